Source: an optimization exercise on an open RTL-to-GDS flow (aim: a short achievable clock period). Production flows keep margins and buffers that such runs may drop. At most, simulation tests tie the RTL to the original design; equivalence was not proved. Order is by start time. A run may have started before the one above it ended, and the first run may already hold edits. Some runs may be left out. An edit can pass the tests and still lose a function that they never use. Only the layout flow was run in runs 1 to 12, 17, 18, 33 and 35 to 38; the RTL was not checked for function there. In runs 7 and 9 to 38 the design's own scripts or RTL, not TritonCTS, make the clock network. No driver is modelled on the clock port, so clock power and skew are understated where the tree is cut down; a real chip needs a root buffer or a tree.

--- design/flow/run.sh ---
#!/bin/bash
# synth_recipe.tcl (not shown) runs the flow's synth.tcl, then flattens the netlist and writes it again
# the make line also repeats each setting of config.mk as NAME=value (left out here)
make -C /OpenROAD-flow-scripts/flow DESIGN_CONFIG=/design/flow/config.mk WORK_HOME=/design/flow/orfs CLKGATE_MAP_FILE= SYNTH_SCRIPT=/design/flow/synth_recipe.tcl finish
--- design/flow/config.mk ---
export PLATFORM = sky130hd
export DESIGN_NAME = Fifo
export DESIGN_NICKNAME = Fifo
export VERILOG_FILES = /design/flow/design.v
export SDC_FILE = /design/flow/constraint.sdc
export NUM_CORES = 4
export LEC_CHECK = 0
export CAP_MARGIN = 20
export CORE_MARGIN = 2
export CORE_UTILIZATION = 40
export SLEW_MARGIN = 20
--- design/flow/constraint.sdc ---
create_clock -name core_clock -period 4.0 [get_ports {clk}]
set_input_delay 0.8000 -clock core_clock [delete_from_list [all_inputs] [get_ports {clk}]]
set_output_delay 0.8000 -clock core_clock [all_outputs]
set_load 0.01 [all_outputs]
--- design/flow/design.v ---
module Fifo   
(
input clk,rst, wr_en, rd_en,
input           [7:0] buf_in,
output reg      [7:0] buf_out,
output reg      [7:0] fifo_counter,
output reg      buf_empty,buf_full  
);
reg [5:0] tail, head;
reg [7:0] buf_mem[63:0];
always @(fifo_counter)
begin
     buf_empty = (fifo_counter==0);      
     buf_full = (fifo_counter==64);     
end
always @(posedge clk or posedge rst)
begin
if(rst)                                                   
     fifo_counter <= 0;                                  
else if((!buf_full && wr_en) && (!buf_empty && rd_en))  
     fifo_counter <= fifo_counter;                     
else if(!buf_full && wr_en)                           
     fifo_counter <= fifo_counter + 1;               
else if(!buf_empty && rd_en)                        
     fifo_counter <= fifo_counter - 1;             
else                                              
     fifo_counter <= fifo_counter;               
end
always @(posedge clk or posedge rst)
begin
if(rst)
     buf_out <= 0;
else
begin
if(!buf_empty && rd_en)
         buf_out <= buf_mem [tail];   
else       
         buf_out <= buf_out;
end
end
always @(posedge clk)
begin
if(!buf_full && wr_en)
         buf_mem[head] <= buf_in ;   
else
         buf_mem[head] <= buf_mem[head];
end
always @(posedge clk or posedge rst)
begin
if(rst)
begin
         head<=0;
         tail<=0;
end
else
begin
         if(!buf_full && wr_en)
               head <= head+1;
         else
               head <= head; 
         if(!buf_empty && rd_en)
               tail <= tail+1;
         else
               tail <= tail;
end
end
endmodule
==> results.py, run 1 <==
metrics = {
    "yosys": {
        "ys_warn_count": 1,
        "synth_area_um2": 21700,
        "yosysSeqAreaShare_pct": 74.2,
        "ys_seq_elements": 540,
        "netlist-cell-type-count": 51,
        "synth_fp_nets": 1152,
        "avgSynthCellArea_um2": 19.1,
        "synth_cells": 1131,
    },
    "worst_setup_path": {
        "cp_max_fo": 4,
        "start_kind": "flip-flop",
        "criticalPathCategory": "reg -> out",
        "worst_setup_path_end_kind": "primary output",
        "critPathBufInv": 1,
        "cpMaxStageDelayCell": "clkdlybuf4s50_1",
        "worst_ep_required_time_ns": 3.20,
        "arrival_ns": 2.28,
        "cpPeakStageDelay_ns": 0.55,
        "critical-path-top-delay-family": "simple AND/OR/NAND/NOR gates",
        "crit_chain": "nor4_2, nand2_1, nor2_1, clkdlybuf4s50_1",
    },
    "global_route": {
        "antenna_found_initial": 0,
        "track_usage_pct": 16.7,
        "grt_max_degree": 51,
        "grt_overflow_total": 0,
        "grt_pass1_vias": 11000,
        "grt_pass1_wl_um": 69300,
    },
    "finish": {
        "drive_gt1_share_pct": 19.5,
        "area_delta_synth_final_pct": 12.8,
        "diodes": 0,
        "nets": 1223,
    },
    "timing": {
        "hold_viol_final": 0,
        "period_share_pct": 76.9,
        "finalCriticalPeriod_ns": 3.08,
        "rsz0062_at_grt": "no",
        "tightest_slew_ns": 1.06,
        "setup_slack_ns": 0.924,
        "setup-tns-final_ns": 0,
        "setup_viol": 0,
        "maxSlewViolCount": 0,
        "fmax_mhz": 325,
        "relSlewSlack_pct": 29.2,
        "skew_ns": 0.0174,
    },
    "placement": {
        "pre_cts_ws_ns": 0.515,
        "dp_hpwl_um": 29100,
        "port_buffers": 29,
        "place.gp.congestion": 0.832,
    },
    "floorplanning": {
        "die-height_um": 237,
        "num_rows": 85,
        "ioPinCount": 30,
        "die-area_um2": 56000,
        "fp.dieW_um": 237,
        "start_util_pct": 40.3,
        "core_area_um2": 53700,
    },
    "clocking": {
        "root_buffer": "clkbuf_16",
        "post_cts_buffers": 0,
        "numClockSinks": 540,
        "clk_latency_ns": 0.62,
        "cts_tree": "yes",
        "hold_buffers": 0,
        "path_clk_slew_ns": 0.06,
        "cts-buffers-inserted": 52,
        "cts_buffer_depth": 3,
        "h-tree-depth": 2,
        "cts_resized": 0,
    },
    "drt": {
        "ant_nets": 0,
        "routed_via_density": 5.45,
        "drc": 0,
        "drt_iter0_drc": 815,
        "firstDrtPassIters": 5,
        "wl_per_cell_um": 23.8,
        "routed_wl_um": 46100,
        "num_vias": 10600,
    },
    "min_path": {
        "worstHoldPathType": "reg -> reg",
    },
    "flow_run": {
        "maxCapViolCount": 0,
    },
    "run_status": {
        "outcome": "complete, no violations",
    },
}
-- final cells by class --
| type | count | area [um2] |
|---|---|---|
| fillers | 4418 | 29300 |
| flip-flops and latches | 540 | 16100 |
| multi-input cells | 517 | 5070 |
| clock buffers | 62 | 1340 |
| well taps | 696 | 871 |
| repair buffers | 81 | 678 |
| clock inverters | 34 | 348 |
| inverters | 10 | 37.5 |
-- state kept, by name, summed over array words and instances, names as in the netlist --
signal        flops
buf_mem         512
buf_out           8
fifo_counter      8
head              6
tail              6
-- stage by stage --
step | hold slack, ns | utilization, % | std cells | instance area, um2
after floorplan | 0.528 | - | 1131 | 21700
after global placement | 0.479 | 42.3 | 1844 | 22700
after detailed placement | 0.481 | 42.3 | 1844 | 22700
after CTS | 0.495 | 45.5 | 1940 | 24400
after global routing | 0.512 | 45.5 | 1940 | 24400
final | 0.493 | 45.5 | 1940 | 24400
-- cells by family after synthesis --
logic type	synth area share, %
AOI/OAI and AO/OA	4.02
muxes	14.4
DFF	74.2
and+or+nand+nor	3.84
buffers and inverters	2.33
xor gates and xnor gates	0.607
adders and majority gates	0.555
-- cell usage after synthesis (all sizes together) --
library cell  number  share of area [%]
inv               10               0.17
a21o               1              0.035
nand3b             3               0.10
xnor2             10               0.40
and2               1              0.029
nand2b             6               0.17
o21ai             12               0.28
edfxtp           512                 71
nor2             100                1.7
o22ai              9               0.26
nor3              11               0.25
o221ai             8               0.32
clkbuf            14               0.27
nand2             32               0.55
a31oi              2              0.058
dfrtp             28                3.2
or3                1              0.029
ha                 8               0.46
o41ai              9               0.36
mux2               1              0.052
nor2b             14               0.44
buf               50                1.9
a211oi             8               0.37
or3b               2              0.081
mux4              96                 10
o31ai              8               0.46
mux2i             89                4.1
nor4               1              0.058
and4b              1              0.046
xor2               5               0.20
nand3              8               0.18
or2                1              0.029
nand4              3              0.087
and3               1              0.029
a22oi             24               0.83
a21oi             40               0.99
fa                 1              0.092
a31o               1              0.040
-- worst reg2reg max path, cell delays in order (launching register included) --
cell     delay, ns
dfrtp_1       0.42
nor4_2        0.45
a31oi_1       0.18
inv_1         0.30
ha_1          0.30
a21o_1        0.18
a21oi_1       0.22
o22ai_1       0.14
o41ai_1       0.32
mux2i_1       0.26
xnor2_1       0.13
-- routing by layer --
layer | global-route usage, % | wire length [um]
met2 | 26.5 | 21800
met5 | 0 | 0
met4 | 6.52 | 1530
met3 | 2.63 | 2320
met1 | 23.2 | 20500
-- layout by cell type (no fill, tap or decap), drive strengths merged, types with 28 or more instances in the layout --
master,synthesis,final
a21oi,40,40
buf,50,60
clkbuf,14,62
clkinv,0,28
dfrtp,28,28
edfxtp,512,512
mux2i,89,89
mux4,96,96
nand2,32,32
nor2,100,100
-- worst paths after layout --
kind,start,to,slack (ns),cells after the start
max,fifo_counter[2],buf_full,0.92,4
min,buf_out[7],buf_out[7],0.49,2
max reg2reg,fifo_counter[2],fifo_counter[7],1.02,10
min reg2reg,buf_out[7],buf_out[7],0.49,2
max in group asynchronous,rst,head[4],2.76,3
min in group asynchronous,rst,fifo_counter[2],0.60,2
Power of run 1 is not shown: the default activity estimate is doubtful for this run.
==> inputs of run 2 (changes only) <==
==> design/flow/design.v (replaced) <==
module Fifo
(
input clk,rst, wr_en, rd_en,
input           [7:0] buf_in,
output reg      [7:0] buf_out,
output          [7:0] fifo_counter,
output reg      buf_empty,buf_full
);
reg  [6:0]  cnt;
reg  [63:0] head;    
reg  [63:0] tail;    
reg         wr_q;    
reg  [7:0]  din_q;   
reg  [7:0]  buf_mem [63:0];
assign fifo_counter = {1'b0, cnt};
wire we = wr_en & ~buf_full;
wire re = rd_en & ~buf_empty;
reg  [7:0] mem_rd;
integer i;
always @* begin
     mem_rd = 8'd0;
     for (i = 0; i < 64; i = i + 1)
          mem_rd = mem_rd | (buf_mem[i] & {8{tail[i]}});
end
wire [7:0] rd_data = (wr_q && cnt == 7'd1) ? din_q : mem_rd;
wire [6:0] cnt_up = cnt + 7'd1;
wire [6:0] cnt_dn = cnt - 7'd1;
always @(posedge clk or posedge rst)
begin
if (rst) begin
     cnt       <= 7'd0;
     buf_empty <= 1'b1;
     buf_full  <= 1'b0;
end else if (we && !re) begin
     cnt       <= cnt_up;
     buf_empty <= 1'b0;
     buf_full  <= (cnt == 7'd63);
end else if (re && !we) begin
     cnt       <= cnt_dn;
     buf_empty <= (cnt == 7'd1);
     buf_full  <= 1'b0;
end
end
always @(posedge clk or posedge rst)
begin
if (rst)
     buf_out <= 8'd0;
else if (re)
     buf_out <= rd_data;
end
always @(posedge clk or posedge rst)
begin
if (rst) begin
     head <= 64'd1;
     tail <= 64'd1;
     wr_q <= 1'b0;
end else begin
     if (we)
          head <= {head[62:0], head[63]};
     if (re)
          tail <= {tail[62:0], tail[63]};
     wr_q <= we;
end
end
always @(posedge clk)
begin
if (we)
     din_q <= buf_in;
end
always @(posedge clk)
begin
     for (i = 0; i < 64; i = i + 1)
          if (wr_q && head[(i + 1) % 64])
               buf_mem[i] <= din_q;
end
endmodule
==> run 2 against run 1 <==
  * Still clean
  * Clock skew up 0.0046 ns
  * Synthesized cell count is 29% higher
  * Hold slack improved by 0.014 ns
  * Global-route usage up 7.3 points
  * Critical endpoint is now buf_out[1]
  * Die area grew 13%
  * First-iteration DRC count increased by 140%
==> results.py, run 2 <==
metrics = {
    "run_status": {
        "outcome": "complete, no violations",
    },
    "yosys": {
        "synth_common_cells": "edfxtp_1, nand2_1, dfrtp_1",
        "ys.flop_type": "edfxtp_1",
        "netlist-cell-type-count": 41,
        "yosysSeqAreaShare_pct": 78.8,
        "synth_cells": 1463,
        "synth_fp_nets": 1479,
        "synth_area_leader_cell": "edfxtp_1",
        "yosys-top-cells-area": "edfxtp_1, dfrtp_1, a22oi_1",
        "synth-edff-count": 520,
        "avgSynthCellArea_um2": 16.7,
        "ys_warn_count": 2,
        "ys_seq_elements": 666,
        "async_flop_share_pct": 21.9,
        "synth_area_um2": 24400,
        "synth_top_area_share_pct": 63.9,
        "yosysMostFrequentCell": "edfxtp_1",
    },
    "worst_setup_path": {
        "worst_setup_path_end_kind": "flip-flop",
        "worst_ep_required_time_ns": 4.45,
        "reg2reg_to": "buf_out[1]",
        "r2r_start": "tail[31]",
        "worst-r2r-cell-count": 5,
        "arrival_ns": 3.13,
        "criticalPathCategory": "in -> reg",
        "start_kind": "input pin",
        "r2r_slack_ns": 1.40,
        "cp_max_fo": 73,
    },
    "timing": {
        "finalCriticalPeriod_ns": 2.68,
        "setup-tns-final_ns": 0,
        "fmax_mhz": 373,
        "period_share_pct": 67.1,
        "skew_ns": 0.0220,
        "hold_viol_final": 0,
        "setup_viol": 0,
        "rsz0062_at_grt": "no",
        "maxSlewViolCount": 0,
        "relSlewSlack_pct": 23.6,
        "hold_ws_ns": 0.507,
        "tightest_slew_ns": 1.15,
    },
    "min_path": {
        "min_from": "head[21]",
        "hold_path_depth": 1,
        "worstHoldPathType": "reg -> reg",
        "worstHoldEndpoint": "head[22]",
    },
    "global_route": {
        "met3_usage_pct": 4.91,
        "track_usage_pct": 24.0,
        "antenna_found_initial": 2,
        "use_met2_pct": 37.1,
        "use_met1_pct": 33.5,
        "grt_pass1_vias": 13700,
        "grt_overflow_total": 0,
        "grt_max_degree": 74,
        "grt_busiest_layer": "met2",
        "grt_pass1_wl_um": 105000,
    },
    "drt": {
        "routed_wl_um": 74500,
        "firstDrtPassIters": 5,
        "wl_per_cell_um": 32.1,
        "ant_nets": 0,
        "num_vias": 14200,
        "drc": 0,
        "routed_via_density": 6.10,
        "drt_iter0_drc": 1929,
    },
    "floorplanning": {
        "start_util_pct": 40.5,
        "ioPinCount": 30,
        "die-height_um": 251,
        "core_area_um2": 60400,
        "fp.dieW_um": 251,
        "die-area_um2": 63100,
        "num_rows": 90,
    },
    "finish": {
        "fill_cells": 5211,
        "area_delta_synth_final_pct": 13.3,
        "diodes": 0,
        "post-route-cell-area_um2": 27700,
        "layout_commonest_cell": "edfxtp_1",
        "drive_gt1_share_pct": 12.9,
        "nets": 1505,
        "seqCellArea_um2": 19300,
        "largest_reg_flops": 512,
        "layout_common_cells": "edfxtp_1, nand2_1, dfrtp_1, a22oi_1",
        "fin_cells": 2323,
        "multi_input_area_um2": 4740,
        "top_register": "buf_mem",
    },
    "flow_run": {
        "maxCapViolCount": 0,
    },
    "placement": {
        "place_area_um2": 25500,
        "place.gp.congestion": 0.883,
        "dp_cells": 2201,
        "port_buffers": 28,
        "dp_hpwl_um": 47900,
    },
    "clocking": {
        "path_clk_slew_ns": 0.06,
        "root_buffer": "clkbuf_16",
        "post_cts_buffers": 0,
        "cts_tree": "yes",
        "h-tree-depth": 3,
        "cts_buffer_depth": 3,
        "cts_resized": 0,
        "cts-buffers-inserted": 67,
        "numClockSinks": 666,
        "hold_buffers": 0,
        "clk_latency_ns": 0.60,
    },
}
==> run 2: cell types whose count changed after synthesis, sizes merged, moves of 39 or more <==
cell,delta
a221oi,+72
a22o,+72
a22oi,+88
and2,+63
dfrtp,+115
mux2,+63
mux2i,-88
mux4,-96
nand2,+163
nand4,+39
nor2,-97
==> run 2: metrics by stage <==
| stage | setup slack, ns | util (%) |
|---|---|---|
| final | 1.32 | 45.9 |
| after global routing | 1.14 | 45.9 |
| after CTS | 1.33 | 45.9 |
| after detailed placement | 0.707 | 42.2 |
| after global placement | 0.798 | 42.2 |
| after floorplan | 1.37 | - |
==> run 2: worst max-delay path by stage <==
| stage | from | to | slack [ns] | depth (start not counted) |
|---|---|---|---|---|
| finish | rd_en | buf_out[1] | 1.32 | 6 |
| global route | rd_en | buf_out[1] | 1.14 | 6 |
| CTS | rd_en | buf_out[1] | 1.33 | 6 |
| detailed placement | rd_en | buf_out[1] | 0.71 | 6 |
| global placement | rd_en | buf_out[1] | 0.80 | 6 |
| floorplan | rst | buf_full | 1.37 | 1 |
==> run 2: logic make-up after synthesis <==
kind of cell | Yosys count | synth area share, %
flip-flops | 666 | 78.8
AND/OR/NAND/NOR | 338 | 6.60
AO/OA/AOI/OAI | 280 | 9.27
buffers and inverters | 102 | 1.84
multiplexers | 65 | 2.99
XOR/XNOR | 7 | 0.251
adder cells (fa/ha/maj) | 4 | 0.205
other | 1 | 0.0153
==> run 2: final cells by class <==
type	count	share of cell area (%)
clock buffers	99	7.01
flip-flops and latches	666	69.6
inverters	6	0.0949
repair buffers	53	1.81
well taps	782	3.53
multi-input cells	695	17.1
clock inverters	22	0.867
==> run 2: worst max-delay path, stage by stage <==
cell and delay, ns:
clkdlybuf4s50_1 0.47, nor2b_4 0.16, buf_4 0.74, nand4_1 0.57, o22ai_1 0.29, a21oi_1 0.07
==> run 2: routing by layer <==
| metal | routed length, um | share of wire, % |
|---|---|---|
| met1 | 29300 | 39 |
| met2 | 34400 | 46 |
| met3 | 8060 | 11 |
| met4 | 2750 | 3.7 |
| met5 | 0 | 0 |
Power of run 2 is not shown: the default activity estimate is doubtful for this run.
==> inputs of run 3 (changes only) <==
--- a/design/flow/config.mk
+++ b/design/flow/config.mk
@@ -5,7 +5,11 @@
 export SDC_FILE = /design/flow/constraint.sdc
 export NUM_CORES = 4
 export LEC_CHECK = 0
+export ABC_CLOCK_PERIOD_IN_PS = 1000
 export CAP_MARGIN = 20
 export CORE_MARGIN = 2
-export CORE_UTILIZATION = 40
+export CORE_UTILIZATION = 60
+export CTS_CLUSTER_DIAMETER = 100
+export CTS_CLUSTER_SIZE = 30
+export SETUP_SLACK_MARGIN = 2.5
 export SLEW_MARGIN = 20
==> run 3 against run 2 <==
  * Still clean on timing, DRC and antenna
  * Count of clock-buffer cells in the layout shrank 52
  * Utilization rose by 26 points
  * Die area fell by 33%
  * Largest cell class unchanged
  * Highest routed layer unchanged
==> results.py, run 3 <==
metrics = {
    "placement": {
        "port_buffers": 28,
        "dp_hpwl_um": 47000,
        "place.gp.congestion": 0.911,
    },
    "worst_setup_path": {
        "crit_chain": "a22o_1, a221oi_4, nand4_1, nor4_4, a21oi_1",
        "reg2reg_to": "buf_out[4]",
        "criticalPathCategory": "reg -> reg",
        "worst_setup_path_end_kind": "flip-flop",
        "cpMaxStageDelayCell": "dfrtp_4",
        "worst_ep_required_time_ns": 4.48,
        "r2r_slack_ns": 1.86,
        "worst-r2r-cell-count": 5,
        "arrival_ns": 2.61,
        "cpPeakStageDelay_ns": 0.52,
        "r2r_start": "tail[20]",
        "start_kind": "flip-flop",
        "cp_max_fo": 4,
    },
    "finish": {
        "nets": 1587,
        "layout_commonest_cell": "edfxtp_1",
        "layout_common_cells": "edfxtp_1, nand2_1, a22oi_1, buf_4, dfrtp_1",
        "area_delta_synth_final_pct": 17.0,
        "drive_gt1_share_pct": 29.5,
        "largest_reg_flops": 512,
        "top_register": "buf_mem",
    },
    "global_route": {
        "use_met2_pct": 58.4,
        "grt_pass1_vias": 14000,
        "grt_max_degree": 92,
        "track_usage_pct": 38.1,
        "use_met1_pct": 54.8,
        "antenna_found_initial": 0,
        "grt_busiest_layer": "met2",
        "grt_pass1_wl_um": 109000,
        "grt_overflow_total": 0,
        "met3_usage_pct": 8.12,
    },
    "clocking": {
        "cts_buffer_depth": 3,
        "cts-buffers-inserted": 26,
        "clk_latency_ns": 0.61,
        "root_buffer": "clkbuf_16",
        "h-tree-depth": 1,
        "cts_tree": "yes",
        "hold_buffers": 0,
        "path_clk_slew_ns": 0.11,
        "numClockSinks": 666,
    },
    "yosys": {
        "synth_fp_nets": 1479,
        "netlist-cell-type-count": 41,
        "ys.flop_type": "edfxtp_1",
        "async_flop_share_pct": 21.9,
        "ys_seq_elements": 666,
        "avgSynthCellArea_um2": 16.7,
        "synth_top_area_share_pct": 63.9,
        "synth_common_cells": "edfxtp_1, nand2_1, dfrtp_1",
        "yosys-top-cells-area": "edfxtp_1, dfrtp_1, a22oi_1",
        "yosysSeqAreaShare_pct": 78.8,
        "yosysMostFrequentCell": "edfxtp_1",
        "synth-edff-count": 520,
        "synth_area_leader_cell": "edfxtp_1",
        "synth_cells": 1463,
        "synth_area_um2": 24400,
        "ys_warn_count": 2,
    },
    "timing": {
        "fmax_mhz": 468,
        "setup_viol": 0,
        "period_share_pct": 53.4,
        "setup-tns-final_ns": 0,
        "skew_ns": 0.0362,
        "finalCriticalPeriod_ns": 2.14,
        "tightest_slew_ns": 0.846,
        "maxSlewViolCount": 0,
        "rsz0062_at_grt": "yes",
        "hold_viol_final": 0,
        "relSlewSlack_pct": 43.6,
    },
    "flow_run": {
        "maxCapViolCount": 0,
    },
    "drt": {
        "firstDrtPassIters": 6,
        "routed_via_density": 7.05,
        "drc": 0,
        "wl_per_cell_um": 37.3,
        "routed_wl_um": 79000,
        "ant_nets": 0,
        "num_vias": 14900,
        "drt_iter0_drc": 2137,
    },
    "floorplanning": {
        "die-area_um2": 42400,
        "start_util_pct": 61.1,
        "core_area_um2": 40000,
        "ioPinCount": 30,
        "die-height_um": 206,
        "num_rows": 73,
        "fp.dieW_um": 206,
    },
    "min_path": {
        "min_from": "head[3]",
        "worstHoldPathType": "reg -> reg",
        "worstHoldEndpoint": "head[4]",
        "hold_path_depth": 1,
    },
    "run_status": {
        "outcome": "complete, no violations",
    },
}
-- run 3: cell counts after synthesis --
No cell type changed its count.
-- run 3: repair_timing --
action                                  in CTS  in global routing
resized for setup                          355                 52
gates cloned                                 9                  1
endpoints found under the setup margin     887                234
pin swaps                                   46                 24
endpoints found under the hold margin        0                  0
buffers inserted                            96                 19
-- run 3: kinds of logic after synthesis --
family / synth area share [%]
AND/OR/NAND/NOR: 6.60
XOR/XNOR: 0.251
other: 0.0153
AO/OA/AOI/OAI: 9.27
buffers and inverters: 1.84
flip-flops: 78.8
multiplexers: 2.99
adder cells (fa/ha/maj): 0.205
-- run 3: metal layers --
layer  share of wire, %  up-vias
met4                4.5        0
met3                 12      194
met1                 38     7772
li1                   -     5912
met5                  0        -
met2                 46     1046
-- run 3: how the worst max path moves through the flow --
stage	start	slack [ns]	depth (start not counted)	endpoint
2_1_floorplan	rst	1.37	1	buf_full
3_3_place_gp	wr_en	1.18	8	cnt[5]
3_5_place_dp	wr_en	1.18	8	cnt[5]
4_1_cts	buf_empty	1.96	1	buf_empty
5_1_grt	tail[49]	1.86	4	buf_out[4]
6_report	tail[20]	1.86	5	buf_out[4]
-- run 3: worst max-delay path, delay by kind of cell, from the launching register on --
family | cells | cell delay [ns]
AND/OR/NAND/NOR | 2 | 0.79
AO/OA/AOI/OAI | 3 | 0.70
flip-flops | 1 | 0.52
-- run 3: per-stage QoR --
step | cell area, um2 | std cells | hold slack [ns] | worst slack, ns | util (%)
floorplan | 24900 | 1463 | 0.489 | 1.37 | -
global placement | 25400 | 1941 | 0.500 | 1.18 | 63.5
detailed placement | 25400 | 1943 | 0.507 | 1.18 | 63.6
CTS | 28200 | 2096 | 0.514 | 1.96 | 70.4
global route | 28600 | 2116 | 0.530 | 1.86 | 71.5
finish | 28600 | 2117 | 0.517 | 1.86 | 71.5
-- run 3: cell type report --
cell class,instances,area [um2]
Inverter,6,38.8
Sequential cell,666,19400
Clock inverter,1,30.0
Tap cell,525,657
Fill cell,2548,11400
Timing Repair Buffer,176,1950
Multi-Input combinational cell,695,5800
Clock buffer,47,751
Antenna cell,1,2.50
Power of run 3 is not shown: the default activity estimate is doubtful for this run.
==> inputs of run 4 (changes only) <==
==> design/flow/config.mk (replaced) <==
export PLATFORM = sky130hd
export DESIGN_NAME = Fifo
export DESIGN_NICKNAME = Fifo
export VERILOG_FILES = /design/flow/design.v
export SDC_FILE = /design/flow/constraint.sdc
export NUM_CORES = 4
export LEC_CHECK = 0
export CAP_MARGIN = 20
export CORE_MARGIN = 2
export CORE_UTILIZATION = 40
export SETUP_SLACK_MARGIN = 2.5
export SLEW_MARGIN = 20
==> run 4 against run 3 <==
  * Still clean on timing, DRC and antenna
  * Cell count is 15% higher
  * Highest routed layer unchanged
  * Clock skew is 0.011 ns lower
  * Routed wire length is 1.4% higher
  * Utilization is 22 points lower
  * Setup slack worse by 0.014 ns
  * Maximum frequency is 0.67% lower
  * First-iteration DRC count is 2.5% higher
  * Hold slack better by 0.0088 ns
  * Critical endpoint is now buf_out[2]
  * Sequential share of layout area is 3.2 points lower
  * Design area is 4.8% higher
  * Die area is 49% higher
  * Register-to-register slack hardly changed
==> results.py, run 4 <==
metrics = {
    "global_route": {
        "track_usage_pct": 24.4,
        "grt_pass1_vias": 14400,
        "grt_pass1_wl_um": 107000,
        "grt_overflow_total": 0,
        "antenna_found_initial": 0,
        "grt_max_degree": 73,
    },
    "worst_setup_path": {
        "reg2reg_to": "buf_out[2]",
        "worst-r2r-cell-count": 5,
        "start_kind": "flip-flop",
        "crit_end": "buf_out[2]",
        "r2r_slack_ns": 1.85,
        "worst_ep_required_time_ns": 4.46,
        "r2r_start": "tail[46]",
        "worst_setup_path_end_kind": "flip-flop",
        "criticalPathCategory": "reg -> reg",
        "cp_max_fo": 8,
        "crit_start": "tail[46]",
        "arrival_ns": 2.61,
    },
    "placement": {
        "port_buffers": 28,
        "dp_hpwl_um": 46400,
        "pre_cts_ws_ns": 1.24,
        "place.gp.congestion": 0.882,
    },
    "yosys": {
        "avgSynthCellArea_um2": 16.7,
        "synth_area_leader_cell": "edfxtp_1",
        "synth_top_area_share_pct": 63.9,
        "yosysMostFrequentCell": "edfxtp_1",
        "ys_warn_count": 2,
        "ys_seq_elements": 666,
        "yosysSeqAreaShare_pct": 78.8,
        "synth-edff-count": 520,
        "synth_common_cells": "edfxtp_1, nand2_1, dfrtp_1",
        "async_flop_share_pct": 21.9,
        "synth_fp_nets": 1479,
        "netlist-cell-type-count": 41,
        "yosys-top-cells-area": "edfxtp_1, dfrtp_1, a22oi_1",
        "synth_cells": 1463,
        "ys.flop_type": "edfxtp_1",
        "synth_area_um2": 24400,
    },
    "finish": {
        "fill_cells": 4884,
        "largest_reg_flops": 512,
        "multi_input_area_um2": 5630,
        "nets": 1608,
        "drive_gt1_share_pct": 31.2,
        "area_delta_synth_final_pct": 22.6,
        "top_register": "buf_mem",
        "seqCellArea_um2": 19400,
        "diodes": 0,
        "layout_commonest_cell": "edfxtp_1",
        "layout_common_cells": "edfxtp_1, nand2_1, a22oi_1, dfrtp_1, clkbuf_16",
    },
    "floorplanning": {
        "num_rows": 90,
        "fp.dieW_um": 251,
        "ioPinCount": 30,
        "die-height_um": 251,
        "start_util_pct": 40.5,
        "die-area_um2": 63100,
        "core_area_um2": 60400,
    },
    "timing": {
        "tightest_slew_ns": 0.843,
        "relSlewSlack_pct": 43.8,
        "setup_viol": 0,
        "setup-tns-final_ns": 0,
        "finalCriticalPeriod_ns": 2.15,
        "setup_slack_ns": 1.85,
        "maxSlewViolCount": 0,
        "skew_ns": 0.0253,
        "hold_viol_final": 0,
        "period_share_pct": 53.7,
        "rsz0062_at_grt": "yes",
        "fmax_mhz": 465,
    },
    "drt": {
        "wl_per_cell_um": 33.0,
        "num_vias": 14800,
        "ant_nets": 0,
        "routed_via_density": 6.09,
        "routed_wl_um": 80200,
        "drt_iter0_drc": 2191,
        "drc": 0,
        "firstDrtPassIters": 5,
    },
    "min_path": {
        "worstHoldPathType": "in -> async",
    },
    "clocking": {
        "clk_latency_ns": 0.61,
        "h-tree-depth": 3,
        "path_clk_slew_ns": 0.06,
        "cts_tree": "yes",
        "cts-buffers-inserted": 68,
        "cts_buffer_depth": 3,
        "root_buffer": "clkbuf_16",
        "hold_buffers": 0,
        "numClockSinks": 666,
    },
    "flow_run": {
        "maxCapViolCount": 0,
    },
    "run_status": {
        "outcome": "complete, no violations",
    },
}
[run 4: cell counts after synthesis]
No cell type changed its count.
[run 4: what timing repair did]
item | in CTS | in global routing
endpoints found under the setup margin | 710 | 251
endpoints found under the hold margin | 0 | 0
gates resized for setup | 304 | 39
cloned | 4 | 14
pin swaps | 41 | 33
setup buffers | 73 | 18
[run 4: logic make-up (layout without fill, tap and decap cells)]
family,after synthesis,count (layout),share of synthesized area [%]
flip-flops,666,666,78.8
AND/OR/NAND/NOR,338,338,6.60
AO/OA/AOI/OAI,280,280,9.27
buffers and inverters,102,285,1.84
multiplexers,65,65,2.99
XOR/XNOR,7,7,0.251
adder cells (fa/ha/maj),4,4,0.205
other,1,1,0.0153
[run 4: worst min-delay path by stage]
| stage | end | slack (ns) |
|---|---|---|
| 6_report | head[28] | 0.53 |
| 5_1_grt | head[61] | 0.55 |
| 4_1_cts | buf_full | 0.50 |
| 3_5_place_dp | buf_full | 0.49 |
| 3_3_place_gp | buf_empty | 0.50 |
| 2_1_floorplan | head[62] | 0.49 |
[run 4: area by class of cell]
type	count	share of cell area [%]
Clock buffer	93	6.64
Timing Repair Buffer	155	5.83
Tap cell	782	3.26
Multi-Input combinational cell	695	18.8
Clock inverter	31	0.739
Inverter	6	0.129
Sequential cell	666	64.6
[run 4: worst max-delay path: stages (launching register included)]
cell and delay [ns]:
dfrtp_4 0.59, a22o_1 0.25, a221oi_2 0.26, nand4_1 0.26
nor4_4 0.54, a21oi_1 0.11
[run 4: metal layers]
layer	vias to the layer above	track usage (%)	share of wire, %
li1	6004	-	-
met1	7547	31.8	37
met2	1047	37.4	46
met3	190	6.66	12
met4	0	13.0	5.1
met5	-	0	0
[run 4: stage by stage]
stage	util, %	cell area [um2]	hold WS [ns]	std cells
after global routing	49.7	30000	0.549	2428
after detailed placement	42.6	25700	0.494	2195
after CTS	48.7	29400	0.503	2396
after global placement	42.6	25700	0.496	2195
after floorplan	-	24900	0.489	1463
final	49.7	30000	0.526	2428
Power of run 4 is not shown: the default activity estimate is doubtful for this run.
==> inputs of run 5 (changes only) <==
==> design/flow/design.v (replaced) <==
module Fifo
(
input clk,rst, wr_en, rd_en,
input           [7:0] buf_in,
output reg      [7:0] buf_out,
output          [7:0] fifo_counter,
output reg      buf_empty,buf_full
);
reg  [6:0]  cnt;
reg  [7:0]  ent [63:0];
assign fifo_counter = {1'b0, cnt};
wire we = wr_en & ~buf_full;
wire re = rd_en & ~buf_empty;
wire [64:0] at;
genvar g;
generate
for (g = 0; g <= 64; g = g + 1) begin : dec
     assign at[g] = (cnt == g);
end
endgenerate
wire [6:0] cnt_up = cnt + 7'd1;
wire [6:0] cnt_dn = cnt - 7'd1;
always @(posedge clk or posedge rst)
begin
if (rst) begin
     cnt       <= 7'd0;
     buf_empty <= 1'b1;
     buf_full  <= 1'b0;
end else if (we && !re) begin
     cnt       <= cnt_up;
     buf_empty <= 1'b0;
     buf_full  <= at[63];
end else if (re && !we) begin
     cnt       <= cnt_dn;
     buf_empty <= at[1];
     buf_full  <= 1'b0;
end
end
always @(posedge clk or posedge rst)
begin
if (rst)
     buf_out <= 8'd0;
else if (re)
     buf_out <= ent[0];
end
integer i;
always @(posedge clk)
begin
     for (i = 0; i < 63; i = i + 1)
          if (re)
               ent[i] <= (wr_en && at[i + 1]) ? buf_in : ent[i + 1];
          else if (wr_en && at[i])
               ent[i] <= buf_in;
     if (!re && wr_en && at[63])
          ent[63] <= buf_in;
end
endmodule
--- a/design/flow/config.mk
+++ b/design/flow/config.mk
@@ -8,5 +8,5 @@
 export CAP_MARGIN = 20
 export CORE_MARGIN = 2
 export CORE_UTILIZATION = 40
-export SETUP_SLACK_MARGIN = 2.5
+export SETUP_SLACK_MARGIN = 2.7
 export SLEW_MARGIN = 20
==> run 5 against run 4 <==
  * First-iteration DRC count increased by 40%
  * Utilization increased by 11 points
  * Clock skew fell by 0.0021 ns
  * Critical path depth up 2
  * Count of clock-buffer cells in the layout down 9
  * Synthesized area down 14%
  * Sequential share of layout area decreased by 31 points
  * Maximum frequency decreased by 6.5%
  * Critical path type unchanged
  * Die area down 13%
  * Design area rose by 6.4%
  * Synthesized cell count grew 38%
  * Register-to-register slack worse by 0.15 ns
  * Still clean
==> results.py, run 5 <==
metrics = {
    "finish": {
        "layout_common_cells": "dfxtp_1, o221a_2, nand2_1, nand2_2, nand2_4",
        "top_register": "ent",
        "area_delta_synth_final_pct": 51.0,
        "multi_input_area_um2": 13500,
        "drive_gt1_share_pct": 61.0,
        "largest_reg_flops": 512,
        "layout_commonest_cell": "dfxtp_1",
        "fill_cells": 3741,
        "nets": 2331,
        "seqCellArea_um2": 10900,
        "post-route-cell-area_um2": 31900,
        "fin_cells": 3050,
    },
    "worst_setup_path": {
        "worst_setup_path_end_kind": "flip-flop",
        "criticalPathCategory": "reg -> reg",
        "cp_max_fo": 8,
        "worst_ep_required_time_ns": 4.48,
        "cpPeakStageDelay_ns": 0.51,
        "arrival_ns": 2.78,
        "start_kind": "flip-flop",
        "crit_chain": "buf_8, buf_12, nor4bb_4, buf_6, nand3_4, o21ai_4, a222oi_1",
        "cpMaxStageDelayCell": "dfrtp_4",
    },
    "placement": {
        "port_buffers": 28,
        "dp_hpwl_um": 42800,
        "place.gp.congestion": 0.871,
        "place_area_um2": 22000,
        "dp_cells": 2655,
    },
    "drt": {
        "wl_met2_um": 40100,
        "routed_via_density": 6.75,
        "drc": 0,
        "wl_per_cell_um": 32.3,
        "firstDrtPassIters": 15,
        "routed.top_layer": "met5",
        "met1_length_um": 35400,
        "met3_length_um": 13700,
        "drt_iter0_drc": 3073,
        "num_vias": 20600,
        "routed_wl_um": 98500,
        "ant_nets": 0,
    },
    "yosys": {
        "async_flop_share_pct": 3.21,
        "synthAdderAreaFrac_pct": 0.355,
        "yosys-top-cells-area": "dfxtp_1, o221a_2, nand2_1",
        "synth_top_area_share_pct": 47.0,
        "synth_cells": 2021,
        "synth-compound-area-share_pct": 27.0,
        "ys_warn_count": 2,
        "muxShareOfSynthArea_pct": 0.948,
        "synth-simple-area-share_pct": 15.4,
        "ys.flop_type": "dfxtp_1",
        "synth_area_um2": 21100,
        "yosysMostFrequentCell": "nand2_1",
        "synth_top_family_by_area": "compound AO/OA/AOI/OAI gates",
        "synth_area_leader_cell": "dfxtp_1",
        "yosysSeqAreaShare_pct": 51.3,
        "synth-edff-count": 16,
        "avgSynthCellArea_um2": 10.5,
        "synth-xor-area-share_pct": 0.290,
        "ys_seq_elements": 529,
        "synth_common_cells": "nand2_1, dfxtp_1, o221a_2",
        "netlist-cell-type-count": 51,
        "synth_fp_nets": 2039,
    },
    "floorplanning": {
        "fp.dieW_um": 234,
        "num_rows": 84,
        "ioPinCount": 30,
        "die-area_um2": 54700,
        "die-height_um": 234,
        "core_area_um2": 52300,
        "start_util_pct": 40.4,
    },
    "global_route": {
        "track_usage_pct": 30.9,
        "antenna_found_initial": 5,
        "grt_pass1_vias": 19000,
        "grt_pass1_wl_um": 126000,
        "grt_max_degree": 25,
        "grt_overflow_total": 0,
    },
    "clocking": {
        "cts-buffers-inserted": 55,
        "hold_buffers": 0,
        "cts_buffer_depth": 3,
        "h-tree-depth": 2,
        "cts_tree": "yes",
        "path_clk_slew_ns": 0.07,
        "numClockSinks": 529,
        "clk_latency_ns": 0.64,
        "root_buffer": "clkbuf_16",
    },
    "timing": {
        "maxSlewViolCount": 0,
        "finalCriticalPeriod_ns": 2.30,
        "skew_ns": 0.0231,
        "hold_viol_final": 0,
        "tightest_slew_ns": 0.918,
        "rsz0062_at_grt": "yes",
        "period_share_pct": 57.5,
        "setup-tns-final_ns": 0,
        "fmax_mhz": 435,
        "relSlewSlack_pct": 38.8,
        "setup_viol": 0,
    },
    "flow_run": {
        "maxCapViolCount": 0,
    },
    "run_status": {
        "outcome": "complete, no violations",
    },
    "min_path": {
        "worstHoldPathType": "reg -> reg",
    },
}
==> run 5: cell count changes in the layout (fill, tap and decap cells not counted), moves of 69 or more <==
cell,delta
o221a_2,+324
o221a_4,+134
edfxtp_1,-504
a22oi_1,-108
dfxtp_1,+496
nand2_4,+181
dfrtp_1,-75
a22o_1,-69
nand2_2,+247
==> run 5: through the flow <==
| stage | util, % | hold WS (ns) | setup WS, ns |
|---|---|---|---|
| final | 60.9 | 0.442 | 1.70 |
| after global routing | 60.9 | 0.461 | 1.77 |
| after CTS | 54.3 | 0.445 | 1.92 |
| after detailed placement | 42.0 | 0.432 | 0.509 |
| after global placement | 42.0 | 0.427 | 0.534 |
| after floorplan | - | 0.422 | 1.51 |
==> run 5: path summary, 6_finish.rpt <==
path | cells past startpoint | start | endpoint | slack, ns
max in group asynchronous | 2 | rst | buf_empty | 3.16
worst max register to register | 7 | cnt[3] | ent[47][4] | 1.70
worst min-delay path | 2 | ent[0][1] | buf_out[1] | 0.44
worst max-delay path | 7 | cnt[3] | ent[47][4] | 1.70
min in group asynchronous | 2 | rst | buf_out[7] | 0.51
worst min register to register | 2 | ent[0][1] | buf_out[1] | 0.44
==> run 5: layout make-up <==
class,count,share of cell area [%]
clock buffers,84,5.03
repair inverters,1,0.0275
multi-input cells,1340,42.2
clock inverters,19,0.510
repair buffers,326,14.7
well taps,688,2.70
flip-flops and latches,529,34.0
inverters,60,0.777
diodes,3,0.0235
==> run 5: metal layers <==
metal | GRT usage [%] | vias to the layer above
met4 | 21.6 | 6
li1 | - | 8386
met5 | 0.536 | -
met3 | 10.9 | 614
met2 | 44.9 | 1579
met1 | 38.2 | 10000
==> run 5: repair_timing <==
action                                  4_1_cts  5_1_grt
cloned                                       57       14
gates resized for setup                     547      587
endpoints found under the setup margin      555      555
pin swaps                                   124      102
setup buffers                               175       43
hold endpoints to repair                      0        0
==> run 5: cells by family (layout without fill, tap and decap cells) <==
kind of cell,after synthesis,in the layout
AND/OR/NAND/NOR,764,769
flip-flops,529,529
AO/OA/AOI/OAI,520,521
buffers and inverters,177,490
multiplexers,17,36
XOR/XNOR,7,7
adder cells (fa/ha/maj),6,6
other,1,4
==> run 5: worst max-delay path: cells and delay by family (launching register included) <==
family	cells	cell delay, ns
AND/OR/NAND/NOR	2	0.65
buffers and inverters	3	0.55
flip-flops	1	0.51
AO/OA/AOI/OAI	2	0.41
Power of run 5 is not shown: the default activity estimate is doubtful for this run.
==> inputs of run 6 (changes only) <==
==> design/flow/design.v (replaced) <==
module Fifo
(
input clk,rst, wr_en, rd_en,
input           [7:0] buf_in,
output reg      [7:0] buf_out,
output          [7:0] fifo_counter,
output          buf_empty,
output reg      buf_full
);
reg  [6:0]  cnt;      
reg  [6:0]  cnt_p;    
reg  [6:0]  cnt_m;    
reg  [64:0] lvl;      
reg         nempty;   
reg  [7:0]  ent [63:0];
assign fifo_counter = {1'b0, cnt};
assign buf_empty    = ~nempty;
wire we  = wr_en & ~buf_full;
wire re  = rd_en & nempty;
wire inc = we & ~re;
wire dec = re & ~we;
always @(posedge clk or posedge rst)
begin
if (rst) begin
     cnt    <= 7'd0;
     cnt_p  <= 7'd1;
     cnt_m  <= 7'h7f;
     lvl    <= 65'd1;
     nempty <= 1'b0;
     buf_full <= 1'b0;
end else if (inc) begin
     cnt    <= cnt_p;
     cnt_p  <= cnt_p + 7'd1;
     cnt_m  <= cnt;
     lvl    <= {lvl[63:0], 1'b0};
     nempty <= 1'b1;
     buf_full <= lvl[63];
end else if (dec) begin
     cnt    <= cnt_m;
     cnt_p  <= cnt;
     cnt_m  <= cnt_m - 7'd1;
     lvl    <= {1'b0, lvl[64:1]};
     nempty <= ~lvl[1];
     buf_full <= 1'b0;
end
end
always @(posedge clk or posedge rst)
begin
if (rst)
     buf_out <= 8'd0;
else if (re)
     buf_out <= ent[0];
end
integer i;
always @(posedge clk)
begin
     for (i = 0; i < 63; i = i + 1)
          if (re)
               ent[i] <= (wr_en && lvl[i + 1]) ? buf_in : ent[i + 1];
          else if (wr_en && lvl[i])
               ent[i] <= buf_in;
     if (!re && wr_en && lvl[63])
          ent[63] <= buf_in;
end
endmodule
--- a/design/flow/config.mk
+++ b/design/flow/config.mk
@@ -5,8 +5,10 @@
 export SDC_FILE = /design/flow/constraint.sdc
 export NUM_CORES = 4
 export LEC_CHECK = 0
+export ABC_CLOCK_PERIOD_IN_PS = 1000
 export CAP_MARGIN = 20
 export CORE_MARGIN = 2
-export CORE_UTILIZATION = 40
+export CORE_UTILIZATION = 50
 export SETUP_SLACK_MARGIN = 2.7
 export SLEW_MARGIN = 20
+export TNS_END_PERCENT = 5
==> run 6 against run 5 <==
  * Setup slack better by 0.23 ns
  * Highest routed layer is now met4
  * Die area is 7.3% higher
  * Still clean on timing, DRC and antenna
  * Critical endpoint is now buf_empty
  * Synthesized area is 34% higher
==> results.py, run 6 <==
metrics = {
    "run_status": {
        "outcome": "complete, no violations",
    },
    "clocking": {
        "cts_buffer_depth": 3,
        "path_clk_slew_ns": 0.06,
        "root_buffer": "clkbuf_16",
        "cts-buffers-inserted": 68,
        "cts_tree": "yes",
        "numClockSinks": 607,
        "h-tree-depth": 3,
        "clk_latency_ns": 0.60,
    },
    "timing": {
        "fmax_mhz": 484,
        "tightest_slew_ns": 1.08,
        "setup-tns-final_ns": 0,
        "maxSlewViolCount": 0,
        "setup_viol": 0,
        "hold_ws_ns": 0.444,
        "rsz0062_at_grt": "yes",
        "relSlewSlack_pct": 28.3,
        "skew_ns": 0.0209,
        "period_share_pct": 51.7,
        "hold_viol_final": 0,
        "finalCriticalPeriod_ns": 2.07,
    },
    "global_route": {
        "grt_pass1_vias": 20000,
        "track_usage_pct": 24.8,
        "grt_max_degree": 107,
        "grt_overflow_total": 0,
        "antenna_found_initial": 0,
        "grt_pass1_wl_um": 118000,
    },
    "placement": {
        "place.gp.congestion": 0.811,
        "port_buffers": 28,
        "dp_hpwl_um": 42300,
    },
    "yosys": {
        "avgSynthCellArea_um2": 11.5,
        "ys.flop_type": "dfxtp_1",
        "synth_area_leader_cell": "dfxtp_1",
        "synth_common_cells": "dfxtp_1, nand2b_1, o221a_1",
        "synth_top_area_share_pct": 35.0,
        "synth-edff-count": 16,
        "async_flop_share_pct": 15.7,
        "ys_seq_elements": 607,
        "ys_warn_count": 2,
        "synth_cells": 2465,
        "netlist-cell-type-count": 62,
        "yosysSeqAreaShare_pct": 45.1,
        "yosys-top-cells-area": "dfxtp_1, o221a_1, o221a_2",
        "yosysMostFrequentCell": "dfxtp_1",
        "synth_fp_nets": 2480,
        "synth_area_um2": 28400,
    },
    "finish": {
        "largest_reg_flops": 512,
        "area_delta_synth_final_pct": 14.5,
        "fill_cells": 4706,
        "top_register": "ent",
        "layout_commonest_cell": "dfxtp_1",
        "layout_common_cells": "dfxtp_1, nand2b_1, o221a_1, o221a_2, nand2_1",
        "drive_gt1_share_pct": 27.5,
        "fin_util_pct": 57.7,
        "diodes": 0,
        "nets": 2499,
    },
    "drt": {
        "drc": 0,
        "routed_wl_um": 74700,
        "routed_via_density": 6.07,
        "wl_per_cell_um": 22.7,
        "drt_iter0_drc": 1443,
        "num_vias": 20000,
        "ant_nets": 0,
        "firstDrtPassIters": 5,
    },
    "floorplanning": {
        "die-area_um2": 58600,
        "fp.dieW_um": 242,
        "num_rows": 87,
        "die-height_um": 242,
        "start_util_pct": 50.4,
        "ioPinCount": 30,
        "core_area_um2": 56300,
    },
    "worst_setup_path": {
        "crit_chain": "inv_4, buf_6",
        "cpPeakStageDelay_ns": 0.50,
        "worst-r2r-cell-count": 8,
        "worst_setup_path_end_kind": "primary output",
        "criticalPathCategory": "reg -> out",
        "arrival_ns": 1.27,
        "path_depth": 2,
        "critical-path-top-delay-family": "flip-flops",
        "critPathBufInv": 2,
        "cp_max_fo": 2,
        "start_kind": "flip-flop",
        "worst_ep_required_time_ns": 3.20,
        "cpMaxStageDelayCell": "dfrtp_4",
    },
    "flow_run": {
        "maxCapViolCount": 0,
    },
    "min_path": {
        "worstHoldPathType": "reg -> reg",
        "hold_path_depth": 2,
    },
}
run 6: path summary, 6_finish.rpt:
check                           from    endpoint  slack, ns
min                        ent[0][2]  buf_out[2]       0.44
min in group asynchronous        rst      lvl[2]       0.65
min reg2reg                ent[0][2]  buf_out[2]       0.44
max in group asynchronous        rst    cnt_m[1]       2.89
max reg2reg                   nempty    cnt_p[5]       1.93
max                           nempty   buf_empty       1.93
run 6: final cells by class:
cell class | count | area, um2 | area share (%)
clock buffer | 106 | 2100 | 6.47
clock inverter | 15 | 229 | 0.705
inverter | 7 | 40.0 | 0.123
multi-input combinational | 1691 | 14700 | 45.3
sequential | 607 | 12800 | 39.4
tap | 756 | 946 | 2.91
timing repair buffer | 109 | 1650 | 5.08
run 6: repair_timing:
| item | in CTS | in global routing |
|---|---|---|
| hold buffers | 0 | 0 |
| buffers inserted | 31 | 6 |
| gates resized for setup | 106 | 26 |
| pin swaps | 10 | 3 |
| cloned | 14 | 6 |
| setup endpoints to repair | 637 | 637 |
run 6: kinds of logic after synthesis:
logic type | Yosys count | synth area share (%)
AND/OR/NAND/NOR | 818 | 17.5
AO/OA/AOI/OAI | 791 | 30.8
flip-flops | 607 | 45.1
buffers and inverters | 167 | 3.59
multiplexers | 78 | 2.79
adder cells (fa/ha/maj) | 3 | 0.132
other | 1 | 0.0132
run 6: per-layer routing:
| metal | vias to the layer above | global-route usage [%] | part of all wire, % |
|---|---|---|---|
| li1 | 9499 | - | - |
| met1 | 9945 | 35.2 | 49 |
| met2 | 424 | 39.6 | 45 |
| met3 | 116 | 3.00 | 3.9 |
| met4 | 0 | 7.39 | 2.4 |
| met5 | - | 0 | 0 |
run 6: stage by stage:
step | worst slack [ns] | area (um2) | instances
6_report | 1.93 | 32500 | 3291
5_1_grt | 1.90 | 32500 | 3291
4_1_cts | 1.91 | 32200 | 3279
3_5_place_dp | 0.861 | 28900 | 3113
3_3_place_gp | 0.877 | 28900 | 3113
2_1_floorplan | 1.52 | 28400 | 2465
run 6: tightest hold or removal path: stages, from the launching register on:
cell      delay, ns
edfxtp_1       0.32
nand2_1        0.05
nand2_1        0.05
Power of run 6 is not shown: the default activity estimate is doubtful for this run.
==> inputs of run 7 (changes only) <==
==> design/flow/design.v (replaced) <==
module Fifo
(
input clk,rst, wr_en, rd_en,
input           [7:0] buf_in,
output reg      [7:0] buf_out,
output          [7:0] fifo_counter,
output          buf_empty,
output reg      buf_full
);
reg  [6:0]  cnt;      
reg         nempty;   
reg         sh;       
reg  [7:0]  ent [63:0];
assign fifo_counter = {1'b0, cnt};
assign buf_empty    = ~nempty;
wire [6:0] cnt_inc = cnt + 7'd1;
wire [6:0] cnt_dec = cnt - 7'd1;
wire       at1     = (cnt == 7'd1);
wire       at63    = (cnt == 7'd63);
wire [6:0] cnt_w  = buf_full ? cnt : cnt_inc;
wire       full_w = buf_full | at63;
wire [6:0] cnt_r  = nempty ? cnt_dec : cnt;
wire       ne_r   = nempty & ~at1;
wire [6:0] cnt_b  = buf_full ? cnt_dec : (nempty ? cnt : cnt_inc);
always @(posedge clk or posedge rst)
begin
if (rst) begin
     cnt      <= 7'd0;
     nempty   <= 1'b0;
     buf_full <= 1'b0;
end else begin
     case ({wr_en, rd_en})
     2'b10: begin cnt <= cnt_w; nempty <= 1'b1;   buf_full <= full_w; end
     2'b01: begin cnt <= cnt_r; nempty <= ne_r;   buf_full <= 1'b0;   end
     2'b11: begin cnt <= cnt_b; nempty <= 1'b1;   buf_full <= 1'b0;   end
     default: ;
     endcase
end
end
wire [7:0] head = sh ? ent[1] : ent[0];
always @(posedge clk or posedge rst)
begin
if (rst) begin
     buf_out <= 8'd0;
     sh      <= 1'b0;
end else begin
     if (rd_en && nempty)
          buf_out <= head;
     sh <= rd_en & nempty;
end
end
integer i;
always @(posedge clk)
begin
     for (i = 0; i < 64; i = i + 1)
          if (wr_en && cnt == i)
               ent[i] <= buf_in;
          else if (sh && i < 63)
               ent[i] <= ent[i + 1];
end
endmodule
==> design/flow/flow/run.sh (new file) <==
#!/bin/bash
# The standard layout (standard.sh), except that the clock tree is built
# by flow/mycts.tcl (hooked in through ORFS's PRE_CTS_TCL): the clock port
# drives MY_CTS_COLS clkbuf_16 roots, each driving MY_CTS_ROWS clkbuf_16
# leaves, each driving an equal group of nearby flip-flops.
set -euo pipefail
export PRE_CTS_TCL=$PWD/flow/pre_cts.tcl
export MY_CTS_COLS=4
export MY_CTS_ROWS=5
bash standard.sh > standard.log 2>&1
==> design/flow/flow/mycts.tcl (new file) <==
proc my_clock_tree {ncol nrow} {
  set block [ord::get_db_block]
  set db [ord::get_db]
  set master [$db findMaster sky130_fd_sc_hd__clkbuf_16]
  set clk [$block findNet clk]
  set sinks {}
  foreach it [$clk getITerms] {
    set inst [$it getInst]
    set bb [$inst getBBox]
    set x [expr {([$bb xMin] + [$bb xMax]) / 2}]
    set y [expr {([$bb yMin] + [$bb yMax]) / 2}]
    lappend sinks [list $x $y $it]
  }
  set n [llength $sinks]
  # columns by x, equal counts
  set sx [lsort -integer -index 0 $sinks]
  set per_col [expr {($n + $ncol - 1) / $ncol}]
  set root_i 0
  set leaf_i 0
  for {set c 0} {$c < $ncol} {incr c} {
    set col [lrange $sx [expr {$c * $per_col}] [expr {($c + 1) * $per_col - 1}]]
    if {[llength $col] == 0} continue
    set rnet [odb::dbNet_create $block "clknet_root_$c"]
    $rnet setSigType CLOCK
    set rinst [odb::dbInst_create $block $master "clkbuf_root_$c"]
    [$rinst findITerm A] connect $clk
    [$rinst findITerm X] connect $rnet
    set sy [lsort -integer -index 1 $col]
    set m [llength $sy]
    set per_row [expr {($m + $nrow - 1) / $nrow}]
    set lx 0; set ly 0; set nl 0
    for {set r 0} {$r < $nrow} {incr r} {
      set grp [lrange $sy [expr {$r * $per_row}] [expr {($r + 1) * $per_row - 1}]]
      if {[llength $grp] == 0} continue
      set lnet [odb::dbNet_create $block "clknet_leaf_${c}_$r"]
      $lnet setSigType CLOCK
      set linst [odb::dbInst_create $block $master "clkbuf_leaf_${c}_$r"]
      [$linst findITerm A] connect $rnet
      [$linst findITerm X] connect $lnet
      set gx 0; set gy 0
      foreach s $grp {
        lassign $s x y it
        $it disconnect
        $it connect $lnet
        set gx [expr {$gx + $x}]; set gy [expr {$gy + $y}]
      }
      set gx [expr {$gx / [llength $grp]}]
      set gy [expr {$gy / [llength $grp]}]
      $linst setLocation $gx $gy
      $linst setPlacementStatus PLACED
      set lx [expr {$lx + $gx}]; set ly [expr {$ly + $gy}]; incr nl
    }
    $rinst setLocation [expr {$lx / $nl}] [expr {$ly / $nl}]
    $rinst setPlacementStatus PLACED
  }
  $clk setSigType CLOCK
  puts "my_clock_tree: $n sinks, $ncol roots, $ncol x $nrow leaves"
}
==> design/flow/flow/pre_cts.tcl (new file) <==
# Sourced by ORFS's cts.tcl (PRE_CTS_TCL) just before it builds the clock
# tree: replace TritonCTS with the two-level tree of mycts.tcl. The rest of
# cts.tcl (legalisation, timing repair) runs as usual.
source [file join [file dirname [info script]] mycts.tcl]
rename clock_tree_synthesis _tritoncts
proc clock_tree_synthesis {args} {
  my_clock_tree $::env(MY_CTS_COLS) $::env(MY_CTS_ROWS)
}
==> design/flow/standard.sh (new file) <==
#!/bin/bash
# synth_recipe.tcl (not shown) runs the flow's synth.tcl, then flattens the netlist and writes it again
# the make line also repeats each setting of config.mk as NAME=value (left out here)
make -C /OpenROAD-flow-scripts/flow DESIGN_CONFIG=/design/flow/config.mk WORK_HOME=/design/flow/orfs CLKGATE_MAP_FILE= SYNTH_SCRIPT=/design/flow/synth_recipe.tcl "${@:-finish}"
removed: design/flow/run.sh
==> run 7 against run 6 <==
  * Still clean
  * Flip-flop and latch count down 77
  * Cell count down 38%
  * Routed wire length down 35%
  * Hold slack better by 0.084 ns
  * Die area down 16%
  * Utilization down 0.23 points
  * Clock skew up 0.0026 ns
  * Setup slack worse by 0.047 ns
  * Critical path type unchanged
  * Critical endpoint is now buf_full
==> results.py, run 7 <==
metrics = {
    "worst_setup_path": {
        "criticalPathCategory": "reg -> out",
        "cp_max_fo": 3,
        "cpPeakStageDelay_ns": 0.54,
        "cpMaxStageDelayCell": "clkdlybuf4s50_1",
        "critPathBufInv": 1,
        "critical-path-top-delay-family": "buffers and inverters",
        "worst_ep_required_time_ns": 3.20,
        "arrival_ns": 1.31,
        "reg2reg_to": "ent[14][0]",
        "r2r_start": "cnt[0]",
        "r2r_slack_ns": 1.89,
        "start_kind": "flip-flop",
        "crit_chain": "clkdlybuf4s50_1",
        "worst-r2r-cell-count": 6,
        "path_depth": 1,
        "worst_setup_path_end_kind": "primary output",
    },
    "placement": {
        "dp_hpwl_um": 27400,
        "place_area_um2": 24500,
        "place.gp.congestion": 0.773,
        "port_buffers": 28,
    },
    "finish": {
        "top_register": "ent",
        "fill_cells": 3529,
        "layout_commonest_cell": "edfxtp_1",
        "post-route-cell-area_um2": 26800,
        "layout_common_cells": "edfxtp_1, mux2_2, buf_4, mux2_1, mux2_4",
        "drive_gt1_share_pct": 52.9,
        "largest_reg_flops": 512,
        "diodes": 0,
        "nets": 1451,
        "area_delta_synth_final_pct": 13.2,
    },
    "timing": {
        "hold_viol_final": 0,
        "fmax_mhz": 473,
        "setup-tns-final_ns": 0,
        "finalCriticalPeriod_ns": 2.11,
        "tightest_slew_ns": 0.726,
        "skew_ns": 0.0236,
        "period_share_pct": 52.8,
        "maxSlewViolCount": 0,
        "relSlewSlack_pct": 51.6,
        "setup_viol": 0,
        "rsz0062_at_grt": "yes",
    },
    "drt": {
        "firstDrtPassIters": 16,
        "num_vias": 11600,
        "ant_nets": 0,
        "routed_wl_um": 48800,
        "drt_iter0_drc": 918,
        "routed_via_density": 5.70,
        "drc": 0,
        "wl_per_cell_um": 23.9,
    },
    "global_route": {
        "antenna_found_initial": 0,
        "track_usage_pct": 19.3,
        "grt_max_degree": 46,
        "grt_overflow_total": 0,
        "grt_pass1_vias": 11800,
        "grt_pass1_wl_um": 73700,
    },
    "yosys": {
        "synth_common_cells": "edfxtp_1, mux2_2, clkbuf_1",
        "ys_warn_count": 2,
        "yosysMostFrequentCell": "edfxtp_1",
        "synth_area_um2": 23700,
        "netlist-cell-type-count": 47,
        "synth-edff-count": 504,
        "yosysSeqAreaShare_pct": 66.5,
        "ys_seq_elements": 530,
        "synth_top_area_share_pct": 63.9,
        "synth_area_leader_cell": "edfxtp_1",
        "yosys-top-cells-area": "edfxtp_1, mux2_2, mux2_1",
        "synth_fp_nets": 1373,
        "ys.flop_type": "edfxtp_1",
        "synth_cells": 1356,
        "async_flop_share_pct": 3.40,
        "avgSynthCellArea_um2": 17.5,
    },
    "floorplanning": {
        "die-height_um": 222,
        "num_rows": 79,
        "fp.dieW_um": 222,
        "core_area_um2": 46700,
        "die-area_um2": 49100,
        "ioPinCount": 30,
        "start_util_pct": 50.8,
    },
    "min_path": {
        "worstHoldEndpoint": "ent[55][1]",
        "worstHoldPathType": "reg -> reg",
        "min_from": "ent[56][1]",
        "hold_path_depth": 1,
    },
    "clocking": {
        "clk_latency_ns": 0.36,
        "path_clk_slew_ns": 0.11,
    },
    "flow_run": {
        "maxCapViolCount": 0,
    },
    "run_status": {
        "outcome": "complete, no violations",
    },
}
## run 7: logic make-up (layout without fill, tap and decap cells)
logic type | count (synthesis) | count (layout) | share of synthesized area, %
AO/OA/AOI/OAI | 30 | 30 | 0.718
multiplexers | 504 | 504 | 23.9
adder cells (fa/ha/maj) | 5 | 5 | 0.264
other | 1 | 1 | 0.0158
XOR/XNOR | 7 | 7 | 0.259
buffers and inverters | 89 | 138 | 1.59
flip-flops | 530 | 530 | 66.5
AND/OR/NAND/NOR | 190 | 217 | 6.75
## run 7: final cells by class
type / instances / area (um2) / area share [%]
sequential: 530 / 15800 / 58.8
multi-input combinational: 764 / 8440 / 31.5
timing repair buffer: 109 / 1220 / 4.54
tap: 607 / 759 / 2.83
buffer: 24 / 601 / 2.24
inverter: 5 / 18.8 / 0.0700
## run 7: how the worst max path moves through the flow
stage	start	end	slack [ns]
after floorplan	wr_en	ent[44][0]	1.93
after detailed placement	wr_en	ent[14][5]	0.77
after global routing	cnt[0]	ent[14][0]	1.85
final	buf_full	buf_full	1.89
after CTS	wr_en	ent[27][0]	1.62
after global placement	wr_en	ent[28][4]	0.81
## run 7: per-layer routing
metal	up-vias	track usage, %	part of all wire [%]
met5	-	0	0
met4	0	2.96	2.0
met3	42	1.26	3.4
met2	235	30.7	47
met1	6031	29.8	48
li1	5306	-	-
## run 7: timing repair
action                     4_1_cts  5_1_grt
pin swaps                       29       11
setup buffers                   22       43
gates cloned                    25        4
hold buffers                     0        0
resized for setup              117       97
setup endpoints to repair     1069     1062
## run 7: metrics by stage
step                      utilization [%]  hold slack (ns)  instances  worst slack (ns)
after floorplan                         -            0.486       1356              1.93
after global placement               52.5            0.506       1921             0.806
after detailed placement             52.5            0.510       1921             0.765
after CTS                            55.8            0.512       1992              1.62
after global routing                 57.4            0.551       2039              1.85
final                                57.4            0.529       2039              1.89
Power of run 7 is not shown: the default activity estimate is doubtful for this run.
==> inputs of run 8 (changes only) <==
==> design/flow/run.sh (new file) <==
#!/bin/bash
# synth_recipe.tcl (not shown) runs the flow's synth.tcl, then flattens the netlist and writes it again
# the make line also repeats each setting of config.mk as NAME=value (left out here)
make -C /OpenROAD-flow-scripts/flow DESIGN_CONFIG=/design/flow/config.mk WORK_HOME=/design/flow/orfs CLKGATE_MAP_FILE= SYNTH_SCRIPT=/design/flow/synth_recipe.tcl finish
removed: design/flow/flow/run.sh
removed: design/flow/flow/mycts.tcl
removed: design/flow/flow/pre_cts.tcl
removed: design/flow/standard.sh
==> run 8 against run 7 <==
  * Synthesized cell count is the same
  * First-iteration DRC count is 14% lower
  * Flip-flop and latch count did not move
  * Maximum frequency grew 0.42%
  * Sequential share of layout area fell by 2.4 points
  * Critical endpoint is now ent[27][0]
==> results.py, run 8 <==
metrics = {
    "run_status": {
        "outcome": "complete, no violations",
    },
    "worst_setup_path": {
        "worst-r2r-cell-count": 7,
        "reg2reg_to": "ent[27][0]",
        "critPathBufInv": 3,
        "criticalPathCategory": "reg -> reg",
        "r2r_start": "cnt[6]",
        "cpMaxStageDelayCell": "dfrtp_2",
        "r2r_slack_ns": 1.90,
        "arrival_ns": 2.47,
        "crit_chain": "buf_6, and2b_4, nand3b_4, buf_12, nor2_4, clkbuf_16, mux2_4",
        "path_depth": 7,
        "start_kind": "flip-flop",
        "worst_ep_required_time_ns": 4.37,
        "worst_setup_path_end_kind": "flip-flop",
        "critical-path-top-delay-family": "simple AND/OR/NAND/NOR gates",
        "cp_max_fo": 7,
        "cpPeakStageDelay_ns": 0.41,
    },
    "yosys": {
        "yosysMostFrequentCell": "edfxtp_1",
        "synth_area_um2": 23700,
        "ys_warn_count": 2,
        "ys.flop_type": "edfxtp_1",
        "async_flop_share_pct": 3.40,
        "netlist-cell-type-count": 47,
        "synth_cells": 1356,
        "ys_seq_elements": 530,
        "synth_area_leader_cell": "edfxtp_1",
        "yosys-top-cells-area": "edfxtp_1, mux2_2, mux2_1",
        "synth_top_area_share_pct": 63.9,
        "synth_fp_nets": 1373,
        "yosysSeqAreaShare_pct": 66.5,
        "synth-edff-count": 504,
        "synth_common_cells": "edfxtp_1, mux2_2, clkbuf_1",
        "avgSynthCellArea_um2": 17.5,
    },
    "global_route": {
        "grt_pass1_vias": 12300,
        "grt_overflow_total": 0,
        "grt_pass1_wl_um": 76700,
        "grt_max_degree": 46,
        "antenna_found_initial": 0,
        "track_usage_pct": 20.5,
    },
    "clocking": {
        "cts-buffers-inserted": 56,
        "numClockSinks": 530,
        "cts_buffer_depth": 3,
        "hold_buffers": 0,
        "root_buffer": "clkbuf_16",
        "path_clk_slew_ns": 0.06,
        "cts_tree": "yes",
        "h-tree-depth": 2,
        "clk_latency_ns": 0.62,
    },
    "min_path": {
        "min_from": "wr_en",
        "worstHoldEndpoint": "nempty",
        "hold_path_depth": 2,
        "worstHoldPathType": "in -> reg",
    },
    "floorplanning": {
        "ioPinCount": 30,
        "num_rows": 79,
        "die-height_um": 222,
        "fp.dieW_um": 222,
        "die-area_um2": 49100,
        "core_area_um2": 46700,
        "start_util_pct": 50.8,
    },
    "finish": {
        "layout_common_cells": "edfxtp_1, mux2_2, clkbuf_16, mux2_1, nor2_4",
        "diodes": 0,
        "layout_commonest_cell": "edfxtp_1",
        "area_delta_synth_final_pct": 17.9,
        "fill_cells": 3438,
        "largest_reg_flops": 512,
        "drive_gt1_share_pct": 54.1,
        "fin_util_pct": 59.9,
        "top_register": "ent",
        "nets": 1474,
    },
    "flow_run": {
        "maxCapViolCount": 0,
    },
    "drt": {
        "routed_via_density": 5.65,
        "routed_wl_um": 50200,
        "wl_per_cell_um": 23.8,
        "drc": 0,
        "num_vias": 11900,
        "firstDrtPassIters": 15,
        "ant_nets": 0,
        "drt_iter0_drc": 786,
    },
    "timing": {
        "skew_ns": 0.0244,
        "finalCriticalPeriod_ns": 2.10,
        "maxSlewViolCount": 0,
        "rsz0062_at_grt": "yes",
        "hold_ws_ns": 0.524,
        "fmax_mhz": 475,
        "period_share_pct": 52.6,
        "setup_viol": 0,
        "hold_viol_final": 0,
        "relSlewSlack_pct": 34.3,
        "setup-tns-final_ns": 0,
        "tightest_slew_ns": 0.986,
    },
    "placement": {
        "place.gp.congestion": 0.773,
        "port_buffers": 28,
        "dp_hpwl_um": 27400,
    },
}
-- run 8: cell counts after synthesis --
No cell type changed its count.
-- run 8: cells by family after synthesis --
group,after synthesis,share of synthesized area [%]
flip-flops,530,66.5
multiplexers,504,23.9
AND/OR/NAND/NOR,190,6.75
buffers and inverters,89,1.59
AO/OA/AOI/OAI,30,0.718
XOR/XNOR,7,0.259
adder cells (fa/ha/maj),5,0.264
other,1,0.0158
-- run 8: metrics by stage --
step / cell area (um2) / setup WS [ns] / instances
finish: 27900 / 1.90 / 2109
global route: 27900 / 1.87 / 2109
CTS: 27500 / 1.95 / 2089
detailed placement: 24500 / 0.765 / 1921
global placement: 24500 / 0.806 / 1921
floorplan: 23700 / 1.93 / 1356
-- run 8: what timing repair did --
item                                     CTS  global route
endpoints found under the setup margin  1046          1044
pin swaps                                 48            11
gates resized for setup                  185            42
cloned                                    33             8
setup buffers                             32            12
-- run 8: worst max path at each step --
stage / startpoint / end
3_3_place_gp: wr_en / ent[28][4]
6_report: cnt[6] / ent[27][0]
4_1_cts: cnt[1] / fifo_counter[1]
2_1_floorplan: wr_en / ent[44][0]
3_5_place_dp: wr_en / ent[14][5]
5_1_grt: cnt[6] / ent[22][5]
-- run 8: area by class of cell --
type                    instances  area [um2]  share of cell area, %
repair buffers                 91        1100                   3.96
inverters                       5        18.8                 0.0672
multi-input cells             773        8440                   30.2
well taps                     607         759                   2.72
flip-flops and latches        530       15800                   56.4
clock inverters                27         264                  0.945
clock buffers                  76        1580                   5.66
-- run 8: worst register-to-register path, cell delays in order, from the launching register on --
cell       delay, ns
dfrtp_2         0.41
buf_6           0.12
and2b_4         0.33
nand3b_4        0.14
buf_12          0.18
nor2_4          0.20
clkbuf_16       0.19
mux2_4          0.30
-- run 8: per-layer routing --
| layer | wire [um] | global-route usage, % |
|---|---|---|
| met1 | 23500 | 29.7 |
| met2 | 23300 | 32.2 |
| met3 | 2270 | 3.34 |
| met4 | 1160 | 5.75 |
| met5 | 0 | 0 |
Power of run 8 is not shown: the default activity estimate is doubtful for this run.
==> inputs of run 9 (changes only) <==
==> design/flow/design.v (replaced) <==
module Fifo
(
input clk,rst, wr_en, rd_en,
input           [7:0] buf_in,
output reg      [7:0] buf_out,
output          [7:0] fifo_counter,
output          buf_empty,
output reg      buf_full
);
reg  [6:0]  cnt_o;    
reg  [6:0]  cnt_n;    
reg  [7:0]  lo;       
reg  [8:0]  hi;       
reg         empty;    
reg         nfull;    
reg         ne_o;     
reg         sh;       
reg  [7:0]  ent [63:0];
assign fifo_counter = {1'b0, cnt_o};
assign buf_empty    = ~ne_o;
wire [6:0] cnt     = ~cnt_n;
wire       nempty  = ~empty;
wire       full    = ~nfull;
wire [6:0] cnt_inc = cnt + 7'd1;
wire [6:0] cnt_dec = cnt - 7'd1;
wire [7:0] lo_inc  = {lo[6:0], lo[7]};
wire [7:0] lo_dec  = {lo[0], lo[7:1]};
wire [8:0] hi_inc  = lo[7] ? {hi[7:0], 1'b0} : hi;
wire [8:0] hi_dec  = lo[0] ? {1'b0, hi[8:1]} : hi;
wire       ne_dec  = ~(lo[1] & hi[0]);    
wire       full_inc = lo[7] & hi[7];      
wire inc_w = nfull;
wire dec_r = nempty;
wire inc_b = empty;
wire dec_b = full;
reg  [6:0] cnt_nx;
reg  [7:0] lo_nx;
reg  [8:0] hi_nx;
reg        ne_nx, full_nx;
always @*
begin
     cnt_nx = cnt; lo_nx = lo; hi_nx = hi; ne_nx = nempty; full_nx = full;
     case ({wr_en, rd_en})
     2'b10: if (inc_w) begin
               cnt_nx = cnt_inc; lo_nx = lo_inc; hi_nx = hi_inc;
               ne_nx = 1'b1; full_nx = full_inc;
            end
     2'b01: if (dec_r) begin
               cnt_nx = cnt_dec; lo_nx = lo_dec; hi_nx = hi_dec;
               ne_nx = ne_dec; full_nx = 1'b0;
            end
     2'b11: if (inc_b) begin
               cnt_nx = cnt_inc; lo_nx = lo_inc; hi_nx = hi_inc;
               ne_nx = 1'b1; full_nx = 1'b0;
            end else if (dec_b) begin
               cnt_nx = cnt_dec; lo_nx = lo_dec; hi_nx = hi_dec;
               ne_nx = 1'b1; full_nx = 1'b0;
            end
     default: ;
     endcase
end
always @(posedge clk or posedge rst)
begin
if (rst) begin
     cnt_o     <= 7'd0;
     cnt_n     <= 7'h7f;
     lo        <= 8'd1;
     hi        <= 9'd1;
     empty     <= 1'b1;
     nfull     <= 1'b1;
     ne_o      <= 1'b0;
     buf_full  <= 1'b0;
end else begin
     cnt_o     <= cnt_nx;
     cnt_n     <= ~cnt_nx;
     lo        <= lo_nx;
     hi        <= hi_nx;
     empty     <= ~ne_nx;
     nfull     <= ~full_nx;
     ne_o      <= ne_nx;
     buf_full  <= full_nx;
end
end
wire [7:0] head = sh ? ent[1] : ent[0];
wire       re   = rd_en & nempty;
always @(posedge clk or posedge rst)
begin
if (rst) begin
     buf_out <= 8'd0;
     sh      <= 1'b0;
end else begin
     if (re)
          buf_out <= head;
     sh <= re;
end
end
integer i;
always @(posedge clk)
begin
     for (i = 0; i < 64; i = i + 1)
          if (wr_en && lo[i % 8] && hi[i / 8])
               ent[i] <= buf_in;
          else if (sh && i < 63)
               ent[i] <= ent[i + 1];
end
endmodule
==> design/flow/flow/run.sh (new file) <==
#!/bin/bash
# The standard layout (standard.sh), except that the clock tree is built
# by flow/mycts.tcl (hooked in through ORFS's PRE_CTS_TCL): the clock port
# drives MY_CTS_COLS clkbuf_16 roots, each driving MY_CTS_ROWS clkbuf_16
# leaves, each driving an equal group of nearby flip-flops.
set -euo pipefail
export PRE_CTS_TCL=$PWD/flow/pre_cts.tcl
export MY_CTS_COLS=4
export MY_CTS_ROWS=6
bash standard.sh > standard.log 2>&1
==> design/flow/flow/mycts.tcl (new file) <==
proc my_clock_tree {ncol nrow} {
  set block [ord::get_db_block]
  set db [ord::get_db]
  set master [$db findMaster sky130_fd_sc_hd__clkbuf_16]
  set clk [$block findNet clk]
  set sinks {}
  foreach it [$clk getITerms] {
    set inst [$it getInst]
    set bb [$inst getBBox]
    set x [expr {([$bb xMin] + [$bb xMax]) / 2}]
    set y [expr {([$bb yMin] + [$bb yMax]) / 2}]
    lappend sinks [list $x $y $it]
  }
  set n [llength $sinks]
  # columns by x, equal counts
  set sx [lsort -integer -index 0 $sinks]
  set per_col [expr {($n + $ncol - 1) / $ncol}]
  set root_i 0
  set leaf_i 0
  for {set c 0} {$c < $ncol} {incr c} {
    set col [lrange $sx [expr {$c * $per_col}] [expr {($c + 1) * $per_col - 1}]]
    if {[llength $col] == 0} continue
    set rnet [odb::dbNet_create $block "clknet_root_$c"]
    $rnet setSigType CLOCK
    set rinst [odb::dbInst_create $block $master "clkbuf_root_$c"]
    [$rinst findITerm A] connect $clk
    [$rinst findITerm X] connect $rnet
    set sy [lsort -integer -index 1 $col]
    set m [llength $sy]
    set per_row [expr {($m + $nrow - 1) / $nrow}]
    set lx 0; set ly 0; set nl 0
    for {set r 0} {$r < $nrow} {incr r} {
      set grp [lrange $sy [expr {$r * $per_row}] [expr {($r + 1) * $per_row - 1}]]
      if {[llength $grp] == 0} continue
      set lnet [odb::dbNet_create $block "clknet_leaf_${c}_$r"]
      $lnet setSigType CLOCK
      set linst [odb::dbInst_create $block $master "clkbuf_leaf_${c}_$r"]
      [$linst findITerm A] connect $rnet
      [$linst findITerm X] connect $lnet
      set gx 0; set gy 0
      foreach s $grp {
        lassign $s x y it
        $it disconnect
        $it connect $lnet
        set gx [expr {$gx + $x}]; set gy [expr {$gy + $y}]
      }
      set gx [expr {$gx / [llength $grp]}]
      set gy [expr {$gy / [llength $grp]}]
      $linst setLocation $gx $gy
      $linst setPlacementStatus PLACED
      set lx [expr {$lx + $gx}]; set ly [expr {$ly + $gy}]; incr nl
    }
    $rinst setLocation [expr {$lx / $nl}] [expr {$ly / $nl}]
    $rinst setPlacementStatus PLACED
  }
  $clk setSigType CLOCK
  puts "my_clock_tree: $n sinks, $ncol roots, $ncol x $nrow leaves"
}
==> design/flow/flow/pre_cts.tcl (new file) <==
# Sourced by ORFS's cts.tcl (PRE_CTS_TCL) just before it builds the clock
# tree: replace TritonCTS with the two-level tree of mycts.tcl. The rest of
# cts.tcl (legalisation, timing repair) runs as usual.
source [file join [file dirname [info script]] mycts.tcl]
rename clock_tree_synthesis _tritoncts
proc clock_tree_synthesis {args} {
  my_clock_tree $::env(MY_CTS_COLS) $::env(MY_CTS_ROWS)
}
==> design/flow/standard.sh (new file) <==
#!/bin/bash
# synth_recipe.tcl (not shown) runs the flow's synth.tcl, then flattens the netlist and writes it again
# the make line also repeats each setting of config.mk as NAME=value (left out here)
make -C /OpenROAD-flow-scripts/flow DESIGN_CONFIG=/design/flow/config.mk WORK_HOME=/design/flow/orfs CLKGATE_MAP_FILE= SYNTH_SCRIPT=/design/flow/synth_recipe.tcl "${@:-finish}"
removed: design/flow/run.sh
==> run 9 against run 8 <==
  * Global-route usage is 0.43 points lower
  * Routed wire length is 1.7% higher
  * Design area is 0.27% higher
  * Clock skew is 0.0033 ns lower
  * Via count is 4.1% higher
  * Synthesized cell count is 8.4% higher
  * Critical path type unchanged
  * Largest cell class unchanged
==> results.py, run 9 <==
metrics = {
    "finish": {
        "top_register": "ent",
        "layout_commonest_cell": "edfxtp_1",
        "diodes": 0,
        "fill_cells": 3620,
        "nets": 1537,
        "layout_common_cells": "edfxtp_1, mux2_2, mux2_4, nand2b_2, buf_4",
        "area_delta_synth_final_pct": 15.1,
        "fin_util_pct": 58.5,
        "drive_gt1_share_pct": 53.9,
        "largest_reg_flops": 512,
    },
    "global_route": {
        "grt_pass1_wl_um": 78400,
        "grt_max_degree": 65,
        "met3_usage_pct": 0.810,
        "track_usage_pct": 20.1,
        "use_met1_pct": 29.3,
        "grt_busiest_layer": "met2",
        "grt_pass1_vias": 12900,
        "antenna_found_initial": 0,
        "use_met2_pct": 34.5,
        "grt_overflow_total": 0,
    },
    "drt": {
        "routed_wl_um": 51100,
        "wl_per_cell_um": 23.9,
        "drc": 0,
        "num_vias": 12400,
        "ant_nets": 0,
        "firstDrtPassIters": 5,
        "drt_iter0_drc": 904,
        "routed_via_density": 5.80,
    },
    "yosys": {
        "yosys-top-cells-area": "edfxtp_1, mux2_2, dfrtp_1",
        "avgSynthCellArea_um2": 16.5,
        "ys_warn_count": 2,
        "synth_area_um2": 24300,
        "synth_fp_nets": 1484,
        "synth_area_leader_cell": "edfxtp_1",
        "ys.flop_type": "edfxtp_1",
        "netlist-cell-type-count": 55,
        "synth-edff-count": 504,
        "ys_seq_elements": 556,
        "yosysSeqAreaShare_pct": 67.5,
        "synth_cells": 1470,
        "synth_top_area_share_pct": 62.2,
        "yosysMostFrequentCell": "edfxtp_1",
        "async_flop_share_pct": 7.91,
        "synth_common_cells": "edfxtp_1, mux2_2, clkbuf_1",
    },
    "placement": {
        "dp_hpwl_um": 29000,
        "pre_cts_ws_ns": 0.906,
        "place.gp.congestion": 0.780,
        "port_buffers": 28,
    },
    "min_path": {
        "min_from": "buf_out[6]",
        "worstHoldEndpoint": "buf_out[6]",
        "worstHoldPathType": "reg -> reg",
        "hold_path_depth": 2,
    },
    "timing": {
        "fmax_mhz": 534,
        "period_share_pct": 46.8,
        "setup_viol": 0,
        "relSlewSlack_pct": 46.2,
        "setup_slack_ns": 2.13,
        "skew_ns": 0.0211,
        "hold_ws_ns": 0.493,
        "maxSlewViolCount": 0,
        "tightest_slew_ns": 0.808,
        "hold_viol_final": 0,
        "setup-tns-final_ns": 0,
        "finalCriticalPeriod_ns": 1.87,
        "rsz0062_at_grt": "yes",
    },
    "worst_setup_path": {
        "crit_chain": "ha_2, nand4_1, or3_1, o32a_1, o211a_1",
        "cpPeakStageDelay_ns": 0.62,
        "worst_setup_path_end_kind": "flip-flop",
        "r2r_start": "cnt_n[1]",
        "worst-r2r-cell-count": 5,
        "criticalPathCategory": "reg -> reg",
        "arrival_ns": 2.17,
        "start_kind": "flip-flop",
        "r2r_slack_ns": 2.13,
        "cpMaxStageDelayCell": "dfstp_2",
        "worst_ep_required_time_ns": 4.30,
        "cp_max_fo": 6,
    },
    "floorplanning": {
        "core_area_um2": 47800,
        "start_util_pct": 50.8,
        "die-area_um2": 50400,
        "die-height_um": 225,
        "ioPinCount": 30,
        "fp.dieW_um": 225,
        "num_rows": 80,
    },
    "clocking": {
        "clk_latency_ns": 0.36,
        "path_clk_slew_ns": 0.10,
        "hold_buffers": 0,
    },
    "flow_run": {
        "maxCapViolCount": 0,
    },
    "run_status": {
        "outcome": "complete, no violations",
    },
}
==> run 9: cell count changes in the layout (fill, tap and decap cells not counted), sizes merged, moves of 8 or more <==
cell,delta
o21ai,+23
nand2b,+48
dfrtp,+15
clkbuf,-36
a22oi,+8
nor2,-85
o2bb2ai,+8
clkinv,-19
dfstp,+11
or2,-47
nand2,+77
==> run 9: cell type report <==
cell class / count / area, um2 / share of cell area (%)
well taps: 615 / 769 / 2.75
flip-flops and latches: 556 / 16400 / 58.7
plain buffers: 28 / 701 / 2.50
multi-input cells: 824 / 8940 / 31.9
repair buffers: 99 / 1080 / 3.87
inverters: 14 / 72.6 / 0.259
==> run 9: worst max path at each step <==
stage | start | endpoint | slack [ns]
6_report | cnt_n[1] | flip-flop | 2.13
5_1_grt | cnt_n[1] | flip-flop | 2.06
4_1_cts | wr_en | ent[39][7] | 1.92
3_5_place_dp | wr_en | ent[55][4] | 0.91
3_3_place_gp | wr_en | ent[55][2] | 0.93
2_1_floorplan | rd_en | flip-flop | 2.00
==> run 9: kinds of logic (layout without fill, tap and decap cells) <==
family | Yosys count | after routing | share of synthesized area (%)
buffers and inverters | 111 | 141 | 1.89
other | 1 | 1 | 0.0154
DFF | 556 | 556 | 67.5
adders and majority gates | 2 | 2 | 0.103
xor gates and xnor gates | 6 | 6 | 0.216
muxes | 511 | 511 | 23.6
AOI/OAI and AO/OA | 80 | 83 | 2.21
and+or+nand+nor | 203 | 221 | 4.51
==> run 9: critical path: cells and delay by family, from the launching register on <==
family / cells / cell delay, ns
AO/OA/AOI/OAI: 2 / 0.44
adder cells (fa/ha/maj): 1 / 0.23
flip-flops: 1 / 0.62
AND/OR/NAND/NOR: 2 / 0.52
==> run 9: timing repair <==
| action | CTS | global route |
|---|---|---|
| setup buffers | 23 | 18 |
| endpoints found under the setup margin | 1121 | 1117 |
| cloned | 22 | 4 |
| pin swaps | 4 | 6 |
| resized for setup | 217 | 69 |
==> run 9: metal layers <==
layer / routed length, um / vias up
met5: 0 / -
met4: 901 / 0
met3: 1220 / 44
met2: 25100 / 210
met1: 23800 / 6406
li1: - / 5735
==> run 9: metrics by stage <==
stage          cell area, um2  std cells
2_1_floorplan           24800       1470
3_3_place_gp            25600       2041
3_5_place_dp            25600       2041
4_1_cts                 27700       2114
5_1_grt                 28000       2136
6_report                28000       2136
Power of run 9 is not shown: the default activity estimate is doubtful for this run.
==> inputs of run 10 (changes only) <==
--- a/design/flow/config.mk
+++ b/design/flow/config.mk
@@ -8,7 +8,7 @@
 export ABC_CLOCK_PERIOD_IN_PS = 1000
 export CAP_MARGIN = 20
 export CORE_MARGIN = 2
-export CORE_UTILIZATION = 50
+export CORE_UTILIZATION = 65
 export SETUP_SLACK_MARGIN = 2.7
 export SLEW_MARGIN = 20
 export TNS_END_PERCENT = 5
==> run 10 against run 9 <==
  * Via count rose by 1.3%
  * Global-route usage increased by 4.3 points
  * Setup slack gained 0.054 ns
  * Synthesized area did not move
==> results.py, run 10 <==
metrics = {
    "finish": {
        "nets": 1544,
        "top_register": "ent",
        "area_delta_synth_final_pct": 14.9,
        "largest_reg_flops": 512,
        "fin_util_pct": 76.2,
        "layout_commonest_cell": "edfxtp_1",
        "fin_cells": 1996,
        "layout_common_cells": "edfxtp_1, mux2_2, buf_4, mux2_4, nand2b_2",
        "diodes": 0,
        "drive_gt1_share_pct": 55.2,
    },
    "worst_setup_path": {
        "worst-r2r-cell-count": 6,
        "cp_max_fo": 8,
        "r2r_slack_ns": 2.18,
        "critPathBufInv": 1,
        "crit_chain": "nand2b_4, inv_8, a21oi_4, o21ai_4, o21bai_4, o2bb2ai_2",
        "worst_ep_required_time_ns": 4.24,
        "criticalPathCategory": "reg -> reg",
        "cpMaxStageDelayCell": "dfstp_4",
        "reg2reg_to": "hi[4]",
        "r2r_start": "empty",
        "start_kind": "flip-flop",
        "cpPeakStageDelay_ns": 0.66,
        "worst_setup_path_end_kind": "flip-flop",
        "arrival_ns": 2.06,
        "critical-path-top-delay-family": "compound AO/OA/AOI/OAI gates",
    },
    "floorplanning": {
        "die-area_um2": 39000,
        "core_area_um2": 36700,
        "start_util_pct": 66.3,
        "num_rows": 70,
        "ioPinCount": 30,
        "die-height_um": 197,
        "fp.dieW_um": 197,
    },
    "yosys": {
        "synthAdderAreaFrac_pct": 0.103,
        "avgSynthCellArea_um2": 16.5,
        "synth_fp_nets": 1484,
        "ys_warn_count": 2,
        "synth_area_leader_cell": "edfxtp_1",
        "synth-simple-area-share_pct": 4.51,
        "netlist-cell-type-count": 55,
        "synth_common_cells": "edfxtp_1, mux2_2, clkbuf_1",
        "synth-compound-area-share_pct": 2.21,
        "synth_area_um2": 24300,
        "synth_top_family_by_area": "multiplexers",
        "synth-xor-area-share_pct": 0.216,
        "yosys-top-cells-area": "edfxtp_1, mux2_2, dfrtp_1",
        "ys.flop_type": "edfxtp_1",
        "ys_seq_elements": 556,
        "synth-edff-count": 504,
        "synth_top_area_share_pct": 62.2,
        "synth_cells": 1470,
        "muxShareOfSynthArea_pct": 23.6,
        "async_flop_share_pct": 7.91,
        "yosysMostFrequentCell": "edfxtp_1",
        "yosysSeqAreaShare_pct": 67.5,
    },
    "drt": {
        "routed_wl_um": 48900,
        "firstDrtPassIters": 5,
        "wl_per_cell_um": 24.5,
        "num_vias": 12600,
        "drc": 0,
        "ant_nets": 0,
        "drt_iter0_drc": 851,
        "routed_via_density": 6.29,
    },
    "global_route": {
        "grt_overflow_total": 0,
        "grt_pass1_vias": 12700,
        "track_usage_pct": 24.3,
        "antenna_found_initial": 0,
        "grt_pass1_wl_um": 73300,
        "grt_max_degree": 49,
    },
    "timing": {
        "setup-tns-final_ns": 0,
        "finalCriticalPeriod_ns": 1.82,
        "maxSlewViolCount": 0,
        "fmax_mhz": 550,
        "hold_viol_final": 0,
        "hold_ws_ns": 0.490,
        "period_share_pct": 45.5,
        "setup_viol": 0,
        "skew_ns": 0.0321,
        "relSlewSlack_pct": 43.8,
        "tightest_slew_ns": 0.843,
        "rsz0062_at_grt": "yes",
    },
    "min_path": {
        "worstHoldPathType": "reg -> reg",
        "min_from": "buf_out[0]",
        "worstHoldEndpoint": "buf_out[0]",
        "hold_path_depth": 2,
    },
    "clocking": {
        "hold_buffers": 0,
        "path_clk_slew_ns": 0.10,
        "clk_latency_ns": 0.36,
    },
    "flow_run": {
        "maxCapViolCount": 0,
    },
    "placement": {
        "port_buffers": 28,
        "place.gp.congestion": 0.779,
        "dp_hpwl_um": 28000,
        "dp_cells": 1889,
    },
    "run_status": {
        "outcome": "complete, no violations",
    },
}
[run 10: cell counts after synthesis]
No cell type changed its count.
[run 10: worst max path at each step]
stage	start	to	slack, ns	cells past startpoint
floorplan	rd_en	flip-flop	2.00	6
global placement	wr_en	ent[14][4]	0.72	4
detailed placement	wr_en	ent[32][4]	0.65	5
CTS	rd_en	hi[3]	1.96	8
global route	hi[6]	ent[48][4]	2.15	2
finish	empty	hi[4]	2.18	6
[run 10: area by class of cell]
type / instances / area, um2
Fill cell: 2099 / 8750
Multi-Input combinational cell: 811 / 8900
Sequential cell: 556 / 16400
Inverter: 14 / 75.1
Timing Repair Buffer: 119 / 1250
Tap cell: 468 / 586
Buffer: 28 / 701
[run 10: repair_timing]
item,in CTS,in global routing
gates cloned,10,2
setup endpoints to repair,1121,1117
buffers inserted,32,35
gates resized for setup,220,98
pin swaps,5,10
[run 10: through the flow]
step                cell area, um2  setup WS (ns)
global placement             25300          0.718
global route                 27900           2.15
CTS                          27400           1.96
floorplan                    24800           2.00
detailed placement           25300          0.651
finish                       27900           2.18
[run 10: metal layers]
metal	up-vias	track usage, %	wire length [um]	part of all wire (%)
li1	5701	-	-	-
met1	6479	33.6	20900	43
met2	301	43.7	24900	51
met3	72	1.25	1950	4.0
met4	0	4.40	1170	2.4
met5	-	0	0	0
[run 10: cell families after synthesis]
family                     after synthesis
xor gates and xnor gates                 6
other                                    1
and+or+nand+nor                        203
AOI/OAI and AO/OA                       80
buffers and inverters                  111
muxes                                  511
adders and majority gates                2
DFF                                    556
[run 10: worst reg2reg max path, stage by stage, from the launching register on]
cell and delay, ns:
dfstp_4 0.66, nand2b_4 0.20, inv_8 0.06, a21oi_4 0.18, o21ai_4 0.15, o21bai_4 0.28, o2bb2ai_2 0.18
Power of run 10 is not shown: the default activity estimate is doubtful for this run.
==> inputs of run 11 (changes only) <==
==> design/flow/design.v (replaced) <==
module Fifo
(
input clk,rst, wr_en, rd_en,
input           [7:0] buf_in,
output reg      [7:0] buf_out,
output          [7:0] fifo_counter,
output          buf_empty,
output reg      buf_full
);
reg  [6:0]  cnt_o;    
reg         ne_o;     
reg  [7:0]  lo_r;     
reg  [8:0]  hi_r;     
reg         sh;       
reg         wq;       
reg  [7:0]  din_q;    
reg  [7:0]  ent [63:0];
assign fifo_counter = {1'b0, cnt_o};
assign buf_empty    = ~ne_o;
wire [7:0] lo = {lo_r[7:1], ~lo_r[0]};
wire [8:0] hi = {hi_r[8:1], ~hi_r[0]};
wire empty = lo[0] & hi[0];      
wire full  = hi[8];              
wire at1   = lo[1] & hi[0];      
wire at63  = lo[7] & hi[7];      
wire [7:0] lo_inc = {lo[6:0], lo[7]};
wire [7:0] lo_dec = {lo[0], lo[7:1]};
wire [8:0] hi_inc = lo[7] ? {hi[7:0], 1'b0} : hi;
wire [8:0] hi_dec = lo[0] ? {1'b0, hi[8:1]} : hi;
function [6:0] enc;
     input [7:0] l;
     input [8:0] h;
     begin
          enc[0] = l[1] | l[3] | l[5] | l[7];
          enc[1] = l[2] | l[3] | l[6] | l[7];
          enc[2] = l[4] | l[5] | l[6] | l[7];
          enc[3] = h[1] | h[3] | h[5] | h[7];
          enc[4] = h[2] | h[3] | h[6] | h[7];
          enc[5] = h[4] | h[5] | h[6] | h[7];
          enc[6] = h[8];
     end
endfunction
wire [6:0] b_hold = enc(lo, hi);
wire [6:0] b_inc  = enc(lo_inc, hi_inc);
wire [6:0] b_dec  = enc(lo_dec, hi_dec);
wire [7:0] lo_10 = full  ? lo : lo_inc;
wire [8:0] hi_10 = full  ? hi : hi_inc;
wire [6:0] b_10  = full  ? b_hold : b_inc;
wire       f_10  = full | at63;
wire [7:0] lo_01 = empty ? lo : lo_dec;
wire [8:0] hi_01 = empty ? hi : hi_dec;
wire [6:0] b_01  = empty ? b_hold : b_dec;
wire       ne_01 = ~(empty | at1);
wire [7:0] lo_11 = full ? lo_dec : (empty ? lo_inc : lo);
wire [8:0] hi_11 = full ? hi_dec : (empty ? hi_inc : hi);
wire [6:0] b_11  = full ? b_dec  : (empty ? b_inc  : b_hold);
reg  [7:0] lo_nx;
reg  [8:0] hi_nx;
reg  [6:0] b_nx;
reg        ne_nx, f_nx;
always @*
begin
     case ({wr_en, rd_en})
     2'b10:   begin lo_nx = lo_10; hi_nx = hi_10; b_nx = b_10;   ne_nx = 1'b1;   f_nx = f_10; end
     2'b01:   begin lo_nx = lo_01; hi_nx = hi_01; b_nx = b_01;   ne_nx = ne_01;  f_nx = 1'b0; end
     2'b11:   begin lo_nx = lo_11; hi_nx = hi_11; b_nx = b_11;   ne_nx = 1'b1;   f_nx = 1'b0; end
     default: begin lo_nx = lo;    hi_nx = hi;    b_nx = b_hold; ne_nx = ~empty; f_nx = full; end
     endcase
end
always @(posedge clk or posedge rst)
begin
if (rst) begin
     cnt_o    <= 7'd0;
     ne_o     <= 1'b0;
     buf_full <= 1'b0;
     lo_r     <= 8'd0;
     hi_r     <= 9'd0;
end else begin
     cnt_o    <= b_nx;
     ne_o     <= ne_nx;
     buf_full <= f_nx;
     lo_r     <= {lo_nx[7:1], ~lo_nx[0]};
     hi_r     <= {hi_nx[8:1], ~hi_nx[0]};
end
end
wire [7:0] head = (wq && at1) ? din_q : (sh ? ent[1] : ent[0]);
wire       re   = rd_en & ~empty;
wire       we   = wr_en & ~full;
always @(posedge clk or posedge rst)
begin
if (rst) begin
     buf_out <= 8'd0;
     sh      <= 1'b0;
     wq      <= 1'b0;
end else begin
     if (re)
          buf_out <= head;
     sh <= re;
     wq <= we;
end
end
always @(posedge clk)
     din_q <= buf_in;
integer i;
always @(posedge clk)
begin
     for (i = 0; i < 64; i = i + 1)
          if (wq && lo_dec[i % 8] && hi_dec[i / 8])
               ent[i] <= din_q;
          else if (sh && i < 63)
               ent[i] <= ent[i + 1];
end
endmodule
==> run 11 against run 10 <==
  * First-iteration DRC count up 11%
  * Critical endpoint is now ent[2][7]
  * Die area up 0.32%
  * Maximum frequency down 8.5%
==> results.py, run 11 <==
metrics = {
    "yosys": {
        "synth-edff-count": 504,
        "netlist-cell-type-count": 55,
        "synth_common_cells": "edfxtp_1, mux2_2, clkbuf_1, nand2_1, o21ai_0",
        "yosysSeqAreaShare_pct": 67.0,
        "synth_area_um2": 24400,
        "synth_cells": 1522,
        "async_flop_share_pct": 6.47,
        "ys.flop_type": "edfxtp_1",
        "synth_fp_nets": 1534,
        "yosysMostFrequentCell": "edfxtp_1",
        "ys_warn_count": 2,
        "ys_seq_elements": 556,
        "avgSynthCellArea_um2": 16.0,
        "yosys-top-cells-area": "edfxtp_1, mux2_2, dfrtp_1",
        "synth_area_leader_cell": "edfxtp_1",
        "synth_top_area_share_pct": 62.0,
    },
    "finish": {
        "top_register": "ent",
        "largest_reg_flops": 512,
        "nets": 1591,
        "area_delta_synth_final_pct": 11.9,
        "drive_gt1_share_pct": 50.9,
        "fill_cells": 2238,
        "layout_common_cells": "edfxtp_1, mux2_2, nand2_1, nor2_4, o21ai_0",
        "layout_commonest_cell": "edfxtp_1",
    },
    "clocking": {
        "hold_buffers": 0,
        "path_clk_slew_ns": 0.10,
        "clk_latency_ns": 0.35,
    },
    "min_path": {
        "worstHoldPathType": "reg -> reg",
        "min_from": "ent[40][4]",
        "hold_path_depth": 2,
    },
    "timing": {
        "tightest_slew_ns": 0.892,
        "finalCriticalPeriod_ns": 1.99,
        "skew_ns": 0.0251,
        "setup_viol": 0,
        "setup-tns-final_ns": 0,
        "relSlewSlack_pct": 40.5,
        "maxSlewViolCount": 0,
        "period_share_pct": 49.7,
        "fmax_mhz": 503,
        "rsz0062_at_grt": "yes",
        "hold_viol_final": 0,
    },
    "drt": {
        "num_vias": 13000,
        "routed_via_density": 6.36,
        "ant_nets": 0,
        "drc": 0,
        "routed_wl_um": 50900,
        "drt_iter0_drc": 941,
        "firstDrtPassIters": 5,
        "wl_per_cell_um": 24.9,
    },
    "global_route": {
        "grt_pass1_vias": 13200,
        "grt_pass1_wl_um": 77200,
        "track_usage_pct": 26.0,
        "grt_overflow_total": 0,
        "antenna_found_initial": 3,
        "grt_max_degree": 58,
    },
    "worst_setup_path": {
        "arrival_ns": 2.09,
        "critPathBufInv": 2,
        "cp_max_fo": 7,
        "worst_ep_required_time_ns": 4.11,
        "cpMaxStageDelayCell": "dfrtp_4",
        "critical-path-top-delay-family": "flip-flops",
        "path_depth": 6,
        "criticalPathCategory": "reg -> reg",
        "crit_chain": "buf_12, nor2b_4, a21oi_4, buf_12, nor2_2, mux2_2",
        "cpPeakStageDelay_ns": 0.54,
        "worst_setup_path_end_kind": "flip-flop",
        "worst-r2r-cell-count": 6,
        "start_kind": "flip-flop",
        "crit_top_cell": "buf_12",
    },
    "run_status": {
        "outcome": "complete, no violations",
    },
    "floorplanning": {
        "start_util_pct": 66.3,
        "core_area_um2": 36800,
        "die-area_um2": 39100,
        "fp.dieW_um": 198,
        "ioPinCount": 30,
        "num_rows": 70,
        "die-height_um": 198,
    },
    "flow_run": {
        "maxCapViolCount": 0,
    },
    "placement": {
        "dp_hpwl_um": 30100,
        "port_buffers": 28,
        "place.gp.congestion": 0.823,
    },
}
==> run 11: cell count changes after synthesis, sizes merged, moves of 7 or more <==
cell / delta
or2: +55
nand2b: -51
nor2: +48
o21ai: +34
mux2: -21
dfstp: -11
and2: -8
dfxtp: +8
mux2i: +8
o221ai: +8
o2bb2ai: -8
clkbuf: +7
nand2: -7
==> run 11: repair_timing <==
| action | CTS | global route |
|---|---|---|
| resized for setup | 166 | 56 |
| gates cloned | 17 | 7 |
| hold endpoints to repair | 0 | 0 |
| pin swaps | 27 | 12 |
| buffers inserted | 36 | 16 |
| endpoints found under the setup margin | 1108 | 1099 |
==> run 11: path summary, 6_finish.rpt <==
check	to	slack, ns
max	ent[2][7]	2.01
min	ent[39][4]	0.52
max reg2reg	ent[2][7]	2.01
min reg2reg	ent[39][4]	0.52
max in group asynchronous	wq	2.50
min in group asynchronous	cnt_o[1]	0.85
==> run 11: layout make-up <==
cell class,instances,area (um2),share of cell area [%]
sequential,556,16400,60.0
multi-input combinational,872,8460,31.0
timing repair buffer,105,1110,4.07
buffer,28,701,2.57
tap,468,586,2.14
inverter,16,66.3,0.243
antenna,1,2.50,0.00916
==> run 11: layer usage <==
metal  GRT usage (%)  share of wire, %
met4            7.44               3.1
met5               0                 0
met1            36.7                43
met3            2.20               5.0
met2            43.9                49
==> run 11: worst register-to-register path, stage by stage (launching register included) <==
cell and delay (ns):
dfrtp_4 0.54, buf_12 0.17, nor2b_4 0.25, a21oi_4 0.06
buf_12 0.16, nor2_2 0.20, mux2_2 0.36
==> run 11: stage by stage <==
| stage | std cells | worst slack (ns) | util, % | area [um2] | hold WS [ns] |
|---|---|---|---|---|---|
| floorplan | 1522 | 2.09 | - | 24500 | 0.406 |
| global placement | 1939 | 1.21 | 68.2 | 25100 | 0.481 |
| detailed placement | 1941 | 1.12 | 68.3 | 25100 | 0.503 |
| CTS | 2022 | 2.03 | 73.6 | 27100 | 0.508 |
| global route | 2046 | 1.97 | 74.2 | 27300 | 0.551 |
| finish | 2046 | 2.01 | 74.2 | 27300 | 0.521 |
==> run 11: logic make-up after synthesis <==
kind of cell           share of synthesized area (%)
AO/OA/AOI/OAI                                   2.60
AND/OR/NAND/NOR                                 5.43
other                                         0.0154
flip-flops                                      67.0
buffers and inverters                           1.88
multiplexers                                    23.0
Power of run 11 is not shown: the default activity estimate is doubtful for this run.
==> inputs of run 12 (changes only) <==
--- a/design/flow/flow/run.sh
+++ b/design/flow/flow/run.sh
@@ -6,5 +6,5 @@
 set -euo pipefail
 export PRE_CTS_TCL=$PWD/flow/pre_cts.tcl
 export MY_CTS_COLS=4
-export MY_CTS_ROWS=6
+export MY_CTS_ROWS=8
 bash standard.sh > standard.log 2>&1
==> run 12 against run 11 <==
  * Sequential share of layout area down 0.27 points
  * Flip-flop and latch count unchanged
  * Still clean
  * Highest routed layer unchanged
  * First-iteration DRC count down 0.21%
  * Critical path depth unchanged
  * Via count up 0.76%
  * Register-to-register slack worse by 0.02 ns
  * Cell count unchanged
  * Synthesized cell count unchanged
  * Routed wire length up 0.54%
  * Clock skew up 0.0063 ns
  * Hold slack worse by 0.0033 ns
==> results.py, run 12 <==
metrics = {
    "finish": {
        "fill_cells": 2229,
        "fin_cells": 2046,
        "seqCellArea_um2": 16400,
        "top_register": "ent",
        "multi_input_area_um2": 8430,
        "drive_gt1_share_pct": 50.8,
        "diodes": 0,
        "layout_common_cells": "edfxtp_1, mux2_2, nand2_1, nor2_4, o21ai_0",
        "largest_reg_flops": 512,
        "nets": 1592,
        "area_delta_synth_final_pct": 12.4,
        "layout_commonest_cell": "edfxtp_1",
    },
    "worst_setup_path": {
        "worst_setup_path_end_kind": "flip-flop",
        "arrival_ns": 2.10,
        "start_kind": "flip-flop",
        "criticalPathCategory": "reg -> reg",
        "worst_ep_required_time_ns": 4.09,
        "cp_max_fo": 9,
    },
    "drt": {
        "wl_met2_um": 25200,
        "wl_per_cell_um": 25.0,
        "drt_iter0_drc": 939,
        "num_vias": 13100,
        "routed_wl_um": 51100,
        "met3_length_um": 2710,
        "routed_via_density": 6.41,
        "drc": 0,
        "met1_length_um": 21500,
        "ant_nets": 0,
        "firstDrtPassIters": 5,
        "routed.top_layer": "met4",
    },
    "clocking": {
        "clk_latency_ns": 0.36,
        "path_clk_slew_ns": 0.08,
    },
    "floorplanning": {
        "start_util_pct": 66.3,
        "fp.dieW_um": 198,
        "num_rows": 70,
        "ioPinCount": 30,
        "die-height_um": 198,
        "die-area_um2": 39100,
        "core_area_um2": 36800,
    },
    "flow_run": {
        "maxCapViolCount": 0,
    },
    "yosys": {
        "ys_warn_count": 2,
        "ys.flop_type": "edfxtp_1",
        "async_flop_share_pct": 6.47,
        "synth_area_leader_cell": "edfxtp_1",
        "avgSynthCellArea_um2": 16.0,
        "synth_area_um2": 24400,
        "synth_cells": 1522,
        "netlist-cell-type-count": 55,
        "synth-edff-count": 504,
        "yosysSeqAreaShare_pct": 67.0,
        "yosysMostFrequentCell": "edfxtp_1",
        "synth_top_area_share_pct": 62.0,
        "ys_seq_elements": 556,
        "yosys-top-cells-area": "edfxtp_1, mux2_2, dfrtp_1",
        "synth_fp_nets": 1534,
        "synth_common_cells": "edfxtp_1, mux2_2, clkbuf_1, nand2_1, o21ai_0",
    },
    "timing": {
        "maxSlewViolCount": 0,
        "rsz0062_at_grt": "yes",
        "hold_viol_final": 0,
        "period_share_pct": 50.2,
        "fmax_mhz": 498,
        "relSlewSlack_pct": 39.5,
        "skew_ns": 0.0314,
        "finalCriticalPeriod_ns": 2.01,
        "setup-tns-final_ns": 0,
        "tightest_slew_ns": 0.908,
        "setup_viol": 0,
    },
    "global_route": {
        "grt_pass1_wl_um": 77700,
        "grt_max_degree": 58,
        "antenna_found_initial": 0,
        "grt_pass1_vias": 13400,
        "track_usage_pct": 26.2,
        "grt_overflow_total": 0,
    },
    "placement": {
        "port_buffers": 28,
        "dp_hpwl_um": 30100,
        "dp_cells": 1941,
        "place.gp.congestion": 0.823,
    },
    "run_status": {
        "outcome": "complete, no violations",
    },
    "min_path": {
        "worstHoldPathType": "reg -> reg",
    },
}
[run 12: cell counts after synthesis]
No cell type changed its count.
[run 12: kinds of logic (layout without fill, tap and decap cells)]
kind of cell / count (synthesis) / count (layout) / synth area share (%)
mux: 498 / 498 / 23.0
flops: 556 / 556 / 67.0
simple gates: 248 / 267 / 5.43
buf+inv: 114 / 150 / 1.88
compound gates: 105 / 106 / 2.60
other cells: 1 / 1 / 0.0154
[run 12: stage by stage]
stage	hold slack, ns	setup slack [ns]	area, um2	utilization (%)
2_1_floorplan	0.406	2.09	24500	-
3_3_place_gp	0.481	1.21	25100	68.2
3_5_place_dp	0.503	1.12	25100	68.3
4_1_cts	0.508	2.03	27300	74.2
5_1_grt	0.546	1.95	27400	74.6
6_report	0.518	1.99	27400	74.6
[run 12: layout make-up]
cell class                      instances  area share, %
Inverter                               16          0.228
Sequential cell                       556           59.7
Tap cell                              468           2.14
Multi-Input combinational cell        872           30.8
Buffer                                 36           3.28
Timing Repair Buffer                   98           3.87
[run 12: worst max-delay path, stage by stage (launching register included)]
cell and delay (ns):
dfrtp_4 0.55, buf_12 0.18, mux2i_4 0.21, buf_12 0.19, nor2_4 0.13, buf_12 0.14
mux2_2 0.33
[run 12: final timing paths]
| kind | start | end | slack, ns | depth (start not counted) |
|---|---|---|---|---|
| worst min register to register | buf_out[1] | buf_out[1] | 0.52 | 2 |
| worst min-delay path | buf_out[1] | buf_out[1] | 0.52 | 2 |
| max in group asynchronous | rst | wq | 2.50 | 3 |
| min in group asynchronous | rst | buf_out[2] | 0.85 | 2 |
| worst max register to register | flip-flop | ent[12][1] | 1.99 | 6 |
| worst max-delay path | flip-flop | ent[12][1] | 1.99 | 6 |
[run 12: what timing repair did]
action | 4_1_cts | 5_1_grt
resized for setup | 167 | 48
setup buffers | 35 | 10
endpoints found under the setup margin | 1108 | 1099
hold buffers | 0 | 0
cloned | 18 | 6
pin swaps | 30 | 9
[run 12: per-layer routing]
| metal | global-route usage (%) | vias to the layer above |
|---|---|---|
| met4 | 7.57 | 0 |
| li1 | - | 5857 |
| met2 | 43.9 | 433 |
| met3 | 2.42 | 98 |
| met5 | 0 | - |
| met1 | 37.0 | 6717 |
Power of run 12 is not shown: the default activity estimate is doubtful for this run.
==> inputs of run 13 (changes only) <==
--- a/design/flow/design.v
+++ b/design/flow/design.v
@@ -12,8 +12,6 @@
 reg  [7:0]  lo_r;     
 reg  [8:0]  hi_r;     
 reg         sh;       
-reg         wq;       
-reg  [7:0]  din_q;    
 reg  [7:0]  ent [63:0];
 assign fifo_counter = {1'b0, cnt_o};
 assign buf_empty    = ~ne_o;
@@ -83,30 +81,25 @@
      hi_r     <= {hi_nx[8:1], ~hi_nx[0]};
 end
 end
-wire [7:0] head = (wq && at1) ? din_q : (sh ? ent[1] : ent[0]);
+wire [7:0] head = sh ? ent[1] : ent[0];
 wire       re   = rd_en & ~empty;
-wire       we   = wr_en & ~full;
 always @(posedge clk or posedge rst)
 begin
 if (rst) begin
      buf_out <= 8'd0;
      sh      <= 1'b0;
-     wq      <= 1'b0;
 end else begin
      if (re)
           buf_out <= head;
      sh <= re;
-     wq <= we;
 end
 end
-always @(posedge clk)
-     din_q <= buf_in;
 integer i;
 always @(posedge clk)
 begin
      for (i = 0; i < 64; i = i + 1)
-          if (wq && lo_dec[i % 8] && hi_dec[i / 8])
-               ent[i] <= din_q;
+          if (wr_en && lo[i % 8] && hi[i / 8])
+               ent[i] <= buf_in;
           else if (sh && i < 63)
                ent[i] <= ent[i + 1];
 end
--- a/design/flow/flow/run.sh
+++ b/design/flow/flow/run.sh
@@ -6,5 +6,5 @@
 set -euo pipefail
 export PRE_CTS_TCL=$PWD/flow/pre_cts.tcl
 export MY_CTS_COLS=4
-export MY_CTS_ROWS=8
+export MY_CTS_ROWS=6
 bash standard.sh > standard.log 2>&1
==> run 13 against run 12 <==
  * Utilization decreased by 1.2 points
  * Critical path type unchanged
  * Via count decreased by 3.7%
  * Die area increased by 1.0%
  * Flip-flop and latch count decreased by 9
==> results.py, run 13 <==
metrics = {
    "yosys": {
        "yosysMostFrequentCell": "edfxtp_1",
        "ys.flop_type": "edfxtp_1",
        "synth_fp_nets": 1485,
        "yosysSeqAreaShare_pct": 65.6,
        "ys_seq_elements": 547,
        "synth_area_um2": 24700,
        "synth_common_cells": "edfxtp_1, mux2_2, mux2_4, nand2b_1, clkbuf_1",
        "synth_top_area_share_pct": 61.4,
        "avgSynthCellArea_um2": 16.7,
        "async_flop_share_pct": 6.40,
        "netlist-cell-type-count": 68,
        "ys_warn_count": 2,
        "synth_area_leader_cell": "edfxtp_1",
        "yosys-top-cells-area": "edfxtp_1, mux2_2, mux2_4",
        "synth-edff-count": 504,
        "synth_cells": 1473,
    },
    "global_route": {
        "grt_pass1_wl_um": 72400,
        "grt_overflow_total": 0,
        "antenna_found_initial": 0,
        "grt_pass1_vias": 12200,
        "track_usage_pct": 24.0,
        "grt_max_degree": 50,
    },
    "run_status": {
        "outcome": "complete, no violations",
    },
    "finish": {
        "fin_cells": 2020,
        "fill_cells": 2281,
        "drive_gt1_share_pct": 53.3,
        "largest_reg_flops": 512,
        "diodes": 0,
        "top_register": "ent",
        "layout_common_cells": "edfxtp_1, mux2_2, mux2_4, buf_4, nand2b_2",
        "area_delta_synth_final_pct": 11.5,
        "layout_commonest_cell": "edfxtp_1",
        "nets": 1523,
    },
    "drt": {
        "drc": 0,
        "wl_per_cell_um": 24.6,
        "routed_via_density": 6.24,
        "routed_wl_um": 49600,
        "ant_nets": 0,
        "drt_iter0_drc": 1112,
        "firstDrtPassIters": 6,
        "num_vias": 12600,
    },
    "clocking": {
        "path_clk_slew_ns": 0.10,
        "hold_buffers": 0,
        "clk_latency_ns": 0.35,
    },
    "placement": {
        "dp_cells": 1936,
        "pre_cts_ws_ns": 0.678,
        "place.gp.congestion": 0.813,
        "port_buffers": 28,
        "dp_hpwl_um": 28900,
    },
    "floorplanning": {
        "die-area_um2": 39500,
        "ioPinCount": 30,
        "core_area_um2": 37500,
        "fp.dieW_um": 199,
        "num_rows": 71,
        "die-height_um": 199,
        "start_util_pct": 65.8,
    },
    "timing": {
        "rsz0062_at_grt": "yes",
        "finalCriticalPeriod_ns": 1.81,
        "hold_viol_final": 0,
        "period_share_pct": 45.2,
        "relSlewSlack_pct": 54.5,
        "setup-tns-final_ns": 0,
        "setup_slack_ns": 2.19,
        "skew_ns": 0.0186,
        "maxSlewViolCount": 0,
        "fmax_mhz": 553,
        "setup_viol": 0,
        "tightest_slew_ns": 0.682,
    },
    "flow_run": {
        "maxCapViolCount": 0,
    },
    "worst_setup_path": {
        "criticalPathCategory": "reg -> reg",
        "worst_setup_path_end_kind": "flip-flop",
        "cp_max_fo": 15,
        "start_kind": "flip-flop",
        "worst_ep_required_time_ns": 4.22,
        "arrival_ns": 2.02,
    },
    "min_path": {
        "worstHoldPathType": "reg -> reg",
    },
}
-- run 13: layout make-up --
class                      instances  area [um2]  share of cell area [%]
timing repair buffer             113        1090                    3.95
buffer                            28         701                    2.55
sequential                       547       16200                    58.9
multi-input combinational        811        8810                    32.1
tap                              511         639                    2.33
inverter                          10        55.1                   0.200
-- run 13: critical path: stages (launching register included) --
cell and delay, ns:
dfrtp_4 0.67, or4_1 0.63, o211ai_1 0.23, o211ai_1 0.16
-- run 13: final timing paths --
| check | to | depth (start not counted) | slack, ns | from |
|---|---|---|---|---|
| min in group asynchronous | hi_r[8] | 2 | 0.83 | rst |
| max reg2reg | cnt_o[3] | 3 | 2.19 | hi_r[1] |
| max | cnt_o[3] | 3 | 2.19 | hi_r[1] |
| max in group asynchronous | hi_r[5] | 3 | 2.67 | rst |
| min reg2reg | buf_out[1] | 2 | 0.51 | buf_out[1] |
| min | buf_out[1] | 2 | 0.51 | buf_out[1] |
-- run 13: kinds of logic after synthesis --
family	after synthesis	synth area share, %
compound gates	77	2.27
mux	507	24.1
flops	547	65.6
simple gates	224	5.78
buf+inv	117	2.27
other cells	1	0.0152
-- run 13: timing repair --
action	CTS	global route
endpoints found under the hold margin	0	0
cloned	1	4
pin swaps	3	11
buffers inserted	11	40
setup endpoints to repair	1103	1099
resized for setup	124	110
-- run 13: through the flow --
stage | instance area (um2) | hold WS (ns) | util (%)
6_report | 27500 | 0.507 | 73.4
5_1_grt | 27500 | 0.559 | 73.4
4_1_cts | 26900 | 0.471 | 71.6
3_5_place_dp | 25600 | 0.471 | 68.4
3_3_place_gp | 25600 | 0.466 | 68.3
2_1_floorplan | 25000 | 0.504 | -
-- run 13: per-layer routing --
| metal | vias to the layer above | track usage [%] | wire, um |
|---|---|---|---|
| li1 | 5690 | - | - |
| met1 | 6494 | 37.0 | 22700 |
| met2 | 350 | 39.0 | 23500 |
| met3 | 80 | 0.882 | 2030 |
| met4 | 0 | 4.51 | 1340 |
| met5 | - | 0 | 0 |
Power of run 13 is not shown: the default activity estimate is doubtful for this run.
==> inputs of run 14 (changes only) <==
--- a/design/flow/design.v
+++ b/design/flow/design.v
@@ -12,6 +12,10 @@
 reg  [7:0]  lo_r;     
 reg  [8:0]  hi_r;     
 reg         sh;       
+reg         wq;       
+reg  [7:0]  din_q;    
+reg  [7:0]  wlo;      
+reg  [7:0]  whi;      
 reg  [7:0]  ent [63:0];
 assign fifo_counter = {1'b0, cnt_o};
 assign buf_empty    = ~ne_o;
@@ -81,25 +85,34 @@
      hi_r     <= {hi_nx[8:1], ~hi_nx[0]};
 end
 end
-wire [7:0] head = sh ? ent[1] : ent[0];
+wire [7:0] head = (wq && at1) ? din_q : (sh ? ent[1] : ent[0]);
 wire       re   = rd_en & ~empty;
+wire       we   = wr_en & ~full;
 always @(posedge clk or posedge rst)
 begin
 if (rst) begin
      buf_out <= 8'd0;
      sh      <= 1'b0;
+     wq      <= 1'b0;
+     wlo     <= 8'd0;
+     whi     <= 8'd0;
 end else begin
      if (re)
           buf_out <= head;
-     sh <= re;
+     sh  <= re;
+     wq  <= we;
+     wlo <= re ? lo_dec : lo;
+     whi <= we ? (re ? hi_dec[7:0] : hi[7:0]) : 8'd0;
 end
 end
+always @(posedge clk)
+     din_q <= buf_in;
 integer i;
 always @(posedge clk)
 begin
      for (i = 0; i < 64; i = i + 1)
-          if (wr_en && lo[i % 8] && hi[i / 8])
-               ent[i] <= buf_in;
+          if (wlo[i % 8] && whi[i / 8])
+               ent[i] <= din_q;
           else if (sh && i < 63)
                ent[i] <= ent[i + 1];
 end
--- a/design/flow/flow/run.sh
+++ b/design/flow/flow/run.sh
@@ -6,5 +6,5 @@
 set -euo pipefail
 export PRE_CTS_TCL=$PWD/flow/pre_cts.tcl
 export MY_CTS_COLS=4
-export MY_CTS_ROWS=6
+export MY_CTS_ROWS=8
 bash standard.sh > standard.log 2>&1
--- a/design/flow/config.mk
+++ b/design/flow/config.mk
@@ -11,4 +11,4 @@
 export CORE_UTILIZATION = 65
 export SETUP_SLACK_MARGIN = 2.7
 export SLEW_MARGIN = 20
-export TNS_END_PERCENT = 5
+export TNS_END_PERCENT = 30
==> run 14 against run 13 <==
  * Cell count rose by 13%
  * Synthesized cell count is 5.3% higher
  * Design area grew 14%
  * Clock skew rose by 0.0025 ns
  * First-iteration DRC count shrank 7.4%
  * Synthesized area grew 0.80%
  * Utilization is 10 points higher
  * Routed wire length rose by 26%
  * Largest cell class unchanged
==> results.py, run 14 <==
metrics = {
    "run_status": {
        "outcome": "complete, no violations",
    },
    "worst_setup_path": {
        "worst_setup_path_end_kind": "primary output",
        "critical-path-top-delay-family": "flip-flops",
        "crit_chain": "clkbuf_2",
        "start_kind": "flip-flop",
        "worst-r2r-cell-count": 5,
        "reg2reg_to": "cnt_o[5]",
        "r2r_start": "lo_r[7]",
        "r2r_slack_ns": 2.25,
        "worst_ep_required_time_ns": 3.20,
        "cp_max_fo": 2,
        "cpPeakStageDelay_ns": 0.44,
        "arrival_ns": 0.97,
        "critPathBufInv": 1,
        "cpMaxStageDelayCell": "dfrtp_1",
        "criticalPathCategory": "reg -> out",
    },
    "finish": {
        "largest_reg_flops": 512,
        "layout_common_cells": "edfxtp_1, mux2_2, mux2_4, buf_4, nand2b_4",
        "seqCellArea_um2": 16900,
        "area_delta_synth_final_pct": 26.5,
        "nets": 1787,
        "layout_commonest_cell": "edfxtp_1",
        "drive_gt1_share_pct": 58.2,
        "top_register": "ent",
        "multi_input_area_um2": 10000,
        "fill_cells": 1799,
    },
    "yosys": {
        "ys_warn_count": 2,
        "synth_area_leader_cell": "edfxtp_1",
        "netlist-cell-type-count": 52,
        "yosysSeqAreaShare_pct": 67.4,
        "yosys-top-cells-area": "edfxtp_1, mux2_2, dfrtp_1",
        "synth_fp_nets": 1563,
        "synth_cells": 1551,
        "synth_area_um2": 24900,
        "ys_seq_elements": 572,
        "yosysMostFrequentCell": "edfxtp_1",
        "ys.flop_type": "edfxtp_1",
        "synth_common_cells": "edfxtp_1, mux2_2, nand2_1",
        "avgSynthCellArea_um2": 16.0,
        "async_flop_share_pct": 9.09,
        "synth_top_area_share_pct": 60.9,
        "synth-edff-count": 504,
    },
    "timing": {
        "setup-tns-final_ns": 0,
        "relSlewSlack_pct": 42.5,
        "fmax_mhz": 564,
        "period_share_pct": 44.3,
        "hold_ws_ns": 0.430,
        "hold_viol_final": 0,
        "skew_ns": 0.0211,
        "finalCriticalPeriod_ns": 1.77,
        "maxSlewViolCount": 0,
        "tightest_slew_ns": 0.858,
        "setup_viol": 0,
        "rsz0062_at_grt": "yes",
    },
    "global_route": {
        "grt_pass1_vias": 13700,
        "grt_max_degree": 38,
        "grt_pass1_wl_um": 81700,
        "antenna_found_initial": 0,
        "track_usage_pct": 27.4,
        "grt_overflow_total": 0,
    },
    "drt": {
        "num_vias": 14600,
        "firstDrtPassIters": 5,
        "routed_via_density": 6.39,
        "drt_iter0_drc": 1030,
        "ant_nets": 0,
        "drc": 0,
        "wl_per_cell_um": 27.4,
        "routed_wl_um": 62700,
    },
    "floorplanning": {
        "fp.dieW_um": 200,
        "die-height_um": 200,
        "core_area_um2": 37700,
        "start_util_pct": 66.0,
        "ioPinCount": 30,
        "num_rows": 71,
        "die-area_um2": 39800,
    },
    "flow_run": {
        "maxCapViolCount": 0,
    },
    "clocking": {
        "path_clk_slew_ns": 0.08,
        "clk_latency_ns": 0.37,
        "hold_buffers": 0,
    },
    "placement": {
        "place.gp.congestion": 0.861,
        "port_buffers": 28,
        "dp_hpwl_um": 29400,
    },
    "min_path": {
        "worstHoldPathType": "in -> async",
    },
}
-- run 14: cell types whose count changed in the layout (fill, tap and decap cells not counted), sizes merged, moves of 7 or more --
cell	previous run	this run
buf	94	255
clkdlybuf4s50	1	8
dfrtp	35	52
dfxtp	8	16
mux2i	11	20
nand2	86	131
nor2	24	37
o21ai	15	23
-- run 14: how the worst max path moves through the flow --
stage                from    endpoint  slack, ns  cells past startpoint
2_1_floorplan       wr_en     lo_r[7]       2.07                      8
3_3_place_gp        wr_en     lo_r[4]       1.17                      6
3_5_place_dp        rd_en     hi_r[1]       1.14                      6
4_1_cts             wr_en    cnt_o[5]       2.02                      6
5_1_grt           lo_r[7]    cnt_o[5]       2.21                      5
6_report       buf_out[7]  buf_out[7]       2.23                      1
-- run 14: layout make-up --
type	instances	share of cell area (%)
buffer	36	2.87
timing repair inverter	1	0.0159
multi-input combinational	878	31.8
tap	511	2.03
antenna	1	0.00796
timing repair buffer	277	9.49
sequential	572	53.6
inverter	9	0.159
-- run 14: layer usage --
layer	share of wire, %	track usage, %	up-vias
li1	-	-	6340
met4	2.9	5.84	0
met2	49	46.4	526
met3	5.7	2.14	127
met1	42	39.4	7607
met5	0	0	-
-- run 14: kinds of logic after synthesis --
kind of cell           count (synthesis)  share of synthesized area (%)
buffers and inverters                124                           2.01
other                                  1                         0.0151
multiplexers                         516                           23.3
AND/OR/NAND/NOR                      246                           4.70
AO/OA/AOI/OAI                         92                           2.56
flip-flops                           572                           67.4
-- run 14: what timing repair did --
action                                  4_1_cts  5_1_grt
cloned                                       12       19
pin swaps                                    19       33
resized for setup                           290      375
buffers inserted                             73      154
endpoints found under the setup margin     1142     1049
-- run 14: stage by stage --
stage	area (um2)	util (%)	setup WS, ns	instances
final	31400	83.5	2.23	2285
after global routing	31400	83.5	2.21	2284
after CTS	28500	75.8	2.02	2111
after detailed placement	25700	68.3	1.14	1990
after global placement	25700	68.3	1.17	1990
after floorplan	25200	-	2.07	1551
Power of run 14 is not shown: the default activity estimate is doubtful for this run.
==> inputs of run 15 (changes only) <==
==> design/flow/flow/run.sh (replaced) <==
#!/bin/bash
# The standard layout (standard.sh), except that:
# - the clock tree is built by flow/mycts.tcl (hooked in through ORFS's
#   PRE_CTS_TCL): the clock port drives MY_CTS_COLS roots, each driving
#   MY_CTS_ROWS leaves, each driving an equal group of nearby flip-flops;
# - the port buffers that ORFS adds to every input and output are
#   BUFFER_CELL instead of the smallest buffer.
# Everything standard.sh runs logs to standard.log and ORFS's own logs.
set -euo pipefail
export PRE_CTS_TCL=$PWD/flow/pre_cts.tcl
export MY_CTS_COLS=4
export MY_CTS_ROWS=10
export MY_CTS_ROOT_CELL=sky130_fd_sc_hd__buf_16
export MY_CTS_LEAF_CELL=sky130_fd_sc_hd__clkbuf_8
export BUFFER_PORTS_ARGS="-buffer_cell sky130_fd_sc_hd__buf_6"
bash standard.sh > standard.log 2>&1
--- a/design/flow/flow/mycts.tcl
+++ b/design/flow/flow/mycts.tcl
@@ -1,7 +1,12 @@
 proc my_clock_tree {ncol nrow} {
   set block [ord::get_db_block]
   set db [ord::get_db]
-  set master [$db findMaster sky130_fd_sc_hd__clkbuf_16]
+  set rcell sky130_fd_sc_hd__clkbuf_16
+  set lcell sky130_fd_sc_hd__clkbuf_16
+  if {[info exists ::env(MY_CTS_ROOT_CELL)]} { set rcell $::env(MY_CTS_ROOT_CELL) }
+  if {[info exists ::env(MY_CTS_LEAF_CELL)]} { set lcell $::env(MY_CTS_LEAF_CELL) }
+  set rmaster [$db findMaster $rcell]
+  set lmaster [$db findMaster $lcell]
   set clk [$block findNet clk]
   set sinks {}
   foreach it [$clk getITerms] {
@@ -22,7 +27,7 @@
     if {[llength $col] == 0} continue
     set rnet [odb::dbNet_create $block "clknet_root_$c"]
     $rnet setSigType CLOCK
-    set rinst [odb::dbInst_create $block $master "clkbuf_root_$c"]
+    set rinst [odb::dbInst_create $block $rmaster "clkbuf_root_$c"]
     [$rinst findITerm A] connect $clk
     [$rinst findITerm X] connect $rnet
     set sy [lsort -integer -index 1 $col]
@@ -34,7 +39,7 @@
       if {[llength $grp] == 0} continue
       set lnet [odb::dbNet_create $block "clknet_leaf_${c}_$r"]
       $lnet setSigType CLOCK
-      set linst [odb::dbInst_create $block $master "clkbuf_leaf_${c}_$r"]
+      set linst [odb::dbInst_create $block $lmaster "clkbuf_leaf_${c}_$r"]
       [$linst findITerm A] connect $rnet
       [$linst findITerm X] connect $lnet
       set gx 0; set gy 0
--- a/design/flow/config.mk
+++ b/design/flow/config.mk
@@ -11,4 +11,4 @@
 export CORE_UTILIZATION = 65
 export SETUP_SLACK_MARGIN = 2.7
 export SLEW_MARGIN = 20
-export TNS_END_PERCENT = 30
+export TNS_END_PERCENT = 5
==> run 15 against run 14 <==
  * Flip-flop and latch count unchanged
  * Die area did not move
  * Synthesized area unchanged
  * Global-route usage is 2.8 points lower
  * Critical path depth is 4 higher
  * Setup slack lost 0.058 ns
  * Highest routed layer unchanged
  * Synthesized cell count did not move
  * Still clean
  * Register-to-register slack got worse by 0.08 ns
==> results.py, run 15 <==
metrics = {
    "yosys": {
        "ys.flop_type": "edfxtp_1",
        "synth_area_um2": 24900,
        "ys_seq_elements": 572,
        "synth_fp_nets": 1563,
        "avgSynthCellArea_um2": 16.0,
        "async_flop_share_pct": 9.09,
        "yosysSeqAreaShare_pct": 67.4,
        "ys_warn_count": 2,
        "synth_top_area_share_pct": 60.9,
        "synth_common_cells": "edfxtp_1, mux2_2, nand2_1",
        "synth_area_leader_cell": "edfxtp_1",
        "yosysMostFrequentCell": "edfxtp_1",
        "netlist-cell-type-count": 52,
        "synth_cells": 1551,
        "synth-edff-count": 504,
        "yosys-top-cells-area": "edfxtp_1, mux2_2, dfrtp_1",
    },
    "finish": {
        "fin_util_pct": 73.4,
        "drive_gt1_share_pct": 48.8,
        "fin_cells": 2104,
        "layout_commonest_cell": "edfxtp_1",
        "diodes": 0,
        "nets": 1607,
        "area_delta_synth_final_pct": 11.3,
        "top_register": "ent",
        "post-route-cell-area_um2": 27700,
        "largest_reg_flops": 512,
        "layout_common_cells": "edfxtp_1, mux2_2, nand2_1, buf_4, clkbuf_8",
    },
    "global_route": {
        "grt_pass1_wl_um": 74800,
        "grt_pass1_vias": 13100,
        "grt_max_degree": 53,
        "antenna_found_initial": 0,
        "track_usage_pct": 24.6,
        "grt_overflow_total": 0,
    },
    "floorplanning": {
        "core_area_um2": 37700,
        "die-area_um2": 39800,
        "start_util_pct": 66.0,
        "fp.dieW_um": 200,
        "die-height_um": 200,
        "num_rows": 71,
        "ioPinCount": 30,
    },
    "worst_setup_path": {
        "arrival_ns": 2.04,
        "cp_max_fo": 10,
        "worst_ep_required_time_ns": 4.21,
        "start_kind": "flip-flop",
        "worst_setup_path_end_kind": "flip-flop",
        "criticalPathCategory": "reg -> reg",
    },
    "drt": {
        "firstDrtPassIters": 6,
        "num_vias": 13300,
        "drc": 0,
        "routed_wl_um": 51400,
        "wl_per_cell_um": 24.4,
        "routed_via_density": 6.34,
        "drt_iter0_drc": 1034,
        "ant_nets": 0,
    },
    "timing": {
        "rsz0062_at_grt": "yes",
        "period_share_pct": 45.7,
        "skew_ns": 0.0333,
        "fmax_mhz": 547,
        "finalCriticalPeriod_ns": 1.83,
        "hold_viol_final": 0,
        "relSlewSlack_pct": 52.1,
        "setup-tns-final_ns": 0,
        "tightest_slew_ns": 0.718,
        "setup_viol": 0,
        "maxSlewViolCount": 0,
    },
    "placement": {
        "dp_hpwl_um": 28400,
        "port_buffers": 28,
        "place_area_um2": 25500,
        "place.gp.congestion": 0.859,
        "dp_cells": 1986,
    },
    "clocking": {
        "clk_latency_ns": 0.32,
        "path_clk_slew_ns": 0.10,
    },
    "flow_run": {
        "maxCapViolCount": 0,
    },
    "min_path": {
        "worstHoldPathType": "reg -> reg",
    },
    "run_status": {
        "outcome": "complete, no violations",
    },
}
-- run 15: cell counts after synthesis --
Identical to the previous run, type by type.
-- run 15: per-stage QoR --
stage | hold WS [ns] | worst slack (ns)
2_1_floorplan | 0.406 | 2.07
3_3_place_gp | 0.492 | 1.46
3_5_place_dp | 0.497 | 1.42
6_report | 0.516 | 2.17
4_1_cts | 0.497 | 2.09
5_1_grt | 0.536 | 2.15
-- run 15: cell type report --
class	count	area, um2
flip-flops and latches	572	16800
inverters	9	47.5
repair buffers	107	1200
well taps	511	639
plain buffers	44	661
fillers	2381	10000
multi-input cells	861	8250
-- run 15: what timing repair did --
action,in CTS,in global routing
setup endpoints to repair,1127,1087
gates resized for setup,77,131
buffers inserted,25,41
pin swaps,15,18
hold buffers,0,0
cloned,3,5
-- run 15: path summary, 6_finish.rpt --
path	end	depth (start not counted)	startpoint	slack, ns
max reg2reg	flip-flop	5	flip-flop	2.17
min reg2reg	buf_out[2]	2	buf_out[2]	0.52
max in group asynchronous	lo_r[7]	3	rst	2.77
min in group asynchronous	cnt_o[5]	3	rst	0.68
min	buf_out[2]	2	buf_out[2]	0.52
max	flip-flop	5	flip-flop	2.17
-- run 15: logic make-up after synthesis --
group                  count (synthesis)  share of synthesized area, %
DFF                                  572                          67.4
muxes                                516                          23.3
and+or+nand+nor                      246                          4.70
buffers and inverters                124                          2.01
AOI/OAI and AO/OA                     92                          2.56
other                                  1                        0.0151
-- run 15: worst max-delay path, stage by stage (launching register included) --
cell	delay [ns]
dfrtp_4	0.49
buf_2	0.20
clkbuf_4	0.24
a21boi_0	0.42
o32ai_1	0.19
a31oi_1	0.21
-- run 15: metal layers --
metal / wire (um) / part of all wire [%] / up-vias / global-route usage (%)
li1: - / - / 5942 / -
met1: 22700 / 44 / 6846 / 36.1
met2: 24600 / 48 / 431 / 40.7
met3: 2550 / 5.0 / 117 / 1.97
met4: 1460 / 2.8 / 0 / 5.35
met5: 0 / 0 / - / 0
Power of run 15 is not shown: the default activity estimate is doubtful for this run.
==> inputs of run 16 (changes only) <==
==> design/flow/flow/run.sh (replaced) <==
#!/bin/bash
# The standard layout (standard.sh), except that the clock tree is built
# by flow/mycts.tcl (hooked in through ORFS's PRE_CTS_TCL): the clock port
# drives MY_CTS_COLS clkbuf_16 roots, each driving MY_CTS_ROWS clkbuf_16
# leaves, each driving an equal group of nearby flip-flops.
set -euo pipefail
export PRE_CTS_TCL=$PWD/flow/pre_cts.tcl
export MY_CTS_COLS=4
export MY_CTS_ROWS=8
bash standard.sh > standard.log 2>&1
--- a/design/flow/flow/mycts.tcl
+++ b/design/flow/flow/mycts.tcl
@@ -1,12 +1,7 @@
 proc my_clock_tree {ncol nrow} {
   set block [ord::get_db_block]
   set db [ord::get_db]
-  set rcell sky130_fd_sc_hd__clkbuf_16
-  set lcell sky130_fd_sc_hd__clkbuf_16
-  if {[info exists ::env(MY_CTS_ROOT_CELL)]} { set rcell $::env(MY_CTS_ROOT_CELL) }
-  if {[info exists ::env(MY_CTS_LEAF_CELL)]} { set lcell $::env(MY_CTS_LEAF_CELL) }
-  set rmaster [$db findMaster $rcell]
-  set lmaster [$db findMaster $lcell]
+  set master [$db findMaster sky130_fd_sc_hd__clkbuf_16]
   set clk [$block findNet clk]
   set sinks {}
   foreach it [$clk getITerms] {
@@ -27,7 +22,7 @@
     if {[llength $col] == 0} continue
     set rnet [odb::dbNet_create $block "clknet_root_$c"]
     $rnet setSigType CLOCK
-    set rinst [odb::dbInst_create $block $rmaster "clkbuf_root_$c"]
+    set rinst [odb::dbInst_create $block $master "clkbuf_root_$c"]
     [$rinst findITerm A] connect $clk
     [$rinst findITerm X] connect $rnet
     set sy [lsort -integer -index 1 $col]
@@ -39,7 +34,7 @@
       if {[llength $grp] == 0} continue
       set lnet [odb::dbNet_create $block "clknet_leaf_${c}_$r"]
       $lnet setSigType CLOCK
-      set linst [odb::dbInst_create $block $lmaster "clkbuf_leaf_${c}_$r"]
+      set linst [odb::dbInst_create $block $master "clkbuf_leaf_${c}_$r"]
       [$linst findITerm A] connect $rnet
       [$linst findITerm X] connect $lnet
       set gx 0; set gy 0
==> run 16 against run 15 <==
  * Still clean on timing, DRC and antenna
  * Sequential share of layout area increased by 0.40 points
  * Synthesized cell count unchanged
  * Critical path depth decreased by 4
  * Utilization fell by 0.57 points
  * Critical path type is now reg -> out
  * Largest cell class unchanged
==> results.py, run 16 <==
metrics = {
    "run_status": {
        "outcome": "complete, no violations",
    },
    "finish": {
        "diodes": 0,
        "largest_reg_flops": 512,
        "top_register": "ent",
        "layout_common_cells": "edfxtp_1, mux2_2, nand2_1, nand2b_2, buf_4",
        "drive_gt1_share_pct": 47.6,
        "area_delta_synth_final_pct": 10.4,
        "nets": 1582,
        "layout_commonest_cell": "edfxtp_1",
        "fin_util_pct": 72.8,
    },
    "yosys": {
        "netlist-cell-type-count": 52,
        "synth-xor-area-share_pct": 0,
        "ys_warn_count": 2,
        "ys_seq_elements": 572,
        "synth_cells": 1551,
        "ys.flop_type": "edfxtp_1",
        "yosysMostFrequentCell": "edfxtp_1",
        "yosys-top-cells-area": "edfxtp_1, mux2_2, dfrtp_1",
        "muxShareOfSynthArea_pct": 23.3,
        "synthAdderAreaFrac_pct": 0,
        "synth_top_family_by_area": "multiplexers",
        "yosysSeqAreaShare_pct": 67.4,
        "synth_area_um2": 24900,
        "synth_fp_nets": 1563,
        "synth-edff-count": 504,
        "async_flop_share_pct": 9.09,
        "synth-simple-area-share_pct": 4.70,
        "synth_common_cells": "edfxtp_1, mux2_2, nand2_1",
        "synth_area_leader_cell": "edfxtp_1",
        "synth-compound-area-share_pct": 2.56,
        "synth_top_area_share_pct": 60.9,
        "avgSynthCellArea_um2": 16.0,
    },
    "worst_setup_path": {
        "worst_setup_path_end_kind": "primary output",
        "start_kind": "flip-flop",
        "cpMaxStageDelayCell": "dfrtp_1",
        "cpPeakStageDelay_ns": 0.39,
        "reg2reg_to": "lo_r[6]",
        "critPathBufInv": 1,
        "arrival_ns": 0.93,
        "worst-r2r-cell-count": 4,
        "crit_chain": "dlymetal6s2s_1",
        "crit_start": "cnt_o[1]",
        "cp_max_fo": 1,
        "worst_ep_required_time_ns": 3.20,
        "critical-path-top-delay-family": "flip-flops",
        "r2r_slack_ns": 2.28,
        "criticalPathCategory": "reg -> out",
    },
    "drt": {
        "ant_nets": 0,
        "routed_via_density": 6.25,
        "routed_wl_um": 49500,
        "drt_iter0_drc": 695,
        "firstDrtPassIters": 5,
        "wl_per_cell_um": 23.8,
        "drc": 0,
        "num_vias": 13000,
    },
    "timing": {
        "hold_ws_ns": 0.536,
        "relSlewSlack_pct": 40.1,
        "setup_slack_ns": 2.27,
        "skew_ns": 0.0167,
        "tightest_slew_ns": 0.894,
        "fmax_mhz": 577,
        "maxSlewViolCount": 0,
        "setup_viol": 0,
        "rsz0062_at_grt": "yes",
        "hold_viol_final": 0,
        "finalCriticalPeriod_ns": 1.73,
        "period_share_pct": 43.3,
        "setup-tns-final_ns": 0,
    },
    "global_route": {
        "grt_overflow_total": 0,
        "antenna_found_initial": 1,
        "grt_pass1_vias": 13500,
        "grt_max_degree": 50,
        "track_usage_pct": 24.7,
        "grt_pass1_wl_um": 75700,
    },
    "clocking": {
        "path_clk_slew_ns": 0.08,
        "clk_latency_ns": 0.36,
        "hold_buffers": 0,
    },
    "min_path": {
        "worstHoldEndpoint": "buf_out[6]",
        "hold_path_depth": 2,
        "min_from": "buf_out[6]",
        "worstHoldPathType": "reg -> reg",
    },
    "placement": {
        "port_buffers": 28,
        "dp_hpwl_um": 28600,
        "pre_cts_ws_ns": 0.955,
        "place.gp.congestion": 0.871,
    },
    "floorplanning": {
        "die-height_um": 200,
        "core_area_um2": 37700,
        "fp.dieW_um": 200,
        "num_rows": 71,
        "start_util_pct": 66.0,
        "ioPinCount": 30,
        "die-area_um2": 39800,
    },
    "flow_run": {
        "maxCapViolCount": 0,
    },
}
run 16: tightest hold or removal path: stages (launching register included):
cell     delay [ns]
dfrtp_1        0.37
nand2_1        0.06
o21ai_0        0.07
run 16: cell type report:
| cell class | count | area (um2) |
|---|---|---|
| buffer | 36 | 901 |
| fill | 2390 | 10200 |
| inverter | 9 | 55.1 |
| multi-input combinational | 856 | 8060 |
| sequential | 572 | 16800 |
| tap | 511 | 639 |
| timing repair buffer | 94 | 951 |
| timing repair inverter | 1 | 5.00 |
run 16: how the worst max path moves through the flow:
| stage | to | slack, ns | cells after the start |
|---|---|---|---|
| after floorplan | lo_r[7] | 2.07 | 8 |
| after global placement | lo_r[2] | 0.99 | 7 |
| after detailed placement | lo_r[6] | 0.95 | 7 |
| after CTS | ent[16][5] | 2.00 | 2 |
| after global routing | whi[5] | 2.23 | 6 |
| final | fifo_counter[1] | 2.27 | 1 |
run 16: metal layers:
metal | GRT usage (%) | part of all wire [%]
met1 | 35.0 | 44
met3 | 1.70 | 4.4
met5 | 0 | 0
met4 | 4.94 | 2.6
met2 | 42.6 | 49
run 16: timing repair:
item	4_1_cts	5_1_grt
endpoints found under the hold margin	0	0
pin swaps	22	2
endpoints found under the setup margin	1144	1130
setup buffers	26	24
cloned	4	2
resized for setup	83	153
run 16: kinds of logic after synthesis:
group,after synthesis
flops,572
mux,516
simple gates,246
buf+inv,124
compound gates,92
other cells,1
run 16: per-stage QoR:
step / instance area, um2 / std cells
floorplan: 24900 / 1551
detailed placement: 25400 / 1987
global placement: 25400 / 1987
CTS: 26800 / 2053
global route: 27400 / 2079
finish: 27400 / 2079
Power of run 16 is not shown: the default activity estimate is doubtful for this run.
==> inputs of run 17 (changes only) <==
--- a/design/flow/design.v
+++ b/design/flow/design.v
@@ -14,8 +14,7 @@
 reg         sh;       
 reg         wq;       
 reg  [7:0]  din_q;    
-reg  [7:0]  wlo;      
-reg  [7:0]  whi;      
+reg  [63:0] wsel;     
 reg  [7:0]  ent [63:0];
 assign fifo_counter = {1'b0, cnt_o};
 assign buf_empty    = ~ne_o;
@@ -85,6 +84,14 @@
      hi_r     <= {hi_nx[8:1], ~hi_nx[0]};
 end
 end
+wire [63:0] at, at_dec;
+genvar g;
+generate
+for (g = 0; g < 64; g = g + 1) begin : dec
+     assign at[g]     = lo[g % 8] & hi[g / 8];
+     assign at_dec[g] = lo[(g + 1) % 8] & hi[(g + 1) / 8];
+end
+endgenerate
 wire [7:0] head = (wq && at1) ? din_q : (sh ? ent[1] : ent[0]);
 wire       re   = rd_en & ~empty;
 wire       we   = wr_en & ~full;
@@ -94,15 +101,13 @@
      buf_out <= 8'd0;
      sh      <= 1'b0;
      wq      <= 1'b0;
-     wlo     <= 8'd0;
-     whi     <= 8'd0;
+     wsel    <= 64'd0;
 end else begin
      if (re)
           buf_out <= head;
      sh  <= re;
      wq  <= we;
-     wlo <= re ? lo_dec : lo;
-     whi <= we ? (re ? hi_dec[7:0] : hi[7:0]) : 8'd0;
+     wsel <= we ? (re ? at_dec : at) : 64'd0;
 end
 end
 always @(posedge clk)
@@ -111,7 +116,7 @@
 always @(posedge clk)
 begin
      for (i = 0; i < 64; i = i + 1)
-          if (wlo[i % 8] && whi[i / 8])
+          if (wsel[i])
                ent[i] <= din_q;
           else if (sh && i < 63)
                ent[i] <= ent[i + 1];
==> design/flow/flow/run.sh (replaced) <==
#!/bin/bash
# The standard layout (standard.sh), except that:
# - the clock tree is built by flow/mycts.tcl (hooked in through ORFS's
#   PRE_CTS_TCL): the clock port drives MY_CTS_COLS roots, each driving
#   MY_CTS_ROWS leaves, each driving an equal group of nearby flip-flops;
# - the port buffers that ORFS adds to every input and output are
#   BUFFER_CELL instead of the smallest buffer.
# Everything standard.sh runs logs to standard.log and ORFS's own logs.
set -euo pipefail
export PRE_CTS_TCL=$PWD/flow/pre_cts.tcl
export MY_CTS_COLS=4
export MY_CTS_ROWS=10
export MY_CTS_ROOT_CELL=sky130_fd_sc_hd__buf_16
export MY_CTS_LEAF_CELL=sky130_fd_sc_hd__clkbuf_8
export BUFFER_PORTS_ARGS="-buffer_cell sky130_fd_sc_hd__buf_6"
bash standard.sh > standard.log 2>&1
--- a/design/flow/flow/mycts.tcl
+++ b/design/flow/flow/mycts.tcl
@@ -1,7 +1,12 @@
 proc my_clock_tree {ncol nrow} {
   set block [ord::get_db_block]
   set db [ord::get_db]
-  set master [$db findMaster sky130_fd_sc_hd__clkbuf_16]
+  set rcell sky130_fd_sc_hd__clkbuf_16
+  set lcell sky130_fd_sc_hd__clkbuf_16
+  if {[info exists ::env(MY_CTS_ROOT_CELL)]} { set rcell $::env(MY_CTS_ROOT_CELL) }
+  if {[info exists ::env(MY_CTS_LEAF_CELL)]} { set lcell $::env(MY_CTS_LEAF_CELL) }
+  set rmaster [$db findMaster $rcell]
+  set lmaster [$db findMaster $lcell]
   set clk [$block findNet clk]
   set sinks {}
   foreach it [$clk getITerms] {
@@ -22,7 +27,7 @@
     if {[llength $col] == 0} continue
     set rnet [odb::dbNet_create $block "clknet_root_$c"]
     $rnet setSigType CLOCK
-    set rinst [odb::dbInst_create $block $master "clkbuf_root_$c"]
+    set rinst [odb::dbInst_create $block $rmaster "clkbuf_root_$c"]
     [$rinst findITerm A] connect $clk
     [$rinst findITerm X] connect $rnet
     set sy [lsort -integer -index 1 $col]
@@ -34,7 +39,7 @@
       if {[llength $grp] == 0} continue
       set lnet [odb::dbNet_create $block "clknet_leaf_${c}_$r"]
       $lnet setSigType CLOCK
-      set linst [odb::dbInst_create $block $master "clkbuf_leaf_${c}_$r"]
+      set linst [odb::dbInst_create $block $lmaster "clkbuf_leaf_${c}_$r"]
       [$linst findITerm A] connect $rnet
       [$linst findITerm X] connect $lnet
       set gx 0; set gy 0
==> run 17 against run 16 <==
  * Still clean on timing, DRC and antenna
  * Cell count grew 3.1%
  * Flip-flop and latch count increased by 48
  * First-iteration DRC count increased by 57%
  * Largest cell class unchanged
  * Highest routed layer unchanged
==> results.py, run 17 <==
metrics = {
    "timing": {
        "hold_viol_final": 0,
        "maxSlewViolCount": 0,
        "period_share_pct": 43.5,
        "setup-tns-final_ns": 0,
        "setup_viol": 0,
        "skew_ns": 0.0349,
        "relSlewSlack_pct": 51.9,
        "rsz0062_at_grt": "yes",
        "fmax_mhz": 574,
        "finalCriticalPeriod_ns": 1.74,
        "tightest_slew_ns": 0.721,
    },
    "yosys": {
        "async_flop_share_pct": 16.1,
        "ys_seq_elements": 620,
        "synth_common_cells": "mux2_2, edfxtp_1, dfrtp_1",
        "netlist-cell-type-count": 58,
        "ys_warn_count": 2,
        "synth_fp_nets": 1633,
        "synth_top_area_share_pct": 57.4,
        "yosysMostFrequentCell": "mux2_2",
        "yosysSeqAreaShare_pct": 68.1,
        "ys.flop_type": "edfxtp_1",
        "synth_area_um2": 26400,
        "avgSynthCellArea_um2": 16.3,
        "synth-edff-count": 504,
        "yosys-top-cells-area": "edfxtp_1, mux2_2, dfrtp_1",
        "synth_cells": 1621,
        "synth_area_leader_cell": "edfxtp_1",
    },
    "drt": {
        "firstDrtPassIters": 8,
        "ant_nets": 0,
        "drc": 0,
        "drt_iter0_drc": 1091,
        "routed_via_density": 6.28,
        "routed_wl_um": 53500,
        "num_vias": 13500,
        "wl_per_cell_um": 24.9,
    },
    "finish": {
        "fin_cells": 2143,
        "largest_reg_flops": 512,
        "seqCellArea_um2": 18000,
        "post-route-cell-area_um2": 28700,
        "drive_gt1_share_pct": 49.6,
        "top_register": "ent",
        "multi_input_area_um2": 8030,
        "area_delta_synth_final_pct": 8.86,
        "layout_commonest_cell": "mux2_2",
        "nets": 1630,
        "layout_common_cells": "mux2_2, edfxtp_1, dfrtp_1, or2_2, buf_4",
        "fill_cells": 2448,
    },
    "clocking": {
        "clk_latency_ns": 0.32,
        "path_clk_slew_ns": 0.10,
    },
    "worst_setup_path": {
        "worst_ep_required_time_ns": 4.22,
        "arrival_ns": 1.96,
        "cp_max_fo": 6,
        "r2r_slack_ns": 2.26,
        "worst-r2r-cell-count": 5,
        "start_kind": "flip-flop",
        "worst_setup_path_end_kind": "flip-flop",
        "reg2reg_to": "cnt_o[4]",
        "criticalPathCategory": "reg -> reg",
    },
    "placement": {
        "place.gp.congestion": 0.865,
        "dp_hpwl_um": 30300,
        "dp_cells": 2018,
        "place_area_um2": 26800,
        "port_buffers": 28,
    },
    "floorplanning": {
        "die-height_um": 205,
        "core_area_um2": 39900,
        "fp.dieW_um": 205,
        "start_util_pct": 66.1,
        "num_rows": 73,
        "ioPinCount": 30,
        "die-area_um2": 42200,
    },
    "global_route": {
        "grt_max_degree": 83,
        "antenna_found_initial": 1,
        "grt_overflow_total": 0,
        "grt_pass1_vias": 13400,
        "track_usage_pct": 24.1,
        "grt_pass1_wl_um": 78300,
    },
    "run_status": {
        "outcome": "complete, no violations",
    },
    "flow_run": {
        "maxCapViolCount": 0,
    },
    "min_path": {
        "worstHoldPathType": "in -> async",
    },
}
[run 17: changes by cell type after synthesis, moves of 5 or more]
| cell | delta |
|---|---|
| nand2_1 | -80 |
| nand2b_1 | -65 |
| or2_2 | +62 |
| buf_1 | +55 |
| and2_1 | +52 |
| dfrtp_1 | +48 |
| nor2_1 | -22 |
| mux2_2 | +14 |
| nand3_1 | +14 |
| o21ai_0 | -7 |
| a21o_1 | +5 |
| a22o_1 | +5 |
[run 17: what timing repair did]
item / 4_1_cts / 5_1_grt
gates cloned: 4 / 1
pin swaps: 17 / 16
setup buffers: 35 / 39
gates resized for setup: 50 / 74
hold buffers: 0 / 0
setup endpoints to repair: 1150 / 1174
[run 17: cells by family (layout without fill, tap and decap cells)]
| group | count (synthesis) | in the layout | share of synthesized area [%] |
|---|---|---|---|
| compound gates | 81 | 81 | 2.13 |
| flops | 620 | 620 | 68.1 |
| simple gates | 217 | 219 | 4.75 |
| mux | 527 | 527 | 22.4 |
| other cells | 1 | 3 | 0.0142 |
| buf+inv | 175 | 168 | 2.60 |
[run 17: metrics by stage]
step / hold WS, ns / worst slack (ns) / util [%]
after floorplan: 0.406 / 2.01 / -
after global placement: 0.489 / 1.58 / 67.2
after CTS: 0.497 / 2.01 / 70.2
after detailed placement: 0.500 / 1.51 / 67.2
after global routing: 0.483 / 2.23 / 71.9
final: 0.464 / 2.26 / 71.9
[run 17: critical path, stage by stage, from the launching register on]
cell and delay [ns]:
dfrtp_4 0.56, o21ai_4 0.21, buf_12 0.17, nor2_4 0.04
a211o_4 0.33, a221o_1 0.32
[run 17: worst max-delay path by stage]
stage,endpoint,from,slack (ns)
3_5_place_dp,hi_r[6],wr_en,1.51
2_1_floorplan,async pin,rst,2.01
3_3_place_gp,hi_r[3],wr_en,1.58
4_1_cts,cnt_o[4],wr_en,2.01
5_1_grt,cnt_o[4],flip-flop,2.23
6_report,cnt_o[4],flip-flop,2.26
[run 17: final cells by class]
class / instances / share of cell area [%]
Sequential cell: 620 / 62.8
Multi-Input combinational cell: 828 / 28.0
Timing Repair Buffer: 115 / 4.49
Buffer: 44 / 2.30
Tap cell: 525 / 2.29
Inverter: 8 / 0.166
Timing Repair inverter: 1 / 0.0218
Antenna cell: 2 / 0.0174
[run 17: per-layer routing]
layer  track usage, %  wire (um)
met4             4.11       1500
met5                0          0
met2             41.1      26300
met1             35.2      23200
met3             1.41       2440
Power of run 17 is not shown: the default activity estimate is doubtful for this run.
==> inputs of run 18 (changes only) <==
==> design/flow/design.v (replaced) <==
module Fifo
(
input clk,rst, wr_en, rd_en,
input           [7:0] buf_in,
output reg      [7:0] buf_out,
output          [7:0] fifo_counter,
output          buf_empty,
output reg      buf_full
);
reg  [6:0]  cnt_o;    
reg         ne_o;     
reg  [64:0] lvl;      
reg  [7:0]  lo_r;     
reg  [8:0]  hi_r;     
reg         lvl64_n;  
reg         sh;       
reg  [63:0] wsel;     
reg  [7:0]  din_q;    
reg  [7:0]  ent [63:0];
assign fifo_counter = {1'b0, cnt_o};
assign buf_empty    = ~ne_o;
wire [7:0]  lo = {lo_r[7:1], ~lo_r[0]};
wire [8:0]  hi = {hi_r[8:1], ~hi_r[0]};
wire [64:0] lv = {~lvl64_n, lvl[63:0]};
wire empty = lv[0];
wire full  = lv[64];
function [6:0] enc;
     input [7:0] l;
     input [8:0] h;
     begin
          enc[0] = l[1] | l[3] | l[5] | l[7];
          enc[1] = l[2] | l[3] | l[6] | l[7];
          enc[2] = l[4] | l[5] | l[6] | l[7];
          enc[3] = h[1] | h[3] | h[5] | h[7];
          enc[4] = h[2] | h[3] | h[6] | h[7];
          enc[5] = h[4] | h[5] | h[6] | h[7];
          enc[6] = h[8];
     end
endfunction
wire [64:0] lv_10 = {lv[64] | lv[63], lv[62:0], 1'b0};
wire [64:0] lv_01 = {1'b0, lv[64:2], lv[1] | lv[0]};
wire [64:0] lv_11 = {1'b0, lv[63] | lv[64], lv[62:2], lv[1] | lv[0], 1'b0};
wire [7:0]  lo_10 = {lo[6:1], lo[0] & ~full, lo[7] | full};
wire [7:0]  lo_01 = {lo[0] & ~empty, lo[7:2], lo[1] | empty};
wire [7:0]  lo_11 = {lo[7] | full, lo[6:2], lo[1] | empty, lo[0] & ~full & ~empty};
wire [8:0]  hi_10 = lo[7] ? {hi[7:0], 1'b0} : hi;
wire [8:0]  hi_01 = lo[0] ? {1'b0, hi[8:2], hi[1] | hi[0]} : hi;
wire [8:0]  hi_11 = {1'b0, hi[7] | hi[8], hi[6:0]};
reg  [64:0] lv_nx;
reg  [7:0]  lo_nx;
reg  [8:0]  hi_nx;
reg  [6:0]  b_nx;
reg         ne_nx, f_nx;
always @*
begin
     case ({wr_en, rd_en})
     2'b10:   begin lv_nx = lv_10; lo_nx = lo_10; hi_nx = hi_10; b_nx = enc(lo_10, hi_10); end
     2'b01:   begin lv_nx = lv_01; lo_nx = lo_01; hi_nx = hi_01; b_nx = enc(lo_01, hi_01); end
     2'b11:   begin lv_nx = lv_11; lo_nx = lo_11; hi_nx = hi_11; b_nx = enc(lo_11, hi_11); end
     default: begin lv_nx = lv;    lo_nx = lo;    hi_nx = hi;    b_nx = enc(lo, hi);       end
     endcase
     case ({wr_en, rd_en})
     2'b10:   begin ne_nx = 1'b1;               f_nx = lv[64] | lv[63]; end
     2'b01:   begin ne_nx = ~(lv[0] | lv[1]);   f_nx = 1'b0; end
     2'b11:   begin ne_nx = 1'b1;               f_nx = 1'b0; end
     default: begin ne_nx = ~lv[0];             f_nx = lv[64]; end
     endcase
end
always @(posedge clk or posedge rst)
begin
if (rst) begin
     cnt_o    <= 7'd0;
     ne_o     <= 1'b0;
     buf_full <= 1'b0;
     lvl      <= 64'd1;
     lvl64_n  <= 1'b1;
     lo_r     <= 8'd0;
     hi_r     <= 9'd0;
end else begin
     cnt_o    <= b_nx;
     ne_o     <= ne_nx;
     buf_full <= f_nx;
     lvl      <= lv_nx[63:0];
     lvl64_n  <= ~lv_nx[64];
     lo_r     <= {lo_nx[7:1], ~lo_nx[0]};
     hi_r     <= {hi_nx[8:1], ~hi_nx[0]};
end
end
wire [7:0] head = wsel[0] ? din_q : (sh ? ent[1] : ent[0]);
wire [63:0] wsel_nx;
assign wsel_nx[0] = wr_en & (rd_en ? (lv[1] | lv[0]) : lv[0]);
genvar g;
generate
for (g = 1; g < 63; g = g + 1) begin : ws
     assign wsel_nx[g] = wr_en & (rd_en ? lv[g + 1] : lv[g]);
end
endgenerate
assign wsel_nx[63] = wr_en & ~rd_en & lv[63];
always @(posedge clk or posedge rst)
begin
if (rst) begin
     buf_out <= 8'd0;
     sh      <= 1'b0;
     wsel    <= 64'd0;
end else begin
     if (rd_en && !empty)
          buf_out <= head;
     sh   <= rd_en & ~empty;
     wsel <= wsel_nx;
end
end
always @(posedge clk)
     din_q <= buf_in;
integer i;
always @(posedge clk)
begin
     for (i = 0; i < 64; i = i + 1)
          if (wsel[i])
               ent[i] <= din_q;
          else if (sh && i < 63)
               ent[i] <= ent[i + 1];
end
endmodule
==> design/flow/flow/run.sh (replaced) <==
#!/bin/bash
# The standard layout (standard.sh), except that the clock tree is built
# by flow/mycts.tcl (hooked in through ORFS's PRE_CTS_TCL): the clock port
# drives MY_CTS_COLS clkbuf_16 roots, each driving MY_CTS_ROWS clkbuf_16
# leaves, each driving an equal group of nearby flip-flops.
set -euo pipefail
export PRE_CTS_TCL=$PWD/flow/pre_cts.tcl
export MY_CTS_COLS=4
export MY_CTS_ROWS=8
bash standard.sh > standard.log 2>&1
==> run 18 against run 17 <==
  * Synthesized area grew 12%
  * Via count rose by 18%
  * Critical path type is now in -> reg
  * Routed wire length rose by 12%
  * Global-route usage increased by 0.42 points
  * Clock skew decreased by 0.0091 ns
  * Maximum frequency fell by 4.7%
  * Utilization grew 0.59 points
  * Setup slack got worse by 0.086 ns
  * Design area rose by 14%
  * Critical path depth grew 3
  * Largest cell class unchanged
==> results.py, run 18 <==
metrics = {
    "run_status": {
        "outcome": "complete, no violations",
    },
    "global_route": {
        "track_usage_pct": 24.5,
        "antenna_found_initial": 2,
        "use_met1_pct": 35.6,
        "grt_busiest_layer": "met2",
        "met3_usage_pct": 1.80,
        "grt_overflow_total": 0,
        "grt_max_degree": 93,
        "use_met2_pct": 40.6,
        "grt_pass1_vias": 16300,
        "grt_pass1_wl_um": 92000,
    },
    "worst_setup_path": {
        "crit_top_cell": "buf_16",
        "cpMaxStageDelayCell": "ha_4",
        "path_depth": 8,
        "cpPeakStageDelay_ns": 0.23,
        "critPathBufInv": 5,
        "worst_setup_path_end_kind": "flip-flop",
        "worst-r2r-cell-count": 2,
        "crit_chain": "buf_16, clkinvlp_4, ha_4, buf_12, buf_8, buf_16, a22oi_1, o22ai_1",
        "start_kind": "input pin",
        "arrival_ns": 2.07,
        "crit_start": "rd_en",
        "r2r_start": "din_q[2]",
        "criticalPathCategory": "in -> reg",
        "cp_max_fo": 5,
        "critical-path-top-delay-family": "buffers and inverters",
        "worst_ep_required_time_ns": 4.24,
    },
    "floorplanning": {
        "die-area_um2": 47100,
        "start_util_pct": 65.4,
        "ioPinCount": 30,
        "fp.dieW_um": 217,
        "num_rows": 78,
        "die-height_um": 217,
        "core_area_um2": 45100,
    },
    "timing": {
        "tightest_slew_ns": 0.784,
        "period_share_pct": 45.7,
        "hold_viol_final": 0,
        "rsz0062_at_grt": "yes",
        "fmax_mhz": 547,
        "skew_ns": 0.0258,
        "setup_viol": 0,
        "setup-tns-final_ns": 0,
        "maxSlewViolCount": 0,
        "relSlewSlack_pct": 47.7,
        "finalCriticalPeriod_ns": 1.83,
        "hold_ws_ns": 0.514,
    },
    "clocking": {
        "hold_buffers": 0,
        "clk_latency_ns": 0.37,
        "path_clk_slew_ns": 0.10,
    },
    "drt": {
        "num_vias": 15900,
        "wl_per_cell_um": 23.9,
        "routed_via_density": 6.30,
        "ant_nets": 0,
        "drc": 0,
        "drt_iter0_drc": 1354,
        "firstDrtPassIters": 5,
        "routed_wl_um": 60100,
    },
    "yosys": {
        "synth-edff-count": 504,
        "synth_area_um2": 29500,
        "ys_seq_elements": 684,
        "netlist-cell-type-count": 49,
        "synth_common_cells": "edfxtp_1, mux2_2, dfrtp_1",
        "ys_warn_count": 2,
        "synth_cells": 1946,
        "synth_area_leader_cell": "edfxtp_1",
        "avgSynthCellArea_um2": 15.2,
        "yosysSeqAreaShare_pct": 66.3,
        "synth_top_area_share_pct": 51.3,
        "async_flop_share_pct": 24.0,
        "ys.flop_type": "edfxtp_1",
        "synth_fp_nets": 1962,
        "yosys-top-cells-area": "edfxtp_1, mux2_2, dfrtp_1",
    },
    "finish": {
        "nets": 1935,
        "layout_common_cells": "mux2_2, edfxtp_1, dfrtp_1, inv_1, nor2_1",
        "fin_util_pct": 72.5,
        "drive_gt1_share_pct": 42.1,
        "area_delta_synth_final_pct": 10.9,
        "largest_reg_flops": 512,
        "top_register": "ent",
    },
    "placement": {
        "dp_hpwl_um": 32600,
        "place.gp.congestion": 0.879,
        "port_buffers": 28,
    },
    "flow_run": {
        "maxCapViolCount": 0,
    },
    "min_path": {
        "min_from": "buf_out[5]",
        "worstHoldPathType": "reg -> reg",
        "hold_path_depth": 1,
    },
}
run 18: what timing repair did:
action | 4_1_cts | 5_1_grt
gates cloned | 23 | 3
gates resized for setup | 128 | 99
endpoints found under the setup margin | 1138 | 1221
pin swaps | 38 | 8
setup buffers | 31 | 16
run 18: worst paths after layout:
kind | slack (ns) | endpoint
worst min register to register | 0.51 | buf_out[5]
worst min-delay path | 0.51 | buf_out[5]
worst max-delay path | 2.17 | lv[24]
min in group asynchronous | 0.84 | buf_out[6]
worst max register to register | 2.36 | ent[36][2]
max in group asynchronous | 2.39 | wsel[47]
run 18: layer usage:
metal / part of all wire (%) / vias to the layer above
met1: 44 / 8197
met3: 4.1 / 131
li1: - / 7095
met5: 0 / -
met2: 49 / 451
met4: 3.4 / 0
run 18: cell families (layout without fill, tap and decap cells):
logic type                 count (synthesis)  in the layout  synth area share [%]
muxes                                    576            576                  21.7
DFF                                      684            684                  66.3
other                                      1              2                0.0127
AOI/OAI and AO/OA                        215            215                  4.83
buffers and inverters                    272            242                  3.76
and+or+nand+nor                          194            195                  3.20
adders and majority gates                  4              4                 0.170
run 18: stage by stage:
step / worst slack [ns] / area (um2) / instances
final: 2.17 / 32700 / 2518
after global routing: 2.15 / 32700 / 2518
after CTS: 1.95 / 32300 / 2498
after detailed placement: 1.02 / 29900 / 2408
after global placement: 1.11 / 29900 / 2408
after floorplan: 1.12 / 29500 / 1946
run 18: final cells by class:
cell class	instances	area, um2
Buffer	36	901
Sequential cell	684	19600
Timing Repair Buffer	119	1800
Antenna cell	1	2.50
Timing Repair inverter	1	5.00
Multi-Input combinational cell	991	9320
Fill cell	2817	12400
Inverter	86	335
Tap cell	600	751
Power of run 18 is not shown: the default activity estimate is doubtful for this run.
==> inputs of run 19 (changes only) <==
==> design/flow/design.v: back to that of run 14 <==
==> design/flow/flow/run.sh (replaced) <==
#!/bin/bash
# The standard layout (standard.sh), except that:
# - the clock tree is built by flow/mycts.tcl (hooked in through ORFS's
#   PRE_CTS_TCL): the clock port drives MY_CTS_COLS roots, each driving
#   MY_CTS_ROWS leaves, each driving an equal group of nearby flip-flops;
# - the port buffers that ORFS adds to every input and output are
#   buf_6 instead of the smallest buffer;
# - timing repair may resize a cell to one of another footprint
#   (MATCH_CELL_FOOTPRINT=0; the platform sets 1).
# Everything standard.sh runs logs to standard.log and ORFS's own logs.
set -euo pipefail
export PRE_CTS_TCL=$PWD/flow/pre_cts.tcl
export MY_CTS_COLS=4
export MY_CTS_ROWS=8
export MY_CTS_ROOT_CELL=sky130_fd_sc_hd__clkbuf_16
export MY_CTS_LEAF_CELL=sky130_fd_sc_hd__clkbuf_16
export BUFFER_PORTS_ARGS="-buffer_cell sky130_fd_sc_hd__buf_6"
bash standard.sh MATCH_CELL_FOOTPRINT=0 finish > standard.log 2>&1
==> run 19 against run 18 <==
  * Synthesized area shrank 16%
  * Synthesized cell count decreased by 20%
  * Critical path depth shrank 3
  * Sequential share of layout area is 0.50 points higher
  * Critical endpoint is now lo_r[1]
  * Flip-flop and latch count down 112
  * Clock skew down 0.013 ns
  * Cell count down 17%
  * First-iteration DRC count down 42%
  * Still clean
  * Hold slack got worse by 0.0016 ns
  * Global-route usage grew 0.091 points
  * Register-to-register slack got worse by 0.15 ns
  * Maximum frequency up 2.1%
==> results.py, run 19 <==
metrics = {
    "drt": {
        "wl_per_cell_um": 24.4,
        "routed_wl_um": 51200,
        "drt_iter0_drc": 782,
        "num_vias": 13200,
        "ant_nets": 0,
        "drc": 0,
        "firstDrtPassIters": 5,
        "routed_via_density": 6.28,
    },
    "finish": {
        "area_delta_synth_final_pct": 12.2,
        "fin_cells": 2094,
        "drive_gt1_share_pct": 48.1,
        "layout_commonest_cell": "edfxtp_1",
        "largest_reg_flops": 512,
        "diodes": 0,
        "layout_common_cells": "edfxtp_1, mux2_2, nand2_1, buf_4, clkbuf_16",
        "top_register": "ent",
        "nets": 1597,
    },
    "timing": {
        "skew_ns": 0.0128,
        "maxSlewViolCount": 0,
        "relSlewSlack_pct": 45.2,
        "finalCriticalPeriod_ns": 1.79,
        "setup_slack_ns": 2.21,
        "tightest_slew_ns": 0.822,
        "hold_viol_final": 0,
        "setup_viol": 0,
        "rsz0062_at_grt": "yes",
        "period_share_pct": 44.7,
        "setup-tns-final_ns": 0,
        "hold_ws_ns": 0.513,
        "fmax_mhz": 559,
    },
    "yosys": {
        "synth_area_um2": 24900,
        "ys_warn_count": 2,
        "synth_area_leader_cell": "edfxtp_1",
        "netlist-cell-type-count": 52,
        "yosysMostFrequentCell": "edfxtp_1",
        "synth_common_cells": "edfxtp_1, mux2_2, nand2_1",
        "synth_fp_nets": 1563,
        "synth_top_area_share_pct": 60.9,
        "synth_cells": 1551,
        "yosysSeqAreaShare_pct": 67.4,
        "ys_seq_elements": 572,
        "synth-edff-count": 504,
        "ys.flop_type": "edfxtp_1",
        "yosys-top-cells-area": "edfxtp_1, mux2_2, dfrtp_1",
        "async_flop_share_pct": 9.09,
        "avgSynthCellArea_um2": 16.0,
    },
    "floorplanning": {
        "die-height_um": 200,
        "ioPinCount": 30,
        "die-area_um2": 39800,
        "start_util_pct": 66.0,
        "num_rows": 71,
        "core_area_um2": 37700,
        "fp.dieW_um": 200,
    },
    "placement": {
        "pre_cts_ws_ns": 1.42,
        "port_buffers": 28,
        "place.gp.congestion": 0.859,
        "dp_cells": 1986,
        "dp_hpwl_um": 28400,
    },
    "global_route": {
        "grt_max_degree": 53,
        "grt_pass1_vias": 13000,
        "grt_pass1_wl_um": 74900,
        "track_usage_pct": 24.6,
        "grt_overflow_total": 0,
        "antenna_found_initial": 1,
    },
    "clocking": {
        "hold_buffers": 0,
        "path_clk_slew_ns": 0.08,
        "clk_latency_ns": 0.36,
    },
    "worst_setup_path": {
        "cp_max_fo": 7,
        "start_kind": "flip-flop",
        "worst_ep_required_time_ns": 4.29,
        "worst_setup_path_end_kind": "flip-flop",
        "criticalPathCategory": "reg -> reg",
        "arrival_ns": 2.07,
    },
    "flow_run": {
        "maxCapViolCount": 0,
    },
    "run_status": {
        "outcome": "complete, no violations",
    },
    "min_path": {
        "worstHoldPathType": "reg -> reg",
    },
}
## run 19: changes by cell type after synthesis, sizes merged, moves of 40 or more
| cell | delta |
|---|---|
| dfrtp | -110 |
| nand2b | +60 |
| a22oi | -71 |
| nand2 | +81 |
| or2 | -61 |
| o22ai | -72 |
| nor2 | -41 |
| inv | -77 |
| clkbuf | -40 |
| mux2i | -50 |
## run 19: metal layers
| layer | global-route usage, % | routed length (um) |
|---|---|---|
| met4 | 4.75 | 1280 |
| met3 | 2.11 | 2540 |
| met1 | 35.9 | 22200 |
| met5 | 0 | 13 |
| met2 | 41.2 | 25100 |
## run 19: worst paths after layout
path | from | to | slack (ns) | cells after the start
hold / removal | buf_out[2] | buf_out[2] | 0.51 | 2
hold reg to reg | buf_out[2] | buf_out[2] | 0.51 | 2
setup reg to reg | flip-flop | lo_r[1] | 2.21 | 5
max in group asynchronous | rst | wlo[4] | 2.80 | 3
min in group asynchronous | rst | hi_r[5] | 0.63 | 3
setup / recovery | flip-flop | lo_r[1] | 2.21 | 5
## run 19: critical path, cell delays in order (launching register included)
cell and delay (ns):
dfrtp_4 0.54, o21ai_4 0.27, clkinv_4 0.12, a211oi_4 0.35
or2_4 0.26, a221o_1 0.17
## run 19: through the flow
step,utilization (%),area (um2)
floorplan,-,24900
global placement,67.5,25400
detailed placement,67.6,25500
CTS,71.3,26900
global route,74.0,27900
finish,74.0,27900
## run 19: layout make-up
class | count | area (um2)
Inverter | 9 | 50.0
Multi-Input combinational cell | 863 | 8290
Tap cell | 511 | 639
Sequential cell | 572 | 16800
Buffer | 36 | 901
Fill cell | 2314 | 9780
Timing Repair Buffer | 103 | 1160
## run 19: cell families (layout without fill, tap and decap cells)
| logic type | Yosys count | after routing | share of synthesized area [%] |
|---|---|---|---|
| DFF | 572 | 572 | 67.4 |
| muxes | 516 | 516 | 23.3 |
| and+or+nand+nor | 246 | 253 | 4.70 |
| buffers and inverters | 124 | 148 | 2.01 |
| AOI/OAI and AO/OA | 92 | 93 | 2.56 |
| other | 1 | 1 | 0.0151 |
## run 19: timing repair
item	CTS	global route
pin swaps	16	25
resized for setup	68	152
setup endpoints to repair	1127	1083
setup buffers	24	38
cloned	3	7
Power of run 19 is not shown: the default activity estimate is doubtful for this run.
==> inputs of run 20 (changes only) <==
--- a/design/flow/flow/run.sh
+++ b/design/flow/flow/run.sh
@@ -12,7 +12,7 @@
 export PRE_CTS_TCL=$PWD/flow/pre_cts.tcl
 export MY_CTS_COLS=4
 export MY_CTS_ROWS=8
-export MY_CTS_ROOT_CELL=sky130_fd_sc_hd__clkbuf_16
+export MY_CTS_ROOT_CELL=sky130_fd_sc_hd__buf_16
 export MY_CTS_LEAF_CELL=sky130_fd_sc_hd__clkbuf_16
 export BUFFER_PORTS_ARGS="-buffer_cell sky130_fd_sc_hd__buf_6"
 bash standard.sh MATCH_CELL_FOOTPRINT=0 finish > standard.log 2>&1
==> run 20 against run 19 <==
  * Critical endpoint is now hi_r[1]
  * Still clean on timing, DRC and antenna
  * Synthesized area did not move
  * Register-to-register slack got worse by 0.07 ns
  * Sequential share of layout area fell by 0.082 points
  * Maximum frequency fell by 3.7%
  * Largest cell class unchanged
  * Design area rose by 0.12%
  * Die area did not move
  * Highest routed layer is now met4
==> results.py, run 20 <==
metrics = {
    "yosys": {
        "ys_seq_elements": 572,
        "synth-edff-count": 504,
        "synth_area_um2": 24900,
        "muxShareOfSynthArea_pct": 23.3,
        "synth_top_area_share_pct": 60.9,
        "synth-simple-area-share_pct": 4.70,
        "synth_fp_nets": 1563,
        "avgSynthCellArea_um2": 16.0,
        "async_flop_share_pct": 9.09,
        "ys.flop_type": "edfxtp_1",
        "synth_common_cells": "edfxtp_1, mux2_2, nand2_1",
        "netlist-cell-type-count": 52,
        "synth-xor-area-share_pct": 0,
        "yosysMostFrequentCell": "edfxtp_1",
        "synthAdderAreaFrac_pct": 0,
        "synth_cells": 1551,
        "yosysSeqAreaShare_pct": 67.4,
        "synth_area_leader_cell": "edfxtp_1",
        "ys_warn_count": 2,
        "yosys-top-cells-area": "edfxtp_1, mux2_2, dfrtp_1",
        "synth_top_family_by_area": "multiplexers",
        "synth-compound-area-share_pct": 2.56,
    },
    "finish": {
        "top_register": "ent",
        "area_delta_synth_final_pct": 12.4,
        "diodes": 0,
        "nets": 1603,
        "drive_gt1_share_pct": 48.9,
        "fin_util_pct": 74.1,
        "layout_commonest_cell": "edfxtp_1",
        "layout_common_cells": "edfxtp_1, mux2_2, nand2_1, buf_4",
        "largest_reg_flops": 512,
    },
    "timing": {
        "tightest_slew_ns": 0.730,
        "skew_ns": 0.0122,
        "hold_ws_ns": 0.512,
        "period_share_pct": 46.4,
        "setup-tns-final_ns": 0,
        "rsz0062_at_grt": "yes",
        "finalCriticalPeriod_ns": 1.86,
        "fmax_mhz": 538,
        "relSlewSlack_pct": 51.3,
        "setup_viol": 0,
        "hold_viol_final": 0,
        "maxSlewViolCount": 0,
    },
    "drt": {
        "wl_per_cell_um": 24.4,
        "drt_iter0_drc": 901,
        "routed_wl_um": 51200,
        "routed_via_density": 6.32,
        "ant_nets": 0,
        "firstDrtPassIters": 6,
        "num_vias": 13300,
        "drc": 0,
    },
    "worst_setup_path": {
        "cpPeakStageDelay_ns": 0.54,
        "criticalPathCategory": "reg -> reg",
        "cp_max_fo": 7,
        "start_kind": "flip-flop",
        "arrival_ns": 2.03,
        "reg2reg_to": "hi_r[1]",
        "critical-path-top-delay-family": "compound AO/OA/AOI/OAI gates",
        "worst_setup_path_end_kind": "flip-flop",
        "critPathBufInv": 2,
        "crit_chain": "o21ai_4, buf_6, nor2_4, buf_4, o31ai_2, o221ai_1",
        "worst_ep_required_time_ns": 4.18,
        "r2r_slack_ns": 2.14,
        "crit_end": "hi_r[1]",
        "path_depth": 6,
        "worst-r2r-cell-count": 6,
        "cpMaxStageDelayCell": "dfrtp_4",
    },
    "global_route": {
        "grt_overflow_total": 0,
        "grt_max_degree": 53,
        "grt_pass1_wl_um": 74900,
        "antenna_found_initial": 1,
        "grt_pass1_vias": 13000,
        "track_usage_pct": 24.6,
    },
    "placement": {
        "place.gp.congestion": 0.859,
        "dp_hpwl_um": 28400,
        "port_buffers": 28,
    },
    "floorplanning": {
        "die-area_um2": 39800,
        "num_rows": 71,
        "die-height_um": 200,
        "fp.dieW_um": 200,
        "ioPinCount": 30,
        "start_util_pct": 66.0,
        "core_area_um2": 37700,
    },
    "run_status": {
        "outcome": "complete, no violations",
    },
    "flow_run": {
        "maxCapViolCount": 0,
    },
    "clocking": {
        "path_clk_slew_ns": 0.08,
        "clk_latency_ns": 0.33,
        "hold_buffers": 0,
    },
    "min_path": {
        "worstHoldPathType": "reg -> reg",
    },
}
-- run 20: repair_timing --
| action | in CTS | in global routing |
|---|---|---|
| setup endpoints to repair | 1127 | 1090 |
| buffers inserted | 24 | 46 |
| hold endpoints to repair | 0 | 0 |
| resized for setup | 68 | 153 |
| cloned | 3 | 5 |
| pin swaps | 16 | 24 |
-- run 20: cell families after synthesis --
group	Yosys count
buf+inv	124
flops	572
other cells	1
mux	516
simple gates	246
compound gates	92
-- run 20: how the worst min path moves through the flow --
| stage | from | to | slack, ns | cells past startpoint |
|---|---|---|---|---|
| 4_1_cts | buf_out[2] | buf_out[2] | 0.50 | 2 |
| 5_1_grt | buf_out[2] | buf_out[2] | 0.53 | 2 |
| 6_report | buf_out[2] | buf_out[2] | 0.51 | 2 |
| 2_1_floorplan | din_q[0] | ent[63][0] | 0.41 | 0 |
| 3_3_place_gp | buf_out[2] | buf_out[2] | 0.49 | 2 |
| 3_5_place_dp | buf_out[2] | buf_out[2] | 0.50 | 2 |
-- run 20: stage by stage --
step	setup WS (ns)	area (um2)	cells
after floorplan	2.07	24900	1551
after global routing	2.14	27900	2100
after CTS	2.04	26900	2049
after global placement	1.46	25400	1985
after detailed placement	1.42	25500	1986
final	2.14	27900	2100
-- run 20: layout make-up --
cell class / count / area [um2]
timing repair buffer: 111 / 1220
inverter: 9 / 50.0
tap: 511 / 639
buffer: 36 / 911
multi-input combinational: 861 / 8260
fill: 2293 / 9740
sequential: 572 / 16800
-- run 20: layer usage --
layer	global-route usage, %	share of wire, %	vias up	routed length, um
met2	41.1	49	364	25000
met4	4.86	2.7	0	1370
met1	36.0	44	6867	22300
met3	2.06	4.7	91	2410
met5	0	0	-	0
li1	-	-	5941	-
-- run 20: worst reg2reg max path, delay by kind of cell (launching register included) --
| family | cells | cell delay, ns |
|---|---|---|
| simple gates | 1 | 0.04 |
| buf+inv | 2 | 0.31 |
| flops | 1 | 0.54 |
| compound gates | 3 | 0.81 |
Power of run 20 is not shown: the default activity estimate is doubtful for this run.
==> inputs of run 21 (changes only) <==
--- a/design/flow/config.mk
+++ b/design/flow/config.mk
@@ -5,7 +5,7 @@
 export SDC_FILE = /design/flow/constraint.sdc
 export NUM_CORES = 4
 export LEC_CHECK = 0
-export ABC_CLOCK_PERIOD_IN_PS = 1000
+export ABC_CLOCK_PERIOD_IN_PS = 150
 export CAP_MARGIN = 20
 export CORE_MARGIN = 2
 export CORE_UTILIZATION = 65
==> run 21 against run 20 <==
  * Hold slack stayed put
  * Critical path depth unchanged
  * Synthesized area stayed put
  * Sequential share of layout area unchanged
  * Setup slack unchanged
  * Cell count stayed put
  * Flip-flop and latch count unchanged
==> results.py, run 21 <==
metrics = {
    "yosys": {
        "synth_fp_nets": 1563,
        "ys_seq_elements": 572,
        "async_flop_share_pct": 9.09,
        "ys_warn_count": 2,
        "yosys-top-cells-area": "edfxtp_1, mux2_2, dfrtp_1",
        "synth_area_um2": 24900,
        "synth_common_cells": "edfxtp_1, mux2_2, nand2_1",
        "yosysSeqAreaShare_pct": 67.4,
        "synth_top_area_share_pct": 60.9,
        "synth_cells": 1551,
        "synth-edff-count": 504,
        "netlist-cell-type-count": 52,
        "ys.flop_type": "edfxtp_1",
        "avgSynthCellArea_um2": 16.0,
        "synth_area_leader_cell": "edfxtp_1",
        "yosysMostFrequentCell": "edfxtp_1",
    },
    "timing": {
        "setup-tns-final_ns": 0,
        "setup_viol": 0,
        "finalCriticalPeriod_ns": 1.86,
        "fmax_mhz": 538,
        "skew_ns": 0.0122,
        "relSlewSlack_pct": 51.3,
        "hold_viol_final": 0,
        "rsz0062_at_grt": "yes",
        "maxSlewViolCount": 0,
        "tightest_slew_ns": 0.730,
        "period_share_pct": 46.4,
    },
    "worst_setup_path": {
        "cpPeakStageDelay_ns": 0.54,
        "worst-r2r-cell-count": 6,
        "worst_setup_path_end_kind": "flip-flop",
        "arrival_ns": 2.03,
        "crit_chain": "o21ai_4, buf_6, nor2_4, buf_4, o31ai_2, o221ai_1",
        "criticalPathCategory": "reg -> reg",
        "cpMaxStageDelayCell": "dfrtp_4",
        "reg2reg_to": "hi_r[1]",
        "start_kind": "flip-flop",
        "cp_max_fo": 7,
        "worst_ep_required_time_ns": 4.18,
        "r2r_slack_ns": 2.14,
    },
    "drt": {
        "wl_per_cell_um": 24.4,
        "routed_wl_um": 51200,
        "routed_via_density": 6.32,
        "firstDrtPassIters": 6,
        "drt_iter0_drc": 901,
        "ant_nets": 0,
        "drc": 0,
        "num_vias": 13300,
    },
    "min_path": {
        "hold_path_depth": 2,
        "worstHoldEndpoint": "buf_out[2]",
        "min_from": "buf_out[2]",
        "worstHoldPathType": "reg -> reg",
    },
    "floorplanning": {
        "start_util_pct": 66.0,
        "num_rows": 71,
        "fp.dieW_um": 200,
        "die-area_um2": 39800,
        "core_area_um2": 37700,
        "ioPinCount": 30,
        "die-height_um": 200,
    },
    "finish": {
        "layout_common_cells": "edfxtp_1, mux2_2, nand2_1, buf_4",
        "diodes": 0,
        "fin_cells": 2100,
        "layout_commonest_cell": "edfxtp_1",
        "drive_gt1_share_pct": 48.9,
        "largest_reg_flops": 512,
        "area_delta_synth_final_pct": 12.4,
        "nets": 1603,
        "top_register": "ent",
    },
    "global_route": {
        "track_usage_pct": 24.6,
        "antenna_found_initial": 1,
        "grt_max_degree": 53,
        "grt_pass1_wl_um": 74900,
        "grt_pass1_vias": 13000,
        "grt_overflow_total": 0,
    },
    "placement": {
        "port_buffers": 28,
        "dp_cells": 1986,
        "dp_hpwl_um": 28400,
        "place.gp.congestion": 0.859,
    },
    "clocking": {
        "clk_latency_ns": 0.33,
        "path_clk_slew_ns": 0.08,
        "hold_buffers": 0,
    },
    "run_status": {
        "outcome": "complete, no violations",
    },
    "flow_run": {
        "maxCapViolCount": 0,
    },
}
## run 21: cell counts in the layout (fill, tap and decap cells not counted)
No cell type changed its count.
## run 21: cell type report
| cell class | instances | area (um2) |
|---|---|---|
| fillers | 2293 | 9740 |
| multi-input cells | 861 | 8260 |
| plain buffers | 36 | 911 |
| inverters | 9 | 50.0 |
| repair buffers | 111 | 1220 |
| well taps | 511 | 639 |
| flip-flops and latches | 572 | 16800 |
## run 21: logic make-up after synthesis
logic type,count (synthesis),share of synthesized area (%)
mux,516,23.3
simple gates,246,4.70
flops,572,67.4
buf+inv,124,2.01
compound gates,92,2.56
other cells,1,0.0151
## run 21: per-stage QoR
stage | setup slack [ns] | hold WS [ns] | util, % | instance area, um2
floorplan | 2.07 | 0.406 | - | 24900
global placement | 1.46 | 0.492 | 67.5 | 25400
detailed placement | 1.42 | 0.497 | 67.6 | 25500
CTS | 2.04 | 0.497 | 71.4 | 26900
global route | 2.14 | 0.532 | 74.1 | 27900
finish | 2.14 | 0.512 | 74.1 | 27900
## run 21: how the worst max path moves through the flow
stage	from	endpoint	cells after the start
after global placement	flip-flop	lo_r[7]	5
after global routing	flip-flop	hi_r[1]	6
final	flip-flop	hi_r[1]	6
after detailed placement	flip-flop	lo_r[1]	5
after CTS	rd_en	lo_r[1]	6
after floorplan	wr_en	lo_r[7]	8
## run 21: layer usage
| metal | global-route usage, % | wire length, um | vias up |
|---|---|---|---|
| li1 | - | - | 5941 |
| met1 | 36.0 | 22300 | 6867 |
| met5 | 0 | 0 | - |
| met4 | 4.86 | 1370 | 0 |
| met2 | 41.1 | 25000 | 364 |
| met3 | 2.06 | 2410 | 91 |
## run 21: worst max-delay path: cells and delay by family, from the launching register on
kind / cells / cell delay, ns
buffers and inverters: 2 / 0.31
DFF: 1 / 0.54
and+or+nand+nor: 1 / 0.04
AOI/OAI and AO/OA: 3 / 0.81
## run 21: timing repair
item	4_1_cts	5_1_grt
resized for setup	68	153
pin swaps	16	24
setup buffers	24	46
endpoints found under the setup margin	1127	1090
cloned	3	5
Power of run 21 is not shown: the default activity estimate is doubtful for this run.
==> inputs of run 22 (changes only) <==
--- a/design/flow/config.mk
+++ b/design/flow/config.mk
@@ -5,7 +5,7 @@
 export SDC_FILE = /design/flow/constraint.sdc
 export NUM_CORES = 4
 export LEC_CHECK = 0
-export ABC_CLOCK_PERIOD_IN_PS = 150
+export ABC_CLOCK_PERIOD_IN_PS = 400
 export CAP_MARGIN = 20
 export CORE_MARGIN = 2
 export CORE_UTILIZATION = 65
==> run 22 against run 21 <==
  * Critical endpoint unchanged
  * Die area unchanged
  * Clock skew unchanged
  * Via count is the same
  * Cell count did not move
  * Largest cell class unchanged
  * First-iteration DRC count stayed put
  * Design area did not move
  * Critical path depth is the same
  * Global-route usage stayed put
  * Flip-flop and latch count stayed put
  * Still clean
==> results.py, run 22 <==
metrics = {
    "run_status": {
        "outcome": "complete, no violations",
    },
    "yosys": {
        "synth_common_cells": "edfxtp_1, mux2_2, nand2_1",
        "synth_cells": 1551,
        "yosys-top-cells-area": "edfxtp_1, mux2_2, dfrtp_1",
        "synth_fp_nets": 1563,
        "netlist-cell-type-count": 52,
        "synth-edff-count": 504,
        "ys_warn_count": 2,
        "yosysMostFrequentCell": "edfxtp_1",
        "synth_top_area_share_pct": 60.9,
        "ys_seq_elements": 572,
        "synth_area_leader_cell": "edfxtp_1",
        "yosysSeqAreaShare_pct": 67.4,
        "avgSynthCellArea_um2": 16.0,
        "synth_area_um2": 24900,
        "async_flop_share_pct": 9.09,
        "ys.flop_type": "edfxtp_1",
    },
    "timing": {
        "tightest_slew_ns": 0.730,
        "maxSlewViolCount": 0,
        "rsz0062_at_grt": "yes",
        "finalCriticalPeriod_ns": 1.86,
        "hold_viol_final": 0,
        "skew_ns": 0.0122,
        "fmax_mhz": 538,
        "setup_viol": 0,
        "period_share_pct": 46.4,
        "setup-tns-final_ns": 0,
        "relSlewSlack_pct": 51.3,
    },
    "clocking": {
        "path_clk_slew_ns": 0.08,
        "hold_buffers": 0,
        "clk_latency_ns": 0.33,
    },
    "global_route": {
        "use_met1_pct": 36.0,
        "antenna_found_initial": 1,
        "use_met2_pct": 41.1,
        "grt_pass1_wl_um": 74900,
        "track_usage_pct": 24.6,
        "grt_overflow_total": 0,
        "grt_pass1_vias": 13000,
        "met3_usage_pct": 2.06,
        "grt_busiest_layer": "met2",
        "grt_max_degree": 53,
    },
    "placement": {
        "port_buffers": 28,
        "dp_hpwl_um": 28400,
        "place.gp.congestion": 0.859,
        "dp_cells": 1986,
    },
    "worst_setup_path": {
        "criticalPathCategory": "reg -> reg",
        "cpPeakStageDelay_ns": 0.54,
        "worst_setup_path_end_kind": "flip-flop",
        "crit_chain": "o21ai_4, buf_6, nor2_4, buf_4, o31ai_2, o221ai_1",
        "cp_max_fo": 7,
        "cpMaxStageDelayCell": "dfrtp_4",
        "critical-path-top-delay-family": "compound AO/OA/AOI/OAI gates",
        "critPathBufInv": 2,
        "start_kind": "flip-flop",
        "arrival_ns": 2.03,
        "worst_ep_required_time_ns": 4.18,
    },
    "floorplanning": {
        "fp.dieW_um": 200,
        "core_area_um2": 37700,
        "num_rows": 71,
        "die-height_um": 200,
        "start_util_pct": 66.0,
        "die-area_um2": 39800,
        "ioPinCount": 30,
    },
    "finish": {
        "nets": 1603,
        "largest_reg_flops": 512,
        "diodes": 0,
        "layout_commonest_cell": "edfxtp_1",
        "drive_gt1_share_pct": 48.9,
        "area_delta_synth_final_pct": 12.4,
        "layout_common_cells": "edfxtp_1, mux2_2, nand2_1, buf_4",
        "fin_cells": 2100,
        "fill_cells": 2293,
        "top_register": "ent",
    },
    "drt": {
        "firstDrtPassIters": 6,
        "drt_iter0_drc": 901,
        "num_vias": 13300,
        "ant_nets": 0,
        "drc": 0,
        "wl_per_cell_um": 24.4,
        "routed_wl_um": 51200,
        "routed_via_density": 6.32,
    },
    "flow_run": {
        "maxCapViolCount": 0,
    },
    "min_path": {
        "worstHoldPathType": "reg -> reg",
    },
}
## run 22: kinds of logic after synthesis
kind of cell    Yosys count  synth area share, %
other cells               1               0.0151
compound gates           92                 2.56
buf+inv                 124                 2.01
flops                   572                 67.4
simple gates            246                 4.70
mux                     516                 23.3
## run 22: path summary, 6_finish.rpt
path | startpoint | end | slack (ns) | cells after the start
worst max-delay path | flip-flop | hi_r[1] | 2.14 | 6
worst min-delay path | buf_out[2] | buf_out[2] | 0.51 | 2
worst max register to register | flip-flop | hi_r[1] | 2.14 | 6
worst min register to register | buf_out[2] | buf_out[2] | 0.51 | 2
max in group asynchronous | rst | wlo[6] | 2.77 | 3
min in group asynchronous | rst | hi_r[5] | 0.66 | 3
## run 22: tightest hold or removal path, delay by kind of cell (launching register included)
kind | cells | cell delay [ns]
AOI/OAI and AO/OA | 1 | 0.06
and+or+nand+nor | 1 | 0.05
DFF | 1 | 0.37
## run 22: metal layers
metal	vias to the layer above	part of all wire, %	wire (um)
met4	0	2.7	1370
met2	364	49	25000
met3	91	4.7	2410
met5	-	0	0
met1	6867	44	22300
li1	5941	-	-
## run 22: repair_timing
| item | CTS | global route |
|---|---|---|
| pin swaps | 16 | 24 |
| gates cloned | 3 | 5 |
| gates resized for setup | 68 | 153 |
| endpoints found under the hold margin | 0 | 0 |
| endpoints found under the setup margin | 1127 | 1090 |
| setup buffers | 24 | 46 |
## run 22: area by class of cell
type | instances | area [um2] | area share [%]
Buffer | 36 | 911 | 3.26
Inverter | 9 | 50.0 | 0.179
Timing Repair Buffer | 111 | 1220 | 4.38
Sequential cell | 572 | 16800 | 60.3
Tap cell | 511 | 639 | 2.29
Multi-Input combinational cell | 861 | 8260 | 29.6
## run 22: stage by stage
step	hold slack (ns)	util [%]	worst slack, ns	instance area (um2)
3_3_place_gp	0.492	67.5	1.46	25400
6_report	0.512	74.1	2.14	27900
2_1_floorplan	0.406	-	2.07	24900
3_5_place_dp	0.497	67.6	1.42	25500
4_1_cts	0.497	71.4	2.04	26900
5_1_grt	0.532	74.1	2.14	27900
Power of run 22 is not shown: the default activity estimate is doubtful for this run.
==> inputs of run 23 (changes only) <==
==> design/flow/design.v (replaced) <==
module Fifo
(
input clk,rst, wr_en, rd_en,
input           [7:0] buf_in,
output reg      [7:0] buf_out,
output          [7:0] fifo_counter,
output          buf_empty,
output reg      buf_full
);
reg  [6:0]  cnt_o;    
reg         ne_o;     
reg  [7:0]  lo_r;     
reg  [8:0]  hi_r;     
reg         sh;       
reg         wq;       
reg  [7:0]  din_q;    
reg  [7:0]  wlo;      
reg  [7:0]  whi;      
reg  [7:0]  ent [63:0];
assign fifo_counter = {1'b0, cnt_o};
assign buf_empty    = ~ne_o;
wire [7:0] lo = {lo_r[7:1], ~lo_r[0]};
wire [8:0] hi = {hi_r[8:1], ~hi_r[0]};
wire empty = lo[0] & hi[0];      
wire full  = hi[8];              
function [6:0] enc;
     input [7:0] l;
     input [8:0] h;
     begin
          enc[0] = l[1] | l[3] | l[5] | l[7];
          enc[1] = l[2] | l[3] | l[6] | l[7];
          enc[2] = l[4] | l[5] | l[6] | l[7];
          enc[3] = h[1] | h[3] | h[5] | h[7];
          enc[4] = h[2] | h[3] | h[6] | h[7];
          enc[5] = h[4] | h[5] | h[6] | h[7];
          enc[6] = h[8];
     end
endfunction
wire [7:0] lo_10 = {lo[6:1], lo[0] & ~full, lo[7] | full};
wire [7:0] lo_01 = {lo[0] & ~empty, lo[7:2], lo[1] | empty};
wire [7:0] lo_11 = {lo[7] | full, lo[6:2], lo[1] | empty, lo[0] & ~full & ~empty};
wire [8:0] hi_10 = lo[7] ? {hi[7:0], 1'b0} : hi;
wire [8:0] hi_01 = lo[0] ? {1'b0, hi[8:2], hi[1] | hi[0]} : hi;
wire [8:0] hi_11 = {1'b0, hi[7] | hi[8], hi[6:0]};
wire [6:0] b_10 = enc(lo_10, hi_10);
wire [6:0] b_01 = enc(lo_01, hi_01);
wire [6:0] b_11 = enc(lo_11, hi_11);
wire [6:0] b_00 = enc(lo, hi);
wire       ne_01 = ~(hi[0] & (lo[0] | lo[1]));
wire       f_10  = hi[8] | (lo[7] & hi[7]);
wire [7:0] wlo_1 = {lo[0] & ~empty, lo[7:2], lo[1] | empty};    
wire [7:0] whi_1 = {hi[7] & ~lo[0], lo[0] ? hi[7:2] : hi[6:1], lo[0] ? (hi[1] | hi[0]) : hi[0]};
always @(posedge clk or posedge rst)
begin
if (rst) begin
     cnt_o    <= 7'd0;
     ne_o     <= 1'b0;
     buf_full <= 1'b0;
     lo_r     <= 8'd0;
     hi_r     <= 9'd0;
     wlo      <= 8'd0;
     whi      <= 8'd0;
end else begin
     cnt_o    <= wr_en ? (rd_en ? b_11 : b_10) : (rd_en ? b_01 : b_00);
     ne_o     <= wr_en | (rd_en ? ne_01 : ~empty);
     buf_full <= ~rd_en & (wr_en ? f_10 : full);
     lo_r     <= wr_en ? (rd_en ? {lo_11[7:1], ~lo_11[0]} : {lo_10[7:1], ~lo_10[0]})
                       : (rd_en ? {lo_01[7:1], ~lo_01[0]} : lo_r);
     hi_r     <= wr_en ? (rd_en ? {hi_11[8:1], ~hi_11[0]} : {hi_10[8:1], ~hi_10[0]})
                       : (rd_en ? {hi_01[8:1], ~hi_01[0]} : hi_r);
     wlo      <= rd_en ? wlo_1 : lo;
     whi      <= wr_en ? (rd_en ? whi_1 : hi[7:0]) : 8'd0;
end
end
wire [7:0] head = (wq && lo[1] && hi[0]) ? din_q : (sh ? ent[1] : ent[0]);
wire       re   = rd_en & ~empty;
always @(posedge clk or posedge rst)
begin
if (rst) begin
     buf_out <= 8'd0;
     sh      <= 1'b0;
     wq      <= 1'b0;
end else begin
     if (re)
          buf_out <= head;
     sh <= re;
     wq <= wr_en & ~full;
end
end
always @(posedge clk)
     din_q <= buf_in;
integer i;
always @(posedge clk)
begin
     for (i = 0; i < 64; i = i + 1)
          if (wlo[i % 8] && whi[i / 8])
               ent[i] <= din_q;
          else if (sh && i < 63)
               ent[i] <= ent[i + 1];
end
endmodule
==> design/flow/flow/run.sh (replaced) <==
#!/bin/bash
# The standard layout (standard.sh), except that the clock tree is built
# by flow/mycts.tcl (hooked in through ORFS's PRE_CTS_TCL): the clock port
# drives MY_CTS_COLS clkbuf_16 roots, each driving MY_CTS_ROWS clkbuf_16
# leaves, each driving an equal group of nearby flip-flops.
set -euo pipefail
export PRE_CTS_TCL=$PWD/flow/pre_cts.tcl
export MY_CTS_COLS=4
export MY_CTS_ROWS=8
bash standard.sh > standard.log 2>&1
--- a/design/flow/flow/mycts.tcl
+++ b/design/flow/flow/mycts.tcl
@@ -1,12 +1,7 @@
 proc my_clock_tree {ncol nrow} {
   set block [ord::get_db_block]
   set db [ord::get_db]
-  set rcell sky130_fd_sc_hd__clkbuf_16
-  set lcell sky130_fd_sc_hd__clkbuf_16
-  if {[info exists ::env(MY_CTS_ROOT_CELL)]} { set rcell $::env(MY_CTS_ROOT_CELL) }
-  if {[info exists ::env(MY_CTS_LEAF_CELL)]} { set lcell $::env(MY_CTS_LEAF_CELL) }
-  set rmaster [$db findMaster $rcell]
-  set lmaster [$db findMaster $lcell]
+  set master [$db findMaster sky130_fd_sc_hd__clkbuf_16]
   set clk [$block findNet clk]
   set sinks {}
   foreach it [$clk getITerms] {
@@ -27,7 +22,7 @@
     if {[llength $col] == 0} continue
     set rnet [odb::dbNet_create $block "clknet_root_$c"]
     $rnet setSigType CLOCK
-    set rinst [odb::dbInst_create $block $rmaster "clkbuf_root_$c"]
+    set rinst [odb::dbInst_create $block $master "clkbuf_root_$c"]
     [$rinst findITerm A] connect $clk
     [$rinst findITerm X] connect $rnet
     set sy [lsort -integer -index 1 $col]
@@ -39,7 +34,7 @@
       if {[llength $grp] == 0} continue
       set lnet [odb::dbNet_create $block "clknet_leaf_${c}_$r"]
       $lnet setSigType CLOCK
-      set linst [odb::dbInst_create $block $lmaster "clkbuf_leaf_${c}_$r"]
+      set linst [odb::dbInst_create $block $master "clkbuf_leaf_${c}_$r"]
       [$linst findITerm A] connect $rnet
       [$linst findITerm X] connect $lnet
       set gx 0; set gy 0
--- a/design/flow/config.mk
+++ b/design/flow/config.mk
@@ -5,7 +5,7 @@
 export SDC_FILE = /design/flow/constraint.sdc
 export NUM_CORES = 4
 export LEC_CHECK = 0
-export ABC_CLOCK_PERIOD_IN_PS = 400
+export ABC_CLOCK_PERIOD_IN_PS = 1000
 export CAP_MARGIN = 20
 export CORE_MARGIN = 2
 export CORE_UTILIZATION = 65
==> run 23 against run 22 <==
  * Still clean
  * Synthesized area is 0.28% lower
  * Utilization fell by 1.7 points
  * Clock skew shrank 0.00058 ns
  * Die area down 0.28%
  * Maximum frequency grew 5.5%
  * Hold slack worse by 0.033 ns
  * Cell count fell by 2.8%
  * Flip-flop and latch count unchanged
  * Sequential share of layout area up 1.5 points
  * First-iteration DRC count decreased by 33%
  * Setup slack better by 0.097 ns
  * Critical endpoint is now buf_out[4]
==> results.py, run 23 <==
metrics = {
    "run_status": {
        "outcome": "complete, no violations",
    },
    "yosys": {
        "yosysSeqAreaShare_pct": 67.6,
        "ys_warn_count": 2,
        "avgSynthCellArea_um2": 16.2,
        "async_flop_share_pct": 9.09,
        "synth_area_um2": 24800,
        "synth-edff-count": 504,
        "synth-compound-area-share_pct": 2.28,
        "synth-simple-area-share_pct": 4.88,
        "synth-xor-area-share_pct": 0,
        "ys.flop_type": "edfxtp_1",
        "yosys-top-cells-area": "edfxtp_1, mux2_2, dfrtp_1",
        "synth_top_area_share_pct": 61.1,
        "synthAdderAreaFrac_pct": 0.0505,
        "ys_seq_elements": 572,
        "muxShareOfSynthArea_pct": 23.3,
        "synth_top_family_by_area": "multiplexers",
        "synth_cells": 1526,
        "netlist-cell-type-count": 56,
        "synth_area_leader_cell": "edfxtp_1",
        "yosysMostFrequentCell": "edfxtp_1",
        "synth_fp_nets": 1539,
        "synth_common_cells": "edfxtp_1, mux2_2, nand2_1",
    },
    "drt": {
        "wl_per_cell_um": 23.0,
        "drc": 0,
        "ant_nets": 0,
        "num_vias": 12700,
        "routed_wl_um": 46900,
        "drt_iter0_drc": 608,
        "routed_via_density": 6.23,
        "firstDrtPassIters": 5,
    },
    "finish": {
        "layout_common_cells": "edfxtp_1, mux2_2, nand2_1, clkbuf_16, nand2b_2",
        "area_delta_synth_final_pct": 9.80,
        "nets": 1545,
        "layout_commonest_cell": "edfxtp_1",
        "diodes": 0,
        "largest_reg_flops": 512,
        "top_register": "ent",
        "drive_gt1_share_pct": 45.0,
    },
    "global_route": {
        "antenna_found_initial": 0,
        "grt_pass1_vias": 12800,
        "grt_max_degree": 53,
        "grt_overflow_total": 0,
        "grt_pass1_wl_um": 72800,
        "track_usage_pct": 23.7,
    },
    "worst_setup_path": {
        "start_kind": "flip-flop",
        "worst_setup_path_end_kind": "primary output",
        "critical-path-top-delay-family": "flip-flops",
        "crit_chain": "buf_6",
        "criticalPathCategory": "reg -> out",
        "worst-r2r-cell-count": 2,
        "cpPeakStageDelay_ns": 0.46,
        "cp_max_fo": 2,
        "reg2reg_to": "ent[43][5]",
        "worst_ep_required_time_ns": 3.20,
        "r2r_slack_ns": 2.28,
        "cpMaxStageDelayCell": "dfrtp_2",
        "r2r_start": "wlo[3]",
        "critPathBufInv": 1,
        "arrival_ns": 0.96,
    },
    "placement": {
        "dp_hpwl_um": 27600,
        "port_buffers": 28,
        "place.gp.congestion": 0.781,
    },
    "floorplanning": {
        "fp.dieW_um": 199,
        "num_rows": 71,
        "start_util_pct": 65.9,
        "core_area_um2": 37600,
        "die-area_um2": 39700,
        "ioPinCount": 30,
        "die-height_um": 199,
    },
    "min_path": {
        "worstHoldEndpoint": "buf_out[6]",
        "hold_path_depth": 2,
        "min_from": "buf_out[6]",
        "worstHoldPathType": "reg -> reg",
    },
    "clocking": {
        "path_clk_slew_ns": 0.07,
        "clk_latency_ns": 0.36,
        "hold_buffers": 0,
    },
    "timing": {
        "relSlewSlack_pct": 54.5,
        "hold_ws_ns": 0.479,
        "period_share_pct": 44.0,
        "setup_viol": 0,
        "hold_viol_final": 0,
        "skew_ns": 0.0117,
        "finalCriticalPeriod_ns": 1.76,
        "setup-tns-final_ns": 0,
        "rsz0062_at_grt": "yes",
        "fmax_mhz": 568,
        "maxSlewViolCount": 0,
        "tightest_slew_ns": 0.683,
    },
    "flow_run": {
        "maxCapViolCount": 0,
    },
}
[run 23: cells by family after synthesis]
logic type / Yosys count
and+or+nand+nor: 240
AOI/OAI and AO/OA: 81
other: 1
buffers and inverters: 117
DFF: 572
muxes: 514
adders and majority gates: 1
[run 23: worst max-delay path by stage]
stage / startpoint / end / slack, ns / cells past startpoint
2_1_floorplan: wr_en / hi_r[1] / 1.80 / 7
3_3_place_gp: rd_en / cnt_o[4] / 1.16 / 5
3_5_place_dp: rd_en / cnt_o[4] / 1.13 / 5
4_1_cts: wlo[5] / ent[37][1] / 1.92 / 2
5_1_grt: buf_out[4] / buf_out[4] / 2.21 / 1
6_report: buf_out[4] / buf_out[4] / 2.24 / 1
[run 23: metrics by stage]
step	instances	cell area, um2	util [%]	setup WS (ns)
final	2041	27200	72.4	2.24
after floorplan	1526	24900	-	1.80
after global routing	2041	27200	72.4	2.21
after CTS	2033	26800	71.4	1.92
after global placement	1969	25400	67.7	1.16
after detailed placement	1970	25500	67.7	1.13
[run 23: area by class of cell]
type / count / area [um2]
fillers: 2339 / 10400
repair inverters: 2 / 12.5
repair buffers: 74 / 848
multi-input cells: 838 / 7930
plain buffers: 36 / 901
well taps: 511 / 639
inverters: 8 / 53.8
flip-flops and latches: 572 / 16800
[run 23: routing by layer]
| layer | GRT usage [%] | up-vias | wire (um) |
|---|---|---|---|
| li1 | - | 5781 | - |
| met1 | 35.4 | 6557 | 21400 |
| met2 | 39.2 | 313 | 22600 |
| met3 | 1.38 | 58 | 1880 |
| met4 | 5.00 | 0 | 1050 |
| met5 | 0 | - | 0 |
[run 23: timing repair]
action | CTS | global route
gates cloned | 5 | 1
pin swaps | 15 | 0
buffers inserted | 22 | 7
endpoints found under the setup margin | 1144 | 1070
resized for setup | 81 | 115
Power of run 23 is not shown: the default activity estimate is doubtful for this run.
==> inputs of run 24 (changes only) <==
==> design/flow/flow/run.sh (replaced) <==
#!/bin/bash
# The standard layout (standard.sh), except that:
# - the clock tree is built by flow/mycts.tcl (hooked in through ORFS's
#   PRE_CTS_TCL): the clock port drives MY_CTS_COLS roots, each driving
#   MY_CTS_ROWS leaves, each driving an equal group of nearby flip-flops;
# - the port buffers that ORFS adds to every input and output are
#   buf_6 instead of the smallest buffer;
# - timing repair may resize a cell to one of another footprint
#   (MATCH_CELL_FOOTPRINT=0; the platform sets 1).
# Everything standard.sh runs logs to standard.log and ORFS's own logs.
set -euo pipefail
export PRE_CTS_TCL=$PWD/flow/pre_cts.tcl
export MY_CTS_COLS=4
export MY_CTS_ROWS=8
export MY_CTS_ROOT_CELL=sky130_fd_sc_hd__buf_16
export MY_CTS_LEAF_CELL=sky130_fd_sc_hd__clkbuf_16
export BUFFER_PORTS_ARGS="-buffer_cell sky130_fd_sc_hd__buf_6"
bash standard.sh MATCH_CELL_FOOTPRINT=0 finish > standard.log 2>&1
--- a/design/flow/flow/mycts.tcl
+++ b/design/flow/flow/mycts.tcl
@@ -1,7 +1,12 @@
 proc my_clock_tree {ncol nrow} {
   set block [ord::get_db_block]
   set db [ord::get_db]
-  set master [$db findMaster sky130_fd_sc_hd__clkbuf_16]
+  set rcell sky130_fd_sc_hd__clkbuf_16
+  set lcell sky130_fd_sc_hd__clkbuf_16
+  if {[info exists ::env(MY_CTS_ROOT_CELL)]} { set rcell $::env(MY_CTS_ROOT_CELL) }
+  if {[info exists ::env(MY_CTS_LEAF_CELL)]} { set lcell $::env(MY_CTS_LEAF_CELL) }
+  set rmaster [$db findMaster $rcell]
+  set lmaster [$db findMaster $lcell]
   set clk [$block findNet clk]
   set sinks {}
   foreach it [$clk getITerms] {
@@ -22,7 +27,7 @@
     if {[llength $col] == 0} continue
     set rnet [odb::dbNet_create $block "clknet_root_$c"]
     $rnet setSigType CLOCK
-    set rinst [odb::dbInst_create $block $master "clkbuf_root_$c"]
+    set rinst [odb::dbInst_create $block $rmaster "clkbuf_root_$c"]
     [$rinst findITerm A] connect $clk
     [$rinst findITerm X] connect $rnet
     set sy [lsort -integer -index 1 $col]
@@ -34,7 +39,7 @@
       if {[llength $grp] == 0} continue
       set lnet [odb::dbNet_create $block "clknet_leaf_${c}_$r"]
       $lnet setSigType CLOCK
-      set linst [odb::dbInst_create $block $master "clkbuf_leaf_${c}_$r"]
+      set linst [odb::dbInst_create $block $lmaster "clkbuf_leaf_${c}_$r"]
       [$linst findITerm A] connect $rnet
       [$linst findITerm X] connect $lnet
       set gx 0; set gy 0
==> run 24 against run 23 <==
  * Cell count is 0.20% lower
  * Utilization decreased by 0.29 points
  * Maximum frequency rose by 0.41%
  * Register-to-register slack about the same
  * Clock skew increased by 0.0012 ns
  * Global-route usage is 0.27 points lower
  * Synthesized cell count stayed put
  * Flip-flop and latch count stayed put
==> results.py, run 24 <==
metrics = {
    "run_status": {
        "outcome": "complete, no violations",
    },
    "yosys": {
        "async_flop_share_pct": 9.09,
        "synth_top_area_share_pct": 61.1,
        "ys.flop_type": "edfxtp_1",
        "yosysMostFrequentCell": "edfxtp_1",
        "synth_fp_nets": 1539,
        "synth_area_leader_cell": "edfxtp_1",
        "avgSynthCellArea_um2": 16.2,
        "netlist-cell-type-count": 56,
        "synth_area_um2": 24800,
        "ys_warn_count": 2,
        "ys_seq_elements": 572,
        "synth_cells": 1526,
        "synth_common_cells": "edfxtp_1, mux2_2, nand2_1",
        "yosys-top-cells-area": "edfxtp_1, mux2_2, dfrtp_1",
        "synth-edff-count": 504,
        "yosysSeqAreaShare_pct": 67.6,
    },
    "min_path": {
        "worstHoldEndpoint": "buf_out[7]",
        "hold_path_depth": 2,
        "min_from": "buf_out[7]",
        "worstHoldPathType": "reg -> reg",
    },
    "timing": {
        "relSlewSlack_pct": 52.1,
        "maxSlewViolCount": 0,
        "setup_viol": 0,
        "hold_viol_final": 0,
        "rsz0062_at_grt": "yes",
        "period_share_pct": 43.8,
        "setup-tns-final_ns": 0,
        "skew_ns": 0.0129,
        "fmax_mhz": 570,
        "finalCriticalPeriod_ns": 1.75,
        "tightest_slew_ns": 0.718,
    },
    "finish": {
        "area_delta_synth_final_pct": 9.36,
        "layout_commonest_cell": "edfxtp_1",
        "top_register": "ent",
        "nets": 1541,
        "layout_common_cells": "edfxtp_1, mux2_2, nand2_1, dfrtp_1, clkbuf_16",
        "fill_cells": 2413,
        "largest_reg_flops": 512,
        "diodes": 0,
        "drive_gt1_share_pct": 45.3,
    },
    "global_route": {
        "track_usage_pct": 23.5,
        "grt_pass1_vias": 12400,
        "grt_overflow_total": 0,
        "grt_max_degree": 53,
        "grt_busiest_layer": "met2",
        "met3_usage_pct": 0.827,
        "antenna_found_initial": 0,
        "use_met2_pct": 38.9,
        "grt_pass1_wl_um": 72000,
        "use_met1_pct": 35.8,
    },
    "worst_setup_path": {
        "start_kind": "input pin",
        "worst-r2r-cell-count": 2,
        "reg2reg_to": "ent[37][1]",
        "r2r_slack_ns": 2.29,
        "arrival_ns": 1.96,
        "cp_max_fo": 6,
        "criticalPathCategory": "in -> reg",
        "worst_ep_required_time_ns": 4.20,
        "r2r_start": "wlo[5]",
        "worst_setup_path_end_kind": "flip-flop",
    },
    "clocking": {
        "hold_buffers": 0,
        "clk_latency_ns": 0.33,
        "path_clk_slew_ns": 0.07,
    },
    "drt": {
        "routed_wl_um": 46200,
        "drt_iter0_drc": 723,
        "ant_nets": 0,
        "firstDrtPassIters": 5,
        "wl_per_cell_um": 22.7,
        "drc": 0,
        "num_vias": 12600,
        "routed_via_density": 6.17,
    },
    "flow_run": {
        "maxCapViolCount": 0,
    },
    "floorplanning": {
        "ioPinCount": 30,
        "start_util_pct": 65.9,
        "fp.dieW_um": 199,
        "core_area_um2": 37600,
        "die-height_um": 199,
        "num_rows": 71,
        "die-area_um2": 39700,
    },
    "placement": {
        "dp_hpwl_um": 27500,
        "port_buffers": 28,
        "place.gp.congestion": 0.812,
    },
}
## run 24: changes by cell type in the layout (fill, tap and decap cells not counted), sizes merged
cell	previous run	this run
buf	51	74
clkbuf	36	35
clkdlybuf4s15	1	0
clkdlybuf4s50	8	0
clkinvlp	3	1
dlymetal6s2s	14	0
nand2	94	93
## run 24: logic make-up (layout without fill, tap and decap cells)
logic type	Yosys count	in the layout	share of synthesized area [%]
other cells	1	1	0.0151
simple gates	240	240	4.88
fa+ha+maj	1	1	0.0505
mux	514	514	23.3
flops	572	572	67.6
buf+inv	117	117	1.86
compound gates	81	81	2.28
## run 24: worst max-delay path: stages
cell and delay (ns):
buf_16 0.11, inv_12 0.03, ha_4 0.28, or3b_4 0.42, a221o_1 0.31
## run 24: area by class of cell
type                       instances  area, um2  area share [%]
buffer                            36        911            3.36
inverter                           8       53.8           0.199
multi-input combinational        837       7860            29.0
sequential                       572      16800            62.1
tap                              511        639            2.36
timing repair buffer              73        813            3.00
## run 24: layer usage
layer  part of all wire [%]  wire (um)
met1                     46      21100
met5                      0          0
met4                    1.7        802
met2                     49      22500
met3                    4.1       1880
## run 24: timing repair
item / 4_1_cts / 5_1_grt
cloned: 3 / 0
pin swaps: 10 / 6
setup endpoints to repair: 1121 / 1080
resized for setup: 59 / 63
setup buffers: 18 / 12
hold endpoints to repair: 0 / 0
## run 24: worst max path at each step
stage	end	depth (start not counted)	slack, ns	startpoint
finish	hi_r[4]	5	2.25	wr_en
global route	hi_r[4]	5	2.23	wr_en
CTS	hi_r[4]	5	1.89	rd_en
detailed placement	hi_r[4]	5	1.52	rd_en
global placement	hi_r[3]	5	1.58	rd_en
floorplan	hi_r[1]	7	1.80	wr_en
## run 24: stage by stage
step	worst slack, ns	cell area [um2]	std cells	hold slack [ns]	utilization (%)
after floorplan	1.80	24900	1526	0.406	-
after global placement	1.58	25500	1968	0.484	67.7
after detailed placement	1.52	25500	1968	0.490	67.7
after CTS	1.89	26800	2025	0.490	71.3
after global routing	2.23	27100	2037	0.532	72.1
final	2.25	27100	2037	0.501	72.1
Power of run 24 is not shown: the default activity estimate is doubtful for this run.
==> inputs of run 25 (changes only) <==
==> design/flow/flow/run.sh (replaced) <==
#!/bin/bash
# The standard layout (standard.sh), except that the clock tree is built
# by flow/mycts.tcl (hooked in through ORFS's PRE_CTS_TCL): the clock port
# drives MY_CTS_COLS clkbuf_16 roots, each driving MY_CTS_ROWS clkbuf_16
# leaves, each driving an equal group of nearby flip-flops.
set -euo pipefail
export PRE_CTS_TCL=$PWD/flow/pre_cts.tcl
export MY_CTS_COLS=4
export MY_CTS_ROWS=8
bash standard.sh > standard.log 2>&1
--- a/design/flow/flow/mycts.tcl
+++ b/design/flow/flow/mycts.tcl
@@ -1,12 +1,7 @@
 proc my_clock_tree {ncol nrow} {
   set block [ord::get_db_block]
   set db [ord::get_db]
-  set rcell sky130_fd_sc_hd__clkbuf_16
-  set lcell sky130_fd_sc_hd__clkbuf_16
-  if {[info exists ::env(MY_CTS_ROOT_CELL)]} { set rcell $::env(MY_CTS_ROOT_CELL) }
-  if {[info exists ::env(MY_CTS_LEAF_CELL)]} { set lcell $::env(MY_CTS_LEAF_CELL) }
-  set rmaster [$db findMaster $rcell]
-  set lmaster [$db findMaster $lcell]
+  set master [$db findMaster sky130_fd_sc_hd__clkbuf_16]
   set clk [$block findNet clk]
   set sinks {}
   foreach it [$clk getITerms] {
@@ -27,7 +22,7 @@
     if {[llength $col] == 0} continue
     set rnet [odb::dbNet_create $block "clknet_root_$c"]
     $rnet setSigType CLOCK
-    set rinst [odb::dbInst_create $block $rmaster "clkbuf_root_$c"]
+    set rinst [odb::dbInst_create $block $master "clkbuf_root_$c"]
     [$rinst findITerm A] connect $clk
     [$rinst findITerm X] connect $rnet
     set sy [lsort -integer -index 1 $col]
@@ -39,7 +34,7 @@
       if {[llength $grp] == 0} continue
       set lnet [odb::dbNet_create $block "clknet_leaf_${c}_$r"]
       $lnet setSigType CLOCK
-      set linst [odb::dbInst_create $block $lmaster "clkbuf_leaf_${c}_$r"]
+      set linst [odb::dbInst_create $block $master "clkbuf_leaf_${c}_$r"]
       [$linst findITerm A] connect $rnet
       [$linst findITerm X] connect $lnet
       set gx 0; set gy 0
--- a/design/flow/config.mk
+++ b/design/flow/config.mk
@@ -9,6 +9,6 @@
 export CAP_MARGIN = 20
 export CORE_MARGIN = 2
 export CORE_UTILIZATION = 65
-export SETUP_SLACK_MARGIN = 2.7
+export SETUP_SLACK_MARGIN = 2.45
 export SLEW_MARGIN = 20
-export TNS_END_PERCENT = 5
+export TNS_END_PERCENT = 30
==> run 25 against run 24 <==
  * Die area unchanged
  * First-iteration DRC count up 0.28%
  * Global-route usage up 0.090 points
  * Critical path depth down 4
==> results.py, run 25 <==
metrics = {
    "drt": {
        "met3_length_um": 2370,
        "routed_via_density": 6.26,
        "met1_length_um": 21700,
        "ant_nets": 0,
        "routed.top_layer": "met4",
        "firstDrtPassIters": 5,
        "drt_iter0_drc": 725,
        "drc": 0,
        "wl_met2_um": 22700,
        "num_vias": 12800,
        "routed_wl_um": 48000,
        "wl_per_cell_um": 23.5,
    },
    "finish": {
        "fin_util_pct": 72.1,
        "post-route-cell-area_um2": 27100,
        "layout_common_cells": "edfxtp_1, mux2_2, nand2b_2, nand2_2, nand2_1",
        "largest_reg_flops": 512,
        "seqCellArea_um2": 16800,
        "top_register": "ent",
        "fin_cells": 2039,
        "fill_cells": 2366,
        "drive_gt1_share_pct": 49.1,
        "nets": 1543,
        "diodes": 0,
        "area_delta_synth_final_pct": 9.34,
        "multi_input_area_um2": 7930,
        "layout_commonest_cell": "edfxtp_1",
    },
    "timing": {
        "relSlewSlack_pct": 54.8,
        "fmax_mhz": 553,
        "setup_viol": 0,
        "finalCriticalPeriod_ns": 1.81,
        "rsz0062_at_grt": "yes",
        "hold_viol_final": 0,
        "setup-tns-final_ns": 0,
        "tightest_slew_ns": 0.677,
        "period_share_pct": 45.2,
        "maxSlewViolCount": 0,
        "skew_ns": 0.0115,
    },
    "min_path": {
        "worstHoldEndpoint": "buf_out[1]",
        "hold_path_depth": 2,
        "min_from": "buf_out[1]",
        "worstHoldPathType": "reg -> reg",
    },
    "floorplanning": {
        "core_area_um2": 37600,
        "die-height_um": 199,
        "die-area_um2": 39700,
        "ioPinCount": 30,
        "fp.dieW_um": 199,
        "num_rows": 71,
        "start_util_pct": 65.9,
    },
    "yosys": {
        "synth_area_leader_cell": "edfxtp_1",
        "synth-edff-count": 504,
        "synth_cells": 1526,
        "ys.flop_type": "edfxtp_1",
        "yosysSeqAreaShare_pct": 67.6,
        "async_flop_share_pct": 9.09,
        "synth_fp_nets": 1539,
        "ys_warn_count": 2,
        "ys_seq_elements": 572,
        "netlist-cell-type-count": 56,
        "yosys-top-cells-area": "edfxtp_1, mux2_2, dfrtp_1",
        "synth_area_um2": 24800,
        "synth_common_cells": "edfxtp_1, mux2_2, nand2_1",
        "synth_top_area_share_pct": 61.1,
        "avgSynthCellArea_um2": 16.2,
        "yosysMostFrequentCell": "edfxtp_1",
    },
    "global_route": {
        "grt_overflow_total": 0,
        "grt_max_degree": 53,
        "antenna_found_initial": 1,
        "grt_pass1_vias": 12900,
        "grt_pass1_wl_um": 72500,
        "track_usage_pct": 23.5,
    },
    "placement": {
        "dp_hpwl_um": 27600,
        "place.gp.congestion": 0.781,
        "dp_cells": 1970,
        "place_area_um2": 25500,
        "port_buffers": 28,
    },
    "worst_setup_path": {
        "critical-path-top-delay-family": "flip-flops",
        "criticalPathCategory": "reg -> out",
        "cpMaxStageDelayCell": "dfrtp_2",
        "arrival_ns": 1.01,
        "start_kind": "flip-flop",
        "reg2reg_to": "ent[33][0]",
        "worst-r2r-cell-count": 2,
        "critPathBufInv": 1,
        "crit_chain": "dlymetal6s2s_1",
        "worst_ep_required_time_ns": 3.20,
        "r2r_slack_ns": 2.26,
        "cp_max_fo": 2,
        "worst_setup_path_end_kind": "primary output",
        "r2r_start": "wlo[1]",
        "cpPeakStageDelay_ns": 0.46,
    },
    "clocking": {
        "path_clk_slew_ns": 0.08,
        "hold_buffers": 0,
        "clk_latency_ns": 0.36,
    },
    "run_status": {
        "outcome": "complete, no violations",
    },
    "flow_run": {
        "maxCapViolCount": 0,
    },
}
-- run 25: per-layer routing --
metal / GRT usage (%) / up-vias
met4: 5.06 / 0
met3: 1.42 / 70
met2: 38.9 / 355
met5: 0 / -
li1: - / 5772
met1: 35.1 / 6573
-- run 25: how the worst max path moves through the flow --
stage                     startpoint  slack (ns)  depth (start not counted)         end
after floorplan                wr_en        1.80                          7     hi_r[1]
after global placement         rd_en        1.16                          5    cnt_o[4]
after detailed placement       rd_en        1.13                          5    cnt_o[4]
after CTS                      wr_en        1.92                          5     hi_r[4]
after global routing      buf_out[4]        2.17                          1  buf_out[4]
final                     buf_out[4]        2.19                          1  buf_out[4]
-- run 25: area by class of cell --
| cell class | count | area share, % |
|---|---|---|
| Buffer | 36 | 3.32 |
| Inverter | 8 | 0.199 |
| Multi-Input combinational cell | 837 | 29.3 |
| Sequential cell | 572 | 62.1 |
| Tap cell | 511 | 2.36 |
| Timing Repair Buffer | 73 | 2.72 |
| Timing Repair inverter | 2 | 0.0462 |
-- run 25: per-stage QoR --
step | hold slack [ns] | setup slack (ns)
CTS | 0.468 | 1.92
detailed placement | 0.469 | 1.13
global route | 0.523 | 2.17
global placement | 0.463 | 1.16
floorplan | 0.406 | 1.80
finish | 0.480 | 2.19
-- run 25: what timing repair did --
action / in CTS / in global routing
buffers inserted: 19 / 10
gates resized for setup: 144 / 86
pin swaps: 15 / 5
endpoints found under the setup margin: 1129 / 816
gates cloned: 4 / 0
-- run 25: cell families (layout without fill, tap and decap cells) --
logic type	Yosys count	in the layout	share of synthesized area, %
buf+inv	117	119	1.86
compound gates	81	81	2.28
simple gates	240	240	4.88
fa+ha+maj	1	1	0.0505
other cells	1	1	0.0151
flops	572	572	67.6
mux	514	514	23.3
Power of run 25 is not shown: the default activity estimate is doubtful for this run.
==> inputs of run 26 (changes only) <==
--- a/design/flow/config.mk
+++ b/design/flow/config.mk
@@ -9,6 +9,6 @@
 export CAP_MARGIN = 20
 export CORE_MARGIN = 2
 export CORE_UTILIZATION = 65
-export SETUP_SLACK_MARGIN = 2.45
+export SETUP_SLACK_MARGIN = 2.35
 export SLEW_MARGIN = 20
-export TNS_END_PERCENT = 30
+export TNS_END_PERCENT = 100
==> run 26 against run 25 <==
  * Hold slack is essentially flat
  * Sequential share of layout area grew 0.59 points
  * Still clean on timing, DRC and antenna
  * Design area shrank 1.0%
  * Cell count shrank 0.88%
  * Global-route usage grew 0.11 points
  * Register-to-register slack gained 0.07 ns
  * Critical path type is now in -> reg
  * Die area is the same
==> results.py, run 26 <==
metrics = {
    "run_status": {
        "outcome": "complete, no violations",
    },
    "finish": {
        "layout_commonest_cell": "edfxtp_1",
        "drive_gt1_share_pct": 47.4,
        "multi_input_area_um2": 7870,
        "diodes": 0,
        "area_delta_synth_final_pct": 8.25,
        "largest_reg_flops": 512,
        "seqCellArea_um2": 16800,
        "nets": 1525,
        "top_register": "ent",
        "layout_common_cells": "edfxtp_1, mux2_2, nand2_1, nand2b_2, clkbuf_16",
        "fill_cells": 2453,
    },
    "timing": {
        "setup-tns-final_ns": 0,
        "relSlewSlack_pct": 60.3,
        "finalCriticalPeriod_ns": 1.71,
        "hold_viol_final": 0,
        "maxSlewViolCount": 0,
        "setup_viol": 0,
        "setup_slack_ns": 2.29,
        "period_share_pct": 42.8,
        "tightest_slew_ns": 0.596,
        "rsz0062_at_grt": "yes",
        "fmax_mhz": 585,
        "skew_ns": 0.0135,
    },
    "yosys": {
        "netlist-cell-type-count": 56,
        "synth_area_um2": 24800,
        "yosys-top-cells-area": "edfxtp_1, mux2_2, dfrtp_1",
        "ys_warn_count": 2,
        "synth_common_cells": "edfxtp_1, mux2_2, nand2_1",
        "synth_top_area_share_pct": 61.1,
        "avgSynthCellArea_um2": 16.2,
        "yosysMostFrequentCell": "edfxtp_1",
        "synth-edff-count": 504,
        "yosysSeqAreaShare_pct": 67.6,
        "ys.flop_type": "edfxtp_1",
        "synth_fp_nets": 1539,
        "async_flop_share_pct": 9.09,
        "ys_seq_elements": 572,
        "synth_area_leader_cell": "edfxtp_1",
        "synth_cells": 1526,
    },
    "min_path": {
        "min_from": "buf_out[2]",
        "worstHoldPathType": "reg -> reg",
    },
    "floorplanning": {
        "num_rows": 71,
        "core_area_um2": 37600,
        "ioPinCount": 30,
        "fp.dieW_um": 199,
        "start_util_pct": 65.9,
        "die-height_um": 199,
        "die-area_um2": 39700,
    },
    "global_route": {
        "grt_pass1_vias": 12600,
        "antenna_found_initial": 1,
        "grt_max_degree": 46,
        "grt_overflow_total": 0,
        "grt_pass1_wl_um": 72800,
        "track_usage_pct": 23.7,
    },
    "worst_setup_path": {
        "r2r_start": "wlo[6]",
        "cpMaxStageDelayCell": "or3b_4",
        "start_kind": "input pin",
        "crit_start": "wr_en",
        "arrival_ns": 1.95,
        "criticalPathCategory": "in -> reg",
        "crit_chain": "buf_12, inv_12, ha_4, or3b_4, a221o_1",
        "worst_setup_path_end_kind": "flip-flop",
        "worst_ep_required_time_ns": 4.24,
        "cpPeakStageDelay_ns": 0.42,
        "cp_max_fo": 6,
    },
    "clocking": {
        "hold_buffers": 0,
        "path_clk_slew_ns": 0.07,
        "clk_latency_ns": 0.36,
    },
    "drt": {
        "num_vias": 12500,
        "wl_per_cell_um": 23.0,
        "ant_nets": 0,
        "routed_via_density": 6.21,
        "firstDrtPassIters": 5,
        "drc": 0,
        "drt_iter0_drc": 722,
        "routed_wl_um": 46500,
    },
    "placement": {
        "dp_hpwl_um": 27500,
        "pre_cts_ws_ns": 0.978,
        "place.gp.congestion": 0.766,
        "port_buffers": 28,
    },
    "flow_run": {
        "maxCapViolCount": 0,
    },
}
[run 26: cell counts after synthesis]
No cell type changed its count.
[run 26: through the flow]
step	util (%)	std cells	instance area [um2]	hold WS, ns
after floorplan	-	1526	24900	0.406
after global placement	67.7	1970	25400	0.461
after detailed placement	67.7	1970	25400	0.471
after CTS	71.2	2018	26800	0.465
after global routing	71.4	2021	26800	0.517
final	71.4	2021	26800	0.480
[run 26: final timing paths]
check,endpoint,cells after the start,slack [ns]
worst min-delay path,buf_out[2],2,0.48
worst max register to register,ent[54][1],2,2.33
worst max-delay path,hi_r[1],5,2.29
min in group asynchronous,cnt_o[6],2,0.95
worst min register to register,buf_out[2],2,0.48
max in group asynchronous,sh,3,2.70
[run 26: final cells by class]
cell class	count	share of cell area, %
multi-input cells	837	29.3
flip-flops and latches	572	62.7
plain buffers	36	3.36
repair inverters	1	0.0280
well taps	511	2.38
inverters	8	0.191
repair buffers	56	2.01
[run 26: metal layers]
metal	share of wire [%]	GRT usage, %
met1	46	36.3
met2	48	38.3
met3	4.3	1.08
met4	2.2	4.92
met5	0	0
[run 26: cells by family (layout without fill, tap and decap cells)]
family	count (synthesis)	in the layout	share of synthesized area (%)
flops	572	572	67.6
simple gates	240	240	4.88
fa+ha+maj	1	1	0.0505
buf+inv	117	101	1.86
other cells	1	1	0.0151
mux	514	514	23.3
compound gates	81	81	2.28
[run 26: repair_timing]
| item | CTS | global route |
|---|---|---|
| buffers inserted | 10 | 3 |
| hold endpoints to repair | 0 | 0 |
| pin swaps | 12 | 6 |
| setup endpoints to repair | 1126 | 406 |
| cloned | 2 | 0 |
| gates resized for setup | 146 | 73 |
[run 26: worst max-delay path: cells and delay by family]
| family | cells | cell delay [ns] |
|---|---|---|
| adders and majority gates | 1 | 0.28 |
| and+or+nand+nor | 1 | 0.42 |
| buffers and inverters | 2 | 0.13 |
| AOI/OAI and AO/OA | 1 | 0.31 |
Power of run 26 is not shown: the default activity estimate is doubtful for this run.
==> inputs of run 27 (changes only) <==
--- a/design/flow/design.v
+++ b/design/flow/design.v
@@ -12,10 +12,11 @@
 reg  [7:0]  lo_r;     
 reg  [8:0]  hi_r;     
 reg         sh;       
-reg         wq;       
 reg  [7:0]  din_q;    
-reg  [7:0]  wlo;      
-reg  [7:0]  whi;      
+reg  [63:0] wsel;     
+reg  [7:0]  dlo_n;    
+reg  [8:0]  dhi_n;    
+reg  [7:0]  bo_n;     
 reg  [7:0]  ent [63:0];
 assign fifo_counter = {1'b0, cnt_o};
 assign buf_empty    = ~ne_o;
@@ -48,8 +49,25 @@
 wire [6:0] b_00 = enc(lo, hi);
 wire       ne_01 = ~(hi[0] & (lo[0] | lo[1]));
 wire       f_10  = hi[8] | (lo[7] & hi[7]);
-wire [7:0] wlo_1 = {lo[0] & ~empty, lo[7:2], lo[1] | empty};    
-wire [7:0] whi_1 = {hi[7] & ~lo[0], lo[0] ? hi[7:2] : hi[6:1], lo[0] ? (hi[1] | hi[0]) : hi[0]};
+wire [7:0] lo_nx = wr_en ? (rd_en ? lo_11 : lo_10) : (rd_en ? lo_01 : lo);
+wire [8:0] hi_nx = wr_en ? (rd_en ? hi_11 : hi_10) : (rd_en ? hi_01 : hi);
+wire [7:0]  dl = ~dlo_n;
+wire [8:0]  dh = ~dhi_n;
+wire [64:0] at;
+genvar g;
+generate
+for (g = 0; g <= 64; g = g + 1) begin : dec
+     assign at[g] = dl[g % 8] & dh[g / 8];
+end
+endgenerate
+wire [63:0] wsel_nx;
+assign wsel_nx[0] = wr_en & (rd_en ? (at[1] | at[0]) : at[0]);
+generate
+for (g = 1; g < 63; g = g + 1) begin : ws
+     assign wsel_nx[g] = wr_en & (rd_en ? at[g + 1] : at[g]);
+end
+endgenerate
+assign wsel_nx[63] = wr_en & ~rd_en & at[63];
 always @(posedge clk or posedge rst)
 begin
 if (rst) begin
@@ -58,33 +76,32 @@
      buf_full <= 1'b0;
      lo_r     <= 8'd0;
      hi_r     <= 9'd0;
-     wlo      <= 8'd0;
-     whi      <= 8'd0;
+     dlo_n    <= 8'hfe;
+     dhi_n    <= 9'h1fe;
+     wsel     <= 64'd0;
 end else begin
      cnt_o    <= wr_en ? (rd_en ? b_11 : b_10) : (rd_en ? b_01 : b_00);
      ne_o     <= wr_en | (rd_en ? ne_01 : ~empty);
      buf_full <= ~rd_en & (wr_en ? f_10 : full);
-     lo_r     <= wr_en ? (rd_en ? {lo_11[7:1], ~lo_11[0]} : {lo_10[7:1], ~lo_10[0]})
-                       : (rd_en ? {lo_01[7:1], ~lo_01[0]} : lo_r);
-     hi_r     <= wr_en ? (rd_en ? {hi_11[8:1], ~hi_11[0]} : {hi_10[8:1], ~hi_10[0]})
-                       : (rd_en ? {hi_01[8:1], ~hi_01[0]} : hi_r);
-     wlo      <= rd_en ? wlo_1 : lo;
-     whi      <= wr_en ? (rd_en ? whi_1 : hi[7:0]) : 8'd0;
+     lo_r     <= {lo_nx[7:1], ~lo_nx[0]};
+     hi_r     <= {hi_nx[8:1], ~hi_nx[0]};
+     dlo_n    <= wr_en ? (rd_en ? ~lo_11 : ~lo_10) : (rd_en ? ~lo_01 : dlo_n);
+     dhi_n    <= wr_en ? (rd_en ? ~hi_11 : ~hi_10) : (rd_en ? ~hi_01 : dhi_n);
+     wsel     <= wsel_nx;
 end
 end
-wire [7:0] head = (wq && lo[1] && hi[0]) ? din_q : (sh ? ent[1] : ent[0]);
+wire [7:0] head = wsel[0] ? din_q : (sh ? ent[1] : ent[0]);
 wire       re   = rd_en & ~empty;
 always @(posedge clk or posedge rst)
 begin
 if (rst) begin
      buf_out <= 8'd0;
+     bo_n    <= 8'hff;
      sh      <= 1'b0;
-     wq      <= 1'b0;
 end else begin
-     if (re)
-          buf_out <= head;
+     buf_out <= re ? head : ~bo_n;
+     bo_n    <= re ? ~head : bo_n;
      sh <= re;
-     wq <= wr_en & ~full;
 end
 end
 always @(posedge clk)
@@ -93,7 +110,7 @@
 always @(posedge clk)
 begin
      for (i = 0; i < 64; i = i + 1)
-          if (wlo[i % 8] && whi[i / 8])
+          if (wsel[i])
                ent[i] <= din_q;
           else if (sh && i < 63)
                ent[i] <= ent[i + 1];
==> run 27 against run 26 <==
  * Via count grew 14%
  * Synthesized cell count grew 14%
  * Critical path depth shrank 4
  * Setup slack lost 0.079 ns
  * Synthesized area grew 10%
  * Global-route usage grew 1.7 points
  * Flip-flop and latch count grew 71
  * Critical path type is now reg -> out
  * Largest cell class unchanged
==> results.py, run 27 <==
metrics = {
    "run_status": {
        "outcome": "complete, no violations",
    },
    "yosys": {
        "synth_area_leader_cell": "edfxtp_1",
        "synth_fp_nets": 1747,
        "netlist-cell-type-count": 67,
        "ys_seq_elements": 643,
        "avgSynthCellArea_um2": 15.8,
        "synth_area_um2": 27400,
        "async_flop_share_pct": 19.1,
        "synth_common_cells": "edfxtp_1, mux2_2, clkbuf_1",
        "synth-edff-count": 504,
        "yosysSeqAreaShare_pct": 67.8,
        "yosys-top-cells-area": "edfxtp_1, mux2_2, dfrtp_1",
        "yosysMostFrequentCell": "edfxtp_1",
        "ys.flop_type": "edfxtp_1",
        "ys_warn_count": 2,
        "synth_cells": 1733,
        "synth_top_area_share_pct": 55.3,
    },
    "floorplanning": {
        "die-height_um": 209,
        "core_area_um2": 41800,
        "die-area_um2": 43800,
        "fp.dieW_um": 209,
        "start_util_pct": 65.6,
        "ioPinCount": 30,
        "num_rows": 75,
    },
    "drt": {
        "num_vias": 14300,
        "drc": 0,
        "routed_via_density": 6.36,
        "firstDrtPassIters": 5,
        "routed_wl_um": 55900,
        "wl_per_cell_um": 24.9,
        "ant_nets": 0,
        "drt_iter0_drc": 1225,
    },
    "worst_setup_path": {
        "cpPeakStageDelay_ns": 0.47,
        "r2r_slack_ns": 2.41,
        "r2r_start": "lo_r[7]",
        "cp_max_fo": 1,
        "reg2reg_to": "cnt_o[0]",
        "critical-path-top-delay-family": "flip-flops",
        "critPathBufInv": 1,
        "path_depth": 1,
        "arrival_ns": 0.99,
        "crit_chain": "clkbuf_2",
        "worst_setup_path_end_kind": "primary output",
        "cpMaxStageDelayCell": "dfrtp_2",
        "criticalPathCategory": "reg -> out",
        "worst_ep_required_time_ns": 3.20,
        "worst-r2r-cell-count": 3,
        "start_kind": "flip-flop",
    },
    "finish": {
        "area_delta_synth_final_pct": 10.3,
        "fin_util_pct": 72.3,
        "fill_cells": 2525,
        "largest_reg_flops": 512,
        "diodes": 0,
        "drive_gt1_share_pct": 48.8,
        "nets": 1727,
        "top_register": "ent",
        "layout_commonest_cell": "edfxtp_1",
        "layout_common_cells": "edfxtp_1, mux2_2, dfrtp_1, nor2_1, or2_2",
    },
    "clocking": {
        "clk_latency_ns": 0.37,
        "path_clk_slew_ns": 0.08,
        "hold_buffers": 0,
    },
    "min_path": {
        "hold_path_depth": 2,
        "worstHoldEndpoint": "bo_n[7]",
        "min_from": "bo_n[7]",
        "worstHoldPathType": "reg -> reg",
    },
    "timing": {
        "setup_viol": 0,
        "rsz0062_at_grt": "yes",
        "relSlewSlack_pct": 47.5,
        "skew_ns": 0.0264,
        "tightest_slew_ns": 0.783,
        "setup-tns-final_ns": 0,
        "finalCriticalPeriod_ns": 1.79,
        "hold_viol_final": 0,
        "fmax_mhz": 559,
        "maxSlewViolCount": 0,
        "period_share_pct": 44.7,
    },
    "global_route": {
        "grt_overflow_total": 0,
        "antenna_found_initial": 2,
        "grt_max_degree": 46,
        "grt_pass1_wl_um": 86500,
        "grt_pass1_vias": 14900,
        "track_usage_pct": 25.4,
    },
    "placement": {
        "port_buffers": 28,
        "dp_hpwl_um": 32300,
        "place.gp.congestion": 0.840,
    },
    "flow_run": {
        "maxCapViolCount": 0,
    },
}
==> run 27: cell families (layout without fill, tap and decap cells) <==
| group | Yosys count | in the layout | synth area share, % |
|---|---|---|---|
| and+or+nand+nor | 226 | 226 | 4.03 |
| other | 1 | 1 | 0.0137 |
| AOI/OAI and AO/OA | 135 | 137 | 3.55 |
| adders and majority gates | 2 | 2 | 0.0914 |
| buffers and inverters | 204 | 180 | 3.17 |
| DFF | 643 | 643 | 67.8 |
| muxes | 522 | 522 | 21.4 |
==> run 27: layer usage <==
metal | up-vias | share of wire, % | GRT usage (%)
met3 | 93 | 4.2 | 1.37
met2 | 434 | 49 | 43.8
met4 | 0 | 2.8 | 5.27
met1 | 7477 | 44 | 36.6
met5 | - | 0 | 0
li1 | 6307 | - | -
==> run 27: repair_timing <==
item | 4_1_cts | 5_1_grt
gates cloned | 15 | 0
endpoints found under the hold margin | 0 | 0
gates resized for setup | 162 | 48
setup buffers | 51 | 8
pin swaps | 38 | 0
endpoints found under the setup margin | 864 | 201
==> run 27: layout make-up <==
class                   instances  area (um2)  share of cell area [%]
repair inverters                1        5.00                  0.0166
well taps                     539         674                    2.23
repair buffers                115        1440                    4.77
inverters                      28         133                   0.439
flip-flops and latches        643       18600                    61.6
plain buffers                  36         901                    2.98
multi-input cells             888        8440                    27.9
==> run 27: worst max path at each step <==
stage                           from         end  slack (ns)
final                     buf_out[2]  buf_out[2]        2.21
after global routing      buf_out[2]  buf_out[2]        2.19
after CTS                      wr_en     hi_r[7]        2.15
after detailed placement       rd_en     lo_r[1]        1.44
after global placement         wr_en     lo_r[1]        1.45
after floorplan                  rst   async pin        1.71
==> run 27: metrics by stage <==
step           instances  instance area [um2]  hold slack, ns  setup slack [ns]
6_report            2250                30200           0.477              2.21
5_1_grt             2250                30200           0.491              2.19
4_1_cts             2242                30100           0.466              2.15
3_5_place_dp        2140                27900           0.483              1.44
3_3_place_gp        2140                27900           0.463              1.45
2_1_floorplan       1733                27700           0.406              1.71
Power of run 27 is not shown: the default activity estimate is doubtful for this run.
==> inputs of run 28 (changes only) <==
==> design/flow/flow/run.sh (replaced) <==
#!/bin/bash
# The standard layout (standard.sh), except that:
# - the clock tree is built by flow/mycts.tcl (hooked in through ORFS's
#   PRE_CTS_TCL): the clock port drives MY_CTS_COLS roots, each driving
#   MY_CTS_ROWS leaves, each driving an equal group of nearby flip-flops;
# - the port buffers that ORFS adds to every input and output are
#   buf_6 instead of the smallest buffer;
# - timing repair may resize a cell to one of another footprint
#   (MATCH_CELL_FOOTPRINT=0; the platform sets 1).
# Everything standard.sh runs logs to standard.log and ORFS's own logs.
set -euo pipefail
export PRE_CTS_TCL=$PWD/flow/pre_cts.tcl
export MY_CTS_COLS=4
export MY_CTS_ROWS=8
export MY_CTS_ROOT_CELL=sky130_fd_sc_hd__buf_16
export MY_CTS_LEAF_CELL=sky130_fd_sc_hd__clkbuf_16
export BUFFER_PORTS_ARGS="-buffer_cell sky130_fd_sc_hd__buf_6"
bash standard.sh MATCH_CELL_FOOTPRINT=0 finish > standard.log 2>&1
--- a/design/flow/flow/mycts.tcl
+++ b/design/flow/flow/mycts.tcl
@@ -1,7 +1,12 @@
 proc my_clock_tree {ncol nrow} {
   set block [ord::get_db_block]
   set db [ord::get_db]
-  set master [$db findMaster sky130_fd_sc_hd__clkbuf_16]
+  set rcell sky130_fd_sc_hd__clkbuf_16
+  set lcell sky130_fd_sc_hd__clkbuf_16
+  if {[info exists ::env(MY_CTS_ROOT_CELL)]} { set rcell $::env(MY_CTS_ROOT_CELL) }
+  if {[info exists ::env(MY_CTS_LEAF_CELL)]} { set lcell $::env(MY_CTS_LEAF_CELL) }
+  set rmaster [$db findMaster $rcell]
+  set lmaster [$db findMaster $lcell]
   set clk [$block findNet clk]
   set sinks {}
   foreach it [$clk getITerms] {
@@ -22,7 +27,7 @@
     if {[llength $col] == 0} continue
     set rnet [odb::dbNet_create $block "clknet_root_$c"]
     $rnet setSigType CLOCK
-    set rinst [odb::dbInst_create $block $master "clkbuf_root_$c"]
+    set rinst [odb::dbInst_create $block $rmaster "clkbuf_root_$c"]
     [$rinst findITerm A] connect $clk
     [$rinst findITerm X] connect $rnet
     set sy [lsort -integer -index 1 $col]
@@ -34,7 +39,7 @@
       if {[llength $grp] == 0} continue
       set lnet [odb::dbNet_create $block "clknet_leaf_${c}_$r"]
       $lnet setSigType CLOCK
-      set linst [odb::dbInst_create $block $master "clkbuf_leaf_${c}_$r"]
+      set linst [odb::dbInst_create $block $lmaster "clkbuf_leaf_${c}_$r"]
       [$linst findITerm A] connect $rnet
       [$linst findITerm X] connect $lnet
       set gx 0; set gy 0
==> run 28 against run 27 <==
  * Still clean on timing, DRC and antenna
  * Utilization down 0.71 points
  * Routed wire length down 2.3%
  * Synthesized area unchanged
  * Critical endpoint is now buf_out[5]
==> results.py, run 28 <==
metrics = {
    "yosys": {
        "synth-xor-area-share_pct": 0,
        "synth-edff-count": 504,
        "netlist-cell-type-count": 67,
        "synth_top_area_share_pct": 55.3,
        "async_flop_share_pct": 19.1,
        "synth_fp_nets": 1747,
        "synth-simple-area-share_pct": 4.03,
        "synth_area_leader_cell": "edfxtp_1",
        "avgSynthCellArea_um2": 15.8,
        "yosysSeqAreaShare_pct": 67.8,
        "muxShareOfSynthArea_pct": 21.4,
        "synthAdderAreaFrac_pct": 0.0914,
        "yosys-top-cells-area": "edfxtp_1, mux2_2, dfrtp_1",
        "synth-compound-area-share_pct": 3.55,
        "yosysMostFrequentCell": "edfxtp_1",
        "ys.flop_type": "edfxtp_1",
        "ys_seq_elements": 643,
        "synth_area_um2": 27400,
        "synth_top_family_by_area": "multiplexers",
        "synth_common_cells": "edfxtp_1, mux2_2, clkbuf_1",
        "ys_warn_count": 2,
        "synth_cells": 1733,
    },
    "timing": {
        "maxSlewViolCount": 0,
        "setup_slack_ns": 2.26,
        "skew_ns": 0.0294,
        "finalCriticalPeriod_ns": 1.74,
        "rsz0062_at_grt": "yes",
        "fmax_mhz": 576,
        "relSlewSlack_pct": 33.8,
        "setup-tns-final_ns": 0,
        "period_share_pct": 43.4,
        "setup_viol": 0,
        "hold_viol_final": 0,
        "tightest_slew_ns": 0.988,
    },
    "worst_setup_path": {
        "worst_ep_required_time_ns": 3.20,
        "worst_setup_path_end_kind": "primary output",
        "r2r_slack_ns": 2.39,
        "start_kind": "flip-flop",
        "criticalPathCategory": "reg -> out",
        "path_depth": 1,
        "critical-path-top-delay-family": "flip-flops",
        "reg2reg_to": "cnt_o[2]",
        "crit_chain": "buf_6",
        "critPathBufInv": 1,
        "cp_max_fo": 1,
        "crit_end": "buf_out[5]",
        "worst-r2r-cell-count": 4,
        "cpPeakStageDelay_ns": 0.47,
        "cpMaxStageDelayCell": "dfrtp_2",
        "arrival_ns": 0.94,
        "crit_start": "buf_out[5]",
    },
    "placement": {
        "pre_cts_ws_ns": 1.33,
        "place.gp.congestion": 0.771,
        "port_buffers": 28,
        "dp_hpwl_um": 31400,
    },
    "drt": {
        "firstDrtPassIters": 5,
        "num_vias": 14000,
        "routed_wl_um": 54700,
        "drt_iter0_drc": 936,
        "ant_nets": 0,
        "routed_via_density": 6.25,
        "drc": 0,
        "wl_per_cell_um": 24.5,
    },
    "finish": {
        "largest_reg_flops": 512,
        "top_register": "ent",
        "area_delta_synth_final_pct": 9.21,
        "diodes": 0,
        "layout_common_cells": "edfxtp_1, mux2_2, dfrtp_1, nor2_1, or2_2",
        "nets": 1712,
        "drive_gt1_share_pct": 47.8,
        "layout_commonest_cell": "edfxtp_1",
    },
    "min_path": {
        "worstHoldPathType": "reg -> reg",
    },
    "global_route": {
        "grt_pass1_vias": 14500,
        "antenna_found_initial": 0,
        "grt_pass1_wl_um": 84900,
        "track_usage_pct": 25.1,
        "grt_overflow_total": 0,
        "grt_max_degree": 49,
    },
    "clocking": {
        "hold_buffers": 0,
        "clk_latency_ns": 0.34,
        "path_clk_slew_ns": 0.08,
    },
    "floorplanning": {
        "core_area_um2": 41800,
        "ioPinCount": 30,
        "num_rows": 75,
        "die-area_um2": 43800,
        "fp.dieW_um": 209,
        "start_util_pct": 65.6,
        "die-height_um": 209,
    },
    "flow_run": {
        "maxCapViolCount": 0,
    },
    "run_status": {
        "outcome": "complete, no violations",
    },
}
-- run 28: cell counts after synthesis --
Identical to the previous run, type by type.
-- run 28: logic make-up after synthesis --
kind of cell             Yosys count
AO/OA/AOI/OAI                    135
adder cells (fa/ha/maj)            2
buffers and inverters            204
flip-flops                       643
multiplexers                     522
other                              1
AND/OR/NAND/NOR                  226
-- run 28: routing by layer --
layer / track usage [%] / vias up / wire length (um)
met1: 35.9 / 7235 / 23900
met3: 2.55 / 99 / 2520
met4: 5.99 / 0 / 1640
met5: 0 / - / 0
met2: 42.2 / 364 / 26600
li1: - / 6272 / -
-- run 28: per-stage QoR --
| step | util [%] | hold slack [ns] | std cells | area, um2 |
|---|---|---|---|---|
| after detailed placement | 66.8 | 0.494 | 2138 | 27900 |
| after floorplan | - | 0.406 | 1733 | 27600 |
| after global routing | 71.6 | 0.494 | 2235 | 29900 |
| final | 71.6 | 0.474 | 2235 | 29900 |
| after global placement | 66.8 | 0.488 | 2138 | 27900 |
| after CTS | 71.4 | 0.465 | 2229 | 29800 |
-- run 28: area by class of cell --
type                    count  area, um2
repair buffers             99       1260
repair inverters            1       5.00
fillers                  2628      11900
well taps                 539        674
plain buffers              36        911
flip-flops and latches    643      18600
multi-input cells         889       8300
inverters                  28        143
-- run 28: repair_timing --
action,in CTS,in global routing
buffers inserted,42,6
gates cloned,13,0
resized for setup,100,7
pin swaps,32,0
endpoints found under the setup margin,908,246
-- run 28: how the worst min path moves through the flow --
| stage | cells past startpoint | slack (ns) | end | start |
|---|---|---|---|---|
| after floorplan | 0 | 0.41 | ent[63][0] | din_q[0] |
| after global placement | 2 | 0.49 | bo_n[6] | bo_n[6] |
| after detailed placement | 2 | 0.49 | bo_n[6] | bo_n[6] |
| after CTS | 2 | 0.47 | bo_n[0] | bo_n[0] |
| after global routing | 2 | 0.49 | bo_n[0] | bo_n[0] |
| final | 2 | 0.47 | bo_n[0] | bo_n[0] |
Power of run 28 is not shown: the default activity estimate is doubtful for this run.
==> inputs of run 29 (changes only) <==
--- a/design/flow/design.v
+++ b/design/flow/design.v
@@ -12,10 +12,10 @@
 reg  [7:0]  lo_r;     
 reg  [8:0]  hi_r;     
 reg         sh;       
+reg         wq;       
 reg  [7:0]  din_q;    
-reg  [63:0] wsel;     
-reg  [7:0]  dlo_n;    
-reg  [8:0]  dhi_n;    
+reg  [7:0]  wlo;      
+reg  [7:0]  whi;      
 reg  [7:0]  bo_n;     
 reg  [7:0]  ent [63:0];
 assign fifo_counter = {1'b0, cnt_o};
@@ -49,25 +49,8 @@
 wire [6:0] b_00 = enc(lo, hi);
 wire       ne_01 = ~(hi[0] & (lo[0] | lo[1]));
 wire       f_10  = hi[8] | (lo[7] & hi[7]);
-wire [7:0] lo_nx = wr_en ? (rd_en ? lo_11 : lo_10) : (rd_en ? lo_01 : lo);
-wire [8:0] hi_nx = wr_en ? (rd_en ? hi_11 : hi_10) : (rd_en ? hi_01 : hi);
-wire [7:0]  dl = ~dlo_n;
-wire [8:0]  dh = ~dhi_n;
-wire [64:0] at;
-genvar g;
-generate
-for (g = 0; g <= 64; g = g + 1) begin : dec
-     assign at[g] = dl[g % 8] & dh[g / 8];
-end
-endgenerate
-wire [63:0] wsel_nx;
-assign wsel_nx[0] = wr_en & (rd_en ? (at[1] | at[0]) : at[0]);
-generate
-for (g = 1; g < 63; g = g + 1) begin : ws
-     assign wsel_nx[g] = wr_en & (rd_en ? at[g + 1] : at[g]);
-end
-endgenerate
-assign wsel_nx[63] = wr_en & ~rd_en & at[63];
+wire [7:0] wlo_1 = {lo[0] & ~empty, lo[7:2], lo[1] | empty};    
+wire [7:0] whi_1 = {hi[7] & ~lo[0], lo[0] ? hi[7:2] : hi[6:1], lo[0] ? (hi[1] | hi[0]) : hi[0]};
 always @(posedge clk or posedge rst)
 begin
 if (rst) begin
@@ -76,21 +59,21 @@
      buf_full <= 1'b0;
      lo_r     <= 8'd0;
      hi_r     <= 9'd0;
-     dlo_n    <= 8'hfe;
-     dhi_n    <= 9'h1fe;
-     wsel     <= 64'd0;
+     wlo      <= 8'd0;
+     whi      <= 8'd0;
 end else begin
      cnt_o    <= wr_en ? (rd_en ? b_11 : b_10) : (rd_en ? b_01 : b_00);
      ne_o     <= wr_en | (rd_en ? ne_01 : ~empty);
      buf_full <= ~rd_en & (wr_en ? f_10 : full);
-     lo_r     <= {lo_nx[7:1], ~lo_nx[0]};
-     hi_r     <= {hi_nx[8:1], ~hi_nx[0]};
-     dlo_n    <= wr_en ? (rd_en ? ~lo_11 : ~lo_10) : (rd_en ? ~lo_01 : dlo_n);
-     dhi_n    <= wr_en ? (rd_en ? ~hi_11 : ~hi_10) : (rd_en ? ~hi_01 : dhi_n);
-     wsel     <= wsel_nx;
+     lo_r     <= wr_en ? (rd_en ? {lo_11[7:1], ~lo_11[0]} : {lo_10[7:1], ~lo_10[0]})
+                       : (rd_en ? {lo_01[7:1], ~lo_01[0]} : lo_r);
+     hi_r     <= wr_en ? (rd_en ? {hi_11[8:1], ~hi_11[0]} : {hi_10[8:1], ~hi_10[0]})
+                       : (rd_en ? {hi_01[8:1], ~hi_01[0]} : hi_r);
+     wlo      <= rd_en ? wlo_1 : lo;
+     whi      <= wr_en ? (rd_en ? whi_1 : hi[7:0]) : 8'd0;
 end
 end
-wire [7:0] head = wsel[0] ? din_q : (sh ? ent[1] : ent[0]);
+wire [7:0] head = (wq && lo[1] && hi[0]) ? din_q : (sh ? ent[1] : ent[0]);
 wire       re   = rd_en & ~empty;
 always @(posedge clk or posedge rst)
 begin
@@ -98,10 +81,12 @@
      buf_out <= 8'd0;
      bo_n    <= 8'hff;
      sh      <= 1'b0;
+     wq      <= 1'b0;
 end else begin
      buf_out <= re ? head : ~bo_n;
      bo_n    <= re ? ~head : bo_n;
      sh <= re;
+     wq <= wr_en & ~full;
 end
 end
 always @(posedge clk)
@@ -110,7 +95,7 @@
 always @(posedge clk)
 begin
      for (i = 0; i < 64; i = i + 1)
-          if (wsel[i])
+          if (wlo[i % 8] && whi[i / 8])
                ent[i] <= din_q;
           else if (sh && i < 63)
                ent[i] <= ent[i + 1];
==> design/flow/flow/run.sh (replaced) <==
#!/bin/bash
# The standard layout (standard.sh), except that the clock tree is built
# by flow/mycts.tcl (hooked in through ORFS's PRE_CTS_TCL): the clock port
# drives MY_CTS_COLS clkbuf_16 roots, each driving MY_CTS_ROWS clkbuf_16
# leaves, each driving an equal group of nearby flip-flops.
set -euo pipefail
export PRE_CTS_TCL=$PWD/flow/pre_cts.tcl
export MY_CTS_COLS=4
export MY_CTS_ROWS=8
bash standard.sh > standard.log 2>&1
--- a/design/flow/flow/mycts.tcl
+++ b/design/flow/flow/mycts.tcl
@@ -1,12 +1,7 @@
 proc my_clock_tree {ncol nrow} {
   set block [ord::get_db_block]
   set db [ord::get_db]
-  set rcell sky130_fd_sc_hd__clkbuf_16
-  set lcell sky130_fd_sc_hd__clkbuf_16
-  if {[info exists ::env(MY_CTS_ROOT_CELL)]} { set rcell $::env(MY_CTS_ROOT_CELL) }
-  if {[info exists ::env(MY_CTS_LEAF_CELL)]} { set lcell $::env(MY_CTS_LEAF_CELL) }
-  set rmaster [$db findMaster $rcell]
-  set lmaster [$db findMaster $lcell]
+  set master [$db findMaster sky130_fd_sc_hd__clkbuf_16]
   set clk [$block findNet clk]
   set sinks {}
   foreach it [$clk getITerms] {
@@ -27,7 +22,7 @@
     if {[llength $col] == 0} continue
     set rnet [odb::dbNet_create $block "clknet_root_$c"]
     $rnet setSigType CLOCK
-    set rinst [odb::dbInst_create $block $rmaster "clkbuf_root_$c"]
+    set rinst [odb::dbInst_create $block $master "clkbuf_root_$c"]
     [$rinst findITerm A] connect $clk
     [$rinst findITerm X] connect $rnet
     set sy [lsort -integer -index 1 $col]
@@ -39,7 +34,7 @@
       if {[llength $grp] == 0} continue
       set lnet [odb::dbNet_create $block "clknet_leaf_${c}_$r"]
       $lnet setSigType CLOCK
-      set linst [odb::dbInst_create $block $lmaster "clkbuf_leaf_${c}_$r"]
+      set linst [odb::dbInst_create $block $master "clkbuf_leaf_${c}_$r"]
       [$linst findITerm A] connect $rnet
       [$linst findITerm X] connect $lnet
       set gx 0; set gy 0
==> run 29 against run 28 <==
  * Synthesized area is 8.1% lower
  * Routed wire length decreased by 8.3%
  * Critical path type unchanged
  * Still clean on timing, DRC and antenna
  * Setup slack better by 0.045 ns
==> results.py, run 29 <==
metrics = {
    "placement": {
        "port_buffers": 28,
        "place_area_um2": 25800,
        "place.gp.congestion": 0.786,
        "dp_hpwl_um": 28000,
        "pre_cts_ws_ns": 0.950,
    },
    "timing": {
        "hold_ws_ns": 0.485,
        "skew_ns": 0.0301,
        "setup-tns-final_ns": 0,
        "relSlewSlack_pct": 56.3,
        "maxSlewViolCount": 0,
        "fmax_mhz": 591,
        "period_share_pct": 42.3,
        "setup_viol": 0,
        "finalCriticalPeriod_ns": 1.69,
        "setup_slack_ns": 2.31,
        "hold_viol_final": 0,
        "tightest_slew_ns": 0.656,
        "rsz0062_at_grt": "yes",
    },
    "yosys": {
        "avgSynthCellArea_um2": 16.4,
        "yosysMostFrequentCell": "mux2_2",
        "yosysSeqAreaShare_pct": 67.4,
        "synth_area_leader_cell": "edfxtp_1",
        "ys_warn_count": 2,
        "yosys-top-cells-area": "edfxtp_1, mux2_2, dfrtp_1",
        "synth_common_cells": "mux2_2, edfxtp_1, nand2_1",
        "synth_area_um2": 25200,
        "async_flop_share_pct": 10.3,
        "synth_fp_nets": 1549,
        "ys_seq_elements": 580,
        "synth_top_area_share_pct": 60.2,
        "synth-edff-count": 504,
        "synth_cells": 1536,
        "ys.flop_type": "edfxtp_1",
        "netlist-cell-type-count": 61,
    },
    "finish": {
        "largest_reg_flops": 512,
        "top_register": "ent",
        "area_delta_synth_final_pct": 9.66,
        "nets": 1556,
        "drive_gt1_share_pct": 51.2,
        "post-route-cell-area_um2": 27600,
        "layout_common_cells": "mux2_2, edfxtp_1, nand2_1, nand2b_2",
        "layout_commonest_cell": "mux2_2",
    },
    "worst_setup_path": {
        "cpMaxStageDelayCell": "dfrtp_1",
        "cpPeakStageDelay_ns": 0.37,
        "path_depth": 1,
        "start_kind": "flip-flop",
        "crit_chain": "dlymetal6s2s_1",
        "worst_setup_path_end_kind": "primary output",
        "arrival_ns": 0.89,
        "critical-path-top-delay-family": "flip-flops",
        "worst_ep_required_time_ns": 3.20,
        "cp_max_fo": 1,
        "critPathBufInv": 1,
        "worst-r2r-cell-count": 2,
        "criticalPathCategory": "reg -> out",
    },
    "drt": {
        "wl_per_cell_um": 24.3,
        "drc": 0,
        "num_vias": 12900,
        "routed_wl_um": 50100,
        "firstDrtPassIters": 6,
        "ant_nets": 0,
        "drt_iter0_drc": 864,
        "routed_via_density": 6.28,
    },
    "clocking": {
        "clk_latency_ns": 0.37,
        "path_clk_slew_ns": 0.08,
        "hold_buffers": 0,
    },
    "run_status": {
        "outcome": "complete, no violations",
    },
    "floorplanning": {
        "core_area_um2": 38500,
        "die-area_um2": 40300,
        "die-height_um": 201,
        "start_util_pct": 65.4,
        "fp.dieW_um": 201,
        "num_rows": 72,
        "ioPinCount": 30,
    },
    "flow_run": {
        "maxCapViolCount": 0,
    },
    "global_route": {
        "antenna_found_initial": 1,
        "grt_max_degree": 52,
        "grt_overflow_total": 0,
        "grt_pass1_vias": 13100,
        "grt_pass1_wl_um": 77100,
        "track_usage_pct": 24.5,
    },
    "min_path": {
        "hold_path_depth": 2,
        "worstHoldPathType": "reg -> reg",
    },
}
## run 29: cells by family (layout without fill, tap and decap cells)
kind of cell	Yosys count	count (layout)	synth area share (%)
compound gates	85	87	2.34
fa+ha+maj	1	1	0.0497
flops	580	580	67.4
other cells	1	3	0.0149
simple gates	213	214	4.28
buf+inv	122	124	1.98
mux	534	534	23.9
## run 29: layout make-up
type | instances | area [um2]
multi-input combinational | 837 | 8120
timing repair buffer | 77 | 813
fill | 2415 | 10900
sequential | 580 | 17000
inverter | 9 | 50.0
buffer | 36 | 901
tap | 518 | 648
timing repair inverter | 2 | 12.5
antenna | 2 | 5.00
## run 29: final timing paths
| kind | end | slack (ns) | start |
|---|---|---|---|
| min | bo_n[4] | 0.48 | bo_n[4] |
| min reg2reg | bo_n[4] | 0.48 | bo_n[4] |
| max | buf_out[6] | 2.31 | buf_out[6] |
| min in group asynchronous | hi_r[6] | 0.74 | rst |
| max reg2reg | ent[27][2] | 2.32 | wlo[3] |
| max in group asynchronous | wlo[0] | 2.79 | rst |
## run 29: layer usage
| layer | wire length [um] | share of wire, % | GRT usage (%) | vias to the layer above |
|---|---|---|---|---|
| met2 | 24400 | 49 | 40.7 | 320 |
| met4 | 1190 | 2.4 | 5.85 | 0 |
| met1 | 22300 | 45 | 36.2 | 6728 |
| met3 | 2170 | 4.3 | 1.36 | 59 |
| li1 | - | - | - | 5839 |
| met5 | 0 | 0 | 0 | - |
## run 29: worst reg2reg max path, delay by kind of cell (launching register included)
kind / cells / cell delay, ns
mux: 1 / 0.38
simple gates: 1 / 0.39
flops: 1 / 0.66
## run 29: what timing repair did
item                                    4_1_cts  5_1_grt
resized for setup                           181       59
gates cloned                                  8        0
endpoints found under the setup margin     1133      229
pin swaps                                    31        0
buffers inserted                             23        9
## run 29: through the flow
step / util (%) / std cells
after global placement: 67.0 / 1983
after floorplan: - / 1536
after CTS: 71.4 / 2050
final: 71.7 / 2061
after detailed placement: 67.0 / 1983
after global routing: 71.7 / 2059
Power of run 29 is not shown: the default activity estimate is doubtful for this run.
==> inputs of run 30 (changes only) <==
==> design/flow/design.v: back to that of run 27 <==
==> design/flow/flow/run.sh (replaced) <==
#!/bin/bash
# The standard layout (standard.sh), except that:
# - the clock tree is built by flow/mycts.tcl (hooked in through ORFS's
#   PRE_CTS_TCL): the clock port drives MY_CTS_COLS roots, each driving
#   MY_CTS_ROWS leaves, each driving an equal group of nearby flip-flops;
# - the port buffers that ORFS adds to every input and output are
#   buf_6 instead of the smallest buffer;
# - timing repair may resize a cell to one of another footprint
#   (MATCH_CELL_FOOTPRINT=0; the platform sets 1).
# Everything standard.sh runs logs to standard.log and ORFS's own logs.
set -euo pipefail
export PRE_CTS_TCL=$PWD/flow/pre_cts.tcl
export MY_CTS_COLS=4
export MY_CTS_ROWS=8
export MY_CTS_ROOT_CELL=sky130_fd_sc_hd__buf_16
export MY_CTS_LEAF_CELL=sky130_fd_sc_hd__clkbuf_16
export MY_MOVE_OUTPUT_FLOPS=1
export BUFFER_PORTS_ARGS="-buffer_cell sky130_fd_sc_hd__buf_6"
bash standard.sh MATCH_CELL_FOOTPRINT=0 finish > standard.log 2>&1
--- a/design/flow/flow/mycts.tcl
+++ b/design/flow/flow/mycts.tcl
@@ -1,7 +1,12 @@
 proc my_clock_tree {ncol nrow} {
   set block [ord::get_db_block]
   set db [ord::get_db]
-  set master [$db findMaster sky130_fd_sc_hd__clkbuf_16]
+  set rcell sky130_fd_sc_hd__clkbuf_16
+  set lcell sky130_fd_sc_hd__clkbuf_16
+  if {[info exists ::env(MY_CTS_ROOT_CELL)]} { set rcell $::env(MY_CTS_ROOT_CELL) }
+  if {[info exists ::env(MY_CTS_LEAF_CELL)]} { set lcell $::env(MY_CTS_LEAF_CELL) }
+  set rmaster [$db findMaster $rcell]
+  set lmaster [$db findMaster $lcell]
   set clk [$block findNet clk]
   set sinks {}
   foreach it [$clk getITerms] {
@@ -22,7 +27,7 @@
     if {[llength $col] == 0} continue
     set rnet [odb::dbNet_create $block "clknet_root_$c"]
     $rnet setSigType CLOCK
-    set rinst [odb::dbInst_create $block $master "clkbuf_root_$c"]
+    set rinst [odb::dbInst_create $block $rmaster "clkbuf_root_$c"]
     [$rinst findITerm A] connect $clk
     [$rinst findITerm X] connect $rnet
     set sy [lsort -integer -index 1 $col]
@@ -34,7 +39,7 @@
       if {[llength $grp] == 0} continue
       set lnet [odb::dbNet_create $block "clknet_leaf_${c}_$r"]
       $lnet setSigType CLOCK
-      set linst [odb::dbInst_create $block $master "clkbuf_leaf_${c}_$r"]
+      set linst [odb::dbInst_create $block $lmaster "clkbuf_leaf_${c}_$r"]
       [$linst findITerm A] connect $rnet
       [$linst findITerm X] connect $lnet
       set gx 0; set gy 0
==> design/flow/flow/outflops.tcl (new file) <==
# Move the flip-flop that drives each output port (through the port's
# buffer, and at most one more single-fanout cell such as an inverter) next
# to that buffer, so that the flip-flop's output wire is short. Legalisation
# (detailed_placement in cts.tcl) then settles the cells into rows.
proc my_driver_inst {net} {
  if {$net eq "NULL" || $net eq ""} { return "" }
  foreach it [$net getITerms] {
    if {[$it isOutputSignal]} { return [$it getInst] }
  }
  return ""
}
proc my_sole_input_net {inst} {
  set nets {}
  foreach it [$inst getITerms] {
    if {[$it isInputSignal]} {
      set n [$it getNet]
      if {$n ne "NULL"} { lappend nets $n }
    }
  }
  if {[llength $nets] == 1} { return [lindex $nets 0] }
  return ""
}
proc my_move_output_flops {} {
  set block [ord::get_db_block]
  set moved 0
  foreach bt [$block getBTerms] {
    if {[$bt getIoType] ne "OUTPUT"} continue
    set buf [my_driver_inst [$bt getNet]]
    if {$buf eq ""} continue
    set anchor $buf
    set cur $buf
    for {set step 0} {$step < 3} {incr step} {
      set in [my_sole_input_net $cur]
      if {$in eq ""} break
      set drv [my_driver_inst $in]
      if {$drv eq ""} break
      # only single-fanout nets: the cell feeds nothing else
      if {[llength [$in getITerms]] != 2} break
      set loc [$anchor getLocation]
      set w [[$drv getMaster] getWidth]
      $drv setLocation [expr {[lindex $loc 0] - $w}] [lindex $loc 1]
      $drv setPlacementStatus PLACED
      incr moved
      if {[string match "*df*" [[$drv getMaster] getName]]} break
      set anchor $drv
      set cur $drv
    }
  }
  puts "my_move_output_flops: moved $moved cells"
}
==> design/flow/flow/pre_cts.tcl (replaced) <==
# Sourced by ORFS's cts.tcl (PRE_CTS_TCL) just before it builds the clock
# tree: if MY_MOVE_OUTPUT_FLOPS is 1, move the flip-flops that drive the
# outputs next to the output buffers (outflops.tcl); then replace TritonCTS
# with the two-level tree of mycts.tcl. The rest of cts.tcl (legalisation,
# timing repair) runs as usual.
source [file join [file dirname [info script]] mycts.tcl]
source [file join [file dirname [info script]] outflops.tcl]
if {[info exists ::env(MY_MOVE_OUTPUT_FLOPS)] && $::env(MY_MOVE_OUTPUT_FLOPS)} {
  my_move_output_flops
}
rename clock_tree_synthesis _tritoncts
proc clock_tree_synthesis {args} {
  my_clock_tree $::env(MY_CTS_COLS) $::env(MY_CTS_ROWS)
}
==> run 30 against run 29 <==
  * Design area is 8.0% higher
  * Critical path type unchanged
  * Utilization shrank 0.37 points
  * Critical path depth is 1 higher
  * Synthesized cell count increased by 13%
  * Critical endpoint is now buf_empty
==> results.py, run 30 <==
metrics = {
    "clocking": {
        "hold_buffers": 0,
        "path_clk_slew_ns": 0.08,
        "clk_latency_ns": 0.34,
    },
    "drt": {
        "wl_per_cell_um": 24.2,
        "firstDrtPassIters": 5,
        "ant_nets": 0,
        "drt_iter0_drc": 875,
        "routed_via_density": 6.20,
        "num_vias": 13800,
        "drc": 0,
        "routed_wl_um": 53800,
    },
    "worst_setup_path": {
        "worst_setup_path_end_kind": "primary output",
        "worst_ep_required_time_ns": 3.20,
        "cpMaxStageDelayCell": "dfrtp_1",
        "reg2reg_to": "cnt_o[2]",
        "crit_chain": "inv_2, buf_6",
        "cpPeakStageDelay_ns": 0.38,
        "arrival_ns": 0.85,
        "critPathBufInv": 2,
        "cp_max_fo": 1,
        "start_kind": "flip-flop",
        "r2r_slack_ns": 2.36,
        "critical-path-top-delay-family": "flip-flops",
        "criticalPathCategory": "reg -> out",
        "worst-r2r-cell-count": 4,
    },
    "run_status": {
        "outcome": "complete, no violations",
    },
    "finish": {
        "layout_common_cells": "edfxtp_1, mux2_2, dfrtp_1, nor2_1, or2_2",
        "multi_input_area_um2": 8300,
        "drive_gt1_share_pct": 47.8,
        "fill_cells": 2648,
        "nets": 1705,
        "area_delta_synth_final_pct": 8.82,
        "fin_util_pct": 71.4,
        "post-route-cell-area_um2": 29800,
        "seqCellArea_um2": 18600,
        "largest_reg_flops": 512,
        "layout_commonest_cell": "edfxtp_1",
        "top_register": "ent",
    },
    "yosys": {
        "synth-compound-area-share_pct": 3.55,
        "synth_area_leader_cell": "edfxtp_1",
        "synth_top_area_share_pct": 55.3,
        "synth_fp_nets": 1747,
        "yosys-top-cells-area": "edfxtp_1, mux2_2, dfrtp_1",
        "synth_area_um2": 27400,
        "yosysMostFrequentCell": "edfxtp_1",
        "synth_top_family_by_area": "multiplexers",
        "async_flop_share_pct": 19.1,
        "ys_warn_count": 2,
        "ys_seq_elements": 643,
        "synth_common_cells": "edfxtp_1, mux2_2, clkbuf_1",
        "synth-simple-area-share_pct": 4.03,
        "synth-edff-count": 504,
        "ys.flop_type": "edfxtp_1",
        "avgSynthCellArea_um2": 15.8,
        "netlist-cell-type-count": 67,
        "synth_cells": 1733,
        "synthAdderAreaFrac_pct": 0.0914,
        "yosysSeqAreaShare_pct": 67.8,
        "muxShareOfSynthArea_pct": 21.4,
        "synth-xor-area-share_pct": 0,
    },
    "flow_run": {
        "maxCapViolCount": 0,
    },
    "timing": {
        "skew_ns": 0.0319,
        "setup_slack_ns": 2.35,
        "setup_viol": 0,
        "relSlewSlack_pct": 59.0,
        "maxSlewViolCount": 0,
        "setup-tns-final_ns": 0,
        "hold_viol_final": 0,
        "period_share_pct": 41.2,
        "tightest_slew_ns": 0.614,
        "rsz0062_at_grt": "yes",
        "fmax_mhz": 607,
        "finalCriticalPeriod_ns": 1.65,
    },
    "placement": {
        "place.gp.congestion": 0.771,
        "place_area_um2": 27900,
        "pre_cts_ws_ns": 1.33,
        "dp_hpwl_um": 31400,
        "port_buffers": 28,
    },
    "floorplanning": {
        "start_util_pct": 65.6,
        "die-area_um2": 43800,
        "ioPinCount": 30,
        "num_rows": 75,
        "die-height_um": 209,
        "core_area_um2": 41800,
        "fp.dieW_um": 209,
    },
    "global_route": {
        "grt_pass1_wl_um": 84600,
        "grt_overflow_total": 0,
        "antenna_found_initial": 1,
        "track_usage_pct": 25.0,
        "grt_max_degree": 49,
        "grt_pass1_vias": 14400,
    },
    "min_path": {
        "worstHoldPathType": "reg -> reg",
        "min_from": "bo_n[3]",
        "worstHoldEndpoint": "bo_n[3]",
        "hold_path_depth": 2,
    },
}
[run 30: routing by layer]
layer | wire length (um) | global-route usage (%)
met1 | 23900 | 36.1
met2 | 26500 | 42.0
met3 | 2090 | 2.01
met4 | 1360 | 5.62
met5 | 0 | 0
[run 30: cells by family (layout without fill, tap and decap cells)]
family	count (synthesis)	count (layout)
AO/OA/AOI/OAI	135	136
other	1	2
buffers and inverters	204	159
flip-flops	643	643
adder cells (fa/ha/maj)	2	2
multiplexers	522	522
AND/OR/NAND/NOR	226	226
[run 30: worst max path at each step]
stage / depth (start not counted) / endpoint / startpoint / slack (ns)
after CTS: 5 / lo_r[1] / wr_en / 2.18
after global routing: 4 / cnt_o[2] / flip-flop / 2.29
after floorplan: 1 / async pin / rst / 1.71
after detailed placement: 7 / lo_r[1] / wr_en / 1.33
final: 2 / buf_empty / ne_o / 2.35
after global placement: 7 / lo_r[1] / wr_en / 1.36
[run 30: per-stage QoR]
step,cells,hold WS (ns)
2_1_floorplan,1733,0.406
3_5_place_dp,2138,0.494
3_3_place_gp,2138,0.488
4_1_cts,2225,0.463
5_1_grt,2228,0.494
6_report,2229,0.474
[run 30: repair_timing]
item	CTS	global route
endpoints found under the setup margin	937	255
buffers inserted	43	3
pin swaps	22	1
gates resized for setup	96	5
cloned	8	0
[run 30: area by class of cell]
cell class / count / share of cell area [%]
Sequential cell: 643 / 62.4
Multi-Input combinational cell: 887 / 27.9
Timing Repair Buffer: 94 / 3.88
Buffer: 36 / 3.06
Tap cell: 539 / 2.26
Inverter: 28 / 0.470
Timing Repair inverter: 1 / 0.0252
Antenna cell: 1 / 0.00840
[run 30: worst reg2reg max path, cell delays in order (launching register included)]
cell and delay, ns:
dfrtp_4 0.62, nand2b_1 0.29, a21oi_1 0.10, nand2b_1 0.16
a211o_2 0.34
Power of run 30 is not shown: the default activity estimate is doubtful for this run.
==> inputs of run 31 (changes only) <==
--- a/design/flow/config.mk
+++ b/design/flow/config.mk
@@ -9,6 +9,6 @@
 export CAP_MARGIN = 20
 export CORE_MARGIN = 2
 export CORE_UTILIZATION = 65
-export SETUP_SLACK_MARGIN = 2.35
+export SETUP_SLACK_MARGIN = 2.5
 export SLEW_MARGIN = 20
 export TNS_END_PERCENT = 100
==> run 31 against run 30 <==
  * Still clean on timing, DRC and antenna
  * Global-route usage increased by 0.43 points
  * Critical path depth did not move
  * Routed wire length up 8.6%
  * Register-to-register slack improved by 0.04 ns
  * Flip-flop and latch count unchanged
  * Critical endpoint unchanged
  * Largest cell class unchanged
  * Highest routed layer unchanged
==> results.py, run 31 <==
metrics = {
    "run_status": {
        "outcome": "complete, no violations",
    },
    "drt": {
        "wl_per_cell_um": 25.7,
        "firstDrtPassIters": 5,
        "drc": 0,
        "routed_wl_um": 58500,
        "routed_via_density": 6.35,
        "num_vias": 14400,
        "ant_nets": 0,
        "drt_iter0_drc": 1195,
    },
    "timing": {
        "finalCriticalPeriod_ns": 1.69,
        "relSlewSlack_pct": 60.3,
        "maxSlewViolCount": 0,
        "period_share_pct": 42.2,
        "rsz0062_at_grt": "yes",
        "setup_viol": 0,
        "fmax_mhz": 593,
        "hold_ws_ns": 0.485,
        "tightest_slew_ns": 0.596,
        "setup-tns-final_ns": 0,
        "skew_ns": 0.0329,
        "hold_viol_final": 0,
    },
    "yosys": {
        "ys_warn_count": 2,
        "synth_top_area_share_pct": 55.3,
        "netlist-cell-type-count": 67,
        "synth-edff-count": 504,
        "synth_fp_nets": 1747,
        "yosysMostFrequentCell": "edfxtp_1",
        "avgSynthCellArea_um2": 15.8,
        "synth_area_um2": 27400,
        "synth_common_cells": "edfxtp_1, mux2_2, clkbuf_1",
        "ys_seq_elements": 643,
        "async_flop_share_pct": 19.1,
        "ys.flop_type": "edfxtp_1",
        "synth_cells": 1733,
        "synth_area_leader_cell": "edfxtp_1",
        "yosysSeqAreaShare_pct": 67.8,
        "yosys-top-cells-area": "edfxtp_1, mux2_2, dfrtp_1",
    },
    "finish": {
        "nets": 1748,
        "layout_common_cells": "edfxtp_1, mux2_2, dfrtp_1, or2_2, nor2_1",
        "layout_commonest_cell": "edfxtp_1",
        "top_register": "ent",
        "largest_reg_flops": 512,
        "fin_util_pct": 73.7,
        "area_delta_synth_final_pct": 12.4,
        "drive_gt1_share_pct": 52.3,
    },
    "global_route": {
        "grt_pass1_vias": 14700,
        "grt_overflow_total": 0,
        "antenna_found_initial": 3,
        "grt_pass1_wl_um": 86000,
        "grt_max_degree": 63,
        "track_usage_pct": 25.4,
    },
    "placement": {
        "place.gp.congestion": 0.785,
        "port_buffers": 28,
        "dp_hpwl_um": 31500,
    },
    "flow_run": {
        "maxCapViolCount": 0,
    },
    "worst_setup_path": {
        "worst_setup_path_end_kind": "primary output",
        "start_kind": "flip-flop",
        "reg2reg_to": "dhi_n[6]",
        "cp_max_fo": 1,
        "arrival_ns": 0.89,
        "worst_ep_required_time_ns": 3.20,
        "r2r_slack_ns": 2.40,
        "criticalPathCategory": "reg -> out",
        "worst-r2r-cell-count": 4,
    },
    "floorplanning": {
        "die-area_um2": 43800,
        "die-height_um": 209,
        "fp.dieW_um": 209,
        "ioPinCount": 30,
        "num_rows": 75,
        "core_area_um2": 41800,
        "start_util_pct": 65.6,
    },
    "clocking": {
        "hold_buffers": 0,
        "clk_latency_ns": 0.35,
        "path_clk_slew_ns": 0.09,
    },
    "min_path": {
        "worstHoldEndpoint": "bo_n[2]",
        "hold_path_depth": 2,
        "worstHoldPathType": "reg -> reg",
        "min_from": "bo_n[2]",
    },
}
-- run 31: cell counts after synthesis --
No cell type changed its count.
-- run 31: cell type report --
type	count	area (um2)
Inverter	28	148
Sequential cell	643	18600
Buffer	36	911
Antenna cell	1	2.50
Timing Repair Buffer	139	1750
Multi-Input combinational cell	886	8690
Tap cell	539	674
Fill cell	2446	11000
-- run 31: per-layer routing --
metal | up-vias | global-route usage, % | routed length [um]
met5 | - | 0 | 0
met4 | 0 | 5.20 | 1800
met3 | 128 | 1.86 | 3010
met2 | 496 | 43.6 | 29100
met1 | 7449 | 36.3 | 24600
li1 | 6345 | - | -
-- run 31: cell families after synthesis --
kind of cell	synth area share [%]
AND/OR/NAND/NOR	4.03
flip-flops	67.8
AO/OA/AOI/OAI	3.55
other	0.0137
multiplexers	21.4
adder cells (fa/ha/maj)	0.0914
buffers and inverters	3.17
-- run 31: how the worst max path moves through the flow --
stage                     slack, ns  cells after the start         to  startpoint
final                          2.31                      2  buf_empty        ne_o
after global routing           2.30                      2  buf_empty        ne_o
after CTS                      2.19                      6    lo_r[1]       wr_en
after detailed placement       1.31                      7    lo_r[1]       wr_en
after global placement         1.36                      7    lo_r[1]       wr_en
after floorplan                1.71                      1  async pin         rst
-- run 31: critical path, stage by stage, from the launching register on --
cell     delay, ns
dfrtp_1       0.39
inv_2         0.05
buf_6         0.09
-- run 31: timing repair --
action / CTS / global route
cloned: 14 / 0
endpoints found under the setup margin: 1030 / 168
setup buffers: 49 / 36
gates resized for setup: 170 / 46
pin swaps: 34 / 18
-- run 31: stage by stage --
step | instances | cell area (um2) | setup WS (ns)
after floorplan | 1733 | 27700 | 1.71
after global placement | 2136 | 27900 | 1.36
after global routing | 2271 | 30800 | 2.30
after CTS | 2235 | 30300 | 2.19
final | 2272 | 30800 | 2.31
after detailed placement | 2136 | 27900 | 1.31
Power of run 31 is not shown: the default activity estimate is doubtful for this run.
==> inputs of run 32 (changes only) <==
--- a/design/flow/flow/run.sh
+++ b/design/flow/flow/run.sh
@@ -3,6 +3,8 @@
 # - the clock tree is built by flow/mycts.tcl (hooked in through ORFS's
 #   PRE_CTS_TCL): the clock port drives MY_CTS_COLS roots, each driving
 #   MY_CTS_ROWS leaves, each driving an equal group of nearby flip-flops;
+#   before that, with MY_MOVE_OUTPUT_FLOPS=1, the flip-flops that drive the
+#   outputs are moved next to their output buffers (flow/outflops.tcl);
 # - the port buffers that ORFS adds to every input and output are
 #   buf_6 instead of the smallest buffer;
 # - timing repair may resize a cell to one of another footprint
--- a/design/flow/config.mk
+++ b/design/flow/config.mk
@@ -9,6 +9,6 @@
 export CAP_MARGIN = 20
 export CORE_MARGIN = 2
 export CORE_UTILIZATION = 65
-export SETUP_SLACK_MARGIN = 2.5
+export SETUP_SLACK_MARGIN = 2.35
 export SLEW_MARGIN = 20
 export TNS_END_PERCENT = 100
==> run 32 against run 31 <==
  * Largest cell class unchanged
  * First-iteration DRC count fell by 27%
  * Sequential share of layout area rose by 2.0 points
  * Highest routed layer unchanged
  * Global-route usage fell by 0.43 points
  * Still clean on timing, DRC and antenna
  * Flip-flop and latch count did not move
  * Design area fell by 3.2%
==> results.py, run 32 <==
metrics = {
    "timing": {
        "hold_ws_ns": 0.474,
        "relSlewSlack_pct": 59.0,
        "finalCriticalPeriod_ns": 1.65,
        "maxSlewViolCount": 0,
        "skew_ns": 0.0319,
        "hold_viol_final": 0,
        "rsz0062_at_grt": "yes",
        "setup-tns-final_ns": 0,
        "fmax_mhz": 607,
        "tightest_slew_ns": 0.614,
        "period_share_pct": 41.2,
        "setup_viol": 0,
    },
    "drt": {
        "ant_nets": 0,
        "routed_wl_um": 53800,
        "drt_iter0_drc": 875,
        "wl_per_cell_um": 24.2,
        "drc": 0,
        "num_vias": 13800,
        "routed_via_density": 6.20,
        "firstDrtPassIters": 5,
    },
    "floorplanning": {
        "ioPinCount": 30,
        "die-area_um2": 43800,
        "start_util_pct": 65.6,
        "fp.dieW_um": 209,
        "die-height_um": 209,
        "core_area_um2": 41800,
        "num_rows": 75,
    },
    "clocking": {
        "clk_latency_ns": 0.34,
        "hold_buffers": 0,
        "path_clk_slew_ns": 0.08,
    },
    "yosys": {
        "yosysMostFrequentCell": "edfxtp_1",
        "ys_warn_count": 2,
        "synth_common_cells": "edfxtp_1, mux2_2, clkbuf_1",
        "synth-edff-count": 504,
        "netlist-cell-type-count": 67,
        "async_flop_share_pct": 19.1,
        "yosys-top-cells-area": "edfxtp_1, mux2_2, dfrtp_1",
        "synth_area_um2": 27400,
        "avgSynthCellArea_um2": 15.8,
        "synth_cells": 1733,
        "yosysSeqAreaShare_pct": 67.8,
        "ys.flop_type": "edfxtp_1",
        "synth_top_area_share_pct": 55.3,
        "synth_fp_nets": 1747,
        "synth_area_leader_cell": "edfxtp_1",
        "ys_seq_elements": 643,
    },
    "flow_run": {
        "maxCapViolCount": 0,
    },
    "finish": {
        "nets": 1705,
        "seqCellArea_um2": 18600,
        "layout_common_cells": "edfxtp_1, mux2_2, dfrtp_1, nor2_1, or2_2",
        "area_delta_synth_final_pct": 8.82,
        "drive_gt1_share_pct": 47.8,
        "multi_input_area_um2": 8300,
        "fill_cells": 2648,
        "layout_commonest_cell": "edfxtp_1",
        "largest_reg_flops": 512,
        "top_register": "ent",
    },
    "global_route": {
        "track_usage_pct": 25.0,
        "grt_overflow_total": 0,
        "antenna_found_initial": 1,
        "grt_pass1_vias": 14400,
        "grt_pass1_wl_um": 84600,
        "grt_max_degree": 49,
    },
    "worst_setup_path": {
        "start_kind": "flip-flop",
        "arrival_ns": 0.85,
        "criticalPathCategory": "reg -> out",
        "worst_ep_required_time_ns": 3.20,
        "cp_max_fo": 1,
        "worst_setup_path_end_kind": "primary output",
    },
    "placement": {
        "port_buffers": 28,
        "dp_hpwl_um": 31400,
        "place.gp.congestion": 0.771,
    },
    "min_path": {
        "worstHoldPathType": "reg -> reg",
    },
    "run_status": {
        "outcome": "complete, no violations",
    },
}
[run 32: metal layers]
metal,vias up,wire [um],share of wire (%),global-route usage (%)
met5,-,0,0,0
met4,0,1360,2.5,5.62
met3,73,2090,3.9,2.01
met2,268,26500,49,42.0
met1,7217,23900,44,36.1
li1,6251,-,-,-
[run 32: path summary, 6_finish.rpt]
path                                start  cells after the start  slack [ns]        end
worst min register to register    bo_n[3]                      2        0.47    bo_n[3]
min in group asynchronous             rst                      2        0.53   wsel[34]
worst max-delay path                 ne_o                      2        2.35  buf_empty
worst min-delay path              bo_n[3]                      2        0.47    bo_n[3]
max in group asynchronous             rst                      3        2.76   dlo_n[6]
worst max register to register  flip-flop                      4        2.36   cnt_o[2]
[run 32: cell families (layout without fill, tap and decap cells)]
family,after synthesis,in the layout,synth area share [%]
multiplexers,522,522,21.4
AND/OR/NAND/NOR,226,226,4.03
other,1,2,0.0137
buffers and inverters,204,159,3.17
flip-flops,643,643,67.8
adder cells (fa/ha/maj),2,2,0.0914
AO/OA/AOI/OAI,135,136,3.55
[run 32: repair_timing]
item / 4_1_cts / 5_1_grt
setup endpoints to repair: 937 / 255
hold endpoints to repair: 0 / 0
cloned: 8 / 0
resized for setup: 96 / 5
pin swaps: 22 / 1
setup buffers: 43 / 3
[run 32: final cells by class]
cell class	count	area share, %
Timing Repair inverter	1	0.0252
Timing Repair Buffer	94	3.88
Sequential cell	643	62.4
Tap cell	539	2.26
Buffer	36	3.06
Antenna cell	1	0.00840
Inverter	28	0.470
Multi-Input combinational cell	887	27.9
[run 32: worst max-delay path: stages, from the launching register on]
cell and delay [ns]:
dfrtp_1 0.38, inv_2 0.05, buf_6 0.09
[run 32: per-stage QoR]
step           setup WS [ns]  cells  cell area [um2]  util (%)
4_1_cts                 2.18   2225            29700      71.2
3_5_place_dp            1.33   2138            27900      66.8
5_1_grt                 2.29   2228            29800      71.3
2_1_floorplan           1.71   1733            27600         -
3_3_place_gp            1.36   2138            27900      66.8
6_report                2.35   2229            29800      71.4
Power of run 32 is not shown: the default activity estimate is doubtful for this run.
==> inputs of run 33 (changes only) <==
--- a/design/flow/design.v
+++ b/design/flow/design.v
@@ -51,8 +51,8 @@
 wire       f_10  = hi[8] | (lo[7] & hi[7]);
 wire [7:0] lo_nx = wr_en ? (rd_en ? lo_11 : lo_10) : (rd_en ? lo_01 : lo);
 wire [8:0] hi_nx = wr_en ? (rd_en ? hi_11 : hi_10) : (rd_en ? hi_01 : hi);
-wire [7:0]  dl = ~dlo_n;
-wire [8:0]  dh = ~dhi_n;
+wire [7:0]  dl = {~dlo_n[7:1], dlo_n[0]};
+wire [8:0]  dh = {~dhi_n[8:1], dhi_n[0]};
 wire [64:0] at;
 genvar g;
 generate
@@ -76,8 +76,8 @@
      buf_full <= 1'b0;
      lo_r     <= 8'd0;
      hi_r     <= 9'd0;
-     dlo_n    <= 8'hfe;
-     dhi_n    <= 9'h1fe;
+     dlo_n    <= 8'hff;
+     dhi_n    <= 9'h1ff;
      wsel     <= 64'd0;
 end else begin
      cnt_o    <= wr_en ? (rd_en ? b_11 : b_10) : (rd_en ? b_01 : b_00);
@@ -85,8 +85,10 @@
      buf_full <= ~rd_en & (wr_en ? f_10 : full);
      lo_r     <= {lo_nx[7:1], ~lo_nx[0]};
      hi_r     <= {hi_nx[8:1], ~hi_nx[0]};
-     dlo_n    <= wr_en ? (rd_en ? ~lo_11 : ~lo_10) : (rd_en ? ~lo_01 : dlo_n);
-     dhi_n    <= wr_en ? (rd_en ? ~hi_11 : ~hi_10) : (rd_en ? ~hi_01 : dhi_n);
+     dlo_n    <= wr_en ? (rd_en ? {~lo_11[7:1], lo_11[0]} : {~lo_10[7:1], lo_10[0]})
+                       : (rd_en ? {~lo_01[7:1], lo_01[0]} : dlo_n);
+     dhi_n    <= wr_en ? (rd_en ? {~hi_11[8:1], hi_11[0]} : {~hi_10[8:1], hi_10[0]})
+                       : (rd_en ? {~hi_01[8:1], hi_01[0]} : dhi_n);
      wsel     <= wsel_nx;
 end
 end
==> run 33 against run 32 <==
  * Still clean on timing, DRC and antenna
  * Synthesized cell count shrank 0.75%
  * Clock skew is 0.0075 ns lower
  * Routed wire length shrank 1.1%
  * Flip-flop and latch count unchanged
  * Maximum frequency fell by 2.1%
  * Die area down 0.54%
  * First-iteration DRC count grew 15%
  * Register-to-register slack worse by 0.04 ns
  * Sequential share of layout area is 0.73 points higher
  * Setup slack got worse by 0.036 ns
  * Synthesized area down 0.55%
  * Cell count fell by 1.1%
  * Critical path type is now reg -> reg
==> results.py, run 33 <==
metrics = {
    "run_status": {
        "outcome": "complete, no violations",
    },
    "finish": {
        "multi_input_area_um2": 8130,
        "area_delta_synth_final_pct": 8.16,
        "top_register": "ent",
        "post-route-cell-area_um2": 29500,
        "layout_common_cells": "edfxtp_1, mux2_2, dfrtp_1, nor2_1, or2_2",
        "drive_gt1_share_pct": 46.7,
        "diodes": 0,
        "layout_commonest_cell": "edfxtp_1",
        "seqCellArea_um2": 18600,
        "fill_cells": 2614,
        "largest_reg_flops": 512,
        "nets": 1688,
    },
    "timing": {
        "rsz0062_at_grt": "yes",
        "tightest_slew_ns": 0.785,
        "maxSlewViolCount": 0,
        "finalCriticalPeriod_ns": 1.68,
        "period_share_pct": 42.1,
        "hold_ws_ns": 0.480,
        "setup-tns-final_ns": 0,
        "skew_ns": 0.0243,
        "fmax_mhz": 594,
        "setup_viol": 0,
        "relSlewSlack_pct": 47.6,
        "hold_viol_final": 0,
    },
    "global_route": {
        "grt_busiest_layer": "met2",
        "antenna_found_initial": 1,
        "grt_max_degree": 65,
        "use_met2_pct": 39.8,
        "track_usage_pct": 24.2,
        "grt_overflow_total": 0,
        "grt_pass1_vias": 14100,
        "use_met1_pct": 36.6,
        "met3_usage_pct": 1.59,
        "grt_pass1_wl_um": 82500,
    },
    "floorplanning": {
        "die-area_um2": 43500,
        "core_area_um2": 41100,
        "ioPinCount": 30,
        "start_util_pct": 66.2,
        "die-height_um": 209,
        "fp.dieW_um": 209,
        "num_rows": 74,
    },
    "yosys": {
        "avgSynthCellArea_um2": 15.8,
        "ys.flop_type": "edfxtp_1",
        "yosysMostFrequentCell": "edfxtp_1",
        "netlist-cell-type-count": 55,
        "synth_area_leader_cell": "edfxtp_1",
        "synth_common_cells": "edfxtp_1, mux2_2, clkbuf_1",
        "synth_top_area_share_pct": 55.6,
        "synth-edff-count": 504,
        "async_flop_share_pct": 19.1,
        "synth_cells": 1720,
        "synth_area_um2": 27200,
        "yosysSeqAreaShare_pct": 68.2,
        "yosys-top-cells-area": "edfxtp_1, mux2_2, dfrtp_1",
        "ys_seq_elements": 643,
        "synth_fp_nets": 1734,
        "ys_warn_count": 2,
    },
    "worst_setup_path": {
        "r2r_slack_ns": 2.32,
        "worst_ep_required_time_ns": 4.22,
        "start_kind": "flip-flop",
        "cp_max_fo": 12,
        "criticalPathCategory": "reg -> reg",
        "cpPeakStageDelay_ns": 0.57,
        "arrival_ns": 1.90,
        "cpMaxStageDelayCell": "dfrtp_1",
        "r2r_start": "hi_r[8]",
        "worst-r2r-cell-count": 4,
        "crit_chain": "or3b_1, o21ai_1, a32oi_1, or3_1",
        "worst_setup_path_end_kind": "flip-flop",
        "reg2reg_to": "cnt_o[5]",
        "crit_start": "hi_r[8]",
    },
    "drt": {
        "routed_via_density": 6.31,
        "ant_nets": 0,
        "firstDrtPassIters": 5,
        "routed_wl_um": 53200,
        "num_vias": 13900,
        "drc": 0,
        "drt_iter0_drc": 1008,
        "wl_per_cell_um": 24.2,
    },
    "placement": {
        "port_buffers": 28,
        "place.gp.congestion": 0.782,
        "dp_hpwl_um": 30900,
        "place_area_um2": 27800,
    },
    "min_path": {
        "hold_path_depth": 2,
        "worstHoldPathType": "reg -> reg",
        "worstHoldEndpoint": "bo_n[6]",
        "min_from": "bo_n[6]",
    },
    "clocking": {
        "clk_latency_ns": 0.34,
        "hold_buffers": 0,
        "path_clk_slew_ns": 0.09,
    },
    "flow_run": {
        "maxCapViolCount": 0,
    },
}
## run 33: changes by cell type after synthesis, moves of 4 or more
| cell | previous run | this run |
|---|---|---|
| a211oi_1 | 11 | 7 |
| a21oi_1 | 29 | 34 |
| a2bb2oi_1 | 0 | 4 |
| buf_2 | 7 | 14 |
| buf_4 | 13 | 7 |
| buf_6 | 6 | 1 |
| mux2_2 | 497 | 502 |
| nand2_1 | 34 | 38 |
| nand2b_1 | 9 | 4 |
| nor2_1 | 90 | 82 |
| o211ai_1 | 3 | 10 |
| o22ai_1 | 5 | 1 |
## run 33: repair_timing
| action | 4_1_cts | 5_1_grt |
|---|---|---|
| pin swaps | 12 | 0 |
| gates resized for setup | 98 | 3 |
| buffers inserted | 25 | 6 |
| setup endpoints to repair | 795 | 501 |
| cloned | 11 | 0 |
## run 33: critical path: cells and delay by family (launching register included)
| family | cells | cell delay [ns] |
|---|---|---|
| flops | 1 | 0.57 |
| compound gates | 2 | 0.20 |
| simple gates | 2 | 0.79 |
## run 33: cell type report
class	count	share of cell area, %
Tap cell	532	2.26
Timing Repair Buffer	85	3.39
Multi-Input combinational cell	879	27.6
Timing Repair inverter	2	0.0510
Inverter	27	0.429
Buffer	36	3.09
Sequential cell	643	63.2
## run 33: cells by family after synthesis
kind of cell	share of synthesized area (%)
DFF	68.2
muxes	21.8
and+or+nand+nor	3.86
buffers and inverters	2.97
AOI/OAI and AO/OA	3.14
adders and majority gates	0.0919
other	0.0138
## run 33: worst max-delay path by stage
| stage | to | cells past startpoint |
|---|---|---|
| final | cnt_o[5] | 4 |
| after global routing | cnt_o[5] | 4 |
| after CTS | cnt_o[5] | 5 |
| after detailed placement | dhi_n[2] | 7 |
| after global placement | dhi_n[2] | 7 |
| after floorplan | async pin | 1 |
## run 33: per-layer routing
metal  routed length, um  share of wire (%)  up-vias
li1                    -                  -     6192
met1               24500                 46     7298
met2               25600                 48      345
met3                2090                3.9       67
met4                1100                2.1        0
met5                   0                  0        -
## run 33: per-stage QoR
step                setup WS (ns)  util, %  cells
floorplan                    1.71        -   1720
global placement             1.60     67.6   2126
detailed placement           1.58     67.6   2126
CTS                          2.06     71.5   2198
global route                 2.26     71.6   2204
finish                       2.32     71.6   2204
Power of run 33 is not shown: the default activity estimate is doubtful for this run.
==> inputs of run 34 (changes only) <==
--- a/design/flow/design.v
+++ b/design/flow/design.v
@@ -51,8 +51,8 @@
 wire       f_10  = hi[8] | (lo[7] & hi[7]);
 wire [7:0] lo_nx = wr_en ? (rd_en ? lo_11 : lo_10) : (rd_en ? lo_01 : lo);
 wire [8:0] hi_nx = wr_en ? (rd_en ? hi_11 : hi_10) : (rd_en ? hi_01 : hi);
-wire [7:0]  dl = {~dlo_n[7:1], dlo_n[0]};
-wire [8:0]  dh = {~dhi_n[8:1], dhi_n[0]};
+wire [7:0]  dl = ~dlo_n;
+wire [8:0]  dh = ~dhi_n;
 wire [64:0] at;
 genvar g;
 generate
@@ -76,8 +76,8 @@
      buf_full <= 1'b0;
      lo_r     <= 8'd0;
      hi_r     <= 9'd0;
-     dlo_n    <= 8'hff;
-     dhi_n    <= 9'h1ff;
+     dlo_n    <= 8'hfe;
+     dhi_n    <= 9'h1fe;
      wsel     <= 64'd0;
 end else begin
      cnt_o    <= wr_en ? (rd_en ? b_11 : b_10) : (rd_en ? b_01 : b_00);
@@ -85,10 +85,8 @@
      buf_full <= ~rd_en & (wr_en ? f_10 : full);
      lo_r     <= {lo_nx[7:1], ~lo_nx[0]};
      hi_r     <= {hi_nx[8:1], ~hi_nx[0]};
-     dlo_n    <= wr_en ? (rd_en ? {~lo_11[7:1], lo_11[0]} : {~lo_10[7:1], lo_10[0]})
-                       : (rd_en ? {~lo_01[7:1], lo_01[0]} : dlo_n);
-     dhi_n    <= wr_en ? (rd_en ? {~hi_11[8:1], hi_11[0]} : {~hi_10[8:1], hi_10[0]})
-                       : (rd_en ? {~hi_01[8:1], hi_01[0]} : dhi_n);
+     dlo_n    <= wr_en ? (rd_en ? ~lo_11 : ~lo_10) : (rd_en ? ~lo_01 : dlo_n);
+     dhi_n    <= wr_en ? (rd_en ? ~hi_11 : ~hi_10) : (rd_en ? ~hi_01 : dhi_n);
      wsel     <= wsel_nx;
 end
 end
--- a/design/flow/flow/run.sh
+++ b/design/flow/flow/run.sh
@@ -13,7 +13,7 @@
 set -euo pipefail
 export PRE_CTS_TCL=$PWD/flow/pre_cts.tcl
 export MY_CTS_COLS=4
-export MY_CTS_ROWS=8
+export MY_CTS_ROWS=6
 export MY_CTS_ROOT_CELL=sky130_fd_sc_hd__buf_16
 export MY_CTS_LEAF_CELL=sky130_fd_sc_hd__clkbuf_16
 export MY_MOVE_OUTPUT_FLOPS=1
==> run 34 against run 33 <==
  * Clock skew is 0.0086 ns lower
  * Setup slack better by 0.020 ns
  * Utilization is 0.23 points lower
  * Flip-flop and latch count did not move
  * Global-route usage rose by 1.1 points
  * Critical path depth is 2 lower
==> results.py, run 34 <==
metrics = {
    "run_status": {
        "outcome": "complete, no violations",
    },
    "timing": {
        "skew_ns": 0.0158,
        "relSlewSlack_pct": 61.6,
        "maxSlewViolCount": 0,
        "finalCriticalPeriod_ns": 1.66,
        "fmax_mhz": 601,
        "setup_viol": 0,
        "period_share_pct": 41.6,
        "tightest_slew_ns": 0.576,
        "rsz0062_at_grt": "yes",
        "hold_viol_final": 0,
        "setup-tns-final_ns": 0,
    },
    "floorplanning": {
        "die-height_um": 209,
        "fp.dieW_um": 209,
        "num_rows": 75,
        "ioPinCount": 30,
        "start_util_pct": 65.6,
        "core_area_um2": 41800,
        "die-area_um2": 43800,
    },
    "global_route": {
        "grt_max_degree": 49,
        "grt_pass1_wl_um": 85600,
        "grt_pass1_vias": 14600,
        "track_usage_pct": 25.3,
        "grt_overflow_total": 0,
        "antenna_found_initial": 0,
    },
    "flow_run": {
        "maxCapViolCount": 0,
    },
    "finish": {
        "nets": 1710,
        "largest_reg_flops": 512,
        "multi_input_area_um2": 8330,
        "drive_gt1_share_pct": 47.9,
        "diodes": 0,
        "area_delta_synth_final_pct": 8.91,
        "seqCellArea_um2": 18600,
        "layout_commonest_cell": "edfxtp_1",
        "top_register": "ent",
        "layout_common_cells": "edfxtp_1, mux2_2, dfrtp_1, nor2_1, or2_2",
        "fill_cells": 2610,
    },
    "yosys": {
        "synth_fp_nets": 1747,
        "synth_top_area_share_pct": 55.3,
        "synth_area_leader_cell": "edfxtp_1",
        "yosys-top-cells-area": "edfxtp_1, mux2_2, dfrtp_1",
        "synth_cells": 1733,
        "synth_area_um2": 27400,
        "synth_common_cells": "edfxtp_1, mux2_2, clkbuf_1",
        "ys.flop_type": "edfxtp_1",
        "yosysMostFrequentCell": "edfxtp_1",
        "async_flop_share_pct": 19.1,
        "ys_warn_count": 2,
        "avgSynthCellArea_um2": 15.8,
        "synth-edff-count": 504,
        "yosysSeqAreaShare_pct": 67.8,
        "ys_seq_elements": 643,
        "netlist-cell-type-count": 67,
    },
    "worst_setup_path": {
        "worst_ep_required_time_ns": 3.20,
        "start_kind": "flip-flop",
        "arrival_ns": 0.86,
        "criticalPathCategory": "reg -> out",
        "worst_setup_path_end_kind": "primary output",
        "cp_max_fo": 1,
    },
    "placement": {
        "dp_hpwl_um": 31400,
        "port_buffers": 28,
        "place.gp.congestion": 0.771,
    },
    "drt": {
        "drc": 0,
        "drt_iter0_drc": 946,
        "num_vias": 14000,
        "wl_per_cell_um": 24.7,
        "routed_via_density": 6.28,
        "ant_nets": 0,
        "routed_wl_um": 55000,
        "firstDrtPassIters": 5,
    },
    "clocking": {
        "clk_latency_ns": 0.34,
        "path_clk_slew_ns": 0.10,
    },
    "min_path": {
        "worstHoldPathType": "in -> async",
    },
}
## run 34: path summary, 6_finish.rpt
path / slack [ns] / startpoint / endpoint / cells past startpoint
min: 0.47 / rst / wsel[43] / 2
max in group asynchronous: 2.83 / rst / wsel[54] / 3
max reg2reg: 2.38 / lo_r[7] / cnt_o[0] / 3
min in group core_clock: 0.49 / bo_n[7] / bo_n[7] / 2
max: 2.34 / ne_o / buf_empty / 2
min reg2reg: 0.49 / bo_n[7] / bo_n[7] / 2
## run 34: layout make-up
class | count | area share [%]
buffer | 28 | 2.38
inverter | 28 | 0.478
multi-input combinational | 888 | 27.9
sequential | 643 | 62.4
tap | 539 | 2.26
timing repair buffer | 105 | 4.51
timing repair inverter | 2 | 0.0420
## run 34: critical path: stages, from the launching register on
cell	delay [ns]
dfrtp_1	0.37
inv_1	0.06
buf_6	0.09
## run 34: logic make-up (layout without fill, tap and decap cells)
family,after synthesis,after routing,synth area share [%]
AOI/OAI and AO/OA,135,137,3.55
and+or+nand+nor,226,226,4.03
DFF,643,643,67.8
adders and majority gates,2,2,0.0914
buffers and inverters,204,163,3.17
muxes,522,522,21.4
other,1,1,0.0137
## run 34: per-stage QoR
step	instance area [um2]	hold slack (ns)	util, %	cells	worst slack [ns]
6_report	29800	0.471	71.4	2233	2.34
5_1_grt	29800	0.490	71.4	2233	2.31
4_1_cts	29700	0.473	71.2	2227	2.14
3_5_place_dp	27900	0.494	66.8	2138	1.33
3_3_place_gp	27900	0.488	66.8	2138	1.36
2_1_floorplan	27600	0.406	-	1733	1.71
## run 34: metal layers
metal / GRT usage [%] / wire [um]
met1: 36.2 / 24400
met2: 42.5 / 26900
met3: 2.10 / 2330
met4: 6.50 / 1470
met5: 0 / 0
## run 34: timing repair
item,in CTS,in global routing
resized for setup,109,6
hold buffers,0,0
setup endpoints to repair,938,275
cloned,13,0
setup buffers,48,6
pin swaps,36,0
Power of run 34 is not shown: the default activity estimate is doubtful for this run.
==> inputs of run 35 (changes only) <==
--- a/design/flow/design.v
+++ b/design/flow/design.v
@@ -17,13 +17,15 @@
 reg  [7:0]  dlo_n;    
 reg  [8:0]  dhi_n;    
 reg  [7:0]  bo_n;     
+reg         empty_i;  
+reg         nfull_i;  
 reg  [7:0]  ent [63:0];
 assign fifo_counter = {1'b0, cnt_o};
 assign buf_empty    = ~ne_o;
 wire [7:0] lo = {lo_r[7:1], ~lo_r[0]};
 wire [8:0] hi = {hi_r[8:1], ~hi_r[0]};
-wire empty = lo[0] & hi[0];      
-wire full  = hi[8];              
+wire empty = empty_i;            
+wire full  = ~nfull_i;           
 function [6:0] enc;
      input [7:0] l;
      input [8:0] h;
@@ -79,7 +81,11 @@
      dlo_n    <= 8'hfe;
      dhi_n    <= 9'h1fe;
      wsel     <= 64'd0;
+     empty_i  <= 1'b1;
+     nfull_i  <= 1'b1;
 end else begin
+     empty_i  <= ~wr_en & (rd_en ? ~ne_01 : empty);
+     nfull_i  <= rd_en | ~(wr_en ? f_10 : full);
      cnt_o    <= wr_en ? (rd_en ? b_11 : b_10) : (rd_en ? b_01 : b_00);
      ne_o     <= wr_en | (rd_en ? ne_01 : ~empty);
      buf_full <= ~rd_en & (wr_en ? f_10 : full);
--- a/design/flow/flow/run.sh
+++ b/design/flow/flow/run.sh
@@ -13,7 +13,7 @@
 set -euo pipefail
 export PRE_CTS_TCL=$PWD/flow/pre_cts.tcl
 export MY_CTS_COLS=4
-export MY_CTS_ROWS=6
+export MY_CTS_ROWS=8
 export MY_CTS_ROOT_CELL=sky130_fd_sc_hd__buf_16
 export MY_CTS_LEAF_CELL=sky130_fd_sc_hd__clkbuf_16
 export MY_MOVE_OUTPUT_FLOPS=1
==> run 35 against run 34 <==
  * Sequential share of layout area is 0.085 points lower
  * Highest routed layer unchanged
  * Critical path type unchanged
  * Utilization is 0.28 points higher
  * Global-route usage is 0.90 points lower
  * Still clean on timing, DRC and antenna
  * Flip-flop and latch count is 2 higher
  * Die area is 0.11% lower
  * Design area is 0.40% higher
  * Clock skew is 0.0080 ns higher
  * Synthesized cell count is 0.58% higher
  * First-iteration DRC count is 23% higher
  * Critical path depth stayed put
==> results.py, run 35 <==
metrics = {
    "run_status": {
        "outcome": "complete, no violations",
    },
    "timing": {
        "relSlewSlack_pct": 54.7,
        "finalCriticalPeriod_ns": 1.66,
        "setup-tns-final_ns": 0,
        "hold_ws_ns": 0.474,
        "skew_ns": 0.0238,
        "fmax_mhz": 602,
        "tightest_slew_ns": 0.680,
        "maxSlewViolCount": 0,
        "period_share_pct": 41.6,
        "rsz0062_at_grt": "yes",
        "hold_viol_final": 0,
        "setup_viol": 0,
    },
    "global_route": {
        "antenna_found_initial": 0,
        "track_usage_pct": 24.4,
        "grt_overflow_total": 0,
        "grt_max_degree": 85,
        "grt_pass1_vias": 14200,
        "grt_pass1_wl_um": 83300,
    },
    "yosys": {
        "synth_cells": 1743,
        "synth-edff-count": 504,
        "ys_warn_count": 2,
        "async_flop_share_pct": 19.4,
        "avgSynthCellArea_um2": 15.7,
        "ys_seq_elements": 645,
        "synth_area_leader_cell": "edfxtp_1",
        "synth_common_cells": "edfxtp_1, mux2_2, clkbuf_1",
        "synth_area_um2": 27400,
        "synth_top_area_share_pct": 55.3,
        "yosys-top-cells-area": "edfxtp_1, mux2_2, dfrtp_1",
        "yosysSeqAreaShare_pct": 68.1,
        "ys.flop_type": "edfxtp_1",
        "yosysMostFrequentCell": "edfxtp_1",
        "synth_fp_nets": 1757,
        "netlist-cell-type-count": 57,
    },
    "min_path": {
        "worstHoldPathType": "in -> async",
    },
    "finish": {
        "top_register": "ent",
        "post-route-cell-area_um2": 29900,
        "drive_gt1_share_pct": 47.4,
        "fin_cells": 2246,
        "largest_reg_flops": 512,
        "nets": 1723,
        "area_delta_synth_final_pct": 9.46,
        "layout_common_cells": "edfxtp_1, mux2_2, dfrtp_1, nor2_1, or2_2",
        "layout_commonest_cell": "edfxtp_1",
        "fill_cells": 2597,
        "diodes": 0,
    },
    "placement": {
        "place.gp.congestion": 0.797,
        "port_buffers": 28,
        "place_area_um2": 27900,
        "dp_cells": 2149,
        "dp_hpwl_um": 31200,
    },
    "drt": {
        "ant_nets": 0,
        "routed_wl_um": 53900,
        "num_vias": 13900,
        "drt_iter0_drc": 1165,
        "wl_per_cell_um": 24.0,
        "drc": 0,
        "routed_via_density": 6.20,
        "firstDrtPassIters": 6,
    },
    "worst_setup_path": {
        "cp_max_fo": 1,
        "arrival_ns": 0.86,
        "criticalPathCategory": "reg -> out",
        "worst_ep_required_time_ns": 3.20,
        "start_kind": "flip-flop",
        "crit_start": "ne_o",
        "worst_setup_path_end_kind": "primary output",
    },
    "floorplanning": {
        "start_util_pct": 65.5,
        "num_rows": 75,
        "fp.dieW_um": 209,
        "ioPinCount": 30,
        "die-area_um2": 43700,
        "core_area_um2": 41800,
        "die-height_um": 209,
    },
    "clocking": {
        "clk_latency_ns": 0.34,
        "hold_buffers": 0,
        "path_clk_slew_ns": 0.08,
    },
    "flow_run": {
        "maxCapViolCount": 0,
    },
}
run 35: layout make-up:
| class | count | area, um2 | area share (%) |
|---|---|---|---|
| sequential | 645 | 18700 | 62.3 |
| buffer | 36 | 911 | 3.04 |
| inverter | 27 | 146 | 0.489 |
| timing repair buffer | 103 | 1280 | 4.28 |
| tap | 539 | 674 | 2.25 |
| timing repair inverter | 2 | 12.5 | 0.0418 |
| multi-input combinational | 894 | 8260 | 27.6 |
run 35: what timing repair did:
action,4_1_cts,5_1_grt
pin swaps,34,0
setup buffers,45,3
endpoints found under the setup margin,628,42
hold endpoints to repair,0,0
cloned,13,0
resized for setup,120,6
run 35: layer usage:
| metal | track usage (%) | routed length (um) | vias to the layer above |
|---|---|---|---|
| met2 | 40.0 | 26000 | 330 |
| met1 | 36.6 | 24600 | 7210 |
| li1 | - | - | 6310 |
| met3 | 1.76 | 1990 | 82 |
| met4 | 5.02 | 1290 | 0 |
| met5 | 0 | 0 | - |
run 35: kinds of logic (layout without fill, tap and decap cells):
group | Yosys count | count (layout) | share of synthesized area [%]
mux | 520 | 520 | 21.3
other cells | 1 | 1 | 0.0137
fa+ha+maj | 2 | 2 | 0.0915
compound gates | 138 | 138 | 3.44
simple gates | 233 | 233 | 4.11
flops | 645 | 645 | 68.1
buf+inv | 204 | 168 | 2.99
run 35: final timing paths:
check / endpoint / cells past startpoint / slack, ns
setup / recovery: buf_empty / 2 / 2.34
hold / removal: wsel[5] / 2 / 0.47
setup reg to reg: cnt_o[2] / 4 / 2.36
hold reg to reg: bo_n[3] / 2 / 0.48
max in group asynchronous: sh / 3 / 2.74
min in group core_clock: bo_n[3] / 2 / 0.48
run 35: stage by stage:
step,util (%),setup slack [ns]
6_report,71.7,2.34
5_1_grt,71.7,2.30
4_1_cts,71.5,2.15
3_5_place_dp,66.8,1.50
3_3_place_gp,66.8,1.55
2_1_floorplan,-,1.68
run 35: worst max-delay path, stage by stage (launching register included):
cell and delay, ns:
dfrtp_1 0.37, inv_1 0.06, buf_6 0.09
Power of run 35 is not shown: the default activity estimate is doubtful for this run.
==> inputs of run 36 (changes only) <==
--- a/design/flow/design.v
+++ b/design/flow/design.v
@@ -53,8 +53,8 @@
 wire       f_10  = hi[8] | (lo[7] & hi[7]);
 wire [7:0] lo_nx = wr_en ? (rd_en ? lo_11 : lo_10) : (rd_en ? lo_01 : lo);
 wire [8:0] hi_nx = wr_en ? (rd_en ? hi_11 : hi_10) : (rd_en ? hi_01 : hi);
-wire [7:0]  dl = ~dlo_n;
-wire [8:0]  dh = ~dhi_n;
+wire [7:0]  dl = {~dlo_n[7:1], dlo_n[0]};
+wire [8:0]  dh = {~dhi_n[8:1], dhi_n[0]};
 wire [64:0] at;
 genvar g;
 generate
@@ -78,8 +78,8 @@
      buf_full <= 1'b0;
      lo_r     <= 8'd0;
      hi_r     <= 9'd0;
-     dlo_n    <= 8'hfe;
-     dhi_n    <= 9'h1fe;
+     dlo_n    <= 8'hff;
+     dhi_n    <= 9'h1ff;
      wsel     <= 64'd0;
      empty_i  <= 1'b1;
      nfull_i  <= 1'b1;
@@ -91,8 +91,10 @@
      buf_full <= ~rd_en & (wr_en ? f_10 : full);
      lo_r     <= {lo_nx[7:1], ~lo_nx[0]};
      hi_r     <= {hi_nx[8:1], ~hi_nx[0]};
-     dlo_n    <= wr_en ? (rd_en ? ~lo_11 : ~lo_10) : (rd_en ? ~lo_01 : dlo_n);
-     dhi_n    <= wr_en ? (rd_en ? ~hi_11 : ~hi_10) : (rd_en ? ~hi_01 : dhi_n);
+     dlo_n    <= wr_en ? (rd_en ? {~lo_11[7:1], lo_11[0]} : {~lo_10[7:1], lo_10[0]})
+                       : (rd_en ? {~lo_01[7:1], lo_01[0]} : dlo_n);
+     dhi_n    <= wr_en ? (rd_en ? {~hi_11[8:1], hi_11[0]} : {~hi_10[8:1], hi_10[0]})
+                       : (rd_en ? {~hi_01[8:1], hi_01[0]} : dhi_n);
      wsel     <= wsel_nx;
 end
 end
==> run 36 against run 35 <==
  * Still clean
  * Via count up 0.29%
  * Synthesized area about the same
  * Critical path depth unchanged
  * First-iteration DRC count decreased by 5.4%
  * Largest cell class unchanged
==> results.py, run 36 <==
metrics = {
    "yosys": {
        "yosysSeqAreaShare_pct": 68.0,
        "avgSynthCellArea_um2": 15.7,
        "synth_fp_nets": 1757,
        "synth_top_area_share_pct": 55.3,
        "yosysMostFrequentCell": "edfxtp_1",
        "ys_warn_count": 2,
        "synth_area_um2": 27400,
        "async_flop_share_pct": 19.4,
        "yosys-top-cells-area": "edfxtp_1, mux2_2, dfrtp_1",
        "ys.flop_type": "edfxtp_1",
        "synth_common_cells": "edfxtp_1, mux2_2, clkbuf_1",
        "synth-edff-count": 504,
        "synth_cells": 1743,
        "synth_area_leader_cell": "edfxtp_1",
        "netlist-cell-type-count": 55,
        "ys_seq_elements": 645,
    },
    "worst_setup_path": {
        "crit_chain": "inv_1, buf_6",
        "worst_ep_required_time_ns": 3.20,
        "start_kind": "flip-flop",
        "r2r_slack_ns": 2.39,
        "criticalPathCategory": "reg -> out",
        "arrival_ns": 0.87,
        "cp_max_fo": 1,
        "cpMaxStageDelayCell": "dfrtp_1",
        "worst_setup_path_end_kind": "primary output",
        "critical-path-top-delay-family": "flip-flops",
        "critPathBufInv": 2,
        "cpPeakStageDelay_ns": 0.38,
    },
    "timing": {
        "setup-tns-final_ns": 0,
        "setup_viol": 0,
        "period_share_pct": 41.8,
        "fmax_mhz": 597,
        "finalCriticalPeriod_ns": 1.67,
        "skew_ns": 0.0259,
        "relSlewSlack_pct": 40.1,
        "tightest_slew_ns": 0.893,
        "maxSlewViolCount": 0,
        "rsz0062_at_grt": "yes",
        "hold_viol_final": 0,
    },
    "floorplanning": {
        "num_rows": 75,
        "start_util_pct": 65.6,
        "core_area_um2": 41800,
        "ioPinCount": 30,
        "die-area_um2": 43800,
        "die-height_um": 209,
        "fp.dieW_um": 209,
    },
    "global_route": {
        "grt_pass1_wl_um": 84600,
        "grt_overflow_total": 0,
        "grt_pass1_vias": 14600,
        "antenna_found_initial": 3,
        "grt_max_degree": 68,
        "track_usage_pct": 24.8,
    },
    "placement": {
        "place.gp.congestion": 0.823,
        "dp_hpwl_um": 30900,
        "port_buffers": 28,
    },
    "drt": {
        "num_vias": 14000,
        "ant_nets": 0,
        "routed_via_density": 6.24,
        "routed_wl_um": 54000,
        "firstDrtPassIters": 5,
        "wl_per_cell_um": 24.1,
        "drt_iter0_drc": 1102,
        "drc": 0,
    },
    "finish": {
        "layout_commonest_cell": "edfxtp_1",
        "fin_util_pct": 71.6,
        "drive_gt1_share_pct": 46.9,
        "largest_reg_flops": 512,
        "area_delta_synth_final_pct": 9.15,
        "layout_common_cells": "edfxtp_1, mux2_2, dfrtp_1, nor2_1, or2_2",
        "top_register": "ent",
        "nets": 1716,
        "fill_cells": 2622,
    },
    "run_status": {
        "outcome": "complete, no violations",
    },
    "flow_run": {
        "maxCapViolCount": 0,
    },
    "clocking": {
        "clk_latency_ns": 0.34,
        "hold_buffers": 0,
        "path_clk_slew_ns": 0.09,
    },
    "min_path": {
        "worstHoldPathType": "in -> async",
    },
}
==> run 36: cell count changes after synthesis, moves of 4 or more <==
cell      previous run  this run
nor2_1              90        94
nand2_1             45        50
nand2b_1             7         3
o211ai_2             0         6
o21ai_1              3        17
buf_2               13         9
o21ai_0             35        20
buf_4                5         9
a211oi_1            10         6
o211ai_1             7         1
clkbuf_1           153       147
==> run 36: cells by family after synthesis <==
family,Yosys count,synth area share (%)
AO/OA/AOI/OAI,136,3.37
flip-flops,645,68.0
AND/OR/NAND/NOR,237,4.13
adder cells (fa/ha/maj),2,0.0914
buffers and inverters,200,3.04
other,1,0.0137
multiplexers,522,21.4
==> run 36: worst paths after layout <==
path,start,to,cells past startpoint
min in group core_clock,bo_n[6],bo_n[6],2
min reg2reg,bo_n[6],bo_n[6],2
max reg2reg,lo_r[7],cnt_o[2],4
max,ne_o,buf_empty,2
min,rst,hi_r[5],2
max in group asynchronous,rst,bo_n[1],3
==> run 36: per-layer routing <==
layer	global-route usage, %	wire [um]	vias up	part of all wire, %
li1	-	-	6275	-
met1	35.7	23800	7213	44
met2	41.1	26100	387	48
met3	2.42	2490	96	4.6
met4	7.07	1640	2	3.0
met5	0	13	-	0.024
==> run 36: repair_timing <==
| action | CTS | global route |
|---|---|---|
| gates cloned | 11 | 0 |
| setup endpoints to repair | 933 | 240 |
| pin swaps | 33 | 0 |
| setup buffers | 42 | 2 |
| resized for setup | 112 | 5 |
==> run 36: stage by stage <==
stage | instances | hold slack [ns] | setup WS (ns) | cell area, um2
global route | 2239 | 0.471 | 2.30 | 29900
CTS | 2237 | 0.468 | 2.21 | 29800
finish | 2241 | 0.465 | 2.33 | 29900
global placement | 2148 | 0.460 | 1.73 | 27800
detailed placement | 2148 | 0.472 | 1.66 | 27800
floorplan | 1743 | 0.406 | 1.68 | 27500
==> run 36: cell type report <==
type                            instances  area, um2  area share (%)
Antenna cell                            2       5.00          0.0167
Buffer                                 36        911            3.05
Inverter                               27        149           0.498
Multi-Input combinational cell        898       8300            27.8
Sequential cell                       645      18700            62.4
Tap cell                              539        674            2.26
Timing Repair Buffer                   93       1180            3.97
Timing Repair inverter                  1       5.00          0.0167
Power of run 36 is not shown: the default activity estimate is doubtful for this run.
==> inputs of run 37 (changes only) <==
--- a/design/flow/design.v
+++ b/design/flow/design.v
@@ -53,8 +53,8 @@
 wire       f_10  = hi[8] | (lo[7] & hi[7]);
 wire [7:0] lo_nx = wr_en ? (rd_en ? lo_11 : lo_10) : (rd_en ? lo_01 : lo);
 wire [8:0] hi_nx = wr_en ? (rd_en ? hi_11 : hi_10) : (rd_en ? hi_01 : hi);
-wire [7:0]  dl = {~dlo_n[7:1], dlo_n[0]};
-wire [8:0]  dh = {~dhi_n[8:1], dhi_n[0]};
+wire [7:0]  dl = ~dlo_n;
+wire [8:0]  dh = ~dhi_n;
 wire [64:0] at;
 genvar g;
 generate
@@ -78,8 +78,8 @@
      buf_full <= 1'b0;
      lo_r     <= 8'd0;
      hi_r     <= 9'd0;
-     dlo_n    <= 8'hff;
-     dhi_n    <= 9'h1ff;
+     dlo_n    <= 8'hfe;
+     dhi_n    <= 9'h1fe;
      wsel     <= 64'd0;
      empty_i  <= 1'b1;
      nfull_i  <= 1'b1;
@@ -91,10 +91,8 @@
      buf_full <= ~rd_en & (wr_en ? f_10 : full);
      lo_r     <= {lo_nx[7:1], ~lo_nx[0]};
      hi_r     <= {hi_nx[8:1], ~hi_nx[0]};
-     dlo_n    <= wr_en ? (rd_en ? {~lo_11[7:1], lo_11[0]} : {~lo_10[7:1], lo_10[0]})
-                       : (rd_en ? {~lo_01[7:1], lo_01[0]} : dlo_n);
-     dhi_n    <= wr_en ? (rd_en ? {~hi_11[8:1], hi_11[0]} : {~hi_10[8:1], hi_10[0]})
-                       : (rd_en ? {~hi_01[8:1], hi_01[0]} : dhi_n);
+     dlo_n    <= wr_en ? (rd_en ? ~lo_11 : ~lo_10) : (rd_en ? ~lo_01 : dlo_n);
+     dhi_n    <= wr_en ? (rd_en ? ~hi_11 : ~hi_10) : (rd_en ? ~hi_01 : dhi_n);
      wsel     <= wsel_nx;
 end
 end
--- a/design/flow/config.mk
+++ b/design/flow/config.mk
@@ -8,7 +8,7 @@
 export ABC_CLOCK_PERIOD_IN_PS = 1000
 export CAP_MARGIN = 20
 export CORE_MARGIN = 2
-export CORE_UTILIZATION = 65
+export CORE_UTILIZATION = 70
 export SETUP_SLACK_MARGIN = 2.35
 export SLEW_MARGIN = 20
 export TNS_END_PERCENT = 100
==> run 37 against run 36 <==
  * Cell count down 0.89%
  * Critical path depth up 2
  * Utilization up 5.8 points
  * Critical endpoint is now cnt_o[0]
  * Highest routed layer is now met4
==> results.py, run 37 <==
metrics = {
    "yosys": {
        "ys_seq_elements": 645,
        "yosysSeqAreaShare_pct": 68.1,
        "synth_area_um2": 27400,
        "synth_common_cells": "edfxtp_1, mux2_2, clkbuf_1",
        "yosysMostFrequentCell": "edfxtp_1",
        "ys_warn_count": 2,
        "synth_top_area_share_pct": 55.3,
        "synth_cells": 1743,
        "synth_area_leader_cell": "edfxtp_1",
        "avgSynthCellArea_um2": 15.7,
        "yosys-top-cells-area": "edfxtp_1, mux2_2, dfrtp_1",
        "netlist-cell-type-count": 57,
        "synth_fp_nets": 1757,
        "ys.flop_type": "edfxtp_1",
        "synth-edff-count": 504,
        "async_flop_share_pct": 19.4,
    },
    "global_route": {
        "grt_max_degree": 66,
        "grt_pass1_wl_um": 85000,
        "track_usage_pct": 26.6,
        "grt_pass1_vias": 14800,
        "antenna_found_initial": 1,
        "grt_overflow_total": 0,
    },
    "placement": {
        "port_buffers": 28,
        "dp_hpwl_um": 30900,
        "place.gp.congestion": 0.782,
    },
    "finish": {
        "largest_reg_flops": 512,
        "area_delta_synth_final_pct": 9.36,
        "drive_gt1_share_pct": 47.6,
        "layout_common_cells": "edfxtp_1, mux2_2, dfrtp_1, nor2_1, or2_2",
        "top_register": "ent",
        "diodes": 0,
        "nets": 1719,
        "layout_commonest_cell": "edfxtp_1",
    },
    "worst_setup_path": {
        "worst-r2r-cell-count": 4,
        "critical-path-top-delay-family": "flip-flops",
        "r2r_slack_ns": 2.30,
        "r2r_start": "lo_r[7]",
        "start_kind": "flip-flop",
        "worst_ep_required_time_ns": 4.19,
        "crit_start": "lo_r[7]",
        "arrival_ns": 1.89,
        "criticalPathCategory": "reg -> reg",
        "reg2reg_to": "cnt_o[0]",
        "cpPeakStageDelay_ns": 0.61,
        "cpMaxStageDelayCell": "dfrtp_4",
        "cp_max_fo": 14,
        "critPathBufInv": 0,
        "worst_setup_path_end_kind": "flip-flop",
        "crit_chain": "nor2_1, nand2_1, o311ai_1, o21ai_2",
    },
    "floorplanning": {
        "start_util_pct": 70.8,
        "num_rows": 72,
        "core_area_um2": 38600,
        "ioPinCount": 30,
        "die-height_um": 202,
        "fp.dieW_um": 202,
        "die-area_um2": 40700,
    },
    "timing": {
        "tightest_slew_ns": 0.650,
        "setup_viol": 0,
        "period_share_pct": 42.5,
        "maxSlewViolCount": 0,
        "relSlewSlack_pct": 56.6,
        "hold_viol_final": 0,
        "skew_ns": 0.0250,
        "setup-tns-final_ns": 0,
        "fmax_mhz": 589,
        "finalCriticalPeriod_ns": 1.70,
        "rsz0062_at_grt": "yes",
    },
    "clocking": {
        "clk_latency_ns": 0.35,
        "hold_buffers": 0,
        "path_clk_slew_ns": 0.10,
    },
    "run_status": {
        "outcome": "complete, no violations",
    },
    "min_path": {
        "worstHoldPathType": "reg -> reg",
        "min_from": "bo_n[0]",
        "worstHoldEndpoint": "bo_n[0]",
        "hold_path_depth": 2,
    },
    "drt": {
        "routed_via_density": 6.44,
        "num_vias": 14300,
        "routed_wl_um": 54300,
        "wl_per_cell_um": 24.5,
        "ant_nets": 0,
        "drc": 0,
        "drt_iter0_drc": 1052,
        "firstDrtPassIters": 5,
    },
    "flow_run": {
        "maxCapViolCount": 0,
    },
}
-- run 37: cells by family after synthesis --
kind of cell	count (synthesis)	share of synthesized area (%)
AND/OR/NAND/NOR	233	4.11
flip-flops	645	68.1
multiplexers	520	21.3
buffers and inverters	204	2.99
AO/OA/AOI/OAI	138	3.44
adder cells (fa/ha/maj)	2	0.0915
other	1	0.0137
-- run 37: what timing repair did --
item | CTS | global route
pin swaps | 27 | 1
setup endpoints to repair | 477 | 111
gates resized for setup | 129 | 17
gates cloned | 10 | 0
buffers inserted | 42 | 4
-- run 37: how the worst max path moves through the flow --
stage,to,slack [ns],cells after the start
global placement,cnt_o[0],1.58,4
global route,cnt_o[0],2.29,4
CTS,cnt_o[1],2.19,4
detailed placement,cnt_o[0],1.49,4
finish,cnt_o[0],2.30,4
floorplan,async pin,1.68,1
-- run 37: cell type report --
class / instances / area [um2]
tap: 518 / 648
fill: 2094 / 8730
timing repair buffer: 101 / 1230
multi-input combinational: 894 / 8320
sequential: 645 / 18600
inverter: 27 / 156
buffer: 36 / 911
-- run 37: routing by layer --
layer | track usage [%] | up-vias | part of all wire (%)
met5 | 0 | - | 0
met4 | 7.54 | 0 | 3.6
met3 | 2.14 | 147 | 5.2
met2 | 43.7 | 509 | 48
met1 | 39.1 | 7375 | 44
li1 | - | 6278 | -
-- run 37: through the flow --
step | hold slack [ns] | cells | setup WS [ns] | cell area [um2] | util, %
after detailed placement | 0.479 | 2129 | 1.49 | 27900 | 72.1
after global routing | 0.499 | 2221 | 2.29 | 29900 | 77.4
after CTS | 0.469 | 2217 | 2.19 | 29800 | 77.1
after floorplan | 0.406 | 1743 | 1.68 | 27600 | -
after global placement | 0.474 | 2128 | 1.58 | 27800 | 72.1
final | 0.477 | 2221 | 2.30 | 29900 | 77.4
-- run 37: tightest hold or removal path, stage by stage, from the launching register on --
cell	delay, ns
dfstp_2	0.37
nand2_1	0.04
o21ai_1	0.07
Power of run 37 is not shown: the default activity estimate is doubtful for this run.
==> inputs of run 38 (changes only) <==
--- a/design/flow/config.mk
+++ b/design/flow/config.mk
@@ -8,7 +8,7 @@
 export ABC_CLOCK_PERIOD_IN_PS = 1000
 export CAP_MARGIN = 20
 export CORE_MARGIN = 2
-export CORE_UTILIZATION = 70
+export CORE_UTILIZATION = 60
 export SETUP_SLACK_MARGIN = 2.35
 export SLEW_MARGIN = 20
 export TNS_END_PERCENT = 100
==> run 38 against run 37 <==
  * Still clean on timing, DRC and antenna
  * Clock skew fell by 0.0052 ns
  * Cell count rose by 4.0%
  * Maximum frequency fell by 1.9%
  * Utilization fell by 11 points
  * Global-route usage fell by 3.3 points
  * First-iteration DRC count rose by 1.4%
  * Routed wire length rose by 3.3%
  * Flip-flop and latch count did not move
  * Critical path type unchanged
==> results.py, run 38 <==
metrics = {
    "yosys": {
        "yosysSeqAreaShare_pct": 68.1,
        "synth_cells": 1743,
        "synth_top_area_share_pct": 55.3,
        "synth_area_leader_cell": "edfxtp_1",
        "synth_common_cells": "edfxtp_1, mux2_2, clkbuf_1",
        "async_flop_share_pct": 19.4,
        "avgSynthCellArea_um2": 15.7,
        "netlist-cell-type-count": 57,
        "yosysMostFrequentCell": "edfxtp_1",
        "ys.flop_type": "edfxtp_1",
        "ys_seq_elements": 645,
        "yosys-top-cells-area": "edfxtp_1, mux2_2, dfrtp_1",
        "synth_area_um2": 27400,
        "ys_warn_count": 2,
        "synth-edff-count": 504,
        "synth_fp_nets": 1757,
    },
    "floorplanning": {
        "start_util_pct": 60.5,
        "num_rows": 78,
        "die-height_um": 218,
        "die-area_um2": 47300,
        "ioPinCount": 30,
        "fp.dieW_um": 218,
        "core_area_um2": 45200,
    },
    "worst_setup_path": {
        "crit_chain": "nor2_1, a2111oi_4, a31oi_1, or3_4",
        "cp_max_fo": 6,
        "criticalPathCategory": "reg -> reg",
        "critPathBufInv": 0,
        "r2r_slack_ns": 2.27,
        "worst-r2r-cell-count": 4,
        "start_kind": "flip-flop",
        "worst_ep_required_time_ns": 4.20,
        "arrival_ns": 1.93,
        "reg2reg_to": "cnt_o[2]",
        "r2r_start": "empty_i",
        "worst_setup_path_end_kind": "flip-flop",
        "critical-path-top-delay-family": "flip-flops",
        "cpMaxStageDelayCell": "dfstp_2",
        "cpPeakStageDelay_ns": 0.63,
    },
    "run_status": {
        "outcome": "complete, no violations",
    },
    "finish": {
        "largest_reg_flops": 512,
        "diodes": 0,
        "layout_common_cells": "edfxtp_1, mux2_2, dfrtp_1, nor2_1, or2_2",
        "area_delta_synth_final_pct": 9.96,
        "top_register": "ent",
        "drive_gt1_share_pct": 47.8,
        "post-route-cell-area_um2": 30100,
        "fin_util_pct": 66.6,
        "layout_commonest_cell": "edfxtp_1",
        "nets": 1726,
    },
    "global_route": {
        "grt_pass1_wl_um": 85800,
        "grt_pass1_vias": 14300,
        "grt_overflow_total": 0,
        "grt_max_degree": 74,
        "antenna_found_initial": 2,
        "track_usage_pct": 23.4,
    },
    "drt": {
        "ant_nets": 0,
        "wl_per_cell_um": 24.3,
        "drt_iter0_drc": 1067,
        "num_vias": 14100,
        "routed_via_density": 6.08,
        "routed_wl_um": 56100,
        "drc": 0,
        "firstDrtPassIters": 7,
    },
    "timing": {
        "setup-tns-final_ns": 0,
        "fmax_mhz": 577,
        "rsz0062_at_grt": "yes",
        "tightest_slew_ns": 0.956,
        "period_share_pct": 43.3,
        "maxSlewViolCount": 0,
        "hold_viol_final": 0,
        "finalCriticalPeriod_ns": 1.73,
        "setup_viol": 0,
        "setup_slack_ns": 2.27,
        "relSlewSlack_pct": 35.9,
        "skew_ns": 0.0198,
    },
    "min_path": {
        "min_from": "bo_n[4]",
        "worstHoldPathType": "reg -> reg",
        "worstHoldEndpoint": "bo_n[4]",
        "hold_path_depth": 2,
    },
    "clocking": {
        "path_clk_slew_ns": 0.08,
        "hold_buffers": 0,
        "clk_latency_ns": 0.34,
    },
    "placement": {
        "pre_cts_ws_ns": 1.52,
        "place.gp.congestion": 0.769,
        "dp_hpwl_um": 32000,
        "place_area_um2": 28000,
        "port_buffers": 28,
    },
    "flow_run": {
        "maxCapViolCount": 0,
    },
}
## run 38: cell counts after synthesis
Identical to the previous run, type by type.
## run 38: cells by family after synthesis
group	count (synthesis)	share of synthesized area [%]
compound gates	138	3.44
fa+ha+maj	2	0.0915
buf+inv	204	2.99
flops	645	68.1
mux	520	21.3
other cells	1	0.0137
simple gates	233	4.11
## run 38: metrics by stage
step	hold slack, ns	instances
after global routing	0.489	2310
after floorplan	0.406	1743
final	0.475	2310
after detailed placement	0.485	2212
after global placement	0.474	2212
after CTS	0.462	2301
## run 38: repair_timing
action,4_1_cts,5_1_grt
setup buffers,43,9
endpoints found under the setup margin,709,393
gates resized for setup,143,8
pin swaps,28,0
gates cloned,10,0
## run 38: worst max-delay path by stage
stage / start / end / slack, ns / cells past startpoint
4_1_cts: rd_en / cnt_o[4] / 2.12 / 6
6_report: empty_i / cnt_o[2] / 2.27 / 4
3_3_place_gp: rd_en / cnt_o[0] / 1.53 / 4
2_1_floorplan: rst / async pin / 1.68 / 1
3_5_place_dp: rd_en / cnt_o[0] / 1.52 / 4
5_1_grt: empty_i / cnt_o[2] / 2.21 / 4
## run 38: layout make-up
cell class / instances / area (um2)
multi-input cells: 894 / 8330
fillers: 3033 / 15100
flip-flops and latches: 645 / 18700
repair inverters: 1 / 5.00
repair buffers: 107 / 1300
well taps: 600 / 751
inverters: 27 / 135
plain buffers: 36 / 911
## run 38: per-layer routing
metal	share of wire [%]	global-route usage (%)	vias to the layer above
met5	0.023	0	-
met4	2.2	4.95	2
met3	4.0	1.26	74
met2	47	37.1	374
met1	47	36.2	7293
li1	-	-	6308
## run 38: worst reg2reg max path, cell delays in order, from the launching register on
cell	delay (ns)
dfstp_2	0.63
nor2_1	0.13
a2111oi_4	0.35
a31oi_1	0.07
or3_4	0.42
Power of run 38 is not shown: the default activity estimate is doubtful for this run.

[re-timing with driven ports]
No port has a modelled driver above. Below, the same layouts with a new extraction and two added sets of constraints. Step 1 (the two cells are an assumption about what drives the block):
set clk [get_ports {clk}]
set_driving_cell -lib_cell sky130_fd_sc_hd__clkbuf_16 $clk
set_driving_cell -lib_cell sky130_fd_sc_hd__buf_2 [delete_from_list [all_inputs] $clk]
Step 2, shift: input delay + t, output delay - t, t = (earliest + latest rising clock arrival at the registers) / 2. This alone moves slack from input paths to output paths. Three values: ideal, step 1, step 2; two values: the first two.
run	shift t [ns]	setup WS [ns]	hold slack, ns	latest minus earliest clock arrival (ns)	worst data-port slew with drivers (ns)
run 1	0.663	0.924 / 0.868 / 0.479	0.493 / 0.493 / 0.493	0.023 / 0.022	0.04
run 2	0.649	1.316 / 1.351 / 0.702	0.507 / 0.507 / 0.507	0.022 / 0.022	0.06
run 3	0.645	1.865 / 1.865 / 1.664	0.517 / 0.517 / 0.517	0.039 / 0.038	0.03
run 4	0.653	1.850 / 1.850 / 1.621	0.526 / 0.491 / 0.529	0.027 / 0.027	0.04
run 5	0.691	1.702 / 1.702 / 1.083	0.442 / 0.442 / 0.442	0.029 / 0.029	0.03
run 6	0.649	1.934 / 1.874 / 1.304	0.444 / 0.444 / 0.444	0.023 / 0.023	0.09
run 7	0.444	1.886 / 1.787 / 1.562	0.529 / 0.529 / 0.529	0.026 / 0.025	0.07
run 8	0.661	1.895 / 1.883 / 1.460	0.523 / 0.496 / 0.524	0.026 / 0.026	0.03
run 9	0.439	2.127 / 2.127 / 1.751	0.493 / 0.493 / 0.493	0.026 / 0.026	0.19
run 10	0.433	2.181 / 2.181 / 1.783	0.490 / 0.490 / 0.490	0.035 / 0.034	0.15
run 11	0.438	2.011 / 2.011 / 2.006	0.521 / 0.522 / 0.522	0.026 / 0.025	0.05
run 12	0.443	1.991 / 1.991 / 1.991	0.518 / 0.518 / 0.518	0.033 / 0.032	0.05
run 13	0.436	2.193 / 2.111 / 1.675	0.507 / 0.507 / 0.507	0.020 / 0.019	0.20
run 14	0.452	2.228 / 2.134 / 1.895	0.430 / 0.365 / 0.533	0.021 / 0.022	0.07
run 15	0.416	2.170 / 2.170 / 1.920	0.516 / 0.491 / 0.516	0.040 / 0.040	0.12
run 16	0.440	2.268 / 2.180 / 1.921	0.536 / 0.536 / 0.536	0.018 / 0.018	0.07
run 17	0.421	2.259 / 2.163 / 1.901	0.464 / 0.383 / 0.516	0.035 / 0.035	0.12
run 18	0.459	2.173 / 2.128 / 1.669	0.514 / 0.514 / 0.514	0.029 / 0.029	0.14
run 19	0.447	2.211 / 2.184 / 1.899	0.513 / 0.477 / 0.513	0.015 / 0.015	0.14
run 20	0.442	2.143 / 2.143 / 1.816	0.512 / 0.483 / 0.512	0.014 / 0.014	0.14
run 21	0.442	2.143 / 2.143 / 1.816	0.512 / 0.483 / 0.512	0.014 / 0.014	0.14
run 22	0.442	2.143 / 2.143 / 1.816	0.512 / 0.483 / 0.512	0.014 / 0.014	0.14
run 23	0.441	2.240 / 2.150 / 1.859	0.479 / 0.479 / 0.479	0.013 / 0.013	0.06
run 24	0.436	2.247 / 2.171 / 1.735	0.501 / 0.489 / 0.501	0.015 / 0.014	0.20
run 25	0.443	2.193 / 2.103 / 1.876	0.480 / 0.480 / 0.480	0.012 / 0.012	0.06
run 26	0.442	2.290 / 2.198 / 1.871	0.480 / 0.480 / 0.480	0.015 / 0.016	0.07
run 27	0.453	2.211 / 2.113 / 1.884	0.477 / 0.477 / 0.477	0.030 / 0.030	0.29
run 28	0.445	2.263 / 2.145 / 1.843	0.474 / 0.449 / 0.474	0.031 / 0.032	0.27
run 29	0.449	2.308 / 2.212 / 1.970	0.485 / 0.485 / 0.485	0.034 / 0.034	0.11
run 30	0.446	2.353 / 2.235 / 1.921	0.474 / 0.446 / 0.474	0.035 / 0.035	0.22
run 31	0.453	2.314 / 2.195 / 1.775	0.485 / 0.461 / 0.485	0.040 / 0.040	0.39
run 32	0.446	2.353 / 2.235 / 1.921	0.474 / 0.446 / 0.474	0.035 / 0.035	0.22
run 33	0.439	2.317 / 2.230 / 1.862	0.480 / 0.417 / 0.480	0.024 / 0.024	0.22
run 34	0.448	2.337 / 2.220 / 1.816	0.471 / 0.389 / 0.487	0.021 / 0.021	0.28
run 35	0.448	2.338 / 2.222 / 1.922	0.474 / 0.389 / 0.484	0.029 / 0.029	0.31
run 36	0.448	2.326 / 2.211 / 1.892	0.465 / 0.387 / 0.478	0.032 / 0.033	0.33
run 37	0.446	2.301 / 2.223 / 1.802	0.477 / 0.472 / 0.477	0.033 / 0.033	0.35
run 38	0.443	2.268 / 2.245 / 1.868	0.475 / 0.408 / 0.475	0.022 / 0.021	0.24
After both steps setup and hold are still met in every run listed. For run 6, which loses most, drivers alone change the setup slack by -0.060 ns; drivers and shift together by -0.630 ns.
